What follows belongs to an exercise in optimizing a design on an open flow for small area and a short achievable clock period; a production flow would make more cautious choices.
RTL that was checked went through simulation tests only; none was proved equivalent to the original.
Order is by start time. A run may have started before the one above it ended, and the first run may already hold edits.
Some runs may be left out. An edit can pass the tests and still lose a function that they never use.
The RTL of runs 2, 3, 12 and 18 was laid out without a check of its function.
No driver is modelled on the clock port, so clocking that relies on it looks cheaper here than on a real chip.
Power is estimated from default activity; no workload was simulated.

## design/flow/config.mk

```make
export PLATFORM = sky130hd
export DESIGN_NAME = adder_tree
export DESIGN_NICKNAME = adder_tree
export VERILOG_FILES = /design/flow/design.v
export SDC_FILE = /design/flow/constraint.sdc
export NUM_CORES = 4
export LEC_CHECK = 0
export CAP_MARGIN = 20
export CORE_MARGIN = 2
export CORE_UTILIZATION = 40
export SLEW_MARGIN = 20
```

## design/flow/constraint.sdc

```tcl
create_clock -name core_clock -period 7.0 [get_ports {clk}]
set_input_delay 1.4000 -clock core_clock [delete_from_list [all_inputs] [get_ports {clk}]]
set_output_delay 1.4000 -clock core_clock [all_outputs]
set_load 0.01 [all_outputs]
```

## design/flow/design.v

```verilog
module adder_tree
#(
    parameter   NB_IN               = 16,
    parameter   IN_WIDTH            = 16,
    parameter   OUT_WIDTH           = IN_WIDTH+NB_IN,
    parameter   USE_PIPE            = 0
)
(
    input   wire                        clk,
    input   wire                        aresetn,
    input   wire [NB_IN*IN_WIDTH-1:0]   data_in,
    input   wire                        data_in_en,
    output  reg [OUT_WIDTH-1:0]        data_out,
    output  reg                        data_out_en
);
reg [OUT_WIDTH-1:0]        data_out_tmp;
integer i;
generate
    if (USE_PIPE==0) begin
        always @(posedge clk or negedge aresetn)
        begin
            if(!aresetn) begin
                data_out    <= { OUT_WIDTH {1'b0} };
                data_out_en <= 1'b0;
            end
            else begin
                data_out_tmp = 0;
                for(i=0;i<NB_IN;i++)begin
                    data_out_tmp = data_out_tmp+data_in[i*IN_WIDTH +: IN_WIDTH];
                end
                data_out <= data_out_tmp;
                data_out_en <= data_in_en;
            end
        end
    end
    if (USE_PIPE==1) begin
        always @(posedge clk or negedge aresetn)
        begin
            if(!aresetn) begin
            end
            else begin
            end
        end
    end
endgenerate
endmodule
```

## design/flow/run.sh

```bash
#!/bin/bash
# synth_recipe.tcl (not shown) runs the flow's synth.tcl, then flattens the netlist and writes it again
# the make line also repeats each setting of config.mk as NAME=value (left out here)
make -C /OpenROAD-flow-scripts/flow DESIGN_CONFIG=/design/flow/config.mk WORK_HOME=/design/flow/orfs CLKGATE_MAP_FILE= SYNTH_SCRIPT=/design/flow/synth_recipe.tcl finish
```

==> flow_summary.json, run 1 <==
{
  "endpoint": "data_out[14]",
  "hold_path_class": "in -> async",
  "drc": 0,
  "cp-startpoint": "data_in[2]",
  "cts_root_buf": "clkbuf_16",
  "syn_to_final_growth_pct": 43.10,
  "dieWidth_um": 139.6,
  "track_usage_pct": 17.88,
  "cp-start-kind": "input port",
  "post-route-period-util_pct": 96.56,
  "finalSetupViolations": 0,
  "cp_max_fo": 3,
  "vias": 5220,
  "grt_pass1_wl_um": 28090,
  "pre_cts_ws_ps": -1.525,
  "cts.hold.buffers_added": 0,
  "critPathMaxStageDelay_ps": 550,
  "drive_gt1_share_pct": 1.569,
  "grt_pass1_vias": 5941,
  "max-clock-path-buffers": 2,
  "layout_commonest_cell": "inv_1",
  "core.rowCount": 49,
  "ant_nets": 0,
  "cts_tree": "built",
  "maxSlewHeadroom_pct": 66.19,
  "pin_count": 292,
  "cts_buffers": 3,
  "hold_viol": 0,
  "syn_inst": 733,
  "rsz0062_at_grt": "false",
  "post_cts_resized": 0,
  "htree_num_levels": 1,
  "cts_setup_buffers": 0,
  "vias_per_cell": 4.179,
  "yosys_register_bits": 22,
  "layout_common_cells": "inv_1, clkdlybuf4s50_1, fa_1, ha_1, dfrtp_1",
  "drt-initial-drc-count": 89,
  "timing.max_cap.violations": 0,
  "critPathRequiredTime_ps": 7180,
  "dieArea_sq_mm": 0.01949,
  "post-route-util_pct": 58.41,
  "io_buffer_count": 280,
  "ys_types": 36,
  "multi_input_area_sq_mm": 0.005380,
  "run_status": "finished clean",
  "cts_sinks": 22,
  "path_clk_slew_ps": 60,
  "crit_slowest_cell": "fa_1",
  "syn-cell-area_sq_mm": 0.007357,
  "dr.pass1.iters": 4,
  "core_sq_mm": 0.01802,
  "initial_core_util_pct": 40.82,
  "synthArstFlopShare_pct": 100.0,
  "antenna_found_initial": 0,
  "fin_crit_ps": 6760,
  "setup_slack_ps": 240.5,
  "wl_per_cell_um": 13.16,
  "fillers": 1616,
  "wirelength_um": 16430,
  "synth_enable_flop_cells": 0,
  "dieHeight_um": 139.6,
  "arrival_ps": 6940,
  "maxSlewViolCount": 0,
  "tns_ps": 0,
  "tightest_slew_ps": 507.2,
  "ys_seq_area_share_pct": 7.483,
  "crit_chain": "clkdlybuf4s50_1, inv_1, fa_1, inv_1, fa_1, fa_1, fa_1, fa_1, inv_1, fa_1, inv_1, ha_1, fa_1, a21o_1, a221oi_2, o211ai_1, a41oi_1, xnor2_1",
  "diodes": 0,
  "synth.avg_cell_area_sq_um": 10.04,
  "yosys_warnings": 1,
  "grt_overflow_total": 0,
  "layout.nets": 1529,
  "grt_max_degree": 23,
  "place_hpwl_um": 16080,
  "ys.flop_type": "dfrtp_1",
  "clock.fmax_ghz": 0.1479,
  "crit_top_cell": "fa_1",
  "register_area_sq_um": 550.5,
  "worstSetupPathType": "in -> reg",
  "cp-end-kind": "register",
  "place.gp.congestion": 0.7813
}
[stage by stage]
step | cell area [sq um] | hold WS (ps) | cells
6_report | 10530 | 1112 | 1249
5_1_grt | 10530 | 1148 | 1249
4_1_cts | 10530 | 1589 | 1249
3_5_place_dp | 10430 | 1858 | 1245
3_3_place_gp | 10430 | 1849 | 1245
2_1_floorplan | 7395 | 1104 | 743
[sequential cells by signal (all words and copies together) (netlist names)]
name and cells:
data_out 21, data_out_en 1
[synth_stat cells, drive strengths merged (5+ instances only)]
| cell | number | area [sq um] |
|---|---|---|
| inv | 365 | 1370 |
| fa | 220 | 4404 |
| ha | 29 | 362.9 |
| dfrtp | 22 | 550.5 |
| a21oi | 15 | 75.07 |
| buf | 12 | 93.84 |
| nand2 | 10 | 37.54 |
| a21o | 8 | 60.06 |
| xor2 | 8 | 70.07 |
| xnor2 | 6 | 52.55 |
| nand3 | 5 | 25.02 |
[logic make-up (layout without fill, tap and decap cells)]
logic type,count (synthesis),count (layout),synth area share [%]
AOI/OAI and AO/OA,44,44,4.218
xor gates and xnor gates,14,14,1.667
adders and majority gates,249,249,64.80
buffers and inverters,377,654,19.90
DFF,22,22,7.483
other,1,11,0.05097
and+or+nand+nor,26,26,1.888
[critical path: cells and delay by family]
family | cells | cell delay (ps)
buffers and inverters | 5 | 730
AOI/OAI and AO/OA | 4 | 940
adders and majority gates | 8 | 3710
xor gates and xnor gates | 1 | 150
[final cells by class]
type / instances / area share (%)
multi-input cells: 344 / 51.11
clock inverters: 1 / 0.2852
inverters: 365 / 13.01
well taps: 229 / 2.722
repair buffers: 285 / 26.93
clock buffers: 3 / 0.7131
flip-flops and latches: 22 / 5.229
[per-layer routing]
| metal | track usage, % | vias to the layer above | part of all wire, % |
|---|---|---|---|
| li1 | - | 2493 | - |
| met1 | 23.64 | 2554 | 40 |
| met2 | 32.53 | 171 | 53 |
| met3 | 2.856 | 2 | 7.0 |
| met4 | 1.421 | 0 | 0.24 |
| met5 | 0 | - | 0 |
[worst min path at each step]
| stage | startpoint | to | depth (start not counted) |
|---|---|---|---|
| 2_1_floorplan | aresetn | data_out[0] | 0 |
| 3_3_place_gp | data_in_en | data_out_en | 1 |
| 3_5_place_dp | data_in_en | data_out_en | 1 |
| 4_1_cts | data_in_en | data_out_en | 1 |
| 5_1_grt | aresetn | data_out[0] | 1 |
| 6_report | aresetn | data_out_en | 1 |
Power of run 1 is not shown: default switching activity piles up to over one toggle a cycle in this logic, so the estimate is an artifact.
==> inputs of run 2 (changes only) <==
==> design/flow/design.v (replaced) <==
module adder_tree
#(
    parameter   NB_IN               = 16,
    parameter   IN_WIDTH            = 16,
    parameter   OUT_WIDTH           = IN_WIDTH+NB_IN,
    parameter   USE_PIPE            = 0
)
(
    input   wire                        clk,
    input   wire                        aresetn,
    input   wire [NB_IN*IN_WIDTH-1:0]   data_in,
    input   wire                        data_in_en,
    output  reg [OUT_WIDTH-1:0]        data_out,
    output  reg                        data_out_en
);
wire s0;
wire c0;
wire s1;
wire c1;
wire s2;
wire c2;
wire s3;
wire c3;
wire s4;
wire c4;
wire s5;
wire c5;
wire s6;
wire c6;
wire s7;
wire c7;
wire s8;
wire c8;
wire s9;
wire c9;
wire s10;
wire c10;
wire s11;
wire c11;
wire s12;
wire c12;
wire s13;
wire c13;
wire s14;
wire c14;
wire s15;
wire c15;
wire s16;
wire c16;
wire s17;
wire c17;
wire s18;
wire c18;
wire s19;
wire c19;
wire s20;
wire c20;
wire s21;
wire c21;
wire s22;
wire c22;
wire s23;
wire c23;
wire s24;
wire c24;
wire s25;
wire c25;
wire s26;
wire c26;
wire s27;
wire c27;
wire s28;
wire c28;
wire s29;
wire c29;
wire s30;
wire c30;
wire s31;
wire c31;
wire s32;
wire c32;
wire s33;
wire c33;
wire s34;
wire c34;
wire s35;
wire c35;
wire s36;
wire c36;
wire s37;
wire c37;
wire s38;
wire c38;
wire s39;
wire c39;
wire s40;
wire c40;
wire s41;
wire c41;
wire s42;
wire c42;
wire s43;
wire c43;
wire s44;
wire c44;
wire s45;
wire c45;
wire s46;
wire c46;
wire s47;
wire c47;
wire s48;
wire c48;
wire s49;
wire c49;
wire s50;
wire c50;
wire s51;
wire c51;
wire s52;
wire c52;
wire s53;
wire c53;
wire s54;
wire c54;
wire s55;
wire c55;
wire s56;
wire c56;
wire s57;
wire c57;
wire s58;
wire c58;
wire s59;
wire c59;
wire s60;
wire c60;
wire s61;
wire c61;
wire s62;
wire c62;
wire s63;
wire c63;
wire s64;
wire c64;
wire s65;
wire c65;
wire s66;
wire c66;
wire s67;
wire c67;
wire s68;
wire c68;
wire s69;
wire c69;
wire s70;
wire c70;
wire s71;
wire c71;
wire s72;
wire c72;
wire s73;
wire c73;
wire s74;
wire c74;
wire s75;
wire c75;
wire s76;
wire c76;
wire s77;
wire c77;
wire s78;
wire c78;
wire s79;
wire c79;
wire s80;
wire c80;
wire s81;
wire c81;
wire s82;
wire c82;
wire s83;
wire c83;
wire s84;
wire c84;
wire s85;
wire c85;
wire s86;
wire c86;
wire s87;
wire c87;
wire s88;
wire c88;
wire s89;
wire c89;
wire s90;
wire c90;
wire s91;
wire c91;
wire s92;
wire c92;
wire s93;
wire c93;
wire s94;
wire c94;
wire s95;
wire c95;
wire s96;
wire c96;
wire s97;
wire c97;
wire s98;
wire c98;
wire s99;
wire c99;
wire s100;
wire c100;
wire s101;
wire c101;
wire s102;
wire c102;
wire s103;
wire c103;
wire s104;
wire c104;
wire s105;
wire c105;
wire s106;
wire c106;
wire s107;
wire c107;
wire s108;
wire c108;
wire s109;
wire c109;
wire s110;
wire c110;
wire s111;
wire c111;
wire s112;
wire c112;
wire s113;
wire c113;
wire s114;
wire c114;
wire s115;
wire c115;
wire s116;
wire c116;
wire s117;
wire c117;
wire s118;
wire c118;
wire s119;
wire c119;
wire s120;
wire c120;
wire s121;
wire c121;
wire s122;
wire c122;
wire s123;
wire c123;
wire s124;
wire c124;
wire s125;
wire c125;
wire s126;
wire c126;
wire s127;
wire c127;
wire s128;
wire c128;
wire s129;
wire c129;
wire s130;
wire c130;
wire s131;
wire c131;
wire s132;
wire c132;
wire s133;
wire c133;
wire s134;
wire c134;
wire s135;
wire c135;
wire s136;
wire c136;
wire s137;
wire c137;
wire s138;
wire c138;
wire s139;
wire c139;
wire s140;
wire c140;
wire s141;
wire c141;
wire s142;
wire c142;
wire s143;
wire c143;
wire s144;
wire c144;
wire s145;
wire c145;
wire s146;
wire c146;
wire s147;
wire c147;
wire s148;
wire c148;
wire s149;
wire c149;
wire s150;
wire c150;
wire s151;
wire c151;
wire s152;
wire c152;
wire s153;
wire c153;
wire s154;
wire c154;
wire s155;
wire c155;
wire s156;
wire c156;
reg [103:0] p1;
wire s157;
wire c157;
wire s158;
wire c158;
wire s159;
wire c159;
wire s160;
wire c160;
wire s161;
wire c161;
wire s162;
wire c162;
wire s163;
wire c163;
wire s164;
wire c164;
wire s165;
wire c165;
wire s166;
wire c166;
wire s167;
wire c167;
wire s168;
wire c168;
wire s169;
wire c169;
wire s170;
wire c170;
wire s171;
wire c171;
wire s172;
wire c172;
wire s173;
wire c173;
wire s174;
wire c174;
wire s175;
wire c175;
wire s176;
wire c176;
wire s177;
wire c177;
wire s178;
wire c178;
wire s179;
wire c179;
wire s180;
wire c180;
wire s181;
wire c181;
wire s182;
wire c182;
wire s183;
wire c183;
wire s184;
wire c184;
wire s185;
wire c185;
wire s186;
wire c186;
wire s187;
wire c187;
wire s188;
wire c188;
wire s189;
wire c189;
wire s190;
wire c190;
wire s191;
wire c191;
wire s192;
wire c192;
wire s193;
wire c193;
wire s194;
wire c194;
wire s195;
wire c195;
wire s196;
wire c196;
wire s197;
wire c197;
wire s198;
wire c198;
wire s199;
wire c199;
wire s200;
wire c200;
wire s201;
wire c201;
wire s202;
wire c202;
wire s203;
wire c203;
wire s204;
wire c204;
wire s205;
wire c205;
wire s206;
wire c206;
wire s207;
wire c207;
wire s208;
wire c208;
wire s209;
wire c209;
wire s210;
wire c210;
wire s211;
wire c211;
wire s212;
wire c212;
wire s213;
wire c213;
wire s214;
wire c214;
wire s215;
wire c215;
wire s216;
wire c216;
wire s217;
wire c217;
wire s218;
wire c218;
wire s219;
wire c219;
wire s220;
wire c220;
wire s221;
wire c221;
wire s222;
wire c222;
wire s223;
wire c223;
wire s224;
wire c224;
wire s225;
wire c225;
wire [19:0] cpa_a = {1'b0, c207, s225, s224, s223, s222, s221, s220, s219, s218, s217, s216, s215, s214, s213, s212, s211, s210, s209, s190};
wire [19:0] cpa_b = {1'b0, c225, c224, c223, c222, c221, c220, c219, c218, c217, c216, c215, c214, c213, c212, c211, c210, c209, c208, s208};
wire [19:0] cpa_s = cpa_a + cpa_b;
assign s0 = data_in[0] ^ data_in[16] ^ data_in[32];
assign c0 = (data_in[0] & data_in[16]) | (data_in[0] & data_in[32]) | (data_in[16] & data_in[32]);
assign s1 = data_in[48] ^ data_in[64];
assign c1 = data_in[48] & data_in[64];
assign s2 = data_in[1] ^ data_in[17] ^ data_in[33];
assign c2 = (data_in[1] & data_in[17]) | (data_in[1] & data_in[33]) | (data_in[17] & data_in[33]);
assign s3 = data_in[49] ^ data_in[65] ^ data_in[81];
assign c3 = (data_in[49] & data_in[65]) | (data_in[49] & data_in[81]) | (data_in[65] & data_in[81]);
assign s4 = data_in[97] ^ data_in[113];
assign c4 = data_in[97] & data_in[113];
assign s5 = data_in[2] ^ data_in[18] ^ data_in[34];
assign c5 = (data_in[2] & data_in[18]) | (data_in[2] & data_in[34]) | (data_in[18] & data_in[34]);
assign s6 = data_in[50] ^ data_in[66] ^ data_in[82];
assign c6 = (data_in[50] & data_in[66]) | (data_in[50] & data_in[82]) | (data_in[66] & data_in[82]);
assign s7 = data_in[98] ^ data_in[114] ^ data_in[130];
assign c7 = (data_in[98] & data_in[114]) | (data_in[98] & data_in[130]) | (data_in[114] & data_in[130]);
assign s8 = data_in[3] ^ data_in[19] ^ data_in[35];
assign c8 = (data_in[3] & data_in[19]) | (data_in[3] & data_in[35]) | (data_in[19] & data_in[35]);
assign s9 = data_in[51] ^ data_in[67] ^ data_in[83];
assign c9 = (data_in[51] & data_in[67]) | (data_in[51] & data_in[83]) | (data_in[67] & data_in[83]);
assign s10 = data_in[99] ^ data_in[115] ^ data_in[131];
assign c10 = (data_in[99] & data_in[115]) | (data_in[99] & data_in[131]) | (data_in[115] & data_in[131]);
assign s11 = data_in[4] ^ data_in[20] ^ data_in[36];
assign c11 = (data_in[4] & data_in[20]) | (data_in[4] & data_in[36]) | (data_in[20] & data_in[36]);
assign s12 = data_in[52] ^ data_in[68] ^ data_in[84];
assign c12 = (data_in[52] & data_in[68]) | (data_in[52] & data_in[84]) | (data_in[68] & data_in[84]);
assign s13 = data_in[100] ^ data_in[116] ^ data_in[132];
assign c13 = (data_in[100] & data_in[116]) | (data_in[100] & data_in[132]) | (data_in[116] & data_in[132]);
assign s14 = data_in[5] ^ data_in[21] ^ data_in[37];
assign c14 = (data_in[5] & data_in[21]) | (data_in[5] & data_in[37]) | (data_in[21] & data_in[37]);
assign s15 = data_in[53] ^ data_in[69] ^ data_in[85];
assign c15 = (data_in[53] & data_in[69]) | (data_in[53] & data_in[85]) | (data_in[69] & data_in[85]);
assign s16 = data_in[101] ^ data_in[117] ^ data_in[133];
assign c16 = (data_in[101] & data_in[117]) | (data_in[101] & data_in[133]) | (data_in[117] & data_in[133]);
assign s17 = data_in[6] ^ data_in[22] ^ data_in[38];
assign c17 = (data_in[6] & data_in[22]) | (data_in[6] & data_in[38]) | (data_in[22] & data_in[38]);
assign s18 = data_in[54] ^ data_in[70] ^ data_in[86];
assign c18 = (data_in[54] & data_in[70]) | (data_in[54] & data_in[86]) | (data_in[70] & data_in[86]);
assign s19 = data_in[102] ^ data_in[118] ^ data_in[134];
assign c19 = (data_in[102] & data_in[118]) | (data_in[102] & data_in[134]) | (data_in[118] & data_in[134]);
assign s20 = data_in[7] ^ data_in[23] ^ data_in[39];
assign c20 = (data_in[7] & data_in[23]) | (data_in[7] & data_in[39]) | (data_in[23] & data_in[39]);
assign s21 = data_in[55] ^ data_in[71] ^ data_in[87];
assign c21 = (data_in[55] & data_in[71]) | (data_in[55] & data_in[87]) | (data_in[71] & data_in[87]);
assign s22 = data_in[103] ^ data_in[119] ^ data_in[135];
assign c22 = (data_in[103] & data_in[119]) | (data_in[103] & data_in[135]) | (data_in[119] & data_in[135]);
assign s23 = data_in[8] ^ data_in[24] ^ data_in[40];
assign c23 = (data_in[8] & data_in[24]) | (data_in[8] & data_in[40]) | (data_in[24] & data_in[40]);
assign s24 = data_in[56] ^ data_in[72] ^ data_in[88];
assign c24 = (data_in[56] & data_in[72]) | (data_in[56] & data_in[88]) | (data_in[72] & data_in[88]);
assign s25 = data_in[104] ^ data_in[120] ^ data_in[136];
assign c25 = (data_in[104] & data_in[120]) | (data_in[104] & data_in[136]) | (data_in[120] & data_in[136]);
assign s26 = data_in[9] ^ data_in[25] ^ data_in[41];
assign c26 = (data_in[9] & data_in[25]) | (data_in[9] & data_in[41]) | (data_in[25] & data_in[41]);
assign s27 = data_in[57] ^ data_in[73] ^ data_in[89];
assign c27 = (data_in[57] & data_in[73]) | (data_in[57] & data_in[89]) | (data_in[73] & data_in[89]);
assign s28 = data_in[105] ^ data_in[121] ^ data_in[137];
assign c28 = (data_in[105] & data_in[121]) | (data_in[105] & data_in[137]) | (data_in[121] & data_in[137]);
assign s29 = data_in[10] ^ data_in[26] ^ data_in[42];
assign c29 = (data_in[10] & data_in[26]) | (data_in[10] & data_in[42]) | (data_in[26] & data_in[42]);
assign s30 = data_in[58] ^ data_in[74] ^ data_in[90];
assign c30 = (data_in[58] & data_in[74]) | (data_in[58] & data_in[90]) | (data_in[74] & data_in[90]);
assign s31 = data_in[106] ^ data_in[122] ^ data_in[138];
assign c31 = (data_in[106] & data_in[122]) | (data_in[106] & data_in[138]) | (data_in[122] & data_in[138]);
assign s32 = data_in[11] ^ data_in[27] ^ data_in[43];
assign c32 = (data_in[11] & data_in[27]) | (data_in[11] & data_in[43]) | (data_in[27] & data_in[43]);
assign s33 = data_in[59] ^ data_in[75] ^ data_in[91];
assign c33 = (data_in[59] & data_in[75]) | (data_in[59] & data_in[91]) | (data_in[75] & data_in[91]);
assign s34 = data_in[107] ^ data_in[123] ^ data_in[139];
assign c34 = (data_in[107] & data_in[123]) | (data_in[107] & data_in[139]) | (data_in[123] & data_in[139]);
assign s35 = data_in[12] ^ data_in[28] ^ data_in[44];
assign c35 = (data_in[12] & data_in[28]) | (data_in[12] & data_in[44]) | (data_in[28] & data_in[44]);
assign s36 = data_in[60] ^ data_in[76] ^ data_in[92];
assign c36 = (data_in[60] & data_in[76]) | (data_in[60] & data_in[92]) | (data_in[76] & data_in[92]);
assign s37 = data_in[108] ^ data_in[124] ^ data_in[140];
assign c37 = (data_in[108] & data_in[124]) | (data_in[108] & data_in[140]) | (data_in[124] & data_in[140]);
assign s38 = data_in[13] ^ data_in[29] ^ data_in[45];
assign c38 = (data_in[13] & data_in[29]) | (data_in[13] & data_in[45]) | (data_in[29] & data_in[45]);
assign s39 = data_in[61] ^ data_in[77] ^ data_in[93];
assign c39 = (data_in[61] & data_in[77]) | (data_in[61] & data_in[93]) | (data_in[77] & data_in[93]);
assign s40 = data_in[109] ^ data_in[125] ^ data_in[141];
assign c40 = (data_in[109] & data_in[125]) | (data_in[109] & data_in[141]) | (data_in[125] & data_in[141]);
assign s41 = data_in[14] ^ data_in[30] ^ data_in[46];
assign c41 = (data_in[14] & data_in[30]) | (data_in[14] & data_in[46]) | (data_in[30] & data_in[46]);
assign s42 = data_in[62] ^ data_in[78] ^ data_in[94];
assign c42 = (data_in[62] & data_in[78]) | (data_in[62] & data_in[94]) | (data_in[78] & data_in[94]);
assign s43 = data_in[110] ^ data_in[126] ^ data_in[142];
assign c43 = (data_in[110] & data_in[126]) | (data_in[110] & data_in[142]) | (data_in[126] & data_in[142]);
assign s44 = data_in[15] ^ data_in[31] ^ data_in[47];
assign c44 = (data_in[15] & data_in[31]) | (data_in[15] & data_in[47]) | (data_in[31] & data_in[47]);
assign s45 = data_in[63] ^ data_in[79] ^ data_in[95];
assign c45 = (data_in[63] & data_in[79]) | (data_in[63] & data_in[95]) | (data_in[79] & data_in[95]);
assign s46 = data_in[111] ^ data_in[127] ^ data_in[143];
assign c46 = (data_in[111] & data_in[127]) | (data_in[111] & data_in[143]) | (data_in[127] & data_in[143]);
assign s47 = data_in[80] ^ data_in[96] ^ data_in[112];
assign c47 = (data_in[80] & data_in[96]) | (data_in[80] & data_in[112]) | (data_in[96] & data_in[112]);
assign s48 = data_in[128] ^ data_in[144] ^ data_in[160];
assign c48 = (data_in[128] & data_in[144]) | (data_in[128] & data_in[160]) | (data_in[144] & data_in[160]);
assign s49 = data_in[129] ^ data_in[145] ^ data_in[161];
assign c49 = (data_in[129] & data_in[145]) | (data_in[129] & data_in[161]) | (data_in[145] & data_in[161]);
assign s50 = data_in[177] ^ data_in[193] ^ data_in[209];
assign c50 = (data_in[177] & data_in[193]) | (data_in[177] & data_in[209]) | (data_in[193] & data_in[209]);
assign s51 = data_in[225] ^ data_in[241] ^ s2;
assign c51 = (data_in[225] & data_in[241]) | (data_in[225] & s2) | (data_in[241] & s2);
assign s52 = data_in[146] ^ data_in[162] ^ data_in[178];
assign c52 = (data_in[146] & data_in[162]) | (data_in[146] & data_in[178]) | (data_in[162] & data_in[178]);
assign s53 = data_in[194] ^ data_in[210] ^ data_in[226];
assign c53 = (data_in[194] & data_in[210]) | (data_in[194] & data_in[226]) | (data_in[210] & data_in[226]);
assign s54 = data_in[242] ^ s5 ^ s6;
assign c54 = (data_in[242] & s5) | (data_in[242] & s6) | (s5 & s6);
assign s55 = s7 ^ c2;
assign c55 = s7 & c2;
assign s56 = data_in[147] ^ data_in[163] ^ data_in[179];
assign c56 = (data_in[147] & data_in[163]) | (data_in[147] & data_in[179]) | (data_in[163] & data_in[179]);
assign s57 = data_in[195] ^ data_in[211] ^ data_in[227];
assign c57 = (data_in[195] & data_in[211]) | (data_in[195] & data_in[227]) | (data_in[211] & data_in[227]);
assign s58 = data_in[243] ^ s8 ^ s9;
assign c58 = (data_in[243] & s8) | (data_in[243] & s9) | (s8 & s9);
assign s59 = s10 ^ c5 ^ c6;
assign c59 = (s10 & c5) | (s10 & c6) | (c5 & c6);
assign s60 = data_in[148] ^ data_in[164] ^ data_in[180];
assign c60 = (data_in[148] & data_in[164]) | (data_in[148] & data_in[180]) | (data_in[164] & data_in[180]);
assign s61 = data_in[196] ^ data_in[212] ^ data_in[228];
assign c61 = (data_in[196] & data_in[212]) | (data_in[196] & data_in[228]) | (data_in[212] & data_in[228]);
assign s62 = data_in[244] ^ s11 ^ s12;
assign c62 = (data_in[244] & s11) | (data_in[244] & s12) | (s11 & s12);
assign s63 = s13 ^ c8 ^ c9;
assign c63 = (s13 & c8) | (s13 & c9) | (c8 & c9);
assign s64 = data_in[149] ^ data_in[165] ^ data_in[181];
assign c64 = (data_in[149] & data_in[165]) | (data_in[149] & data_in[181]) | (data_in[165] & data_in[181]);
assign s65 = data_in[197] ^ data_in[213] ^ data_in[229];
assign c65 = (data_in[197] & data_in[213]) | (data_in[197] & data_in[229]) | (data_in[213] & data_in[229]);
assign s66 = data_in[245] ^ s14 ^ s15;
assign c66 = (data_in[245] & s14) | (data_in[245] & s15) | (s14 & s15);
assign s67 = s16 ^ c11 ^ c12;
assign c67 = (s16 & c11) | (s16 & c12) | (c11 & c12);
assign s68 = data_in[150] ^ data_in[166] ^ data_in[182];
assign c68 = (data_in[150] & data_in[166]) | (data_in[150] & data_in[182]) | (data_in[166] & data_in[182]);
assign s69 = data_in[198] ^ data_in[214] ^ data_in[230];
assign c69 = (data_in[198] & data_in[214]) | (data_in[198] & data_in[230]) | (data_in[214] & data_in[230]);
assign s70 = data_in[246] ^ s17 ^ s18;
assign c70 = (data_in[246] & s17) | (data_in[246] & s18) | (s17 & s18);
assign s71 = s19 ^ c14 ^ c15;
assign c71 = (s19 & c14) | (s19 & c15) | (c14 & c15);
assign s72 = data_in[151] ^ data_in[167] ^ data_in[183];
assign c72 = (data_in[151] & data_in[167]) | (data_in[151] & data_in[183]) | (data_in[167] & data_in[183]);
assign s73 = data_in[199] ^ data_in[215] ^ data_in[231];
assign c73 = (data_in[199] & data_in[215]) | (data_in[199] & data_in[231]) | (data_in[215] & data_in[231]);
assign s74 = data_in[247] ^ s20 ^ s21;
assign c74 = (data_in[247] & s20) | (data_in[247] & s21) | (s20 & s21);
assign s75 = s22 ^ c17 ^ c18;
assign c75 = (s22 & c17) | (s22 & c18) | (c17 & c18);
assign s76 = data_in[152] ^ data_in[168] ^ data_in[184];
assign c76 = (data_in[152] & data_in[168]) | (data_in[152] & data_in[184]) | (data_in[168] & data_in[184]);
assign s77 = data_in[200] ^ data_in[216] ^ data_in[232];
assign c77 = (data_in[200] & data_in[216]) | (data_in[200] & data_in[232]) | (data_in[216] & data_in[232]);
assign s78 = data_in[248] ^ s23 ^ s24;
assign c78 = (data_in[248] & s23) | (data_in[248] & s24) | (s23 & s24);
assign s79 = s25 ^ c20 ^ c21;
assign c79 = (s25 & c20) | (s25 & c21) | (c20 & c21);
assign s80 = data_in[153] ^ data_in[169] ^ data_in[185];
assign c80 = (data_in[153] & data_in[169]) | (data_in[153] & data_in[185]) | (data_in[169] & data_in[185]);
assign s81 = data_in[201] ^ data_in[217] ^ data_in[233];
assign c81 = (data_in[201] & data_in[217]) | (data_in[201] & data_in[233]) | (data_in[217] & data_in[233]);
assign s82 = data_in[249] ^ s26 ^ s27;
assign c82 = (data_in[249] & s26) | (data_in[249] & s27) | (s26 & s27);
assign s83 = s28 ^ c23 ^ c24;
assign c83 = (s28 & c23) | (s28 & c24) | (c23 & c24);
assign s84 = data_in[154] ^ data_in[170] ^ data_in[186];
assign c84 = (data_in[154] & data_in[170]) | (data_in[154] & data_in[186]) | (data_in[170] & data_in[186]);
assign s85 = data_in[202] ^ data_in[218] ^ data_in[234];
assign c85 = (data_in[202] & data_in[218]) | (data_in[202] & data_in[234]) | (data_in[218] & data_in[234]);
assign s86 = data_in[250] ^ s29 ^ s30;
assign c86 = (data_in[250] & s29) | (data_in[250] & s30) | (s29 & s30);
assign s87 = s31 ^ c26 ^ c27;
assign c87 = (s31 & c26) | (s31 & c27) | (c26 & c27);
assign s88 = data_in[155] ^ data_in[171] ^ data_in[187];
assign c88 = (data_in[155] & data_in[171]) | (data_in[155] & data_in[187]) | (data_in[171] & data_in[187]);
assign s89 = data_in[203] ^ data_in[219] ^ data_in[235];
assign c89 = (data_in[203] & data_in[219]) | (data_in[203] & data_in[235]) | (data_in[219] & data_in[235]);
assign s90 = data_in[251] ^ s32 ^ s33;
assign c90 = (data_in[251] & s32) | (data_in[251] & s33) | (s32 & s33);
assign s91 = s34 ^ c29 ^ c30;
assign c91 = (s34 & c29) | (s34 & c30) | (c29 & c30);
assign s92 = data_in[156] ^ data_in[172] ^ data_in[188];
assign c92 = (data_in[156] & data_in[172]) | (data_in[156] & data_in[188]) | (data_in[172] & data_in[188]);
assign s93 = data_in[204] ^ data_in[220] ^ data_in[236];
assign c93 = (data_in[204] & data_in[220]) | (data_in[204] & data_in[236]) | (data_in[220] & data_in[236]);
assign s94 = data_in[252] ^ s35 ^ s36;
assign c94 = (data_in[252] & s35) | (data_in[252] & s36) | (s35 & s36);
assign s95 = s37 ^ c32 ^ c33;
assign c95 = (s37 & c32) | (s37 & c33) | (c32 & c33);
assign s96 = data_in[157] ^ data_in[173] ^ data_in[189];
assign c96 = (data_in[157] & data_in[173]) | (data_in[157] & data_in[189]) | (data_in[173] & data_in[189]);
assign s97 = data_in[205] ^ data_in[221] ^ data_in[237];
assign c97 = (data_in[205] & data_in[221]) | (data_in[205] & data_in[237]) | (data_in[221] & data_in[237]);
assign s98 = data_in[253] ^ s38 ^ s39;
assign c98 = (data_in[253] & s38) | (data_in[253] & s39) | (s38 & s39);
assign s99 = s40 ^ c35 ^ c36;
assign c99 = (s40 & c35) | (s40 & c36) | (c35 & c36);
assign s100 = data_in[158] ^ data_in[174] ^ data_in[190];
assign c100 = (data_in[158] & data_in[174]) | (data_in[158] & data_in[190]) | (data_in[174] & data_in[190]);
assign s101 = data_in[206] ^ data_in[222] ^ data_in[238];
assign c101 = (data_in[206] & data_in[222]) | (data_in[206] & data_in[238]) | (data_in[222] & data_in[238]);
assign s102 = data_in[254] ^ s41 ^ s42;
assign c102 = (data_in[254] & s41) | (data_in[254] & s42) | (s41 & s42);
assign s103 = s43 ^ c38 ^ c39;
assign c103 = (s43 & c38) | (s43 & c39) | (c38 & c39);
assign s104 = data_in[159] ^ data_in[175] ^ data_in[191];
assign c104 = (data_in[159] & data_in[175]) | (data_in[159] & data_in[191]) | (data_in[175] & data_in[191]);
assign s105 = data_in[207] ^ data_in[223] ^ data_in[239];
assign c105 = (data_in[207] & data_in[223]) | (data_in[207] & data_in[239]) | (data_in[223] & data_in[239]);
assign s106 = data_in[255] ^ s44 ^ s45;
assign c106 = (data_in[255] & s44) | (data_in[255] & s45) | (s44 & s45);
assign s107 = s46 ^ c41 ^ c42;
assign c107 = (s46 & c41) | (s46 & c42) | (c41 & c42);
assign s108 = data_in[176] ^ data_in[192] ^ data_in[208];
assign c108 = (data_in[176] & data_in[192]) | (data_in[176] & data_in[208]) | (data_in[192] & data_in[208]);
assign s109 = data_in[224] ^ data_in[240];
assign c109 = data_in[224] & data_in[240];
assign s110 = s3 ^ s4 ^ c0;
assign c110 = (s3 & s4) | (s3 & c0) | (s4 & c0);
assign s111 = c1 ^ s49 ^ s50;
assign c111 = (c1 & s49) | (c1 & s50) | (s49 & s50);
assign s112 = s51 ^ c47;
assign c112 = s51 & c47;
assign s113 = c3 ^ c4 ^ s52;
assign c113 = (c3 & c4) | (c3 & s52) | (c4 & s52);
assign s114 = s53 ^ s54 ^ s55;
assign c114 = (s53 & s54) | (s53 & s55) | (s54 & s55);
assign s115 = c49 ^ c50 ^ c51;
assign c115 = (c49 & c50) | (c49 & c51) | (c50 & c51);
assign s116 = c7 ^ s56 ^ s57;
assign c116 = (c7 & s56) | (c7 & s57) | (s56 & s57);
assign s117 = s58 ^ s59 ^ c52;
assign c117 = (s58 & s59) | (s58 & c52) | (s59 & c52);
assign s118 = c53 ^ c54 ^ c55;
assign c118 = (c53 & c54) | (c53 & c55) | (c54 & c55);
assign s119 = c10 ^ s60 ^ s61;
assign c119 = (c10 & s60) | (c10 & s61) | (s60 & s61);
assign s120 = s62 ^ s63 ^ c56;
assign c120 = (s62 & s63) | (s62 & c56) | (s63 & c56);
assign s121 = c57 ^ c58 ^ c59;
assign c121 = (c57 & c58) | (c57 & c59) | (c58 & c59);
assign s122 = c13 ^ s64 ^ s65;
assign c122 = (c13 & s64) | (c13 & s65) | (s64 & s65);
assign s123 = s66 ^ s67 ^ c60;
assign c123 = (s66 & s67) | (s66 & c60) | (s67 & c60);
assign s124 = c61 ^ c62 ^ c63;
assign c124 = (c61 & c62) | (c61 & c63) | (c62 & c63);
assign s125 = c16 ^ s68 ^ s69;
assign c125 = (c16 & s68) | (c16 & s69) | (s68 & s69);
assign s126 = s70 ^ s71 ^ c64;
assign c126 = (s70 & s71) | (s70 & c64) | (s71 & c64);
assign s127 = c65 ^ c66 ^ c67;
assign c127 = (c65 & c66) | (c65 & c67) | (c66 & c67);
assign s128 = c19 ^ s72 ^ s73;
assign c128 = (c19 & s72) | (c19 & s73) | (s72 & s73);
assign s129 = s74 ^ s75 ^ c68;
assign c129 = (s74 & s75) | (s74 & c68) | (s75 & c68);
assign s130 = c69 ^ c70 ^ c71;
assign c130 = (c69 & c70) | (c69 & c71) | (c70 & c71);
assign s131 = c22 ^ s76 ^ s77;
assign c131 = (c22 & s76) | (c22 & s77) | (s76 & s77);
assign s132 = s78 ^ s79 ^ c72;
assign c132 = (s78 & s79) | (s78 & c72) | (s79 & c72);
assign s133 = c73 ^ c74 ^ c75;
assign c133 = (c73 & c74) | (c73 & c75) | (c74 & c75);
assign s134 = c25 ^ s80 ^ s81;
assign c134 = (c25 & s80) | (c25 & s81) | (s80 & s81);
assign s135 = s82 ^ s83 ^ c76;
assign c135 = (s82 & s83) | (s82 & c76) | (s83 & c76);
assign s136 = c77 ^ c78 ^ c79;
assign c136 = (c77 & c78) | (c77 & c79) | (c78 & c79);
assign s137 = c28 ^ s84 ^ s85;
assign c137 = (c28 & s84) | (c28 & s85) | (s84 & s85);
assign s138 = s86 ^ s87 ^ c80;
assign c138 = (s86 & s87) | (s86 & c80) | (s87 & c80);
assign s139 = c81 ^ c82 ^ c83;
assign c139 = (c81 & c82) | (c81 & c83) | (c82 & c83);
assign s140 = c31 ^ s88 ^ s89;
assign c140 = (c31 & s88) | (c31 & s89) | (s88 & s89);
assign s141 = s90 ^ s91 ^ c84;
assign c141 = (s90 & s91) | (s90 & c84) | (s91 & c84);
assign s142 = c85 ^ c86 ^ c87;
assign c142 = (c85 & c86) | (c85 & c87) | (c86 & c87);
assign s143 = c34 ^ s92 ^ s93;
assign c143 = (c34 & s92) | (c34 & s93) | (s92 & s93);
assign s144 = s94 ^ s95 ^ c88;
assign c144 = (s94 & s95) | (s94 & c88) | (s95 & c88);
assign s145 = c89 ^ c90 ^ c91;
assign c145 = (c89 & c90) | (c89 & c91) | (c90 & c91);
assign s146 = c37 ^ s96 ^ s97;
assign c146 = (c37 & s96) | (c37 & s97) | (s96 & s97);
assign s147 = s98 ^ s99 ^ c92;
assign c147 = (s98 & s99) | (s98 & c92) | (s99 & c92);
assign s148 = c93 ^ c94 ^ c95;
assign c148 = (c93 & c94) | (c93 & c95) | (c94 & c95);
assign s149 = c40 ^ s100 ^ s101;
assign c149 = (c40 & s100) | (c40 & s101) | (s100 & s101);
assign s150 = s102 ^ s103 ^ c96;
assign c150 = (s102 & s103) | (s102 & c96) | (s103 & c96);
assign s151 = c97 ^ c98 ^ c99;
assign c151 = (c97 & c98) | (c97 & c99) | (c98 & c99);
assign s152 = c43 ^ s104 ^ s105;
assign c152 = (c43 & s104) | (c43 & s105) | (s104 & s105);
assign s153 = s106 ^ s107 ^ c100;
assign c153 = (s106 & s107) | (s106 & c100) | (s107 & c100);
assign s154 = c101 ^ c102 ^ c103;
assign c154 = (c101 & c102) | (c101 & c103) | (c102 & c103);
assign s155 = c44 ^ c45 ^ c46;
assign c155 = (c44 & c45) | (c44 & c46) | (c45 & c46);
assign s156 = c104 ^ c105 ^ c106;
assign c156 = (c104 & c105) | (c104 & c106) | (c105 & c106);
assign s157 = p1[0] ^ p1[1] ^ p1[2];
assign c157 = (p1[0] & p1[1]) | (p1[0] & p1[2]) | (p1[1] & p1[2]);
assign s158 = p1[6] ^ p1[7] ^ p1[8];
assign c158 = (p1[6] & p1[7]) | (p1[6] & p1[8]) | (p1[7] & p1[8]);
assign s159 = p1[9] ^ p1[10];
assign c159 = p1[9] & p1[10];
assign s160 = p1[12] ^ p1[13] ^ p1[14];
assign c160 = (p1[12] & p1[13]) | (p1[12] & p1[14]) | (p1[13] & p1[14]);
assign s161 = p1[15] ^ p1[16] ^ p1[17];
assign c161 = (p1[15] & p1[16]) | (p1[15] & p1[17]) | (p1[16] & p1[17]);
assign s162 = p1[18] ^ p1[19] ^ p1[20];
assign c162 = (p1[18] & p1[19]) | (p1[18] & p1[20]) | (p1[19] & p1[20]);
assign s163 = p1[21] ^ p1[22] ^ p1[23];
assign c163 = (p1[21] & p1[22]) | (p1[21] & p1[23]) | (p1[22] & p1[23]);
assign s164 = p1[24] ^ p1[25] ^ p1[26];
assign c164 = (p1[24] & p1[25]) | (p1[24] & p1[26]) | (p1[25] & p1[26]);
assign s165 = p1[27] ^ p1[28] ^ p1[29];
assign c165 = (p1[27] & p1[28]) | (p1[27] & p1[29]) | (p1[28] & p1[29]);
assign s166 = p1[30] ^ p1[31] ^ p1[32];
assign c166 = (p1[30] & p1[31]) | (p1[30] & p1[32]) | (p1[31] & p1[32]);
assign s167 = p1[33] ^ p1[34] ^ p1[35];
assign c167 = (p1[33] & p1[34]) | (p1[33] & p1[35]) | (p1[34] & p1[35]);
assign s168 = p1[36] ^ p1[37] ^ p1[38];
assign c168 = (p1[36] & p1[37]) | (p1[36] & p1[38]) | (p1[37] & p1[38]);
assign s169 = p1[39] ^ p1[40] ^ p1[41];
assign c169 = (p1[39] & p1[40]) | (p1[39] & p1[41]) | (p1[40] & p1[41]);
assign s170 = p1[42] ^ p1[43] ^ p1[44];
assign c170 = (p1[42] & p1[43]) | (p1[42] & p1[44]) | (p1[43] & p1[44]);
assign s171 = p1[45] ^ p1[46] ^ p1[47];
assign c171 = (p1[45] & p1[46]) | (p1[45] & p1[47]) | (p1[46] & p1[47]);
assign s172 = p1[48] ^ p1[49] ^ p1[50];
assign c172 = (p1[48] & p1[49]) | (p1[48] & p1[50]) | (p1[49] & p1[50]);
assign s173 = p1[51] ^ p1[52] ^ p1[53];
assign c173 = (p1[51] & p1[52]) | (p1[51] & p1[53]) | (p1[52] & p1[53]);
assign s174 = p1[54] ^ p1[55] ^ p1[56];
assign c174 = (p1[54] & p1[55]) | (p1[54] & p1[56]) | (p1[55] & p1[56]);
assign s175 = p1[57] ^ p1[58] ^ p1[59];
assign c175 = (p1[57] & p1[58]) | (p1[57] & p1[59]) | (p1[58] & p1[59]);
assign s176 = p1[60] ^ p1[61] ^ p1[62];
assign c176 = (p1[60] & p1[61]) | (p1[60] & p1[62]) | (p1[61] & p1[62]);
assign s177 = p1[63] ^ p1[64] ^ p1[65];
assign c177 = (p1[63] & p1[64]) | (p1[63] & p1[65]) | (p1[64] & p1[65]);
assign s178 = p1[66] ^ p1[67] ^ p1[68];
assign c178 = (p1[66] & p1[67]) | (p1[66] & p1[68]) | (p1[67] & p1[68]);
assign s179 = p1[69] ^ p1[70] ^ p1[71];
assign c179 = (p1[69] & p1[70]) | (p1[69] & p1[71]) | (p1[70] & p1[71]);
assign s180 = p1[72] ^ p1[73] ^ p1[74];
assign c180 = (p1[72] & p1[73]) | (p1[72] & p1[74]) | (p1[73] & p1[74]);
assign s181 = p1[75] ^ p1[76] ^ p1[77];
assign c181 = (p1[75] & p1[76]) | (p1[75] & p1[77]) | (p1[76] & p1[77]);
assign s182 = p1[78] ^ p1[79] ^ p1[80];
assign c182 = (p1[78] & p1[79]) | (p1[78] & p1[80]) | (p1[79] & p1[80]);
assign s183 = p1[81] ^ p1[82] ^ p1[83];
assign c183 = (p1[81] & p1[82]) | (p1[81] & p1[83]) | (p1[82] & p1[83]);
assign s184 = p1[84] ^ p1[85] ^ p1[86];
assign c184 = (p1[84] & p1[85]) | (p1[84] & p1[86]) | (p1[85] & p1[86]);
assign s185 = p1[87] ^ p1[88] ^ p1[89];
assign c185 = (p1[87] & p1[88]) | (p1[87] & p1[89]) | (p1[88] & p1[89]);
assign s186 = p1[90] ^ p1[91] ^ p1[92];
assign c186 = (p1[90] & p1[91]) | (p1[90] & p1[92]) | (p1[91] & p1[92]);
assign s187 = p1[93] ^ p1[94] ^ p1[95];
assign c187 = (p1[93] & p1[94]) | (p1[93] & p1[95]) | (p1[94] & p1[95]);
assign s188 = p1[96] ^ p1[97] ^ p1[98];
assign c188 = (p1[96] & p1[97]) | (p1[96] & p1[98]) | (p1[97] & p1[98]);
assign s189 = p1[99] ^ p1[100] ^ p1[101];
assign c189 = (p1[99] & p1[100]) | (p1[99] & p1[101]) | (p1[100] & p1[101]);
assign s190 = p1[3] ^ p1[4];
assign c190 = p1[3] & p1[4];
assign s191 = p1[11] ^ s158 ^ s159;
assign c191 = (p1[11] & s158) | (p1[11] & s159) | (s158 & s159);
assign s192 = s160 ^ s161 ^ c158;
assign c192 = (s160 & s161) | (s160 & c158) | (s161 & c158);
assign s193 = s162 ^ s163 ^ c160;
assign c193 = (s162 & s163) | (s162 & c160) | (s163 & c160);
assign s194 = s164 ^ s165 ^ c162;
assign c194 = (s164 & s165) | (s164 & c162) | (s165 & c162);
assign s195 = s166 ^ s167 ^ c164;
assign c195 = (s166 & s167) | (s166 & c164) | (s167 & c164);
assign s196 = s168 ^ s169 ^ c166;
assign c196 = (s168 & s169) | (s168 & c166) | (s169 & c166);
assign s197 = s170 ^ s171 ^ c168;
assign c197 = (s170 & s171) | (s170 & c168) | (s171 & c168);
assign s198 = s172 ^ s173 ^ c170;
assign c198 = (s172 & s173) | (s172 & c170) | (s173 & c170);
assign s199 = s174 ^ s175 ^ c172;
assign c199 = (s174 & s175) | (s174 & c172) | (s175 & c172);
assign s200 = s176 ^ s177 ^ c174;
assign c200 = (s176 & s177) | (s176 & c174) | (s177 & c174);
assign s201 = s178 ^ s179 ^ c176;
assign c201 = (s178 & s179) | (s178 & c176) | (s179 & c176);
assign s202 = s180 ^ s181 ^ c178;
assign c202 = (s180 & s181) | (s180 & c178) | (s181 & c178);
assign s203 = s182 ^ s183 ^ c180;
assign c203 = (s182 & s183) | (s182 & c180) | (s183 & c180);
assign s204 = s184 ^ s185 ^ c182;
assign c204 = (s184 & s185) | (s184 & c182) | (s185 & c182);
assign s205 = s186 ^ s187 ^ c184;
assign c205 = (s186 & s187) | (s186 & c184) | (s187 & c184);
assign s206 = s188 ^ s189 ^ c186;
assign c206 = (s188 & s189) | (s188 & c186) | (s189 & c186);
assign s207 = p1[102] ^ p1[103] ^ c188;
assign c207 = (p1[102] & p1[103]) | (p1[102] & c188) | (p1[103] & c188);
assign s208 = p1[5] ^ s157;
assign c208 = p1[5] & s157;
assign s209 = c157 ^ s191 ^ c190;
assign c209 = (c157 & s191) | (c157 & c190) | (s191 & c190);
assign s210 = c159 ^ s192 ^ c191;
assign c210 = (c159 & s192) | (c159 & c191) | (s192 & c191);
assign s211 = c161 ^ s193 ^ c192;
assign c211 = (c161 & s193) | (c161 & c192) | (s193 & c192);
assign s212 = c163 ^ s194 ^ c193;
assign c212 = (c163 & s194) | (c163 & c193) | (s194 & c193);
assign s213 = c165 ^ s195 ^ c194;
assign c213 = (c165 & s195) | (c165 & c194) | (s195 & c194);
assign s214 = c167 ^ s196 ^ c195;
assign c214 = (c167 & s196) | (c167 & c195) | (s196 & c195);
assign s215 = c169 ^ s197 ^ c196;
assign c215 = (c169 & s197) | (c169 & c196) | (s197 & c196);
assign s216 = c171 ^ s198 ^ c197;
assign c216 = (c171 & s198) | (c171 & c197) | (s198 & c197);
assign s217 = c173 ^ s199 ^ c198;
assign c217 = (c173 & s199) | (c173 & c198) | (s199 & c198);
assign s218 = c175 ^ s200 ^ c199;
assign c218 = (c175 & s200) | (c175 & c199) | (s200 & c199);
assign s219 = c177 ^ s201 ^ c200;
assign c219 = (c177 & s201) | (c177 & c200) | (s201 & c200);
assign s220 = c179 ^ s202 ^ c201;
assign c220 = (c179 & s202) | (c179 & c201) | (s202 & c201);
assign s221 = c181 ^ s203 ^ c202;
assign c221 = (c181 & s203) | (c181 & c202) | (s203 & c202);
assign s222 = c183 ^ s204 ^ c203;
assign c222 = (c183 & s204) | (c183 & c203) | (s204 & c203);
assign s223 = c185 ^ s205 ^ c204;
assign c223 = (c185 & s205) | (c185 & c204) | (s205 & c204);
assign s224 = c187 ^ s206 ^ c205;
assign c224 = (c187 & s206) | (c187 & c205) | (s206 & c205);
assign s225 = c189 ^ s207 ^ c206;
assign c225 = (c189 & s207) | (c189 & c206) | (s207 & c206);
always @(posedge clk) begin
    p1 <= {c156, c155, c154, c153, c152, s156, s155, c107, c151, c150, c149, s154, s153, s152, c148, c147, c146, s151, s150, s149, c145, c144, c143, s148, s147, s146, c142, c141, c140, s145, s144, s143, c139, c138, c137, s142, s141, s140, c136, c135, c134, s139, s138, s137, c133, c132, c131, s136, s135, s134, c130, c129, c128, s133, s132, s131, c127, c126, c125, s130, s129, s128, c124, c123, c122, s127, s126, s125, c121, c120, c119, s124, s123, s122, c118, c117, c116, s121, s120, s119, c115, c114, c113, s118, s117, s116, c112, c111, c110, s115, s114, s113, c109, c108, s112, s111, s110, c48, s109, s108, s48, s47, s1, s0};
    data_out <= {12'd0, cpa_s};
end
reg [0:0] en_pipe;
always @(posedge clk or negedge aresetn) begin
    if (!aresetn) begin
        en_pipe <= 0;
        data_out_en <= 1'b0;
    end else begin
        en_pipe <= data_in_en;
        data_out_en <= en_pipe[0];
    end
end
endmodule
==> flow_summary.json, run 2 <==
{
  "run_status": "finished clean",
  "dieHeight_um": 157.6,
  "clk_latency_ps": 410,
  "fin_crit_ps": 3603,
  "finalSetupViolations": 0,
  "post-route-period-util_pct": 51.48,
  "dr.pass1.iters": 4,
  "initial_core_util_pct": 40.43,
  "path_clk_slew_ps": 60,
  "ys_seq_area_share_pct": 26.85,
  "arrival_ps": 3900,
  "worstSetupPathType": "reg -> reg",
  "ys.flop_type": "dfxtp_1",
  "hold_depth": 0,
  "r2r_cells": 13,
  "track_usage_pct": 15.77,
  "min_to": "data_out_en",
  "drive_gt1_share_pct": 3.568,
  "multi_input_area_sq_mm": 0.005385,
  "yosys_warnings": 1,
  "syn_to_final_growth_pct": 39.40,
  "drt-initial-drc-count": 59,
  "cp-start-kind": "register",
  "hold_start": "en_pipe",
  "place.gp.congestion": 0.7600,
  "synth_enable_flop_cells": 0,
  "hold_viol": 0,
  "layout.nets": 1669,
  "clock.fmax_ghz": 0.2775,
  "cts_setup_buffers": 0,
  "syn_inst": 870,
  "top_regs": "p1: 104 flops, data_out: 20 flops",
  "max-clock-path-buffers": 2,
  "yosys_register_bits": 126,
  "core.rowCount": 56,
  "io_buffer_count": 279,
  "cts_tree": "built",
  "maxSlewViolCount": 0,
  "place_hpwl_um": 16110,
  "post_cts_resized": 0,
  "cts_root_buf": "clkbuf_16",
  "syn-cell-area_sq_mm": 0.009433,
  "whs_ps": 358.4,
  "ys_top_cells_by_count": "inv_1, fa_1, dfxtp_1, ha_1, a21oi_1",
  "critPathRequiredTime_ps": 7300,
  "timing.max_cap.violations": 0,
  "dieWidth_um": 157.6,
  "grt_pass1_wl_um": 30260,
  "hold_path_class": "reg -> reg",
  "wl_per_cell_um": 11.95,
  "synth.avg_cell_area_sq_um": 10.84,
  "vias_per_cell": 3.989,
  "ys_types": 35,
  "tns_ps": 0,
  "top_register": "p1",
  "htree_num_levels": 4,
  "synthTopCellsByArea": "fa_1, dfxtp_1, inv_1",
  "synthArstFlopShare_pct": 1.587,
  "cts_buffers": 17,
  "ant_nets": 0,
  "cp_max_fo": 4,
  "grt_pass1_vias": 6875,
  "synth_top_area_share_pct": 46.48,
  "register_area_sq_mm": 0.002532,
  "crit-reg2reg-launch": "p1[12]",
  "rsz0062_at_grt": "false",
  "layout_common_cells": "inv_1, clkdlybuf4s50_1, fa_1, dfxtp_1, ha_1",
  "antenna_found_initial": 0,
  "largest_reg_flops": 104,
  "yosysMostFrequentCell": "inv_1",
  "layout_commonest_cell": "inv_1",
  "vias": 5968,
  "grt_overflow_total": 0,
  "reg2reg_to": "data_out[19]",
  "diodes": 0,
  "drc": 0,
  "rrSetupSlack_ps": 3400,
  "grt_max_degree": 17,
  "dieArea_sq_mm": 0.02483,
  "cp-end-kind": "register",
  "fin_skew_ps": 7.209,
  "wirelength_um": 17880,
  "pin_count": 292,
  "cts.hold.buffers_added": 0,
  "fillers": 2061,
  "cts_sinks": 126,
  "core_sq_mm": 0.02333,
  "synth_top_cell_by_area": "fa_1"
}
[run 2: changes by cell type after synthesis, sizes merged, moves of 4 or more]
cell and change:
nand2b +4, a21o -6, nand3 -5, xnor2 +4, dfxtp +124, inv +22
dfrtp -20, a21oi +6, o21ai +8
[run 2: worst max path at each step]
| stage | to | startpoint | slack [ps] | cells past startpoint |
|---|---|---|---|---|
| after CTS | data_out[14] | p1[6] | 3370 | 13 |
| after global routing | data_out[19] | p1[12] | 3220 | 13 |
| after detailed placement | p1[85] | data_in[110] | 3380 | 6 |
| after floorplan | data_out[14] | p1[6] | 3680 | 13 |
| final | data_out[19] | p1[12] | 3400 | 13 |
| after global placement | p1[73] | data_in[108] | 3410 | 6 |
[run 2: final cells by class]
| type | count | share of cell area [%] |
|---|---|---|
| sequential | 126 | 19.26 |
| clock buffer | 17 | 3.235 |
| inverter | 387 | 11.05 |
| multi-input combinational | 353 | 40.96 |
| clock inverter | 15 | 1.228 |
| tap | 319 | 3.035 |
| timing repair buffer | 279 | 21.24 |
[run 2: worst max-delay path: stages, from the launching register on]
cell and delay [ps]:
dfxtp_1 330, inv_1 60, fa_1 540, inv_1 50, fa_1 480, inv_1 60, fa_1 500, inv_1 40
ha_1 340, o211ai_2 180, o211ai_1 160, a21oi_2 270, o21ai_2 110, a311o_1 360
[run 2: routing by layer]
| layer | wire length (um) | GRT usage, % | vias to the layer above |
|---|---|---|---|
| met5 | 0 | 0 | - |
| met4 | 166 | 3.593 | 0 |
| met3 | 1350 | 4.598 | 12 |
| met2 | 9286 | 28.76 | 180 |
| met1 | 7080 | 18.27 | 2877 |
| li1 | - | - | 2899 |
[run 2: metrics by stage]
| step | utilization (%) | setup WS (ps) | std cells | cell area, sq um |
|---|---|---|---|---|
| 4_1_cts | 56.35 | 3375 | 1496 | 13150 |
| 2_1_floorplan | - | 3677 | 881 | 9474 |
| 3_3_place_gp | 53.84 | 3410 | 1464 | 12560 |
| 6_report | 56.35 | 3397 | 1496 | 13150 |
| 5_1_grt | 56.35 | 3217 | 1496 | 13150 |
| 3_5_place_dp | 53.84 | 3377 | 1464 | 12560 |
[run 2: cells by family (layout without fill, tap and decap cells)]
kind of cell	after synthesis	count (layout)	synth area share [%]
other	1	12	0.03975
AOI/OAI and AO/OA	49	49	3.542
and+or+nand+nor	29	29	1.433
buffers and inverters	402	698	16.50
xor gates and xnor gates	17	17	1.578
DFF	126	126	26.85
adders and majority gates	246	246	50.06
Power of run 2 is left out for the same reason.
==> inputs of run 3 (changes only) <==
==> design/flow/design.v (replaced) <==
module adder_tree
#(
    parameter   NB_IN               = 16,
    parameter   IN_WIDTH            = 16,
    parameter   OUT_WIDTH           = IN_WIDTH+NB_IN,
    parameter   USE_PIPE            = 0
)
(
    input   wire                        clk,
    input   wire                        aresetn,
    input   wire [NB_IN*IN_WIDTH-1:0]   data_in,
    input   wire                        data_in_en,
    output  reg [OUT_WIDTH-1:0]        data_out,
    output  reg                        data_out_en
);
wire s0;
wire c0;
wire s1;
wire c1;
wire s2;
wire c2;
wire s3;
wire c3;
wire s4;
wire c4;
wire s5;
wire c5;
wire s6;
wire c6;
wire s7;
wire c7;
wire s8;
wire c8;
wire s9;
wire c9;
wire s10;
wire c10;
wire s11;
wire c11;
wire s12;
wire c12;
wire s13;
wire c13;
wire s14;
wire c14;
wire s15;
wire c15;
wire s16;
wire c16;
wire s17;
wire c17;
wire s18;
wire c18;
wire s19;
wire c19;
wire s20;
wire c20;
wire s21;
wire c21;
wire s22;
wire c22;
wire s23;
wire c23;
wire s24;
wire c24;
wire s25;
wire c25;
wire s26;
wire c26;
wire s27;
wire c27;
wire s28;
wire c28;
wire s29;
wire c29;
wire s30;
wire c30;
wire s31;
wire c31;
wire s32;
wire c32;
wire s33;
wire c33;
wire s34;
wire c34;
wire s35;
wire c35;
wire s36;
wire c36;
wire s37;
wire c37;
wire s38;
wire c38;
wire s39;
wire c39;
wire s40;
wire c40;
wire s41;
wire c41;
wire s42;
wire c42;
wire s43;
wire c43;
wire s44;
wire c44;
wire s45;
wire c45;
wire s46;
wire c46;
wire s47;
wire c47;
wire s48;
wire c48;
wire s49;
wire c49;
wire s50;
wire c50;
wire s51;
wire c51;
wire s52;
wire c52;
wire s53;
wire c53;
wire s54;
wire c54;
wire s55;
wire c55;
wire s56;
wire c56;
wire s57;
wire c57;
wire s58;
wire c58;
wire s59;
wire c59;
wire s60;
wire c60;
wire s61;
wire c61;
wire s62;
wire c62;
wire s63;
wire c63;
wire s64;
wire c64;
wire s65;
wire c65;
wire s66;
wire c66;
wire s67;
wire c67;
wire s68;
wire c68;
wire s69;
wire c69;
wire s70;
wire c70;
wire s71;
wire c71;
wire s72;
wire c72;
wire s73;
wire c73;
wire s74;
wire c74;
wire s75;
wire c75;
wire s76;
wire c76;
wire s77;
wire c77;
wire s78;
wire c78;
wire s79;
wire c79;
wire s80;
wire c80;
wire s81;
wire c81;
wire s82;
wire c82;
wire s83;
wire c83;
wire s84;
wire c84;
wire s85;
wire c85;
wire s86;
wire c86;
wire s87;
wire c87;
wire s88;
wire c88;
wire s89;
wire c89;
wire s90;
wire c90;
wire s91;
wire c91;
wire s92;
wire c92;
wire s93;
wire c93;
wire s94;
wire c94;
wire s95;
wire c95;
wire s96;
wire c96;
wire s97;
wire c97;
wire s98;
wire c98;
wire s99;
wire c99;
wire s100;
wire c100;
wire s101;
wire c101;
wire s102;
wire c102;
wire s103;
wire c103;
wire s104;
wire c104;
wire s105;
wire c105;
wire s106;
wire c106;
wire s107;
wire c107;
wire s108;
wire c108;
wire s109;
wire c109;
wire s110;
wire c110;
wire s111;
wire c111;
wire s112;
wire c112;
wire s113;
wire c113;
wire s114;
wire c114;
wire s115;
wire c115;
wire s116;
wire c116;
wire s117;
wire c117;
wire s118;
wire c118;
wire s119;
wire c119;
wire s120;
wire c120;
wire s121;
wire c121;
wire s122;
wire c122;
wire s123;
wire c123;
wire s124;
wire c124;
wire s125;
wire c125;
wire s126;
wire c126;
wire s127;
wire c127;
wire s128;
wire c128;
wire s129;
wire c129;
wire s130;
wire c130;
wire s131;
wire c131;
wire s132;
wire c132;
wire s133;
wire c133;
wire s134;
wire c134;
wire s135;
wire c135;
wire s136;
wire c136;
wire s137;
wire c137;
wire s138;
wire c138;
wire s139;
wire c139;
wire s140;
wire c140;
wire s141;
wire c141;
wire s142;
wire c142;
wire s143;
wire c143;
wire s144;
wire c144;
wire s145;
wire c145;
wire s146;
wire c146;
wire s147;
wire c147;
wire s148;
wire c148;
wire s149;
wire c149;
wire s150;
wire c150;
wire s151;
wire c151;
wire s152;
wire c152;
wire s153;
wire c153;
wire s154;
wire c154;
wire s155;
wire c155;
wire s156;
wire c156;
wire s157;
wire c157;
wire s158;
wire c158;
wire s159;
wire c159;
reg [95:0] p1;
wire s160;
wire c160;
wire s161;
wire c161;
wire s162;
wire c162;
wire s163;
wire c163;
wire s164;
wire c164;
wire s165;
wire c165;
wire s166;
wire c166;
wire s167;
wire c167;
wire s168;
wire c168;
wire s169;
wire c169;
wire s170;
wire c170;
wire s171;
wire c171;
wire s172;
wire c172;
wire s173;
wire c173;
wire s174;
wire c174;
wire s175;
wire c175;
wire s176;
wire c176;
wire s177;
wire c177;
wire s178;
wire c178;
wire s179;
wire c179;
wire s180;
wire c180;
wire s181;
wire c181;
wire s182;
wire c182;
wire s183;
wire c183;
wire s184;
wire c184;
wire s185;
wire c185;
wire s186;
wire c186;
wire s187;
wire c187;
wire s188;
wire c188;
wire s189;
wire c189;
wire s190;
wire c190;
wire s191;
wire c191;
wire s192;
wire c192;
wire s193;
wire c193;
wire s194;
wire c194;
wire s195;
wire c195;
wire s196;
wire c196;
wire s197;
wire c197;
wire s198;
wire c198;
wire s199;
wire c199;
wire s200;
wire c200;
wire s201;
wire c201;
wire s202;
wire c202;
wire s203;
wire c203;
wire s204;
wire c204;
wire s205;
wire c205;
wire s206;
wire c206;
wire s207;
wire c207;
wire s208;
wire c208;
wire s209;
wire c209;
wire s210;
wire c210;
wire s211;
wire c211;
wire s212;
wire c212;
wire s213;
wire c213;
wire s214;
wire c214;
wire s215;
wire c215;
wire s216;
wire c216;
wire s217;
wire c217;
wire s218;
wire c218;
wire s219;
wire c219;
wire s220;
wire c220;
wire [19:0] cpa_a = {1'b0, c219, c218, c215, c211, c207, c203, c199, c195, c191, c187, c183, c179, c175, c171, c167, s167, s163, s160, p1[0]};
wire [19:0] cpa_b = {1'b0, c220, s220, s218, s215, s211, s207, s203, s199, s195, s191, s187, s183, s179, s175, s171, 1'b0, 1'b0, 1'b0, p1[1]};
wire [19:0] cpa_s = cpa_a + cpa_b;
adder_tree_fa u_fa0 (.a(data_in[0]), .b(data_in[112]), .c(data_in[128]), .s(s0), .co(c0));
adder_tree_fa u_fa1 (.a(data_in[144]), .b(data_in[160]), .c(data_in[16]), .s(s1), .co(c1));
adder_tree_fa u_fa2 (.a(data_in[176]), .b(data_in[192]), .c(data_in[208]), .s(s2), .co(c2));
adder_tree_fa u_fa3 (.a(data_in[224]), .b(data_in[240]), .c(data_in[32]), .s(s3), .co(c3));
adder_tree_fa u_fa4 (.a(data_in[48]), .b(data_in[64]), .c(data_in[80]), .s(s4), .co(c4));
adder_tree_fa u_fa5 (.a(data_in[96]), .b(s0), .c(s1), .s(s5), .co(c5));
adder_tree_fa u_fa6 (.a(s2), .b(s3), .c(s4), .s(s6), .co(c6));
adder_tree_fa u_fa7 (.a(data_in[113]), .b(data_in[129]), .c(data_in[145]), .s(s7), .co(c7));
adder_tree_fa u_fa8 (.a(data_in[161]), .b(data_in[177]), .c(data_in[17]), .s(s8), .co(c8));
adder_tree_fa u_fa9 (.a(data_in[193]), .b(data_in[1]), .c(data_in[209]), .s(s9), .co(c9));
adder_tree_fa u_fa10 (.a(data_in[225]), .b(data_in[241]), .c(data_in[33]), .s(s10), .co(c10));
adder_tree_fa u_fa11 (.a(data_in[49]), .b(data_in[65]), .c(data_in[81]), .s(s11), .co(c11));
adder_tree_fa u_fa12 (.a(data_in[97]), .b(c0), .c(c1), .s(s12), .co(c12));
adder_tree_fa u_fa13 (.a(c2), .b(c3), .c(c4), .s(s13), .co(c13));
adder_tree_fa u_fa14 (.a(s10), .b(s11), .c(s7), .s(s14), .co(c14));
adder_tree_fa u_fa15 (.a(s8), .b(s9), .c(c5), .s(s15), .co(c15));
adder_tree_fa u_fa16 (.a(c6), .b(s12), .c(s13), .s(s16), .co(c16));
adder_tree_fa u_fa17 (.a(data_in[114]), .b(data_in[130]), .c(data_in[146]), .s(s17), .co(c17));
adder_tree_fa u_fa18 (.a(data_in[162]), .b(data_in[178]), .c(data_in[18]), .s(s18), .co(c18));
adder_tree_fa u_fa19 (.a(data_in[194]), .b(data_in[210]), .c(data_in[226]), .s(s19), .co(c19));
adder_tree_fa u_fa20 (.a(data_in[242]), .b(data_in[2]), .c(data_in[34]), .s(s20), .co(c20));
adder_tree_fa u_fa21 (.a(data_in[50]), .b(data_in[66]), .c(data_in[82]), .s(s21), .co(c21));
adder_tree_fa u_fa22 (.a(data_in[98]), .b(c10), .c(c11), .s(s22), .co(c22));
adder_tree_fa u_fa23 (.a(c7), .b(c8), .c(c9), .s(s23), .co(c23));
adder_tree_fa u_fa24 (.a(s17), .b(s18), .c(s19), .s(s24), .co(c24));
adder_tree_fa u_fa25 (.a(s20), .b(s21), .c(c12), .s(s25), .co(c25));
adder_tree_fa u_fa26 (.a(c13), .b(c14), .c(s22), .s(s26), .co(c26));
adder_tree_fa u_fa27 (.a(data_in[115]), .b(data_in[131]), .c(data_in[147]), .s(s27), .co(c27));
adder_tree_fa u_fa28 (.a(data_in[163]), .b(data_in[179]), .c(data_in[195]), .s(s28), .co(c28));
adder_tree_fa u_fa29 (.a(data_in[19]), .b(data_in[211]), .c(data_in[227]), .s(s29), .co(c29));
adder_tree_fa u_fa30 (.a(data_in[243]), .b(data_in[35]), .c(data_in[3]), .s(s30), .co(c30));
adder_tree_fa u_fa31 (.a(data_in[51]), .b(data_in[67]), .c(data_in[83]), .s(s31), .co(c31));
adder_tree_fa u_fa32 (.a(data_in[99]), .b(c17), .c(c18), .s(s32), .co(c32));
adder_tree_fa u_fa33 (.a(c19), .b(c20), .c(c21), .s(s33), .co(c33));
adder_tree_fa u_fa34 (.a(s27), .b(s28), .c(s29), .s(s34), .co(c34));
adder_tree_fa u_fa35 (.a(s30), .b(s31), .c(c22), .s(s35), .co(c35));
adder_tree_fa u_fa36 (.a(c23), .b(c24), .c(s32), .s(s36), .co(c36));
adder_tree_fa u_fa37 (.a(data_in[100]), .b(data_in[116]), .c(data_in[132]), .s(s37), .co(c37));
adder_tree_fa u_fa38 (.a(data_in[148]), .b(data_in[164]), .c(data_in[180]), .s(s38), .co(c38));
adder_tree_fa u_fa39 (.a(data_in[196]), .b(data_in[20]), .c(data_in[212]), .s(s39), .co(c39));
adder_tree_fa u_fa40 (.a(data_in[228]), .b(data_in[244]), .c(data_in[36]), .s(s40), .co(c40));
adder_tree_fa u_fa41 (.a(data_in[4]), .b(data_in[52]), .c(data_in[68]), .s(s41), .co(c41));
adder_tree_fa u_fa42 (.a(data_in[84]), .b(c27), .c(c28), .s(s42), .co(c42));
adder_tree_fa u_fa43 (.a(c29), .b(c30), .c(c31), .s(s43), .co(c43));
adder_tree_fa u_fa44 (.a(s37), .b(s38), .c(s39), .s(s44), .co(c44));
adder_tree_fa u_fa45 (.a(s40), .b(s41), .c(c32), .s(s45), .co(c45));
adder_tree_fa u_fa46 (.a(c33), .b(c34), .c(s42), .s(s46), .co(c46));
adder_tree_fa u_fa47 (.a(data_in[101]), .b(data_in[117]), .c(data_in[133]), .s(s47), .co(c47));
adder_tree_fa u_fa48 (.a(data_in[149]), .b(data_in[165]), .c(data_in[181]), .s(s48), .co(c48));
adder_tree_fa u_fa49 (.a(data_in[197]), .b(data_in[213]), .c(data_in[21]), .s(s49), .co(c49));
adder_tree_fa u_fa50 (.a(data_in[229]), .b(data_in[245]), .c(data_in[37]), .s(s50), .co(c50));
adder_tree_fa u_fa51 (.a(data_in[53]), .b(data_in[5]), .c(data_in[69]), .s(s51), .co(c51));
adder_tree_fa u_fa52 (.a(data_in[85]), .b(c37), .c(c38), .s(s52), .co(c52));
adder_tree_fa u_fa53 (.a(c39), .b(c40), .c(c41), .s(s53), .co(c53));
adder_tree_fa u_fa54 (.a(s47), .b(s48), .c(s49), .s(s54), .co(c54));
adder_tree_fa u_fa55 (.a(s50), .b(s51), .c(c42), .s(s55), .co(c55));
adder_tree_fa u_fa56 (.a(c43), .b(c44), .c(s52), .s(s56), .co(c56));
adder_tree_fa u_fa57 (.a(data_in[102]), .b(data_in[118]), .c(data_in[134]), .s(s57), .co(c57));
adder_tree_fa u_fa58 (.a(data_in[150]), .b(data_in[166]), .c(data_in[182]), .s(s58), .co(c58));
adder_tree_fa u_fa59 (.a(data_in[198]), .b(data_in[214]), .c(data_in[22]), .s(s59), .co(c59));
adder_tree_fa u_fa60 (.a(data_in[230]), .b(data_in[246]), .c(data_in[38]), .s(s60), .co(c60));
adder_tree_fa u_fa61 (.a(data_in[54]), .b(data_in[6]), .c(data_in[70]), .s(s61), .co(c61));
adder_tree_fa u_fa62 (.a(data_in[86]), .b(c47), .c(c48), .s(s62), .co(c62));
adder_tree_fa u_fa63 (.a(c49), .b(c50), .c(c51), .s(s63), .co(c63));
adder_tree_fa u_fa64 (.a(s57), .b(s58), .c(s59), .s(s64), .co(c64));
adder_tree_fa u_fa65 (.a(s60), .b(s61), .c(c52), .s(s65), .co(c65));
adder_tree_fa u_fa66 (.a(c53), .b(c54), .c(s62), .s(s66), .co(c66));
adder_tree_fa u_fa67 (.a(data_in[103]), .b(data_in[119]), .c(data_in[135]), .s(s67), .co(c67));
adder_tree_fa u_fa68 (.a(data_in[151]), .b(data_in[167]), .c(data_in[183]), .s(s68), .co(c68));
adder_tree_fa u_fa69 (.a(data_in[199]), .b(data_in[215]), .c(data_in[231]), .s(s69), .co(c69));
adder_tree_fa u_fa70 (.a(data_in[23]), .b(data_in[247]), .c(data_in[39]), .s(s70), .co(c70));
adder_tree_fa u_fa71 (.a(data_in[55]), .b(data_in[71]), .c(data_in[7]), .s(s71), .co(c71));
adder_tree_fa u_fa72 (.a(data_in[87]), .b(c57), .c(c58), .s(s72), .co(c72));
adder_tree_fa u_fa73 (.a(c59), .b(c60), .c(c61), .s(s73), .co(c73));
adder_tree_fa u_fa74 (.a(s67), .b(s68), .c(s69), .s(s74), .co(c74));
adder_tree_fa u_fa75 (.a(s70), .b(s71), .c(c62), .s(s75), .co(c75));
adder_tree_fa u_fa76 (.a(c63), .b(c64), .c(s72), .s(s76), .co(c76));
adder_tree_fa u_fa77 (.a(data_in[104]), .b(data_in[120]), .c(data_in[136]), .s(s77), .co(c77));
adder_tree_fa u_fa78 (.a(data_in[152]), .b(data_in[168]), .c(data_in[184]), .s(s78), .co(c78));
adder_tree_fa u_fa79 (.a(data_in[200]), .b(data_in[216]), .c(data_in[232]), .s(s79), .co(c79));
adder_tree_fa u_fa80 (.a(data_in[248]), .b(data_in[24]), .c(data_in[40]), .s(s80), .co(c80));
adder_tree_fa u_fa81 (.a(data_in[56]), .b(data_in[72]), .c(data_in[88]), .s(s81), .co(c81));
adder_tree_fa u_fa82 (.a(data_in[8]), .b(c67), .c(c68), .s(s82), .co(c82));
adder_tree_fa u_fa83 (.a(c69), .b(c70), .c(c71), .s(s83), .co(c83));
adder_tree_fa u_fa84 (.a(s77), .b(s78), .c(s79), .s(s84), .co(c84));
adder_tree_fa u_fa85 (.a(s80), .b(s81), .c(c72), .s(s85), .co(c85));
adder_tree_fa u_fa86 (.a(c73), .b(c74), .c(s82), .s(s86), .co(c86));
adder_tree_fa u_fa87 (.a(data_in[105]), .b(data_in[121]), .c(data_in[137]), .s(s87), .co(c87));
adder_tree_fa u_fa88 (.a(data_in[153]), .b(data_in[169]), .c(data_in[185]), .s(s88), .co(c88));
adder_tree_fa u_fa89 (.a(data_in[201]), .b(data_in[217]), .c(data_in[233]), .s(s89), .co(c89));
adder_tree_fa u_fa90 (.a(data_in[249]), .b(data_in[25]), .c(data_in[41]), .s(s90), .co(c90));
adder_tree_fa u_fa91 (.a(data_in[57]), .b(data_in[73]), .c(data_in[89]), .s(s91), .co(c91));
adder_tree_fa u_fa92 (.a(data_in[9]), .b(c77), .c(c78), .s(s92), .co(c92));
adder_tree_fa u_fa93 (.a(c79), .b(c80), .c(c81), .s(s93), .co(c93));
adder_tree_fa u_fa94 (.a(s87), .b(s88), .c(s89), .s(s94), .co(c94));
adder_tree_fa u_fa95 (.a(s90), .b(s91), .c(c82), .s(s95), .co(c95));
adder_tree_fa u_fa96 (.a(c83), .b(c84), .c(s92), .s(s96), .co(c96));
adder_tree_fa u_fa97 (.a(data_in[106]), .b(data_in[10]), .c(data_in[122]), .s(s97), .co(c97));
adder_tree_fa u_fa98 (.a(data_in[138]), .b(data_in[154]), .c(data_in[170]), .s(s98), .co(c98));
adder_tree_fa u_fa99 (.a(data_in[186]), .b(data_in[202]), .c(data_in[218]), .s(s99), .co(c99));
adder_tree_fa u_fa100 (.a(data_in[234]), .b(data_in[250]), .c(data_in[26]), .s(s100), .co(c100));
adder_tree_fa u_fa101 (.a(data_in[42]), .b(data_in[58]), .c(data_in[74]), .s(s101), .co(c101));
adder_tree_fa u_fa102 (.a(data_in[90]), .b(c87), .c(c88), .s(s102), .co(c102));
adder_tree_fa u_fa103 (.a(c89), .b(c90), .c(c91), .s(s103), .co(c103));
adder_tree_fa u_fa104 (.a(s100), .b(s101), .c(s97), .s(s104), .co(c104));
adder_tree_fa u_fa105 (.a(s98), .b(s99), .c(c92), .s(s105), .co(c105));
adder_tree_fa u_fa106 (.a(c93), .b(c94), .c(s102), .s(s106), .co(c106));
adder_tree_fa u_fa107 (.a(data_in[107]), .b(data_in[11]), .c(data_in[123]), .s(s107), .co(c107));
adder_tree_fa u_fa108 (.a(data_in[139]), .b(data_in[155]), .c(data_in[171]), .s(s108), .co(c108));
adder_tree_fa u_fa109 (.a(data_in[187]), .b(data_in[203]), .c(data_in[219]), .s(s109), .co(c109));
adder_tree_fa u_fa110 (.a(data_in[235]), .b(data_in[251]), .c(data_in[27]), .s(s110), .co(c110));
adder_tree_fa u_fa111 (.a(data_in[43]), .b(data_in[59]), .c(data_in[75]), .s(s111), .co(c111));
adder_tree_fa u_fa112 (.a(data_in[91]), .b(c100), .c(c101), .s(s112), .co(c112));
adder_tree_fa u_fa113 (.a(c97), .b(c98), .c(c99), .s(s113), .co(c113));
adder_tree_fa u_fa114 (.a(s107), .b(s108), .c(s109), .s(s114), .co(c114));
adder_tree_fa u_fa115 (.a(s110), .b(s111), .c(c102), .s(s115), .co(c115));
adder_tree_fa u_fa116 (.a(c103), .b(c104), .c(s112), .s(s116), .co(c116));
adder_tree_fa u_fa117 (.a(data_in[108]), .b(data_in[124]), .c(data_in[12]), .s(s117), .co(c117));
adder_tree_fa u_fa118 (.a(data_in[140]), .b(data_in[156]), .c(data_in[172]), .s(s118), .co(c118));
adder_tree_fa u_fa119 (.a(data_in[188]), .b(data_in[204]), .c(data_in[220]), .s(s119), .co(c119));
adder_tree_fa u_fa120 (.a(data_in[236]), .b(data_in[252]), .c(data_in[28]), .s(s120), .co(c120));
adder_tree_fa u_fa121 (.a(data_in[44]), .b(data_in[60]), .c(data_in[76]), .s(s121), .co(c121));
adder_tree_fa u_fa122 (.a(data_in[92]), .b(c107), .c(c108), .s(s122), .co(c122));
adder_tree_fa u_fa123 (.a(c109), .b(c110), .c(c111), .s(s123), .co(c123));
adder_tree_fa u_fa124 (.a(s117), .b(s118), .c(s119), .s(s124), .co(c124));
adder_tree_fa u_fa125 (.a(s120), .b(s121), .c(c112), .s(s125), .co(c125));
adder_tree_fa u_fa126 (.a(c113), .b(c114), .c(s122), .s(s126), .co(c126));
adder_tree_fa u_fa127 (.a(data_in[109]), .b(data_in[125]), .c(data_in[13]), .s(s127), .co(c127));
adder_tree_fa u_fa128 (.a(data_in[141]), .b(data_in[157]), .c(data_in[173]), .s(s128), .co(c128));
adder_tree_fa u_fa129 (.a(data_in[189]), .b(data_in[205]), .c(data_in[221]), .s(s129), .co(c129));
adder_tree_fa u_fa130 (.a(data_in[237]), .b(data_in[253]), .c(data_in[29]), .s(s130), .co(c130));
adder_tree_fa u_fa131 (.a(data_in[45]), .b(data_in[61]), .c(data_in[77]), .s(s131), .co(c131));
adder_tree_fa u_fa132 (.a(data_in[93]), .b(c117), .c(c118), .s(s132), .co(c132));
adder_tree_fa u_fa133 (.a(c119), .b(c120), .c(c121), .s(s133), .co(c133));
adder_tree_fa u_fa134 (.a(s127), .b(s128), .c(s129), .s(s134), .co(c134));
adder_tree_fa u_fa135 (.a(s130), .b(s131), .c(c122), .s(s135), .co(c135));
adder_tree_fa u_fa136 (.a(c123), .b(c124), .c(s132), .s(s136), .co(c136));
adder_tree_fa u_fa137 (.a(data_in[110]), .b(data_in[126]), .c(data_in[142]), .s(s137), .co(c137));
adder_tree_fa u_fa138 (.a(data_in[14]), .b(data_in[158]), .c(data_in[174]), .s(s138), .co(c138));
adder_tree_fa u_fa139 (.a(data_in[190]), .b(data_in[206]), .c(data_in[222]), .s(s139), .co(c139));
adder_tree_fa u_fa140 (.a(data_in[238]), .b(data_in[254]), .c(data_in[30]), .s(s140), .co(c140));
adder_tree_fa u_fa141 (.a(data_in[46]), .b(data_in[62]), .c(data_in[78]), .s(s141), .co(c141));
adder_tree_fa u_fa142 (.a(data_in[94]), .b(c127), .c(c128), .s(s142), .co(c142));
adder_tree_fa u_fa143 (.a(c129), .b(c130), .c(c131), .s(s143), .co(c143));
adder_tree_fa u_fa144 (.a(s137), .b(s138), .c(s139), .s(s144), .co(c144));
adder_tree_fa u_fa145 (.a(s140), .b(s141), .c(c132), .s(s145), .co(c145));
adder_tree_fa u_fa146 (.a(c133), .b(c134), .c(s142), .s(s146), .co(c146));
adder_tree_fa u_fa147 (.a(data_in[111]), .b(data_in[127]), .c(data_in[143]), .s(s147), .co(c147));
adder_tree_fa u_fa148 (.a(data_in[159]), .b(data_in[15]), .c(data_in[175]), .s(s148), .co(c148));
adder_tree_fa u_fa149 (.a(data_in[191]), .b(data_in[207]), .c(data_in[223]), .s(s149), .co(c149));
adder_tree_fa u_fa150 (.a(data_in[239]), .b(data_in[255]), .c(data_in[31]), .s(s150), .co(c150));
adder_tree_fa u_fa151 (.a(data_in[47]), .b(data_in[63]), .c(data_in[79]), .s(s151), .co(c151));
adder_tree_fa u_fa152 (.a(data_in[95]), .b(c137), .c(c138), .s(s152), .co(c152));
adder_tree_fa u_fa153 (.a(c139), .b(c140), .c(c141), .s(s153), .co(c153));
adder_tree_fa u_fa154 (.a(s147), .b(s148), .c(s149), .s(s154), .co(c154));
adder_tree_fa u_fa155 (.a(s150), .b(s151), .c(c142), .s(s155), .co(c155));
adder_tree_fa u_fa156 (.a(c143), .b(c144), .c(s152), .s(s156), .co(c156));
adder_tree_fa u_fa157 (.a(c147), .b(c148), .c(c149), .s(s157), .co(c157));
adder_tree_fa u_fa158 (.a(c150), .b(c151), .c(c152), .s(s158), .co(c158));
adder_tree_fa u_fa159 (.a(c153), .b(c154), .c(s157), .s(s159), .co(c159));
adder_tree_fa u_fa160 (.a(p1[2]), .b(p1[3]), .c(p1[4]), .s(s160), .co(c160));
adder_tree_fa u_fa161 (.a(p1[10]), .b(p1[5]), .c(p1[6]), .s(s161), .co(c161));
adder_tree_fa u_fa162 (.a(p1[7]), .b(p1[8]), .c(p1[9]), .s(s162), .co(c162));
adder_tree_fa u_fa163 (.a(c160), .b(s161), .c(s162), .s(s163), .co(c163));
adder_tree_fa u_fa164 (.a(p1[11]), .b(p1[12]), .c(p1[13]), .s(s164), .co(c164));
adder_tree_fa u_fa165 (.a(p1[14]), .b(p1[15]), .c(p1[16]), .s(s165), .co(c165));
adder_tree_fa u_fa166 (.a(c161), .b(c162), .c(s164), .s(s166), .co(c166));
adder_tree_fa u_fa167 (.a(s165), .b(c163), .c(s166), .s(s167), .co(c167));
adder_tree_fa u_fa168 (.a(p1[17]), .b(p1[18]), .c(p1[19]), .s(s168), .co(c168));
adder_tree_fa u_fa169 (.a(p1[20]), .b(p1[21]), .c(p1[22]), .s(s169), .co(c169));
adder_tree_fa u_fa170 (.a(c164), .b(c165), .c(s168), .s(s170), .co(c170));
adder_tree_fa u_fa171 (.a(s169), .b(c166), .c(s170), .s(s171), .co(c171));
adder_tree_fa u_fa172 (.a(p1[23]), .b(p1[24]), .c(p1[25]), .s(s172), .co(c172));
adder_tree_fa u_fa173 (.a(p1[26]), .b(p1[27]), .c(p1[28]), .s(s173), .co(c173));
adder_tree_fa u_fa174 (.a(c168), .b(c169), .c(s172), .s(s174), .co(c174));
adder_tree_fa u_fa175 (.a(s173), .b(c170), .c(s174), .s(s175), .co(c175));
adder_tree_fa u_fa176 (.a(p1[29]), .b(p1[30]), .c(p1[31]), .s(s176), .co(c176));
adder_tree_fa u_fa177 (.a(p1[32]), .b(p1[33]), .c(p1[34]), .s(s177), .co(c177));
adder_tree_fa u_fa178 (.a(c172), .b(c173), .c(s176), .s(s178), .co(c178));
adder_tree_fa u_fa179 (.a(s177), .b(c174), .c(s178), .s(s179), .co(c179));
adder_tree_fa u_fa180 (.a(p1[35]), .b(p1[36]), .c(p1[37]), .s(s180), .co(c180));
adder_tree_fa u_fa181 (.a(p1[38]), .b(p1[39]), .c(p1[40]), .s(s181), .co(c181));
adder_tree_fa u_fa182 (.a(c176), .b(c177), .c(s180), .s(s182), .co(c182));
adder_tree_fa u_fa183 (.a(s181), .b(c178), .c(s182), .s(s183), .co(c183));
adder_tree_fa u_fa184 (.a(p1[41]), .b(p1[42]), .c(p1[43]), .s(s184), .co(c184));
adder_tree_fa u_fa185 (.a(p1[44]), .b(p1[45]), .c(p1[46]), .s(s185), .co(c185));
adder_tree_fa u_fa186 (.a(c180), .b(c181), .c(s184), .s(s186), .co(c186));
adder_tree_fa u_fa187 (.a(s185), .b(c182), .c(s186), .s(s187), .co(c187));
adder_tree_fa u_fa188 (.a(p1[47]), .b(p1[48]), .c(p1[49]), .s(s188), .co(c188));
adder_tree_fa u_fa189 (.a(p1[50]), .b(p1[51]), .c(p1[52]), .s(s189), .co(c189));
adder_tree_fa u_fa190 (.a(c184), .b(c185), .c(s188), .s(s190), .co(c190));
adder_tree_fa u_fa191 (.a(s189), .b(c186), .c(s190), .s(s191), .co(c191));
adder_tree_fa u_fa192 (.a(p1[53]), .b(p1[54]), .c(p1[55]), .s(s192), .co(c192));
adder_tree_fa u_fa193 (.a(p1[56]), .b(p1[57]), .c(p1[58]), .s(s193), .co(c193));
adder_tree_fa u_fa194 (.a(c188), .b(c189), .c(s192), .s(s194), .co(c194));
adder_tree_fa u_fa195 (.a(s193), .b(c190), .c(s194), .s(s195), .co(c195));
adder_tree_fa u_fa196 (.a(p1[59]), .b(p1[60]), .c(p1[61]), .s(s196), .co(c196));
adder_tree_fa u_fa197 (.a(p1[62]), .b(p1[63]), .c(p1[64]), .s(s197), .co(c197));
adder_tree_fa u_fa198 (.a(c192), .b(c193), .c(s196), .s(s198), .co(c198));
adder_tree_fa u_fa199 (.a(s197), .b(c194), .c(s198), .s(s199), .co(c199));
adder_tree_fa u_fa200 (.a(p1[65]), .b(p1[66]), .c(p1[67]), .s(s200), .co(c200));
adder_tree_fa u_fa201 (.a(p1[68]), .b(p1[69]), .c(p1[70]), .s(s201), .co(c201));
adder_tree_fa u_fa202 (.a(c196), .b(c197), .c(s200), .s(s202), .co(c202));
adder_tree_fa u_fa203 (.a(s201), .b(c198), .c(s202), .s(s203), .co(c203));
adder_tree_fa u_fa204 (.a(p1[71]), .b(p1[72]), .c(p1[73]), .s(s204), .co(c204));
adder_tree_fa u_fa205 (.a(p1[74]), .b(p1[75]), .c(p1[76]), .s(s205), .co(c205));
adder_tree_fa u_fa206 (.a(c200), .b(c201), .c(s204), .s(s206), .co(c206));
adder_tree_fa u_fa207 (.a(s205), .b(c202), .c(s206), .s(s207), .co(c207));
adder_tree_fa u_fa208 (.a(p1[77]), .b(p1[78]), .c(p1[79]), .s(s208), .co(c208));
adder_tree_fa u_fa209 (.a(p1[80]), .b(p1[81]), .c(p1[82]), .s(s209), .co(c209));
adder_tree_fa u_fa210 (.a(c204), .b(c205), .c(s208), .s(s210), .co(c210));
adder_tree_fa u_fa211 (.a(s209), .b(c206), .c(s210), .s(s211), .co(c211));
adder_tree_fa u_fa212 (.a(p1[83]), .b(p1[84]), .c(p1[85]), .s(s212), .co(c212));
adder_tree_fa u_fa213 (.a(p1[86]), .b(p1[87]), .c(p1[88]), .s(s213), .co(c213));
adder_tree_fa u_fa214 (.a(c208), .b(c209), .c(s212), .s(s214), .co(c214));
adder_tree_fa u_fa215 (.a(s213), .b(c210), .c(s214), .s(s215), .co(c215));
adder_tree_fa u_fa216 (.a(p1[89]), .b(p1[90]), .c(p1[91]), .s(s216), .co(c216));
adder_tree_fa u_fa217 (.a(p1[92]), .b(c212), .c(c213), .s(s217), .co(c217));
adder_tree_fa u_fa218 (.a(s216), .b(c214), .c(s217), .s(s218), .co(c218));
adder_tree_fa u_fa219 (.a(p1[93]), .b(p1[94]), .c(p1[95]), .s(s219), .co(c219));
adder_tree_fa u_fa220 (.a(c216), .b(s219), .c(c217), .s(s220), .co(c220));
always @(posedge clk) begin
    p1 <= {c159, c158, c157, s159, s158, c156, c155, s156, s155, c146, c145, s154, s153, s146, s145, c136, c135, s144, s143, s136, s135, c126, c125, s134, s133, s126, s125, c116, c115, s124, s123, s116, s115, c106, c105, s114, s113, s106, s105, c96, c95, s104, s103, s96, s95, c86, c85, s94, s93, s86, s85, c76, c75, s84, s83, s76, s75, c66, c65, s74, s73, s66, s65, c56, c55, s64, s63, s56, s55, c46, c45, s54, s53, s46, s45, c36, c35, s44, s43, s36, s35, c26, c25, s34, s33, s26, s25, c16, c15, s24, s23, s16, s15, s14, s6, s5};
    data_out <= {12'd0, cpa_s};
end
reg [0:0] en_pipe;
always @(posedge clk or negedge aresetn) begin
    if (!aresetn) begin
        en_pipe <= 0;
        data_out_en <= 1'b0;
    end else begin
        en_pipe <= data_in_en;
        data_out_en <= en_pipe[0];
    end
end
endmodule
module adder_tree_fa (input wire a, input wire b, input wire c, output wire s, output wire co);
assign s  = a ^ b ^ c;
assign co = (a & b) | (a & c) | (b & c);
endmodule
--- a/design/flow/config.mk
+++ b/design/flow/config.mk
@@ -11 +11,3 @@
 export SLEW_MARGIN = 20
+export SYNTH_HIERARCHICAL = 1
+export SYNTH_MINIMUM_KEEP_SIZE = 0
==> flow_summary.json, run 3 <==
{
  "run_status": "finished clean",
  "multi_input_area_sq_mm": 0.005340,
  "htree_num_levels": 4,
  "ys_seq_area_share_pct": 30.42,
  "syn_inst": 474,
  "post_cts_resized": 0,
  "dr.pass1.iters": 4,
  "cts_buffers": 17,
  "initial_core_util_pct": 40.46,
  "rrSetupSlack_ps": 3540,
  "antenna_found_initial": 0,
  "yosys_warnings": 7,
  "place.gp.congestion": 0.7715,
  "clock.fmax_ghz": 0.2894,
  "hold_viol": 0,
  "hold_path_class": "reg -> reg",
  "min_to": "data_out_en",
  "use_met3_pct": 4.732,
  "yosys_register_bits": 118,
  "hold_depth": 0,
  "synth.avg_cell_area_sq_um": 16.45,
  "reg2reg_to": "data_out[19]",
  "crit-reg2reg-launch": "p1[47]",
  "dieHeight_um": 143.6,
  "cp_num_buf_inv": 0,
  "dieArea_sq_mm": 0.02063,
  "largest_reg_flops": 96,
  "vias": 4659,
  "layout_common_cells": "clkdlybuf4s50_1, fa_1, dfxtp_1, ha_1, clkbuf_16",
  "grt_busiest_layer": "met2",
  "r2r_cells": 9,
  "synth_top_area_share_pct": 56.74,
  "timing.max_cap.violations": 0,
  "wl_per_cell_um": 16.71,
  "fin_crit_ps": 3455,
  "tightest_slew_ps": 567.4,
  "ant_nets": 0,
  "cts_tree": "built",
  "layout.nets": 1264,
  "grt_pass1_vias": 5706,
  "arrival_ps": 3750,
  "synthArstFlopShare_pct": 1.695,
  "layout_commonest_cell": "clkdlybuf4s50_1",
  "finalSetupViolations": 0,
  "max-clock-path-buffers": 2,
  "core.rowCount": 51,
  "ys_top_cells_by_count": "fa_1, dfxtp_1, ha_1, buf_4",
  "drc": 0,
  "path_clk_slew_ps": 50,
  "crit_family": "adder cells",
  "place_hpwl_um": 16090,
  "yosysMostFrequentCell": "fa_1",
  "fin_skew_ps": 5.410,
  "grt_max_degree": 17,
  "cts_root_buf": "clkbuf_16",
  "critPathRequiredTime_ps": 7300,
  "fillers": 1541,
  "diodes": 0,
  "syn-cell-area_sq_mm": 0.007797,
  "top_regs": "p1: 96 flops, data_out: 20 flops",
  "synthTopCellsByArea": "fa_1, dfxtp_1, ha_1",
  "hold_start": "en_pipe",
  "tns_ps": 0,
  "use_met2_pct": 33.56,
  "ys.flop_type": "dfxtp_1",
  "top_register": "p1",
  "dieWidth_um": 143.6,
  "crit_chain": "fa_1, fa_1, fa_1, ha_1, a21oi_1, nor2_1, a211oi_1, o211ai_1, o221a_2",
  "register_area_sq_mm": 0.002372,
  "clk_latency_ps": 410,
  "ys_types": 46,
  "syn_to_final_growth_pct": 47.67,
  "drive_gt1_share_pct": 5.641,
  "grt_overflow_total": 0,
  "rsz0062_at_grt": "false",
  "maxSlewViolCount": 0,
  "synth_enable_flop_cells": 0,
  "cp-end-kind": "register",
  "cp-start-kind": "register",
  "vias_per_cell": 4.458,
  "io_buffer_count": 279,
  "critPathMaxStageDelay_ps": 570,
  "crit_top_cell": "fa_1",
  "synth_top_cell_by_area": "fa_1",
  "pin_count": 292,
  "post-route-period-util_pct": 49.36,
  "grt_pass1_wl_um": 28290,
  "track_usage_pct": 18.48,
  "worstSetupPathType": "reg -> reg",
  "met1_usage_pct": 21.22,
  "crit_slowest_cell": "fa_1",
  "core_sq_mm": 0.01927,
  "maxSlewHeadroom_pct": 61.95,
  "drt-initial-drc-count": 116,
  "cp_max_fo": 5,
  "wirelength_um": 17460,
  "cts.hold.buffers_added": 0,
  "cts_setup_buffers": 0,
  "cts_sinks": 118
}
## run 3: cell count changes after synthesis, sizes merged, moves of 3 or more
cell / delta
a211oi: +3
a21oi: -8
buf: +3
dfxtp: -8
ha: -10
inv: -384
nand2: -5
nand2b: -3
nand3: +8
nor2: +4
o21a: -3
o21ai: -6
## run 3: cell type report
type                       count  share of cell area (%)
clock inverter                11                   1.706
tap                          265                   2.879
inverter                       3                 0.09779
timing repair buffer         279                   24.25
clock buffer                  21                   4.086
multi-input combinational    348                   46.38
sequential                   118                   20.60
## run 3: cells by family (layout without fill, tap and decap cells)
| family | Yosys count | in the layout | synth area share (%) |
|---|---|---|---|
| other | 1 | 12 | 0.04809 |
| multiplexers | 1 | 1 | 0.1284 |
| adder cells (fa/ha/maj) | 238 | 238 | 59.47 |
| AND/OR/NAND/NOR | 41 | 41 | 2.632 |
| buffers and inverters | 19 | 314 | 1.621 |
| XOR/XNOR | 15 | 15 | 1.685 |
| AO/OA/AOI/OAI | 41 | 41 | 3.995 |
| flip-flops | 118 | 118 | 30.42 |
## run 3: how the worst max path moves through the flow
stage,startpoint,end,slack (ps),cells after the start
floorplan,p1[65],data_out[18],3960,10
global placement,data_in[105],p1[58],3570,4
detailed placement,data_in[0],p1[4],3510,4
CTS,p1[47],data_out[19],3570,9
global route,p1[47],data_out[19],3430,9
finish,p1[47],data_out[19],3540,9
## run 3: per-module statistics from Yosys (local to each module, per instance)
module	copies in the design	cell area, sq um	flops+latches	cells inside
adder_tree	1	3373	118	253
adder_tree_fa	221	20.02	0	1
## run 3: routing by layer
metal | part of all wire, % | vias up
li1 | - | 2097
met1 | 37 | 2339
met2 | 54 | 202
met3 | 7.5 | 21
met4 | 1.9 | 0
met5 | 0 | -
## run 3: through the flow
| step | area (sq um) | std cells | setup slack [ps] | utilization (%) | hold slack, ps |
|---|---|---|---|---|---|
| after floorplan | 7839 | 485 | 3959 | - | 331.2 |
| after global placement | 10850 | 1013 | 3569 | 56.29 | 339.0 |
| after detailed placement | 10850 | 1013 | 3511 | 56.29 | 347.8 |
| after CTS | 11510 | 1045 | 3569 | 59.75 | 360.3 |
| after global routing | 11510 | 1045 | 3429 | 59.75 | 368.0 |
| final | 11510 | 1045 | 3545 | 59.75 | 356.4 |
Power of run 3 is left out for the same reason.
==> inputs of run 4 (changes only) <==
==> design/flow/design.v (replaced) <==
module adder_tree
#(
    parameter   NB_IN               = 16,
    parameter   IN_WIDTH            = 16,
    parameter   OUT_WIDTH           = IN_WIDTH+NB_IN,
    parameter   USE_PIPE            = 0
)
(
    input   wire                        clk,
    input   wire                        aresetn,
    input   wire [NB_IN*IN_WIDTH-1:0]   data_in,
    input   wire                        data_in_en,
    output  reg [OUT_WIDTH-1:0]        data_out,
    output  reg                        data_out_en
);
wire s0;
wire c0;
wire s1;
wire c1;
wire s2;
wire c2;
wire s3;
wire c3;
wire s4;
wire c4;
wire s5;
wire c5;
wire s6;
wire c6;
wire s7;
wire c7;
wire s8;
wire c8;
wire s9;
wire c9;
wire s10;
wire c10;
wire s11;
wire c11;
wire s12;
wire c12;
wire s13;
wire c13;
wire s14;
wire c14;
wire s15;
wire c15;
wire s16;
wire c16;
wire s17;
wire c17;
wire s18;
wire c18;
wire s19;
wire c19;
wire s20;
wire c20;
wire s21;
wire c21;
wire s22;
wire c22;
wire s23;
wire c23;
wire s24;
wire c24;
wire s25;
wire c25;
wire s26;
wire c26;
wire s27;
wire c27;
wire s28;
wire c28;
wire s29;
wire c29;
wire s30;
wire c30;
wire s31;
wire c31;
wire s32;
wire c32;
wire s33;
wire c33;
wire s34;
wire c34;
wire s35;
wire c35;
wire s36;
wire c36;
wire s37;
wire c37;
wire s38;
wire c38;
wire s39;
wire c39;
wire s40;
wire c40;
wire s41;
wire c41;
wire s42;
wire c42;
wire s43;
wire c43;
wire s44;
wire c44;
wire s45;
wire c45;
wire s46;
wire c46;
wire s47;
wire c47;
wire s48;
wire c48;
wire s49;
wire c49;
wire s50;
wire c50;
wire s51;
wire c51;
wire s52;
wire c52;
wire s53;
wire c53;
wire s54;
wire c54;
wire s55;
wire c55;
wire s56;
wire c56;
wire s57;
wire c57;
wire s58;
wire c58;
wire s59;
wire c59;
wire s60;
wire c60;
wire s61;
wire c61;
wire s62;
wire c62;
wire s63;
wire c63;
wire s64;
wire c64;
wire s65;
wire c65;
wire s66;
wire c66;
wire s67;
wire c67;
wire s68;
wire c68;
wire s69;
wire c69;
wire s70;
wire c70;
wire s71;
wire c71;
wire s72;
wire c72;
wire s73;
wire c73;
wire s74;
wire c74;
wire s75;
wire c75;
wire s76;
wire c76;
wire s77;
wire c77;
wire s78;
wire c78;
wire s79;
wire c79;
wire s80;
wire c80;
wire s81;
wire c81;
wire s82;
wire c82;
wire s83;
wire c83;
wire s84;
wire c84;
wire s85;
wire c85;
wire s86;
wire c86;
wire s87;
wire c87;
wire s88;
wire c88;
wire s89;
wire c89;
wire s90;
wire c90;
wire s91;
wire c91;
wire s92;
wire c92;
wire s93;
wire c93;
wire s94;
wire c94;
wire s95;
wire c95;
wire s96;
wire c96;
wire s97;
wire c97;
wire s98;
wire c98;
wire s99;
wire c99;
wire s100;
wire c100;
wire s101;
wire c101;
wire s102;
wire c102;
wire s103;
wire c103;
wire s104;
wire c104;
wire s105;
wire c105;
wire s106;
wire c106;
wire s107;
wire c107;
wire s108;
wire c108;
wire s109;
wire c109;
wire s110;
wire c110;
wire s111;
wire c111;
wire s112;
wire c112;
wire s113;
wire c113;
wire s114;
wire c114;
wire s115;
wire c115;
wire s116;
wire c116;
wire s117;
wire c117;
wire s118;
wire c118;
wire s119;
wire c119;
wire s120;
wire c120;
wire s121;
wire c121;
wire s122;
wire c122;
wire s123;
wire c123;
wire s124;
wire c124;
wire s125;
wire c125;
wire s126;
wire c126;
wire s127;
wire c127;
reg [127:0] p1;
wire s128;
wire c128;
wire s129;
wire c129;
wire s130;
wire c130;
wire s131;
wire c131;
wire s132;
wire c132;
wire s133;
wire c133;
wire s134;
wire c134;
wire s135;
wire c135;
wire s136;
wire c136;
wire s137;
wire c137;
wire s138;
wire c138;
wire s139;
wire c139;
wire s140;
wire c140;
wire s141;
wire c141;
wire s142;
wire c142;
wire s143;
wire c143;
wire s144;
wire c144;
wire s145;
wire c145;
wire s146;
wire c146;
wire s147;
wire c147;
wire s148;
wire c148;
wire s149;
wire c149;
wire s150;
wire c150;
wire s151;
wire c151;
wire s152;
wire c152;
wire s153;
wire c153;
wire s154;
wire c154;
wire s155;
wire c155;
wire s156;
wire c156;
wire s157;
wire c157;
wire s158;
wire c158;
wire s159;
wire c159;
wire s160;
wire c160;
wire s161;
wire c161;
wire s162;
wire c162;
wire s163;
wire c163;
wire s164;
wire c164;
wire s165;
wire c165;
wire s166;
wire c166;
wire s167;
wire c167;
wire s168;
wire c168;
wire s169;
wire c169;
wire s170;
wire c170;
wire s171;
wire c171;
wire s172;
wire c172;
wire s173;
wire c173;
wire s174;
wire c174;
wire s175;
wire c175;
wire s176;
wire c176;
wire s177;
wire c177;
wire s178;
wire c178;
wire s179;
wire c179;
wire s180;
wire c180;
wire s181;
wire c181;
wire s182;
wire c182;
wire s183;
wire c183;
wire s184;
wire c184;
wire s185;
wire c185;
wire s186;
wire c186;
wire s187;
wire c187;
wire s188;
wire c188;
wire s189;
wire c189;
wire s190;
wire c190;
wire s191;
wire c191;
wire s192;
wire c192;
wire s193;
wire c193;
wire s194;
wire c194;
wire s195;
wire c195;
wire s196;
wire c196;
wire s197;
wire c197;
wire s198;
wire c198;
wire s199;
wire c199;
wire s200;
wire c200;
wire s201;
wire c201;
wire s202;
wire c202;
wire s203;
wire c203;
wire s204;
wire c204;
wire s205;
wire c205;
wire s206;
wire c206;
wire s207;
wire c207;
wire s208;
wire c208;
wire s209;
wire c209;
wire s210;
wire c210;
wire s211;
wire c211;
wire s212;
wire c212;
wire s213;
wire c213;
wire s214;
wire c214;
wire s215;
wire c215;
wire s216;
wire c216;
wire s217;
wire c217;
wire s218;
wire c218;
wire s219;
wire c219;
wire s220;
wire c220;
reg [34:0] p2;
wire [19:0] cpa_a = {1'b0, p2[33], p2[31], p2[29], p2[27], p2[25], p2[23], p2[21], p2[19], p2[17], p2[15], p2[13], p2[11], p2[10], p2[7], p2[5], p2[4], p2[3], p2[2], p2[0]};
wire [19:0] cpa_b = {1'b0, p2[34], p2[32], p2[30], p2[28], p2[26], p2[24], p2[22], p2[20], p2[18], p2[16], p2[14], p2[12], p2[9], p2[8], p2[6], 1'b0, 1'b0, 1'b0, p2[1]};
wire [19:0] cpa_s = cpa_a + cpa_b;
adder_tree_fa u_fa0 (.a(data_in[0]), .b(data_in[112]), .c(data_in[128]), .s(s0), .co(c0));
adder_tree_fa u_fa1 (.a(data_in[144]), .b(data_in[160]), .c(data_in[16]), .s(s1), .co(c1));
adder_tree_fa u_fa2 (.a(data_in[176]), .b(data_in[192]), .c(data_in[208]), .s(s2), .co(c2));
adder_tree_fa u_fa3 (.a(data_in[224]), .b(data_in[240]), .c(data_in[32]), .s(s3), .co(c3));
adder_tree_fa u_fa4 (.a(data_in[48]), .b(data_in[64]), .c(data_in[80]), .s(s4), .co(c4));
adder_tree_fa u_fa5 (.a(data_in[96]), .b(s0), .c(s1), .s(s5), .co(c5));
adder_tree_fa u_fa6 (.a(s2), .b(s3), .c(s4), .s(s6), .co(c6));
adder_tree_fa u_fa7 (.a(data_in[113]), .b(data_in[129]), .c(data_in[145]), .s(s7), .co(c7));
adder_tree_fa u_fa8 (.a(data_in[161]), .b(data_in[177]), .c(data_in[17]), .s(s8), .co(c8));
adder_tree_fa u_fa9 (.a(data_in[193]), .b(data_in[1]), .c(data_in[209]), .s(s9), .co(c9));
adder_tree_fa u_fa10 (.a(data_in[225]), .b(data_in[241]), .c(data_in[33]), .s(s10), .co(c10));
adder_tree_fa u_fa11 (.a(data_in[49]), .b(data_in[65]), .c(data_in[81]), .s(s11), .co(c11));
adder_tree_fa u_fa12 (.a(data_in[97]), .b(c0), .c(c1), .s(s12), .co(c12));
adder_tree_fa u_fa13 (.a(c2), .b(c3), .c(c4), .s(s13), .co(c13));
adder_tree_fa u_fa14 (.a(s10), .b(s11), .c(s7), .s(s14), .co(c14));
adder_tree_fa u_fa15 (.a(data_in[114]), .b(data_in[130]), .c(data_in[146]), .s(s15), .co(c15));
adder_tree_fa u_fa16 (.a(data_in[162]), .b(data_in[178]), .c(data_in[18]), .s(s16), .co(c16));
adder_tree_fa u_fa17 (.a(data_in[194]), .b(data_in[210]), .c(data_in[226]), .s(s17), .co(c17));
adder_tree_fa u_fa18 (.a(data_in[242]), .b(data_in[2]), .c(data_in[34]), .s(s18), .co(c18));
adder_tree_fa u_fa19 (.a(data_in[50]), .b(data_in[66]), .c(data_in[82]), .s(s19), .co(c19));
adder_tree_fa u_fa20 (.a(data_in[98]), .b(c10), .c(c11), .s(s20), .co(c20));
adder_tree_fa u_fa21 (.a(c7), .b(c8), .c(c9), .s(s21), .co(c21));
adder_tree_fa u_fa22 (.a(s15), .b(s16), .c(s17), .s(s22), .co(c22));
adder_tree_fa u_fa23 (.a(data_in[115]), .b(data_in[131]), .c(data_in[147]), .s(s23), .co(c23));
adder_tree_fa u_fa24 (.a(data_in[163]), .b(data_in[179]), .c(data_in[195]), .s(s24), .co(c24));
adder_tree_fa u_fa25 (.a(data_in[19]), .b(data_in[211]), .c(data_in[227]), .s(s25), .co(c25));
adder_tree_fa u_fa26 (.a(data_in[243]), .b(data_in[35]), .c(data_in[3]), .s(s26), .co(c26));
adder_tree_fa u_fa27 (.a(data_in[51]), .b(data_in[67]), .c(data_in[83]), .s(s27), .co(c27));
adder_tree_fa u_fa28 (.a(data_in[99]), .b(c15), .c(c16), .s(s28), .co(c28));
adder_tree_fa u_fa29 (.a(c17), .b(c18), .c(c19), .s(s29), .co(c29));
adder_tree_fa u_fa30 (.a(s23), .b(s24), .c(s25), .s(s30), .co(c30));
adder_tree_fa u_fa31 (.a(data_in[100]), .b(data_in[116]), .c(data_in[132]), .s(s31), .co(c31));
adder_tree_fa u_fa32 (.a(data_in[148]), .b(data_in[164]), .c(data_in[180]), .s(s32), .co(c32));
adder_tree_fa u_fa33 (.a(data_in[196]), .b(data_in[20]), .c(data_in[212]), .s(s33), .co(c33));
adder_tree_fa u_fa34 (.a(data_in[228]), .b(data_in[244]), .c(data_in[36]), .s(s34), .co(c34));
adder_tree_fa u_fa35 (.a(data_in[4]), .b(data_in[52]), .c(data_in[68]), .s(s35), .co(c35));
adder_tree_fa u_fa36 (.a(data_in[84]), .b(c23), .c(c24), .s(s36), .co(c36));
adder_tree_fa u_fa37 (.a(c25), .b(c26), .c(c27), .s(s37), .co(c37));
adder_tree_fa u_fa38 (.a(s31), .b(s32), .c(s33), .s(s38), .co(c38));
adder_tree_fa u_fa39 (.a(data_in[101]), .b(data_in[117]), .c(data_in[133]), .s(s39), .co(c39));
adder_tree_fa u_fa40 (.a(data_in[149]), .b(data_in[165]), .c(data_in[181]), .s(s40), .co(c40));
adder_tree_fa u_fa41 (.a(data_in[197]), .b(data_in[213]), .c(data_in[21]), .s(s41), .co(c41));
adder_tree_fa u_fa42 (.a(data_in[229]), .b(data_in[245]), .c(data_in[37]), .s(s42), .co(c42));
adder_tree_fa u_fa43 (.a(data_in[53]), .b(data_in[5]), .c(data_in[69]), .s(s43), .co(c43));
adder_tree_fa u_fa44 (.a(data_in[85]), .b(c31), .c(c32), .s(s44), .co(c44));
adder_tree_fa u_fa45 (.a(c33), .b(c34), .c(c35), .s(s45), .co(c45));
adder_tree_fa u_fa46 (.a(s39), .b(s40), .c(s41), .s(s46), .co(c46));
adder_tree_fa u_fa47 (.a(data_in[102]), .b(data_in[118]), .c(data_in[134]), .s(s47), .co(c47));
adder_tree_fa u_fa48 (.a(data_in[150]), .b(data_in[166]), .c(data_in[182]), .s(s48), .co(c48));
adder_tree_fa u_fa49 (.a(data_in[198]), .b(data_in[214]), .c(data_in[22]), .s(s49), .co(c49));
adder_tree_fa u_fa50 (.a(data_in[230]), .b(data_in[246]), .c(data_in[38]), .s(s50), .co(c50));
adder_tree_fa u_fa51 (.a(data_in[54]), .b(data_in[6]), .c(data_in[70]), .s(s51), .co(c51));
adder_tree_fa u_fa52 (.a(data_in[86]), .b(c39), .c(c40), .s(s52), .co(c52));
adder_tree_fa u_fa53 (.a(c41), .b(c42), .c(c43), .s(s53), .co(c53));
adder_tree_fa u_fa54 (.a(s47), .b(s48), .c(s49), .s(s54), .co(c54));
adder_tree_fa u_fa55 (.a(data_in[103]), .b(data_in[119]), .c(data_in[135]), .s(s55), .co(c55));
adder_tree_fa u_fa56 (.a(data_in[151]), .b(data_in[167]), .c(data_in[183]), .s(s56), .co(c56));
adder_tree_fa u_fa57 (.a(data_in[199]), .b(data_in[215]), .c(data_in[231]), .s(s57), .co(c57));
adder_tree_fa u_fa58 (.a(data_in[23]), .b(data_in[247]), .c(data_in[39]), .s(s58), .co(c58));
adder_tree_fa u_fa59 (.a(data_in[55]), .b(data_in[71]), .c(data_in[7]), .s(s59), .co(c59));
adder_tree_fa u_fa60 (.a(data_in[87]), .b(c47), .c(c48), .s(s60), .co(c60));
adder_tree_fa u_fa61 (.a(c49), .b(c50), .c(c51), .s(s61), .co(c61));
adder_tree_fa u_fa62 (.a(s55), .b(s56), .c(s57), .s(s62), .co(c62));
adder_tree_fa u_fa63 (.a(data_in[104]), .b(data_in[120]), .c(data_in[136]), .s(s63), .co(c63));
adder_tree_fa u_fa64 (.a(data_in[152]), .b(data_in[168]), .c(data_in[184]), .s(s64), .co(c64));
adder_tree_fa u_fa65 (.a(data_in[200]), .b(data_in[216]), .c(data_in[232]), .s(s65), .co(c65));
adder_tree_fa u_fa66 (.a(data_in[248]), .b(data_in[24]), .c(data_in[40]), .s(s66), .co(c66));
adder_tree_fa u_fa67 (.a(data_in[56]), .b(data_in[72]), .c(data_in[88]), .s(s67), .co(c67));
adder_tree_fa u_fa68 (.a(data_in[8]), .b(c55), .c(c56), .s(s68), .co(c68));
adder_tree_fa u_fa69 (.a(c57), .b(c58), .c(c59), .s(s69), .co(c69));
adder_tree_fa u_fa70 (.a(s63), .b(s64), .c(s65), .s(s70), .co(c70));
adder_tree_fa u_fa71 (.a(data_in[105]), .b(data_in[121]), .c(data_in[137]), .s(s71), .co(c71));
adder_tree_fa u_fa72 (.a(data_in[153]), .b(data_in[169]), .c(data_in[185]), .s(s72), .co(c72));
adder_tree_fa u_fa73 (.a(data_in[201]), .b(data_in[217]), .c(data_in[233]), .s(s73), .co(c73));
adder_tree_fa u_fa74 (.a(data_in[249]), .b(data_in[25]), .c(data_in[41]), .s(s74), .co(c74));
adder_tree_fa u_fa75 (.a(data_in[57]), .b(data_in[73]), .c(data_in[89]), .s(s75), .co(c75));
adder_tree_fa u_fa76 (.a(data_in[9]), .b(c63), .c(c64), .s(s76), .co(c76));
adder_tree_fa u_fa77 (.a(c65), .b(c66), .c(c67), .s(s77), .co(c77));
adder_tree_fa u_fa78 (.a(s71), .b(s72), .c(s73), .s(s78), .co(c78));
adder_tree_fa u_fa79 (.a(data_in[106]), .b(data_in[10]), .c(data_in[122]), .s(s79), .co(c79));
adder_tree_fa u_fa80 (.a(data_in[138]), .b(data_in[154]), .c(data_in[170]), .s(s80), .co(c80));
adder_tree_fa u_fa81 (.a(data_in[186]), .b(data_in[202]), .c(data_in[218]), .s(s81), .co(c81));
adder_tree_fa u_fa82 (.a(data_in[234]), .b(data_in[250]), .c(data_in[26]), .s(s82), .co(c82));
adder_tree_fa u_fa83 (.a(data_in[42]), .b(data_in[58]), .c(data_in[74]), .s(s83), .co(c83));
adder_tree_fa u_fa84 (.a(data_in[90]), .b(c71), .c(c72), .s(s84), .co(c84));
adder_tree_fa u_fa85 (.a(c73), .b(c74), .c(c75), .s(s85), .co(c85));
adder_tree_fa u_fa86 (.a(s79), .b(s80), .c(s81), .s(s86), .co(c86));
adder_tree_fa u_fa87 (.a(data_in[107]), .b(data_in[11]), .c(data_in[123]), .s(s87), .co(c87));
adder_tree_fa u_fa88 (.a(data_in[139]), .b(data_in[155]), .c(data_in[171]), .s(s88), .co(c88));
adder_tree_fa u_fa89 (.a(data_in[187]), .b(data_in[203]), .c(data_in[219]), .s(s89), .co(c89));
adder_tree_fa u_fa90 (.a(data_in[235]), .b(data_in[251]), .c(data_in[27]), .s(s90), .co(c90));
adder_tree_fa u_fa91 (.a(data_in[43]), .b(data_in[59]), .c(data_in[75]), .s(s91), .co(c91));
adder_tree_fa u_fa92 (.a(data_in[91]), .b(c79), .c(c80), .s(s92), .co(c92));
adder_tree_fa u_fa93 (.a(c81), .b(c82), .c(c83), .s(s93), .co(c93));
adder_tree_fa u_fa94 (.a(s87), .b(s88), .c(s89), .s(s94), .co(c94));
adder_tree_fa u_fa95 (.a(data_in[108]), .b(data_in[124]), .c(data_in[12]), .s(s95), .co(c95));
adder_tree_fa u_fa96 (.a(data_in[140]), .b(data_in[156]), .c(data_in[172]), .s(s96), .co(c96));
adder_tree_fa u_fa97 (.a(data_in[188]), .b(data_in[204]), .c(data_in[220]), .s(s97), .co(c97));
adder_tree_fa u_fa98 (.a(data_in[236]), .b(data_in[252]), .c(data_in[28]), .s(s98), .co(c98));
adder_tree_fa u_fa99 (.a(data_in[44]), .b(data_in[60]), .c(data_in[76]), .s(s99), .co(c99));
adder_tree_fa u_fa100 (.a(data_in[92]), .b(c87), .c(c88), .s(s100), .co(c100));
adder_tree_fa u_fa101 (.a(c89), .b(c90), .c(c91), .s(s101), .co(c101));
adder_tree_fa u_fa102 (.a(s95), .b(s96), .c(s97), .s(s102), .co(c102));
adder_tree_fa u_fa103 (.a(data_in[109]), .b(data_in[125]), .c(data_in[13]), .s(s103), .co(c103));
adder_tree_fa u_fa104 (.a(data_in[141]), .b(data_in[157]), .c(data_in[173]), .s(s104), .co(c104));
adder_tree_fa u_fa105 (.a(data_in[189]), .b(data_in[205]), .c(data_in[221]), .s(s105), .co(c105));
adder_tree_fa u_fa106 (.a(data_in[237]), .b(data_in[253]), .c(data_in[29]), .s(s106), .co(c106));
adder_tree_fa u_fa107 (.a(data_in[45]), .b(data_in[61]), .c(data_in[77]), .s(s107), .co(c107));
adder_tree_fa u_fa108 (.a(data_in[93]), .b(c95), .c(c96), .s(s108), .co(c108));
adder_tree_fa u_fa109 (.a(c97), .b(c98), .c(c99), .s(s109), .co(c109));
adder_tree_fa u_fa110 (.a(s103), .b(s104), .c(s105), .s(s110), .co(c110));
adder_tree_fa u_fa111 (.a(data_in[110]), .b(data_in[126]), .c(data_in[142]), .s(s111), .co(c111));
adder_tree_fa u_fa112 (.a(data_in[14]), .b(data_in[158]), .c(data_in[174]), .s(s112), .co(c112));
adder_tree_fa u_fa113 (.a(data_in[190]), .b(data_in[206]), .c(data_in[222]), .s(s113), .co(c113));
adder_tree_fa u_fa114 (.a(data_in[238]), .b(data_in[254]), .c(data_in[30]), .s(s114), .co(c114));
adder_tree_fa u_fa115 (.a(data_in[46]), .b(data_in[62]), .c(data_in[78]), .s(s115), .co(c115));
adder_tree_fa u_fa116 (.a(data_in[94]), .b(c103), .c(c104), .s(s116), .co(c116));
adder_tree_fa u_fa117 (.a(c105), .b(c106), .c(c107), .s(s117), .co(c117));
adder_tree_fa u_fa118 (.a(s111), .b(s112), .c(s113), .s(s118), .co(c118));
adder_tree_fa u_fa119 (.a(data_in[111]), .b(data_in[127]), .c(data_in[143]), .s(s119), .co(c119));
adder_tree_fa u_fa120 (.a(data_in[159]), .b(data_in[15]), .c(data_in[175]), .s(s120), .co(c120));
adder_tree_fa u_fa121 (.a(data_in[191]), .b(data_in[207]), .c(data_in[223]), .s(s121), .co(c121));
adder_tree_fa u_fa122 (.a(data_in[239]), .b(data_in[255]), .c(data_in[31]), .s(s122), .co(c122));
adder_tree_fa u_fa123 (.a(data_in[47]), .b(data_in[63]), .c(data_in[79]), .s(s123), .co(c123));
adder_tree_fa u_fa124 (.a(data_in[95]), .b(c111), .c(c112), .s(s124), .co(c124));
adder_tree_fa u_fa125 (.a(c113), .b(c114), .c(c115), .s(s125), .co(c125));
adder_tree_fa u_fa126 (.a(s119), .b(s120), .c(s121), .s(s126), .co(c126));
adder_tree_fa u_fa127 (.a(c119), .b(c120), .c(c121), .s(s127), .co(c127));
adder_tree_fa u_fa128 (.a(p1[2]), .b(p1[3]), .c(p1[4]), .s(s128), .co(c128));
adder_tree_fa u_fa129 (.a(p1[5]), .b(p1[6]), .c(p1[7]), .s(s129), .co(c129));
adder_tree_fa u_fa130 (.a(p1[8]), .b(s128), .c(s129), .s(s130), .co(c130));
adder_tree_fa u_fa131 (.a(p1[10]), .b(p1[11]), .c(p1[12]), .s(s131), .co(c131));
adder_tree_fa u_fa132 (.a(p1[13]), .b(p1[14]), .c(p1[15]), .s(s132), .co(c132));
adder_tree_fa u_fa133 (.a(p1[16]), .b(p1[9]), .c(c128), .s(s133), .co(c133));
adder_tree_fa u_fa134 (.a(c129), .b(s131), .c(s132), .s(s134), .co(c134));
adder_tree_fa u_fa135 (.a(c130), .b(s133), .c(s134), .s(s135), .co(c135));
adder_tree_fa u_fa136 (.a(p1[17]), .b(p1[18]), .c(p1[19]), .s(s136), .co(c136));
adder_tree_fa u_fa137 (.a(p1[20]), .b(p1[21]), .c(p1[22]), .s(s137), .co(c137));
adder_tree_fa u_fa138 (.a(p1[23]), .b(p1[24]), .c(c131), .s(s138), .co(c138));
adder_tree_fa u_fa139 (.a(c132), .b(s136), .c(s137), .s(s139), .co(c139));
adder_tree_fa u_fa140 (.a(c133), .b(c134), .c(s138), .s(s140), .co(c140));
adder_tree_fa u_fa141 (.a(s139), .b(c135), .c(s140), .s(s141), .co(c141));
adder_tree_fa u_fa142 (.a(p1[25]), .b(p1[26]), .c(p1[27]), .s(s142), .co(c142));
adder_tree_fa u_fa143 (.a(p1[28]), .b(p1[29]), .c(p1[30]), .s(s143), .co(c143));
adder_tree_fa u_fa144 (.a(p1[31]), .b(p1[32]), .c(c136), .s(s144), .co(c144));
adder_tree_fa u_fa145 (.a(c137), .b(s142), .c(s143), .s(s145), .co(c145));
adder_tree_fa u_fa146 (.a(c138), .b(c139), .c(s144), .s(s146), .co(c146));
adder_tree_fa u_fa147 (.a(s145), .b(c140), .c(s146), .s(s147), .co(c147));
adder_tree_fa u_fa148 (.a(p1[33]), .b(p1[34]), .c(p1[35]), .s(s148), .co(c148));
adder_tree_fa u_fa149 (.a(p1[36]), .b(p1[37]), .c(p1[38]), .s(s149), .co(c149));
adder_tree_fa u_fa150 (.a(p1[39]), .b(p1[40]), .c(c142), .s(s150), .co(c150));
adder_tree_fa u_fa151 (.a(c143), .b(s148), .c(s149), .s(s151), .co(c151));
adder_tree_fa u_fa152 (.a(c144), .b(c145), .c(s150), .s(s152), .co(c152));
adder_tree_fa u_fa153 (.a(s151), .b(c146), .c(s152), .s(s153), .co(c153));
adder_tree_fa u_fa154 (.a(p1[41]), .b(p1[42]), .c(p1[43]), .s(s154), .co(c154));
adder_tree_fa u_fa155 (.a(p1[44]), .b(p1[45]), .c(p1[46]), .s(s155), .co(c155));
adder_tree_fa u_fa156 (.a(p1[47]), .b(p1[48]), .c(c148), .s(s156), .co(c156));
adder_tree_fa u_fa157 (.a(c149), .b(s154), .c(s155), .s(s157), .co(c157));
adder_tree_fa u_fa158 (.a(c150), .b(c151), .c(s156), .s(s158), .co(c158));
adder_tree_fa u_fa159 (.a(s157), .b(c152), .c(s158), .s(s159), .co(c159));
adder_tree_fa u_fa160 (.a(p1[49]), .b(p1[50]), .c(p1[51]), .s(s160), .co(c160));
adder_tree_fa u_fa161 (.a(p1[52]), .b(p1[53]), .c(p1[54]), .s(s161), .co(c161));
adder_tree_fa u_fa162 (.a(p1[55]), .b(p1[56]), .c(c154), .s(s162), .co(c162));
adder_tree_fa u_fa163 (.a(c155), .b(s160), .c(s161), .s(s163), .co(c163));
adder_tree_fa u_fa164 (.a(c156), .b(c157), .c(s162), .s(s164), .co(c164));
adder_tree_fa u_fa165 (.a(s163), .b(c158), .c(s164), .s(s165), .co(c165));
adder_tree_fa u_fa166 (.a(p1[57]), .b(p1[58]), .c(p1[59]), .s(s166), .co(c166));
adder_tree_fa u_fa167 (.a(p1[60]), .b(p1[61]), .c(p1[62]), .s(s167), .co(c167));
adder_tree_fa u_fa168 (.a(p1[63]), .b(p1[64]), .c(c160), .s(s168), .co(c168));
adder_tree_fa u_fa169 (.a(c161), .b(s166), .c(s167), .s(s169), .co(c169));
adder_tree_fa u_fa170 (.a(c162), .b(c163), .c(s168), .s(s170), .co(c170));
adder_tree_fa u_fa171 (.a(s169), .b(c164), .c(s170), .s(s171), .co(c171));
adder_tree_fa u_fa172 (.a(p1[65]), .b(p1[66]), .c(p1[67]), .s(s172), .co(c172));
adder_tree_fa u_fa173 (.a(p1[68]), .b(p1[69]), .c(p1[70]), .s(s173), .co(c173));
adder_tree_fa u_fa174 (.a(p1[71]), .b(p1[72]), .c(c166), .s(s174), .co(c174));
adder_tree_fa u_fa175 (.a(c167), .b(s172), .c(s173), .s(s175), .co(c175));
adder_tree_fa u_fa176 (.a(c168), .b(c169), .c(s174), .s(s176), .co(c176));
adder_tree_fa u_fa177 (.a(s175), .b(c170), .c(s176), .s(s177), .co(c177));
adder_tree_fa u_fa178 (.a(p1[73]), .b(p1[74]), .c(p1[75]), .s(s178), .co(c178));
adder_tree_fa u_fa179 (.a(p1[76]), .b(p1[77]), .c(p1[78]), .s(s179), .co(c179));
adder_tree_fa u_fa180 (.a(p1[79]), .b(p1[80]), .c(c172), .s(s180), .co(c180));
adder_tree_fa u_fa181 (.a(c173), .b(s178), .c(s179), .s(s181), .co(c181));
adder_tree_fa u_fa182 (.a(c174), .b(c175), .c(s180), .s(s182), .co(c182));
adder_tree_fa u_fa183 (.a(s181), .b(c176), .c(s182), .s(s183), .co(c183));
adder_tree_fa u_fa184 (.a(p1[81]), .b(p1[82]), .c(p1[83]), .s(s184), .co(c184));
adder_tree_fa u_fa185 (.a(p1[84]), .b(p1[85]), .c(p1[86]), .s(s185), .co(c185));
adder_tree_fa u_fa186 (.a(p1[87]), .b(p1[88]), .c(c178), .s(s186), .co(c186));
adder_tree_fa u_fa187 (.a(c179), .b(s184), .c(s185), .s(s187), .co(c187));
adder_tree_fa u_fa188 (.a(c180), .b(c181), .c(s186), .s(s188), .co(c188));
adder_tree_fa u_fa189 (.a(s187), .b(c182), .c(s188), .s(s189), .co(c189));
adder_tree_fa u_fa190 (.a(p1[89]), .b(p1[90]), .c(p1[91]), .s(s190), .co(c190));
adder_tree_fa u_fa191 (.a(p1[92]), .b(p1[93]), .c(p1[94]), .s(s191), .co(c191));
adder_tree_fa u_fa192 (.a(p1[95]), .b(p1[96]), .c(c184), .s(s192), .co(c192));
adder_tree_fa u_fa193 (.a(c185), .b(s190), .c(s191), .s(s193), .co(c193));
adder_tree_fa u_fa194 (.a(c186), .b(c187), .c(s192), .s(s194), .co(c194));
adder_tree_fa u_fa195 (.a(s193), .b(c188), .c(s194), .s(s195), .co(c195));
adder_tree_fa u_fa196 (.a(p1[100]), .b(p1[101]), .c(p1[102]), .s(s196), .co(c196));
adder_tree_fa u_fa197 (.a(p1[103]), .b(p1[104]), .c(p1[97]), .s(s197), .co(c197));
adder_tree_fa u_fa198 (.a(p1[98]), .b(p1[99]), .c(c190), .s(s198), .co(c198));
adder_tree_fa u_fa199 (.a(c191), .b(s196), .c(s197), .s(s199), .co(c199));
adder_tree_fa u_fa200 (.a(c192), .b(c193), .c(s198), .s(s200), .co(c200));
adder_tree_fa u_fa201 (.a(s199), .b(c194), .c(s200), .s(s201), .co(c201));
adder_tree_fa u_fa202 (.a(p1[105]), .b(p1[106]), .c(p1[107]), .s(s202), .co(c202));
adder_tree_fa u_fa203 (.a(p1[108]), .b(p1[109]), .c(p1[110]), .s(s203), .co(c203));
adder_tree_fa u_fa204 (.a(p1[111]), .b(p1[112]), .c(c196), .s(s204), .co(c204));
adder_tree_fa u_fa205 (.a(c197), .b(s202), .c(s203), .s(s205), .co(c205));
adder_tree_fa u_fa206 (.a(c198), .b(c199), .c(s204), .s(s206), .co(c206));
adder_tree_fa u_fa207 (.a(s205), .b(c200), .c(s206), .s(s207), .co(c207));
adder_tree_fa u_fa208 (.a(p1[113]), .b(p1[114]), .c(p1[115]), .s(s208), .co(c208));
adder_tree_fa u_fa209 (.a(p1[116]), .b(p1[117]), .c(p1[118]), .s(s209), .co(c209));
adder_tree_fa u_fa210 (.a(p1[119]), .b(p1[120]), .c(c202), .s(s210), .co(c210));
adder_tree_fa u_fa211 (.a(c203), .b(s208), .c(s209), .s(s211), .co(c211));
adder_tree_fa u_fa212 (.a(c204), .b(c205), .c(s210), .s(s212), .co(c212));
adder_tree_fa u_fa213 (.a(s211), .b(c206), .c(s212), .s(s213), .co(c213));
adder_tree_fa u_fa214 (.a(p1[121]), .b(p1[122]), .c(p1[123]), .s(s214), .co(c214));
adder_tree_fa u_fa215 (.a(p1[124]), .b(p1[125]), .c(p1[126]), .s(s215), .co(c215));
adder_tree_fa u_fa216 (.a(c208), .b(c209), .c(s214), .s(s216), .co(c216));
adder_tree_fa u_fa217 (.a(s215), .b(c210), .c(c211), .s(s217), .co(c217));
adder_tree_fa u_fa218 (.a(s216), .b(c212), .c(s217), .s(s218), .co(c218));
adder_tree_fa u_fa219 (.a(p1[127]), .b(c214), .c(c215), .s(s219), .co(c219));
adder_tree_fa u_fa220 (.a(c216), .b(s219), .c(c217), .s(s220), .co(c220));
always @(posedge clk) begin
    p1 <= {c127, s127, c126, c125, c124, c123, c122, s126, s125, s124, c118, c117, c116, s123, s122, s118, s117, s116, c110, c109, c108, s115, s114, s110, s109, s108, c102, c101, c100, s107, s106, s102, s101, s100, c94, c93, c92, s99, s98, s94, s93, s92, c86, c85, c84, s91, s90, s86, s85, s84, c78, c77, c76, s83, s82, s78, s77, s76, c70, c69, c68, s75, s74, s70, s69, s68, c62, c61, c60, s67, s66, s62, s61, s60, c54, c53, c52, s59, s58, s54, s53, s52, c46, c45, c44, s51, s50, s46, s45, s44, c38, c37, c36, s43, s42, s38, s37, s36, c30, c29, c28, s35, s34, s30, s29, s28, c22, c21, c20, s27, s26, s22, s21, s20, c14, c13, c12, s19, s18, s14, s13, s12, c6, c5, s9, s8, s6, s5};
    p2 <= {c220, c219, s220, c218, s218, c213, s213, c207, s207, c201, s201, c195, s195, c189, s189, c183, s183, c177, s177, c171, s171, c165, s165, c159, s159, c153, s153, c147, s147, c141, s141, s135, s130, p1[1], p1[0]};
    data_out <= {12'd0, cpa_s};
end
reg [1:0] en_pipe;
always @(posedge clk or negedge aresetn) begin
    if (!aresetn) begin
        en_pipe <= 0;
        data_out_en <= 1'b0;
    end else begin
        en_pipe <= {en_pipe[0:0], data_in_en};
        data_out_en <= en_pipe[1];
    end
end
endmodule
module adder_tree_fa (input wire a, input wire b, input wire c, output wire s, output wire co);
assign s  = a ^ b ^ c;
assign co = (a & b) | (a & c) | (b & c);
endmodule
==> flow_summary.json, run 4 <==
{
  "grt_max_degree": 19,
  "cts_buffers": 17,
  "drt-met1-wl_um": 7222,
  "vias": 5001,
  "synthArstFlopShare_pct": 1.613,
  "register_area_sq_mm": 0.003739,
  "max-clock-path-buffers": 2,
  "layout_common_cells": "clkdlybuf4s50_1, fa_1, dfxtp_1, ha_1, clkbuf_16",
  "wl_per_cell_um": 16.41,
  "cp-startpoint": "data_out[15]",
  "met2WireLength_um": 9908,
  "cts_root_buf": "clkbuf_16",
  "highest_layer": "met4",
  "post_cts_resized": 0,
  "syn-cell-area_sq_mm": 0.009164,
  "synth.avg_cell_area_sq_um": 16.91,
  "ys_top_cells_by_count": "fa_1, dfxtp_1, ha_1, buf_4",
  "grt_pass1_vias": 6159,
  "synth_enable_flop_cells": 0,
  "pin_count": 292,
  "crit_family": "buffers and inverters",
  "place_hpwl_um": 16570,
  "initial_core_util_pct": 40.60,
  "ys.flop_type": "dfxtp_1",
  "tns_ps": 0,
  "dieWidth_um": 155.4,
  "core_sq_mm": 0.02257,
  "static-leakage-power_nw": 4.973,
  "drc": 0,
  "grt_overflow_total": 0,
  "io_buffer_count": 279,
  "yosys_warnings": 7,
  "top_register": "p1",
  "cts_sinks": 186,
  "htree_num_levels": 4,
  "rsz0062_at_grt": "false",
  "drt-initial-drc-count": 154,
  "yosysMostFrequentCell": "fa_1",
  "cp-start-kind": "register",
  "crit_slowest_cell": "clkdlybuf4s50_1",
  "cp_num_buf_inv": 1,
  "maxSlewViolCount": 0,
  "crit_chain": "clkdlybuf4s50_1",
  "crit-reg2reg-launch": "p1[17]",
  "vdd_drop_max_uv": 221.0,
  "hold_depth": 0,
  "finalSetupViolations": 0,
  "ys_seq_area_share_pct": 40.80,
  "critPathRequiredTime_ps": 5600,
  "p_per_area_mw_per_mm2": 383.9,
  "worstSetupPathType": "reg -> out",
  "hold_viol": 0,
  "cts.hold.buffers_added": 0,
  "clk_latency_ps": 430,
  "timing.max_cap.violations": 0,
  "cp-end-kind": "output pin",
  "core.rowCount": 55,
  "dr.pass1.iters": 4,
  "syn_inst": 542,
  "clock.fmax_ghz": 0.3671,
  "cts_setup_buffers": 0,
  "place.gp.congestion": 0.7941,
  "synth_top_area_share_pct": 48.28,
  "post-route-period-util_pct": 38.91,
  "layout.nets": 1332,
  "synth_top_cell_by_area": "fa_1",
  "fillers": 1777,
  "dieHeight_um": 155.4,
  "critPathMaxStageDelay_ps": 550,
  "antenna_found_initial": 0,
  "syn_to_final_growth_pct": 39.99,
  "drive_gt1_share_pct": 5.307,
  "fin_crit_ps": 2724,
  "post-route-util_pct": 56.83,
  "path_clk_slew_ps": 70,
  "largest_reg_flops": 128,
  "synthTopCellsByArea": "fa_1, dfxtp_1, ha_1",
  "layout_commonest_cell": "clkdlybuf4s50_1",
  "grt_pass1_wl_um": 30410,
  "top_regs": "p1: 128 flops, p2: 35 flops, data_out: 20 flops",
  "cts_tree": "built",
  "yosys_register_bits": 186,
  "worst-path-stages": 1,
  "cp_max_fo": 1,
  "fin_skew_ps": 10.12,
  "diodes": 0,
  "multi_input_area_sq_mm": 0.005340,
  "track_usage_pct": 16.60,
  "dieArea_sq_mm": 0.02414,
  "wirelength_um": 18590,
  "hold_path_class": "reg -> reg",
  "ant_nets": 0,
  "whs_ps": 333.4,
  "ys_types": 46,
  "run_status": "finished clean",
  "arrival_ps": 1320,
  "hold_start": "p1[1]",
  "vias_per_cell": 4.414,
  "met3WireLength_um": 1113,
  "r2r_cells": 4
}
[run 4: cell count changes after synthesis]
cell	previous run	this run
dfxtp_1	116	183
dfrtp_1	2	3
[run 4: kinds of logic after synthesis]
family | Yosys count | synth area share [%]
buffers and inverters | 19 | 1.379
XOR/XNOR | 15 | 1.434
AO/OA/AOI/OAI | 41 | 3.400
AND/OR/NAND/NOR | 41 | 2.239
multiplexers | 1 | 0.1092
adder cells (fa/ha/maj) | 238 | 50.60
flip-flops | 186 | 40.80
other | 1 | 0.04092
[run 4: path summary, 6_finish.rpt]
kind                                      to  slack (ps)
worst min register to register         p2[1]         330
worst max-delay path            data_out[15]        4280
worst max register to register         p2[6]        4630
min in group asynchronous         en_pipe[0]        1160
max in group asynchronous        data_out_en        5700
worst min-delay path                   p2[1]         330
[run 4: cell type report]
type	count	share of cell area (%)
repair buffers	279	21.77
multi-input cells	348	41.63
well taps	285	2.780
clock inverters	14	1.170
inverters	3	0.08778
clock buffers	18	3.423
flip-flops and latches	186	29.14
[run 4: modules after synthesis (local to each module, per instance)]
module,flops+latches,times used,area (sq um)
adder_tree,186,1,4740
adder_tree_fa,0,221,20.02
[run 4: layer usage]
metal / track usage, % / up-vias
li1: - / 2312
met1: 19.67 / 2474
met2: 29.73 / 193
met3: 3.872 / 22
met4: 5.636 / 0
met5: 0 / -
[run 4: metrics by stage]
stage | cells | area (sq um) | power (mW) | worst slack [ps]
floorplan | 553 | 9205 | 3.197 | 4515
global placement | 1101 | 12240 | 4.051 | 3989
detailed placement | 1101 | 12240 | 4.076 | 3986
CTS | 1133 | 12830 | 5.060 | 4251
global route | 1133 | 12830 | 5.439 | 4207
finish | 1133 | 12830 | 4.925 | 4276
[run 4: where the power goes]
group	switching [mW]	internal, mW	leakage, nW	total (mW)
clock network	0.431	0.516	0.288	0.947
registers	0.158	1.46	1.58	1.61
logic	1.18	1.19	3.11	2.36
==> inputs of run 5 (changes only) <==
==> design/flow/flow/run.sh (new file) <==
#!/bin/bash
# Own layout flow: the standard ORFS flow (standard.sh, unchanged synthesis),
# with the port buffers chosen explicitly (small buf_1 on inputs, buf_2 on outputs)
# instead of the default clkdlybuf4s50_1 delay buffers.
set -euo pipefail
here=$(pwd)
export PRE_GLOBAL_PLACE_TCL=$here/flow/pre_gp.tcl
bash standard.sh > $here/orfs_flow.log 2>&1
==> design/flow/flow/pre_gp.tcl (new file) <==
# Sourced by ORFS global_place.tcl before it buffers the ports: make its
# buffer_ports call put buf_1 on every input and buf_2 on every output.
rename buffer_ports orfs_buffer_ports
proc buffer_ports { args } {
  orfs_buffer_ports -inputs -buffer_cell sky130_fd_sc_hd__buf_1
  orfs_buffer_ports -outputs -buffer_cell sky130_fd_sc_hd__buf_2
}
==> design/flow/standard.sh (new file) <==
#!/bin/bash
# synth_recipe.tcl (not shown) runs the flow's synth.tcl, then flattens the netlist and writes it again
# the make line also repeats each setting of config.mk as NAME=value (left out here)
make -C /OpenROAD-flow-scripts/flow DESIGN_CONFIG=/design/flow/config.mk WORK_HOME=/design/flow/orfs CLKGATE_MAP_FILE= SYNTH_SCRIPT=/design/flow/synth_recipe.tcl "${@:-finish}"
removed: design/flow/run.sh
==> flow_summary.json, run 5 <==
{
  "run_status": "finished clean",
  "power_mw": 4.766,
  "top_regs": "p1: 128 flops, p2: 35 flops, data_out: 20 flops",
  "cell_internal_pwr_mw": 2.995,
  "arrival_ps": 2660,
  "initial_core_util_pct": 40.60,
  "layout.nets": 1332,
  "hold_depth": 0,
  "cts_setup_buffers": 0,
  "power.switching_mw": 1.771,
  "pin_count": 292,
  "vias": 4952,
  "finalSetupViolations": 0,
  "static-leakage-power_nw": 4.277,
  "ant_nets": 0,
  "vdd_drop_max_uv": 165.2,
  "synth_top_area_share_pct": 48.28,
  "dr.pass1.iters": 4,
  "syn_to_final_growth_pct": 21.34,
  "post_cts_resized": 0,
  "layout_commonest_cell": "buf_1",
  "cp-start-kind": "register",
  "vias_per_cell": 4.371,
  "htree_num_levels": 4,
  "dieArea_sq_mm": 0.02414,
  "ys_top_cells_by_count": "fa_1, dfxtp_1, ha_1, buf_4",
  "dieHeight_um": 155.4,
  "cts_buffers": 17,
  "critPathRequiredTime_ps": 7300,
  "post-route-period-util_pct": 33.68,
  "cts_tree": "built",
  "clk_latency_ps": 420,
  "hold_viol": 0,
  "power_frac_seq_pct": 33.8,
  "io_buffer_count": 279,
  "grt_max_degree": 20,
  "drc": 0,
  "syn_inst": 542,
  "synthArstFlopShare_pct": 1.613,
  "synth_enable_flop_cells": 0,
  "layout_common_cells": "buf_1, fa_1, dfxtp_1, buf_2",
  "grt_pass1_vias": 5775,
  "yosys_register_bits": 186,
  "track_usage_pct": 15.00,
  "grt_overflow_total": 0,
  "fin_skew_ps": 13.33,
  "cts.hold.buffers_added": 0,
  "wl_per_cell_um": 14.46,
  "place_hpwl_um": 14490,
  "place.gp.congestion": 0.7789,
  "clock.fmax_ghz": 0.4241,
  "dieWidth_um": 155.4,
  "drt-initial-drc-count": 161,
  "ys.flop_type": "dfxtp_1",
  "power.share.switching_pct": 37.16,
  "fin_crit_ps": 2358,
  "maxSlewViolCount": 0,
  "max-clock-path-buffers": 2,
  "wirelength_um": 16380,
  "grt_pass1_wl_um": 27570,
  "core.rowCount": 55,
  "diodes": 0,
  "cts_sinks": 186,
  "path_clk_slew_ps": 70,
  "largest_reg_flops": 128,
  "pwr-share-clk_pct": 20.3,
  "synth_top_cell_by_area": "fa_1",
  "synthTopCellsByArea": "fa_1, dfxtp_1, ha_1",
  "worstSetupPathType": "reg -> reg",
  "cts_root_buf": "clkbuf_16",
  "drive_gt1_share_pct": 7.783,
  "yosys_warnings": 7,
  "ys_seq_area_share_pct": 40.80,
  "rsz0062_at_grt": "false",
  "timing.max_cap.violations": 0,
  "top_register": "p1",
  "combPwrFrac_pct": 45.9,
  "tns_ps": 0,
  "antenna_found_initial": 0,
  "yosysMostFrequentCell": "fa_1",
  "syn-cell-area_sq_mm": 0.009164,
  "hold_path_class": "reg -> reg",
  "core_sq_mm": 0.02257,
  "ys_types": 46,
  "p_per_area_mw_per_mm2": 428.6,
  "cp-end-kind": "register",
  "cp_max_fo": 1,
  "r2r_cells": 4,
  "synth.avg_cell_area_sq_um": 16.91
}
## run 5: worst paths after layout
path / start / endpoint / slack [ps]
hold / removal: p1[0] / p2[0] / 340
setup reg to reg: p1[13] / p2[4] / 4640
hold reg to reg: p1[0] / p2[0] / 340
min in group asynchronous: aresetn / en_pipe[0] / 770
setup / recovery: p1[13] / p2[4] / 4640
max in group asynchronous: aresetn / data_out_en / 6070
## run 5: kinds of logic (layout without fill, tap and decap cells)
family | after synthesis | in the layout | synth area share [%]
flip-flops | 186 | 186 | 40.80
other | 1 | 12 | 0.04092
AO/OA/AOI/OAI | 41 | 41 | 3.400
buffers and inverters | 19 | 314 | 1.379
AND/OR/NAND/NOR | 41 | 41 | 2.239
multiplexers | 1 | 1 | 0.1092
adder cells (fa/ha/maj) | 238 | 238 | 50.60
XOR/XNOR | 15 | 15 | 1.434
## run 5: critical path: stages (launching register included)
cell and delay, ps:
dfxtp_1 320, fa_1 600, fa_1 440, fa_1 400, fa_1 470
## run 5: metal layers
layer | routed length [um] | vias up | track usage, % | part of all wire [%]
met4 | 201 | 0 | 4.675 | 1.2
li1 | - | 2305 | - | -
met5 | 0 | - | 0 | 0
met2 | 8508 | 193 | 25.56 | 52
met1 | 6635 | 2439 | 18.93 | 41
met3 | 1033 | 15 | 3.760 | 6.3
## run 5: power by group through the flow
| stage | Combinational (mW) | Clock (mW) | Sequential, mW |
|---|---|---|---|
| 5_1_grt | 2.60 | 1.05 | 1.65 |
| 3_3_place_gp | 2.21 | 0 | 1.64 |
| 4_1_cts | 2.27 | 0.996 | 1.62 |
| 2_1_floorplan | 1.57 | 0 | 1.63 |
| 3_5_place_dp | 2.25 | 0 | 1.65 |
| 6_report | 2.19 | 0.968 | 1.61 |
## run 5: layout make-up
type                       count  area (sq um)
fill                        1990         11450
multi-input combinational    348          5340
sequential                   186          3739
timing repair buffer         279          1074
clock buffer                  17         425.4
tap                          285         356.6
clock inverter                15         173.9
inverter                       3         11.26
## run 5: Yosys stat by module, one instance, submodules excluded
module / area, sq um / times used
adder_tree: 4740 / 1
adder_tree_fa: 20.02 / 221
## run 5: stage by stage
step           setup slack [ps]  hold slack, ps  area (sq um)  std cells  util, %
5_1_grt                    4547           338.9         11120       1133    49.26
3_5_place_dp               4305           317.9         10520       1101    46.61
6_report                   4642           339.0         11120       1133    49.26
4_1_cts                    4616           340.1         11120       1133    49.26
3_3_place_gp               4298           331.8         10520       1101    46.61
2_1_floorplan              4515           309.6          9205        553        -
==> inputs of run 6 (changes only) <==
--- a/design/flow/flow/run.sh
+++ b/design/flow/flow/run.sh
@@ -7,2 +7,3 @@
 export PRE_GLOBAL_PLACE_TCL=$here/flow/pre_gp.tcl
+export CTS_ARGS="-sink_clustering_enable -repair_clock_nets -dont_use_dummy_load"
 bash standard.sh > $here/orfs_flow.log 2>&1
==> flow_summary.json, run 6 <==
{
  "diodes": 0,
  "dieHeight_um": 155.4,
  "layout_commonest_cell": "buf_1",
  "hold_path_class": "reg -> reg",
  "vias": 4926,
  "dr.pass1.iters": 5,
  "path_clk_slew_ps": 70,
  "clk_latency_ps": 410,
  "cts_tree": "built",
  "syn_inst": 542,
  "synthTopCellsByArea": "fa_1, dfxtp_1, ha_1",
  "reg2reg_to": "p2[4]",
  "fin_skew_ps": 22.20,
  "grt_overflow_total": 0,
  "synthArstFlopShare_pct": 1.613,
  "track_usage_pct": 14.80,
  "drive_gt1_share_pct": 6.122,
  "antenna_found_initial": 0,
  "cp_max_fo": 1,
  "static-leakage-power_nw": 4.192,
  "cts_root_buf": "clkbuf_16",
  "power.switching_mw": 1.661,
  "fillers": 2005,
  "largest_reg_flops": 128,
  "pin_count": 292,
  "io_buffer_count": 279,
  "rsz0062_at_grt": "false",
  "critPathRequiredTime_ps": 7270,
  "synth_top_area_share_pct": 48.28,
  "post_cts_resized": 0,
  "syn_to_final_growth_pct": 19.44,
  "cell_internal_pwr_mw": 2.907,
  "whs_ps": 333.3,
  "layout.nets": 1332,
  "cp-start-kind": "register",
  "cp-startpoint": "p1[13]",
  "htree_num_levels": 4,
  "critPathMaxStageDelay_ps": 600,
  "vias_per_cell": 4.406,
  "place_hpwl_um": 14490,
  "top_regs": "p1: 128 flops, p2: 35 flops, data_out: 20 flops",
  "cp-end-kind": "register",
  "endpoint": "p2[4]",
  "hold_viol": 0,
  "combPwrFrac_pct": 47.9,
  "dieWidth_um": 155.4,
  "arrival_ps": 2640,
  "crit-reg2reg-launch": "p1[13]",
  "ys_seq_area_share_pct": 40.80,
  "grt_pass1_wl_um": 27290,
  "rrSetupSlack_ps": 4630,
  "post-route-period-util_pct": 33.80,
  "p_per_area_mw_per_mm2": 417.4,
  "crit_top_cell": "fa_1",
  "tns_ps": 0,
  "grt_max_degree": 20,
  "cts_sinks": 186,
  "top_register": "p1",
  "cts.hold.buffers_added": 0,
  "core.rowCount": 55,
  "layout_common_cells": "buf_1, fa_1, dfxtp_1, buf_2",
  "ys_types": 46,
  "power_frac_seq_pct": 35.3,
  "yosysMostFrequentCell": "fa_1",
  "power_mw": 4.568,
  "core_sq_mm": 0.02257,
  "clock.fmax_ghz": 0.4226,
  "yosys_warnings": 7,
  "post-route-util_pct": 48.49,
  "synth.avg_cell_area_sq_um": 16.91,
  "timing.max_cap.violations": 0,
  "synth_top_cell_by_area": "fa_1",
  "drc": 0,
  "r2r_cells": 4,
  "pwr-share-clk_pct": 16.8,
  "grt_pass1_vias": 5734,
  "worstSetupPathType": "reg -> reg",
  "cts_setup_buffers": 0,
  "run_status": "finished clean",
  "ant_nets": 0,
  "max-clock-path-buffers": 2,
  "cts_buffers": 17,
  "power.share.switching_pct": 36.37,
  "cp_num_buf_inv": 0,
  "synth_enable_flop_cells": 0,
  "wl_per_cell_um": 14.58,
  "crit_slowest_cell": "fa_1",
  "crit_family": "adder cells",
  "place.gp.congestion": 0.7789,
  "worst-path-stages": 4,
  "setup_slack_ps": 4634,
  "vdd_drop_max_uv": 160.6,
  "maxSlewViolCount": 0,
  "hold_start": "p1[0]",
  "syn-cell-area_sq_mm": 0.009164,
  "finalSetupViolations": 0,
  "crit_chain": "fa_1, fa_1, fa_1, fa_1",
  "yosys_register_bits": 186,
  "ys.flop_type": "dfxtp_1",
  "pre_cts_ws_ps": 4305,
  "ys_top_cells_by_count": "fa_1, dfxtp_1, ha_1, buf_4",
  "dieArea_sq_mm": 0.02414,
  "initial_core_util_pct": 40.60,
  "drt-initial-drc-count": 138,
  "wirelength_um": 16300,
  "fin_crit_ps": 2366
}
[run 6: changes by cell type in the layout (fill, tap and decap cells not counted), sizes merged]
cell / before / now
clkinv: 4 / 0
inv: 12 / 3
bufinv: 1 / 0
clkinvlp: 1 / 0
[run 6: layout make-up]
cell class	count	area [sq um]	share of cell area [%]
clock buffers	17	425.4	3.887
repair buffers	279	1074	9.808
multi-input cells	348	5340	48.79
flip-flops and latches	186	3739	34.16
well taps	285	356.6	3.258
inverters	3	11.26	0.1029
[run 6: power by group through the flow]
stage	Clock, mW	Sequential, mW	Combinational [mW]
floorplan	0	1.63	1.57
global placement	0	1.64	2.21
detailed placement	0	1.65	2.25
CTS	0.796	1.62	2.27
global route	0.840	1.65	2.60
finish	0.766	1.61	2.19
[run 6: routing by layer]
| layer | vias up | global-route usage, % | routed length (um) |
|---|---|---|---|
| met3 | 16 | 3.760 | 1018 |
| met5 | - | 0 | 0 |
| met1 | 2430 | 18.63 | 6623 |
| li1 | 2286 | - | - |
| met4 | 0 | 4.019 | 213 |
| met2 | 194 | 25.54 | 8448 |
[run 6: worst min path at each step]
stage            endpoint  slack, ps  cells after the start
4_1_cts             p2[0]        330                      0
2_1_floorplan       p2[0]        310                      0
3_5_place_dp        p2[1]        320                      0
5_1_grt             p2[0]        330                      0
6_report            p2[0]        330                      0
3_3_place_gp   en_pipe[1]        330                      0
[run 6: kinds of logic after synthesis]
| logic type | share of synthesized area, % |
|---|---|
| and+or+nand+nor | 2.239 |
| AOI/OAI and AO/OA | 3.400 |
| xor gates and xnor gates | 1.434 |
| muxes | 0.1092 |
| other | 0.04092 |
| buffers and inverters | 1.379 |
| adders and majority gates | 50.60 |
| DFF | 40.80 |
[run 6: Yosys stat by module (local to each module, per instance)]
module,cells,times used
adder_tree,321,1
adder_tree_fa,1,221
[run 6: per-stage QoR]
stage / std cells / area (sq um)
after global routing: 1118 / 10950
after global placement: 1101 / 10520
after floorplan: 553 / 9205
after CTS: 1118 / 10950
final: 1118 / 10950
after detailed placement: 1101 / 10520
==> inputs of run 7 (changes only) <==
--- a/design/flow/flow/run.sh
+++ b/design/flow/flow/run.sh
@@ -7,3 +7,3 @@
 export PRE_GLOBAL_PLACE_TCL=$here/flow/pre_gp.tcl
-export CTS_ARGS="-sink_clustering_enable -repair_clock_nets -dont_use_dummy_load"
+export CTS_ARGS="-sink_clustering_enable -repair_clock_nets -dont_use_dummy_load -buf_list sky130_fd_sc_hd__clkbuf_8"
 bash standard.sh > $here/orfs_flow.log 2>&1
==> flow_summary.json, run 7 <==
{
  "run_status": "finished clean",
  "core.rowCount": 55,
  "grt_pass1_wl_um": 27320,
  "htree_num_levels": 4,
  "syn-cell-area_sq_mm": 0.009164,
  "critPathRequiredTime_ps": 7310,
  "arrival_ps": 2690,
  "power.switching_mw": 1.636,
  "largest_reg_flops": 128,
  "core_sq_mm": 0.02257,
  "synth.avg_cell_area_sq_um": 16.91,
  "finalSetupViolations": 0,
  "post_cts_resized": 0,
  "clock.fmax_ghz": 0.4208,
  "ys.flop_type": "dfxtp_1",
  "yosys_register_bits": 186,
  "top_regs": "p1: 128 flops, p2: 35 flops, data_out: 20 flops",
  "dieHeight_um": 155.4,
  "ant_nets": 0,
  "timing.max_cap.violations": 0,
  "whs_ps": 330.2,
  "syn_to_final_growth_pct": 17.35,
  "vdd_drop_max_uv": 140.9,
  "cp-end-kind": "register",
  "power_mw": 4.333,
  "rsz0062_at_grt": "false",
  "synthTopCellsByArea": "fa_1, dfxtp_1, ha_1",
  "drive_gt1_share_pct": 6.122,
  "cts_sinks": 186,
  "synth_top_area_share_pct": 48.28,
  "ys_types": 46,
  "layout_commonest_cell": "buf_1",
  "place_hpwl_um": 14490,
  "combPwrFrac_pct": 50.6,
  "drt-initial-drc-count": 149,
  "vias": 4912,
  "rrSetupSlack_ps": 4620,
  "dieWidth_um": 155.4,
  "dieArea_sq_mm": 0.02414,
  "pwr-share-clk_pct": 12.3,
  "track_usage_pct": 14.90,
  "layout_common_cells": "buf_1, fa_1, dfxtp_1, buf_2",
  "tns_ps": 0,
  "grt_max_degree": 20,
  "drc": 0,
  "io_buffer_count": 279,
  "fin_crit_ps": 2377,
  "wl_per_cell_um": 14.60,
  "path_clk_slew_ps": 90,
  "synth_top_cell_by_area": "fa_1",
  "post-route-util_pct": 47.64,
  "grt_pass1_vias": 5771,
  "layout.nets": 1332,
  "vias_per_cell": 4.394,
  "cts.hold.buffers_added": 0,
  "cts_root_buf": "clkbuf_8",
  "power.share.switching_pct": 37.76,
  "cp-start-kind": "register",
  "maxSlewViolCount": 0,
  "grt_overflow_total": 0,
  "cp-startpoint": "p1[13]",
  "hold_viol": 0,
  "syn_inst": 542,
  "ys_seq_area_share_pct": 40.80,
  "max-clock-path-buffers": 2,
  "r2r_cells": 4,
  "place.gp.congestion": 0.7789,
  "wirelength_um": 16320,
  "cts_tree": "built",
  "initial_core_util_pct": 40.60,
  "worstSetupPathType": "reg -> reg",
  "hold_depth": 0,
  "hold_path_class": "reg -> reg",
  "ys_top_cells_by_count": "fa_1, dfxtp_1, ha_1, buf_4",
  "synth_enable_flop_cells": 0,
  "endpoint": "p2[4]",
  "synthArstFlopShare_pct": 1.613,
  "pin_count": 292,
  "cp_max_fo": 1,
  "cts_buffers": 17,
  "dr.pass1.iters": 4,
  "power_frac_seq_pct": 37.1,
  "antenna_found_initial": 0,
  "yosysMostFrequentCell": "fa_1",
  "post-route-period-util_pct": 33.95,
  "yosys_warnings": 7,
  "reg2reg_to": "p2[4]",
  "p_per_area_mw_per_mm2": 402.9,
  "cell_internal_pwr_mw": 2.697,
  "top_register": "p1",
  "crit-reg2reg-launch": "p1[13]",
  "diodes": 0,
  "clk_latency_ps": 460,
  "cts_setup_buffers": 0,
  "fin_skew_ps": 34.48,
  "static-leakage-power_nw": 4.104
}
[run 7: critical path: stages (launching register included)]
cell	delay, ps
dfxtp_1	330
fa_1	600
fa_1	440
fa_1	400
fa_1	470
[run 7: layout make-up]
cell class,instances,area (sq um)
flip-flops and latches,186,3739
inverters,3,11.26
repair buffers,279,1074
fillers,2024,11820
clock buffers,17,234.0
well taps,285,356.6
multi-input cells,348,5340
[run 7: logic make-up (layout without fill, tap and decap cells)]
logic type,count (synthesis),after routing,share of synthesized area (%)
buffers and inverters,19,299,1.379
XOR/XNOR,15,15,1.434
adder cells (fa/ha/maj),238,238,50.60
multiplexers,1,1,0.1092
AO/OA/AOI/OAI,41,41,3.400
AND/OR/NAND/NOR,41,41,2.239
flip-flops,186,186,40.80
other,1,12,0.04092
[run 7: worst min path at each step]
stage | start | endpoint | slack, ps
4_1_cts | p1[0] | p2[0] | 330
5_1_grt | p1[0] | p2[0] | 330
6_report | p1[0] | p2[0] | 330
3_3_place_gp | en_pipe[0] | en_pipe[1] | 330
2_1_floorplan | p1[0] | p2[0] | 310
3_5_place_dp | p1[1] | p2[1] | 320
[run 7: power groups by stage]
| stage | Sequential [mW] | Clock [mW] | Combinational [mW] |
|---|---|---|---|
| global route | 1.65 | 0.605 | 2.60 |
| detailed placement | 1.65 | 0 | 2.25 |
| floorplan | 1.63 | 0 | 1.57 |
| global placement | 1.64 | 0 | 2.21 |
| CTS | 1.62 | 0.561 | 2.27 |
| finish | 1.61 | 0.534 | 2.19 |
[run 7: through the flow]
stage,instances,setup WS [ps],area (sq um)
5_1_grt,1118,4536,10750
6_report,1118,4623,10750
3_5_place_dp,1101,4305,10520
2_1_floorplan,553,4515,9205
4_1_cts,1118,4592,10750
3_3_place_gp,1101,4298,10520
[run 7: routing by layer]
metal  GRT usage [%]  routed length (um)  up-vias
li1                -                   -     2286
met1           18.52                6632     2422
met2           25.54                8422      188
met3           3.928                1036       16
met4           4.675                 229        0
met5               0                   0        -
[run 7: Yosys stat by module (local to each module, per instance)]
module / copies in the design / cell area, sq um / flip-flops and latches / cells inside
adder_tree_fa: 221 / 20.02 / 0 / 1
adder_tree: 1 / 4740 / 186 / 321
==> inputs of run 8 (changes only) <==
--- a/design/flow/flow/run.sh
+++ b/design/flow/flow/run.sh
@@ -7,3 +7,3 @@
 export PRE_GLOBAL_PLACE_TCL=$here/flow/pre_gp.tcl
-export CTS_ARGS="-sink_clustering_enable -repair_clock_nets -dont_use_dummy_load -buf_list sky130_fd_sc_hd__clkbuf_8"
+export CTS_ARGS="-sink_clustering_enable -repair_clock_nets -dont_use_dummy_load -buf_list sky130_fd_sc_hd__clkbuf_8 -sink_clustering_size 30 -sink_clustering_max_diameter 80"
 bash standard.sh > $here/orfs_flow.log 2>&1
--- a/design/flow/config.mk
+++ b/design/flow/config.mk
@@ -9,3 +9,3 @@
 export CORE_MARGIN = 2
-export CORE_UTILIZATION = 40
+export CORE_UTILIZATION = 60
 export SLEW_MARGIN = 20
==> flow_summary.json, run 8 <==
{
  "syn-cell-area_sq_mm": 0.009164,
  "fin_skew_ps": 21.79,
  "synth_enable_flop_cells": 0,
  "critPathRequiredTime_ps": 7290,
  "core.rowCount": 45,
  "yosys_register_bits": 186,
  "ant_nets": 0,
  "ys_types": 46,
  "rrSetupSlack_ps": 4640,
  "antenna_found_initial": 0,
  "largest_reg_flops": 128,
  "timing.max_cap.violations": 0,
  "dr.pass1.iters": 4,
  "wirelength_um": 15350,
  "power.switching_mw": 1.600,
  "stdcell_area_sq_mm": 0.01063,
  "clock.fmax_ghz": 0.4244,
  "power.share.switching_pct": 37.31,
  "fillers": 1084,
  "synthSimpleGateAreaFrac_pct": 2.239,
  "cp-end-kind": "register",
  "diodes": 0,
  "cts_sinks": 186,
  "cts_root_buf": "clkbuf_8",
  "post_cts_resized": 0,
  "synth_top_cell_by_area": "fa_1",
  "finalSetupViolations": 0,
  "cp-start-kind": "register",
  "vias": 4965,
  "fin_crit_ps": 2356,
  "reg2reg_to": "p2[12]",
  "cp_max_fo": 1,
  "path_clk_slew_ps": 90,
  "min_to": "p2[1]",
  "vdd_drop_max_uv": 166.8,
  "register_area_sq_mm": 0.003739,
  "synth_fa_ha_area_share_pct": 50.60,
  "synthArstFlopShare_pct": 1.613,
  "yosys_warnings": 7,
  "grt_pass1_vias": 5856,
  "power_frac_seq_pct": 37.6,
  "crit-reg2reg-launch": "p1[41]",
  "rsz0062_at_grt": "false",
  "drt-initial-drc-count": 117,
  "cts.hold.buffers_added": 0,
  "drc": 0,
  "power_mw": 4.290,
  "dieHeight_um": 127.6,
  "layout_common_cells": "buf_1, fa_1, dfxtp_1, buf_2",
  "static-leakage-power_nw": 4.104,
  "dieWidth_um": 127.6,
  "synthTopCellsByArea": "fa_1, dfxtp_1, ha_1",
  "layout_commonest_cell": "buf_1",
  "top_register": "p1",
  "ys.flop_type": "dfxtp_1",
  "whs_ps": 334.8,
  "pwr-share-clk_pct": 12.0,
  "synth.avg_cell_area_sq_um": 16.91,
  "vias_per_cell": 4.863,
  "post_dp_cell_area_sq_mm": 0.01040,
  "layout.nets": 1332,
  "synth_compound_area_share_pct": 3.400,
  "track_usage_pct": 21.17,
  "post-route-util_pct": 70.46,
  "placedCellCount": 1004,
  "syn_to_final_growth_pct": 16.03,
  "maxSlewViolCount": 0,
  "hold_depth": 0,
  "htree_num_levels": 4,
  "grt_max_degree": 17,
  "cts_buffers": 17,
  "drive_gt1_share_pct": 6.122,
  "cts_setup_buffers": 0,
  "final_cells": 1021,
  "pin_count": 292,
  "run_status": "finished clean",
  "yosysMostFrequentCell": "fa_1",
  "max-clock-path-buffers": 2,
  "io_buffer_count": 279,
  "cts_tree": "built",
  "tns_ps": 0,
  "clk_latency_ps": 430,
  "grt_overflow_total": 0,
  "synth_xor_area_share_pct": 1.434,
  "hold_viol": 0,
  "synth.area.mux_share_pct": 0.1092,
  "core_sq_mm": 0.01509,
  "initial_core_util_pct": 60.73,
  "pre_cts_ws_ps": 4355,
  "synth_top_family_by_area": "adder cells",
  "hold_path_class": "reg -> reg",
  "cell_internal_pwr_mw": 2.689,
  "multi_input_area_sq_mm": 0.005340,
  "ys_top_cells_by_count": "fa_1, dfxtp_1, ha_1, buf_4",
  "setup_slack_ps": 4644,
  "synth_top_area_share_pct": 48.28,
  "top_regs": "p1: 128 flops, p2: 35 flops, data_out: 20 flops",
  "worstSetupPathType": "reg -> reg",
  "grt_pass1_wl_um": 26400,
  "ys_seq_area_share_pct": 40.80,
  "arrival_ps": 2650,
  "place.gp.congestion": 0.7906,
  "wl_per_cell_um": 15.04,
  "p_per_area_mw_per_mm2": 403.4,
  "place_hpwl_um": 13550,
  "r2r_cells": 4,
  "dieArea_sq_mm": 0.01628,
  "syn_inst": 542,
  "hold_start": "p1[1]",
  "combPwrFrac_pct": 50.4,
  "post-route-period-util_pct": 33.66
}
-- run 8: cell counts in the layout (fill, tap and decap cells not counted) --
Identical to the previous run, type by type.
-- run 8: worst max-delay path by stage --
stage                     slack [ps]  endpoint         start
after floorplan                 4510   p1[104]  data_in[109]
after detailed placement        4350    p1[96]  data_in[108]
final                           4640    p2[12]        p1[41]
after CTS                       4620    p2[12]        p1[41]
after global routing            4540    p2[12]        p1[41]
after global placement          4380    p1[72]  data_in[105]
-- run 8: cell type report --
| cell class | instances | share of cell area, % |
|---|---|---|
| well taps | 188 | 2.212 |
| repair buffers | 279 | 10.10 |
| inverters | 3 | 0.1059 |
| clock buffers | 17 | 2.201 |
| multi-input cells | 348 | 50.22 |
| flip-flops and latches | 186 | 35.16 |
-- run 8: cell families after synthesis --
logic type      after synthesis
flops                       186
fa+ha+maj                   238
simple gates                 41
mux                           1
compound gates               41
other cells                   1
buf+inv                      19
xor+xnor                     15
-- run 8: power groups by stage --
stage | Clock [mW] | Sequential (mW) | Combinational [mW]
4_1_cts | 0.537 | 1.62 | 2.23
3_5_place_dp | 0 | 1.64 | 2.19
3_3_place_gp | 0 | 1.63 | 2.17
5_1_grt | 0.579 | 1.65 | 2.54
6_report | 0.515 | 1.61 | 2.16
2_1_floorplan | 0 | 1.63 | 1.57
-- run 8: per-module statistics from Yosys, one instance, submodules excluded --
module,copies in the design,area (sq um),cells
adder_tree,1,4740,321
adder_tree_fa,221,20.02,1
-- run 8: layer usage --
layer	GRT usage, %	vias to the layer above	share of wire, %
met5	0	-	0
met4	4.913	0	1.1
met3	4.858	12	5.5
met2	39.23	165	56
met1	25.22	2500	37
li1	-	2288	-
-- run 8: worst max-delay path, cell delays in order (launching register included) --
cell,delay [ps]
dfxtp_1,330
fa_1,490
fa_1,450
fa_1,530
fa_1,410
==> inputs of run 9 (changes only) <==
--- a/design/flow/flow/run.sh
+++ b/design/flow/flow/run.sh
@@ -7,3 +7,3 @@
 export PRE_GLOBAL_PLACE_TCL=$here/flow/pre_gp.tcl
-export CTS_ARGS="-sink_clustering_enable -repair_clock_nets -dont_use_dummy_load -buf_list sky130_fd_sc_hd__clkbuf_8 -sink_clustering_size 30 -sink_clustering_max_diameter 80"
+export CTS_ARGS="-sink_clustering_enable -repair_clock_nets -dont_use_dummy_load -buf_list sky130_fd_sc_hd__clkbuf_8"
 bash standard.sh > $here/orfs_flow.log 2>&1
==> flow_summary.json, run 9 <==
{
  "run_status": "finished clean",
  "hold_path_class": "reg -> reg",
  "post-route-period-util_pct": 33.66,
  "multi_input_area_sq_mm": 0.005340,
  "post_cts_resized": 0,
  "place_hpwl_um": 13550,
  "clock.fmax_ghz": 0.4244,
  "timing.max_cap.violations": 0,
  "synth_top_area_share_pct": 48.28,
  "hold_viol": 0,
  "cts_root_buf": "clkbuf_8",
  "dieHeight_um": 127.6,
  "grt_pass1_wl_um": 26400,
  "synth_enable_flop_cells": 0,
  "maxSlewViolCount": 0,
  "layout.nets": 1332,
  "pin_count": 292,
  "yosys_register_bits": 186,
  "syn_to_final_growth_pct": 16.03,
  "ys_seq_area_share_pct": 40.80,
  "drc": 0,
  "antenna_found_initial": 0,
  "synth_top_cell_by_area": "fa_1",
  "ys_types": 46,
  "dieWidth_um": 127.6,
  "track_usage_pct": 21.17,
  "worstSetupPathType": "reg -> reg",
  "max-clock-path-buffers": 2,
  "cts_setup_buffers": 0,
  "grt_pass1_vias": 5856,
  "top_regs": "p1: 128 flops, p2: 35 flops, data_out: 20 flops",
  "drive_gt1_share_pct": 6.122,
  "fillers": 1084,
  "p_per_area_mw_per_mm2": 403.4,
  "whs_ps": 334.8,
  "yosysMostFrequentCell": "fa_1",
  "core_sq_mm": 0.01509,
  "cp-end-kind": "register",
  "cp_max_fo": 1,
  "largest_reg_flops": 128,
  "yosys_warnings": 7,
  "critPathRequiredTime_ps": 7290,
  "cp-start-kind": "register",
  "top_register": "p1",
  "fin_skew_ps": 21.79,
  "dieArea_sq_mm": 0.01628,
  "tns_ps": 0,
  "place.gp.congestion": 0.7906,
  "core.rowCount": 45,
  "vias_per_cell": 4.863,
  "register_area_sq_mm": 0.003739,
  "cts_tree": "built",
  "syn-cell-area_sq_mm": 0.009164,
  "fin_crit_ps": 2356,
  "io_buffer_count": 279,
  "rsz0062_at_grt": "false",
  "static-leakage-power_nw": 4.104,
  "wl_per_cell_um": 15.04,
  "synthTopCellsByArea": "fa_1, dfxtp_1, ha_1",
  "vdd_drop_max_uv": 166.8,
  "drt-initial-drc-count": 117,
  "cts_sinks": 186,
  "ant_nets": 0,
  "layout_common_cells": "buf_1, fa_1, dfxtp_1, buf_2",
  "synthArstFlopShare_pct": 1.613,
  "cts_buffers": 17,
  "vias": 4965,
  "wirelength_um": 15350,
  "layout_commonest_cell": "buf_1",
  "finalSetupViolations": 0,
  "grt_max_degree": 17,
  "grt_overflow_total": 0,
  "initial_core_util_pct": 60.73,
  "ys_top_cells_by_count": "fa_1, dfxtp_1, ha_1, buf_4",
  "clk_latency_ps": 430,
  "syn_inst": 542,
  "dr.pass1.iters": 4,
  "synth.avg_cell_area_sq_um": 16.91,
  "cts.hold.buffers_added": 0,
  "htree_num_levels": 4,
  "path_clk_slew_ps": 90,
  "arrival_ps": 2650,
  "ys.flop_type": "dfxtp_1",
  "diodes": 0
}
==> run 9: cell type report <==
cell class / count / share of cell area [%]
inverter: 3 / 0.1059
clock buffer: 17 / 2.201
tap: 188 / 2.212
multi-input combinational: 348 / 50.22
timing repair buffer: 279 / 10.10
sequential: 186 / 35.16
==> run 9: stage by stage <==
| stage | setup WS, ps | instance area, sq um | util (%) | total power, mW | cells |
|---|---|---|---|---|---|
| after floorplan | 4515 | 9205 | - | 3.197 | 553 |
| after global placement | 4379 | 10400 | 68.91 | 3.801 | 1004 |
| after detailed placement | 4355 | 10400 | 68.91 | 3.835 | 1004 |
| after CTS | 4621 | 10630 | 70.46 | 4.384 | 1021 |
| after global routing | 4545 | 10630 | 70.46 | 4.773 | 1021 |
| final | 4644 | 10630 | 70.46 | 4.290 | 1021 |
==> run 9: cell families (layout without fill, tap and decap cells) <==
family	Yosys count	count (layout)	share of synthesized area (%)
DFF	186	186	40.80
adders and majority gates	238	238	50.60
buffers and inverters	19	299	1.379
and+or+nand+nor	41	41	2.239
muxes	1	1	0.1092
xor gates and xnor gates	15	15	1.434
other	1	12	0.04092
AOI/OAI and AO/OA	41	41	3.400
==> run 9: layer usage <==
| layer | global-route usage (%) | part of all wire [%] | up-vias |
|---|---|---|---|
| met5 | 0 | 0 | - |
| met4 | 4.913 | 1.1 | 0 |
| met3 | 4.858 | 5.5 | 12 |
| met2 | 39.23 | 56 | 165 |
| met1 | 25.22 | 37 | 2500 |
| li1 | - | - | 2288 |
==> run 9: power by group <==
| part | internal, mW | switching [mW] | total, mW | leakage [nW] |
|---|---|---|---|---|
| Sequential | 1.46 | 0.156 | 1.61 | 1.58 |
| Clock | 0.215 | 0.300 | 0.515 | 0.122 |
| Combinational | 1.02 | 1.14 | 2.16 | 2.40 |
| Total | 2.69 | 1.60 | 4.29 | 4.10 |
==> run 9: critical path, cell delays in order, from the launching register on <==
cell	delay, ps
dfxtp_1	330
fa_1	490
fa_1	450
fa_1	530
fa_1	410
==> run 9: Yosys stat by module, one instance, submodules excluded <==
module	flops+latches	cells
adder_tree_fa	0	1
adder_tree	186	321
==> run 9: final timing paths <==
| path | from | end | slack (ps) | depth (start not counted) |
|---|---|---|---|---|
| setup / recovery | p1[41] | p2[12] | 4640 | 4 |
| hold / removal | p1[1] | p2[1] | 330 | 0 |
| setup reg to reg | p1[41] | p2[12] | 4640 | 4 |
| hold reg to reg | p1[1] | p2[1] | 330 | 0 |
| max in group asynchronous | aresetn | en_pipe[1] | 6100 | 1 |
| min in group asynchronous | aresetn | en_pipe[0] | 750 | 1 |
==> inputs of run 10 (changes only) <==
--- a/design/flow/flow/run.sh
+++ b/design/flow/flow/run.sh
@@ -3,3 +3,4 @@
 # with the port buffers chosen explicitly (small buf_1 on inputs, buf_2 on outputs)
-# instead of the default clkdlybuf4s50_1 delay buffers.
+# instead of the default clkdlybuf4s50_1 delay buffers, and a clock tree of
+# clkbuf_8 without dummy loads.
 set -euo pipefail
==> flow_summary.json, run 10 <==
{
  "dieArea_sq_mm": 0.01628,
  "synth_fa_ha_area_share_pct": 50.60,
  "grt_pass1_vias": 5856,
  "combPwrFrac_pct": 50.4,
  "maxSlewViolCount": 0,
  "antenna_found_initial": 0,
  "p_per_area_mw_per_mm2": 403.4,
  "diodes": 0,
  "post-route-period-util_pct": 33.66,
  "crit_chain": "fa_1, fa_1, fa_1, fa_1",
  "cts_root_buf": "clkbuf_8",
  "path_clk_slew_ps": 90,
  "syn_inst": 542,
  "synthSimpleGateAreaFrac_pct": 2.239,
  "place_hpwl_um": 13550,
  "drive_gt1_share_pct": 6.122,
  "max-clock-path-buffers": 2,
  "ys_top_cells_by_count": "fa_1, dfxtp_1, ha_1, buf_4",
  "synth_compound_area_share_pct": 3.400,
  "place.gp.congestion": 0.7906,
  "wirelength_um": 15350,
  "dr.pass1.iters": 4,
  "yosys_warnings": 7,
  "critPathMaxStageDelay_ps": 530,
  "synthTopCellsByArea": "fa_1, dfxtp_1, ha_1",
  "syn-cell-area_sq_mm": 0.009164,
  "post-route-util_pct": 70.46,
  "initial_core_util_pct": 60.73,
  "multi_input_area_sq_mm": 0.005340,
  "drt-initial-drc-count": 117,
  "dieWidth_um": 127.6,
  "finalSetupViolations": 0,
  "crit_slowest_cell": "fa_1",
  "layout_commonest_cell": "buf_1",
  "syn_to_final_growth_pct": 16.03,
  "cts_buffers": 17,
  "fin_skew_ps": 21.79,
  "cell_internal_pwr_mw": 2.689,
  "grt_overflow_total": 0,
  "power_frac_seq_pct": 37.6,
  "crit_family": "adder cells",
  "pin_count": 292,
  "drc": 0,
  "rsz0062_at_grt": "false",
  "vias_per_cell": 4.863,
  "vdd_drop_max_uv": 166.8,
  "top_register": "p1",
  "post_dp_cell_area_sq_mm": 0.01040,
  "clock.fmax_ghz": 0.4244,
  "synth_top_cell_by_area": "fa_1",
  "ys_types": 46,
  "yosys_register_bits": 186,
  "power.switching_mw": 1.600,
  "pwr-share-clk_pct": 12.0,
  "synth_xor_area_share_pct": 1.434,
  "synth.avg_cell_area_sq_um": 16.91,
  "synth_top_area_share_pct": 48.28,
  "largest_reg_flops": 128,
  "power.share.switching_pct": 37.31,
  "io_buffer_count": 279,
  "placedCellCount": 1004,
  "fillers": 1084,
  "cts.hold.buffers_added": 0,
  "ys.flop_type": "dfxtp_1",
  "cp_max_fo": 1,
  "layout_common_cells": "buf_1, fa_1, dfxtp_1, buf_2",
  "synth_enable_flop_cells": 0,
  "ant_nets": 0,
  "grt_max_degree": 17,
  "grt_pass1_wl_um": 26400,
  "worstSetupPathType": "reg -> reg",
  "tns_ps": 0,
  "cts_tree": "built",
  "cp-end-kind": "register",
  "ys_seq_area_share_pct": 40.80,
  "post_cts_resized": 0,
  "wl_per_cell_um": 15.04,
  "final_cells": 1021,
  "core_sq_mm": 0.01509,
  "track_usage_pct": 21.17,
  "cp-start-kind": "register",
  "cp_num_buf_inv": 0,
  "htree_num_levels": 4,
  "layout.nets": 1332,
  "stdcell_area_sq_mm": 0.01063,
  "yosysMostFrequentCell": "fa_1",
  "top_regs": "p1: 128 flops, p2: 35 flops, data_out: 20 flops",
  "clk_latency_ps": 430,
  "run_status": "finished clean",
  "crit_top_cell": "fa_1",
  "hold_viol": 0,
  "fin_crit_ps": 2356,
  "timing.max_cap.violations": 0,
  "hold_path_class": "reg -> reg",
  "cts_sinks": 186,
  "synthArstFlopShare_pct": 1.613,
  "critPathRequiredTime_ps": 7290,
  "register_area_sq_mm": 0.003739,
  "arrival_ps": 2650,
  "vias": 4965,
  "cts_setup_buffers": 0,
  "synth_top_family_by_area": "adder cells",
  "synth.area.mux_share_pct": 0.1092,
  "static-leakage-power_nw": 4.104,
  "whs_ps": 334.8,
  "dieHeight_um": 127.6,
  "core.rowCount": 45
}
-- run 10: final timing paths --
kind	startpoint	to	slack [ps]	cells past startpoint
worst max-delay path	p1[41]	p2[12]	4640	4
worst min-delay path	p1[1]	p2[1]	330	0
worst max register to register	p1[41]	p2[12]	4640	4
worst min register to register	p1[1]	p2[1]	330	0
max in group asynchronous	aresetn	en_pipe[1]	6100	1
min in group asynchronous	aresetn	en_pipe[0]	750	1
-- run 10: modules after synthesis (local to each module, per instance) --
| module | flops+latches | times used |
|---|---|---|
| adder_tree | 186 | 1 |
| adder_tree_fa | 0 | 221 |
-- run 10: kinds of logic (layout without fill, tap and decap cells) --
family	count (synthesis)	in the layout
other	1	12
AND/OR/NAND/NOR	41	41
XOR/XNOR	15	15
flip-flops	186	186
multiplexers	1	1
adder cells (fa/ha/maj)	238	238
buffers and inverters	19	299
AO/OA/AOI/OAI	41	41
-- run 10: power groups by stage --
stage / Clock, mW / Combinational [mW] / Sequential [mW]
floorplan: 0 / 1.57 / 1.63
global placement: 0 / 2.17 / 1.63
detailed placement: 0 / 2.19 / 1.64
CTS: 0.537 / 2.23 / 1.62
global route: 0.579 / 2.54 / 1.65
finish: 0.515 / 2.16 / 1.61
-- run 10: cell type report --
cell class	count	share of cell area (%)
multi-input combinational	348	50.22
timing repair buffer	279	10.10
tap	188	2.212
clock buffer	17	2.201
sequential	186	35.16
inverter	3	0.1059
-- run 10: metrics by stage --
| stage | power [mW] | setup slack, ps |
|---|---|---|
| 2_1_floorplan | 3.197 | 4515 |
| 3_3_place_gp | 3.801 | 4379 |
| 3_5_place_dp | 3.835 | 4355 |
| 4_1_cts | 4.384 | 4621 |
| 5_1_grt | 4.773 | 4545 |
| 6_report | 4.290 | 4644 |
-- run 10: per-layer routing --
metal	GRT usage [%]	vias up	wire, um
met2	39.23	165	8655
li1	-	2288	-
met3	4.858	12	852
met4	4.913	0	170
met5	0	-	0
met1	25.22	2500	5674
==> inputs of run 11 (changes only) <==
--- a/design/flow/flow/run.sh
+++ b/design/flow/flow/run.sh
@@ -3,4 +3,3 @@
 # with the port buffers chosen explicitly (small buf_1 on inputs, buf_2 on outputs)
-# instead of the default clkdlybuf4s50_1 delay buffers, and a clock tree of
-# clkbuf_8 without dummy loads.
+# instead of the default clkdlybuf4s50_1 delay buffers.
 set -euo pipefail
--- a/design/flow/config.mk
+++ b/design/flow/config.mk
@@ -10,2 +10,3 @@
 export CORE_UTILIZATION = 60
+export SETUP_SLACK_MARGIN = 4.75
 export SLEW_MARGIN = 20
==> flow_summary.json, run 11 <==
{
  "run_status": "finished clean",
  "htree_num_levels": 4,
  "drc": 0,
  "cts_buffers": 17,
  "clock.fmax_ghz": 0.4248,
  "ant_nets": 0,
  "worstSetupPathType": "reg -> reg",
  "track_usage_pct": 21.23,
  "wl_per_cell_um": 15.23,
  "yosys_warnings": 7,
  "top_register": "p1",
  "tns_ps": 0,
  "ys.flop_type": "dfxtp_1",
  "whs_ps": 321.3,
  "use_met3_pct": 4.690,
  "diodes": 0,
  "layout_commonest_cell": "buf_1",
  "ys_seq_area_share_pct": 40.80,
  "synth_top_cell_by_area": "fa_1",
  "cts_sinks": 186,
  "power_mw": 4.495,
  "grt_pass1_vias": 5925,
  "hold_viol": 0,
  "yosys_register_bits": 186,
  "grt_overflow_total": 0,
  "grt_busiest_layer": "met2",
  "p_per_area_mw_per_mm2": 402.5,
  "finalSetupViolations": 0,
  "register_area_sq_mm": 0.003786,
  "pre_cts_ws_ps": 4348,
  "cp-start-kind": "register",
  "layout_common_cells": "buf_1, fa_2, dfxtp_1, fa_1, dfxtp_2",
  "max-clock-path-buffers": 2,
  "path_clk_slew_ps": 80,
  "hold_depth": 0,
  "vias": 4997,
  "static-leakage-power_nw": 4.006,
  "dr.pass1.iters": 4,
  "syn_inst": 542,
  "syn_to_final_growth_pct": 21.89,
  "rrSetupSlack_ps": 4650,
  "antenna_found_initial": 0,
  "setup_slack_ps": 4646,
  "initial_core_util_pct": 60.73,
  "synth_enable_flop_cells": 0,
  "clk_latency_ps": 440,
  "cts_setup_buffers": 0,
  "grt_pass1_wl_um": 26570,
  "vias_per_cell": 4.894,
  "synth.avg_cell_area_sq_um": 16.91,
  "critPathRequiredTime_ps": 7290,
  "crit-reg2reg-launch": "p1[13]",
  "cts_tree": "built",
  "synthArstFlopShare_pct": 1.613,
  "rsz0062_at_grt": "true",
  "r2r_cells": 4,
  "wirelength_um": 15550,
  "vdd_drop_max_uv": 239.6,
  "grt_max_degree": 17,
  "layout.nets": 1332,
  "post-route-period-util_pct": 33.63,
  "placedCellCount": 1004,
  "yosysMostFrequentCell": "fa_1",
  "dieWidth_um": 127.6,
  "reg2reg_to": "p2[4]",
  "fin_skew_ps": 24.05,
  "core_sq_mm": 0.01509,
  "drive_gt1_share_pct": 29.65,
  "met1_usage_pct": 25.47,
  "place.gp.congestion": 0.7777,
  "cts.hold.buffers_added": 0,
  "pin_count": 292,
  "dieArea_sq_mm": 0.01628,
  "synth_top_area_share_pct": 48.28,
  "hold_path_class": "reg -> reg",
  "place_hpwl_um": 13640,
  "cp_max_fo": 1,
  "synthTopCellsByArea": "fa_1, dfxtp_1, ha_1",
  "cts_root_buf": "clkbuf_8",
  "io_buffer_count": 279,
  "ys_types": 46,
  "min_to": "p2[0]",
  "dieHeight_um": 127.6,
  "largest_reg_flops": 128,
  "ys_top_cells_by_count": "fa_1, dfxtp_1, ha_1, buf_4",
  "hold_start": "p1[0]",
  "multi_input_area_sq_mm": 0.005736,
  "use_met2_pct": 39.01,
  "core.rowCount": 45,
  "final_cells": 1021,
  "timing.max_cap.violations": 0,
  "fin_crit_ps": 2354,
  "cp-end-kind": "register",
  "syn-cell-area_sq_mm": 0.009164,
  "maxSlewViolCount": 0,
  "drt-initial-drc-count": 94,
  "fillers": 1003,
  "arrival_ps": 2640,
  "top_regs": "p1: 128 flops, p2: 35 flops, data_out: 20 flops"
}
-- run 11: timing repair --
item	CTS	global route
pin swaps	18	23
setup endpoints to repair	39	42
resized for setup	48	41
-- run 11: power by group --
| part | leakage (nW) | switching, mW | internal (mW) |
|---|---|---|---|
| Sequential | 1.58 | 0.169 | 1.47 |
| Clock | 0.122 | 0.306 | 0.215 |
| Combinational | 2.30 | 1.18 | 1.15 |
| Total | 4.01 | 1.66 | 2.83 |
-- run 11: worst max path at each step --
stage / to / slack [ps] / from
after detailed placement: p1[8] / 4350 / data_in[49]
after global placement: p1[24] / 4390 / data_in[163]
after global routing: p2[4] / 4580 / p1[11]
after CTS: p2[4] / 4630 / p1[15]
final: p2[4] / 4650 / p1[13]
after floorplan: p1[0] / 4520 / data_in[0]
-- run 11: layout make-up --
type,instances,share of cell area [%]
Tap cell,188,2.106
Inverter,3,0.1008
Sequential cell,186,33.90
Timing Repair Buffer,279,10.45
Clock buffer,17,2.095
Multi-Input combinational cell,348,51.35
-- run 11: routing by layer --
layer | share of wire (%) | up-vias | wire, um
li1 | - | 2288 | -
met1 | 37 | 2521 | 5793
met2 | 56 | 176 | 8766
met3 | 5.4 | 12 | 847
met4 | 0.91 | 0 | 141
met5 | 0 | - | 0
-- run 11: worst max-delay path: stages, from the launching register on --
cell and delay (ps):
dfxtp_2 330, fa_2 600, fa_2 450, fa_2 360, fa_1 470
-- run 11: cell families after synthesis --
| group | count (synthesis) | synth area share, % |
|---|---|---|
| AO/OA/AOI/OAI | 41 | 3.400 |
| XOR/XNOR | 15 | 1.434 |
| adder cells (fa/ha/maj) | 238 | 50.60 |
| buffers and inverters | 19 | 1.379 |
| flip-flops | 186 | 40.80 |
| multiplexers | 1 | 0.1092 |
| other | 1 | 0.04092 |
| AND/OR/NAND/NOR | 41 | 2.239 |
-- run 11: modules after synthesis, one instance, submodules excluded --
module,cells inside,cell area [sq um],copies in the design,flops+latches
adder_tree_fa,1,20.02,221,0
adder_tree,321,4740,1,186
-- run 11: through the flow --
stage / utilization [%] / cell area [sq um]
after floorplan: - / 9513
after global placement: 70.95 / 10710
after detailed placement: 70.95 / 10710
after CTS: 73.41 / 11080
after global routing: 74.02 / 11170
final: 74.02 / 11170
==> inputs of run 12 (changes only) <==
--- a/design/flow/design.v
+++ b/design/flow/design.v
@@ -461,3 +461,71 @@
 wire [19:0] cpa_b = {1'b0, p2[34], p2[32], p2[30], p2[28], p2[26], p2[24], p2[22], p2[20], p2[18], p2[16], p2[14], p2[12], p2[9], p2[8], p2[6], 1'b0, 1'b0, 1'b0, p2[1]};
-wire [19:0] cpa_s = cpa_a + cpa_b;
+wire [19:0] cpa_g = cpa_a & cpa_b;
+wire [19:0] cpa_p = cpa_a ^ cpa_b;
+wire pg0 = cpa_g[1] | (cpa_p[1] & cpa_g[0]);
+wire pp0 = cpa_p[1] & cpa_p[0];
+wire pg1 = cpa_g[3] | (cpa_p[3] & cpa_g[2]);
+wire pp1 = cpa_p[3] & cpa_p[2];
+wire pg2 = cpa_g[5] | (cpa_p[5] & cpa_g[4]);
+wire pp2 = cpa_p[5] & cpa_p[4];
+wire pg3 = cpa_g[7] | (cpa_p[7] & cpa_g[6]);
+wire pp3 = cpa_p[7] & cpa_p[6];
+wire pg4 = cpa_g[9] | (cpa_p[9] & cpa_g[8]);
+wire pp4 = cpa_p[9] & cpa_p[8];
+wire pg5 = cpa_g[11] | (cpa_p[11] & cpa_g[10]);
+wire pp5 = cpa_p[11] & cpa_p[10];
+wire pg6 = cpa_g[13] | (cpa_p[13] & cpa_g[12]);
+wire pp6 = cpa_p[13] & cpa_p[12];
+wire pg7 = cpa_g[15] | (cpa_p[15] & cpa_g[14]);
+wire pp7 = cpa_p[15] & cpa_p[14];
+wire pg8 = cpa_g[17] | (cpa_p[17] & cpa_g[16]);
+wire pp8 = cpa_p[17] & cpa_p[16];
+wire pg9 = cpa_g[19] | (cpa_p[19] & cpa_g[18]);
+wire pp9 = cpa_p[19] & cpa_p[18];
+wire pg10 = pg1 | (pp1 & pg0);
+wire pp10 = pp1 & pp0;
+wire pg11 = pg3 | (pp3 & pg2);
+wire pp11 = pp3 & pp2;
+wire pg12 = pg5 | (pp5 & pg4);
+wire pp12 = pp5 & pp4;
+wire pg13 = pg7 | (pp7 & pg6);
+wire pp13 = pp7 & pp6;
+wire pg14 = pg9 | (pp9 & pg8);
+wire pp14 = pp9 & pp8;
+wire pg15 = pg11 | (pp11 & pg10);
+wire pp15 = pp11 & pp10;
+wire pg16 = pg13 | (pp13 & pg12);
+wire pp16 = pp13 & pp12;
+wire pg17 = pg16 | (pp16 & pg15);
+wire pp17 = pp16 & pp15;
+wire pg18 = pg12 | (pp12 & pg15);
+wire pp18 = pp12 & pp15;
+wire pg19 = pg14 | (pp14 & pg17);
+wire pp19 = pp14 & pp17;
+wire pg20 = pg2 | (pp2 & pg10);
+wire pp20 = pp2 & pp10;
+wire pg21 = pg4 | (pp4 & pg15);
+wire pp21 = pp4 & pp15;
+wire pg22 = pg6 | (pp6 & pg18);
+wire pp22 = pp6 & pp18;
+wire pg23 = pg8 | (pp8 & pg17);
+wire pp23 = pp8 & pp17;
+wire pg24 = cpa_g[2] | (cpa_p[2] & pg0);
+wire pp24 = cpa_p[2] & pp0;
+wire pg25 = cpa_g[4] | (cpa_p[4] & pg10);
+wire pp25 = cpa_p[4] & pp10;
+wire pg26 = cpa_g[6] | (cpa_p[6] & pg20);
+wire pp26 = cpa_p[6] & pp20;
+wire pg27 = cpa_g[8] | (cpa_p[8] & pg15);
+wire pp27 = cpa_p[8] & pp15;
+wire pg28 = cpa_g[10] | (cpa_p[10] & pg21);
+wire pp28 = cpa_p[10] & pp21;
+wire pg29 = cpa_g[12] | (cpa_p[12] & pg18);
+wire pp29 = cpa_p[12] & pp18;
+wire pg30 = cpa_g[14] | (cpa_p[14] & pg22);
+wire pp30 = cpa_p[14] & pp22;
+wire pg31 = cpa_g[16] | (cpa_p[16] & pg17);
+wire pp31 = cpa_p[16] & pp17;
+wire pg32 = cpa_g[18] | (cpa_p[18] & pg23);
+wire pp32 = cpa_p[18] & pp23;
+wire [19:0] cpa_s = cpa_p ^ {pg32, pg23, pg31, pg17, pg30, pg22, pg29, pg18, pg28, pg21, pg27, pg15, pg26, pg20, pg25, pg10, pg24, pg0, cpa_g[0], 1'b0};
 adder_tree_fa u_fa0 (.a(data_in[0]), .b(data_in[112]), .c(data_in[128]), .s(s0), .co(c0));
--- a/design/flow/config.mk
+++ b/design/flow/config.mk
@@ -10,3 +10,2 @@
 export CORE_UTILIZATION = 60
-export SETUP_SLACK_MARGIN = 4.75
 export SLEW_MARGIN = 20
==> flow_summary.json, run 12 <==
{
  "syn-cell-area_sq_mm": 0.008934,
  "path_clk_slew_ps": 80,
  "fillers": 1025,
  "vias_per_cell": 4.730,
  "critPathRequiredTime_ps": 7320,
  "syn_to_final_growth_pct": 16.67,
  "grt_overflow_total": 0,
  "layout.nets": 1301,
  "layout_commonest_cell": "buf_1",
  "fin_crit_ps": 2395,
  "wirelength_um": 14410,
  "finalSetupViolations": 0,
  "cp-start-kind": "register",
  "synth_enable_flop_cells": 0,
  "cts_sinks": 186,
  "dieWidth_um": 126.0,
  "core_sq_mm": 0.01453,
  "vias": 4626,
  "timing.max_cap.violations": 0,
  "vdd_drop_max_uv": 163.9,
  "synth_top_area_share_pct": 51.32,
  "dr.pass1.iters": 4,
  "yosysMostFrequentCell": "fa_1",
  "yosys_warnings": 7,
  "dieHeight_um": 126.0,
  "static-leakage-power_nw": 4.122,
  "grt_pass1_wl_um": 24960,
  "grt_pass1_vias": 5678,
  "arrival_ps": 2720,
  "diodes": 0,
  "track_usage_pct": 20.54,
  "register_area_sq_mm": 0.003739,
  "grt_max_degree": 17,
  "post-route-period-util_pct": 34.21,
  "max-clock-path-buffers": 2,
  "pin_count": 292,
  "post-route-util_pct": 71.71,
  "clock.fmax_ghz": 0.4176,
  "top_regs": "p1: 128 flops, p2: 35 flops, data_out: 20 flops",
  "tns_ps": 0,
  "cts_buffers": 17,
  "ys.flop_type": "dfxtp_1",
  "cts_setup_buffers": 0,
  "post_cts_resized": 0,
  "wl_per_cell_um": 14.74,
  "cp_max_fo": 3,
  "placedCellCount": 961,
  "layout_common_cells": "buf_1, fa_1, dfxtp_1, buf_2, inv_1",
  "cts.hold.buffers_added": 0,
  "cts_root_buf": "clkbuf_8",
  "drive_gt1_share_pct": 4.912,
  "antenna_found_initial": 0,
  "ys_seq_area_share_pct": 41.85,
  "hold_viol": 0,
  "drc": 0,
  "drt-initial-drc-count": 100,
  "run_status": "finished clean",
  "synth.avg_cell_area_sq_um": 17.90,
  "ys_types": 25,
  "largest_reg_flops": 128,
  "cts_tree": "built",
  "htree_num_levels": 4,
  "ys_top_cells_by_count": "fa_1, dfxtp_1, inv_1, ha_1, buf_4",
  "initial_core_util_pct": 61.47,
  "worstSetupPathType": "reg -> reg",
  "hold_path_class": "reg -> reg",
  "maxSlewViolCount": 0,
  "multi_input_area_sq_mm": 0.005079,
  "syn_inst": 499,
  "yosys_register_bits": 186,
  "io_buffer_count": 279,
  "dieArea_sq_mm": 0.01588,
  "ant_nets": 0,
  "fin_skew_ps": 14.82,
  "place_hpwl_um": 13090,
  "p_per_area_mw_per_mm2": 380.3,
  "synthArstFlopShare_pct": 1.613,
  "place.gp.congestion": 0.7538,
  "rsz0062_at_grt": "false",
  "top_register": "p1",
  "synthTopCellsByArea": "fa_1, dfxtp_1, ha_1",
  "clk_latency_ps": 430,
  "synth_top_cell_by_area": "fa_1",
  "core.rowCount": 44,
  "cp-end-kind": "register",
  "final_cells": 978
}
[run 12: final cells by class]
class                           count  share of cell area, %
Tap cell                          184                  2.209
Inverter                           18                 0.6483
Sequential cell                   186                  35.87
Clock buffer                       17                  2.245
Timing Repair Buffer              279                  10.30
Multi-Input combinational cell    294                  48.73
[run 12: cells by family after synthesis]
group | Yosys count | share of synthesized area (%)
XOR/XNOR | 8 | 0.7842
adder cells (fa/ha/maj) | 246 | 53.70
buffers and inverters | 30 | 1.765
flip-flops | 186 | 41.85
other | 1 | 0.04198
AND/OR/NAND/NOR | 12 | 0.7143
AO/OA/AOI/OAI | 16 | 1.148
[run 12: per-module statistics from Yosys (local to each module, per instance)]
module,flip-flops and latches,times used,area [sq um]
adder_tree,186,1,4509
adder_tree_fa,0,221,20.02
[run 12: final timing paths]
check	from	to	slack, ps	depth (start not counted)
setup / recovery	p2[0]	data_out[17]	4610	9
hold / removal	p1[0]	p2[0]	330	0
setup reg to reg	p2[0]	data_out[17]	4610	9
hold reg to reg	p1[0]	p2[0]	330	0
max in group asynchronous	aresetn	en_pipe[1]	6090	1
min in group asynchronous	aresetn	en_pipe[0]	760	1
[run 12: metrics by stage]
stage / total power [mW] / area (sq um) / hold slack (ps) / setup slack (ps)
floorplan: 2.896 / 8975 / 309.6 / 4515
global placement: 3.434 / 10190 / 310.8 / 4365
finish: 3.964 / 10420 / 332.2 / 4605
CTS: 4.058 / 10420 / 334.2 / 4578
global route: 4.415 / 10420 / 337.7 / 4431
detailed placement: 3.538 / 10190 / 315.7 / 4349
[run 12: power breakdown]
part	total [mW]	switching, mW	internal, mW
Combinational	1.83	0.941	0.891
Clock	0.515	0.300	0.215
Sequential	1.62	0.160	1.46
Total	3.96	1.40	2.56
[run 12: layer usage]
layer  track usage, %  share of wire (%)  vias up
met5                0                  0        -
met4            6.658                1.7        0
met3            5.098                6.1       22
met2            37.73                 55      179
met1            23.65                 37     2335
li1                 -                  -     2090
[run 12: worst max-delay path, cell delays in order (launching register included)]
cell	delay [ps]
dfxtp_1	310
ha_1	190
ha_1	220
nand3_1	160
o211ai_1	150
a41o_1	290
and3b_1	200
or2_1	220
fa_1	380
xor2_1	170
==> inputs of run 13 (changes only) <==
--- a/design/flow/design.v
+++ b/design/flow/design.v
@@ -483,49 +483,63 @@
 wire pp9 = cpa_p[19] & cpa_p[18];
-wire pg10 = pg1 | (pp1 & pg0);
-wire pp10 = pp1 & pp0;
-wire pg11 = pg3 | (pp3 & pg2);
-wire pp11 = pp3 & pp2;
-wire pg12 = pg5 | (pp5 & pg4);
-wire pp12 = pp5 & pp4;
-wire pg13 = pg7 | (pp7 & pg6);
-wire pp13 = pp7 & pp6;
-wire pg14 = pg9 | (pp9 & pg8);
-wire pp14 = pp9 & pp8;
-wire pg15 = pg11 | (pp11 & pg10);
-wire pp15 = pp11 & pp10;
-wire pg16 = pg13 | (pp13 & pg12);
-wire pp16 = pp13 & pp12;
-wire pg17 = pg16 | (pp16 & pg15);
-wire pp17 = pp16 & pp15;
-wire pg18 = pg12 | (pp12 & pg15);
-wire pp18 = pp12 & pp15;
-wire pg19 = pg14 | (pp14 & pg17);
-wire pp19 = pp14 & pp17;
-wire pg20 = pg2 | (pp2 & pg10);
-wire pp20 = pp2 & pp10;
-wire pg21 = pg4 | (pp4 & pg15);
-wire pp21 = pp4 & pp15;
-wire pg22 = pg6 | (pp6 & pg18);
-wire pp22 = pp6 & pp18;
-wire pg23 = pg8 | (pp8 & pg17);
-wire pp23 = pp8 & pp17;
-wire pg24 = cpa_g[2] | (cpa_p[2] & pg0);
-wire pp24 = cpa_p[2] & pp0;
-wire pg25 = cpa_g[4] | (cpa_p[4] & pg10);
-wire pp25 = cpa_p[4] & pp10;
-wire pg26 = cpa_g[6] | (cpa_p[6] & pg20);
-wire pp26 = cpa_p[6] & pp20;
-wire pg27 = cpa_g[8] | (cpa_p[8] & pg15);
-wire pp27 = cpa_p[8] & pp15;
-wire pg28 = cpa_g[10] | (cpa_p[10] & pg21);
-wire pp28 = cpa_p[10] & pp21;
-wire pg29 = cpa_g[12] | (cpa_p[12] & pg18);
-wire pp29 = cpa_p[12] & pp18;
-wire pg30 = cpa_g[14] | (cpa_p[14] & pg22);
-wire pp30 = cpa_p[14] & pp22;
-wire pg31 = cpa_g[16] | (cpa_p[16] & pg17);
-wire pp31 = cpa_p[16] & pp17;
-wire pg32 = cpa_g[18] | (cpa_p[18] & pg23);
-wire pp32 = cpa_p[18] & pp23;
-wire [19:0] cpa_s = cpa_p ^ {pg32, pg23, pg31, pg17, pg30, pg22, pg29, pg18, pg28, pg21, pg27, pg15, pg26, pg20, pg25, pg10, pg24, pg0, cpa_g[0], 1'b0};
+wire pg10 = cpa_g[2] | (cpa_p[2] & pg0);
+wire pp10 = cpa_p[2] & pp0;
+wire pg11 = pg1 | (pp1 & pg0);
+wire pp11 = pp1 & pp0;
+wire pg12 = cpa_g[6] | (cpa_p[6] & pg2);
+wire pp12 = cpa_p[6] & pp2;
+wire pg13 = pg3 | (pp3 & pg2);
+wire pp13 = pp3 & pp2;
+wire pg14 = cpa_g[10] | (cpa_p[10] & pg4);
+wire pp14 = cpa_p[10] & pp4;
+wire pg15 = pg5 | (pp5 & pg4);
+wire pp15 = pp5 & pp4;
+wire pg16 = cpa_g[14] | (cpa_p[14] & pg6);
+wire pp16 = cpa_p[14] & pp6;
+wire pg17 = pg7 | (pp7 & pg6);
+wire pp17 = pp7 & pp6;
+wire pg18 = cpa_g[18] | (cpa_p[18] & pg8);
+wire pp18 = cpa_p[18] & pp8;
+wire pg19 = pg9 | (pp9 & pg8);
+wire pp19 = pp9 & pp8;
+wire pg20 = cpa_g[4] | (cpa_p[4] & pg11);
+wire pp20 = cpa_p[4] & pp11;
+wire pg21 = pg2 | (pp2 & pg11);
+wire pp21 = pp2 & pp11;
+wire pg22 = pg12 | (pp12 & pg11);
+wire pp22 = pp12 & pp11;
+wire pg23 = pg13 | (pp13 & pg11);
+wire pp23 = pp13 & pp11;
+wire pg24 = cpa_g[12] | (cpa_p[12] & pg15);
+wire pp24 = cpa_p[12] & pp15;
+wire pg25 = pg6 | (pp6 & pg15);
+wire pp25 = pp6 & pp15;
+wire pg26 = pg16 | (pp16 & pg15);
+wire pp26 = pp16 & pp15;
+wire pg27 = pg17 | (pp17 & pg15);
+wire pp27 = pp17 & pp15;
+wire pg28 = cpa_g[8] | (cpa_p[8] & pg23);
+wire pp28 = cpa_p[8] & pp23;
+wire pg29 = pg4 | (pp4 & pg23);
+wire pp29 = pp4 & pp23;
+wire pg30 = pg14 | (pp14 & pg23);
+wire pp30 = pp14 & pp23;
+wire pg31 = pg15 | (pp15 & pg23);
+wire pp31 = pp15 & pp23;
+wire pg32 = pg24 | (pp24 & pg23);
+wire pp32 = pp24 & pp23;
+wire pg33 = pg25 | (pp25 & pg23);
+wire pp33 = pp25 & pp23;
+wire pg34 = pg26 | (pp26 & pg23);
+wire pp34 = pp26 & pp23;
+wire pg35 = pg27 | (pp27 & pg23);
+wire pp35 = pp27 & pp23;
+wire pg36 = cpa_g[16] | (cpa_p[16] & pg35);
+wire pp36 = cpa_p[16] & pp35;
+wire pg37 = pg8 | (pp8 & pg35);
+wire pp37 = pp8 & pp35;
+wire pg38 = pg18 | (pp18 & pg35);
+wire pp38 = pp18 & pp35;
+wire pg39 = pg19 | (pp19 & pg35);
+wire pp39 = pp19 & pp35;
+wire [19:0] cpa_s = cpa_p ^ {pg38, pg37, pg36, pg35, pg34, pg33, pg32, pg31, pg30, pg29, pg28, pg23, pg22, pg21, pg20, pg11, pg10, pg0, cpa_g[0], 1'b0};
 adder_tree_fa u_fa0 (.a(data_in[0]), .b(data_in[112]), .c(data_in[128]), .s(s0), .co(c0));
--- a/design/flow/config.mk
+++ b/design/flow/config.mk
@@ -10,2 +10,3 @@
 export CORE_UTILIZATION = 60
+export PLACE_DENSITY = 0.75
 export SLEW_MARGIN = 20
==> flow_summary.json, run 13 <==
{
  "fin_crit_ps": 2369,
  "cts_sinks": 186,
  "static-leakage-power_nw": 4.079,
  "antenna_found_initial": 0,
  "top_regs": "p1: 128 flops, p2: 35 flops, data_out: 20 flops",
  "ys_top_cells_by_count": "fa_1, dfxtp_1, ha_1, buf_4, inv_1",
  "setup_slack_ps": 4631,
  "crit_chain": "fa_1, fa_1, fa_1, fa_1",
  "timing.max_cap.violations": 0,
  "place_hpwl_um": 14080,
  "drt-initial-drc-count": 100,
  "post-route-period-util_pct": 33.85,
  "syn-cell-area_sq_mm": 0.008926,
  "track_usage_pct": 21.77,
  "drive_gt1_share_pct": 5.668,
  "yosysMostFrequentCell": "fa_1",
  "yosys_register_bits": 186,
  "whs_ps": 331.1,
  "worstSetupPathType": "reg -> reg",
  "core_sq_mm": 0.01453,
  "layout_commonest_cell": "buf_1",
  "wl_per_cell_um": 15.81,
  "synth.avg_cell_area_sq_um": 17.89,
  "final_cells": 978,
  "hold_viol": 0,
  "grt_max_degree": 17,
  "layout_common_cells": "buf_1, fa_1, dfxtp_1, buf_2, ha_1",
  "drc": 0,
  "vdd_drop_max_uv": 160.9,
  "cts_buffers": 17,
  "tns_ps": 0,
  "cp-end-kind": "register",
  "fin_skew_ps": 18.76,
  "hold_path_class": "reg -> reg",
  "ant_nets": 0,
  "ys.flop_type": "dfxtp_1",
  "cts_setup_buffers": 0,
  "synth_top_area_share_pct": 50.24,
  "path_clk_slew_ps": 80,
  "yosys_warnings": 7,
  "grt_pass1_wl_um": 25970,
  "cts.hold.buffers_added": 0,
  "syn_inst": 499,
  "maxSlewViolCount": 0,
  "cp_max_fo": 1,
  "cts_root_buf": "clkbuf_8",
  "vias_per_cell": 4.850,
  "clock.fmax_ghz": 0.4221,
  "cts_tree": "built",
  "post_cts_resized": 0,
  "dieHeight_um": 126.0,
  "place.gp.congestion": 0.9330,
  "top_register": "p1",
  "clk_latency_ps": 450,
  "rsz0062_at_grt": "false",
  "crit_slowest_cell": "fa_1",
  "p_per_area_mw_per_mm2": 386.6,
  "layout.nets": 1297,
  "diodes": 0,
  "syn_to_final_growth_pct": 16.68,
  "finalSetupViolations": 0,
  "cp-start-kind": "register",
  "pre_cts_ws_ps": 4324,
  "arrival_ps": 2700,
  "pin_count": 292,
  "critPathRequiredTime_ps": 7330,
  "wirelength_um": 15460,
  "dr.pass1.iters": 4,
  "io_buffer_count": 279,
  "placedCellCount": 961,
  "synth_top_cell_by_area": "fa_1",
  "synthTopCellsByArea": "fa_1, dfxtp_1, ha_1",
  "core.rowCount": 44,
  "critPathMaxStageDelay_ps": 550,
  "ys_types": 31,
  "ys_seq_area_share_pct": 41.88,
  "crit_top_cell": "fa_1",
  "initial_core_util_pct": 61.42,
  "vias": 4743,
  "grt_pass1_vias": 5752,
  "htree_num_levels": 4,
  "largest_reg_flops": 128,
  "run_status": "finished clean",
  "synth_enable_flop_cells": 0,
  "grt_overflow_total": 0,
  "dieArea_sq_mm": 0.01587,
  "synthArstFlopShare_pct": 1.613,
  "dieWidth_um": 126.0,
  "max-clock-path-buffers": 2
}
==> run 13: modules after synthesis, one instance, submodules excluded <==
module | flip-flops and latches | area, sq um
adder_tree | 186 | 4502
adder_tree_fa | 0 | 20.02
==> run 13: routing by layer <==
layer  part of all wire [%]  routed length (um)  track usage, %
met4                    2.3                 357           7.822
met1                     34                5186           23.44
met3                    6.2                 963           5.055
met5                      0                   0               0
met2                     58                8956           41.56
==> run 13: area by class of cell <==
class	count	area, sq um
Clock buffer	17	234.0
Fill cell	969	4119
Inverter	8	30.03
Multi-Input combinational cell	304	5109
Sequential cell	186	3739
Tap cell	184	230.2
Timing Repair Buffer	279	1074
==> run 13: report_power, final <==
part	internal [mW]	switching (mW)	total [mW]
Clock	0.214	0.302	0.517
Sequential	1.46	0.163	1.62
Combinational	0.922	0.969	1.89
Total	2.59	1.43	4.03
==> run 13: cells by family after synthesis <==
kind of cell | count (synthesis) | share of synthesized area, %
fa+ha+maj | 242 | 52.76
buf+inv | 20 | 1.346
compound gates | 23 | 1.920
xor+xnor | 10 | 1.065
flops | 186 | 41.88
other cells | 1 | 0.04201
simple gates | 17 | 0.9811
==> run 13: per-stage QoR <==
step	instance area, sq um	utilization (%)	power, mW
after detailed placement	10180	70.05	3.585
after CTS	10420	71.66	4.105
final	10420	71.66	4.026
after global placement	10180	70.05	3.456
after floorplan	8967	-	2.952
after global routing	10420	71.66	4.450
==> run 13: worst max-delay path, delay by kind of cell (launching register included) <==
family | cells | cell delay, ps
flip-flops | 1 | 320
adder cells (fa/ha/maj) | 4 | 1930
==> run 13: path summary, 6_finish.rpt <==
check                      startpoint          end  slack (ps)  cells after the start
max                            p1[25]        p2[8]        4630                      4
min                             p1[0]        p2[0]         330                      0
max reg2reg                    p1[25]        p2[8]        4630                      4
min reg2reg                     p1[0]        p2[0]         330                      0
max in group asynchronous     aresetn   en_pipe[0]        6100                      1
min in group asynchronous     aresetn  data_out_en         740                      1
==> inputs of run 14 (changes only) <==
--- a/design/flow/config.mk
+++ b/design/flow/config.mk
@@ -10,3 +10,2 @@
 export CORE_UTILIZATION = 60
-export PLACE_DENSITY = 0.75
 export SLEW_MARGIN = 20
==> flow_summary.json, run 14 <==
{
  "rsz0062_at_grt": "false",
  "syn_inst": 499,
  "vias": 4615,
  "pin_count": 292,
  "hold_path_class": "reg -> reg",
  "wirelength_um": 14260,
  "core.rowCount": 44,
  "dieHeight_um": 126.0,
  "largest_reg_flops": 128,
  "synthTopCellsByArea": "fa_1, dfxtp_1, ha_1",
  "grt_pass1_vias": 5577,
  "drc": 0,
  "yosys_register_bits": 186,
  "yosys_warnings": 7,
  "ys_top_cells_by_count": "fa_1, dfxtp_1, ha_1, buf_4, inv_1",
  "run_status": "finished clean",
  "wl_per_cell_um": 14.58,
  "clk_latency_ps": 440,
  "cp-end-kind": "register",
  "syn_to_final_growth_pct": 16.68,
  "grt_overflow_total": 0,
  "drive_gt1_share_pct": 5.668,
  "whs_ps": 331.8,
  "cts_root_buf": "clkbuf_8",
  "tns_ps": 0,
  "vdd_drop_max_uv": 169.1,
  "static-leakage-power_nw": 4.079,
  "worstSetupPathType": "reg -> reg",
  "synth_top_area_share_pct": 50.24,
  "final_cells": 978,
  "finalSetupViolations": 0,
  "grt_max_degree": 17,
  "cts_tree": "built",
  "ys.flop_type": "dfxtp_1",
  "critPathRequiredTime_ps": 7310,
  "ys_seq_area_share_pct": 41.88,
  "post-route-period-util_pct": 33.96,
  "hold_viol": 0,
  "layout.nets": 1297,
  "htree_num_levels": 4,
  "cp_max_fo": 1,
  "core_sq_mm": 0.01453,
  "cts_buffers": 17,
  "maxSlewViolCount": 0,
  "grt_pass1_wl_um": 24780,
  "timing.max_cap.violations": 0,
  "fin_crit_ps": 2377,
  "yosysMostFrequentCell": "fa_1",
  "arrival_ps": 2690,
  "place.gp.congestion": 0.8177,
  "layout_common_cells": "buf_1, fa_1, dfxtp_1, buf_2, ha_1",
  "p_per_area_mw_per_mm2": 382.1,
  "dieArea_sq_mm": 0.01587,
  "diodes": 0,
  "dieWidth_um": 126.0,
  "antenna_found_initial": 0,
  "syn-cell-area_sq_mm": 0.008926,
  "cts_setup_buffers": 0,
  "top_regs": "p1: 128 flops, p2: 35 flops, data_out: 20 flops",
  "max-clock-path-buffers": 2,
  "synthArstFlopShare_pct": 1.613,
  "initial_core_util_pct": 61.42,
  "setup_slack_ps": 4623,
  "clock.fmax_ghz": 0.4207,
  "placedCellCount": 961,
  "vias_per_cell": 4.719,
  "cts.hold.buffers_added": 0,
  "ant_nets": 0,
  "synth.avg_cell_area_sq_um": 17.89,
  "post_cts_resized": 0,
  "ys_types": 31,
  "layout_commonest_cell": "buf_1",
  "track_usage_pct": 20.38,
  "cp-start-kind": "register",
  "io_buffer_count": 279,
  "cts_sinks": 186,
  "path_clk_slew_ps": 70,
  "dr.pass1.iters": 4,
  "synth_enable_flop_cells": 0,
  "place_hpwl_um": 12950,
  "top_register": "p1",
  "synth_top_cell_by_area": "fa_1",
  "pre_cts_ws_ps": 4342,
  "fin_skew_ps": 14.15,
  "drt-initial-drc-count": 130
}
-- run 14: cell counts after synthesis --
Identical to the previous run, type by type.
-- run 14: cells by family (layout without fill, tap and decap cells) --
family / Yosys count / in the layout / share of synthesized area [%]
xor+xnor: 10 / 10 / 1.065
buf+inv: 20 / 304 / 1.346
other cells: 1 / 12 / 0.04201
simple gates: 17 / 17 / 0.9811
flops: 186 / 186 / 41.88
compound gates: 23 / 23 / 1.920
fa+ha+maj: 242 / 242 / 52.76
-- run 14: layout make-up --
| type | count | area, sq um |
|---|---|---|
| fill | 1001 | 4119 |
| tap | 184 | 230.2 |
| sequential | 186 | 3739 |
| timing repair buffer | 279 | 1074 |
| inverter | 8 | 30.03 |
| multi-input combinational | 304 | 5109 |
| clock buffer | 17 | 234.0 |
-- run 14: layer usage --
metal,global-route usage [%],wire length (um)
met3,5.523,928
met4,5.171,228
met1,24.78,5423
met5,0,0
met2,36.43,7684
-- run 14: stage by stage --
stage | util, % | area [sq um] | power [mW]
3_3_place_gp | 70.05 | 10180 | 3.477
3_5_place_dp | 70.05 | 10180 | 3.554
5_1_grt | 71.66 | 10420 | 4.443
6_report | 71.66 | 10420 | 3.979
2_1_floorplan | - | 8967 | 2.952
4_1_cts | 71.66 | 10420 | 4.087
-- run 14: power breakdown --
group          internal [mW]  switching [mW]
sequential              1.46           0.160
combinational          0.905           0.941
clock                  0.215           0.303
total                   2.57            1.40
-- run 14: critical path: stages, from the launching register on --
cell	delay, ps
dfxtp_1	390
fa_1	470
fa_1	430
fa_1	550
fa_1	420
-- run 14: final timing paths --
path,from,cells past startpoint,slack [ps],to
worst max-delay path,p1[27],4,4620,p2[8]
worst min-delay path,p1[1],0,330,p2[1]
worst max register to register,p1[27],4,4620,p2[8]
worst min register to register,p1[1],0,330,p2[1]
max in group asynchronous,aresetn,1,6070,data_out_en
min in group asynchronous,aresetn,1,750,en_pipe[0]
-- run 14: per-module statistics from Yosys, one instance, submodules excluded --
module         cells  copies in the design  flip-flops and latches  cell area, sq um
adder_tree_fa      1                   221                       0             20.02
adder_tree       278                     1                     186              4502
==> inputs of run 15 (changes only) <==
--- a/design/flow/flow/run.sh
+++ b/design/flow/flow/run.sh
@@ -7,2 +7,3 @@
 export PRE_GLOBAL_PLACE_TCL=$here/flow/pre_gp.tcl
+export POST_CTS_TCL=$here/flow/post_cts.tcl
 export CTS_ARGS="-sink_clustering_enable -repair_clock_nets -dont_use_dummy_load -buf_list sky130_fd_sc_hd__clkbuf_8"
==> design/flow/flow/post_cts.tcl (new file) <==
# Sourced by ORFS cts.tcl after its own timing repair: upsize cells on the
# critical paths until the setup slack reaches the margin (no buffering).
log_cmd repair_timing -setup -setup_margin 4.70 -sequence "sizeup,swap" -skip_last_gasp
detailed_placement
check_placement -verbose
==> flow_summary.json, run 15 <==
{
  "place.gp.congestion": 0.8177,
  "synthSimpleGateAreaFrac_pct": 0.9812,
  "wl_per_cell_um": 14.76,
  "synth_enable_flop_cells": 0,
  "tns_ps": 0,
  "crit_chain": "fa_1, fa_2, fa_1, fa_1",
  "syn_inst": 499,
  "diodes": 0,
  "top_register": "p1",
  "ys.flop_type": "dfxtp_1",
  "clock.fmax_ghz": 0.4273,
  "maxSlewViolCount": 0,
  "drt-initial-drc-count": 146,
  "grt_max_degree": 17,
  "core.rowCount": 44,
  "layout_commonest_cell": "buf_1",
  "run_status": "finished clean",
  "synth_top_cell_by_area": "fa_1",
  "largest_reg_flops": 128,
  "critPathMaxStageDelay_ps": 550,
  "vias_per_cell": 4.749,
  "placedCellCount": 961,
  "synthArstFlopShare_pct": 1.613,
  "vdd_drop_max_uv": 172.7,
  "final_cells": 978,
  "core_sq_mm": 0.01453,
  "setup_slack_ps": 4660,
  "finalSetupViolations": 0,
  "post-route-period-util_pct": 33.43,
  "static-leakage-power_nw": 4.086,
  "synth_top_family_by_area": "adder cells",
  "synth_xor_area_share_pct": 1.065,
  "place_hpwl_um": 12950,
  "rsz0062_at_grt": "false",
  "grt_overflow_total": 0,
  "track_usage_pct": 20.66,
  "initial_core_util_pct": 61.42,
  "cp_max_fo": 1,
  "cp-end-kind": "register",
  "dieArea_sq_mm": 0.01587,
  "fin_skew_ps": 13.45,
  "wirelength_um": 14440,
  "post-route-util_pct": 72.59,
  "yosys_warnings": 7,
  "hold_viol": 0,
  "synth_compound_area_share_pct": 1.920,
  "yosys_register_bits": 186,
  "ant_nets": 0,
  "layout.nets": 1297,
  "grt_pass1_wl_um": 25110,
  "synth_fa_ha_area_share_pct": 52.76,
  "clk_latency_ps": 440,
  "cp-start-kind": "register",
  "dieHeight_um": 126.0,
  "pin_count": 292,
  "pre_cts_ws_ps": 4342,
  "grt_pass1_vias": 5628,
  "drive_gt1_share_pct": 9.824,
  "timing.max_cap.violations": 0,
  "cts_tree": "built",
  "synth.area.mux_share_pct": 0,
  "worstSetupPathType": "reg -> reg",
  "hold_path_class": "reg -> reg",
  "ys_top_cells_by_count": "fa_1, dfxtp_1, ha_1, buf_4, inv_1",
  "synth.avg_cell_area_sq_um": 17.89,
  "critPathRequiredTime_ps": 7310,
  "ys_types": 31,
  "dr.pass1.iters": 4,
  "top_regs": "p1: 128 flops, p2: 35 flops, data_out: 20 flops",
  "io_buffer_count": 279,
  "vias": 4645,
  "layout_common_cells": "buf_1, fa_1, dfxtp_1, fa_2, ha_1",
  "path_clk_slew_ps": 70,
  "antenna_found_initial": 0,
  "cts_sinks": 186,
  "fin_crit_ps": 2340,
  "synth_top_area_share_pct": 50.24,
  "power_mw": 4.077,
  "crit_top_cell": "fa_1",
  "drc": 0,
  "syn-cell-area_sq_mm": 0.008926,
  "ys_seq_area_share_pct": 41.88,
  "synthTopCellsByArea": "fa_1, dfxtp_1, ha_1",
  "dieWidth_um": 126.0,
  "crit_slowest_cell": "fa_1",
  "yosysMostFrequentCell": "fa_1",
  "syn_to_final_growth_pct": 18.19,
  "p_per_area_mw_per_mm2": 386.4,
  "arrival_ps": 2650
}
run 15: routing by layer:
metal | global-route usage [%] | part of all wire, % | wire length [um]
met1 | 25.13 | 38 | 5426
met2 | 36.81 | 54 | 7797
met3 | 5.607 | 6.6 | 958
met4 | 5.430 | 1.8 | 256
met5 | 0 | 0 | 0
run 15: area by class of cell:
cell class                 count  area [sq um]
multi-input combinational    304          5159
timing repair buffer         279          1142
tap                          184         230.2
clock buffer                  17         234.0
inverter                       8         30.03
fill                         983          3984
sequential                   186          3755
run 15: critical path: cells and delay by family (launching register included):
family / cells / cell delay [ps]
fa+ha+maj: 4 / 1880
flops: 1 / 350
run 15: power by group:
part | internal (mW) | switching [mW] | total [mW]
combinational | 0.972 | 0.954 | 1.93
sequential | 1.46 | 0.168 | 1.63
clock | 0.215 | 0.304 | 0.519
total | 2.65 | 1.43 | 4.08
run 15: logic make-up (layout without fill, tap and decap cells):
logic type / Yosys count / after routing
buffers and inverters: 20 / 304
adders and majority gates: 242 / 242
AOI/OAI and AO/OA: 23 / 23
and+or+nand+nor: 17 / 17
DFF: 186 / 186
xor gates and xnor gates: 10 / 10
other: 1 / 12
run 15: metrics by stage:
stage | hold WS [ps] | cell area [sq um]
after floorplan | 309.6 | 8967
after global placement | 313.8 | 10180
after detailed placement | 318.6 | 10180
after global routing | 348.8 | 10550
final | 331.9 | 10550
run 15: Yosys stat by module, one instance, submodules excluded:
| module | area [sq um] | times used |
|---|---|---|
| adder_tree | 4502 | 1 |
| adder_tree_fa | 20.02 | 221 |
run 15: final timing paths:
kind / from / end / slack (ps) / cells after the start
setup / recovery: p1[27] / p2[8] / 4660 / 4
min in group asynchronous: aresetn / en_pipe[0] / 750 / 1
max in group asynchronous: aresetn / data_out_en / 6070 / 1
hold reg to reg: p1[1] / p2[1] / 330 / 0
setup reg to reg: p1[27] / p2[8] / 4660 / 4
hold / removal: p1[1] / p2[1] / 330 / 0
==> inputs of run 16 (changes only) <==
--- a/design/flow/flow/run.sh
+++ b/design/flow/flow/run.sh
@@ -7,3 +7,3 @@
 export PRE_GLOBAL_PLACE_TCL=$here/flow/pre_gp.tcl
-export POST_CTS_TCL=$here/flow/post_cts.tcl
+export SKIP_REPAIR_TIE_FANOUT=1
 export CTS_ARGS="-sink_clustering_enable -repair_clock_nets -dont_use_dummy_load -buf_list sky130_fd_sc_hd__clkbuf_8"
--- a/design/flow/config.mk
+++ b/design/flow/config.mk
@@ -9,3 +9,3 @@
 export CORE_MARGIN = 2
-export CORE_UTILIZATION = 60
+export CORE_UTILIZATION = 68
 export SLEW_MARGIN = 20
removed: design/flow/flow/post_cts.tcl
==> flow_summary.json, run 16 <==
{
  "run_status": "finished clean",
  "met1_usage_pct": 29.96,
  "dieHeight_um": 118.6,
  "static-leakage-power_nw": 4.044,
  "multi_input_area_sq_mm": 0.005067,
  "endpoint": "p2[4]",
  "initial_core_util_pct": 70.16,
  "register_area_sq_mm": 0.003739,
  "htree_num_levels": 4,
  "grt_pass1_wl_um": 27460,
  "yosys_warnings": 7,
  "whs_ps": 335.8,
  "yosys_register_bits": 186,
  "power.share.switching_pct": 36.38,
  "cts_buffers": 17,
  "path_clk_slew_ps": 80,
  "grt_busiest_layer": "met2",
  "finalSetupViolations": 0,
  "grt_max_degree": 17,
  "crit-reg2reg-launch": "p1[10]",
  "ys_seq_area_share_pct": 41.88,
  "grt_overflow_total": 0,
  "drt-initial-drc-count": 140,
  "worstSetupPathType": "reg -> reg",
  "layout_common_cells": "buf_1, fa_1, dfxtp_1, buf_2, ha_1",
  "track_usage_pct": 26.24,
  "pwr-share-clk_pct": 12.8,
  "clk_latency_ps": 450,
  "place_hpwl_um": 14120,
  "cp_max_fo": 1,
  "syn-cell-area_sq_mm": 0.008926,
  "dieWidth_um": 118.6,
  "r2r_cells": 4,
  "maxSlewViolCount": 0,
  "synth.avg_cell_area_sq_um": 17.89,
  "rsz0062_at_grt": "false",
  "tns_ps": 0,
  "core.rowCount": 41,
  "cts_tree": "built",
  "rrSetupSlack_ps": 4580,
  "dr.pass1.iters": 4,
  "diodes": 0,
  "place.gp.congestion": 0.8333,
  "drive_gt1_share_pct": 5.747,
  "drc": 0,
  "arrival_ps": 2730,
  "worst-path-stages": 4,
  "crit_family": "adder cells",
  "synthArstFlopShare_pct": 1.613,
  "hold_viol": 0,
  "cts_sinks": 186,
  "ys.flop_type": "dfxtp_1",
  "placedCellCount": 938,
  "ant_nets": 0,
  "grt_pass1_vias": 5954,
  "top_regs": "p1: 128 flops, p2: 35 flops, data_out: 20 flops",
  "layout.nets": 1286,
  "ys_top_cells_by_count": "fa_1, dfxtp_1, ha_1, buf_4, inv_1",
  "use_met2_pct": 48.74,
  "largest_reg_flops": 128,
  "syn_inst": 499,
  "crit_slowest_cell": "fa_1",
  "timing.max_cap.violations": 0,
  "synthTopCellsByArea": "fa_1, dfxtp_1, ha_1",
  "power.switching_mw": 1.495,
  "dieArea_sq_mm": 0.01406,
  "post_cts_resized": 0,
  "cp-startpoint": "p1[10]",
  "vias_per_cell": 4.868,
  "cts_setup_buffers": 0,
  "post-route-period-util_pct": 34.58,
  "syn_to_final_growth_pct": 16.05,
  "core_sq_mm": 0.01272,
  "power_frac_seq_pct": 39.7,
  "vdd_drop_max_uv": 227.8,
  "io_buffer_count": 279,
  "reg2reg_to": "p2[4]",
  "synth_top_cell_by_area": "fa_1",
  "fin_crit_ps": 2420,
  "hold_depth": 0,
  "wirelength_um": 16050,
  "synth_enable_flop_cells": 0,
  "cts.hold.buffers_added": 0,
  "cts_root_buf": "clkbuf_8",
  "cp-start-kind": "register",
  "combPwrFrac_pct": 47.5,
  "yosysMostFrequentCell": "fa_1",
  "crit_top_cell": "fa_1",
  "vias": 4649,
  "use_met3_pct": 5.116,
  "fillers": 724,
  "wl_per_cell_um": 16.81,
  "cell_internal_pwr_mw": 2.614,
  "critPathRequiredTime_ps": 7310,
  "pin_count": 292,
  "p_per_area_mw_per_mm2": 396.7,
  "critPathMaxStageDelay_ps": 570,
  "layout_commonest_cell": "buf_1",
  "hold_path_class": "reg -> reg",
  "clock.fmax_ghz": 0.4132,
  "antenna_found_initial": 0,
  "crit_chain": "fa_1, fa_1, fa_1, fa_1",
  "cp-end-kind": "register",
  "max-clock-path-buffers": 2,
  "synth_top_area_share_pct": 50.24,
  "fin_skew_ps": 15.53,
  "cp_num_buf_inv": 0,
  "final_cells": 955,
  "top_register": "p1",
  "ys_types": 31
}
[run 16: per-layer routing]
metal	routed length, um	up-vias
li1	-	2099
met5	0	-
met4	335	0
met2	9306	175
met1	5643	2348
met3	765	27
[run 16: Yosys stat by module, one instance, submodules excluded]
module / flip-flops and latches / area (sq um) / copies in the design
adder_tree_fa: 0 / 20.02 / 221
adder_tree: 186 / 4502 / 1
[run 16: worst min path at each step]
stage                     startpoint  endpoint  slack [ps]
after floorplan                p1[0]     p2[0]         310
after detailed placement       p1[1]     p2[1]         320
after global placement         p1[0]     p2[0]         310
final                          p1[1]     p2[1]         340
after CTS                      p1[1]     p2[1]         340
after global routing           p1[1]     p2[1]         350
[run 16: through the flow]
stage / area [sq um] / utilization (%) / power [mW] / worst slack, ps
final: 10360 / 81.42 / 4.109 / 4580
after global routing: 10360 / 81.42 / 4.521 / 4530
after CTS: 10360 / 81.42 / 4.164 / 4581
after detailed placement: 10120 / 79.58 / 3.614 / 4353
after global placement: 10120 / 79.58 / 3.456 / 4387
after floorplan: 8926 / - / 2.952 / 4515
[run 16: power by group through the flow]
| stage | combinational [mW] | sequential [mW] | clock, mW |
|---|---|---|---|
| final | 1.95 | 1.63 | 0.526 |
| after global routing | 2.27 | 1.66 | 0.582 |
| after CTS | 1.99 | 1.64 | 0.539 |
| after detailed placement | 1.96 | 1.65 | 0 |
| after global placement | 1.82 | 1.64 | 0 |
| after floorplan | 1.32 | 1.63 | 0 |
[run 16: cell type report]
class,count,share of cell area [%]
clock buffers,17,2.259
inverters,8,0.2899
multi-input cells,293,48.92
flip-flops and latches,186,36.09
well taps,172,2.078
repair buffers,279,10.36
[run 16: kinds of logic (layout without fill, tap and decap cells)]
family / after synthesis / in the layout / share of synthesized area, %
adder cells (fa/ha/maj): 242 / 242 / 52.76
flip-flops: 186 / 186 / 41.88
buffers and inverters: 20 / 304 / 1.346
other: 1 / 1 / 0.04201
AND/OR/NAND/NOR: 17 / 17 / 0.9811
XOR/XNOR: 10 / 10 / 1.065
AO/OA/AOI/OAI: 23 / 23 / 1.920
==> inputs of run 17 (changes only) <==
--- a/design/flow/config.mk
+++ b/design/flow/config.mk
@@ -9,3 +9,3 @@
 export CORE_MARGIN = 2
-export CORE_UTILIZATION = 68
+export CORE_UTILIZATION = 60
 export SLEW_MARGIN = 20
==> flow_summary.json, run 17 <==
{
  "run_status": "finished clean",
  "syn-cell-area_sq_mm": 0.008926,
  "vias": 4588,
  "drc": 0,
  "wirelength_um": 14380,
  "cts_tree": "built",
  "ys_types": 31,
  "pin_count": 292,
  "cts_root_buf": "clkbuf_8",
  "htree_num_levels": 4,
  "cp_max_fo": 1,
  "vias_per_cell": 4.745,
  "crit_top_cell": "fa_1",
  "post_dp_cell_area_sq_mm": 0.01014,
  "fin_crit_ps": 2367,
  "max-clock-path-buffers": 2,
  "post_cts_resized": 0,
  "cp-end-kind": "register",
  "hold_start": "p1[1]",
  "wl_per_cell_um": 14.87,
  "dieHeight_um": 126.0,
  "hold_viol": 0,
  "diodes": 0,
  "critPathMaxStageDelay_ps": 550,
  "yosys_warnings": 7,
  "layout_commonest_cell": "buf_1",
  "core.rowCount": 44,
  "ys.flop_type": "dfxtp_1",
  "clock.fmax_ghz": 0.4225,
  "finalSetupViolations": 0,
  "static-leakage-power_nw": 4.044,
  "clk_latency_ps": 440,
  "arrival_ps": 2670,
  "cts_setup_buffers": 0,
  "cts_sinks": 186,
  "crit-reg2reg-launch": "p1[25]",
  "grt_max_degree": 17,
  "power.switching_mw": 1.405,
  "syn_to_final_growth_pct": 16.22,
  "crit_slowest_cell": "fa_1",
  "timing.max_cap.violations": 0,
  "place_hpwl_um": 13160,
  "synth_top_area_share_pct": 50.24,
  "antenna_found_initial": 0,
  "drive_gt1_share_pct": 5.747,
  "top_register": "p1",
  "grt_overflow_total": 0,
  "cts.hold.buffers_added": 0,
  "crit_chain": "fa_1, fa_1, fa_1, fa_1",
  "cts_buffers": 17,
  "combPwrFrac_pct": 46.8,
  "p_per_area_mw_per_mm2": 384.8,
  "layout.nets": 1286,
  "synth_top_cell_by_area": "fa_1",
  "ys_top_cells_by_count": "fa_1, dfxtp_1, ha_1, buf_4, inv_1",
  "top_regs": "p1: 128 flops, p2: 35 flops, data_out: 20 flops",
  "fillers": 1004,
  "tns_ps": 0,
  "path_clk_slew_ps": 80,
  "dieWidth_um": 126.0,
  "synthTopCellsByArea": "fa_1, dfxtp_1, ha_1",
  "hold_path_class": "reg -> reg",
  "cp-start-kind": "register",
  "yosys_register_bits": 186,
  "pwr-share-clk_pct": 12.8,
  "ys_seq_area_share_pct": 41.88,
  "cell_internal_pwr_mw": 2.586,
  "place.gp.congestion": 0.7860,
  "power_frac_seq_pct": 40.3,
  "grt_pass1_vias": 5625,
  "critPathRequiredTime_ps": 7310,
  "synth_enable_flop_cells": 0,
  "grt_pass1_wl_um": 25160,
  "final_cells": 967,
  "cp-startpoint": "p1[25]",
  "post-route-period-util_pct": 33.81,
  "largest_reg_flops": 128,
  "synth.avg_cell_area_sq_um": 17.89,
  "stdcell_area_sq_mm": 0.01037,
  "rsz0062_at_grt": "false",
  "ant_nets": 0,
  "placedCellCount": 950,
  "core_sq_mm": 0.01453,
  "layout_common_cells": "buf_1, fa_1, dfxtp_1, buf_2, ha_1",
  "track_usage_pct": 20.67,
  "dieArea_sq_mm": 0.01587,
  "synthArstFlopShare_pct": 1.613,
  "maxSlewViolCount": 0,
  "worstSetupPathType": "reg -> reg",
  "yosysMostFrequentCell": "fa_1",
  "io_buffer_count": 279,
  "vdd_drop_max_uv": 210.6,
  "dr.pass1.iters": 4,
  "syn_inst": 499,
  "power.share.switching_pct": 35.21,
  "drt-initial-drc-count": 96,
  "fin_skew_ps": 22.51,
  "initial_core_util_pct": 61.42
}
-- run 17: cell counts in the layout (fill, tap and decap cells not counted) --
Identical to the previous run, type by type.
-- run 17: worst max-delay path, delay by kind of cell, from the launching register on --
kind	cells	cell delay, ps
flip-flops	1	330
adder cells (fa/ha/maj)	4	1910
-- run 17: stage by stage --
stage	total power, mW	worst slack, ps	hold slack (ps)	util [%]
final	3.992	4633	331.1	71.38
after global routing	4.458	4541	344.8	71.38
after CTS	4.100	4608	332.9	71.38
after detailed placement	3.580	4355	320.2	69.77
after global placement	3.484	4381	313.1	69.77
after floorplan	2.952	4515	309.6	-
-- run 17: final timing paths --
path / slack, ps / cells past startpoint / to
hold reg to reg: 330 / 0 / p2[1]
min in group asynchronous: 750 / 1 / data_out_en
setup / recovery: 4630 / 4 / p2[8]
hold / removal: 330 / 0 / p2[1]
max in group asynchronous: 6100 / 1 / en_pipe[1]
setup reg to reg: 4630 / 4 / p2[8]
-- run 17: Yosys stat by module, one instance, submodules excluded --
module         area (sq um)  cells
adder_tree             4502    278
adder_tree_fa         20.02      1
-- run 17: final cells by class --
cell class	count	area, sq um	share of cell area (%)
Multi-Input combinational cell	293	5067	48.85
Clock buffer	17	234.0	2.255
Timing Repair Buffer	279	1074	10.35
Inverter	8	30.03	0.2895
Sequential cell	186	3739	36.04
Tap cell	184	230.2	2.219
-- run 17: cell families after synthesis --
logic type,after synthesis,synth area share [%]
buffers and inverters,20,1.346
xor gates and xnor gates,10,1.065
other,1,0.04201
and+or+nand+nor,17,0.9811
DFF,186,41.88
adders and majority gates,242,52.76
AOI/OAI and AO/OA,23,1.920
-- run 17: layer usage --
metal / share of wire [%] / track usage, % / routed length, um / up-vias
li1: - / - / - / 2102
met1: 38 / 24.92 / 5393 / 2303
met2: 54 / 36.56 / 7806 / 163
met3: 6.1 / 5.310 / 871 / 20
met4: 2.1 / 6.852 / 304 / 0
met5: 0 / 0 / 0 / -
-- run 17: power groups by stage --
stage / clock, mW / sequential [mW] / combinational [mW]
floorplan: 0 / 1.63 / 1.32
global placement: 0 / 1.64 / 1.85
detailed placement: 0 / 1.64 / 1.94
global route: 0.570 / 1.65 / 2.24
CTS: 0.533 / 1.62 / 1.95
finish: 0.512 / 1.61 / 1.87
==> inputs of run 18 (changes only) <==
--- a/design/flow/design.v
+++ b/design/flow/design.v
@@ -456,7 +456,7 @@
 wire c219;
+reg [35:0] p2;
 wire s220;
 wire c220;
-reg [34:0] p2;
-wire [19:0] cpa_a = {1'b0, p2[33], p2[31], p2[29], p2[27], p2[25], p2[23], p2[21], p2[19], p2[17], p2[15], p2[13], p2[11], p2[10], p2[7], p2[5], p2[4], p2[3], p2[2], p2[0]};
-wire [19:0] cpa_b = {1'b0, p2[34], p2[32], p2[30], p2[28], p2[26], p2[24], p2[22], p2[20], p2[18], p2[16], p2[14], p2[12], p2[9], p2[8], p2[6], 1'b0, 1'b0, 1'b0, p2[1]};
+wire [19:0] cpa_a = {1'b0, p2[34], p2[32], p2[30], p2[28], p2[26], p2[24], p2[22], p2[20], p2[18], p2[16], p2[14], p2[12], p2[10], p2[8], p2[7], s220, p2[3], p2[2], p2[0]};
+wire [19:0] cpa_b = {1'b0, p2[35], p2[33], p2[31], p2[29], p2[27], p2[25], p2[23], p2[21], p2[19], p2[17], p2[15], p2[13], p2[11], p2[9], c220, 1'b0, 1'b0, 1'b0, p2[1]};
 wire [19:0] cpa_g = cpa_a & cpa_b;
@@ -679,3 +679,3 @@
 adder_tree_fa u_fa134 (.a(c129), .b(s131), .c(s132), .s(s134), .co(c134));
-adder_tree_fa u_fa135 (.a(c130), .b(s133), .c(s134), .s(s135), .co(c135));
+adder_tree_fa u_fa135 (.a(s133), .b(c130), .c(s134), .s(s135), .co(c135));
 adder_tree_fa u_fa136 (.a(p1[17]), .b(p1[18]), .c(p1[19]), .s(s136), .co(c136));
@@ -684,86 +684,86 @@
 adder_tree_fa u_fa139 (.a(c132), .b(s136), .c(s137), .s(s139), .co(c139));
-adder_tree_fa u_fa140 (.a(c133), .b(c134), .c(s138), .s(s140), .co(c140));
-adder_tree_fa u_fa141 (.a(s139), .b(c135), .c(s140), .s(s141), .co(c141));
-adder_tree_fa u_fa142 (.a(p1[25]), .b(p1[26]), .c(p1[27]), .s(s142), .co(c142));
-adder_tree_fa u_fa143 (.a(p1[28]), .b(p1[29]), .c(p1[30]), .s(s143), .co(c143));
-adder_tree_fa u_fa144 (.a(p1[31]), .b(p1[32]), .c(c136), .s(s144), .co(c144));
-adder_tree_fa u_fa145 (.a(c137), .b(s142), .c(s143), .s(s145), .co(c145));
-adder_tree_fa u_fa146 (.a(c138), .b(c139), .c(s144), .s(s146), .co(c146));
-adder_tree_fa u_fa147 (.a(s145), .b(c140), .c(s146), .s(s147), .co(c147));
-adder_tree_fa u_fa148 (.a(p1[33]), .b(p1[34]), .c(p1[35]), .s(s148), .co(c148));
-adder_tree_fa u_fa149 (.a(p1[36]), .b(p1[37]), .c(p1[38]), .s(s149), .co(c149));
-adder_tree_fa u_fa150 (.a(p1[39]), .b(p1[40]), .c(c142), .s(s150), .co(c150));
-adder_tree_fa u_fa151 (.a(c143), .b(s148), .c(s149), .s(s151), .co(c151));
-adder_tree_fa u_fa152 (.a(c144), .b(c145), .c(s150), .s(s152), .co(c152));
-adder_tree_fa u_fa153 (.a(s151), .b(c146), .c(s152), .s(s153), .co(c153));
-adder_tree_fa u_fa154 (.a(p1[41]), .b(p1[42]), .c(p1[43]), .s(s154), .co(c154));
-adder_tree_fa u_fa155 (.a(p1[44]), .b(p1[45]), .c(p1[46]), .s(s155), .co(c155));
-adder_tree_fa u_fa156 (.a(p1[47]), .b(p1[48]), .c(c148), .s(s156), .co(c156));
-adder_tree_fa u_fa157 (.a(c149), .b(s154), .c(s155), .s(s157), .co(c157));
-adder_tree_fa u_fa158 (.a(c150), .b(c151), .c(s156), .s(s158), .co(c158));
-adder_tree_fa u_fa159 (.a(s157), .b(c152), .c(s158), .s(s159), .co(c159));
-adder_tree_fa u_fa160 (.a(p1[49]), .b(p1[50]), .c(p1[51]), .s(s160), .co(c160));
-adder_tree_fa u_fa161 (.a(p1[52]), .b(p1[53]), .c(p1[54]), .s(s161), .co(c161));
-adder_tree_fa u_fa162 (.a(p1[55]), .b(p1[56]), .c(c154), .s(s162), .co(c162));
-adder_tree_fa u_fa163 (.a(c155), .b(s160), .c(s161), .s(s163), .co(c163));
-adder_tree_fa u_fa164 (.a(c156), .b(c157), .c(s162), .s(s164), .co(c164));
-adder_tree_fa u_fa165 (.a(s163), .b(c158), .c(s164), .s(s165), .co(c165));
-adder_tree_fa u_fa166 (.a(p1[57]), .b(p1[58]), .c(p1[59]), .s(s166), .co(c166));
-adder_tree_fa u_fa167 (.a(p1[60]), .b(p1[61]), .c(p1[62]), .s(s167), .co(c167));
-adder_tree_fa u_fa168 (.a(p1[63]), .b(p1[64]), .c(c160), .s(s168), .co(c168));
-adder_tree_fa u_fa169 (.a(c161), .b(s166), .c(s167), .s(s169), .co(c169));
-adder_tree_fa u_fa170 (.a(c162), .b(c163), .c(s168), .s(s170), .co(c170));
-adder_tree_fa u_fa171 (.a(s169), .b(c164), .c(s170), .s(s171), .co(c171));
-adder_tree_fa u_fa172 (.a(p1[65]), .b(p1[66]), .c(p1[67]), .s(s172), .co(c172));
-adder_tree_fa u_fa173 (.a(p1[68]), .b(p1[69]), .c(p1[70]), .s(s173), .co(c173));
-adder_tree_fa u_fa174 (.a(p1[71]), .b(p1[72]), .c(c166), .s(s174), .co(c174));
-adder_tree_fa u_fa175 (.a(c167), .b(s172), .c(s173), .s(s175), .co(c175));
-adder_tree_fa u_fa176 (.a(c168), .b(c169), .c(s174), .s(s176), .co(c176));
-adder_tree_fa u_fa177 (.a(s175), .b(c170), .c(s176), .s(s177), .co(c177));
-adder_tree_fa u_fa178 (.a(p1[73]), .b(p1[74]), .c(p1[75]), .s(s178), .co(c178));
-adder_tree_fa u_fa179 (.a(p1[76]), .b(p1[77]), .c(p1[78]), .s(s179), .co(c179));
-adder_tree_fa u_fa180 (.a(p1[79]), .b(p1[80]), .c(c172), .s(s180), .co(c180));
-adder_tree_fa u_fa181 (.a(c173), .b(s178), .c(s179), .s(s181), .co(c181));
-adder_tree_fa u_fa182 (.a(c174), .b(c175), .c(s180), .s(s182), .co(c182));
-adder_tree_fa u_fa183 (.a(s181), .b(c176), .c(s182), .s(s183), .co(c183));
-adder_tree_fa u_fa184 (.a(p1[81]), .b(p1[82]), .c(p1[83]), .s(s184), .co(c184));
-adder_tree_fa u_fa185 (.a(p1[84]), .b(p1[85]), .c(p1[86]), .s(s185), .co(c185));
-adder_tree_fa u_fa186 (.a(p1[87]), .b(p1[88]), .c(c178), .s(s186), .co(c186));
-adder_tree_fa u_fa187 (.a(c179), .b(s184), .c(s185), .s(s187), .co(c187));
-adder_tree_fa u_fa188 (.a(c180), .b(c181), .c(s186), .s(s188), .co(c188));
-adder_tree_fa u_fa189 (.a(s187), .b(c182), .c(s188), .s(s189), .co(c189));
-adder_tree_fa u_fa190 (.a(p1[89]), .b(p1[90]), .c(p1[91]), .s(s190), .co(c190));
-adder_tree_fa u_fa191 (.a(p1[92]), .b(p1[93]), .c(p1[94]), .s(s191), .co(c191));
-adder_tree_fa u_fa192 (.a(p1[95]), .b(p1[96]), .c(c184), .s(s192), .co(c192));
-adder_tree_fa u_fa193 (.a(c185), .b(s190), .c(s191), .s(s193), .co(c193));
-adder_tree_fa u_fa194 (.a(c186), .b(c187), .c(s192), .s(s194), .co(c194));
-adder_tree_fa u_fa195 (.a(s193), .b(c188), .c(s194), .s(s195), .co(c195));
-adder_tree_fa u_fa196 (.a(p1[100]), .b(p1[101]), .c(p1[102]), .s(s196), .co(c196));
-adder_tree_fa u_fa197 (.a(p1[103]), .b(p1[104]), .c(p1[97]), .s(s197), .co(c197));
-adder_tree_fa u_fa198 (.a(p1[98]), .b(p1[99]), .c(c190), .s(s198), .co(c198));
-adder_tree_fa u_fa199 (.a(c191), .b(s196), .c(s197), .s(s199), .co(c199));
-adder_tree_fa u_fa200 (.a(c192), .b(c193), .c(s198), .s(s200), .co(c200));
-adder_tree_fa u_fa201 (.a(s199), .b(c194), .c(s200), .s(s201), .co(c201));
-adder_tree_fa u_fa202 (.a(p1[105]), .b(p1[106]), .c(p1[107]), .s(s202), .co(c202));
-adder_tree_fa u_fa203 (.a(p1[108]), .b(p1[109]), .c(p1[110]), .s(s203), .co(c203));
-adder_tree_fa u_fa204 (.a(p1[111]), .b(p1[112]), .c(c196), .s(s204), .co(c204));
-adder_tree_fa u_fa205 (.a(c197), .b(s202), .c(s203), .s(s205), .co(c205));
-adder_tree_fa u_fa206 (.a(c198), .b(c199), .c(s204), .s(s206), .co(c206));
-adder_tree_fa u_fa207 (.a(s205), .b(c200), .c(s206), .s(s207), .co(c207));
-adder_tree_fa u_fa208 (.a(p1[113]), .b(p1[114]), .c(p1[115]), .s(s208), .co(c208));
-adder_tree_fa u_fa209 (.a(p1[116]), .b(p1[117]), .c(p1[118]), .s(s209), .co(c209));
-adder_tree_fa u_fa210 (.a(p1[119]), .b(p1[120]), .c(c202), .s(s210), .co(c210));
-adder_tree_fa u_fa211 (.a(c203), .b(s208), .c(s209), .s(s211), .co(c211));
-adder_tree_fa u_fa212 (.a(c204), .b(c205), .c(s210), .s(s212), .co(c212));
-adder_tree_fa u_fa213 (.a(s211), .b(c206), .c(s212), .s(s213), .co(c213));
-adder_tree_fa u_fa214 (.a(p1[121]), .b(p1[122]), .c(p1[123]), .s(s214), .co(c214));
-adder_tree_fa u_fa215 (.a(p1[124]), .b(p1[125]), .c(p1[126]), .s(s215), .co(c215));
-adder_tree_fa u_fa216 (.a(c208), .b(c209), .c(s214), .s(s216), .co(c216));
-adder_tree_fa u_fa217 (.a(s215), .b(c210), .c(c211), .s(s217), .co(c217));
-adder_tree_fa u_fa218 (.a(s216), .b(c212), .c(s217), .s(s218), .co(c218));
-adder_tree_fa u_fa219 (.a(p1[127]), .b(c214), .c(c215), .s(s219), .co(c219));
-adder_tree_fa u_fa220 (.a(c216), .b(s219), .c(c217), .s(s220), .co(c220));
+adder_tree_fa u_fa140 (.a(c133), .b(s138), .c(c134), .s(s140), .co(c140));
+adder_tree_fa u_fa141 (.a(p1[25]), .b(p1[26]), .c(p1[27]), .s(s141), .co(c141));
+adder_tree_fa u_fa142 (.a(p1[28]), .b(p1[29]), .c(p1[30]), .s(s142), .co(c142));
+adder_tree_fa u_fa143 (.a(p1[31]), .b(p1[32]), .c(c136), .s(s143), .co(c143));
+adder_tree_fa u_fa144 (.a(c137), .b(s141), .c(s142), .s(s144), .co(c144));
+adder_tree_fa u_fa145 (.a(c138), .b(s143), .c(c139), .s(s145), .co(c145));
+adder_tree_fa u_fa146 (.a(s144), .b(c140), .c(s145), .s(s146), .co(c146));
+adder_tree_fa u_fa147 (.a(p1[33]), .b(p1[34]), .c(p1[35]), .s(s147), .co(c147));
+adder_tree_fa u_fa148 (.a(p1[36]), .b(p1[37]), .c(p1[38]), .s(s148), .co(c148));
+adder_tree_fa u_fa149 (.a(p1[39]), .b(p1[40]), .c(c141), .s(s149), .co(c149));
+adder_tree_fa u_fa150 (.a(c142), .b(s147), .c(s148), .s(s150), .co(c150));
+adder_tree_fa u_fa151 (.a(c143), .b(s149), .c(c144), .s(s151), .co(c151));
+adder_tree_fa u_fa152 (.a(s150), .b(c145), .c(s151), .s(s152), .co(c152));
+adder_tree_fa u_fa153 (.a(p1[41]), .b(p1[42]), .c(p1[43]), .s(s153), .co(c153));
+adder_tree_fa u_fa154 (.a(p1[44]), .b(p1[45]), .c(p1[46]), .s(s154), .co(c154));
+adder_tree_fa u_fa155 (.a(p1[47]), .b(p1[48]), .c(c147), .s(s155), .co(c155));
+adder_tree_fa u_fa156 (.a(c148), .b(s153), .c(s154), .s(s156), .co(c156));
+adder_tree_fa u_fa157 (.a(c149), .b(s155), .c(c150), .s(s157), .co(c157));
+adder_tree_fa u_fa158 (.a(s156), .b(c151), .c(s157), .s(s158), .co(c158));
+adder_tree_fa u_fa159 (.a(p1[49]), .b(p1[50]), .c(p1[51]), .s(s159), .co(c159));
+adder_tree_fa u_fa160 (.a(p1[52]), .b(p1[53]), .c(p1[54]), .s(s160), .co(c160));
+adder_tree_fa u_fa161 (.a(p1[55]), .b(p1[56]), .c(c153), .s(s161), .co(c161));
+adder_tree_fa u_fa162 (.a(c154), .b(s159), .c(s160), .s(s162), .co(c162));
+adder_tree_fa u_fa163 (.a(c155), .b(s161), .c(c156), .s(s163), .co(c163));
+adder_tree_fa u_fa164 (.a(s162), .b(c157), .c(s163), .s(s164), .co(c164));
+adder_tree_fa u_fa165 (.a(p1[57]), .b(p1[58]), .c(p1[59]), .s(s165), .co(c165));
+adder_tree_fa u_fa166 (.a(p1[60]), .b(p1[61]), .c(p1[62]), .s(s166), .co(c166));
+adder_tree_fa u_fa167 (.a(p1[63]), .b(p1[64]), .c(c159), .s(s167), .co(c167));
+adder_tree_fa u_fa168 (.a(c160), .b(s165), .c(s166), .s(s168), .co(c168));
+adder_tree_fa u_fa169 (.a(c161), .b(s167), .c(c162), .s(s169), .co(c169));
+adder_tree_fa u_fa170 (.a(s168), .b(c163), .c(s169), .s(s170), .co(c170));
+adder_tree_fa u_fa171 (.a(p1[65]), .b(p1[66]), .c(p1[67]), .s(s171), .co(c171));
+adder_tree_fa u_fa172 (.a(p1[68]), .b(p1[69]), .c(p1[70]), .s(s172), .co(c172));
+adder_tree_fa u_fa173 (.a(p1[71]), .b(p1[72]), .c(c165), .s(s173), .co(c173));
+adder_tree_fa u_fa174 (.a(c166), .b(s171), .c(s172), .s(s174), .co(c174));
+adder_tree_fa u_fa175 (.a(c167), .b(s173), .c(c168), .s(s175), .co(c175));
+adder_tree_fa u_fa176 (.a(s174), .b(c169), .c(s175), .s(s176), .co(c176));
+adder_tree_fa u_fa177 (.a(p1[73]), .b(p1[74]), .c(p1[75]), .s(s177), .co(c177));
+adder_tree_fa u_fa178 (.a(p1[76]), .b(p1[77]), .c(p1[78]), .s(s178), .co(c178));
+adder_tree_fa u_fa179 (.a(p1[79]), .b(p1[80]), .c(c171), .s(s179), .co(c179));
+adder_tree_fa u_fa180 (.a(c172), .b(s177), .c(s178), .s(s180), .co(c180));
+adder_tree_fa u_fa181 (.a(c173), .b(s179), .c(c174), .s(s181), .co(c181));
+adder_tree_fa u_fa182 (.a(s180), .b(c175), .c(s181), .s(s182), .co(c182));
+adder_tree_fa u_fa183 (.a(p1[81]), .b(p1[82]), .c(p1[83]), .s(s183), .co(c183));
+adder_tree_fa u_fa184 (.a(p1[84]), .b(p1[85]), .c(p1[86]), .s(s184), .co(c184));
+adder_tree_fa u_fa185 (.a(p1[87]), .b(p1[88]), .c(c177), .s(s185), .co(c185));
+adder_tree_fa u_fa186 (.a(c178), .b(s183), .c(s184), .s(s186), .co(c186));
+adder_tree_fa u_fa187 (.a(c179), .b(s185), .c(c180), .s(s187), .co(c187));
+adder_tree_fa u_fa188 (.a(s186), .b(c181), .c(s187), .s(s188), .co(c188));
+adder_tree_fa u_fa189 (.a(p1[89]), .b(p1[90]), .c(p1[91]), .s(s189), .co(c189));
+adder_tree_fa u_fa190 (.a(p1[92]), .b(p1[93]), .c(p1[94]), .s(s190), .co(c190));
+adder_tree_fa u_fa191 (.a(p1[95]), .b(p1[96]), .c(c183), .s(s191), .co(c191));
+adder_tree_fa u_fa192 (.a(c184), .b(s189), .c(s190), .s(s192), .co(c192));
+adder_tree_fa u_fa193 (.a(c185), .b(s191), .c(c186), .s(s193), .co(c193));
+adder_tree_fa u_fa194 (.a(s192), .b(c187), .c(s193), .s(s194), .co(c194));
+adder_tree_fa u_fa195 (.a(p1[100]), .b(p1[101]), .c(p1[102]), .s(s195), .co(c195));
+adder_tree_fa u_fa196 (.a(p1[103]), .b(p1[104]), .c(p1[97]), .s(s196), .co(c196));
+adder_tree_fa u_fa197 (.a(p1[98]), .b(p1[99]), .c(c189), .s(s197), .co(c197));
+adder_tree_fa u_fa198 (.a(c190), .b(s195), .c(s196), .s(s198), .co(c198));
+adder_tree_fa u_fa199 (.a(c191), .b(s197), .c(c192), .s(s199), .co(c199));
+adder_tree_fa u_fa200 (.a(s198), .b(c193), .c(s199), .s(s200), .co(c200));
+adder_tree_fa u_fa201 (.a(p1[105]), .b(p1[106]), .c(p1[107]), .s(s201), .co(c201));
+adder_tree_fa u_fa202 (.a(p1[108]), .b(p1[109]), .c(p1[110]), .s(s202), .co(c202));
+adder_tree_fa u_fa203 (.a(p1[111]), .b(p1[112]), .c(c195), .s(s203), .co(c203));
+adder_tree_fa u_fa204 (.a(c196), .b(s201), .c(s202), .s(s204), .co(c204));
+adder_tree_fa u_fa205 (.a(c197), .b(s203), .c(c198), .s(s205), .co(c205));
+adder_tree_fa u_fa206 (.a(s204), .b(c199), .c(s205), .s(s206), .co(c206));
+adder_tree_fa u_fa207 (.a(p1[113]), .b(p1[114]), .c(p1[115]), .s(s207), .co(c207));
+adder_tree_fa u_fa208 (.a(p1[116]), .b(p1[117]), .c(p1[118]), .s(s208), .co(c208));
+adder_tree_fa u_fa209 (.a(p1[119]), .b(p1[120]), .c(c201), .s(s209), .co(c209));
+adder_tree_fa u_fa210 (.a(c202), .b(s207), .c(s208), .s(s210), .co(c210));
+adder_tree_fa u_fa211 (.a(c203), .b(s209), .c(c204), .s(s211), .co(c211));
+adder_tree_fa u_fa212 (.a(s210), .b(c205), .c(s211), .s(s212), .co(c212));
+adder_tree_fa u_fa213 (.a(p1[121]), .b(p1[122]), .c(p1[123]), .s(s213), .co(c213));
+adder_tree_fa u_fa214 (.a(p1[124]), .b(p1[125]), .c(p1[126]), .s(s214), .co(c214));
+adder_tree_fa u_fa215 (.a(c207), .b(c208), .c(s213), .s(s215), .co(c215));
+adder_tree_fa u_fa216 (.a(s214), .b(c209), .c(c210), .s(s216), .co(c216));
+adder_tree_fa u_fa217 (.a(s215), .b(c211), .c(s216), .s(s217), .co(c217));
+adder_tree_fa u_fa218 (.a(p1[127]), .b(c213), .c(c214), .s(s218), .co(c218));
+adder_tree_fa u_fa219 (.a(s218), .b(c215), .c(c216), .s(s219), .co(c219));
+adder_tree_fa u_fa220 (.a(p2[4]), .b(p2[5]), .c(p2[6]), .s(s220), .co(c220));
 always @(posedge clk) begin
-    p1 <= {c127, s127, c126, c125, c124, c123, c122, s126, s125, s124, c118, c117, c116, s123, s122, s118, s117, s116, c110, c109, c108, s115, s114, s110, s109, s108, c102, c101, c100, s107, s106, s102, s101, s100, c94, c93, c92, s99, s98, s94, s93, s92, c86, c85, c84, s91, s90, s86, s85, s84, c78, c77, c76, s83, s82, s78, s77, s76, c70, c69, c68, s75, s74, s70, s69, s68, c62, c61, c60, s67, s66, s62, s61, s60, c54, c53, c52, s59, s58, s54, s53, s52, c46, c45, c44, s51, s50, s46, s45, s44, c38, c37, c36, s43, s42, s38, s37, s36, c30, c29, c28, s35, s34, s30, s29, s28, c22, c21, c20, s27, s26, s22, s21, s20, c14, c13, c12, s19, s18, s14, s13, s12, c6, c5, s9, s8, s6, s5};
-    p2 <= {c220, c219, s220, c218, s218, c213, s213, c207, s207, c201, s201, c195, s195, c189, s189, c183, s183, c177, s177, c171, s171, c165, s165, c159, s159, c153, s153, c147, s147, c141, s141, s135, s130, p1[1], p1[0]};
+    p1 <= {c127, s127, c126, c125, c124, c123, c122, s126, s125, c118, s124, c117, c116, s123, s122, s118, s117, c110, s116, c109, c108, s115, s114, s110, s109, c102, s108, c101, c100, s107, s106, s102, s101, c94, s100, c93, c92, s99, s98, s94, s93, c86, s92, c85, c84, s91, s90, s86, s85, c78, s84, c77, c76, s83, s82, s78, s77, c70, s76, c69, c68, s75, s74, s70, s69, c62, s68, c61, c60, s67, s66, s62, s61, c54, s60, c53, c52, s59, s58, s54, s53, c46, s52, c45, c44, s51, s50, s46, s45, c38, s44, c37, c36, s43, s42, s38, s37, c30, s36, c29, c28, s35, s34, s30, s29, c22, s28, c21, c20, s27, s26, s22, s21, c14, s20, c13, c12, s19, s18, s14, s13, c6, c5, s12, s9, s8, s6, s5};
+    p2 <= {c219, c218, s219, c217, s217, c212, s212, c206, s206, c200, s200, c194, s194, c188, s188, c182, s182, c176, s176, c170, s170, c164, s164, c158, s158, c152, s152, c146, s146, c135, s140, s139, s135, s130, p1[1], p1[0]};
     data_out <= {12'd0, cpa_s};
==> flow_summary.json, run 18 <==
{
  "cp_max_fo": 4,
  "synthSimpleGateAreaFrac_pct": 0.9790,
  "grt_pass1_vias": 5580,
  "synthTopCellsByArea": "fa_1, dfxtp_1, ha_1",
  "antenna_found_initial": 0,
  "synth_enable_flop_cells": 0,
  "hold_depth": 0,
  "max-clock-path-buffers": 2,
  "arrival_ps": 2980,
  "grt_pass1_wl_um": 24700,
  "cts_tree": "built",
  "core.rowCount": 44,
  "cts_root_buf": "clkbuf_8",
  "dr.pass1.iters": 4,
  "wirelength_um": 14260,
  "grt_overflow_total": 0,
  "static-leakage-power_nw": 4.052,
  "crit_chain": "fa_1, ha_1, nand4_2, a211oi_2, o21ai_2, o221a_4, fa_1, xnor2_1",
  "post_dp_cell_area_sq_mm": 0.01016,
  "register_area_sq_mm": 0.003759,
  "dieHeight_um": 126.1,
  "cts_sinks": 187,
  "post_cts_resized": 0,
  "synth_xor_area_share_pct": 1.063,
  "stdcell_area_sq_mm": 0.01039,
  "critPathMaxStageDelay_ps": 470,
  "top_regs": "p1: 128 flops, p2: 36 flops, data_out: 20 flops",
  "layout_common_cells": "buf_1, fa_1, dfxtp_1, buf_2, ha_1",
  "synth_top_area_share_pct": 50.13,
  "crit_slowest_cell": "fa_1",
  "dieArea_sq_mm": 0.01590,
  "hold_viol": 0,
  "rrSetupSlack_ps": 4350,
  "ys_seq_area_share_pct": 42.01,
  "drive_gt1_share_pct": 5.740,
  "pre_cts_ws_ps": 4343,
  "ys_types": 31,
  "synth_fa_ha_area_share_pct": 52.64,
  "yosysMostFrequentCell": "fa_1",
  "vias": 4592,
  "synth.avg_cell_area_sq_um": 17.89,
  "fillers": 1033,
  "vias_per_cell": 4.744,
  "hold_start": "p1[0]",
  "core_sq_mm": 0.01453,
  "post-route-period-util_pct": 37.85,
  "ant_nets": 0,
  "synthArstFlopShare_pct": 1.604,
  "layout.nets": 1287,
  "p_per_area_mw_per_mm2": 384.8,
  "cts.hold.buffers_added": 0,
  "post-route-util_pct": 71.51,
  "critPathRequiredTime_ps": 7340,
  "grt_max_degree": 17,
  "syn_to_final_growth_pct": 16.18,
  "drc": 0,
  "ys_top_cells_by_count": "fa_1, dfxtp_1, ha_1, buf_4, inv_1",
  "top_register": "p1",
  "setup_slack_ps": 4350,
  "place.gp.congestion": 0.7759,
  "synth_compound_area_share_pct": 1.916,
  "synth_top_family_by_area": "adder cells",
  "reg2reg_to": "data_out[17]",
  "cp-end-kind": "register",
  "cp-start-kind": "register",
  "clk_latency_ps": 440,
  "crit_top_cell": "fa_1",
  "hold_path_class": "reg -> reg",
  "initial_core_util_pct": 61.55,
  "fin_crit_ps": 2650,
  "fin_skew_ps": 21.92,
  "clock.fmax_ghz": 0.3774,
  "place_hpwl_um": 12820,
  "pin_count": 292,
  "cp_num_buf_inv": 0,
  "cts_buffers": 17,
  "timing.max_cap.violations": 0,
  "io_buffer_count": 279,
  "htree_num_levels": 4,
  "cts_setup_buffers": 0,
  "vdd_drop_max_uv": 190.3,
  "layout_commonest_cell": "buf_1",
  "min_to": "p2[0]",
  "whs_ps": 332.7,
  "run_status": "finished clean",
  "crit-reg2reg-launch": "p2[4]",
  "yosys_warnings": 7,
  "wl_per_cell_um": 14.73,
  "syn_inst": 500,
  "rsz0062_at_grt": "false",
  "maxSlewViolCount": 0,
  "synth.area.mux_share_pct": 0,
  "dieWidth_um": 126.1,
  "finalSetupViolations": 0,
  "r2r_cells": 8,
  "crit_family": "adder cells",
  "track_usage_pct": 20.31,
  "yosys_register_bits": 187,
  "drt-initial-drc-count": 122,
  "diodes": 0,
  "path_clk_slew_ps": 80,
  "tns_ps": 0,
  "ys.flop_type": "dfxtp_1",
  "cp-startpoint": "p2[4]",
  "worst-path-stages": 8,
  "syn-cell-area_sq_mm": 0.008946,
  "synth_top_cell_by_area": "fa_1",
  "worstSetupPathType": "reg -> reg",
  "multi_input_area_sq_mm": 0.005067,
  "largest_reg_flops": 128
}
run 18: worst max-delay path by stage:
stage	end	slack (ps)
2_1_floorplan	p1[104]	4510
3_3_place_gp	data_out[17]	4380
3_5_place_dp	data_out[17]	4340
4_1_cts	data_out[17]	4340
5_1_grt	data_out[17]	4240
6_report	data_out[17]	4350
run 18: stage by stage:
stage / instances / total power [mW]
3_5_place_dp: 951 / 3.570
5_1_grt: 968 / 4.460
6_report: 968 / 3.999
4_1_cts: 968 / 4.102
2_1_floorplan: 500 / 2.962
3_3_place_gp: 951 / 3.489
run 18: cell families (layout without fill, tap and decap cells):
kind of cell,Yosys count,after routing
xor+xnor,10,10
fa+ha+maj,242,242
flops,187,187
compound gates,23,23
buf+inv,20,304
simple gates,17,17
other cells,1,1
run 18: modules after synthesis (local to each module, per instance):
module	area, sq um	times used
adder_tree_fa	20.02	221
adder_tree	4522	1
run 18: area by class of cell:
class / instances / share of cell area (%)
Tap cell: 184 / 2.215
Clock buffer: 17 / 2.251
Inverter: 8 / 0.2889
Sequential cell: 187 / 36.16
Multi-Input combinational cell: 293 / 48.75
Timing Repair Buffer: 279 / 10.33
run 18: layer usage:
metal,part of all wire [%],vias to the layer above,global-route usage (%)
met1,37,2305,24.47
li1,-,2103,-
met5,0,-,0
met3,6.1,16,5.438
met4,1.1,0,4.654
met2,56,168,36.81
run 18: report_power, final:
part           total, mW  switching (mW)  internal [mW]
clock network      0.519           0.304          0.215
registers           1.62           0.159           1.46
logic               1.86           0.949          0.909
run 18: worst register-to-register path, delay by kind of cell (launching register included):
family,cells,cell delay (ps)
AOI/OAI and AO/OA,3,780
xor gates and xnor gates,1,130
adders and majority gates,3,1170
DFF,1,330
and+or+nand+nor,1,150
==> inputs of run 19 (changes only) <==
--- a/design/flow/design.v
+++ b/design/flow/design.v
@@ -456,7 +456,7 @@
 wire c219;
-reg [35:0] p2;
 wire s220;
 wire c220;
-wire [19:0] cpa_a = {1'b0, p2[34], p2[32], p2[30], p2[28], p2[26], p2[24], p2[22], p2[20], p2[18], p2[16], p2[14], p2[12], p2[10], p2[8], p2[7], s220, p2[3], p2[2], p2[0]};
-wire [19:0] cpa_b = {1'b0, p2[35], p2[33], p2[31], p2[29], p2[27], p2[25], p2[23], p2[21], p2[19], p2[17], p2[15], p2[13], p2[11], p2[9], c220, 1'b0, 1'b0, 1'b0, p2[1]};
+reg [34:0] p2;
+wire [19:0] cpa_a = {1'b0, p2[33], p2[31], p2[29], p2[27], p2[25], p2[23], p2[21], p2[19], p2[17], p2[15], p2[13], p2[11], p2[10], p2[7], p2[5], p2[4], p2[3], p2[2], p2[0]};
+wire [19:0] cpa_b = {1'b0, p2[34], p2[32], p2[30], p2[28], p2[26], p2[24], p2[22], p2[20], p2[18], p2[16], p2[14], p2[12], p2[9], p2[8], p2[6], 1'b0, 1'b0, 1'b0, p2[1]};
 wire [19:0] cpa_g = cpa_a & cpa_b;
@@ -685,85 +685,85 @@
 adder_tree_fa u_fa140 (.a(c133), .b(s138), .c(c134), .s(s140), .co(c140));
-adder_tree_fa u_fa141 (.a(p1[25]), .b(p1[26]), .c(p1[27]), .s(s141), .co(c141));
-adder_tree_fa u_fa142 (.a(p1[28]), .b(p1[29]), .c(p1[30]), .s(s142), .co(c142));
-adder_tree_fa u_fa143 (.a(p1[31]), .b(p1[32]), .c(c136), .s(s143), .co(c143));
-adder_tree_fa u_fa144 (.a(c137), .b(s141), .c(s142), .s(s144), .co(c144));
-adder_tree_fa u_fa145 (.a(c138), .b(s143), .c(c139), .s(s145), .co(c145));
-adder_tree_fa u_fa146 (.a(s144), .b(c140), .c(s145), .s(s146), .co(c146));
-adder_tree_fa u_fa147 (.a(p1[33]), .b(p1[34]), .c(p1[35]), .s(s147), .co(c147));
-adder_tree_fa u_fa148 (.a(p1[36]), .b(p1[37]), .c(p1[38]), .s(s148), .co(c148));
-adder_tree_fa u_fa149 (.a(p1[39]), .b(p1[40]), .c(c141), .s(s149), .co(c149));
-adder_tree_fa u_fa150 (.a(c142), .b(s147), .c(s148), .s(s150), .co(c150));
-adder_tree_fa u_fa151 (.a(c143), .b(s149), .c(c144), .s(s151), .co(c151));
-adder_tree_fa u_fa152 (.a(s150), .b(c145), .c(s151), .s(s152), .co(c152));
-adder_tree_fa u_fa153 (.a(p1[41]), .b(p1[42]), .c(p1[43]), .s(s153), .co(c153));
-adder_tree_fa u_fa154 (.a(p1[44]), .b(p1[45]), .c(p1[46]), .s(s154), .co(c154));
-adder_tree_fa u_fa155 (.a(p1[47]), .b(p1[48]), .c(c147), .s(s155), .co(c155));
-adder_tree_fa u_fa156 (.a(c148), .b(s153), .c(s154), .s(s156), .co(c156));
-adder_tree_fa u_fa157 (.a(c149), .b(s155), .c(c150), .s(s157), .co(c157));
-adder_tree_fa u_fa158 (.a(s156), .b(c151), .c(s157), .s(s158), .co(c158));
-adder_tree_fa u_fa159 (.a(p1[49]), .b(p1[50]), .c(p1[51]), .s(s159), .co(c159));
-adder_tree_fa u_fa160 (.a(p1[52]), .b(p1[53]), .c(p1[54]), .s(s160), .co(c160));
-adder_tree_fa u_fa161 (.a(p1[55]), .b(p1[56]), .c(c153), .s(s161), .co(c161));
-adder_tree_fa u_fa162 (.a(c154), .b(s159), .c(s160), .s(s162), .co(c162));
-adder_tree_fa u_fa163 (.a(c155), .b(s161), .c(c156), .s(s163), .co(c163));
-adder_tree_fa u_fa164 (.a(s162), .b(c157), .c(s163), .s(s164), .co(c164));
-adder_tree_fa u_fa165 (.a(p1[57]), .b(p1[58]), .c(p1[59]), .s(s165), .co(c165));
-adder_tree_fa u_fa166 (.a(p1[60]), .b(p1[61]), .c(p1[62]), .s(s166), .co(c166));
-adder_tree_fa u_fa167 (.a(p1[63]), .b(p1[64]), .c(c159), .s(s167), .co(c167));
-adder_tree_fa u_fa168 (.a(c160), .b(s165), .c(s166), .s(s168), .co(c168));
-adder_tree_fa u_fa169 (.a(c161), .b(s167), .c(c162), .s(s169), .co(c169));
-adder_tree_fa u_fa170 (.a(s168), .b(c163), .c(s169), .s(s170), .co(c170));
-adder_tree_fa u_fa171 (.a(p1[65]), .b(p1[66]), .c(p1[67]), .s(s171), .co(c171));
-adder_tree_fa u_fa172 (.a(p1[68]), .b(p1[69]), .c(p1[70]), .s(s172), .co(c172));
-adder_tree_fa u_fa173 (.a(p1[71]), .b(p1[72]), .c(c165), .s(s173), .co(c173));
-adder_tree_fa u_fa174 (.a(c166), .b(s171), .c(s172), .s(s174), .co(c174));
-adder_tree_fa u_fa175 (.a(c167), .b(s173), .c(c168), .s(s175), .co(c175));
-adder_tree_fa u_fa176 (.a(s174), .b(c169), .c(s175), .s(s176), .co(c176));
-adder_tree_fa u_fa177 (.a(p1[73]), .b(p1[74]), .c(p1[75]), .s(s177), .co(c177));
-adder_tree_fa u_fa178 (.a(p1[76]), .b(p1[77]), .c(p1[78]), .s(s178), .co(c178));
-adder_tree_fa u_fa179 (.a(p1[79]), .b(p1[80]), .c(c171), .s(s179), .co(c179));
-adder_tree_fa u_fa180 (.a(c172), .b(s177), .c(s178), .s(s180), .co(c180));
-adder_tree_fa u_fa181 (.a(c173), .b(s179), .c(c174), .s(s181), .co(c181));
-adder_tree_fa u_fa182 (.a(s180), .b(c175), .c(s181), .s(s182), .co(c182));
-adder_tree_fa u_fa183 (.a(p1[81]), .b(p1[82]), .c(p1[83]), .s(s183), .co(c183));
-adder_tree_fa u_fa184 (.a(p1[84]), .b(p1[85]), .c(p1[86]), .s(s184), .co(c184));
-adder_tree_fa u_fa185 (.a(p1[87]), .b(p1[88]), .c(c177), .s(s185), .co(c185));
-adder_tree_fa u_fa186 (.a(c178), .b(s183), .c(s184), .s(s186), .co(c186));
-adder_tree_fa u_fa187 (.a(c179), .b(s185), .c(c180), .s(s187), .co(c187));
-adder_tree_fa u_fa188 (.a(s186), .b(c181), .c(s187), .s(s188), .co(c188));
-adder_tree_fa u_fa189 (.a(p1[89]), .b(p1[90]), .c(p1[91]), .s(s189), .co(c189));
-adder_tree_fa u_fa190 (.a(p1[92]), .b(p1[93]), .c(p1[94]), .s(s190), .co(c190));
-adder_tree_fa u_fa191 (.a(p1[95]), .b(p1[96]), .c(c183), .s(s191), .co(c191));
-adder_tree_fa u_fa192 (.a(c184), .b(s189), .c(s190), .s(s192), .co(c192));
-adder_tree_fa u_fa193 (.a(c185), .b(s191), .c(c186), .s(s193), .co(c193));
-adder_tree_fa u_fa194 (.a(s192), .b(c187), .c(s193), .s(s194), .co(c194));
-adder_tree_fa u_fa195 (.a(p1[100]), .b(p1[101]), .c(p1[102]), .s(s195), .co(c195));
-adder_tree_fa u_fa196 (.a(p1[103]), .b(p1[104]), .c(p1[97]), .s(s196), .co(c196));
-adder_tree_fa u_fa197 (.a(p1[98]), .b(p1[99]), .c(c189), .s(s197), .co(c197));
-adder_tree_fa u_fa198 (.a(c190), .b(s195), .c(s196), .s(s198), .co(c198));
-adder_tree_fa u_fa199 (.a(c191), .b(s197), .c(c192), .s(s199), .co(c199));
-adder_tree_fa u_fa200 (.a(s198), .b(c193), .c(s199), .s(s200), .co(c200));
-adder_tree_fa u_fa201 (.a(p1[105]), .b(p1[106]), .c(p1[107]), .s(s201), .co(c201));
-adder_tree_fa u_fa202 (.a(p1[108]), .b(p1[109]), .c(p1[110]), .s(s202), .co(c202));
-adder_tree_fa u_fa203 (.a(p1[111]), .b(p1[112]), .c(c195), .s(s203), .co(c203));
-adder_tree_fa u_fa204 (.a(c196), .b(s201), .c(s202), .s(s204), .co(c204));
-adder_tree_fa u_fa205 (.a(c197), .b(s203), .c(c198), .s(s205), .co(c205));
-adder_tree_fa u_fa206 (.a(s204), .b(c199), .c(s205), .s(s206), .co(c206));
-adder_tree_fa u_fa207 (.a(p1[113]), .b(p1[114]), .c(p1[115]), .s(s207), .co(c207));
-adder_tree_fa u_fa208 (.a(p1[116]), .b(p1[117]), .c(p1[118]), .s(s208), .co(c208));
-adder_tree_fa u_fa209 (.a(p1[119]), .b(p1[120]), .c(c201), .s(s209), .co(c209));
-adder_tree_fa u_fa210 (.a(c202), .b(s207), .c(s208), .s(s210), .co(c210));
-adder_tree_fa u_fa211 (.a(c203), .b(s209), .c(c204), .s(s211), .co(c211));
-adder_tree_fa u_fa212 (.a(s210), .b(c205), .c(s211), .s(s212), .co(c212));
-adder_tree_fa u_fa213 (.a(p1[121]), .b(p1[122]), .c(p1[123]), .s(s213), .co(c213));
-adder_tree_fa u_fa214 (.a(p1[124]), .b(p1[125]), .c(p1[126]), .s(s214), .co(c214));
-adder_tree_fa u_fa215 (.a(c207), .b(c208), .c(s213), .s(s215), .co(c215));
-adder_tree_fa u_fa216 (.a(s214), .b(c209), .c(c210), .s(s216), .co(c216));
-adder_tree_fa u_fa217 (.a(s215), .b(c211), .c(s216), .s(s217), .co(c217));
-adder_tree_fa u_fa218 (.a(p1[127]), .b(c213), .c(c214), .s(s218), .co(c218));
-adder_tree_fa u_fa219 (.a(s218), .b(c215), .c(c216), .s(s219), .co(c219));
-adder_tree_fa u_fa220 (.a(p2[4]), .b(p2[5]), .c(p2[6]), .s(s220), .co(c220));
+adder_tree_fa u_fa141 (.a(s139), .b(s140), .c(c135), .s(s141), .co(c141));
+adder_tree_fa u_fa142 (.a(p1[25]), .b(p1[26]), .c(p1[27]), .s(s142), .co(c142));
+adder_tree_fa u_fa143 (.a(p1[28]), .b(p1[29]), .c(p1[30]), .s(s143), .co(c143));
+adder_tree_fa u_fa144 (.a(p1[31]), .b(p1[32]), .c(c136), .s(s144), .co(c144));
+adder_tree_fa u_fa145 (.a(c137), .b(s142), .c(s143), .s(s145), .co(c145));
+adder_tree_fa u_fa146 (.a(c138), .b(s144), .c(c139), .s(s146), .co(c146));
+adder_tree_fa u_fa147 (.a(s145), .b(c140), .c(s146), .s(s147), .co(c147));
+adder_tree_fa u_fa148 (.a(p1[33]), .b(p1[34]), .c(p1[35]), .s(s148), .co(c148));
+adder_tree_fa u_fa149 (.a(p1[36]), .b(p1[37]), .c(p1[38]), .s(s149), .co(c149));
+adder_tree_fa u_fa150 (.a(p1[39]), .b(p1[40]), .c(c142), .s(s150), .co(c150));
+adder_tree_fa u_fa151 (.a(c143), .b(s148), .c(s149), .s(s151), .co(c151));
+adder_tree_fa u_fa152 (.a(c144), .b(s150), .c(c145), .s(s152), .co(c152));
+adder_tree_fa u_fa153 (.a(s151), .b(c146), .c(s152), .s(s153), .co(c153));
+adder_tree_fa u_fa154 (.a(p1[41]), .b(p1[42]), .c(p1[43]), .s(s154), .co(c154));
+adder_tree_fa u_fa155 (.a(p1[44]), .b(p1[45]), .c(p1[46]), .s(s155), .co(c155));
+adder_tree_fa u_fa156 (.a(p1[47]), .b(p1[48]), .c(c148), .s(s156), .co(c156));
+adder_tree_fa u_fa157 (.a(c149), .b(s154), .c(s155), .s(s157), .co(c157));
+adder_tree_fa u_fa158 (.a(c150), .b(s156), .c(c151), .s(s158), .co(c158));
+adder_tree_fa u_fa159 (.a(s157), .b(c152), .c(s158), .s(s159), .co(c159));
+adder_tree_fa u_fa160 (.a(p1[49]), .b(p1[50]), .c(p1[51]), .s(s160), .co(c160));
+adder_tree_fa u_fa161 (.a(p1[52]), .b(p1[53]), .c(p1[54]), .s(s161), .co(c161));
+adder_tree_fa u_fa162 (.a(p1[55]), .b(p1[56]), .c(c154), .s(s162), .co(c162));
+adder_tree_fa u_fa163 (.a(c155), .b(s160), .c(s161), .s(s163), .co(c163));
+adder_tree_fa u_fa164 (.a(c156), .b(s162), .c(c157), .s(s164), .co(c164));
+adder_tree_fa u_fa165 (.a(s163), .b(c158), .c(s164), .s(s165), .co(c165));
+adder_tree_fa u_fa166 (.a(p1[57]), .b(p1[58]), .c(p1[59]), .s(s166), .co(c166));
+adder_tree_fa u_fa167 (.a(p1[60]), .b(p1[61]), .c(p1[62]), .s(s167), .co(c167));
+adder_tree_fa u_fa168 (.a(p1[63]), .b(p1[64]), .c(c160), .s(s168), .co(c168));
+adder_tree_fa u_fa169 (.a(c161), .b(s166), .c(s167), .s(s169), .co(c169));
+adder_tree_fa u_fa170 (.a(c162), .b(s168), .c(c163), .s(s170), .co(c170));
+adder_tree_fa u_fa171 (.a(s169), .b(c164), .c(s170), .s(s171), .co(c171));
+adder_tree_fa u_fa172 (.a(p1[65]), .b(p1[66]), .c(p1[67]), .s(s172), .co(c172));
+adder_tree_fa u_fa173 (.a(p1[68]), .b(p1[69]), .c(p1[70]), .s(s173), .co(c173));
+adder_tree_fa u_fa174 (.a(p1[71]), .b(p1[72]), .c(c166), .s(s174), .co(c174));
+adder_tree_fa u_fa175 (.a(c167), .b(s172), .c(s173), .s(s175), .co(c175));
+adder_tree_fa u_fa176 (.a(c168), .b(s174), .c(c169), .s(s176), .co(c176));
+adder_tree_fa u_fa177 (.a(s175), .b(c170), .c(s176), .s(s177), .co(c177));
+adder_tree_fa u_fa178 (.a(p1[73]), .b(p1[74]), .c(p1[75]), .s(s178), .co(c178));
+adder_tree_fa u_fa179 (.a(p1[76]), .b(p1[77]), .c(p1[78]), .s(s179), .co(c179));
+adder_tree_fa u_fa180 (.a(p1[79]), .b(p1[80]), .c(c172), .s(s180), .co(c180));
+adder_tree_fa u_fa181 (.a(c173), .b(s178), .c(s179), .s(s181), .co(c181));
+adder_tree_fa u_fa182 (.a(c174), .b(s180), .c(c175), .s(s182), .co(c182));
+adder_tree_fa u_fa183 (.a(s181), .b(c176), .c(s182), .s(s183), .co(c183));
+adder_tree_fa u_fa184 (.a(p1[81]), .b(p1[82]), .c(p1[83]), .s(s184), .co(c184));
+adder_tree_fa u_fa185 (.a(p1[84]), .b(p1[85]), .c(p1[86]), .s(s185), .co(c185));
+adder_tree_fa u_fa186 (.a(p1[87]), .b(p1[88]), .c(c178), .s(s186), .co(c186));
+adder_tree_fa u_fa187 (.a(c179), .b(s184), .c(s185), .s(s187), .co(c187));
+adder_tree_fa u_fa188 (.a(c180), .b(s186), .c(c181), .s(s188), .co(c188));
+adder_tree_fa u_fa189 (.a(s187), .b(c182), .c(s188), .s(s189), .co(c189));
+adder_tree_fa u_fa190 (.a(p1[89]), .b(p1[90]), .c(p1[91]), .s(s190), .co(c190));
+adder_tree_fa u_fa191 (.a(p1[92]), .b(p1[93]), .c(p1[94]), .s(s191), .co(c191));
+adder_tree_fa u_fa192 (.a(p1[95]), .b(p1[96]), .c(c184), .s(s192), .co(c192));
+adder_tree_fa u_fa193 (.a(c185), .b(s190), .c(s191), .s(s193), .co(c193));
+adder_tree_fa u_fa194 (.a(c186), .b(s192), .c(c187), .s(s194), .co(c194));
+adder_tree_fa u_fa195 (.a(s193), .b(c188), .c(s194), .s(s195), .co(c195));
+adder_tree_fa u_fa196 (.a(p1[100]), .b(p1[101]), .c(p1[102]), .s(s196), .co(c196));
+adder_tree_fa u_fa197 (.a(p1[103]), .b(p1[104]), .c(p1[97]), .s(s197), .co(c197));
+adder_tree_fa u_fa198 (.a(p1[98]), .b(p1[99]), .c(c190), .s(s198), .co(c198));
+adder_tree_fa u_fa199 (.a(c191), .b(s196), .c(s197), .s(s199), .co(c199));
+adder_tree_fa u_fa200 (.a(c192), .b(s198), .c(c193), .s(s200), .co(c200));
+adder_tree_fa u_fa201 (.a(s199), .b(c194), .c(s200), .s(s201), .co(c201));
+adder_tree_fa u_fa202 (.a(p1[105]), .b(p1[106]), .c(p1[107]), .s(s202), .co(c202));
+adder_tree_fa u_fa203 (.a(p1[108]), .b(p1[109]), .c(p1[110]), .s(s203), .co(c203));
+adder_tree_fa u_fa204 (.a(p1[111]), .b(p1[112]), .c(c196), .s(s204), .co(c204));
+adder_tree_fa u_fa205 (.a(c197), .b(s202), .c(s203), .s(s205), .co(c205));
+adder_tree_fa u_fa206 (.a(c198), .b(s204), .c(c199), .s(s206), .co(c206));
+adder_tree_fa u_fa207 (.a(s205), .b(c200), .c(s206), .s(s207), .co(c207));
+adder_tree_fa u_fa208 (.a(p1[113]), .b(p1[114]), .c(p1[115]), .s(s208), .co(c208));
+adder_tree_fa u_fa209 (.a(p1[116]), .b(p1[117]), .c(p1[118]), .s(s209), .co(c209));
+adder_tree_fa u_fa210 (.a(p1[119]), .b(p1[120]), .c(c202), .s(s210), .co(c210));
+adder_tree_fa u_fa211 (.a(c203), .b(s208), .c(s209), .s(s211), .co(c211));
+adder_tree_fa u_fa212 (.a(c204), .b(s210), .c(c205), .s(s212), .co(c212));
+adder_tree_fa u_fa213 (.a(s211), .b(c206), .c(s212), .s(s213), .co(c213));
+adder_tree_fa u_fa214 (.a(p1[121]), .b(p1[122]), .c(p1[123]), .s(s214), .co(c214));
+adder_tree_fa u_fa215 (.a(p1[124]), .b(p1[125]), .c(p1[126]), .s(s215), .co(c215));
+adder_tree_fa u_fa216 (.a(c208), .b(c209), .c(s214), .s(s216), .co(c216));
+adder_tree_fa u_fa217 (.a(s215), .b(c210), .c(c211), .s(s217), .co(c217));
+adder_tree_fa u_fa218 (.a(s216), .b(c212), .c(s217), .s(s218), .co(c218));
+adder_tree_fa u_fa219 (.a(p1[127]), .b(c214), .c(c215), .s(s219), .co(c219));
+adder_tree_fa u_fa220 (.a(s219), .b(c216), .c(c217), .s(s220), .co(c220));
 always @(posedge clk) begin
     p1 <= {c127, s127, c126, c125, c124, c123, c122, s126, s125, c118, s124, c117, c116, s123, s122, s118, s117, c110, s116, c109, c108, s115, s114, s110, s109, c102, s108, c101, c100, s107, s106, s102, s101, c94, s100, c93, c92, s99, s98, s94, s93, c86, s92, c85, c84, s91, s90, s86, s85, c78, s84, c77, c76, s83, s82, s78, s77, c70, s76, c69, c68, s75, s74, s70, s69, c62, s68, c61, c60, s67, s66, s62, s61, c54, s60, c53, c52, s59, s58, s54, s53, c46, s52, c45, c44, s51, s50, s46, s45, c38, s44, c37, c36, s43, s42, s38, s37, c30, s36, c29, c28, s35, s34, s30, s29, c22, s28, c21, c20, s27, s26, s22, s21, c14, s20, c13, c12, s19, s18, s14, s13, c6, c5, s12, s9, s8, s6, s5};
-    p2 <= {c219, c218, s219, c217, s217, c212, s212, c206, s206, c200, s200, c194, s194, c188, s188, c182, s182, c176, s176, c170, s170, c164, s164, c158, s158, c152, s152, c146, s146, c135, s140, s139, s135, s130, p1[1], p1[0]};
+    p2 <= {c220, c219, s220, c218, s218, c213, s213, c207, s207, c201, s201, c195, s195, c189, s189, c183, s183, c177, s177, c171, s171, c165, s165, c159, s159, c153, s153, c147, s147, c141, s141, s135, s130, p1[1], p1[0]};
     data_out <= {12'd0, cpa_s};
==> flow_summary.json, run 19 <==
{
  "yosysMostFrequentCell": "fa_1",
  "cp_max_fo": 1,
  "vias": 4615,
  "initial_core_util_pct": 61.42,
  "crit_top_cell": "fa_1",
  "pin_count": 292,
  "syn_inst": 499,
  "place_hpwl_um": 13180,
  "clock.fmax_ghz": 0.4250,
  "arrival_ps": 2660,
  "synthArstFlopShare_pct": 1.613,
  "cts_sinks": 186,
  "p_per_area_mw_per_mm2": 386.6,
  "grt_max_degree": 17,
  "yosys_warnings": 7,
  "track_usage_pct": 20.97,
  "ant_nets": 0,
  "max-clock-path-buffers": 2,
  "grt_overflow_total": 0,
  "post-route-util_pct": 71.38,
  "min_to": "p2[0]",
  "io_buffer_count": 279,
  "synth_top_area_share_pct": 50.24,
  "finalSetupViolations": 0,
  "ys_top_cells_by_count": "fa_1, dfxtp_1, ha_1, buf_4, inv_1",
  "top_regs": "p1: 128 flops, p2: 35 flops, data_out: 20 flops",
  "core.rowCount": 44,
  "layout_common_cells": "buf_1, fa_1, dfxtp_1, buf_2, ha_1",
  "hold_viol": 0,
  "layout.nets": 1286,
  "hold_depth": 0,
  "fin_crit_ps": 2353,
  "dieArea_sq_mm": 0.01587,
  "cp-start-kind": "register",
  "synth_top_cell_by_area": "fa_1",
  "fillers": 1034,
  "cts_root_buf": "clkbuf_8",
  "dr.pass1.iters": 4,
  "crit_slowest_cell": "fa_1",
  "crit_chain": "fa_1, fa_1, fa_1, fa_1",
  "post-route-period-util_pct": 33.61,
  "rrSetupSlack_ps": 4650,
  "hold_start": "p1[0]",
  "drt-initial-drc-count": 129,
  "placedCellCount": 950,
  "yosys_register_bits": 186,
  "core_sq_mm": 0.01453,
  "grt_pass1_wl_um": 25190,
  "static-leakage-power_nw": 4.044,
  "top_register": "p1",
  "final_cells": 967,
  "hold_path_class": "reg -> reg",
  "ys_types": 31,
  "clk_latency_ps": 450,
  "rsz0062_at_grt": "false",
  "fin_skew_ps": 20.91,
  "ys_seq_area_share_pct": 41.88,
  "timing.max_cap.violations": 0,
  "place.gp.congestion": 0.8065,
  "htree_num_levels": 4,
  "drive_gt1_share_pct": 5.747,
  "layout_commonest_cell": "buf_1",
  "synthTopCellsByArea": "fa_1, dfxtp_1, ha_1",
  "post_cts_resized": 0,
  "dieWidth_um": 126.0,
  "dieHeight_um": 126.0,
  "drc": 0,
  "cts_setup_buffers": 0,
  "r2r_cells": 4,
  "wl_per_cell_um": 15.08,
  "critPathRequiredTime_ps": 7310,
  "reg2reg_to": "p2[8]",
  "cp-startpoint": "p1[27]",
  "critPathMaxStageDelay_ps": 530,
  "cts_tree": "built",
  "ys.flop_type": "dfxtp_1",
  "vdd_drop_max_uv": 198.7,
  "syn-cell-area_sq_mm": 0.008926,
  "syn_to_final_growth_pct": 16.22,
  "largest_reg_flops": 128,
  "tns_ps": 0,
  "antenna_found_initial": 0,
  "maxSlewViolCount": 0,
  "vias_per_cell": 4.772,
  "synth.avg_cell_area_sq_um": 17.89,
  "grt_pass1_vias": 5672,
  "run_status": "finished clean",
  "cts_buffers": 17,
  "register_area_sq_mm": 0.003739,
  "cts.hold.buffers_added": 0,
  "synth_enable_flop_cells": 0,
  "crit-reg2reg-launch": "p1[27]",
  "cp-end-kind": "register",
  "wirelength_um": 14580,
  "diodes": 0,
  "multi_input_area_sq_mm": 0.005067,
  "worstSetupPathType": "reg -> reg",
  "path_clk_slew_ps": 80
}
==> run 19: Yosys stat by module (local to each module, per instance) <==
module | times used | cells
adder_tree | 1 | 278
adder_tree_fa | 221 | 1
==> run 19: worst max-delay path by stage <==
stage                       end  cells after the start
global placement          p1[8]                      3
detailed placement       p1[80]                      3
CTS                 data_out_en                      1
floorplan               p1[104]                      2
finish                    p2[8]                      4
global route        data_out_en                      1
==> run 19: metrics by stage <==
step                      instance area, sq um  hold WS, ps  setup WS [ps]  power, mW
final                                    10370        333.7           4647      4.011
after global routing                     10370        350.7           4593      4.465
after CTS                                10370        335.6           4617      4.105
after detailed placement                 10140        321.7           4348      3.580
after global placement                   10140        313.4           4383      3.487
after floorplan                           8926        309.6           4515      2.956
==> run 19: where the power goes <==
group	internal, mW	switching (mW)
Combinational	0.915	0.966
Sequential	1.46	0.157
Clock	0.215	0.302
==> run 19: final cells by class <==
cell class	count	area share, %
Timing Repair Buffer	279	10.35
Inverter	8	0.2895
Multi-Input combinational cell	293	48.85
Tap cell	184	2.219
Clock buffer	17	2.255
Sequential cell	186	36.04
==> run 19: critical path, delay by kind of cell (launching register included) <==
| kind | cells | cell delay, ps |
|---|---|---|
| DFF | 1 | 390 |
| adders and majority gates | 4 | 1840 |
==> run 19: cell families (layout without fill, tap and decap cells) <==
| group | Yosys count | in the layout | synth area share [%] |
|---|---|---|---|
| fa+ha+maj | 242 | 242 | 52.76 |
| other cells | 1 | 1 | 0.04201 |
| flops | 186 | 186 | 41.88 |
| compound gates | 23 | 23 | 1.920 |
| buf+inv | 20 | 304 | 1.346 |
| xor+xnor | 10 | 10 | 1.065 |
| simple gates | 17 | 17 | 0.9811 |
==> run 19: metal layers <==
layer | track usage (%) | share of wire (%) | vias to the layer above
li1 | - | - | 2101
met1 | 24.58 | 37 | 2326
met2 | 38.17 | 55 | 163
met3 | 4.503 | 6.0 | 25
met4 | 7.628 | 2.4 | 0
met5 | 0 | 0 | -
==> inputs of run 20 (changes only) <==
==> design/flow/flow/run.sh (replaced) <==
#!/bin/bash
# Own layout flow: the standard ORFS flow (standard.sh, unchanged synthesis)
# with three changes:
#  - the port buffers are chosen explicitly (buf_1 on inputs, buf_2 on outputs)
#    instead of the default clkdlybuf4s50_1 delay buffers (flow/pre_gp.tcl);
#  - one tie cell drives all the constant outputs (no tie fanout repair);
#  - the clock tree uses clkbuf_8 buffers and no dummy loads.
set -euo pipefail
here=$(pwd)
export PRE_GLOBAL_PLACE_TCL=$here/flow/pre_gp.tcl
export SKIP_REPAIR_TIE_FANOUT=1
export CTS_ARGS="-sink_clustering_enable -repair_clock_nets -dont_use_dummy_load -buf_list sky130_fd_sc_hd__clkbuf_8"
bash standard.sh > $here/orfs_flow.log 2>&1
==> flow_summary.json, run 20 <==
{
  "vias": 4615,
  "cts.hold.buffers_added": 0,
  "cp-start-kind": "register",
  "yosys_register_bits": 186,
  "rrSetupSlack_ps": 4650,
  "wl_per_cell_um": 15.08,
  "fin_skew_ps": 20.91,
  "hold_start": "p1[0]",
  "hold_path_class": "reg -> reg",
  "min_to": "p2[0]",
  "post-route-util_pct": 71.38,
  "p_per_area_mw_per_mm2": 386.6,
  "arrival_ps": 2660,
  "antenna_found_initial": 0,
  "crit-reg2reg-launch": "p1[27]",
  "cts_buffers": 17,
  "crit_top_cell": "fa_1",
  "dieArea_sq_mm": 0.01587,
  "crit_slowest_cell": "fa_1",
  "cts_sinks": 186,
  "clk_latency_ps": 450,
  "r2r_cells": 4,
  "rsz0062_at_grt": "false",
  "diodes": 0,
  "ys.flop_type": "dfxtp_1",
  "wirelength_um": 14580,
  "synth.avg_cell_area_sq_um": 17.89,
  "dr.pass1.iters": 4,
  "drt-initial-drc-count": 129,
  "synth_top_cell_by_area": "fa_1",
  "layout_common_cells": "buf_1, fa_1, dfxtp_1, buf_2, ha_1",
  "top_regs": "p1: 128 flops, p2: 35 flops, data_out: 20 flops",
  "dieWidth_um": 126.0,
  "synth_top_area_share_pct": 50.24,
  "post_cts_resized": 0,
  "top_register": "p1",
  "syn-cell-area_sq_mm": 0.008926,
  "syn_to_final_growth_pct": 16.22,
  "cp_max_fo": 1,
  "worstSetupPathType": "reg -> reg",
  "drc": 0,
  "timing.max_cap.violations": 0,
  "ant_nets": 0,
  "max-clock-path-buffers": 2,
  "initial_core_util_pct": 61.42,
  "grt_pass1_wl_um": 25190,
  "path_clk_slew_ps": 80,
  "htree_num_levels": 4,
  "ys_top_cells_by_count": "fa_1, dfxtp_1, ha_1, buf_4, inv_1",
  "track_usage_pct": 20.97,
  "power_mw": 4.011,
  "grt_pass1_vias": 5672,
  "yosysMostFrequentCell": "fa_1",
  "ys_types": 31,
  "maxSlewViolCount": 0,
  "largest_reg_flops": 128,
  "crit_family": "adder cells",
  "vdd_drop_max_uv": 198.7,
  "synth_enable_flop_cells": 0,
  "hold_viol": 0,
  "cp-end-kind": "register",
  "ys_seq_area_share_pct": 41.88,
  "finalSetupViolations": 0,
  "tns_ps": 0,
  "run_status": "finished clean",
  "yosys_warnings": 7,
  "drive_gt1_share_pct": 5.747,
  "layout.nets": 1286,
  "syn_inst": 499,
  "cp_num_buf_inv": 0,
  "io_buffer_count": 279,
  "vias_per_cell": 4.772,
  "post_dp_cell_area_sq_mm": 0.01014,
  "core_sq_mm": 0.01453,
  "critPathMaxStageDelay_ps": 530,
  "synthTopCellsByArea": "fa_1, dfxtp_1, ha_1",
  "static-leakage-power_nw": 4.044,
  "core.rowCount": 44,
  "crit_chain": "fa_1, fa_1, fa_1, fa_1",
  "synthArstFlopShare_pct": 1.613,
  "hold_depth": 0,
  "cts_setup_buffers": 0,
  "pin_count": 292,
  "cts_root_buf": "clkbuf_8",
  "reg2reg_to": "p2[8]",
  "grt_overflow_total": 0,
  "fin_crit_ps": 2353,
  "grt_max_degree": 17,
  "clock.fmax_ghz": 0.4250,
  "post-route-period-util_pct": 33.61,
  "whs_ps": 333.7,
  "critPathRequiredTime_ps": 7310,
  "layout_commonest_cell": "buf_1",
  "place.gp.congestion": 0.8065,
  "stdcell_area_sq_mm": 0.01037,
  "place_hpwl_um": 13180,
  "dieHeight_um": 126.0,
  "cts_tree": "built"
}
==> run 20: cell counts in the layout (fill, tap and decap cells not counted) <==
No cell type changed its count.
==> run 20: area by class of cell <==
class	instances	area [sq um]
repair buffers	279	1074
clock buffers	17	234.0
inverters	8	30.03
flip-flops and latches	186	3739
fillers	1034	4160
multi-input cells	293	5067
well taps	184	230.2
==> run 20: worst reg2reg max path: cells and delay by family (launching register included) <==
family	cells	cell delay (ps)
fa+ha+maj	4	1840
flops	1	390
==> run 20: per-module statistics from Yosys (local to each module, per instance) <==
module	times used	cells inside	area, sq um
adder_tree	1	278	4502
adder_tree_fa	221	1	20.02
==> run 20: cells by family after synthesis <==
kind of cell	count (synthesis)	synth area share [%]
simple gates	17	0.9811
flops	186	41.88
buf+inv	20	1.346
other cells	1	0.04201
xor+xnor	10	1.065
fa+ha+maj	242	52.76
compound gates	23	1.920
==> run 20: routing by layer <==
layer	up-vias	share of wire, %	global-route usage, %
li1	2101	-	-
met1	2326	37	24.58
met2	163	55	38.17
met3	25	6.0	4.503
met4	0	2.4	7.628
met5	-	0	0
==> run 20: power breakdown <==
group          switching (mW)  leakage, nW  internal (mW)
Clock                   0.302        0.122          0.215
Sequential              0.157         1.58           1.46
Combinational           0.966         2.34          0.915
==> run 20: how the worst max path moves through the flow <==
| stage | start | end | slack (ps) | depth (start not counted) |
|---|---|---|---|---|
| 6_report | p1[27] | p2[8] | 4650 | 4 |
| 3_3_place_gp | data_in[225] | p1[8] | 4380 | 3 |
| 4_1_cts | data_out_en | data_out_en | 4620 | 1 |
| 3_5_place_dp | data_in[106] | p1[80] | 4350 | 3 |
| 5_1_grt | data_out_en | data_out_en | 4590 | 1 |
| 2_1_floorplan | data_in[109] | p1[104] | 4510 | 2 |
==> run 20: per-stage QoR <==
step           std cells  worst slack (ps)
3_3_place_gp         950              4383
5_1_grt              967              4593
2_1_floorplan        499              4515
3_5_place_dp         950              4348
6_report             967              4647
4_1_cts              967              4617

[separate check: timing with driven ports]
The results above use ideal ports. As a check the final layouts listed here were re-extracted and re-timed, cells and wires unchanged. Step 1, drivers: a clkbuf_16 drives clk and a buf_2 each remaining input, both assumed. Step 2 adds t to the input delays and takes it off the output delays; t is the mean of the earliest and latest rising clock arrival at the registers after step 1. Input paths then give back, and output paths get back, about the clock's delay inside the block. Three values: ideal ports, drivers, drivers and shift; two values: the first two.
run	t (ns)	slack for setup (ns)	hold slack, ns	clock arrival spread, ns	worst register clock-pin slew, ns
run 1	0.282	0.240 / 0.244 / -0.038	1.112 / 1.105 / 1.387	0.004 / 0.004	0.06 / 0.06
run 2	0.453	3.397 / 3.397 / 3.386	0.358 / 0.358 / 0.358	0.007 / 0.007	0.06 / 0.06
run 3	0.450	3.545 / 3.545 / 3.509	0.356 / 0.356 / 0.356	0.006 / 0.005	0.05 / 0.05
run 4	0.468	4.276 / 4.227 / 3.986	0.333 / 0.333 / 0.333	0.012 / 0.012	0.07 / 0.07
run 5	0.468	4.642 / 4.635 / 4.323	0.339 / 0.339 / 0.339	0.020 / 0.020	0.08 / 0.08
run 6	0.456	4.634 / 4.634 / 4.315	0.333 / 0.333 / 0.333	0.032 / 0.032	0.08 / 0.08
run 7	0.485	4.623 / 4.617 / 4.319	0.330 / 0.330 / 0.330	0.046 / 0.045	0.11 / 0.11
run 8	0.455	4.644 / 4.636 / 4.330	0.335 / 0.335 / 0.335	0.022 / 0.021	0.09 / 0.09
run 9	0.455	4.644 / 4.636 / 4.330	0.335 / 0.335 / 0.335	0.022 / 0.021	0.09 / 0.09
run 10	0.455	4.644 / 4.636 / 4.330	0.335 / 0.335 / 0.335	0.022 / 0.021	0.09 / 0.09
run 11	0.467	4.646 / 4.629 / 4.345	0.321 / 0.321 / 0.321	0.027 / 0.027	0.09 / 0.09
run 12	0.461	4.605 / 4.605 / 4.345	0.332 / 0.332 / 0.332	0.017 / 0.017	0.08 / 0.08
run 13	0.480	4.631 / 4.608 / 4.311	0.331 / 0.331 / 0.331	0.022 / 0.022	0.08 / 0.08
run 14	0.466	4.623 / 4.623 / 4.292	0.332 / 0.332 / 0.332	0.015 / 0.016	0.08 / 0.08
run 15	0.467	4.660 / 4.642 / 4.292	0.332 / 0.332 / 0.332	0.016 / 0.016	0.08 / 0.08
run 16	0.476	4.580 / 4.580 / 4.333	0.336 / 0.336 / 0.336	0.016 / 0.016	0.08 / 0.08
run 17	0.463	4.633 / 4.633 / 4.349	0.331 / 0.331 / 0.331	0.022 / 0.022	0.09 / 0.09
run 18	0.467	4.350 / 4.350 / 4.349	0.333 / 0.333 / 0.333	0.026 / 0.026	0.09 / 0.09
run 19	0.472	4.647 / 4.621 / 4.350	0.334 / 0.334 / 0.334	0.023 / 0.023	0.09 / 0.09
run 20	0.472	4.647 / 4.621 / 4.350	0.334 / 0.334 / 0.334	0.023 / 0.023	0.09 / 0.09
Met with ideal ports but missed after step 2: setup timing in run 1. For run 15, which loses most, drivers alone change the setup slack by -0.018 ns; drivers and shift together by -0.368 ns.
